What follows belongs to an exercise in optimizing a design on an open flow for small area, a short achievable clock period and few clock cycles per item; a production flow would make more cautious choices.
Where RTL was checked, it was by simulation tests only, not by an equivalence proof against the original.
Runs are listed by start time; runs that overlapped did not see each other's results, and the first one shown may already differ from the original design.
Not every run is shown, and edits may drop behaviour that the tests do not exercise.
Only the layout flow was run in runs 2 to 5, 7, 9, 16 to 21, 23, 25, 28 to 34, 36, 37, 40, 41, 44, 45, 48 and 50; the RTL was not checked for function there.
Power figures rest on the tool's default switching activity, not on a simulated workload.

--- design/flow/config.mk ---
export PLATFORM = sky130hd
export DESIGN_NAME = divider
export DESIGN_NICKNAME = divider
export VERILOG_FILES = /design/flow/design.v
export SDC_FILE = /design/flow/constraint.sdc
export NUM_CORES = 4
export LEC_CHECK = 0
export CAP_MARGIN = 20
export CORE_MARGIN = 2
export CORE_UTILIZATION = 45
export PLACE_DENSITY = 0.6
export SLEW_MARGIN = 20
--- design/flow/constraint.sdc ---
create_clock -name core_clock -period 5.5 [get_ports {i_sclk}]
set_input_delay 1.1000 -clock core_clock [delete_from_list [all_inputs] [get_ports {i_sclk}]]
set_output_delay 1.1000 -clock core_clock [all_outputs]
set_load 0.01 [all_outputs]
--- design/flow/design.v ---
`timescale 10ns / 100ps
module divider #
(
    parameter   DIVIDEND_BITDEPTH   = (8'd16                                      )  ,        
    parameter   DIVISOR_BITDEPTH    = (8'd16                                      )   ,
    parameter   DIVIDER_DIV         = (8'd2)        ,        
    parameter   DIVIDER_COUNT       = ((8'd16                                      ) / (8'd2)  )      ,        
    parameter   DIVIDER_REMAIN      = ((8'd16                                      ) % (8'd2)  )              
)(
    input                           i_rstn          ,
    input                           i_sclk          ,
    input                           i_input_valid   ,
    input   [DIVIDEND_BITDEPTH-1:0] i_dividend      ,
    input   [ DIVISOR_BITDEPTH-1:0] i_divisor       ,
    output                          o_output_valid  ,
    output  [DIVIDEND_BITDEPTH-1:0] o_quotient      ,
    output  [DIVIDEND_BITDEPTH-1:0] o_remainder     
);
    reg     [DIVIDER_COUNT-1:0]     r_input_valid_d;
    wire    w_vld_upd   =   i_input_valid || (|r_input_valid_d);
    always @(posedge i_sclk or negedge i_rstn) 
         if (!i_rstn)   r_input_valid_d <= {DIVIDER_COUNT{1'd0}};
    else if (w_vld_upd) r_input_valid_d <= {r_input_valid_d[DIVIDER_COUNT-2:0], i_input_valid};
    wire    [DIVIDEND_BITDEPTH:0]       w_dividend[0:DIVIDEND_BITDEPTH-1]   ;    
    wire    [DIVISOR_BITDEPTH-1:0]      w_divisor[0:DIVIDEND_BITDEPTH-1]    ;    
    wire    [DIVIDEND_BITDEPTH-1:0]     w_quotient                          ;
    wire    [DIVIDEND_BITDEPTH:0]       w_remainder[0:DIVIDEND_BITDEPTH-1]  ;    
    reg     [DIVIDEND_BITDEPTH:0]       r_dividend[0:DIVIDER_COUNT-1]       ;
    reg     [DIVISOR_BITDEPTH-1:0]      r_divisor[0:DIVIDER_COUNT-1]        ;
    reg     [DIVIDEND_BITDEPTH-1:0]     r_quotient[0:DIVIDER_COUNT-1]       ;
    reg     [DIVIDEND_BITDEPTH:0]       r_remainder[0:DIVIDER_COUNT-1]      ;
    wire    [DIVIDER_COUNT-1:0]         w_div_upd   ;
        assign w_dividend[0]  =   {{(DIVIDEND_BITDEPTH){1'd0}} , i_dividend[DIVIDEND_BITDEPTH-1]}               ; 
        assign w_divisor[0]   =   {{(DIVIDEND_BITDEPTH-DIVISOR_BITDEPTH){1'd0}}, i_divisor}                     ;
        assign w_quotient[1]  =   w_dividend[0] < w_divisor[0] ? 1'd0 : 1'd1                                    ;
        assign w_remainder[0] =   w_quotient[1] ? w_dividend[0] - w_divisor[0] : w_dividend[0]                  ;
        assign w_dividend[1]  =  {w_remainder[0], i_dividend[DIVIDEND_BITDEPTH-2]}                              ;    
        assign w_divisor[1]   =   {{(DIVIDEND_BITDEPTH-DIVISOR_BITDEPTH){1'd0}}, i_divisor}                     ;
        assign w_quotient[0]  =   w_dividend[1] < w_divisor[1] ? 1'd0 : 1'd1                                    ;
        assign w_remainder[1] =   w_quotient[0] ? w_dividend[1] - w_divisor[1] : w_dividend[1]                  ;
    always  @(posedge i_sclk or negedge i_rstn)
        if (!i_rstn) begin
            r_dividend[0]   <=  {(DIVIDEND_BITDEPTH+1){1'd0}}     ;
            r_divisor[0]    <=  {(DIVISOR_BITDEPTH){1'd0}}      ;
            r_quotient[0]   <=  {(DIVIDEND_BITDEPTH){1'd0}}     ;
            r_remainder[0]  <=  {(DIVIDEND_BITDEPTH+1){1'd0}}     ;
        end
    else if(i_input_valid)   begin
            r_dividend[0]   <=  {1'd0, i_dividend[DIVIDEND_BITDEPTH-1-DIVIDER_DIV:0] , {DIVIDER_DIV{1'd0}}}  ;
            r_divisor[0]    <=  w_divisor[0]                                                                 ;
            r_quotient[0]   <=  {{(DIVIDEND_BITDEPTH-DIVIDER_DIV){1'd0}}, w_quotient[DIVIDER_DIV-1:0]}       ;
            r_remainder[0]  <=  w_remainder[DIVIDER_DIV-1]                                                   ;
        end
    genvar i;
    generate for ( i = 0 ; i < DIVIDER_COUNT - 1 ; i=i+1) begin : loop_for_divider
        assign  w_div_upd[i] = r_input_valid_d[i]      ;
        assign w_dividend[(i+1)*DIVIDER_DIV]    = {r_remainder[i], r_dividend[i][DIVIDEND_BITDEPTH-1]}                                                          ;    
        assign w_divisor[(i+1)*DIVIDER_DIV]     = {{(DIVIDEND_BITDEPTH-DIVISOR_BITDEPTH){1'd0}}, r_divisor[i]}                                                  ;
        assign w_quotient[(i+1)*DIVIDER_DIV+1]  = w_dividend[(i+1)*DIVIDER_DIV] < w_divisor[(i+1)*DIVIDER_DIV] ? 1'd0 : 1'd1                                    ;
        assign w_remainder[(i+1)*DIVIDER_DIV]   = w_quotient[(i+1)*DIVIDER_DIV+1] ? w_dividend[(i+1)*DIVIDER_DIV] - w_divisor[(i+1)*DIVIDER_DIV]: 
                                                                                    w_dividend[(i+1)*DIVIDER_DIV]                                               ;
        assign w_dividend[(i+1)*DIVIDER_DIV+1]  = {w_remainder[(i+1)*DIVIDER_DIV], r_dividend[i][DIVIDEND_BITDEPTH-2]}                   ;    
        assign w_divisor[(i+1)*DIVIDER_DIV+1]   = {{(DIVIDEND_BITDEPTH-DIVISOR_BITDEPTH){1'd0}}, r_divisor[i]}                                                  ;
        assign w_quotient[(i+1)*DIVIDER_DIV]    = w_dividend[(i+1)*DIVIDER_DIV+1] < w_divisor[(i+1)*DIVIDER_DIV+1] ? 1'd0 : 1'd1                                ;
        assign w_remainder[(i+1)*DIVIDER_DIV+1] = w_quotient[(i+1)*DIVIDER_DIV] ? w_dividend[(i+1)*DIVIDER_DIV+1] - w_divisor[(i+1)*DIVIDER_DIV+1]: 
                                                                                  w_dividend[(i+1)*DIVIDER_DIV+1]                                               ;
        always  @(posedge i_sclk or negedge i_rstn)
        if (!i_rstn) begin
            r_dividend[i+1]   <=  {(DIVIDEND_BITDEPTH){1'd0}}       ;
            r_divisor[i+1]    <=  {(DIVIDEND_BITDEPTH){1'd0}}       ;
            r_quotient[i+1]   <=  {(DIVIDEND_BITDEPTH){1'd0}}       ;
            r_remainder[i+1]  <=  {(DIVIDEND_BITDEPTH){1'd0}}       ;
        end
        else if(w_div_upd[i])   begin
            r_dividend[i+1]   <=  {r_dividend[i][DIVIDEND_BITDEPTH:0] , {DIVIDER_DIV{1'd0}} }                                                                                          ; 
            r_divisor[i+1]    <=  r_divisor[i]                                                                                                                                           ;
            r_quotient[i+1]   <=  {{(DIVIDEND_BITDEPTH-(i+2)*DIVIDER_DIV){1'd0}}, r_quotient[i][(i+1)*DIVIDER_DIV-1:0], w_quotient[(i+1)*DIVIDER_DIV+DIVIDER_DIV-1:(i+1)*DIVIDER_DIV]}   ;
            r_remainder[i+1]  <=  w_remainder[(i+1)*DIVIDER_DIV+(DIVIDER_DIV-1)]                                                                                                         ;
        end
    end
    endgenerate
    assign          o_output_valid  =   r_input_valid_d[DIVIDER_COUNT-1] ;
    assign          o_quotient      =   r_quotient[DIVIDER_COUNT-1]      ;
    assign          o_remainder     =   r_remainder[DIVIDER_COUNT-1]     ;
endmodule
--- design/flow/run.sh ---
#!/bin/bash
# synth_recipe.tcl (not shown) runs the flow's synth.tcl, then flattens the netlist and writes it again
# the make line also repeats each setting of config.mk as NAME=value (left out here)
make -C /OpenROAD-flow-scripts/flow DESIGN_CONFIG=/design/flow/config.mk WORK_HOME=/design/flow/orfs CLKGATE_MAP_FILE= SYNTH_SCRIPT=/design/flow/synth_recipe.tcl finish
==> out/metrics.cfg, run 1 <==
[synthesis]
yosysTopAreaCell=dfrtp_1
ys_types=86
ys_top_cells_by_area=dfrtp_1 35%, ha_1 11%, mux2_2 7.1%
yosysWarnings=5
syn_area_um2=26780
ys_ff_latch=376
synth_common_cells=376 x dfrtp_1, 269 x nand2_1, 257 x o21ai_0
async_flop_share_pct=100.0
synth.most_common_cell=dfrtp_1
synth_enable_flop_cells=0
ys_seq_area_share_pct=35.14
netlist_instances=2954
syn_avg_cell_area_um2=9.065
synth_ff_type=dfrtp_1
synth.top_cell.area_share_pct=35.14

[global_route]
use_met3_pct=2.563
grt_usage_pct=22.30
grt_pass1_vias=21560
grtUsageMet2_pct=39.21
grtUsageMet1_pct=29.05
grt.busiest_layer=met2
overflow=0
grt_pass1_wl_um=111600
antenna_found_initial=1
grt_max_degree=120

[route]
ant_nets=0
wl_um=67890
viasPerCell=5.662
first_pass_iters=6
wl_per_cell_um=17.74
drtIter0Drc=1213
drc=0
vias=21660

[placement]
gp_congestion=0.8862
hpwlAfterDp_um=51520
post_dp_cell_area_um2=28480
io_buffers=67

[timing]
slew_headroom_pct=41.09
fmax_ghz=0.1922
skew_ps=24.67
hold_violations=0
rsz0062_at_grt=false
finalSetupTns_ps=0
tightest_slew_ps=883.6
timing_max_transition_violations_final=0
fin_crit_ps=5203
period_share_pct=94.60
finalSetupViolCount=0

[floorplanning]
dieHeight_um=247.9
start_util_pct=45.46
core_area_um2=58910
io_pins=68
die-area_um2=61470
num_rows=89
die_w_um=247.9

[min_path]
worst_hold_path_type=primary input to asynchronous set/reset pin

[worst_setup_path]
worst_setup_path_start_kind=flop
worstPathRequired_ps=6020
r2r_cells=19
end_kind=flop
crit_fanout=16
critPathArrivalTime_ps=5720
path_class=flop to flop

[status]
status=finished clean

[cts]
cts_buffer_depth=3
clock-sinks=376
cts_buffers=44
htree_num_levels=2
postCtsHoldBufs=0
cts_tree=built
clock_latency_ps=600
clk_root_buffer_cell=clkbuf_16
clk_pin_slew_ps=60

[job]
maxCapViolCount=0

[finish]
drive_gt1_share_pct=11.63
area_delta_synth_final_pct=12.70
nets=3309
antennaDiodeCount=0
design_area_um2=30180

## registers in the layout, indices dropped and copies added (netlist names)
name             cells
r_dividend          56
r_divisor          112
r_input_valid_d      8
r_quotient          72
r_remainder        128
## placed cells by master, fill, tap and decap left out, drive strengths merged, types with 15 or more instances in the layout
cell type and instances:
mux2i 57, nand2b 33, a211oi 18, nor2b 51
inv 205, ha 242, a21oi 203, a31oi 56
and3 19, o211ai 23, o31ai 18, clkbuf 58
a21o 53, o21ai 263, xnor2 101, nand3 53
or3 21, nor3 46, a21boi 16, nor2 221
o21a 55, fa 15, dfrtp 376, mux2 176
xor2 56, buf 56, nand2 269, clkdlybuf4s50 65
## worst max-delay path, cell delays in order, from the launching register on
cell,delay (ps)
dfrtp_2,440
inv_1,120
ha_1,290
nor2b_1,140
o31a_1,320
o311ai_4,290
o211ai_1,200
a211oi_2,400
o21ai_4,190
mux2_2,340
ha_1,260
or3_1,390
o31ai_2,360
a31oi_2,180
o211ai_1,260
nand2b_1,90
a31o_1,230
buf_12,170
mux2_1,330
a21oi_1,140
## metrics by stage
step / hold slack, ps / util (%) / std cells / setup slack [ps]
4_1_cts: 477.6 / 51.09 / 3824 / 4.856
5_1_grt: 501.5 / 51.23 / 3826 / 9.480
3_3_place_gp: 461.2 / 48.35 / 3742 / 92.98
3_5_place_dp: 467.8 / 48.35 / 3742 / 28.61
6_report: 475.7 / 51.23 / 3826 / 297.2
2_1_floorplan: 446.5 / - / 2960 / 499.2
## area by class of cell
type | count | area [µm²]
Tap cell | 773 | 967.2
Sequential cell | 376 | 9419
Fill cell | 5426 | 28730
Inverter | 204 | 765.7
Timing Repair Buffer | 121 | 1176
Clock buffer | 58 | 1244
Clock inverter | 24 | 371.6
Multi-Input combinational cell | 2270 | 16230
## logic make-up after synthesis
| kind of cell | Yosys count | synth area share [%] |
|---|---|---|
| compound gates | 830 | 19.60 |
| xor+xnor | 157 | 5.135 |
| fa+ha+maj | 257 | 12.43 |
| buf+inv | 314 | 4.603 |
| flops | 376 | 35.14 |
| mux | 233 | 9.579 |
| other cells | 1 | 0.01400 |
| simple gates | 786 | 13.50 |
## timing repair
action / in CTS / in global routing
resized for setup: 0 / 16
buffers inserted: 0 / 2
endpoints found under the setup margin: 0 / 78
endpoints found under the hold margin: 0 / 0
## final timing paths
check                                               from                       endpoint  slack (ps)
min in group core_clock    r_dividend[5][12]$_DFFE_PN0P_  r_dividend[6][14]$_DFFE_PN0P_         480
max in group asynchronous                         i_rstn    r_divisor[1][1]$_DFFE_PN0P_        3730
hold / removal                                    i_rstn   r_divisor[4][15]$_DFFE_PN0P_         480
hold reg to reg            r_dividend[5][12]$_DFFE_PN0P_  r_dividend[6][14]$_DFFE_PN0P_         480
setup / recovery             r_divisor[1][1]$_DFFE_PN0P_  r_remainder[2][0]$_DFFE_PN0P_         300
setup reg to reg             r_divisor[1][1]$_DFFE_PN0P_  r_remainder[2][0]$_DFFE_PN0P_         300
## routing by layer
metal  vias up  part of all wire (%)
li1      10680                     -
met1     10560                    45
met2       315                    50
met3       101                   3.0
met4         4                   2.2
met5         -                 0.038
Testbench counts, summed over its fixed seeds: cycles 16,064, items 16,000.
Power of run 1 is not shown: default switching activity piles up to over one toggle a cycle in this logic, so the estimate is an artifact.
==> run 2: changes to the inputs <==
==> design/flow/design.v (replaced) <==
`timescale 10ns / 100ps
module divider #
(
    parameter   [16:0] REGMASK = (17'b1_1010_1010_1010_1000)
)(
    input           i_rstn          ,
    input           i_sclk          ,
    input           i_input_valid   ,
    input   [15:0]  i_dividend      ,
    input   [15:0]  i_divisor       ,
    output          o_output_valid  ,
    output  [15:0]  o_quotient      ,
    output  [15:0]  o_remainder
);
    wire    [15:0]  w_rem [0:16];
    wire    [15:0]  w_aq  [0:16];    
    wire    [15:0]  w_dvs [0:16];
    wire    [16:0]  w_vld;
    wire    [15:0]  s_rem [0:16];
    wire    [15:0]  s_aq  [0:16];
    wire    [15:0]  s_dvs [0:16];
    wire    [16:0]  s_vld;
    assign w_rem[0] = 16'd0;
    assign w_aq[0]  = i_dividend;
    assign w_dvs[0] = i_divisor;
    assign w_vld[0] = i_input_valid;
    genvar k;
    generate for (k = 0; k <= 16; k = k + 1) begin : stage
        if (k >= 1) begin : row
            wire    [k-1:0] x  = (k == 1) ? s_aq[k-1][15] : {s_rem[k-1][k-2 >= 0 ? k-2 : 0:0], s_aq[k-1][15]};
            wire    [k-1:0] bl = s_dvs[k-1][k-1:0];
            wire    [k:0]   d  = {1'b0, x} - {1'b0, bl};
            wire            hz = (k == 16) ? 1'b1 : ~|(s_dvs[k-1] >> k);
            wire            q  = hz & ~d[k];
            wire    [k-1:0] r  = q ? d[k-1:0] : x;
            assign w_rem[k] = {{(16-k){1'b0}}, r};
            assign w_aq[k]  = {s_aq[k-1][14:0], q};
            assign w_dvs[k] = s_dvs[k-1];
            assign w_vld[k] = s_vld[k-1];
        end
        if (REGMASK[k]) begin : pipe
            reg         r_vld;
            reg [15:0]  r_aq;
            always @(posedge i_sclk or negedge i_rstn)
                if (!i_rstn) r_vld <= 1'b0;
                else         r_vld <= w_vld[k];
            always @(posedge i_sclk)
                r_aq <= w_aq[k];
            assign s_vld[k] = r_vld;
            assign s_aq[k]  = r_aq;
            if (k >= 1) begin : rem
                reg [k-1:0] r_rem;
                always @(posedge i_sclk)
                    r_rem <= w_rem[k][k-1:0];
                assign s_rem[k] = {{(16-k){1'b0}}, r_rem};
            end else begin : norem
                assign s_rem[k] = 16'd0;
            end
            if (k < 16) begin : dvs
                reg [15:0] r_dvs;
                always @(posedge i_sclk)
                    r_dvs <= w_dvs[k];
                assign s_dvs[k] = r_dvs;
            end else begin : nodvs
                assign s_dvs[k] = 16'd0;
            end
        end else begin : thru
            assign s_vld[k] = w_vld[k];
            assign s_aq[k]  = w_aq[k];
            assign s_rem[k] = w_rem[k];
            assign s_dvs[k] = w_dvs[k];
        end
    end
    endgenerate
    assign o_output_valid = s_vld[16];
    assign o_quotient     = s_aq[16];
    assign o_remainder    = s_rem[16];
endmodule
==> run 2 against run 1 <==
  * Still clean on timing, DRC and antenna
  * Register-to-register slack gained 280 ps
  * Utilization grew 1.9 points
  * Final cell count shrank 51%
  * Clock skew shrank 2.8 ps
  * Sequential share of layout area grew 8.3 points
  * Fmax grew 5.7%
  * Synthesized cell count shrank 54%
  * Clock-buffer cell count shrank 18
  * Critical path depth shrank 1
  * First-iteration DRC count shrank 64%
  * Highest routed layer is now met4
==> out/metrics.cfg, run 2 <==
[route]
viasPerCell=5.096
first_pass_iters=7
wl_um=25930
drc=0
vias=9561
ant_nets=0
drtIter0Drc=431
wl_per_cell_um=13.82

[job]
maxCapViolCount=0

[floorplanning]
die_w_um=182.2
die-area_um2=33200
start_util_pct=45.52
core_area_um2=31390
io_pins=68
num_rows=65
dieHeight_um=182.2

[timing]
timing_max_transition_violations_final=0
fin_crit_ps=4921
layout_setup_ws_ps=579.4
hold_violations=0
tightest_slew_ps=995.5
whs_ps=321.7
fmax_ghz=0.2032
skew_ps=21.85
period_share_pct=89.47
slew_headroom_pct=33.25
finalSetupViolCount=0
finalSetupTns_ps=0
rsz0062_at_grt=false

[synthesis]
ys_ff_latch=327
synth_fa_ha_area_share_pct=13.92
yosys-mux-area-fraction_pct=9.097
synth_top_family_by_area=adder cells
synth.most_common_cell=dfxtp_1
ys_top_cells_by_area=dfxtp_1 45%, ha_1 12%, mux2_2 6.9%
synth_xor_area_share_pct=4.965
synthSimpleGateAreaFrac_pct=9.132
synth_compound_area_share_pct=12.49
yosysWarnings=1
ys_seq_area_share_pct=46.09
yosysTopAreaCell=dfxtp_1
netlist_instances=1348
ys_types=82
syn_avg_cell_area_um2=10.60
async_flop_share_pct=2.446
synth_common_cells=319 x dfxtp_1, 141 x inv_1, 135 x ha_1
synth_ff_type=dfxtp_1
syn_area_um2=14290
synth.top_cell.area_share_pct=44.69
synth_enable_flop_cells=0

[worst_setup_path]
worstPathRequired_ps=5890
path_cells=ha_1 -> inv_1 -> fa_1 -> a21o_1 -> a22o_1 -> o211ai_1 -> a21o_1 -> nor2_1 -> a21oi_1 -> inv_1 -> ha_1 -> nor2b_1 -> o31ai_2 -> a21oi_1 -> a31o_2 -> o211a_1 -> nor2_2 -> mux2_2
crit_fanout=12
critPathBufInv=2
end_kind=flop
critPathMaxStageDelay_ps=470
path_class=flop to flop
critPathArrivalTime_ps=5310
reg2reg_slack_ps=580
crit_family=compound AO/OA/AOI/OAI gates
crit_path_top_delay_cell=nor2_2
worst_setup_path_start_kind=flop

[cts]
clk_root_buffer_cell=clkbuf_16
clock-sinks=327
clock_latency_ps=520
cts_buffers=36
htree_num_levels=2
clk_pin_slew_ps=50
cts_resized=0
postCtsSetupBuffers=0
cts_buffer_depth=3
cts_tree=built
postCtsHoldBufs=0

[global_route]
grt_pass1_vias=9651
grt_pass1_wl_um=43850
grt_usage_pct=15.78
overflow=0
grt_max_degree=18
antenna_found_initial=0

[placement]
io_buffers=67
place_ws_ps=202.4
post_dp_cell_area_um2=15440
hpwlAfterDp_um=20030
dpl.cell_count=1812
gp_congestion=0.8757

[finish]
largest_reg_flops=128
regArea_um2=6586
drive_gt1_share_pct=13.03
fin_util_pct=53.10
multiInputGateArea_um2=7088
final_common_cell=dfxtp_1
top_regs=stage.pipe.r_aq: 128 flops, stage.pipe.dvs.r_dvs: 112 flops, stage.pipe.rem.r_rem: 79 flops
final_cells=1876
nets=1633
antennaDiodeCount=0
most-common-layout-cells=319 x dfxtp_1, 141 x inv_1, 135 x ha_1, 87 x mux2_2, 72 x nor2_1
design_area_um2=16670
regMostFlops=stage.pipe.r_aq
area_delta_synth_final_pct=16.65
nFillCells=2799

[min_path]
worst_hold_path_type=flop to flop

[power]
leakagePower_nw=7.463
power_density_nw_per_um2=389.0
vdd_drop_max_uv=275.4
finalPower_mw=6.485

[status]
status=finished clean

[run 2: cell count changes in the layout (fill, tap and decap cells not counted), sizes merged, moves of 50 or more]
| cell | before | now |
|---|---|---|
| inv | 205 | 146 |
| nand2 | 269 | 41 |
| dfxtp | 0 | 319 |
| mux2 | 176 | 95 |
| o21ai | 263 | 70 |
| xnor2 | 101 | 51 |
| a21oi | 203 | 60 |
| ha | 242 | 135 |
| dfrtp | 376 | 8 |
| nor2 | 221 | 73 |
[run 2: worst register-to-register path: stages (launching register included)]
cell,delay (ps)
dfxtp_1,350
ha_1,180
inv_1,60
fa_1,390
a21o_1,200
a22o_1,260
o211ai_1,310
a21o_1,380
nor2_1,70
a21oi_1,290
inv_1,90
ha_1,270
nor2b_1,140
o31ai_2,250
a21oi_1,140
a31o_2,290
o211a_1,240
nor2_2,470
mux2_2,410
[run 2: path summary, 6_finish.rpt]
kind,start,to,depth (start not counted)
worst max-delay path,stage[13].pipe.dvs.r_dvs[0]$_DFF_P_,stage[15].pipe.rem.r_rem[4]$_DFF_P_,18
worst min-delay path,stage[7].pipe.r_aq[7]$_DFF_P_,stage[9].pipe.r_aq[9]$_DFF_P_,0
worst max register to register,stage[13].pipe.dvs.r_dvs[0]$_DFF_P_,stage[15].pipe.rem.r_rem[4]$_DFF_P_,18
worst min register to register,stage[7].pipe.r_aq[7]$_DFF_P_,stage[9].pipe.r_aq[9]$_DFF_P_,0
max in group asynchronous,i_rstn,stage[9].pipe.r_vld$_DFF_PN0_,1
min in group asynchronous,i_rstn,stage[16].pipe.r_vld$_DFF_PN0_,1
[run 2: cell type report]
class                           instances  area share (%)
Clock buffer                           40           5.494
Clock inverter                         24           1.899
Inverter                              143           3.220
Multi-Input combinational cell        866           42.52
Sequential cell                       327           39.51
Tap cell                              402           3.017
Timing Repair Buffer                   74           4.338
[run 2: logic make-up (layout without fill, tap and decap cells)]
family,after synthesis,in the layout
flip-flops,327,327
AO/OA/AOI/OAI,267,267
XOR/XNOR,81,81
multiplexers,115,115
AND/OR/NAND/NOR,253,253
adder cells (fa/ha/maj),150,150
buffers and inverters,155,281
[run 2: report_power, final]
group / switching [mW] / total, mW / internal, mW
clock: 0.980 / 2.44 / 1.46
sequential: 0.0847 / 2.65 / 2.56
combinational: 0.689 / 1.39 / 0.704
[run 2: metal layers]
layer / GRT usage, % / wire length, µm
met4: 5.613 / 687
met1: 17.61 / 11060
met2: 30.09 / 13360
met5: 0 / 0
met3: 2.594 / 816
==> run 3: changes to the inputs <==
--- a/design/flow/config.mk
+++ b/design/flow/config.mk
@@ -5,8 +5,10 @@
 export SDC_FILE = /design/flow/constraint.sdc
 export NUM_CORES = 4
 export LEC_CHECK = 0
+export ABC_CLOCK_PERIOD_IN_PS = 2000
 export CAP_MARGIN = 20
 export CORE_MARGIN = 2
 export CORE_UTILIZATION = 45
 export PLACE_DENSITY = 0.6
+export SETUP_SLACK_MARGIN = 3.3
 export SLEW_MARGIN = 20
==> run 3 against run 2 <==
  * Critical path depth up 3
  * Power up 8.3%
  * Area after synthesis unchanged
  * Clock skew down 7.6 ps
  * Clock power up 5%
  * Register-to-register slack better by 750 ps
  * Setup slack better by 750 ps
  * Critical path type unchanged
==> out/metrics.cfg, run 3 <==
[timing]
tightest_slew_ps=487.7
finalSetupViolCount=0
layout_setup_ws_ps=1327
rsz0062_at_grt=true
fin_crit_ps=4173
fmax_ghz=0.2396
whs_ps=320.9
slew_headroom_pct=66.64
hold_violations=0
finalSetupTns_ps=0
skew_ps=14.20
timing_max_transition_violations_final=0
period_share_pct=75.87

[global_route]
antenna_found_initial=0
grt.busiest_layer=met2
grt_pass1_wl_um=47890
grt_max_degree=15
grtUsageMet1_pct=18.61
use_met3_pct=2.934
overflow=0
grt_pass1_vias=10400
grtUsageMet2_pct=34.31
grt_usage_pct=17.34

[synthesis]
synth_common_cells=319 x dfxtp_1, 141 x inv_1, 135 x ha_1
synth_enable_flop_cells=0
netlist_instances=1348
ys_top_cells_by_area=dfxtp_1 45%, ha_1 12%, mux2_2 6.9%
ys_types=82
syn_area_um2=14290
synth_ff_type=dfxtp_1
yosysWarnings=1
ys_seq_area_share_pct=46.09
yosysTopAreaCell=dfxtp_1
ys_ff_latch=327
async_flop_share_pct=2.446
synth.most_common_cell=dfxtp_1
synth.top_cell.area_share_pct=44.69
syn_avg_cell_area_um2=10.60

[cts]
cts_tree=built
clk_root_buffer_cell=clkbuf_16
cts_buffers=36
htree_num_levels=2
cts_buffer_depth=3
clk_pin_slew_ps=60
clock-sinks=327
clock_latency_ps=520

[power]
finalPower_mw=7.026
comb_power_share_pct=25.7
leakagePower_nw=8.570
pwr-share-seq_pct=37.8
intPower_mw=5.125
power_density_nw_per_um2=364.9
p_clk_share_pct=36.5
vdd_drop_max_uv=268.8
switching_share_pct=27.05
p_sw_mw=1.901

[finish]
fin_util_pct=61.34
nets=1769
antennaDiodeCount=0
drive_gt1_share_pct=32.90
area_delta_synth_final_pct=34.74
most-common-layout-cells=298 x dfxtp_1, 119 x inv_1, 102 x ha_1, 99 x buf_4, 64 x nor2_1
regMostFlops=stage.pipe.r_aq
final_common_cell=dfxtp_1
top_regs=stage.pipe.r_aq: 128 flops, stage.pipe.dvs.r_dvs: 112 flops, stage.pipe.rem.r_rem: 79 flops
multiInputGateArea_um2=8421
nFillCells=2538
largest_reg_flops=128
final_cells=2013
design_area_um2=19250
regArea_um2=6618

[route]
wl_met3_um=854
viasPerCell=5.020
highest_layer=met4
wl_um=29160
first_pass_iters=4
drc=0
m1WireLength_um=11890
drtIter0Drc=374
met2WireLength_um=15820
wl_per_cell_um=14.49
vias=10110
ant_nets=0

[worst_setup_path]
critPathArrivalTime_ps=4580
path_class=flop to flop
worstPathRequired_ps=5910
end_kind=flop
worst_setup_path_start_kind=flop
crit_fanout=6

[floorplanning]
num_rows=65
core_area_um2=31390
dieHeight_um=182.2
io_pins=68
die-area_um2=33200
die_w_um=182.2
start_util_pct=45.52

[placement]
gp_congestion=0.7944
io_buffers=67
post_dp_cell_area_um2=15940
dpl.cell_count=1811
place_ws_ps=517.7
hpwlAfterDp_um=20380

[status]
status=finished clean

[job]
maxCapViolCount=0

[min_path]
worst_hold_path_type=flop to flop

[run 3: cell families after synthesis]
group                      count (synthesis)  synth area share [%]
muxes                                    115                 9.097
buffers and inverters                    155                 4.308
AOI/OAI and AO/OA                        267                 12.49
adders and majority gates                150                 13.92
and+or+nand+nor                          253                 9.132
DFF                                      327                 46.09
xor gates and xnor gates                  81                 4.965
[run 3: power groups by stage]
stage	clock, mW	combinational, mW	sequential, mW
after floorplan	0	1.08	2.71
after global placement	0	1.44	2.71
after detailed placement	0	1.46	2.71
after CTS	2.63	1.69	2.66
after global routing	2.75	1.98	2.68
final	2.56	1.81	2.66
[run 3: timing repair]
item                       in CTS  in global routing
setup endpoints to repair     124                113
gates resized for setup       202                120
hold buffers                    0                  0
gates cloned                    4                  1
buffers inserted               93                 39
pin swaps                      73                 72
[run 3: worst paths after layout]
| path | slack (ps) | to | depth (start not counted) | startpoint |
|---|---|---|---|---|
| min reg2reg | 320 | stage[7].pipe.r_aq[14]$_DFF_P_ | 0 | stage[5].pipe.r_aq[12]$_DFF_P_ |
| min in group asynchronous | 850 | stage[3].pipe.r_vld$_DFF_PN0_ | 1 | i_rstn |
| max in group asynchronous | 4410 | stage[13].pipe.r_vld$_DFF_PN0_ | 1 | i_rstn |
| max reg2reg | 1330 | stage[15].pipe.rem.r_rem[14]$_DFF_P_ | 21 | stage[13].pipe.r_aq[15]$_DFF_P_ |
| max | 1330 | stage[15].pipe.rem.r_rem[14]$_DFF_P_ | 21 | stage[13].pipe.r_aq[15]$_DFF_P_ |
| min | 320 | stage[7].pipe.r_aq[14]$_DFF_P_ | 0 | stage[5].pipe.r_aq[12]$_DFF_P_ |
[run 3: critical path: stages, from the launching register on]
cell       delay, ps
dfxtp_2          320
inv_2             60
ha_4             130
inv_2             30
fa_2             330
a21o_1           180
a22o_1           250
o211ai_1         300
a21o_4           220
buf_6            110
nor2_4            30
a21oi_2          110
inv_1             60
ha_1             260
nor2b_4          140
o31ai_4          260
a21oi_2          120
a31o_4           280
o211a_4          250
nor2_4           160
clkbuf_16        190
mux2_4           290
[run 3: area by class of cell]
class,instances,area share [%]
timing repair buffer,207,9.676
multi-input combinational,868,43.73
sequential,327,34.37
clock buffer,46,5.082
inverter,143,2.866
clock inverter,19,1.625
tap,402,2.612
timing repair inverter,1,0.03899
==> run 4: changes to the inputs <==
--- a/design/flow/design.v
+++ b/design/flow/design.v
@@ -1,7 +1,7 @@
 `timescale 10ns / 100ps
 module divider #
 (
-    parameter   [16:0] REGMASK = (17'b1_1010_1010_1010_1000)
+    parameter   [16:0] REGMASK = (17'b1_1111_1111_1111_1000)
 )(
     input           i_rstn          ,
     input           i_sclk          ,
--- a/design/flow/config.mk
+++ b/design/flow/config.mk
@@ -5,7 +5,7 @@
 export SDC_FILE = /design/flow/constraint.sdc
 export NUM_CORES = 4
 export LEC_CHECK = 0
-export ABC_CLOCK_PERIOD_IN_PS = 2000
+export ABC_CLOCK_PERIOD_IN_PS = 2200
 export CAP_MARGIN = 20
 export CORE_MARGIN = 2
 export CORE_UTILIZATION = 45
==> run 4 against run 3 <==
  * Sequential power is 74% higher
  * Non-clock buffer count decreased by 33
  * Setup slack better by 890 ps
  * Highest routed layer unchanged
  * Fmax grew 27%
  * Still clean
  * Sequential share of layout area is 13 points higher
  * Utilization down 3.5 points
  * Final cell count rose by 26%
  * Synthesized cell count is 25% higher
  * First-iteration DRC count is 9.6% lower
  * Combinational power is 4% lower
  * Die area up 35%
  * Critical path type is now primary input to flop
  * Area after synthesis up 36%
==> out/metrics.cfg, run 4 <==
[cts]
clock_latency_ps=610
cts_tree=built
clock-sinks=579
clk_pin_slew_ps=60
cts_buffers=56
htree_num_levels=2
clk_root_buffer_cell=clkbuf_16
postCtsHoldBufs=0
cts_buffer_depth=3

[synthesis]
yosysTopAreaCell=dfxtp_1
ys_seq_area_share_pct=60.01
netlist_instances=1687
yosysWarnings=1
synth.top_cell.area_share_pct=58.20
ys_top_cells_by_area=dfxtp_1 58%, ha_1 8.7%, inv_1 3.6%
synth_enable_flop_cells=0
syn_avg_cell_area_um2=11.52
ys_ff_latch=579
synth.most_common_cell=dfxtp_1
synth_common_cells=565 x dfxtp_1, 185 x inv_1, 135 x ha_1
ys_types=72
synth_ff_type=dfxtp_1
async_flop_share_pct=2.418
syn_area_um2=19430

[floorplanning]
dieHeight_um=211.8
io_pins=68
core_area_um2=42890
die-area_um2=44860
die_w_um=211.8
start_util_pct=45.31
num_rows=76

[finish]
regMostFlops=stage.pipe.r_aq
fin_util_pct=57.87
most-common-layout-cells=538 x dfxtp_1, 173 x inv_1, 102 x ha_1, 73 x buf_4, 65 x nand2_1
antennaDiodeCount=0
drive_gt1_share_pct=26.41
final_cells=2539
final_common_cell=dfxtp_1
top_regs=stage.pipe.r_aq: 224 flops, stage.pipe.dvs.r_dvs: 208 flops, stage.pipe.rem.r_rem: 133 flops
area_delta_synth_final_pct=27.70
nets=2092
design_area_um2=24820
largest_reg_flops=224

[worst_setup_path]
critPathArrivalTime_ps=3810
crit_fanout=5
worst_setup_path_start_kind=primary input
critPathMaxStageDelay_ps=310
end_kind=flop
crit_top_cell=a21oi_1
crit_path_top_delay_cell=dlygate4sd2_1
path_cells=dlygate4sd2_1 -> or2_4 -> nor3_4 -> nand2_1 -> o21ai_2 -> fa_2 -> nor2_2 -> nor4b_2 -> a21oi_1 -> o22a_1 -> ha_4 -> o21ai_4 -> a21oi_4 -> nor2_1 -> a21oi_1
worstPathRequired_ps=6030
path_class=primary input to flop

[timing]
fmax_ghz=0.3049
finalSetupTns_ps=0
period_share_pct=59.64
timing_max_transition_violations_final=0
slew_headroom_pct=56.76
whs_ps=309.7
hold_violations=0
fin_crit_ps=3280
finalSetupViolCount=0
tightest_slew_ps=648.6
skew_ps=29.94
layout_setup_ws_ps=2220
rsz0062_at_grt=true

[power]
finalPower_mw=10.22
p_sw_mw=2.639
pwr-share-seq_pct=45.3
p_clk_share_pct=37.8
vdd_drop_max_uv=212.3
switching_share_pct=25.82
intPower_mw=7.580
leakagePower_nw=10.92
comb_power_share_pct=17.0
power_density_nw_per_um2=411.8

[global_route]
grt_pass1_wl_um=54900
grt_max_degree=17
antenna_found_initial=0
grtUsageMet1_pct=13.89
grtUsageMet2_pct=29.80
use_met3_pct=3.382
grt_pass1_vias=12340
grt_usage_pct=15.06
grt.busiest_layer=met2
overflow=0

[route]
wl_per_cell_um=13.36
wl_met3_um=1313
viasPerCell=4.801
met2WireLength_um=18640
m1WireLength_um=12320
wl_um=33930
first_pass_iters=4
drtIter0Drc=338
highest_layer=met4
drc=0
vias=12190
ant_nets=0

[job]
maxCapViolCount=0

[placement]
hpwlAfterDp_um=21920
place_ws_ps=843.8
dpl.cell_count=2329
post_dp_cell_area_um2=21010
gp_congestion=0.8108
io_buffers=67

[status]
status=finished clean

[min_path]
worst_hold_path_type=flop to flop

run 4: cell count changes after synthesis, moves of 9 or more:
cell,before,now
nor4_1,6,15
mux2_2,87,54
o21ai_0,66,106
nor3_1,34,15
nand2_1,41,81
dfxtp_1,319,565
nor2_1,72,60
inv_1,141,185
a21oi_1,58,75
run 4: critical path: cells and delay by family:
family | cells | cell delay, ps
AOI/OAI and AO/OA | 6 | 830
adders and majority gates | 2 | 580
buffers and inverters | 1 | 310
and+or+nand+nor | 6 | 990
run 4: layout make-up:
cell class                 instances  area, µm²
clock buffer                      71       1498
timing repair buffer             174       1518
multi-input combinational        911       8250
clock inverter                    34      421.7
inverter                         185      696.9
fill                            3470      18070
tap                              585      732.0
sequential                       579      11700
run 4: power groups by stage:
| stage | Sequential, mW | Clock, mW | Combinational (mW) |
|---|---|---|---|
| 4_1_cts | 4.62 | 3.98 | 1.55 |
| 2_1_floorplan | 4.70 | 0 | 0.970 |
| 3_3_place_gp | 4.70 | 0 | 1.31 |
| 3_5_place_dp | 4.70 | 0 | 1.36 |
| 6_report | 4.63 | 3.86 | 1.73 |
| 5_1_grt | 4.66 | 4.16 | 1.90 |
run 4: what timing repair did:
item | CTS | global route
cloned | 8 | 2
setup buffers | 64 | 31
endpoints found under the setup margin | 173 | 133
pin swaps | 65 | 87
gates resized for setup | 334 | 166
run 4: path summary, 6_finish.rpt:
check / start / end / slack [ps] / depth (start not counted)
min reg2reg: stage[5].pipe.r_aq[8]$_DFF_P_ / stage[6].pipe.r_aq[9]$_DFF_P_ / 310 / 0
min in group asynchronous: i_rstn / stage[5].pipe.r_vld$_DFF_PN0_ / 880 / 1
max reg2reg: stage[13].pipe.r_aq[15]$_DFF_P_ / stage[14].pipe.rem.r_rem[6]$_DFF_P_ / 2790 / 12
max: i_divisor[1] / stage[3].pipe.rem.r_rem[2]$_DFF_P_ / 2220 / 15
min: stage[5].pipe.r_aq[8]$_DFF_P_ / stage[6].pipe.r_aq[9]$_DFF_P_ / 310 / 0
max in group asynchronous: i_rstn / stage[16].pipe.r_vld$_DFF_PN0_ / 4240 / 1
run 4: kinds of logic (layout without fill, tap and decap cells):
group,Yosys count,count (layout),share of synthesized area [%]
flip-flops,579,579,60.01
AO/OA/AOI/OAI,309,313,9.909
AND/OR/NAND/NOR,284,284,7.430
buffers and inverters,201,464,3.960
adder cells (fa/ha/maj),150,150,10.24
multiplexers,84,84,4.854
XOR/XNOR,80,80,3.605
==> run 5: changes to the inputs <==
==> design/flow/config.mk (replaced) <==
export PLATFORM = sky130hd
export DESIGN_NAME = divider
export DESIGN_NICKNAME = divider
export VERILOG_FILES = /design/flow/design.v
export SDC_FILE = /design/flow/constraint.sdc
export NUM_CORES = 4
export LEC_CHECK = 0
export CAP_MARGIN = 20
export CORE_MARGIN = 2
export CORE_UTILIZATION = 45
export PLACE_DENSITY = 0.6
export SLEW_MARGIN = 20
==> run 5 against run 4 <==
  * Still clean
  * Sequential power hardly changed
  * Setup slack worse by 1100 ps
  * Via count is 6.2% lower
  * Highest routed layer unchanged
  * Register-to-register slack worse by 540 ps
  * Critical path type unchanged
  * Critical endpoint is now stage[3].pipe.rem.r_rem[0]$_DFF_P_
==> out/metrics.cfg, run 5 <==
[synthesis]
ys_top_cells_by_area=dfxtp_1 58%, ha_1 8.7%, inv_1 3.6%
yosysWarnings=1
synth.top_cell.area_share_pct=58.20
netlist_instances=1687
ys_types=72
syn_area_um2=19430
async_flop_share_pct=2.418
yosysTopAreaCell=dfxtp_1
ys_ff_latch=579
synth_common_cells=565 x dfxtp_1, 185 x inv_1, 135 x ha_1
synth_enable_flop_cells=0
syn_avg_cell_area_um2=11.52
ys_seq_area_share_pct=60.01
synth_ff_type=dfxtp_1
synth.most_common_cell=dfxtp_1

[placement]
io_buffers=67
hpwlAfterDp_um=21610
gp_congestion=0.7893

[global_route]
grtUsageMet2_pct=26.86
grtUsageMet1_pct=13.03
grt_pass1_wl_um=49780
grt_usage_pct=13.44
use_met3_pct=3.145
grt.busiest_layer=met2
antenna_found_initial=0
overflow=0
grt_pass1_vias=11390
grt_max_degree=31

[floorplanning]
core_area_um2=42890
start_util_pct=45.31
die_w_um=211.8
taps=585
die-area_um2=44860
dieHeight_um=211.8
io_pins=68
num_rows=76

[power]
p_sw_mw=2.372
pwr-share-seq_pct=45.4
power_density_nw_per_um2=441.9
leakagePower_nw=10.16
p_clk_share_pct=41.4
intPower_mw=7.767
vdd_drop_max_uv=267.5
comb_power_share_pct=13.2
switching_share_pct=23.40

[cts]
cts_resized=0
htree_num_levels=2
postCtsSetupBuffers=0
clk_root_buffer_cell=clkbuf_16
clk_pin_slew_ps=60
cts_buffer_depth=3
clock_latency_ps=620
cts_tree=built
postCtsHoldBufs=0
clock-sinks=579
cts_buffers=57

[worst_setup_path]
path_class=primary input to flop
crit_fanout=5
critPathArrivalTime_ps=4890
worstPathRequired_ps=6050
end_kind=flop
worst_setup_path_start_kind=primary input

[timing]
timing_max_transition_violations_final=0
fin_crit_ps=4343
fmax_ghz=0.2303
finalSetupTns_ps=0
tightest_slew_ps=905.5
period_share_pct=78.96
skew_ps=38.46
hold_violations=0
rsz0062_at_grt=false
finalSetupViolCount=0
slew_headroom_pct=39.63

[finish]
regArea_um2=11660
final_common_cell=dfxtp_1
largest_reg_flops=224
fin_util_pct=53.50
nonClkBufAreaFrac_pct=3.184
nFillCells=3677
signal_buffers=75
clock_area_share_pct=9.177
multiInputGateArea_um2=7022
multi_input_area_share_pct=30.60
nets=1990
multi_input_cells=907
area_delta_synth_final_pct=18.07
antennaDiodeCount=0
sequential_cell_total=579
clock_buffers=78
seq_share_pct=50.82
regMostFlops=stage.pipe.r_aq
inv_count=185
most-common-layout-cells=565 x dfxtp_1, 185 x inv_1, 135 x ha_1, 106 x o21ai_0, 81 x nand2_1
drive_gt1_share_pct=9.508
top_regs=stage.pipe.r_aq: 224 flops, stage.pipe.dvs.r_dvs: 208 flops, stage.pipe.rem.r_rem: 133 flops
dominant_cells=sequential cells

[route]
wl_um=29340
wl_per_cell_um=12.04
vias=11440
drc=0
ant_nets=0
drtIter0Drc=355
first_pass_iters=4
viasPerCell=4.695

[status]
status=finished clean

[min_path]
worst_hold_path_type=flop to flop

[job]
maxCapViolCount=0

run 5: cell counts after synthesis:
No cell type changed its count.
run 5: cells by family after synthesis:
logic type	Yosys count	share of synthesized area (%)
flip-flops	579	60.01
AO/OA/AOI/OAI	309	9.909
AND/OR/NAND/NOR	284	7.430
buffers and inverters	201	3.960
adder cells (fa/ha/maj)	150	10.24
multiplexers	84	4.854
XOR/XNOR	80	3.605
run 5: power groups by stage:
stage | Clock, mW | Combinational [mW] | Sequential [mW]
after floorplan | 0 | 0.940 | 4.70
after global placement | 0 | 1.29 | 4.70
after detailed placement | 0 | 1.33 | 4.70
after CTS | 4.33 | 1.34 | 4.61
after global routing | 4.51 | 1.50 | 4.63
final | 4.20 | 1.33 | 4.61
run 5: final timing paths:
kind	startpoint	endpoint	slack, ps	cells past startpoint
max	i_divisor[4]	stage[3].pipe.rem.r_rem[0]$_DFF_P_	1160	15
min	stage[4].pipe.r_aq[8]$_DFF_P_	stage[5].pipe.r_aq[9]$_DFF_P_	290	0
max reg2reg	stage[14].pipe.dvs.r_dvs[1]$_DFF_P_	stage[15].pipe.rem.r_rem[3]$_DFF_P_	2250	8
min reg2reg	stage[4].pipe.r_aq[8]$_DFF_P_	stage[5].pipe.r_aq[9]$_DFF_P_	290	0
max in group asynchronous	i_rstn	stage[14].pipe.r_vld$_DFF_PN0_	4250	1
min in group asynchronous	i_rstn	stage[12].pipe.r_vld$_DFF_PN0_	880	1
run 5: layer usage:
layer / share of wire (%) / wire length, µm
met1: 39 / 11450
met2: 55 / 16010
met3: 3.5 / 1039
met4: 2.8 / 832
met5: 0 / 0
run 5: critical path, cell delays in order:
cell	delay, ps
clkdlybuf4s50_1	420
nor4_1	350
nand4_1	290
nor3_1	370
o21ai_0	160
fa_1	460
nor3_1	280
nand2_1	80
o21ai_0	180
inv_1	90
ha_1	280
nor2b_1	110
o21ai_0	70
a21oi_1	420
mux2i_1	230
run 5: per-stage QoR:
stage               instances  total power, mW  area (µm²)  hold WS, ps  setup slack, ps
floorplan                1687            5.638       19430        309.6             1541
global placement         2331            5.985       20830        310.2            621.6
detailed placement       2331            6.033       20840        312.1            517.7
CTS                      2436            10.28       22950        292.4             1179
global route             2436            10.64       22950        293.9            845.0
finish                   2436            10.14       22950        294.8             1157
==> run 6: changes to the inputs <==
--- a/design/flow/design.v
+++ b/design/flow/design.v
@@ -1,7 +1,7 @@
 `timescale 10ns / 100ps
 module divider #
 (
-    parameter   [16:0] REGMASK = (17'b1_1111_1111_1111_1000)
+    parameter   [16:0] REGMASK = (17'b1_1111_1111_1111_1110)
 )(
     input           i_rstn          ,
     input           i_sclk          ,
--- a/design/flow/config.mk
+++ b/design/flow/config.mk
@@ -5,8 +5,10 @@
 export SDC_FILE = /design/flow/constraint.sdc
 export NUM_CORES = 4
 export LEC_CHECK = 0
+export ABC_CLOCK_PERIOD_IN_PS = 2600
 export CAP_MARGIN = 20
 export CORE_MARGIN = 2
 export CORE_UTILIZATION = 45
 export PLACE_DENSITY = 0.6
+export SETUP_SLACK_MARGIN = 2.9
 export SLEW_MARGIN = 20
==> run 6 against run 5 <==
  * Still clean
  * Power increased by 12%
  * Clock skew decreased by 21 ps
  * Clock power increased by 11%
  * Via count increased by 9.3%
  * Combinational power increased by 19%
  * Die area increased by 7.2%
  * Final cell count increased by 7.4%
  * Largest cell class unchanged
  * Largest power group unchanged
==> out/metrics.cfg, run 6 <==
[synthesis]
ys_types=69
yosysWarnings=1
yosys-mux-area-fraction_pct=2.962
synth_ff_type=dfxtp_1
async_flop_share_pct=2.469
yosysTopAreaCell=dfxtp_1
synth.most_common_cell=dfxtp_1
synth.top_cell.area_share_pct=60.63
syn_area_um2=20870
synth_xor_area_share_pct=3.106
ys_ff_latch=648
synth_enable_flop_cells=0
syn_avg_cell_area_um2=11.51
synth_top_family_by_area=compound AO/OA/AOI/OAI gates
synthSimpleGateAreaFrac_pct=7.716
netlist_instances=1813
synth_common_cells=632 x dfxtp_1, 189 x inv_1, 135 x ha_1
ys_top_cells_by_area=dfxtp_1 61%, ha_1 8.1%, inv_1 3.4%
ys_seq_area_share_pct=62.55
synth_fa_ha_area_share_pct=9.533
synth_compound_area_share_pct=10.18

[cts]
cts_buffers=66
clock_latency_ps=610
clk_pin_slew_ps=60
postCtsHoldBufs=0
clock-sinks=648
htree_num_levels=3
cts_buffer_depth=3
cts_tree=built
clk_root_buffer_cell=clkbuf_16

[placement]
hpwlAfterDp_um=24840
gp_congestion=0.8514
io_buffers=67
dpl.cell_count=2466

[worst_setup_path]
critPathArrivalTime_ps=3110
critPathBufInv=2
path_cells=inv_2 -> ha_4 -> fa_2 -> nor2b_4 -> o31a_1 -> o311ai_4 -> a31oi_2 -> a311o_2 -> buf_12 -> mux2_4
end_kind=flop
worst_setup_path_start_kind=flop
crit_path_top_delay_cell=a311o_2
critPathMaxStageDelay_ps=450
path_class=flop to flop
crit_fanout=8
crit_family=compound AO/OA/AOI/OAI gates
worstPathRequired_ps=5990

[route]
drc=0
vias=12490
first_pass_iters=5
viasPerCell=4.776
ant_nets=0
wl_per_cell_um=13.70
drtIter0Drc=399
wl_um=35830

[floorplanning]
num_rows=78
core_area_um2=45580
die-area_um2=48110
start_util_pct=45.79
io_pins=68
dieHeight_um=219.4
die_w_um=219.4

[timing]
fmax_ghz=0.3814
hold_violations=0
rsz0062_at_grt=true
tightest_slew_ps=660.3
finalSetupViolCount=0
timing_max_transition_violations_final=0
period_share_pct=47.68
fin_crit_ps=2622
slew_headroom_pct=55.84
skew_ps=17.86
finalSetupTns_ps=0

[power]
vdd_drop_max_uv=273.9
power_density_nw_per_um2=450.9
leakagePower_nw=11.29

[finish]
drive_gt1_share_pct=13.29
largest_reg_flops=256
regMostFlops=stage.pipe.r_aq
final_common_cell=dfxtp_1
nFillCells=3737
nets=2152
antennaDiodeCount=0
area_delta_synth_final_pct=21.15
most-common-layout-cells=627 x dfxtp_1, 187 x inv_1, 132 x ha_1, 109 x nand2_1, 95 x o21ai_0
fin_util_pct=55.47
final_cells=2616
top_regs=stage.pipe.r_aq: 256 flops, stage.pipe.dvs.r_dvs: 240 flops, stage.pipe.rem.r_rem: 136 flops

[global_route]
antenna_found_initial=0
grt_pass1_wl_um=58480
grtUsageMet1_pct=17.23
overflow=0
grtUsageMet2_pct=27.26
grt_usage_pct=15.26
use_met3_pct=3.493
grt_pass1_vias=12480
grt_max_degree=24
grt.busiest_layer=met2

[min_path]
worst_hold_path_type=flop to flop

[status]
status=finished clean

[job]
maxCapViolCount=0

## run 6: final timing paths
kind	from	to	slack, ps	depth (start not counted)
setup / recovery	stage[15].pipe.r_aq[15]$_DFF_P_	stage[16].pipe.rem.r_rem[4]$_DFF_P_	2880	10
hold / removal	stage[4].pipe.r_aq[14]$_DFF_P_	stage[5].pipe.r_aq[15]$_DFF_P_	310	0
setup reg to reg	stage[15].pipe.r_aq[15]$_DFF_P_	stage[16].pipe.rem.r_rem[4]$_DFF_P_	2880	10
hold reg to reg	stage[4].pipe.r_aq[14]$_DFF_P_	stage[5].pipe.r_aq[15]$_DFF_P_	310	0
max in group asynchronous	i_rstn	stage[7].pipe.r_vld$_DFF_PN0_	4170	1
min in group asynchronous	i_rstn	stage[15].pipe.r_vld$_DFF_PN0_	900	1
## run 6: routing by layer
layer,wire length [µm],vias to the layer above
met5,0,-
met4,1003,0
met3,1495,77
met2,18200,183
met1,15130,5795
li1,-,6439
## run 6: layout make-up
| class | count | area (µm²) | share of cell area (%) |
|---|---|---|---|
| Tap cell | 600 | 750.7 | 2.969 |
| Clock inverter | 26 | 411.6 | 1.628 |
| Sequential cell | 648 | 13060 | 51.65 |
| Multi-Input combinational cell | 958 | 7386 | 29.21 |
| Timing Repair Buffer | 103 | 1033 | 4.088 |
| Clock buffer | 91 | 1927 | 7.621 |
| Inverter | 190 | 715.7 | 2.831 |
## run 6: stage by stage
step | worst slack, ps | area (µm²) | power [mW] | hold WS (ps)
finish | 2878 | 25280 | 11.40 | 313.5
global route | 2798 | 25280 | 11.97 | 322.2
CTS | 2834 | 24910 | 11.47 | 317.3
detailed placement | 2415 | 22220 | 6.619 | 312.1
global placement | 2444 | 22220 | 6.594 | 309.9
floorplan | 3010 | 20870 | 6.227 | 309.6
## run 6: logic make-up (layout without fill, tap and decap cells)
kind of cell | count (synthesis) | count (layout)
muxes | 55 | 55
AOI/OAI and AO/OA | 336 | 338
xor gates and xnor gates | 74 | 74
and+or+nand+nor | 341 | 341
adders and majority gates | 150 | 150
buffers and inverters | 209 | 410
DFF | 648 | 648
## run 6: repair_timing
action / in CTS / in global routing
endpoints found under the setup margin: 84 / 84
buffers inserted: 14 / 12
gates cloned: 2 / 5
gates resized for setup: 55 / 65
pin swaps: 15 / 27
## run 6: power breakdown
group | switching (mW) | internal, mW | total (mW)
sequential | 0.156 | 5.01 | 5.17
clock | 1.83 | 2.82 | 4.66
combinational | 0.794 | 0.782 | 1.58
Testbench counts for the RTL of run 6, summed over its fixed seeds: cycles 16,128, items 16,000.
==> run 7: changes to the inputs <==
--- a/design/flow/design.v
+++ b/design/flow/design.v
@@ -1,7 +1,7 @@
 `timescale 10ns / 100ps
 module divider #
 (
-    parameter   [16:0] REGMASK = (17'b1_1111_1111_1111_1110)
+    parameter   [16:0] REGMASK = (17'b1_1111_1111_1010_1010)
 )(
     input           i_rstn          ,
     input           i_sclk          ,
==> run 7 against run 6 <==
  * Combinational power grew 6%
  * Still clean on timing, DRC and antenna
  * Clock-buffer cell count shrank 22
  * Design area is 7.7% lower
  * Synthesized cell count down 8.2%
==> out/metrics.cfg, run 7 <==
[synthesis]
ys_ff_latch=537
ys_types=70
synth.top_cell.area_share_pct=54.93
netlist_instances=1664
syn_area_um2=19100
yosysWarnings=1
yosysTopAreaCell=dfxtp_1
async_flop_share_pct=2.421
ys_top_cells_by_area=dfxtp_1 55%, ha_1 8.8%, mux2_2 5.4%
ys_seq_area_share_pct=56.63
synth_ff_type=dfxtp_1
synth_enable_flop_cells=0
synth_common_cells=524 x dfxtp_1, 174 x inv_1, 135 x ha_1
syn_avg_cell_area_um2=11.48
synth.most_common_cell=dfxtp_1

[timing]
whs_ps=319.2
finalSetupTns_ps=0
finalSetupViolCount=0
hold_violations=0
period_share_pct=63.96
skew_ps=11.41
timing_max_transition_violations_final=0
tightest_slew_ps=596.6
fin_crit_ps=3518
fmax_ghz=0.2843
rsz0062_at_grt=true
layout_setup_ws_ps=1982
slew_headroom_pct=59.79

[finish]
most-common-layout-cells=512 x dfxtp_1, 165 x inv_1, 128 x ha_1, 83 x nor2_1, 82 x mux2_2
final_common_cell=dfxtp_1
nets=2012
area_delta_synth_final_pct=22.24
regMostFlops=stage.pipe.r_aq
final_cells=2406
antennaDiodeCount=0
largest_reg_flops=208
drive_gt1_share_pct=18.53
nFillCells=3551
top_regs=stage.pipe.r_aq: 208 flops, stage.pipe.dvs.r_dvs: 192 flops, stage.pipe.rem.r_rem: 124 flops
design_area_um2=23340
fin_util_pct=55.65

[worst_setup_path]
crit_path_top_delay_cell=fa_2
r2r_start=stage[5].pipe.r_aq[15]$_DFF_P_
path_class=flop to flop
path_cells=inv_2 -> ha_4 -> inv_2 -> fa_2 -> a211oi_2 -> o21bai_1 -> a21oi_2 -> nor3_4 -> mux2i_2 -> ha_1 -> nor2b_1 -> o21a_1 -> o21a_1 -> o31a_1 -> o31a_4 -> mux2_4
critPathArrivalTime_ps=4000
worst_setup_path_start_kind=flop
worstPathRequired_ps=5980
end_kind=flop
critPathBufInv=2
critPathMaxStageDelay_ps=360
crit_family=compound AO/OA/AOI/OAI gates
crit_fanout=7
cp-startpoint=stage[5].pipe.r_aq[15]$_DFF_P_

[cts]
cts_buffers=55
clock_latency_ps=590
clock-sinks=537
htree_num_levels=2
postCtsHoldBufs=0
clk_root_buffer_cell=clkbuf_16
cts_tree=built
clk_pin_slew_ps=60
cts_buffer_depth=3

[global_route]
grt_usage_pct=15.76
overflow=0
antenna_found_initial=0
grt_pass1_vias=12110
grt_pass1_wl_um=56650
grt_max_degree=16

[min_path]
hp-start=stage[8].pipe.r_aq[11]$_DFF_P_
worst_hold_path_type=flop to flop

[placement]
hpwlAfterDp_um=24420
io_buffers=67
dpl.cell_count=2251
post_dp_cell_area_um2=20440
place_ws_ps=1795
gp_congestion=0.8376

[power]
pwr-share-seq_pct=43.0
finalPower_mw=9.988
comb_power_share_pct=16.8
intPower_mw=7.533
power_density_nw_per_um2=427.9
switching_share_pct=24.58
leakagePower_nw=10.39
vdd_drop_max_uv=222.1
p_clk_share_pct=40.2
p_sw_mw=2.455

[route]
viasPerCell=4.911
ant_nets=0
first_pass_iters=4
drc=0
wl_um=34450
wl_per_cell_um=14.32
vias=11820
drtIter0Drc=393

[floorplanning]
start_util_pct=45.53
dieHeight_um=210.0
die-area_um2=44100
io_pins=68
num_rows=75
die_w_um=210.0
core_area_um2=41950

[status]
status=finished clean

[job]
maxCapViolCount=0

run 7: cell count changes after synthesis, moves of 15 or more:
cell	before	now
mux2_2	37	91
dfxtp_1	632	524
nand2_1	113	44
o21ai_0	107	56
inv_1	189	174
mux2i_1	13	32
xor2_1	33	15
run 7: kinds of logic (layout without fill, tap and decap cells):
logic type               count (synthesis)  after routing  share of synthesized area, %
flip-flops                             537            537                         56.63
AND/OR/NAND/NOR                        269            269                         7.023
AO/OA/AOI/OAI                          314            314                         11.20
adder cells (fa/ha/maj)                150            150                         10.42
buffers and inverters                  196            399                         4.023
XOR/XNOR                                68             68                         3.118
multiplexers                           130            130                         7.593
run 7: cell type report:
cell class,instances,area [µm²],area share (%)
flip-flops and latches,537,10830,46.40
multi-input cells,931,7981,34.19
clock buffers,69,1551,6.646
repair buffers,125,1179,5.049
well taps,539,674.4,2.889
inverters,176,671.9,2.878
clock inverters,28,447.9,1.919
repair inverters,1,6.256,0.02680
run 7: worst paths after layout:
kind	to	slack (ps)	cells after the start
max	stage[7].pipe.rem.r_rem[2]$_DFF_P_	1980	16
max reg2reg	stage[7].pipe.rem.r_rem[2]$_DFF_P_	1980	16
min reg2reg	stage[9].pipe.r_aq[12]$_DFF_P_	320	0
min in group asynchronous	stage[3].pipe.r_vld$_DFF_PN0_	860	1
min	stage[9].pipe.r_aq[12]$_DFF_P_	320	0
max in group asynchronous	stage[14].pipe.r_vld$_DFF_PN0_	4290	1
run 7: power by group through the flow:
stage                     sequential, mW  clock, mW  combinational, mW
after global routing                4.32       4.31               1.86
after CTS                           4.29       4.15               1.64
after floorplan                     4.37          0               1.13
after global placement              4.38          0               1.53
after detailed placement            4.38          0               1.55
final                               4.29       4.01               1.68
run 7: timing repair:
| action | 4_1_cts | 5_1_grt |
|---|---|---|
| pin swaps | 23 | 33 |
| gates resized for setup | 57 | 63 |
| buffers inserted | 39 | 17 |
| setup endpoints to repair | 107 | 112 |
| gates cloned | 0 | 2 |
run 7: per-layer routing:
metal	track usage [%]	part of all wire, %	routed length, µm	vias to the layer above
li1	-	-	-	6064
met1	15.96	39	13290	5496
met2	30.46	54	18670	168
met3	3.337	3.4	1158	87
met4	7.753	3.8	1323	0
met5	0	0	0	-
==> run 8: changes to the inputs <==
--- a/design/flow/design.v
+++ b/design/flow/design.v
@@ -1,7 +1,7 @@
 `timescale 10ns / 100ps
 module divider #
 (
-    parameter   [16:0] REGMASK = (17'b1_1111_1111_1010_1010)
+    parameter   [16:0] REGMASK = (17'b1_1111_1111_1111_1110)
 )(
     input           i_rstn          ,
     input           i_sclk          ,
==> design/flow/config.mk (replaced) <==
export PLATFORM = sky130hd
export DESIGN_NAME = divider
export DESIGN_NICKNAME = divider
export VERILOG_FILES = /design/flow/design.v
export SDC_FILE = /design/flow/constraint.sdc
export NUM_CORES = 4
export LEC_CHECK = 0
export ABC_CLOCK_PERIOD_IN_PS = 1000
export CAP_MARGIN = 20
export CORE_MARGIN = 2
export CORE_UTILIZATION = 45
export PLACE_DENSITY = 0.6
export SETUP_SLACK_MARGIN = 3.0
export SLEW_MARGIN = 20
==> run 8 against run 7 <==
  * Highest routed layer unchanged
  * Sequential share of layout area is 4.8 points higher
  * Fmax is 36% higher
  * Routed wire length up 6.1%
  * Sequential power grew about 20%
  * Still clean
  * Utilization grew 0.39 points
  * Clock power increased by 16%
  * Critical path depth is 6 lower
  * Largest cell class unchanged
  * Clock-buffer cell count increased by 22
  * Critical endpoint is now stage[16].pipe.rem.r_rem[4]$_DFF_P_
  * Die area up 9.1%
==> out/metrics.cfg, run 8 <==
[worst_setup_path]
critPathBufInv=2
crit_family=compound AO/OA/AOI/OAI gates
worstPathRequired_ps=5990
critPathMaxStageDelay_ps=440
crit_fanout=8
path_cells=inv_2 -> ha_4 -> fa_2 -> nor2b_4 -> o31a_1 -> o311ai_4 -> a31oi_2 -> a311o_2 -> buf_12 -> mux2_4
path_class=flop to flop
crit_path_top_delay_cell=a311o_2
worst_setup_path_start_kind=flop
end_kind=flop
critPathArrivalTime_ps=3080

[cts]
cts_buffers=66
clock_latency_ps=610
clock-sinks=648
clk_pin_slew_ps=60
clk_root_buffer_cell=clkbuf_16
cts_tree=built
postCtsHoldBufs=0
htree_num_levels=3
cts_buffer_depth=3

[timing]
whs_ps=313.7
rsz0062_at_grt=true
slew_headroom_pct=53.30
timing_max_transition_violations_final=0
fin_crit_ps=2594
tightest_slew_ps=694.2
finalSetupViolCount=0
fmax_ghz=0.3855
layout_setup_ws_ps=2906
hold_violations=0
finalSetupTns_ps=0
period_share_pct=47.17
skew_ps=19.12

[synthesis]
syn_avg_cell_area_um2=11.51
async_flop_share_pct=2.469
yosysTopAreaCell=dfxtp_1
synth_common_cells=632 x dfxtp_1, 189 x inv_1, 135 x ha_1
syn_area_um2=20870
netlist_instances=1813
ys_types=69
ys_ff_latch=648
synth_ff_type=dfxtp_1
ys_seq_area_share_pct=62.55
synth.most_common_cell=dfxtp_1
ys_top_cells_by_area=dfxtp_1 61%, ha_1 8.1%, inv_1 3.4%
synth.top_cell.area_share_pct=60.63
yosysWarnings=1
synth_enable_flop_cells=0

[power]
power.group.top=sequential cells
switching_share_pct=24.47
power_density_nw_per_um2=445.6
vdd_drop_max_uv=249.0
leakagePower_nw=11.41
seq_power_mw=5.16
pwr-share-seq_pct=45.4
p_comb_mw=1.56
comb_power_share_pct=13.7
p_clk_mw=4.66
p_clk_share_pct=40.9
finalPower_mw=11.38
p_sw_mw=2.785
intPower_mw=8.597

[floorplanning]
die-area_um2=48110
dieHeight_um=219.4
num_rows=78
die_w_um=219.4
start_util_pct=45.79
core_area_um2=45580
io_pins=68

[finish]
drive_gt1_share_pct=15.37
most-common-layout-cells=621 x dfxtp_1, 183 x inv_1, 125 x ha_1, 109 x nand2_1, 89 x o21ai_0
fin_util_pct=56.05
antennaDiodeCount=0
nFillCells=3741
regMostFlops=stage.pipe.r_aq
design_area_um2=25540
final_common_cell=dfxtp_1
final_cells=2630
largest_reg_flops=256
nets=2166
top_regs=stage.pipe.r_aq: 256 flops, stage.pipe.dvs.r_dvs: 240 flops, stage.pipe.rem.r_rem: 136 flops
area_delta_synth_final_pct=22.40

[route]
first_pass_iters=5
vias=12630
drtIter0Drc=520
drc=0
wl_um=36560
viasPerCell=4.802
wl_per_cell_um=13.90
ant_nets=0

[global_route]
grtUsageMet1_pct=17.68
grt.busiest_layer=met2
antenna_found_initial=0
grtUsageMet2_pct=27.44
grt_pass1_vias=12540
grt_max_degree=23
overflow=0
grt_usage_pct=15.49
use_met3_pct=3.507
grt_pass1_wl_um=59330

[placement]
hpwlAfterDp_um=24840
post_dp_cell_area_um2=22220
place_ws_ps=2415
gp_congestion=0.8514
io_buffers=67
dpl.cell_count=2466

[job]
maxCapViolCount=0

[min_path]
worst_hold_path_type=flop to flop

[status]
status=finished clean

==> run 8: cell count changes in the layout (fill, tap and decap cells not counted), sizes merged, moves of 20 or more <==
| cell | previous run | this run |
|---|---|---|
| dfxtp | 524 | 632 |
| nand2 | 44 | 113 |
| o21ai | 58 | 109 |
| clkdlybuf4s50 | 54 | 34 |
| clkbuf | 69 | 93 |
| mux2 | 98 | 42 |
| inv | 176 | 196 |
| dlygate4sd2 | 6 | 33 |
==> run 8: what timing repair did <==
item	4_1_cts	5_1_grt
gates resized for setup	110	88
pin swaps	25	36
gates cloned	5	4
endpoints found under the setup margin	145	94
setup buffers	20	18
==> run 8: cell families (layout without fill, tap and decap cells) <==
family / count (synthesis) / after routing / share of synthesized area [%]
buf+inv: 209 / 424 / 3.957
xor+xnor: 74 / 74 / 3.106
flops: 648 / 648 / 62.55
compound gates: 336 / 338 / 10.18
fa+ha+maj: 150 / 150 / 9.533
simple gates: 341 / 341 / 7.716
mux: 55 / 55 / 2.962
==> run 8: path summary, 6_finish.rpt <==
path | startpoint | endpoint | slack (ps) | depth (start not counted)
worst min-delay path | stage[4].pipe.r_aq[14]$_DFF_P_ | stage[5].pipe.r_aq[15]$_DFF_P_ | 310 | 0
min in group asynchronous | i_rstn | stage[15].pipe.r_vld$_DFF_PN0_ | 900 | 1
max in group asynchronous | i_rstn | stage[7].pipe.r_vld$_DFF_PN0_ | 4170 | 1
worst max register to register | stage[15].pipe.r_aq[15]$_DFF_P_ | stage[16].pipe.rem.r_rem[4]$_DFF_P_ | 2910 | 10
worst max-delay path | stage[15].pipe.r_aq[15]$_DFF_P_ | stage[16].pipe.rem.r_rem[4]$_DFF_P_ | 2910 | 10
worst min register to register | stage[4].pipe.r_aq[14]$_DFF_P_ | stage[5].pipe.r_aq[15]$_DFF_P_ | 310 | 0
==> run 8: cell type report <==
class | count | area (µm²) | share of cell area [%]
Sequential cell | 648 | 13070 | 51.17
Multi-Input combinational cell | 958 | 7520 | 29.44
Clock buffer | 91 | 1927 | 7.543
Timing Repair Buffer | 117 | 1145 | 4.482
Tap cell | 600 | 750.7 | 2.939
Inverter | 190 | 718.2 | 2.812
Clock inverter | 26 | 411.6 | 1.612
==> run 8: metal layers <==
metal | wire length [µm] | up-vias
met2 | 18500 | 206
met4 | 1094 | 0
met3 | 1500 | 79
met5 | 0 | -
met1 | 15460 | 5880
li1 | - | 6464
Testbench counts for the RTL of run 8, summed over its fixed seeds: cycles 16,128, items 16,000.
==> run 9: changes to the inputs <==
--- a/design/flow/design.v
+++ b/design/flow/design.v
@@ -1,7 +1,7 @@
 `timescale 10ns / 100ps
 module divider #
 (
-    parameter   [16:0] REGMASK = (17'b1_1111_1111_1111_1110)
+    parameter   [16:0] REGMASK = (17'b1_1010_1010_1010_1010)
 )(
     input           i_rstn          ,
     input           i_sclk          ,
==> run 9 against run 8 <==
  * Clock skew is 2.5 ps higher
  * Synthesized cell count is 24% lower
  * Flip-flop and latch count is 287 lower
  * Utilization is 5.2 points higher
  * First-iteration DRC count is 55% lower
  * Routed wire length is 21% lower
  * Fmax is 36% lower
  * Setup slack worse by 1400 ps
==> out/metrics.cfg, run 9 <==
[finish]
nets=1778
final_common_cell=dfxtp_1
most-common-layout-cells=330 x dfxtp_1, 109 x inv_1, 94 x ha_1, 89 x nor2_1, 85 x buf_4
area_delta_synth_final_pct=34.31
top_regs=stage.pipe.r_aq: 144 flops, stage.pipe.dvs.r_dvs: 128 flops, stage.pipe.rem.r_rem: 80 flops
regMostFlops=stage.pipe.r_aq
final_cells=2065
drive_gt1_share_pct=28.96
antennaDiodeCount=0
largest_reg_flops=144

[status]
status=finished clean

[route]
drtIter0Drc=233
wl_per_cell_um=13.92
viasPerCell=4.870
first_pass_iters=4
vias=10060
drc=0
ant_nets=0
wl_um=28740

[synthesis]
yosysWarnings=1
ys_types=73
async_flop_share_pct=2.493
netlist_instances=1379
syn_avg_cell_area_um2=10.74
synth.top_cell.area_share_pct=47.59
syn_area_um2=14810
synth_ff_type=dfxtp_1
synth_common_cells=352 x dfxtp_1, 135 x ha_1, 133 x inv_1
synth_enable_flop_cells=0
synth.most_common_cell=dfxtp_1
ys_ff_latch=361
ys_seq_area_share_pct=49.11
yosysTopAreaCell=dfxtp_1
ys_top_cells_by_area=dfxtp_1 48%, ha_1 11%, mux2_2 5.6%

[floorplanning]
die-area_um2=34370
start_util_pct=45.63
io_pins=68
die_w_um=185.4
core_area_um2=32450
num_rows=66
dieHeight_um=185.4

[worst_setup_path]
critPathArrivalTime_ps=4440
cp-startpoint=stage[13].pipe.r_aq[15]$_DFF_P_
crit_path_top_delay_cell=fa_2
worst_setup_path_start_kind=flop
crit_fanout=8
crit_family=compound AO/OA/AOI/OAI gates
reg2reg_slack_ps=1470
path_cells=inv_2 -> ha_4 -> inv_2 -> fa_2 -> a211oi_2 -> o21ai_2 -> a31oi_4 -> a21oi_4 -> buf_12 -> mux2_4 -> ha_4 -> o21a_1 -> o31a_1 -> o21ai_4 -> a211oi_4 -> nor2_2 -> a311o_1 -> buf_6 -> buf_12 -> mux2_4
r2r_start=stage[13].pipe.r_aq[15]$_DFF_P_
path_class=flop to flop
worstPathRequired_ps=5910
rr_endpoint=stage[15].pipe.rem.r_rem[10]$_DFF_P_
critPathMaxStageDelay_ps=350
crit_cells=20
r2r_cells=20
crit_end=stage[15].pipe.rem.r_rem[10]$_DFF_P_
critPathBufInv=5
end_kind=flop

[timing]
skew_ps=21.62
rsz0062_at_grt=true
fmax_ghz=0.2482
slew_headroom_pct=66.86
period_share_pct=73.24
fin_crit_ps=4028
finalSetupTns_ps=0
timing_max_transition_violations_final=0
hold_violations=0
tightest_slew_ps=496.2
finalSetupViolCount=0

[cts]
cts_tree=built
clock_latency_ps=540
cts_buffer_depth=3
clock-sinks=361
htree_num_levels=2
clk_root_buffer_cell=clkbuf_16
cts_buffers=39
clk_pin_slew_ps=60
postCtsHoldBufs=0

[power]
finalPower_mw=7.460
pwr-share-seq_pct=39.1
p_sw_mw=1.974
p_clk_share_pct=37.7
intPower_mw=5.486
power_density_nw_per_um2=375.1
vdd_drop_max_uv=259.0
comb_power_share_pct=23.2
switching_share_pct=26.46
leakagePower_nw=8.957

[job]
maxCapViolCount=0

[placement]
dpl.cell_count=1883
gp_congestion=0.8456
io_buffers=67
hpwlAfterDp_um=19940

[global_route]
grt_pass1_wl_um=47600
grt_pass1_vias=10300
grt_max_degree=16
overflow=0
antenna_found_initial=0
grt_usage_pct=17.02

[min_path]
worst_hold_path_type=flop to flop
hp-start=stage[13].pipe.r_aq[1]$_DFF_P_

run 9: cell types whose count changed after synthesis, sizes merged, moves of 9 or more:
cell   before  now
nand3      21    6
o21ai     109   64
nor4       22   10
xnor2      41   55
nor2       87   97
mux2i      13   22
nand2     113   54
o31ai      19    5
dfxtp     632  352
inv       190  134
mux2       42   84
a21oi      84   71
run 9: stage by stage:
stage               util, %  area (µm²)  setup slack (ps)  hold WS, ps
floorplan                 -       15290              1411        309.5
global placement      50.73       16460              1060        309.9
detailed placement    50.73       16460             926.1        312.0
CTS                   59.35       19260              1535        323.8
global route          61.28       19890              1324        326.7
finish                61.28       19890              1472        321.5
run 9: kinds of logic after synthesis:
| group | share of synthesized area [%] |
|---|---|
| buf+inv | 3.802 |
| mux | 8.002 |
| xor+xnor | 4.968 |
| simple gates | 8.965 |
| flops | 49.11 |
| fa+ha+maj | 13.43 |
| compound gates | 11.72 |
run 9: power by group through the flow:
stage,sequential [mW],combinational (mW),clock (mW)
2_1_floorplan,2.98,1.02,0
3_3_place_gp,2.97,1.38,0
3_5_place_dp,2.97,1.40,0
4_1_cts,2.92,1.63,2.89
5_1_grt,2.94,1.91,3.00
6_report,2.92,1.73,2.81
run 9: worst min-delay path by stage:
stage	endpoint	slack, ps	depth (start not counted)
global route	stage[9].pipe.r_aq[15]$_DFF_P_	330	0
finish	stage[15].pipe.r_aq[3]$_DFF_P_	320	0
detailed placement	stage[9].pipe.r_aq[15]$_DFF_P_	310	0
floorplan	stage[11].pipe.r_aq[15]$_DFF_P_	310	0
global placement	stage[7].pipe.r_aq[15]$_DFF_P_	310	0
CTS	stage[15].pipe.r_aq[14]$_DFF_P_	320	0
run 9: what timing repair did:
item | CTS | global route
gates resized for setup | 154 | 85
cloned | 4 | 1
pin swaps | 60 | 32
buffers inserted | 80 | 26
endpoints found under the setup margin | 98 | 101
run 9: per-layer routing:
metal  wire length [µm]  global-route usage, %  vias to the layer above
met5                  0                      0                        -
met4                571                  4.698                        0
met3                875                  3.087                       45
met2              15130                  32.55                      128
met1              12160                  19.13                     4695
li1                   -                      -                     5189
run 9: final cells by class:
cell class / count / area, µm²
fill: 2641 / 12560
clock buffer: 48 / 1080
inverter: 134 / 503.0
timing repair buffer: 185 / 1780
sequential: 361 / 7305
tap: 442 / 553.0
multi-input combinational: 872 / 8314
clock inverter: 23 / 354.1
==> run 10: changes to the inputs <==
--- a/design/flow/design.v
+++ b/design/flow/design.v
@@ -1,7 +1,7 @@
 `timescale 10ns / 100ps
 module divider #
 (
-    parameter   [16:0] REGMASK = (17'b1_1010_1010_1010_1010)
+    parameter   [16:0] REGMASK = (17'b1_1111_1111_1111_1110)
 )(
     input           i_rstn          ,
     input           i_sclk          ,
==> design/flow/flow/run.sh (new file) <==
#!/bin/bash
# Standard synthesis, unchanged; then the standard layout with port buffers
# that the resizer may resize (no footprint matching).
set -e
bash standard.sh synth > synth.log 2>&1
bash standard.sh MATCH_CELL_FOOTPRINT=0 "BUFFER_PORTS_ARGS=-buffer_cell sky130_fd_sc_hd__buf_4" finish > layout.log 2>&1
==> design/flow/standard.sh (new file) <==
#!/bin/bash
# synth_recipe.tcl (not shown) runs the flow's synth.tcl, then flattens the netlist and writes it again
# the make line also repeats each setting of config.mk as NAME=value (left out here)
make -C /OpenROAD-flow-scripts/flow DESIGN_CONFIG=/design/flow/config.mk WORK_HOME=/design/flow/orfs CLKGATE_MAP_FILE= SYNTH_SCRIPT=/design/flow/synth_recipe.tcl "${@:-finish}"
removed: design/flow/run.sh
==> run 10 against run 9 <==
  * Still clean
  * Fmax up 55%
  * Area after synthesis increased by 41%
  * First-iteration DRC count rose to 2.6 times the previous value
  * Register-to-register slack improved by 1400 ps
  * Combinational power down 6%
  * Design area is 28% higher
  * Clock skew decreased by 4.2 ps
  * Clock-buffer cell count is 34 higher
  * Flip-flop and latch count is 287 higher
  * Largest power group unchanged
  * Highest routed layer unchanged
==> out/metrics.cfg, run 10 <==
[synthesis]
yosysTopAreaCell=dfxtp_1
synth_enable_flop_cells=0
synth.most_common_cell=dfxtp_1
ys_types=69
netlist_instances=1813
syn_avg_cell_area_um2=11.51
synth.top_cell.area_share_pct=60.63
synth_common_cells=632 x dfxtp_1, 189 x inv_1, 135 x ha_1
syn_area_um2=20870
ys_seq_area_share_pct=62.55
ys_top_cells_by_area=dfxtp_1 61%, ha_1 8.1%, inv_1 3.4%
async_flop_share_pct=2.469
yosysWarnings=1
ys_ff_latch=648
synth_ff_type=dfxtp_1

[route]
highest_layer=met4
wl_met3_um=1464
ant_nets=0
drc=0
first_pass_iters=5
viasPerCell=4.791
wl_um=36080
met2WireLength_um=18150
drtIter0Drc=611
wl_per_cell_um=13.69
m1WireLength_um=15400
vias=12630

[power]
finalPower_mw=11.59
intPower_mw=8.814
seq_power_mw=5.17
pwr-share-seq_pct=44.6
p_clk_mw=4.80
p_sw_mw=2.778
power.group.top=sequential cells
comb_power_share_pct=14.0
power_density_nw_per_um2=453.9
p_comb_mw=1.62
vdd_drop_max_uv=275.6
switching_share_pct=23.96
leakagePower_nw=11.47
p_clk_share_pct=41.4

[timing]
finalSetupTns_ps=0
finalSetupViolCount=0
period_share_pct=47.12
slew_headroom_pct=60.07
hold_violations=0
timing_max_transition_violations_final=0
fin_crit_ps=2592
skew_ps=17.42
tightest_slew_ps=599.0
fmax_ghz=0.3859
rsz0062_at_grt=true

[worst_setup_path]
worstPathRequired_ps=5980
critPathArrivalTime_ps=3070
r2r_start=stage[15].pipe.r_aq[15]$_DFF_P_
end_kind=flop
critPathBufInv=2
crit_path_top_delay_cell=a311o_2
crit_family=compound AO/OA/AOI/OAI gates
worst_setup_path_start_kind=flop
crit_fanout=6
r2r_cells=10
rr_endpoint=stage[16].pipe.rem.r_rem[4]$_DFF_P_
reg2reg_slack_ps=2910
critPathMaxStageDelay_ps=470
path_class=flop to flop
path_cells=inv_2 -> ha_4 -> fa_2 -> nor2b_4 -> o31a_1 -> o311ai_4 -> a31oi_2 -> a311o_2 -> buf_12 -> mux2_4

[global_route]
grt_pass1_wl_um=59200
grtUsageMet2_pct=27.55
antenna_found_initial=1
use_met3_pct=3.590
grt_usage_pct=15.38
grt.busiest_layer=met2
grt_max_degree=18
grt_pass1_vias=12680
grtUsageMet1_pct=17.62
overflow=0

[min_path]
holdPathStages=0
worst_hold_path_type=flop to flop
hp-start=stage[15].pipe.r_aq[14]$_DFF_P_
min_to=stage[16].pipe.r_aq[15]$_DFF_P_

[floorplanning]
dieHeight_um=219.4
die_w_um=219.4
num_rows=78
start_util_pct=45.79
io_pins=68
core_area_um2=45580
die-area_um2=48110

[cts]
clk_pin_slew_ps=60
cts_tree=built
clk_root_buffer_cell=clkbuf_16
postCtsHoldBufs=0
clock_latency_ps=590
postCtsSetupBuffers=33
cts_buffer_depth=3
cts_buffers=67
htree_num_levels=3
cts_resized=76
clock-sinks=648

[finish]
regMostFlops=stage.pipe.r_aq
area_delta_synth_final_pct=22.38
nets=2174
drive_gt1_share_pct=18.96
top_regs=stage.pipe.r_aq: 256 flops, stage.pipe.dvs.r_dvs: 240 flops, stage.pipe.rem.r_rem: 136 flops
antennaDiodeCount=0
fin_util_pct=56.04
most-common-layout-cells=624 x dfxtp_1, 187 x inv_1, 129 x ha_1, 106 x nand2_1, 103 x buf_4
largest_reg_flops=256
nFillCells=3808
final_common_cell=dfxtp_1

[job]
maxCapViolCount=0

[placement]
hpwlAfterDp_um=24980
io_buffers=67
gp_congestion=0.8304

[status]
status=finished clean

run 10: cell types whose count changed in the layout (fill, tap and decap cells not counted), sizes merged, moves of 33 or more:
| cell | delta |
|---|---|
| dfxtp | +280 |
| clkbuf | +33 |
| o21ai | +45 |
| nand2 | +59 |
| inv | +59 |
| mux2 | -42 |
| clkdlybuf4s50 | -38 |
run 10: layout make-up:
class / count / area [µm²] / area share [%]
clock buffers: 82 / 1874 / 7.339
clock inverters: 34 / 533.0 / 2.087
inverters: 190 / 715.7 / 2.802
multi-input cells: 958 / 7550 / 29.56
flip-flops and latches: 648 / 13070 / 51.16
well taps: 600 / 750.7 / 2.939
repair buffers: 124 / 1051 / 4.115
run 10: per-stage QoR:
| step | instance area (µm²) | setup WS [ps] | std cells | hold slack, ps |
|---|---|---|---|---|
| 4_1_cts | 25090 | 2896 | 2618 | 322.6 |
| 5_1_grt | 25540 | 2846 | 2636 | 323.8 |
| 2_1_floorplan | 20870 | 3010 | 1813 | 309.6 |
| 3_5_place_dp | 22040 | 2463 | 2465 | 312.1 |
| 3_3_place_gp | 22040 | 2352 | 2465 | 309.7 |
| 6_report | 25540 | 2908 | 2636 | 317.8 |
run 10: cells by family after synthesis:
| group | count (synthesis) | share of synthesized area [%] |
|---|---|---|
| muxes | 55 | 2.962 |
| AOI/OAI and AO/OA | 336 | 10.18 |
| adders and majority gates | 150 | 9.533 |
| and+or+nand+nor | 341 | 7.716 |
| DFF | 648 | 62.55 |
| xor gates and xnor gates | 74 | 3.106 |
| buffers and inverters | 209 | 3.957 |
run 10: worst max-delay path by stage:
stage / from / end / slack, ps / cells past startpoint
after floorplan: stage[13].pipe.r_aq[15]$_DFF_P_ / stage[14].pipe.rem.r_rem[6]$_DFF_P_ / 3010 / 10
after global placement: stage[10].pipe.dvs.r_dvs[2]$_DFF_P_ / stage[11].pipe.rem.r_rem[10]$_DFF_P_ / 2350 / 9
after detailed placement: stage[13].pipe.r_aq[15]$_DFF_P_ / stage[14].pipe.rem.r_rem[6]$_DFF_P_ / 2460 / 10
after CTS: stage[15].pipe.r_aq[15]$_DFF_P_ / stage[16].pipe.rem.r_rem[4]$_DFF_P_ / 2900 / 10
after global routing: stage[15].pipe.r_aq[15]$_DFF_P_ / stage[16].pipe.rem.r_rem[14]$_DFF_P_ / 2850 / 10
final: stage[15].pipe.r_aq[15]$_DFF_P_ / stage[16].pipe.rem.r_rem[4]$_DFF_P_ / 2910 / 10
Testbench counts for the RTL of run 10, summed over its fixed seeds: cycles 16,128, items 16,000.
==> run 11: changes to the inputs <==
==> design/flow/run.sh (new file) <==
#!/bin/bash
# synth_recipe.tcl (not shown) runs the flow's synth.tcl, then flattens the netlist and writes it again
# the make line also repeats each setting of config.mk as NAME=value (left out here)
make -C /OpenROAD-flow-scripts/flow DESIGN_CONFIG=/design/flow/config.mk WORK_HOME=/design/flow/orfs CLKGATE_MAP_FILE= SYNTH_SCRIPT=/design/flow/synth_recipe.tcl finish
--- a/design/flow/config.mk
+++ b/design/flow/config.mk
@@ -9,6 +9,7 @@
 export CAP_MARGIN = 20
 export CORE_MARGIN = 2
 export CORE_UTILIZATION = 45
+export CTS_BUF_LIST = sky130_fd_sc_hd__clkbuf_4 sky130_fd_sc_hd__clkbuf_8
 export PLACE_DENSITY = 0.6
 export SETUP_SLACK_MARGIN = 3.0
 export SLEW_MARGIN = 20
removed: design/flow/flow/run.sh
removed: design/flow/standard.sh
==> run 11 against run 10 <==
  * Clock-buffer cell count grew 62
  * Register-to-register slack about the same
  * Final cell count is 1.4% higher
  * Fmax fell by 0.34%
  * Setup slack worse by 8.7 ps
  * First-iteration DRC count shrank 29%
  * Largest cell class unchanged
  * Highest routed layer is now met5
==> out/metrics.cfg, run 11 <==
[power]
vdd_drop_max_uv=322.3
seq_power_mw=5.17
comb_power_share_pct=14.6
power.group.top=sequential cells
p_comb_mw=1.57
switching_share_pct=24.94
power_density_nw_per_um2=427.2
p_clk_mw=4.02
pwr-share-seq_pct=48.1
intPower_mw=8.070
p_sw_mw=2.682
leakagePower_nw=11.33
p_clk_share_pct=37.3

[floorplanning]
die-area_um2=48110
die_w_um=219.4
core_area_um2=45580
num_rows=78
start_util_pct=45.79
io_pins=68
dieHeight_um=219.4

[timing]
finalSetupTns_ps=0
hold_violations=0
tightest_slew_ps=654.4
skew_ps=26.08
period_share_pct=47.28
fmax_ghz=0.3846
rsz0062_at_grt=true
finalSetupViolCount=0
timing_max_transition_violations_final=0
slew_headroom_pct=56.23
fin_crit_ps=2600

[placement]
hpwlAfterDp_um=24840
io_buffers=67
gp_congestion=0.8514
post_dp_cell_area_um2=22220

[synthesis]
syn_avg_cell_area_um2=11.51
syn_area_um2=20870
netlist_instances=1813
synth_ff_type=dfxtp_1
yosysWarnings=1
ys_seq_area_share_pct=62.55
synth_common_cells=632 x dfxtp_1, 189 x inv_1, 135 x ha_1
synth.most_common_cell=dfxtp_1
ys_types=69
synth.top_cell.area_share_pct=60.63
yosysTopAreaCell=dfxtp_1
ys_top_cells_by_area=dfxtp_1 61%, ha_1 8.1%, inv_1 3.4%
ys_ff_latch=648
synth_enable_flop_cells=0
async_flop_share_pct=2.469

[job]
maxCapViolCount=0

[route]
drtIter0Drc=431
first_pass_iters=5
ant_nets=0
viasPerCell=4.757
wl_um=36430
vias=12720
wl_per_cell_um=13.62
drc=0

[finish]
regMostFlops=stage.pipe.r_aq
top_regs=stage.pipe.r_aq: 256 flops, stage.pipe.dvs.r_dvs: 240 flops, stage.pipe.rem.r_rem: 136 flops
largest_reg_flops=256
antennaDiodeCount=0
nets=2194
final_common_cell=dfxtp_1
area_delta_synth_final_pct=20.61
drive_gt1_share_pct=16.92
design_area_um2=25170
nFillCells=3803
most-common-layout-cells=624 x dfxtp_1, 185 x inv_1, 127 x ha_1, 116 x clkbuf_8, 111 x nand2_1

[global_route]
antenna_found_initial=1
grt_pass1_wl_um=59640
overflow=0
grt_max_degree=23
grt_usage_pct=15.55
grt_pass1_vias=12790

[cts]
cts_tree=built
clk_root_buffer_cell=clkbuf_8
htree_num_levels=3
cts_buffer_depth=3
clock-sinks=648
clk_pin_slew_ps=60
clock_latency_ps=680
cts_buffers=96

[status]
status=finished clean

[worst_setup_path]
critPathArrivalTime_ps=3170
crit_fanout=8
worst_setup_path_start_kind=flop
crit_path_top_delay_cell=a311o_2
crit_family=compound AO/OA/AOI/OAI gates
path_class=flop to flop
end_kind=flop
path_cells=inv_2 -> ha_4 -> fa_2 -> nor2b_4 -> o31a_1 -> o311ai_4 -> a31oi_2 -> a311o_2 -> buf_12 -> mux2_4
critPathMaxStageDelay_ps=420
worstPathRequired_ps=6070
critPathBufInv=2

[min_path]
worst_hold_path_type=flop to flop

==> run 11: cell counts after synthesis <==
Identical to the previous run, type by type.
==> run 11: logic make-up after synthesis <==
kind of cell | synth area share [%]
adders and majority gates | 9.533
muxes | 2.962
AOI/OAI and AO/OA | 10.18
DFF | 62.55
and+or+nand+nor | 7.716
xor gates and xnor gates | 3.106
buffers and inverters | 3.957
==> run 11: timing repair <==
| item | CTS | global route |
|---|---|---|
| hold buffers | 0 | 0 |
| resized for setup | 123 | 68 |
| gates cloned | 6 | 2 |
| pin swaps | 23 | 28 |
| setup buffers | 21 | 16 |
| endpoints found under the setup margin | 141 | 95 |
==> run 11: through the flow <==
stage | hold slack, ps | cells | setup WS, ps | total power, mW | utilization [%]
floorplan | 309.6 | 1813 | 3010 | 6.227 | -
global placement | 309.9 | 2466 | 2444 | 6.594 | 48.74
detailed placement | 312.1 | 2466 | 2415 | 6.619 | 48.74
CTS | 310.8 | 2656 | 2861 | 10.85 | 54.42
global route | 310.9 | 2674 | 2851 | 11.33 | 55.22
finish | 309.2 | 2674 | 2900 | 10.75 | 55.22
==> run 11: final timing paths <==
| kind | slack [ps] | endpoint | from | cells past startpoint |
|---|---|---|---|---|
| min reg2reg | 310 | stage[16].pipe.r_aq[9]$_DFF_P_ | stage[15].pipe.r_aq[8]$_DFF_P_ | 0 |
| min in group asynchronous | 840 | stage[6].pipe.r_vld$_DFF_PN0_ | i_rstn | 1 |
| max | 2900 | stage[16].pipe.rem.r_rem[4]$_DFF_P_ | stage[15].pipe.r_aq[15]$_DFF_P_ | 10 |
| max reg2reg | 2900 | stage[16].pipe.rem.r_rem[4]$_DFF_P_ | stage[15].pipe.r_aq[15]$_DFF_P_ | 10 |
| min | 310 | stage[16].pipe.r_aq[9]$_DFF_P_ | stage[15].pipe.r_aq[8]$_DFF_P_ | 0 |
| max in group asynchronous | 4240 | stage[10].pipe.r_vld$_DFF_PN0_ | i_rstn | 1 |
==> run 11: area by class of cell <==
type | count | area (µm²) | area share (%)
clock buffers | 144 | 1807 | 7.178
clock inverters | 19 | 236.5 | 0.9396
inverters | 190 | 715.7 | 2.844
multi-input cells | 958 | 7466 | 29.66
flip-flops and latches | 648 | 13070 | 51.93
well taps | 600 | 750.7 | 2.983
repair buffers | 115 | 1124 | 4.464
==> run 11: layer usage <==
layer	share of wire, %	GRT usage [%]
met1	42	17.68
met2	50	27.08
met3	4.4	3.784
met4	3.2	7.950
met5	0.036	0
==> run 12: changes to the inputs <==
==> design/flow/flow/run.sh (new file) <==
#!/bin/bash
# Standard synthesis, unchanged; then the standard layout with port buffers
# that the resizer may resize (no footprint matching).
set -e
bash standard.sh synth > synth.log 2>&1
bash standard.sh MATCH_CELL_FOOTPRINT=0 "BUFFER_PORTS_ARGS=-buffer_cell sky130_fd_sc_hd__buf_4" finish > layout.log 2>&1
==> design/flow/standard.sh (new file) <==
#!/bin/bash
# synth_recipe.tcl (not shown) runs the flow's synth.tcl, then flattens the netlist and writes it again
# the make line also repeats each setting of config.mk as NAME=value (left out here)
make -C /OpenROAD-flow-scripts/flow DESIGN_CONFIG=/design/flow/config.mk WORK_HOME=/design/flow/orfs CLKGATE_MAP_FILE= SYNTH_SCRIPT=/design/flow/synth_recipe.tcl "${@:-finish}"
--- a/design/flow/config.mk
+++ b/design/flow/config.mk
@@ -9,7 +9,6 @@
 export CAP_MARGIN = 20
 export CORE_MARGIN = 2
 export CORE_UTILIZATION = 45
-export CTS_BUF_LIST = sky130_fd_sc_hd__clkbuf_4 sky130_fd_sc_hd__clkbuf_8
 export PLACE_DENSITY = 0.6
-export SETUP_SLACK_MARGIN = 3.0
+export SETUP_SLACK_MARGIN = 3.4
 export SLEW_MARGIN = 20
removed: design/flow/run.sh
==> run 12 against run 11 <==
  * Still clean
  * Design area rose by 8.3%
  * Sequential share of layout area fell by 3.7 points
  * First-iteration DRC count rose by 15%
  * Combinational power rose by 16%
  * Setup slack got worse by 20 ps
  * Clock-buffer cell count fell by 57
  * Fmax fell by 0.78%
==> out/metrics.cfg, run 12 <==
[route]
ant_nets=0
viasPerCell=4.896
drc=0
vias=13240
drtIter0Drc=497
wl_per_cell_um=14.70
m1WireLength_um=16290
first_pass_iters=6
highest_layer=met5
met2WireLength_um=20710
wl_met3_um=1739
wl_um=39750

[finish]
area_delta_synth_final_pct=30.59
fin_util_pct=59.80
nFillCells=3643
regArea_um2=13150
nets=2242
most-common-layout-cells=568 x dfxtp_1, 166 x inv_1, 106 x buf_4, 99 x ha_1, 81 x nand2_1
top_regs=stage.pipe.r_aq: 256 flops, stage.pipe.dvs.r_dvs: 240 flops, stage.pipe.rem.r_rem: 136 flops
drive_gt1_share_pct=30.88
antennaDiodeCount=0
multiInputGateArea_um2=8646
final_common_cell=dfxtp_1
largest_reg_flops=256
regMostFlops=stage.pipe.r_aq

[floorplanning]
io_pins=68
dieHeight_um=219.4
start_util_pct=45.79
die-area_um2=48110
num_rows=78
core_area_um2=45580
die_w_um=219.4

[cts]
cts_buffer_depth=3
clk_pin_slew_ps=60
clock-sinks=648
clock_latency_ps=600
clk_root_buffer_cell=clkbuf_16
cts_tree=built
htree_num_levels=3
cts_buffers=66

[power]
p_sw_mw=2.879
pwr-share-seq_pct=45.4
intPower_mw=8.588
vdd_drop_max_uv=252.1
p_clk_share_pct=38.8
switching_share_pct=25.11
comb_power_share_pct=15.8
leakagePower_nw=11.96
power_density_nw_per_um2=420.8

[synthesis]
synthSimpleGateAreaFrac_pct=7.716
ys_ff_latch=648
synth.top_cell.area_share_pct=60.63
synth_fa_ha_area_share_pct=9.533
synth_ff_type=dfxtp_1
synth_xor_area_share_pct=3.106
synth.most_common_cell=dfxtp_1
yosysWarnings=1
yosysTopAreaCell=dfxtp_1
synth_compound_area_share_pct=10.18
async_flop_share_pct=2.469
synth_top_family_by_area=compound AO/OA/AOI/OAI gates
synth_enable_flop_cells=0
ys_types=69
ys_top_cells_by_area=dfxtp_1 61%, ha_1 8.1%, inv_1 3.4%
syn_area_um2=20870
netlist_instances=1813
syn_avg_cell_area_um2=11.51
ys_seq_area_share_pct=62.55
synth_common_cells=632 x dfxtp_1, 189 x inv_1, 135 x ha_1
yosys-mux-area-fraction_pct=2.962

[worst_setup_path]
worstPathRequired_ps=5980
path_class=flop to flop
worst_setup_path_start_kind=flop
end_kind=flop
critPathArrivalTime_ps=3100
crit_fanout=3

[global_route]
antenna_found_initial=3
grt.busiest_layer=met2
grtUsageMet2_pct=29.73
grt_pass1_wl_um=63170
grt_pass1_vias=13090
grtUsageMet1_pct=18.86
grt_max_degree=26
overflow=0
grt_usage_pct=16.50
use_met3_pct=3.534

[timing]
period_share_pct=47.65
rsz0062_at_grt=true
fmax_ghz=0.3816
layout_setup_ws_ps=2879
hold_violations=0
tightest_slew_ps=1048
slew_headroom_pct=29.54
finalSetupViolCount=0
timing_max_transition_violations_final=0
fin_crit_ps=2621
skew_ps=18.74
finalSetupTns_ps=0

[placement]
io_buffers=67
gp_congestion=0.8761
hpwlAfterDp_um=24680
place_ws_ps=2590

[status]
status=finished clean

[job]
maxCapViolCount=0

[min_path]
worst_hold_path_type=flop to flop

-- run 12: cell types whose count changed in the layout (fill, tap and decap cells not counted), moves of 39 or more --
cell / before / now
buf_4: 30 / 106
buf_6: 11 / 70
clkbuf_16: 0 / 68
clkbuf_8: 116 / 5
dfxtp_1: 624 / 568
dfxtp_2: 5 / 56
o21ai_0: 90 / 51
-- run 12: layout make-up --
cell class,count,share of cell area [%]
clock buffer,87,6.533
sequential,648,48.26
timing repair buffer,186,6.547
multi-input combinational,965,31.72
inverter,190,2.654
clock inverter,29,1.524
tap,600,2.755
-- run 12: final timing paths --
| check | start | to | slack, ps | cells past startpoint |
|---|---|---|---|---|
| min reg2reg | stage[2].pipe.r_aq[11]$_DFF_P_ | stage[3].pipe.r_aq[12]$_DFF_P_ | 320 | 0 |
| max reg2reg | stage[13].pipe.r_aq[15]$_DFF_P_ | stage[14].pipe.rem.r_rem[6]$_DFF_P_ | 2880 | 10 |
| max in group asynchronous | i_rstn | stage[12].pipe.r_vld$_DFF_PN0_ | 4970 | 1 |
| min | stage[2].pipe.r_aq[11]$_DFF_P_ | stage[3].pipe.r_aq[12]$_DFF_P_ | 320 | 0 |
| min in group asynchronous | i_rstn | stage[15].pipe.r_vld$_DFF_PN0_ | 350 | 1 |
| max | stage[13].pipe.r_aq[15]$_DFF_P_ | stage[14].pipe.rem.r_rem[6]$_DFF_P_ | 2880 | 10 |
-- run 12: power by group through the flow --
stage / sequential, mW / combinational [mW] / clock (mW)
after global routing: 5.23 / 2.00 / 4.79
after detailed placement: 5.27 / 1.37 / 0
after floorplan: 5.25 / 1.04 / 0
final: 5.21 / 1.82 / 4.44
after CTS: 5.19 / 1.67 / 4.59
after global placement: 5.27 / 1.33 / 0
-- run 12: stage by stage --
stage	cells	instance area (µm²)	power, mW	hold slack (ps)
final	2705	27250	11.47	316.0
after global routing	2705	27250	12.02	322.8
after CTS	2666	26310	11.45	314.2
after detailed placement	2464	22270	6.636	312.1
after global placement	2464	22270	6.596	309.5
after floorplan	1813	21130	6.282	309.5
-- run 12: what timing repair did --
action,4_1_cts,5_1_grt
setup endpoints to repair,169,162
buffers inserted,73,38
cloned,13,1
hold buffers,0,0
pin swaps,124,103
gates resized for setup,298,185
-- run 12: critical path, cell delays in order (launching register included) --
cell and delay (ps):
dfxtp_2 340, inv_2 40, ha_4 160, fa_2 410, nor2b_4 150, o31ai_4 80
a21oi_2 220, o22ai_2 110, a2111o_2 580, inv_4 110, mux2_4 290
==> run 13: changes to the inputs <==
==> design/flow/config.mk (replaced) <==
export PLATFORM = sky130hd
export DESIGN_NAME = divider
export DESIGN_NICKNAME = divider
export VERILOG_FILES = /design/flow/design.v
export SDC_FILE = /design/flow/constraint.sdc
export NUM_CORES = 4
export LEC_CHECK = 0
export ABC_AREA = 1
export CAP_MARGIN = 20
export CORE_MARGIN = 2
export CORE_UTILIZATION = 45
export PLACE_DENSITY = 0.6
export SETUP_SLACK_MARGIN = 3.0
export SLEW_MARGIN = 20
==> run 13 against run 12 <==
  * Still clean
  * Critical path depth shrank 9
  * Clock power increased by 1%
  * First-iteration DRC count rose by 68%
  * Design area shrank 4.8%
  * Register-to-register slack improved by 440 ps
  * Sequential share of layout area increased by 2.0 points
  * Via count increased by 13%
  * Die area increased by 7.7%
  * Routed wire length is 5.2% higher
  * Combinational power down 12%
  * Non-clock buffer count shrank 119
  * Fmax grew 19%
  * Critical endpoint is now o_output_valid
==> out/metrics.cfg, run 13 <==
[synthesis]
synth_xor_area_share_pct=2.530
ys_seq_area_share_pct=58.00
yosys-mux-area-fraction_pct=0
synth.top_cell.area_share_pct=56.22
synth_top_family_by_area=simple AND/OR/NAND/NOR gates
synthSimpleGateAreaFrac_pct=19.79
synth_common_cells=712 x nand2_1, 632 x dfxtp_1, 372 x inv_1
ys_ff_latch=648
syn_area_um2=22500
yosysWarnings=1
ys_top_cells_by_area=dfxtp_1 56%, nand2_1 12%, ha_1 7.5%
async_flop_share_pct=2.469
yosysTopAreaCell=dfxtp_1
netlist_instances=2475
synth_fa_ha_area_share_pct=8.840
ys_types=46
syn_avg_cell_area_um2=9.093
synth_enable_flop_cells=0
synth_ff_type=dfxtp_1
synth_compound_area_share_pct=3.931
synth.most_common_cell=nand2_1

[timing]
rsz0062_at_grt=false
period_share_pct=39.90
finalSetupViolCount=0
hold_violations=0
finalSetupTns_ps=0
layout_setup_ws_ps=3306
slew_headroom_pct=35.55
fmax_ghz=0.4557
timing_max_transition_violations_final=0
tightest_slew_ps=956.6
fin_crit_ps=2194
skew_ps=13.53

[route]
drc=0
first_pass_iters=5
viasPerCell=4.537
ant_nets=0
wl_per_cell_um=12.64
wl_um=41830
vias=15020
drtIter0Drc=834

[floorplanning]
die-area_um2=51810
die_w_um=227.6
num_rows=81
core_area_um2=49150
start_util_pct=45.78
io_pins=68
dieHeight_um=227.6

[finish]
nFillCells=4511
regArea_um2=13050
most-common-layout-cells=711 x nand2_1, 632 x dfxtp_1, 372 x inv_1, 135 x ha_1, 133 x nor2_1
final_cells=3310
multiInputGateArea_um2=7899
nets=2783
largest_reg_flops=256
fin_util_pct=52.80
regMostFlops=stage.pipe.r_aq
top_regs=stage.pipe.r_aq: 256 flops, stage.pipe.dvs.r_dvs: 240 flops, stage.pipe.rem.r_rem: 136 flops
drive_gt1_share_pct=8.806
antennaDiodeCount=0
final_common_cell=nand2_1
area_delta_synth_final_pct=15.33

[worst_setup_path]
critPathBufInv=1
reg2reg_slack_ps=3320
worst_setup_path_start_kind=flop
path_class=flop to output port
crit_family=flip-flops
critPathArrivalTime_ps=1090
r2r_start=stage[11].pipe.r_aq[15]$_DFF_P_
cp-startpoint=stage[16].pipe.r_vld$_DFF_PN0_
critPathMaxStageDelay_ps=370
crit_fanout=1
crit_path_top_delay_cell=dfrtp_1
path_cells=buf_4
end_kind=output port
worstPathRequired_ps=4400

[global_route]
grt_pass1_wl_um=69290
grt_pass1_vias=14560
grt_usage_pct=16.73
overflow=0
antenna_found_initial=1
grt_max_degree=26

[status]
status=finished clean

[placement]
io_buffers=67
place_ws_ps=3210
hpwlAfterDp_um=31710
dpl.cell_count=3193
gp_congestion=0.8264

[cts]
clk_root_buffer_cell=clkbuf_16
postCtsHoldBufs=0
cts_buffer_depth=3
cts_buffers=67
clock-sinks=648
cts_tree=built
clk_pin_slew_ps=60
htree_num_levels=3
clock_latency_ps=590
postCtsSetupBuffers=0

[power]
vdd_drop_max_uv=272.6
leakagePower_nw=13.18
power_density_nw_per_um2=434.4

[min_path]
hp-start=stage[1].pipe.r_aq[2]$_DFF_P_
worst_hold_path_type=flop to flop

[job]
maxCapViolCount=0

[run 13: cells by family (layout without fill, tap and decap cells)]
group,count (synthesis),count (layout)
DFF,648,648
buffers and inverters,391,562
AOI/OAI and AO/OA,154,154
xor gates and xnor gates,65,65
adders and majority gates,150,150
and+or+nand+nor,1067,1067
[run 13: path summary, 6_finish.rpt]
kind,cells past startpoint,endpoint
worst max-delay path,1,o_output_valid
worst min-delay path,0,stage[2].pipe.r_aq[3]$_DFF_P_
worst max register to register,12,stage[12].pipe.rem.r_rem[5]$_DFF_P_
worst min register to register,0,stage[2].pipe.r_aq[3]$_DFF_P_
max in group asynchronous,1,stage[10].pipe.r_vld$_DFF_PN0_
min in group asynchronous,1,stage[15].pipe.r_vld$_DFF_PN0_
[run 13: worst reg2reg max path, stage by stage (launching register included)]
cell and delay, ps:
dfxtp_1 330, inv_1 50, ha_1 220, fa_1 400, inv_1 130, nand3_1 90
nand3_2 110, nand3_1 80, nand3_1 100, nand2_2 200, inv_1 270, nand2_1 90
nand2_1 70
[run 13: report_power, final]
| part | total (mW) | internal, mW | switching (mW) |
|---|---|---|---|
| clock | 4.50 | 2.72 | 1.78 |
| combinational | 1.60 | 0.628 | 0.972 |
| sequential | 5.18 | 5.02 | 0.160 |
[run 13: layer usage]
metal / track usage, % / up-vias / wire [µm]
met5: 0 / - / 0
met4: 6.283 / 0 / 891
met3: 3.432 / 71 / 2217
met2: 28.01 / 284 / 19350
met1: 21.33 / 6734 / 19370
li1: - / 7929 / -
[run 13: repair_timing]
action,in CTS,in global routing
resized for setup,0,1
setup endpoints to repair,0,6
endpoints found under the hold margin,0,0
[run 13: layout make-up]
cell class / count / area share, %
flip-flops and latches: 648 / 50.29
multi-input cells: 1436 / 30.43
clock buffers: 85 / 7.265
inverters: 378 / 5.486
well taps: 664 / 3.201
repair buffers: 67 / 1.938
clock inverters: 32 / 1.384
[run 13: metrics by stage]
step           power (mW)  instance area [µm²]  hold WS (ps)
2_1_floorplan       6.443                22500         309.6
3_5_place_dp        6.872                23710         312.1
6_report            11.27                25950         320.4
3_3_place_gp        6.850                23710         309.6
4_1_cts             11.43                25950         322.6
5_1_grt             11.87                25950         325.2
==> run 14: changes to the inputs <==
--- a/design/flow/config.mk
+++ b/design/flow/config.mk
@@ -6,6 +6,7 @@
 export NUM_CORES = 4
 export LEC_CHECK = 0
 export ABC_AREA = 1
+export ABC_CLOCK_PERIOD_IN_PS = 2000
 export CAP_MARGIN = 20
 export CORE_MARGIN = 2
 export CORE_UTILIZATION = 45
==> run 14 against run 13 <==
  * Register-to-register slack about the same
  * Combinational power about the same
  * Sequential power about the same
  * Power did not move
  * Still clean on timing, DRC and antenna
  * Clock-buffer cell count unchanged
  * Utilization unchanged
  * Global-route usage is the same
  * Clock power hardly changed
  * Sequential share of layout area is the same
  * Highest routed layer unchanged
==> out/metrics.cfg, run 14 <==
[synthesis]
synth.most_common_cell=nand2_1
ys_top_cells_by_area=dfxtp_1 56%, nand2_1 12%, ha_1 7.5%
yosysTopAreaCell=dfxtp_1
synth.top_cell.area_share_pct=56.22
netlist_instances=2475
ys_types=46
syn_avg_cell_area_um2=9.093
synth_common_cells=712 x nand2_1, 632 x dfxtp_1, 372 x inv_1
yosysWarnings=1
async_flop_share_pct=2.469
syn_area_um2=22500
synth_enable_flop_cells=0
ys_ff_latch=648
ys_seq_area_share_pct=58.00
synth_ff_type=dfxtp_1

[cts]
htree_num_levels=3
cts_tree=built
cts_buffers=67
postCtsHoldBufs=0
clock-sinks=648
clk_pin_slew_ps=60
cts_buffer_depth=3
clock_latency_ps=590
cts_resized=0
postCtsSetupBuffers=0
clk_root_buffer_cell=clkbuf_16

[worst_setup_path]
worstPathRequired_ps=4400
reg2reg_slack_ps=3320
end_kind=output port
crit_fanout=1
path_cells=buf_4
worst_setup_path_start_kind=flop
critPathMaxStageDelay_ps=370
crit_path_top_delay_cell=dfrtp_1
critPathBufInv=1
path_class=flop to output port
critPathArrivalTime_ps=1090
crit_family=flip-flops

[floorplanning]
die-area_um2=51810
die_w_um=227.6
io_pins=68
start_util_pct=45.78
dieHeight_um=227.6
num_rows=81
core_area_um2=49150

[placement]
post_dp_cell_area_um2=23710
gp_congestion=0.8264
io_buffers=67
hpwlAfterDp_um=31710

[route]
first_pass_iters=5
viasPerCell=4.537
vias=15020
drc=0
drtIter0Drc=834
wl_um=41830
ant_nets=0
wl_per_cell_um=12.64

[timing]
slew_headroom_pct=35.55
period_share_pct=39.90
finalSetupTns_ps=0
hold_violations=0
fin_crit_ps=2194
timing_max_transition_violations_final=0
rsz0062_at_grt=false
skew_ps=13.53
fmax_ghz=0.4557
finalSetupViolCount=0
whs_ps=320.4
tightest_slew_ps=956.6

[global_route]
grt_pass1_vias=14560
grt_pass1_wl_um=69290
grt_max_degree=26
antenna_found_initial=1
grt_usage_pct=16.73
overflow=0

[finish]
nets=2783
largest_reg_flops=256
final_common_cell=nand2_1
design_area_um2=25950
most-common-layout-cells=711 x nand2_1, 632 x dfxtp_1, 372 x inv_1, 135 x ha_1, 133 x nor2_1
regMostFlops=stage.pipe.r_aq
top_regs=stage.pipe.r_aq: 256 flops, stage.pipe.dvs.r_dvs: 240 flops, stage.pipe.rem.r_rem: 136 flops
area_delta_synth_final_pct=15.33
antennaDiodeCount=0
drive_gt1_share_pct=8.806

[power]
vdd_drop_max_uv=272.6
power_density_nw_per_um2=434.4
leakagePower_nw=13.18

[status]
status=finished clean

[min_path]
worst_hold_path_type=flop to flop

[job]
maxCapViolCount=0

run 14: cell counts in the layout (fill, tap and decap cells not counted):
Identical to the previous run, type by type.
run 14: path summary, 6_finish.rpt:
path	start	end	cells past startpoint
hold reg to reg	stage[1].pipe.r_aq[2]$_DFF_P_	stage[2].pipe.r_aq[3]$_DFF_P_	0
hold / removal	stage[1].pipe.r_aq[2]$_DFF_P_	stage[2].pipe.r_aq[3]$_DFF_P_	0
setup / recovery	stage[16].pipe.r_vld$_DFF_PN0_	o_output_valid	1
setup reg to reg	stage[11].pipe.r_aq[15]$_DFF_P_	stage[12].pipe.rem.r_rem[5]$_DFF_P_	12
max in group asynchronous	i_rstn	stage[10].pipe.r_vld$_DFF_PN0_	1
min in group asynchronous	i_rstn	stage[15].pipe.r_vld$_DFF_PN0_	1
run 14: cell families (layout without fill, tap and decap cells):
family / after synthesis / count (layout) / share of synthesized area, %
flops: 648 / 648 / 58.00
compound gates: 154 / 154 / 3.931
fa+ha+maj: 150 / 150 / 8.840
simple gates: 1067 / 1067 / 19.79
xor+xnor: 65 / 65 / 2.530
buf+inv: 391 / 562 / 6.911
run 14: layout make-up:
class / instances / area, µm²
clock buffers: 85 / 1886
multi-input cells: 1436 / 7899
repair buffers: 67 / 503.0
well taps: 664 / 830.8
fillers: 4511 / 23200
flip-flops and latches: 648 / 13050
inverters: 378 / 1424
clock inverters: 32 / 359.1
run 14: report_power, final:
part | switching (mW) | internal, mW
sequential | 0.160 | 5.02
combinational | 0.972 | 0.628
clock | 1.78 | 2.72
run 14: through the flow:
stage	instances	total power, mW	worst slack, ps	util (%)
detailed placement	3193	6.872	3210	48.23
global placement	3193	6.850	3268	48.23
floorplan	2475	6.443	3484	-
CTS	3310	11.43	3202	52.80
global route	3310	11.87	3007	52.80
finish	3310	11.27	3306	52.80
run 14: per-layer routing:
layer	share of wire [%]	track usage, %
met5	0	0
met4	2.1	6.283
met3	5.3	3.432
met2	46	28.01
met1	46	21.33
==> run 15: changes to the inputs <==
--- a/design/flow/config.mk
+++ b/design/flow/config.mk
@@ -6,10 +6,11 @@
 export NUM_CORES = 4
 export LEC_CHECK = 0
 export ABC_AREA = 1
-export ABC_CLOCK_PERIOD_IN_PS = 2000
 export CAP_MARGIN = 20
 export CORE_MARGIN = 2
 export CORE_UTILIZATION = 45
+export CTS_CLUSTER_DIAMETER = 80
+export CTS_CLUSTER_SIZE = 30
 export PLACE_DENSITY = 0.6
 export SETUP_SLACK_MARGIN = 3.0
 export SLEW_MARGIN = 20
==> run 15 against run 14 <==
  * Still clean
  * Clock power down 36%
  * First-iteration DRC count down 0.84%
  * Clock-buffer cell count down 48
  * Clock skew up 6.9 ps
  * Routed wire length down 2.6%
  * Global-route usage down 0.47 points
  * Register-to-register slack worse by 20 ps
  * Utilization down 2.3 points
  * Power down 15%
==> out/metrics.cfg, run 15 <==
[worst_setup_path]
r2r_cells=12
rr_endpoint=stage[12].pipe.rem.r_rem[11]$_DFF_P_
path_class=flop to flop
reg2reg_slack_ps=3300
crit_fanout=19
end_kind=flop
worst_setup_path_start_kind=flop
critPathArrivalTime_ps=2710
worstPathRequired_ps=6000
r2r_start=stage[11].pipe.r_aq[15]$_DFF_P_
cp-startpoint=stage[11].pipe.r_aq[15]$_DFF_P_

[min_path]
holdPathStages=0
min_to=stage[16].pipe.r_aq[5]$_DFF_P_
hp-start=stage[15].pipe.r_aq[4]$_DFF_P_
worst_hold_path_type=flop to flop

[synthesis]
syn_area_um2=22500
netlist_instances=2475
yosysWarnings=1
async_flop_share_pct=2.469
synth_common_cells=712 x nand2_1, 632 x dfxtp_1, 372 x inv_1
ys_seq_area_share_pct=58.00
syn_avg_cell_area_um2=9.093
ys_top_cells_by_area=dfxtp_1 56%, nand2_1 12%, ha_1 7.5%
yosysTopAreaCell=dfxtp_1
synth_ff_type=dfxtp_1
synth.top_cell.area_share_pct=56.22
synth_enable_flop_cells=0
ys_ff_latch=648
synth.most_common_cell=nand2_1
ys_types=46

[floorplanning]
start_util_pct=45.78
die_w_um=227.6
core_area_um2=49150
num_rows=81
die-area_um2=51810
io_pins=68
dieHeight_um=227.6

[timing]
finalSetupViolCount=0
timing_max_transition_violations_final=0
rsz0062_at_grt=false
tightest_slew_ps=962.0
slew_headroom_pct=35.19
period_share_pct=40.07
whs_ps=320.9
skew_ps=20.47
finalSetupTns_ps=0
fin_crit_ps=2204
hold_violations=0
fmax_ghz=0.4537

[power]
pwr-share-seq_pct=53.7
p_clk_share_pct=29.8
power_density_nw_per_um2=387.7
finalPower_mw=9.628
intPower_mw=6.899
p_sw_mw=2.730
vdd_drop_max_uv=246.9
leakagePower_nw=12.61
switching_share_pct=28.35
comb_power_share_pct=16.6

[finish]
nFillCells=4624
antennaDiodeCount=0
regMostFlops=stage.pipe.r_aq
drive_gt1_share_pct=6.703
top_regs=stage.pipe.r_aq: 256 flops, stage.pipe.dvs.r_dvs: 240 flops, stage.pipe.rem.r_rem: 136 flops
area_delta_synth_final_pct=10.36
design_area_um2=24840
most-common-layout-cells=711 x nand2_1, 632 x dfxtp_1, 372 x inv_1, 135 x ha_1, 133 x nor2_1
nets=2750
fin_util_pct=50.53
largest_reg_flops=256
final_common_cell=nand2_1

[route]
wl_per_cell_um=12.56
drc=0
vias=14770
ant_nets=0
wl_um=40750
first_pass_iters=5
viasPerCell=4.552
drtIter0Drc=827

[placement]
hpwlAfterDp_um=31710
io_buffers=67
post_dp_cell_area_um2=23710
gp_congestion=0.8264

[cts]
cts_buffers=34
clk_pin_slew_ps=90
postCtsHoldBufs=0
clock-sinks=648
clock_latency_ps=570
postCtsSetupBuffers=0
cts_tree=built
cts_resized=0
clk_root_buffer_cell=clkbuf_16
htree_num_levels=2
cts_buffer_depth=3

[global_route]
grt_usage_pct=16.26
grt_max_degree=32
grt_pass1_vias=14110
antenna_found_initial=1
grt_pass1_wl_um=67700
overflow=0

[job]
maxCapViolCount=0

[status]
status=finished clean

[run 15: cell counts after synthesis]
No cell type changed its count.
[run 15: cell families (layout without fill, tap and decap cells)]
group,after synthesis,count (layout),share of synthesized area [%]
DFF,648,648,58.00
xor gates and xnor gates,65,65,2.530
AOI/OAI and AO/OA,154,154,3.931
buffers and inverters,391,497,6.911
and+or+nand+nor,1067,1067,19.79
adders and majority gates,150,150,8.840
[run 15: final cells by class]
type | instances | area (µm²) | share of cell area, %
repair buffers | 67 | 503.0 | 2.025
multi-input cells | 1436 | 7899 | 31.80
inverters | 378 | 1424 | 5.733
flip-flops and latches | 648 | 13050 | 52.55
clock buffers | 37 | 883.3 | 3.557
well taps | 664 | 830.8 | 3.345
clock inverters | 15 | 244.0 | 0.9824
[run 15: worst max path at each step]
stage                                           endpoint  slack [ps]  cells past startpoint
floorplan                stage[1].pipe.rem.r_rem$_DFF_P_        3480                      7
global placement         stage[1].pipe.rem.r_rem$_DFF_P_        3270                      8
detailed placement   stage[10].pipe.rem.r_rem[9]$_DFF_P_        3210                     14
CTS                  stage[10].pipe.rem.r_rem[9]$_DFF_P_        3200                     14
global route          stage[6].pipe.rem.r_rem[5]$_DFF_P_        3010                      8
finish              stage[12].pipe.rem.r_rem[11]$_DFF_P_        3300                     12
[run 15: layer usage]
metal / part of all wire, % / up-vias / global-route usage (%)
met1: 47 / 6642 / 21.38
met4: 2.1 / 0 / 4.449
met2: 46 / 245 / 27.67
met3: 4.7 / 53 / 2.751
met5: 0 / - / 0
li1: - / 7831 / -
[run 15: power groups by stage]
stage          logic [mW]  clock network (mW)  registers (mW)
3_3_place_gp         1.57                   0            5.28
2_1_floorplan        1.19                   0            5.25
6_report             1.60                2.86            5.17
4_1_cts              1.60                2.98            5.18
3_5_place_dp         1.59                   0            5.28
5_1_grt              1.83                3.14            5.21
[run 15: stage by stage]
step                worst slack, ps  std cells
floorplan                      3484       2475
global placement               3268       3193
detailed placement             3210       3193
CTS                            3197       3245
global route                   3013       3245
finish                         3296       3245
[run 15: critical path, stage by stage (launching register included)]
cell     delay [ps]
dfxtp_1         350
inv_1            50
ha_1            220
fa_1            410
inv_1           130
nand3_1          90
nand3_2         110
nand3_1          80
nand3_1         100
nand2_2         200
inv_1           270
nand2_1          90
nand2_1          60
==> run 16: changes to the inputs <==
--- a/design/flow/design.v
+++ b/design/flow/design.v
@@ -1,7 +1,7 @@
 `timescale 10ns / 100ps
 module divider #
 (
-    parameter   [16:0] REGMASK = (17'b1_1111_1111_1111_1110)
+    parameter   [16:0] REGMASK = (17'b1_1111_1111_1111_1100)
 )(
     input           i_rstn          ,
     input           i_sclk          ,
--- a/design/flow/config.mk
+++ b/design/flow/config.mk
@@ -9,8 +9,6 @@
 export CAP_MARGIN = 20
 export CORE_MARGIN = 2
 export CORE_UTILIZATION = 45
-export CTS_CLUSTER_DIAMETER = 80
-export CTS_CLUSTER_SIZE = 30
 export PLACE_DENSITY = 0.6
 export SETUP_SLACK_MARGIN = 3.0
 export SLEW_MARGIN = 20
==> run 16 against run 15 <==
  * Still clean
  * Power grew 10%
  * Setup slack worse by 52 ps
  * Area after synthesis is 3.1% lower
  * Critical endpoint is now stage[10].pipe.rem.r_rem[8]$_DFF_P_
==> out/metrics.cfg, run 16 <==
[synthesis]
synth_common_cells=711 x nand2_1, 599 x dfxtp_1, 378 x inv_1
async_flop_share_pct=2.443
synth.top_cell.area_share_pct=55.00
syn_avg_cell_area_um2=8.958
syn_area_um2=21800
synth_top_family_by_area=simple AND/OR/NAND/NOR gates
yosys-mux-area-fraction_pct=0
yosysWarnings=1
synth_fa_ha_area_share_pct=9.124
ys_ff_latch=614
synth.most_common_cell=nand2_1
synthSimpleGateAreaFrac_pct=20.27
yosysTopAreaCell=dfxtp_1
synth_enable_flop_cells=0
ys_top_cells_by_area=dfxtp_1 55%, nand2_1 12%, ha_1 7.7%
ys_seq_area_share_pct=56.72
synth_xor_area_share_pct=2.531
netlist_instances=2434
synth_ff_type=dfxtp_1
synth_compound_area_share_pct=4.229
ys_types=44

[worst_setup_path]
critPathMaxStageDelay_ps=410
cp-startpoint=stage[9].pipe.r_aq[15]$_DFF_P_
crit_top_cell=nand2_1
path_class=flop to flop
r2r_start=stage[9].pipe.r_aq[15]$_DFF_P_
crit_fanout=16
worstPathRequired_ps=6030
worst_setup_path_start_kind=flop
critPathArrivalTime_ps=2790
end_kind=flop
crit_path_top_delay_cell=fa_1
path_cells=inv_1 -> ha_1 -> fa_1 -> nand3b_1 -> nand2_1 -> nand2_1 -> nand2_1 -> nand2_1 -> nand2_1 -> nand2_2 -> inv_1 -> nand2_1 -> nand2_1

[floorplanning]
io_pins=68
die_w_um=224.1
dieHeight_um=224.1
core_area_um2=47750
start_util_pct=45.67
die-area_um2=50230
num_rows=80

[finish]
final_common_cell=nand2_1
area_delta_synth_final_pct=14.87
most-common-layout-cells=711 x nand2_1, 599 x dfxtp_1, 378 x inv_1, 135 x ha_1, 121 x nor2_1
regMostFlops=stage.pipe.r_aq
drive_gt1_share_pct=9.273
top_regs=stage.pipe.r_aq: 240 flops, stage.pipe.dvs.r_dvs: 224 flops, stage.pipe.rem.r_rem: 135 flops
nets=2735
antennaDiodeCount=0
largest_reg_flops=240

[cts]
clk_root_buffer_cell=clkbuf_16
clk_pin_slew_ps=60
cts_tree=built
postCtsHoldBufs=0
htree_num_levels=2
clock-sinks=614
cts_buffers=59
cts_buffer_depth=3
clock_latency_ps=640

[timing]
tightest_slew_ps=780.2
period_share_pct=41.01
timing_max_transition_violations_final=0
layout_setup_ws_ps=3244
hold_violations=0
rsz0062_at_grt=false
skew_ps=50.93
finalSetupViolCount=0
fin_crit_ps=2256
slew_headroom_pct=47.60
fmax_ghz=0.4433
finalSetupTns_ps=0

[job]
maxCapViolCount=0

[global_route]
grt_pass1_vias=14210
grt_max_degree=26
grt_pass1_wl_um=67670
overflow=0
antenna_found_initial=0
grt_usage_pct=16.57

[placement]
io_buffers=67
hpwlAfterDp_um=30790
place_ws_ps=2601
gp_congestion=0.8809

[route]
first_pass_iters=5
drc=0
wl_um=40600
viasPerCell=4.556
vias=14640
wl_per_cell_um=12.63
drtIter0Drc=876
ant_nets=0

[power]
finalPower_mw=10.61
leakagePower_nw=12.79
power_density_nw_per_um2=423.7
vdd_drop_max_uv=250.1

[status]
status=finished clean

[min_path]
worst_hold_path_type=primary input to asynchronous set/reset pin

[run 16: cell types whose count changed after synthesis, sizes merged, moves of 2 or more]
cell | before | now
dfxtp | 632 | 599
nand3 | 127 | 115
nor2 | 136 | 127
o21ai | 67 | 75
inv | 376 | 383
nand2 | 735 | 740
nand3b | 10 | 14
xor2 | 37 | 34
a21oi | 69 | 67
clkinv | 2 | 0
[run 16: layer usage]
metal	up-vias	routed length [µm]	track usage (%)	part of all wire, %
met2	280	17060	25.66	42
met5	-	0	0	0
li1	7770	-	-	-
met3	49	1889	3.397	4.7
met1	6544	21030	23.55	52
met4	0	624	4.409	1.5
[run 16: kinds of logic after synthesis]
logic type      after synthesis
xor+xnor                     63
fa+ha+maj                   150
flops                       614
compound gates              159
buf+inv                     395
simple gates               1053
[run 16: final timing paths]
check / to / slack, ps / cells past startpoint
max: stage[10].pipe.rem.r_rem[8]$_DFF_P_ / 3240 / 13
min: stage[2].pipe.r_vld$_DFF_PN0_ / 300 / 1
max reg2reg: stage[10].pipe.rem.r_rem[8]$_DFF_P_ / 3240 / 13
min reg2reg: stage[14].pipe.r_aq[15]$_DFF_P_ / 310 / 0
max in group asynchronous: stage[9].pipe.r_vld$_DFF_PN0_ / 5030 / 1
min in group core_clock: stage[14].pipe.r_aq[15]$_DFF_P_ / 310 / 0
[run 16: report_power, final]
group          total [mW]  switching (mW)  internal [mW]
sequential           4.92           0.167           4.75
combinational        1.59           0.958          0.632
clock                4.10            1.71           2.39
total                10.6            2.84           7.78
[run 16: cell type report]
type                    count  area [µm²]
inverters                 383        1443
fillers                  4299       22700
clock buffers              77        1655
clock inverters            33       402.9
multi-input cells        1425        7905
well taps                 615       769.5
flip-flops and latches    614       12370
repair buffers             67       503.0
[run 16: metrics by stage]
step	cells	area, µm²	utilization (%)	hold WS [ps]
2_1_floorplan	2434	21830	-	309.6
3_3_place_gp	3104	22990	48.14	309.7
3_5_place_dp	3104	22990	48.14	312.1
4_1_cts	3214	25050	52.46	264.7
5_1_grt	3214	25050	52.46	275.2
6_report	3214	25050	52.46	302.1
[run 16: critical path, delay by kind of cell (launching register included)]
| kind | cells | cell delay, ps |
|---|---|---|
| DFF | 1 | 340 |
| adders and majority gates | 2 | 640 |
| and+or+nand+nor | 9 | 940 |
| buffers and inverters | 2 | 280 |
[run 16: timing repair]
item	CTS	global route
gates resized for setup	0	1
endpoints found under the setup margin	0	2
buffers inserted	0	0
==> run 17: changes to the inputs <==
--- a/design/flow/design.v
+++ b/design/flow/design.v
@@ -1,7 +1,7 @@
 `timescale 10ns / 100ps
 module divider #
 (
-    parameter   [16:0] REGMASK = (17'b1_1111_1111_1111_1100)
+    parameter   [16:0] REGMASK = (17'b1_1111_1111_1111_1110)
 )(
     input           i_rstn          ,
     input           i_sclk          ,
@@ -29,10 +29,31 @@
         if (k >= 1) begin : row
             wire    [k-1:0] x  = (k == 1) ? s_aq[k-1][15] : {s_rem[k-1][k-2 >= 0 ? k-2 : 0:0], s_aq[k-1][15]};
             wire    [k-1:0] bl = s_dvs[k-1][k-1:0];
-            wire    [k:0]   d  = {1'b0, x} - {1'b0, bl};
+            localparam integer L = $clog2(k) + 1;
+            wire    [k-1:0] g0 = x & ~bl;
+            wire    [k-1:0] p0 = ~(x ^ bl);
+            wire    [k-1:0] gg [0:L];
+            wire    [k-1:0] pp [0:L];
+            assign gg[0] = {g0[k-1:1], g0[0] | p0[0]};
+            assign pp[0] = {p0[k-1:1], 1'b0};
+            genvar l, j;
+            for (l = 0; l < L; l = l + 1) begin : lvl
+                for (j = 0; j < k; j = j + 1) begin : bt
+                    if ((j >> l) & 1) begin : comb
+                        localparam integer m = ((j >> l) << l) - 1;
+                        assign gg[l+1][j] = gg[l][j] | (pp[l][j] & gg[l][m]);
+                        assign pp[l+1][j] = pp[l][j] & pp[l][m];
+                    end else begin : pass
+                        assign gg[l+1][j] = gg[l][j];
+                        assign pp[l+1][j] = pp[l][j];
+                    end
+                end
+            end
+            wire    [k:0]   c  = {gg[L], 1'b1};
+            wire    [k-1:0] d  = p0 ^ c[k-1:0];
             wire            hz = (k == 16) ? 1'b1 : ~|(s_dvs[k-1] >> k);
-            wire            q  = hz & ~d[k];
-            wire    [k-1:0] r  = q ? d[k-1:0] : x;
+            wire            q  = hz & c[k];
+            wire    [k-1:0] r  = q ? d : x;
             assign w_rem[k] = {{(16-k){1'b0}}, r};
             assign w_aq[k]  = {s_aq[k-1][14:0], q};
             assign w_dvs[k] = s_dvs[k-1];
--- a/design/flow/config.mk
+++ b/design/flow/config.mk
@@ -9,6 +9,8 @@
 export CAP_MARGIN = 20
 export CORE_MARGIN = 2
 export CORE_UTILIZATION = 45
+export CTS_CLUSTER_DIAMETER = 80
+export CTS_CLUSTER_SIZE = 30
 export PLACE_DENSITY = 0.6
 export SETUP_SLACK_MARGIN = 3.0
 export SLEW_MARGIN = 20
==> run 17 against run 16 <==
  * Die area shrank 4.6%
  * Combinational power shrank 25%
  * Fmax shrank 8.6%
  * Clock-buffer cell count shrank 44
  * Sequential power grew 4.7%
  * Register-to-register slack lost 210 ps
  * Largest power group unchanged
  * Setup slack lost 210 ps
==> out/metrics.cfg, run 17 <==
[status]
status=finished clean

[finish]
drive_gt1_share_pct=10.92
antennaDiodeCount=0
regMostFlops=stage.pipe.r_aq
largest_reg_flops=256
top_regs=stage.pipe.r_aq: 256 flops, stage.pipe.dvs.r_dvs: 240 flops, stage.pipe.rem.r_rem: 136 flops
regArea_um2=13050
final_common_cell=dfxtp_1
nets=2254
most-common-layout-cells=631 x dfxtp_1, 436 x nand2_1, 273 x inv_1, 117 x ha_1, 82 x nor2_1
area_delta_synth_final_pct=10.83
nFillCells=4099
fin_util_pct=50.64
multiInputGateArea_um2=6606

[timing]
period_share_pct=44.87
finalSetupTns_ps=0
finalSetupViolCount=0
tightest_slew_ps=520.7
hold_violations=0
fmax_ghz=0.4052
rsz0062_at_grt=true
fin_crit_ps=2468
skew_ps=24.75
timing_max_transition_violations_final=0
slew_headroom_pct=64.96

[power]
pwr-share-seq_pct=57.5
switching_share_pct=26.33
power_density_nw_per_um2=388.7
finalPower_mw=8.951
vdd_drop_max_uv=292.1
leakagePower_nw=11.31
intPower_mw=6.594
comb_power_share_pct=13.4
p_sw_mw=2.357
p_clk_share_pct=29.1

[global_route]
grt_pass1_vias=11650
grt_pass1_wl_um=50890
antenna_found_initial=0
overflow=0
grt_usage_pct=12.79
grt_max_degree=32

[route]
vias=11660
ant_nets=0
wl_per_cell_um=11.09
drtIter0Drc=414
drc=0
first_pass_iters=4
viasPerCell=4.370
wl_um=29610

[floorplanning]
die-area_um2=47910
io_pins=68
die_w_um=218.9
start_util_pct=45.69
num_rows=78
core_area_um2=45480
dieHeight_um=218.9

[cts]
htree_num_levels=1
clock-sinks=648
cts_tree=built
clk_pin_slew_ps=100
clock_latency_ps=610
clk_root_buffer_cell=clkbuf_16
cts_buffers=30
cts_buffer_depth=3

[worst_setup_path]
critPathMaxStageDelay_ps=360
reg2reg_slack_ps=3030
cp-startpoint=stage[8].pipe.r_aq[15]$_DFF_P_
crit_cells=16
critPathBufInv=4
r2r_cells=16
crit_path_top_delay_cell=dfxtp_2
end_kind=flop
crit_family=adder cells
worst_setup_path_start_kind=flop
critPathArrivalTime_ps=3030
path_class=flop to flop
path_cells=inv_2 -> ha_4 -> fa_2 -> inv_2 -> nand3_2 -> o211ai_1 -> nand3_1 -> nand2_2 -> a21oi_2 -> fa_2 -> nor2_2 -> nand4_1 -> buf_6 -> inv_4 -> nand3_2 -> nand2_1
worstPathRequired_ps=6060
r2r_start=stage[8].pipe.r_aq[15]$_DFF_P_
crit_fanout=8

[synthesis]
synth_fa_ha_area_share_pct=11.83
syn_area_um2=20780
ys_seq_area_share_pct=62.82
ys_top_cells_by_area=dfxtp_1 61%, nand2_1 8.1%, ha_1 7.1%
synth_ff_type=dfxtp_1
yosys-mux-area-fraction_pct=0
ys_ff_latch=648
synth_top_family_by_area=simple AND/OR/NAND/NOR gates
synth_xor_area_share_pct=1.897
synth.top_cell.area_share_pct=60.89
yosysTopAreaCell=dfxtp_1
synth_enable_flop_cells=0
synthSimpleGateAreaFrac_pct=13.04
async_flop_share_pct=2.469
synth_common_cells=632 x dfxtp_1, 447 x nand2_1, 277 x inv_1
syn_avg_cell_area_um2=10.58
synth_compound_area_share_pct=4.492
synth.most_common_cell=dfxtp_1
ys_types=38
yosysWarnings=3
netlist_instances=1964

[min_path]
holdPathStages=0
worst_hold_path_type=flop to flop
hp-start=stage[1].pipe.r_aq[11]$_DFF_P_

[placement]
io_buffers=67
gp_congestion=0.8193
hpwlAfterDp_um=22410

[job]
maxCapViolCount=0

-- run 17: cell types whose count changed in the layout (fill, tap and decap cells not counted), moves of 12 or more --
cell       change
nand3_1       -57
nor2_1        -39
dfxtp_1       +32
inv_1        -105
o21ai_1       -12
clkbuf_16     -30
ha_1          -18
nand4_1       -19
o21ai_2       +28
fa_1          +33
nand2_1      -275
-- run 17: path summary, 6_finish.rpt --
kind / end
hold / removal: stage[2].pipe.r_aq[12]$_DFF_P_
hold reg to reg: stage[2].pipe.r_aq[12]$_DFF_P_
max in group asynchronous: stage[5].pipe.r_vld$_DFF_PN0_
min in group asynchronous: stage[16].pipe.r_vld$_DFF_PN0_
setup / recovery: stage[9].pipe.rem.r_rem[7]$_DFF_P_
setup reg to reg: stage[9].pipe.rem.r_rem[7]$_DFF_P_
-- run 17: cell type report --
class	count	share of cell area [%]
sequential	648	56.69
inverter	282	4.646
timing repair buffer	75	2.478
clock buffer	33	3.309
tap	600	3.260
multi-input combinational	1015	28.69
clock inverter	16	0.9345
-- run 17: per-stage QoR --
| stage | instances | hold slack [ps] | setup WS, ps | cell area [µm²] |
|---|---|---|---|---|
| final | 2669 | 327.4 | 3032 | 23030 |
| after detailed placement | 2612 | 312.1 | 2382 | 21860 |
| after global routing | 2669 | 315.6 | 2841 | 23030 |
| after global placement | 2612 | 309.7 | 2482 | 21860 |
| after floorplan | 1964 | 309.6 | 3007 | 20780 |
| after CTS | 2667 | 308.5 | 2997 | 22910 |
-- run 17: repair_timing --
item,4_1_cts,5_1_grt
endpoints found under the setup margin,31,68
setup buffers,5,2
hold buffers,0,0
gates resized for setup,19,30
gates cloned,1,0
pin swaps,3,9
-- run 17: routing by layer --
metal	wire, µm	part of all wire, %	global-route usage (%)
met2	15550	53	25.14
met4	940	3.2	4.932
met3	1109	3.7	2.079
met1	12010	41	13.46
met5	0	0	0
-- run 17: logic make-up after synthesis --
kind of cell / Yosys count
buf+inv: 301
fa+ha+maj: 167
xor+xnor: 45
flops: 648
compound gates: 150
simple gates: 653
-- run 17: power groups by stage --
stage,Sequential (mW),Clock (mW),Combinational [mW]
3_5_place_dp,5.26,0,1.19
4_1_cts,5.15,2.72,1.20
5_1_grt,5.19,2.90,1.39
3_3_place_gp,5.26,0,1.14
6_report,5.15,2.60,1.20
2_1_floorplan,5.25,0,0.886
==> run 18: changes to the inputs <==
--- a/design/flow/design.v
+++ b/design/flow/design.v
@@ -1,7 +1,7 @@
 `timescale 10ns / 100ps
 module divider #
 (
-    parameter   [16:0] REGMASK = (17'b1_1111_1111_1111_1110)
+    parameter   [16:0] REGMASK = (17'b1_1111_1111_1111_1100)
 )(
     input           i_rstn          ,
     input           i_sclk          ,
@@ -29,31 +29,10 @@
         if (k >= 1) begin : row
             wire    [k-1:0] x  = (k == 1) ? s_aq[k-1][15] : {s_rem[k-1][k-2 >= 0 ? k-2 : 0:0], s_aq[k-1][15]};
             wire    [k-1:0] bl = s_dvs[k-1][k-1:0];
-            localparam integer L = $clog2(k) + 1;
-            wire    [k-1:0] g0 = x & ~bl;
-            wire    [k-1:0] p0 = ~(x ^ bl);
-            wire    [k-1:0] gg [0:L];
-            wire    [k-1:0] pp [0:L];
-            assign gg[0] = {g0[k-1:1], g0[0] | p0[0]};
-            assign pp[0] = {p0[k-1:1], 1'b0};
-            genvar l, j;
-            for (l = 0; l < L; l = l + 1) begin : lvl
-                for (j = 0; j < k; j = j + 1) begin : bt
-                    if ((j >> l) & 1) begin : comb
-                        localparam integer m = ((j >> l) << l) - 1;
-                        assign gg[l+1][j] = gg[l][j] | (pp[l][j] & gg[l][m]);
-                        assign pp[l+1][j] = pp[l][j] & pp[l][m];
-                    end else begin : pass
-                        assign gg[l+1][j] = gg[l][j];
-                        assign pp[l+1][j] = pp[l][j];
-                    end
-                end
-            end
-            wire    [k:0]   c  = {gg[L], 1'b1};
-            wire    [k-1:0] d  = p0 ^ c[k-1:0];
+            wire    [k:0]   d  = {1'b0, x} - {1'b0, bl};
             wire            hz = (k == 16) ? 1'b1 : ~|(s_dvs[k-1] >> k);
-            wire            q  = hz & c[k];
-            wire    [k-1:0] r  = q ? d : x;
+            wire            q  = hz & ~d[k];
+            wire    [k-1:0] r  = q ? d[k-1:0] : x;
             assign w_rem[k] = {{(16-k){1'b0}}, r};
             assign w_aq[k]  = {s_aq[k-1][14:0], q};
             assign w_dvs[k] = s_dvs[k-1];
==> run 18 against run 17 <==
  * Critical path type unchanged
  * Final cell count is 18% higher
  * Combinational power is 33% higher
  * Non-clock buffer count is 8 lower
  * Critical path depth is 3 lower
  * Sequential power is 4.5% lower
  * Global-route usage is 3.3 points higher
  * Largest power group unchanged
==> out/metrics.cfg, run 18 <==
[floorplanning]
die_w_um=224.1
start_util_pct=45.67
num_rows=80
io_pins=68
die-area_um2=50230
dieHeight_um=224.1
core_area_um2=47750

[synthesis]
yosys-mux-area-fraction_pct=0
async_flop_share_pct=2.443
netlist_instances=2434
synth_ff_type=dfxtp_1
ys_ff_latch=614
synth_compound_area_share_pct=4.229
synth_enable_flop_cells=0
synth_top_family_by_area=simple AND/OR/NAND/NOR gates
synth_common_cells=711 x nand2_1, 599 x dfxtp_1, 378 x inv_1
ys_seq_area_share_pct=56.72
synth.most_common_cell=nand2_1
yosysWarnings=1
synthSimpleGateAreaFrac_pct=20.27
syn_area_um2=21800
synth_xor_area_share_pct=2.531
synth.top_cell.area_share_pct=55.00
ys_top_cells_by_area=dfxtp_1 55%, nand2_1 12%, ha_1 7.7%
yosysTopAreaCell=dfxtp_1
ys_types=44
synth_fa_ha_area_share_pct=9.124
syn_avg_cell_area_um2=8.958

[timing]
fmax_ghz=0.4360
rsz0062_at_grt=false
period_share_pct=41.70
finalSetupTns_ps=0
layout_setup_ws_ps=3207
hold_violations=0
skew_ps=11.25
slew_headroom_pct=44.88
tightest_slew_ps=819.2
whs_ps=317.5
timing_max_transition_violations_final=0
finalSetupViolCount=0
fin_crit_ps=2294

[route]
wl_um=39900
ant_nets=0
drc=0
viasPerCell=4.553
wl_per_cell_um=12.66
vias=14350
drtIter0Drc=869
first_pass_iters=5

[finish]
largest_reg_flops=240
nets=2705
regMostFlops=stage.pipe.r_aq
drive_gt1_share_pct=7.292
area_delta_synth_final_pct=9.807
final_common_cell=nand2_1
top_regs=stage.pipe.r_aq: 240 flops, stage.pipe.dvs.r_dvs: 224 flops, stage.pipe.rem.r_rem: 135 flops
design_area_um2=23940
antennaDiodeCount=0
final_cells=3152
most-common-layout-cells=711 x nand2_1, 599 x dfxtp_1, 378 x inv_1, 135 x ha_1, 121 x nor2_1
fin_util_pct=50.14

[power]
vdd_drop_max_uv=221.8
leakagePower_nw=12.26
p_comb_mw=1.59
finalPower_mw=9.019
p_sw_mw=2.584
pwr-share-seq_pct=54.5
intPower_mw=6.435
seq_power_mw=4.92
power.group.top=sequential cells
comb_power_share_pct=17.6
p_clk_mw=2.52
power_density_nw_per_um2=376.7
p_clk_share_pct=27.9
switching_share_pct=28.65

[cts]
cts_tree=built
clock-sinks=614
postCtsSetupBuffers=0
cts_buffers=29
clk_root_buffer_cell=clkbuf_16
clk_pin_slew_ps=100
cts_resized=0
htree_num_levels=1
postCtsHoldBufs=0
cts_buffer_depth=3
clock_latency_ps=610

[placement]
hpwlAfterDp_um=30790
io_buffers=67
dpl.cell_count=3104
gp_congestion=0.8809
place_ws_ps=2601
post_dp_cell_area_um2=22990

[worst_setup_path]
path_class=flop to flop
worstPathRequired_ps=6050
end_kind=flop
critPathArrivalTime_ps=2840
crit_fanout=16
reg2reg_slack_ps=3210
worst_setup_path_start_kind=flop

[min_path]
worst_hold_path_type=primary input to asynchronous set/reset pin

[global_route]
grt_usage_pct=16.09
grt_pass1_vias=13850
antenna_found_initial=0
overflow=0
grt_max_degree=32
grt_pass1_wl_um=66300

[status]
status=finished clean

[job]
maxCapViolCount=0

run 18: changes by cell type in the layout (fill, tap and decap cells not counted), sizes merged, moves of 9 or more:
cell,previous run,this run
ha,118,135
inv,291,392
fa,49,15
nor2,84,127
nor3,4,15
nand3,57,115
xnor2,20,29
dfxtp,632,599
nand2,470,740
nand4,7,26
xor2,25,34
o21bai,0,10
run 18: worst max-delay path, cell delays in order (launching register included):
cell and delay, ps:
dfxtp_1 360, inv_1 50, ha_1 230, fa_1 410
nand3b_1 170, nand2_1 130, nand2_1 60, nand2_1 90
nand2_1 60, nand2_1 70, nand2_2 200, inv_1 240
nand2_1 80, nand2_1 70
run 18: final cells by class:
class | count | area, µm²
clock inverter | 16 | 207.7
multi-input combinational | 1425 | 7905
inverter | 383 | 1443
clock buffer | 32 | 747.0
timing repair buffer | 67 | 503.0
sequential | 614 | 12370
fill | 4417 | 23800
tap | 615 | 769.5
run 18: cells by family (layout without fill, tap and decap cells):
logic type / Yosys count / count (layout)
compound gates: 159 / 159
xor+xnor: 63 / 63
fa+ha+maj: 150 / 150
buf+inv: 395 / 498
flops: 614 / 614
simple gates: 1053 / 1053
run 18: final timing paths:
kind                                                start                             endpoint  depth (start not counted)
max in group asynchronous                          i_rstn       stage[13].pipe.r_vld$_DFF_PN0_                          1
min reg2reg                stage[12].pipe.r_aq[6]$_DFF_P_       stage[13].pipe.r_aq[7]$_DFF_P_                          0
max                        stage[9].pipe.r_aq[15]$_DFF_P_  stage[10].pipe.rem.r_rem[7]$_DFF_P_                         13
min in group core_clock    stage[12].pipe.r_aq[6]$_DFF_P_       stage[13].pipe.r_aq[7]$_DFF_P_                          0
max reg2reg                stage[9].pipe.r_aq[15]$_DFF_P_  stage[10].pipe.rem.r_rem[7]$_DFF_P_                         13
min                                                i_rstn        stage[2].pipe.r_vld$_DFF_PN0_                          1
run 18: per-layer routing:
layer | wire length [µm] | vias to the layer above | GRT usage [%]
met4 | 730 | 0 | 4.000
met2 | 16610 | 214 | 25.16
met5 | 0 | - | 0
met3 | 1446 | 41 | 1.967
li1 | - | 7674 | -
met1 | 21110 | 6423 | 23.60
==> run 19: changes to the inputs <==
--- a/design/flow/design.v
+++ b/design/flow/design.v
@@ -1,7 +1,7 @@
 `timescale 10ns / 100ps
 module divider #
 (
-    parameter   [16:0] REGMASK = (17'b1_1111_1111_1111_1100)
+    parameter   [16:0] REGMASK = (17'b1_1111_1111_1111_1110)
 )(
     input           i_rstn          ,
     input           i_sclk          ,
@@ -29,10 +29,31 @@
         if (k >= 1) begin : row
             wire    [k-1:0] x  = (k == 1) ? s_aq[k-1][15] : {s_rem[k-1][k-2 >= 0 ? k-2 : 0:0], s_aq[k-1][15]};
             wire    [k-1:0] bl = s_dvs[k-1][k-1:0];
-            wire    [k:0]   d  = {1'b0, x} - {1'b0, bl};
+            localparam integer L = $clog2(k) + 1;
+            wire    [k-1:0] gi = x & ~bl;            
+            wire    [k-1:0] ti = x | ~bl;            
+            wire    [k-1:0] gg [0:L];
+            wire    [k-1:0] pp [0:L];
+            assign gg[0] = {gi[k-1:1], 1'b1};
+            assign pp[0] = {ti[(k > 1 ? k-2 : 0):0], 1'b0};
+            genvar l, j;
+            for (l = 0; l < L; l = l + 1) begin : lvl
+                for (j = 0; j < k; j = j + 1) begin : bt
+                    if ((j >> l) & 1) begin : comb
+                        localparam integer m = ((j >> l) << l) - 1;
+                        assign gg[l+1][j] = gg[l][j] | (pp[l][j] & gg[l][m]);
+                        assign pp[l+1][j] = pp[l][j] & pp[l][m];
+                    end else begin : pass
+                        assign gg[l+1][j] = gg[l][j];
+                        assign pp[l+1][j] = pp[l][j];
+                    end
+                end
+            end
+            wire    [k:0]   c  = {ti & gg[L], 1'b1};
+            wire    [k-1:0] d  = ~(x ^ bl) ^ c[k-1:0];
             wire            hz = (k == 16) ? 1'b1 : ~|(s_dvs[k-1] >> k);
-            wire            q  = hz & ~d[k];
-            wire    [k-1:0] r  = q ? d[k-1:0] : x;
+            wire            q  = hz & c[k];
+            wire    [k-1:0] r  = q ? d : x;
             assign w_rem[k] = {{(16-k){1'b0}}, r};
             assign w_aq[k]  = {s_aq[k-1][14:0], q};
             assign w_dvs[k] = s_dvs[k-1];
==> run 19 against run 18 <==
  * Flip-flop and latch count grew 34
  * Critical endpoint is now stage[9].pipe.rem.r_rem[3]$_DFF_P_
  * Combinational power down 24%
  * Clock-buffer cell count rose by 3
  * Area after synthesis rose by 5.1%
  * Register-to-register slack hardly changed
  * Worst hold slack improved by 11 ps
==> out/metrics.cfg, run 19 <==
[status]
status=finished clean

[timing]
finalSetupTns_ps=0
whs_ps=328.6
timing_max_transition_violations_final=0
rsz0062_at_grt=true
period_share_pct=41.67
fin_crit_ps=2292
tightest_slew_ps=612.0
skew_ps=16.11
hold_violations=0
finalSetupViolCount=0
fmax_ghz=0.4363
slew_headroom_pct=59.10

[placement]
post_dp_cell_area_um2=24140
io_buffers=67
gp_congestion=0.7795
dpl.cell_count=2936
hpwlAfterDp_um=24490

[route]
first_pass_iters=4
ant_nets=0
viasPerCell=4.354
wl_per_cell_um=10.60
wl_um=31680
vias=13020
drtIter0Drc=338
drc=0

[floorplanning]
die_w_um=229.7
die-area_um2=52750
num_rows=82
core_area_um2=50170
io_pins=68
dieHeight_um=229.7
start_util_pct=45.68

[cts]
clock-sinks=648
clk_pin_slew_ps=100
clk_root_buffer_cell=clkbuf_16
htree_num_levels=1
cts_buffers=31
cts_buffer_depth=3
clock_latency_ps=600
cts_tree=built
postCtsHoldBufs=0

[synthesis]
ys_ff_latch=648
syn_avg_cell_area_um2=10.35
ys_types=47
synth_enable_flop_cells=0
synth_ff_type=dfxtp_1
synth.top_cell.area_share_pct=55.21
syn_area_um2=22920
ys_seq_area_share_pct=56.96
yosysTopAreaCell=dfxtp_1
synth_common_cells=632 x dfxtp_1, 402 x nand2_1, 385 x inv_1
async_flop_share_pct=2.469
yosysWarnings=2
ys_top_cells_by_area=dfxtp_1 55%, ha_1 14%, nand2_1 6.6%
netlist_instances=2214
synth.most_common_cell=dfxtp_1

[min_path]
worst_hold_path_type=primary input to asynchronous set/reset pin

[worst_setup_path]
worst_setup_path_start_kind=flop
rr_endpoint=stage[9].pipe.rem.r_rem[3]$_DFF_P_
r2r_start=stage[8].pipe.rem.r_rem[1]$_DFF_P_
crit_fanout=14
critPathArrivalTime_ps=2800
cp-startpoint=stage[8].pipe.rem.r_rem[1]$_DFF_P_
worstPathRequired_ps=6010
crit_end=stage[9].pipe.rem.r_rem[3]$_DFF_P_
reg2reg_slack_ps=3210
r2r_cells=14
end_kind=flop
path_class=flop to flop

[finish]
regMostFlops=stage.pipe.r_aq
top_regs=stage.pipe.r_aq: 256 flops, stage.pipe.dvs.r_dvs: 240 flops, stage.pipe.rem.r_rem: 136 flops
final_cells=2989
nets=2646
area_delta_synth_final_pct=10.09
final_common_cell=dfxtp_1
design_area_um2=25230
most-common-layout-cells=632 x dfxtp_1, 400 x nand2_1, 385 x inv_1, 264 x ha_1, 109 x nor2_1
antennaDiodeCount=0
drive_gt1_share_pct=7.337
fin_util_pct=50.29
largest_reg_flops=256

[power]
intPower_mw=6.722
leakagePower_nw=12.76
vdd_drop_max_uv=294.4
p_sw_mw=2.414
p_clk_share_pct=30.0
comb_power_share_pct=13.3
switching_share_pct=26.42
power_density_nw_per_um2=362.1
pwr-share-seq_pct=56.8

[global_route]
grt_pass1_vias=13450
antenna_found_initial=0
overflow=0
grt_pass1_wl_um=55590
grt_usage_pct=12.38
grt_max_degree=32

[job]
maxCapViolCount=0

[run 19: worst max-delay path: stages, from the launching register on]
cell and delay, ps:
dfxtp_1 360, inv_1 80, ha_1 200, nor2_1 90
o21ai_0 100, nand2_1 120, nand2_1 60, nand2_1 100
nand3_1 100, a21oi_2 150, fa_1 170, nor4b_2 210
nand2_2 120, buf_12 170, o21ai_0 170
[run 19: kinds of logic (layout without fill, tap and decap cells)]
logic type / after synthesis / after routing / synth area share [%]
simple gates: 649 / 649 / 12.01
fa+ha+maj: 313 / 313 / 18.69
xor+xnor: 38 / 38 / 1.452
flops: 648 / 648 / 56.96
buf+inv: 408 / 511 / 6.945
compound gates: 158 / 158 / 3.942
[run 19: stage by stage]
stage	total power, mW	setup WS [ps]
floorplan	6.170	3372
global placement	6.466	2999
detailed placement	6.527	2906
CTS	9.285	3056
global route	9.672	2920
finish	9.136	3208
[run 19: routing by layer]
layer | track usage [%] | vias up | wire, µm
li1 | - | 6840 | -
met3 | 1.662 | 58 | 884
met4 | 4.545 | 0 | 856
met5 | 0 | - | 0
met2 | 26.60 | 119 | 18030
met1 | 11.41 | 5998 | 11900
[run 19: area by class of cell]
type	instances	area (µm²)
multi-input cells	1158	8288
inverters	391	1470
clock buffers	35	810.8
clock inverters	17	244.0
fillers	4523	24940
repair buffers	68	523.0
well taps	672	840.8
flip-flops and latches	648	13050
[run 19: worst min-delay path by stage]
stage,start,endpoint,slack [ps]
6_report,i_rstn,stage[3].pipe.r_vld$_DFF_PN0_,330
5_1_grt,i_rstn,stage[4].pipe.r_vld$_DFF_PN0_,300
4_1_cts,i_rstn,stage[3].pipe.r_vld$_DFF_PN0_,290
3_5_place_dp,stage[9].pipe.r_aq[11]$_DFF_P_,stage[10].pipe.r_aq[12]$_DFF_P_,310
3_3_place_gp,stage[2].pipe.r_aq[14]$_DFF_P_,stage[3].pipe.r_aq[15]$_DFF_P_,310
2_1_floorplan,stage[9].pipe.r_aq[9]$_DFF_P_,stage[10].pipe.r_aq[10]$_DFF_P_,310
[run 19: what timing repair did]
action                                  4_1_cts  5_1_grt
resized for setup                             1        3
setup buffers                                 1        0
endpoints found under the setup margin        5       17
hold endpoints to repair                      0        0
[run 19: power groups by stage]
stage / Combinational, mW / Sequential (mW) / Clock (mW)
global route: 1.42 / 5.23 / 3.02
global placement: 1.17 / 5.29 / 0
CTS: 1.23 / 5.19 / 2.86
detailed placement: 1.22 / 5.30 / 0
finish: 1.21 / 5.19 / 2.74
floorplan: 0.885 / 5.29 / 0
==> run 20: changes to the inputs <==
--- a/design/flow/design.v
+++ b/design/flow/design.v
@@ -50,10 +50,9 @@
                 end
             end
             wire    [k:0]   c  = {ti & gg[L], 1'b1};
-            wire    [k-1:0] d  = ~(x ^ bl) ^ c[k-1:0];
             wire            hz = (k == 16) ? 1'b1 : ~|(s_dvs[k-1] >> k);
             wire            q  = hz & c[k];
-            wire    [k-1:0] r  = q ? d : x;
+            wire    [k-1:0] r  = x ^ ({k{q}} & ~(bl ^ c[k-1:0]));
             assign w_rem[k] = {{(16-k){1'b0}}, r};
             assign w_aq[k]  = {s_aq[k-1][14:0], q};
             assign w_dvs[k] = s_dvs[k-1];
--- a/design/flow/config.mk
+++ b/design/flow/config.mk
@@ -12,5 +12,5 @@
 export CTS_CLUSTER_DIAMETER = 80
 export CTS_CLUSTER_SIZE = 30
 export PLACE_DENSITY = 0.6
-export SETUP_SLACK_MARGIN = 3.0
+export SETUP_SLACK_MARGIN = 3.3
 export SLEW_MARGIN = 20
==> run 20 against run 19 <==
  * Still clean
  * Non-clock buffer count fell by 1
  * Routed wire length fell by 2.4%
  * Sequential share of layout area rose by 5.7 points
  * Fmax rose by 4.7%
  * Via count rose by 3.2%
  * Register-to-register slack improved by 310 ps
  * Setup slack improved by 100 ps
  * Critical path type is now flop to output port
==> out/metrics.cfg, run 20 <==
[status]
status=finished clean

[synthesis]
async_flop_share_pct=2.469
synth_common_cells=632 x dfxtp_1, 628 x nand2_1, 308 x inv_1
yosysWarnings=2
synth_top_family_by_area=simple AND/OR/NAND/NOR gates
ys_seq_area_share_pct=63.53
netlist_instances=2252
synth_ff_type=dfxtp_1
yosys-mux-area-fraction_pct=0
yosysTopAreaCell=dfxtp_1
ys_types=43
synth.top_cell.area_share_pct=61.58
synth_xor_area_share_pct=3.490
syn_avg_cell_area_um2=9.123
ys_top_cells_by_area=dfxtp_1 62%, nand2_1 11%, inv_1 5.6%
synthSimpleGateAreaFrac_pct=21.08
synth.most_common_cell=dfxtp_1
synth_enable_flop_cells=0
synth_compound_area_share_pct=5.572
syn_area_um2=20540
ys_ff_latch=648
synth_fa_ha_area_share_pct=0

[floorplanning]
start_util_pct=45.47
dieHeight_um=217.7
io_pins=68
die_w_um=217.7
core_area_um2=45190
die-area_um2=47380
num_rows=78

[worst_setup_path]
worstPathRequired_ps=4400
worst_setup_path_start_kind=flop
path_cells=buf_6
critPathBufInv=1
crit_family=flip-flops
crit_cells=1
crit_path_top_delay_cell=dfrtp_1
end_kind=output port
crit_fanout=1
critPathMaxStageDelay_ps=380
r2r_cells=10
rr_endpoint=stage[16].pipe.rem.r_rem[10]$_DFF_P_
critPathArrivalTime_ps=1090
path_class=flop to output port
reg2reg_slack_ps=3520
r2r_start=stage[15].pipe.rem.r_rem[3]$_DFF_P_

[job]
maxCapViolCount=0

[cts]
cts_tree=built
postCtsHoldBufs=0
clk_root_buffer_cell=clkbuf_16
cts_buffers=30
clock-sinks=648
cts_buffer_depth=3
htree_num_levels=1
clk_pin_slew_ps=100
clock_latency_ps=600

[min_path]
worst_hold_path_type=flop to flop
holdPathStages=0
min_to=stage[7].pipe.r_aq[10]$_DFF_P_
hp-start=stage[6].pipe.r_aq[9]$_DFF_P_

[finish]
final_common_cell=nand2_1
regMostFlops=stage.pipe.r_aq
drive_gt1_share_pct=8.736
largest_reg_flops=256
design_area_um2=22760
antennaDiodeCount=0
most-common-layout-cells=628 x nand2_1, 621 x dfxtp_1, 308 x inv_1, 110 x nand3_1
nets=2377
area_delta_synth_final_pct=10.78
final_cells=2958
top_regs=stage.pipe.r_aq: 256 flops, stage.pipe.dvs.r_dvs: 240 flops, stage.pipe.rem.r_rem: 136 flops
fin_util_pct=50.37

[timing]
fin_crit_ps=2189
whs_ps=326.5
skew_ps=19.30
finalSetupViolCount=0
rsz0062_at_grt=true
finalSetupTns_ps=0
tightest_slew_ps=715.6
fmax_ghz=0.4568
slew_headroom_pct=52.29
period_share_pct=39.80
timing_max_transition_violations_final=0
hold_violations=0
layout_setup_ws_ps=3311

[power]
finalPower_mw=8.667
power_density_nw_per_um2=380.8
vdd_drop_max_uv=297.5
leakagePower_nw=11.03

[route]
drc=0
drtIter0Drc=668
wl_um=30920
viasPerCell=4.541
wl_per_cell_um=10.45
first_pass_iters=8
ant_nets=0
vias=13430

[placement]
gp_congestion=0.8091
io_buffers=67
dpl.cell_count=2909
place_ws_ps=3363
hpwlAfterDp_um=22830
post_dp_cell_area_um2=21690

[global_route]
grt_max_degree=31
grt_usage_pct=12.81
antenna_found_initial=0
overflow=0
grt_pass1_vias=12520
grt_pass1_wl_um=51760

-- run 20: power breakdown --
part           total (mW)  internal (mW)  switching, mW
clock network        2.58           1.09           1.49
logic               0.958          0.367          0.591
registers            5.13           4.98          0.147
total                8.67           6.44           2.23
-- run 20: repair_timing --
item                                    CTS  global route
setup buffers                             0             0
endpoints found under the setup margin    5            25
pin swaps                                 0             1
resized for setup                         8            17
cloned                                    0             1
-- run 20: cells by family after synthesis --
logic type	after synthesis
XOR/XNOR	81
buffers and inverters	328
flip-flops	648
AO/OA/AOI/OAI	202
AND/OR/NAND/NOR	993
-- run 20: layer usage --
metal	GRT usage (%)	share of wire (%)	vias up
li1	-	-	7190
met1	12.91	40	5970
met2	26.05	54	201
met3	1.785	3.2	72
met4	4.909	2.9	0
met5	0	0	-
-- run 20: final cells by class --
type | instances | area, µm²
multi-input combinational | 1277 | 6210
clock buffer | 33 | 783.3
tap | 600 | 750.7
sequential | 648 | 13070
clock inverter | 15 | 203.9
timing repair buffer | 67 | 551.8
inverter | 318 | 1194
fill | 4110 | 22430
-- run 20: worst reg2reg max path: stages, from the launching register on --
cell,delay [ps]
dfxtp_1,340
inv_1,70
nand2_1,60
o21ai_0,140
nor2_1,150
nand2_2,80
nand2_4,120
nand2_4,100
a21oi_2,570
nand4_1,190
nand2_1,100
-- run 20: worst max-delay path by stage --
stage                                             start                             endpoint
global route             stage[16].pipe.r_vld$_DFF_PN0_                       o_output_valid
finish                   stage[16].pipe.r_vld$_DFF_PN0_                       o_output_valid
CTS                      stage[16].pipe.r_vld$_DFF_PN0_                       o_output_valid
global placement                          i_divisor[10]      stage[1].pipe.rem.r_rem$_DFF_P_
detailed placement  stage[12].pipe.rem.r_rem[0]$_DFF_P_  stage[13].pipe.rem.r_rem[2]$_DFF_P_
floorplan                                 i_divisor[10]      stage[1].pipe.rem.r_rem$_DFF_P_
==> run 21: changes to the inputs <==
--- a/design/flow/config.mk
+++ b/design/flow/config.mk
@@ -12,5 +12,5 @@
 export CTS_CLUSTER_DIAMETER = 80
 export CTS_CLUSTER_SIZE = 30
 export PLACE_DENSITY = 0.6
-export SETUP_SLACK_MARGIN = 3.3
+export SETUP_SLACK_MARGIN = 3.0
 export SLEW_MARGIN = 20
==> run 21 against run 20 <==
  * Die area stayed put
  * Combinational power fell by 2%
  * First-iteration DRC count is 8.4% lower
  * Register-to-register slack worse by 150 ps
  * Flip-flop and latch count is the same
  * Final cell count about the same
  * Worst hold slack about the same
  * Global-route usage hardly changed
  * Synthesized cell count stayed put
  * Clock-buffer cell count unchanged
  * Sequential power barely moved
==> out/metrics.cfg, run 21 <==
[synthesis]
synth_enable_flop_cells=0
ys_ff_latch=648
synth.top_cell.area_share_pct=61.58
synth_common_cells=632 x dfxtp_1, 628 x nand2_1, 308 x inv_1
syn_area_um2=20540
yosysTopAreaCell=dfxtp_1
synth_ff_type=dfxtp_1
syn_avg_cell_area_um2=9.123
ys_types=43
synth.most_common_cell=dfxtp_1
yosysWarnings=2
netlist_instances=2252
async_flop_share_pct=2.469
ys_seq_area_share_pct=63.53
ys_top_cells_by_area=dfxtp_1 62%, nand2_1 11%, inv_1 5.6%

[global_route]
grt_pass1_wl_um=51750
grt_usage_pct=12.80
grt_max_degree=31
overflow=0
grt_pass1_vias=12520
antenna_found_initial=0

[route]
ant_nets=0
wl_um=30650
viasPerCell=4.531
first_pass_iters=6
vias=13400
wl_per_cell_um=10.37
drc=0
drtIter0Drc=612

[cts]
clock-sinks=648
cts_tree=built
htree_num_levels=1
clk_root_buffer_cell=clkbuf_16
clock_latency_ps=600
cts_resized=0
postCtsHoldBufs=0
cts_buffers=30
clk_pin_slew_ps=100
cts_buffer_depth=3
postCtsSetupBuffers=0

[placement]
post_dp_cell_area_um2=21690
hpwlAfterDp_um=22830
io_buffers=67
dpl.cell_count=2909
place_ws_ps=3363
gp_congestion=0.8091

[power]
intPower_mw=6.427
leakagePower_nw=11.01
pwr-share-seq_pct=59.3
switching_share_pct=25.59
power_density_nw_per_um2=380.8
p_clk_share_pct=29.8
comb_power_share_pct=10.9
p_sw_mw=2.210
vdd_drop_max_uv=297.6
finalPower_mw=8.637

[finish]
regMostFlops=stage.pipe.r_aq
nets=2376
final_cells=2957
largest_reg_flops=256
top_regs=stage.pipe.r_aq: 256 flops, stage.pipe.dvs.r_dvs: 240 flops, stage.pipe.rem.r_rem: 136 flops
design_area_um2=22680
drive_gt1_share_pct=8.231
antennaDiodeCount=0
nFillCells=4119
area_delta_synth_final_pct=10.40
fin_util_pct=50.19
most-common-layout-cells=632 x dfxtp_1, 628 x nand2_1, 308 x inv_1, 110 x nand3_1
final_common_cell=dfxtp_1

[job]
maxCapViolCount=0

[worst_setup_path]
crit_family=flip-flops
critPathMaxStageDelay_ps=370
critPathArrivalTime_ps=1090
path_cells=buf_4
critPathBufInv=1
worstPathRequired_ps=4400
worst_setup_path_start_kind=flop
crit_fanout=1
r2r_start=stage[12].pipe.rem.r_rem[0]$_DFF_P_
crit_path_top_delay_cell=dfrtp_1
end_kind=output port
r2r_cells=12
reg2reg_slack_ps=3370
rr_endpoint=stage[13].pipe.rem.r_rem[2]$_DFF_P_
path_class=flop to output port

[min_path]
holdPathStages=0
min_to=stage[7].pipe.r_aq[10]$_DFF_P_
worst_hold_path_type=flop to flop
hp-start=stage[6].pipe.r_aq[9]$_DFF_P_

[timing]
hold_violations=0
timing_max_transition_violations_final=0
layout_setup_ws_ps=3306
slew_headroom_pct=43.48
skew_ps=18.83
tightest_slew_ps=847.9
finalSetupViolCount=0
fin_crit_ps=2194
fmax_ghz=0.4557
period_share_pct=39.90
rsz0062_at_grt=false
finalSetupTns_ps=0
whs_ps=326.5

[floorplanning]
die_w_um=217.7
die-area_um2=47380
dieHeight_um=217.7
start_util_pct=45.47
core_area_um2=45190
io_pins=68
num_rows=78

[status]
status=finished clean

## run 21: layout make-up
| class | count | area, µm² | share of cell area [%] |
|---|---|---|---|
| sequential | 648 | 13050 | 57.55 |
| multi-input combinational | 1276 | 6193 | 27.31 |
| inverter | 318 | 1194 | 5.263 |
| clock buffer | 33 | 783.3 | 3.453 |
| tap | 600 | 750.7 | 3.310 |
| timing repair buffer | 67 | 503.0 | 2.218 |
| clock inverter | 15 | 203.9 | 0.8992 |
## run 21: worst register-to-register path, cell delays in order (launching register included)
cell and delay (ps):
dfxtp_1 340, inv_1 60, nand2_1 70, nand2_1 50, inv_1 40, nand2_1 70, nand2_2 100, nand2_1 70
nand2_2 90, nand2_1 100, a21oi_2 700, nand2_1 170, xor2_1 180
## run 21: power groups by stage
stage	Combinational (mW)	Sequential (mW)	Clock [mW]
floorplan	0.691	5.22	0
global placement	0.897	5.23	0
detailed placement	0.937	5.23	0
CTS	0.940	5.12	2.71
global route	1.07	5.16	2.87
finish	0.940	5.12	2.58
## run 21: worst max-delay path by stage
| stage | cells past startpoint | endpoint | startpoint |
|---|---|---|---|
| finish | 1 | o_output_valid | stage[16].pipe.r_vld$_DFF_PN0_ |
| global route | 12 | stage[13].pipe.rem.r_rem[4]$_DFF_P_ | stage[12].pipe.rem.r_rem[0]$_DFF_P_ |
| CTS | 1 | o_output_valid | stage[16].pipe.r_vld$_DFF_PN0_ |
| detailed placement | 12 | stage[13].pipe.rem.r_rem[2]$_DFF_P_ | stage[12].pipe.rem.r_rem[0]$_DFF_P_ |
| global placement | 5 | stage[1].pipe.rem.r_rem$_DFF_P_ | i_divisor[10] |
| floorplan | 4 | stage[1].pipe.rem.r_rem$_DFF_P_ | i_divisor[10] |
## run 21: per-layer routing
| layer | GRT usage [%] | vias to the layer above | share of wire [%] |
|---|---|---|---|
| li1 | - | 7183 | - |
| met2 | 26.04 | 193 | 54 |
| met5 | 0 | - | 0 |
| met3 | 1.785 | 62 | 3.2 |
| met1 | 12.91 | 5960 | 40 |
| met4 | 4.909 | 0 | 2.6 |
## run 21: kinds of logic (layout without fill, tap and decap cells)
| family | after synthesis | count (layout) | synth area share, % |
|---|---|---|---|
| xor+xnor | 81 | 81 | 3.490 |
| buf+inv | 328 | 433 | 6.322 |
| flops | 648 | 648 | 63.53 |
| simple gates | 993 | 993 | 21.08 |
| compound gates | 202 | 202 | 5.572 |
==> run 22: changes to the inputs <==
--- a/design/flow/design.v
+++ b/design/flow/design.v
@@ -29,7 +29,7 @@
         if (k >= 1) begin : row
             wire    [k-1:0] x  = (k == 1) ? s_aq[k-1][15] : {s_rem[k-1][k-2 >= 0 ? k-2 : 0:0], s_aq[k-1][15]};
             wire    [k-1:0] bl = s_dvs[k-1][k-1:0];
-            localparam integer L = $clog2(k) + 1;
+            localparam integer L = 5;                  
             wire    [k-1:0] gi = x & ~bl;            
             wire    [k-1:0] ti = x | ~bl;            
             wire    [k-1:0] gg [0:L];
==> run 22 against run 21 <==
  * Area after synthesis stayed put
  * Setup slack unchanged
  * Routed wire length is the same
  * Utilization unchanged
  * Power is the same
  * Clock power about the same
  * Sequential power is essentially flat
  * Register-to-register slack is essentially flat
  * Via count unchanged
  * Combinational power hardly changed
  * Critical path type unchanged
==> out/metrics.cfg, run 22 <==
[floorplanning]
dieHeight_um=217.7
die-area_um2=47380
start_util_pct=45.47
die_w_um=217.7
num_rows=78
io_pins=68
core_area_um2=45190

[power]
comb_power_share_pct=10.9
leakagePower_nw=11.01
switching_share_pct=25.59
intPower_mw=6.427
p_sw_mw=2.210
pwr-share-seq_pct=59.3
vdd_drop_max_uv=297.6
power_density_nw_per_um2=380.8
p_clk_share_pct=29.8

[route]
ant_nets=0
wl_um=30650
viasPerCell=4.531
wl_met3_um=979
first_pass_iters=6
drtIter0Drc=612
m1WireLength_um=12360
highest_layer=met4
wl_per_cell_um=10.37
drc=0
met2WireLength_um=16530
vias=13400

[cts]
clk_root_buffer_cell=clkbuf_16
cts_tree=built
postCtsHoldBufs=0
clock_latency_ps=600
postCtsSetupBuffers=0
cts_resized=0
cts_buffers=30
cts_buffer_depth=3
clk_pin_slew_ps=100
clock-sinks=648
htree_num_levels=1

[timing]
skew_ps=18.83
slew_headroom_pct=43.48
fmax_ghz=0.4557
finalSetupViolCount=0
period_share_pct=39.90
fin_crit_ps=2194
hold_violations=0
finalSetupTns_ps=0
rsz0062_at_grt=false
tightest_slew_ps=847.9
timing_max_transition_violations_final=0

[placement]
io_buffers=67
post_dp_cell_area_um2=21690
gp_congestion=0.8091
hpwlAfterDp_um=22830
dpl.cell_count=2909

[synthesis]
netlist_instances=2252
yosysTopAreaCell=dfxtp_1
yosysWarnings=2
ys_types=43
synth_common_cells=632 x dfxtp_1, 628 x nand2_1, 308 x inv_1
ys_top_cells_by_area=dfxtp_1 62%, nand2_1 11%, inv_1 5.6%
yosys-mux-area-fraction_pct=0
ys_ff_latch=648
synth.most_common_cell=dfxtp_1
synth_xor_area_share_pct=3.490
async_flop_share_pct=2.469
syn_avg_cell_area_um2=9.123
synth_ff_type=dfxtp_1
synth_top_family_by_area=simple AND/OR/NAND/NOR gates
synth.top_cell.area_share_pct=61.58
synth_compound_area_share_pct=5.572
synth_fa_ha_area_share_pct=0
ys_seq_area_share_pct=63.53
synthSimpleGateAreaFrac_pct=21.08
syn_area_um2=20540
synth_enable_flop_cells=0

[worst_setup_path]
crit_fanout=1
end_kind=output port
crit_family=flip-flops
crit_path_top_delay_cell=dfrtp_1
path_cells=buf_4
critPathBufInv=1
critPathMaxStageDelay_ps=370
worst_setup_path_start_kind=flop
path_class=flop to output port
worstPathRequired_ps=4400
critPathArrivalTime_ps=1090

[finish]
design_area_um2=22680
largest_reg_flops=256
drive_gt1_share_pct=8.231
top_regs=stage.pipe.r_aq: 256 flops, stage.pipe.dvs.r_dvs: 240 flops, stage.pipe.rem.r_rem: 136 flops
area_delta_synth_final_pct=10.40
final_cells=2957
antennaDiodeCount=0
regMostFlops=stage.pipe.r_aq
most-common-layout-cells=632 x dfxtp_1, 628 x nand2_1, 308 x inv_1, 110 x nand3_1
final_common_cell=dfxtp_1
nets=2376

[global_route]
grt_max_degree=31
overflow=0
antenna_found_initial=0
grt_pass1_vias=12520
grt_pass1_wl_um=51750
grt_usage_pct=12.80

[job]
maxCapViolCount=0

[min_path]
worst_hold_path_type=flop to flop

[status]
status=finished clean

## run 22: routing by layer
metal	vias to the layer above	track usage, %
li1	7183	-
met1	5960	12.91
met2	193	26.04
met3	62	1.785
met4	0	4.909
met5	-	0
## run 22: per-stage QoR
step	total power [mW]	utilization, %	worst slack [ps]	hold slack, ps
6_report	8.637	50.19	3306	326.5
5_1_grt	9.098	50.19	3041	308.2
2_1_floorplan	5.908	-	3635	309.6
4_1_cts	8.769	50.19	3246	291.7
3_3_place_gp	6.125	48.01	3367	309.6
3_5_place_dp	6.168	48.01	3363	312.1
## run 22: path summary, 6_finish.rpt
check / depth (start not counted) / from / end / slack, ps
worst max register to register: 12 / stage[12].pipe.rem.r_rem[0]$_DFF_P_ / stage[13].pipe.rem.r_rem[2]$_DFF_P_ / 3370
max in group asynchronous: 1 / i_rstn / stage[12].pipe.r_vld$_DFF_PN0_ / 4990
worst min register to register: 0 / stage[6].pipe.r_aq[9]$_DFF_P_ / stage[7].pipe.r_aq[10]$_DFF_P_ / 330
min in group asynchronous: 1 / i_rstn / stage[16].pipe.r_vld$_DFF_PN0_ / 340
worst min-delay path: 0 / stage[6].pipe.r_aq[9]$_DFF_P_ / stage[7].pipe.r_aq[10]$_DFF_P_ / 330
worst max-delay path: 1 / stage[16].pipe.r_vld$_DFF_PN0_ / o_output_valid / 3310
## run 22: layout make-up
| cell class | instances | area [µm²] |
|---|---|---|
| Inverter | 318 | 1194 |
| Sequential cell | 648 | 13050 |
| Multi-Input combinational cell | 1276 | 6193 |
| Clock buffer | 33 | 783.3 |
| Tap cell | 600 | 750.7 |
| Timing Repair Buffer | 67 | 503.0 |
| Clock inverter | 15 | 203.9 |
| Fill cell | 4119 | 22510 |
## run 22: kinds of logic after synthesis
kind of cell           after synthesis
buffers and inverters              328
AO/OA/AOI/OAI                      202
flip-flops                         648
XOR/XNOR                            81
AND/OR/NAND/NOR                    993
## run 22: power by group through the flow
stage | Sequential (mW) | Combinational [mW] | Clock [mW]
2_1_floorplan | 5.22 | 0.691 | 0
3_3_place_gp | 5.23 | 0.897 | 0
3_5_place_dp | 5.23 | 0.937 | 0
4_1_cts | 5.12 | 0.940 | 2.71
5_1_grt | 5.16 | 1.07 | 2.87
6_report | 5.12 | 0.940 | 2.58
Testbench counts for the RTL of run 22, summed over its fixed seeds: cycles 16,128, items 16,000.
==> run 23: changes to the inputs <==
--- a/design/flow/design.v
+++ b/design/flow/design.v
@@ -29,7 +29,7 @@
         if (k >= 1) begin : row
             wire    [k-1:0] x  = (k == 1) ? s_aq[k-1][15] : {s_rem[k-1][k-2 >= 0 ? k-2 : 0:0], s_aq[k-1][15]};
             wire    [k-1:0] bl = s_dvs[k-1][k-1:0];
-            localparam integer L = 5;                  
+            localparam integer L = 7;                  
             wire    [k-1:0] gi = x & ~bl;            
             wire    [k-1:0] ti = x | ~bl;            
             wire    [k-1:0] gg [0:L];
@@ -39,8 +39,11 @@
             genvar l, j;
             for (l = 0; l < L; l = l + 1) begin : lvl
                 for (j = 0; j < k; j = j + 1) begin : bt
-                    if ((j >> l) & 1) begin : comb
-                        localparam integer m = ((j >> l) << l) - 1;
+                    localparam integer s  = (l < 4) ? l : 6 - l;
+                    localparam integer ok = (l < 4) ? ((j + 1) % (2 << s) == 0)
+                                                    : ((j + 1) % (2 << s) == (1 << s) && j >= (2 << s));
+                    if (ok) begin : comb
+                        localparam integer m = j - (1 << s);
                         assign gg[l+1][j] = gg[l][j] | (pp[l][j] & gg[l][m]);
                         assign pp[l+1][j] = pp[l][j] & pp[l][m];
                     end else begin : pass
--- a/design/flow/config.mk
+++ b/design/flow/config.mk
@@ -12,5 +12,5 @@
 export CTS_CLUSTER_DIAMETER = 80
 export CTS_CLUSTER_SIZE = 30
 export PLACE_DENSITY = 0.6
-export SETUP_SLACK_MARGIN = 3.0
+export SETUP_SLACK_MARGIN = 3.3
 export SLEW_MARGIN = 20
==> run 23 against run 22 <==
  * Still clean on timing, DRC and antenna
  * Clock skew grew 7.6 ps
  * Via count shrank 7.2%
  * Clock-buffer cell count grew 6
  * First-iteration DRC count shrank 17%
  * Power grew 1.6%
  * Register-to-register slack gained 160 ps
  * Routed wire length shrank 7.7%
  * Final cell count shrank 5.6%
  * Combinational power shrank 13%
  * Critical path depth is the same
==> out/metrics.cfg, run 23 <==
[finish]
most-common-layout-cells=632 x dfxtp_1, 520 x nand2_1, 291 x inv_1, 115 x nand3_1, 108 x o21ai_0
antennaDiodeCount=0
area_delta_synth_final_pct=11.61
drive_gt1_share_pct=8.595
regMostFlops=stage.pipe.r_aq
largest_reg_flops=256
nets=2213
final_common_cell=dfxtp_1
fin_util_pct=50.67
top_regs=stage.pipe.r_aq: 256 flops, stage.pipe.dvs.r_dvs: 240 flops, stage.pipe.rem.r_rem: 136 flops

[floorplanning]
dieHeight_um=214.8
start_util_pct=45.40
die-area_um2=46120
num_rows=77
io_pins=68
core_area_um2=44030
die_w_um=214.8

[cts]
clk_root_buffer_cell=clkbuf_16
cts_tree=built
clock_latency_ps=570
htree_num_levels=2
clock-sinks=648
clk_pin_slew_ps=100
cts_buffer_depth=3
cts_buffers=34
postCtsHoldBufs=0

[route]
ant_nets=0
drtIter0Drc=509
drc=0
wl_um=28290
wl_per_cell_um=10.14
viasPerCell=4.457
first_pass_iters=8
vias=12440

[worst_setup_path]
crit_fanout=1
critPathArrivalTime_ps=1060
worstPathRequired_ps=4400
path_class=flop to output port
end_kind=output port
worst_setup_path_start_kind=flop
path_cells=buf_6
crit_path_top_delay_cell=dfrtp_1
critPathBufInv=1
crit_family=flip-flops
critPathMaxStageDelay_ps=380

[power]
finalPower_mw=8.774
vdd_drop_max_uv=263.0
leakagePower_nw=10.55
power_density_nw_per_um2=393.3

[synthesis]
synth.top_cell.area_share_pct=63.30
ys_seq_area_share_pct=65.30
synth.most_common_cell=dfxtp_1
ys_ff_latch=648
syn_avg_cell_area_um2=9.559
ys_top_cells_by_area=dfxtp_1 63%, nand2_1 9.8%, inv_1 5.5%
synth_ff_type=dfxtp_1
synth_common_cells=632 x dfxtp_1, 521 x nand2_1, 291 x inv_1
ys_types=46
synth_enable_flop_cells=0
yosysWarnings=2
syn_area_um2=19990
yosysTopAreaCell=dfxtp_1
netlist_instances=2091
async_flop_share_pct=2.469

[placement]
hpwlAfterDp_um=20760
gp_congestion=0.7923
io_buffers=67

[global_route]
grt.busiest_layer=met2
grt_pass1_wl_um=48800
grt_usage_pct=12.49
antenna_found_initial=0
grtUsageMet1_pct=12.94
grt_pass1_vias=11680
overflow=0
grtUsageMet2_pct=24.30
grt_max_degree=32
use_met3_pct=2.180

[timing]
period_share_pct=39.23
finalSetupTns_ps=0
slew_headroom_pct=54.69
tightest_slew_ps=678.1
finalSetupViolCount=0
whs_ps=320.3
skew_ps=26.47
rsz0062_at_grt=true
hold_violations=0
fin_crit_ps=2158
timing_max_transition_violations_final=0
fmax_ghz=0.4635

[job]
maxCapViolCount=0

[status]
status=finished clean

[min_path]
worst_hold_path_type=flop to flop

[run 23: repair_timing]
item / CTS / global route
endpoints found under the setup margin: 1 / 50
resized for setup: 1 / 11
pin swaps: 0 / 1
setup buffers: 0 / 0
hold endpoints to repair: 0 / 0
[run 23: area by class of cell]
type,count,area [µm²]
fillers,3987,21720
flip-flops and latches,648,13050
multi-input cells,1130,5749
inverters,296,1116
clock buffers,39,910.9
well taps,592,740.7
repair buffers,68,514.2
clock inverters,18,225.2
[run 23: metal layers]
layer  part of all wire, %  wire length (µm)
met3                   3.0               853
met1                    41             11710
met4                   3.0               859
met5                     0                 0
met2                    53             14860
[run 23: logic make-up after synthesis]
family | after synthesis | share of synthesized area [%]
buffers and inverters | 313 | 6.197
and+or+nand+nor | 828 | 18.02
xor gates and xnor gates | 108 | 4.883
DFF | 648 | 65.30
AOI/OAI and AO/OA | 194 | 5.602
[run 23: worst paths after layout]
| kind | slack (ps) | cells after the start | endpoint | start |
|---|---|---|---|---|
| max | 3340 | 1 | o_output_valid | stage[16].pipe.r_vld$_DFF_PN0_ |
| min | 320 | 0 | stage[3].pipe.r_aq[12]$_DFF_P_ | stage[2].pipe.r_aq[11]$_DFF_P_ |
| max reg2reg | 3530 | 10 | stage[16].pipe.rem.r_rem[13]$_DFF_P_ | stage[15].pipe.rem.r_rem[0]$_DFF_P_ |
| min reg2reg | 320 | 0 | stage[3].pipe.r_aq[12]$_DFF_P_ | stage[2].pipe.r_aq[11]$_DFF_P_ |
| max in group asynchronous | 4960 | 1 | stage[6].pipe.r_vld$_DFF_PN0_ | i_rstn |
| min in group asynchronous | 370 | 1 | stage[2].pipe.r_vld$_DFF_PN0_ | i_rstn |
[run 23: power breakdown]
group          switching, mW  total (mW)  internal, mW
combinational          0.485       0.819         0.334
clock                   1.56        2.83          1.28
sequential             0.146        5.12          4.97
[run 23: through the flow]
stage / setup WS [ps] / instance area [µm²] / cells
floorplan: 3592 / 19990 / 2091
global placement: 3444 / 21120 / 2734
detailed placement: 3360 / 21120 / 2734
CTS: 3304 / 22260 / 2791
global route: 3293 / 22310 / 2791
finish: 3342 / 22310 / 2791
==> run 24: changes to the inputs <==
--- a/design/flow/design.v
+++ b/design/flow/design.v
@@ -29,7 +29,7 @@
         if (k >= 1) begin : row
             wire    [k-1:0] x  = (k == 1) ? s_aq[k-1][15] : {s_rem[k-1][k-2 >= 0 ? k-2 : 0:0], s_aq[k-1][15]};
             wire    [k-1:0] bl = s_dvs[k-1][k-1:0];
-            localparam integer L = 7;                  
+            localparam integer L = 5;                  
             wire    [k-1:0] gi = x & ~bl;            
             wire    [k-1:0] ti = x | ~bl;            
             wire    [k-1:0] gg [0:L];
@@ -39,11 +39,8 @@
             genvar l, j;
             for (l = 0; l < L; l = l + 1) begin : lvl
                 for (j = 0; j < k; j = j + 1) begin : bt
-                    localparam integer s  = (l < 4) ? l : 6 - l;
-                    localparam integer ok = (l < 4) ? ((j + 1) % (2 << s) == 0)
-                                                    : ((j + 1) % (2 << s) == (1 << s) && j >= (2 << s));
-                    if (ok) begin : comb
-                        localparam integer m = j - (1 << s);
+                    if ((j >> l) & 1) begin : comb
+                        localparam integer m = ((j >> l) << l) - 1;
                         assign gg[l+1][j] = gg[l][j] | (pp[l][j] & gg[l][m]);
                         assign pp[l+1][j] = pp[l][j] & pp[l][m];
                     end else begin : pass
--- a/design/flow/config.mk
+++ b/design/flow/config.mk
@@ -8,9 +8,9 @@
 export ABC_AREA = 1
 export CAP_MARGIN = 20
 export CORE_MARGIN = 2
-export CORE_UTILIZATION = 45
+export CORE_UTILIZATION = 65
 export CTS_CLUSTER_DIAMETER = 80
 export CTS_CLUSTER_SIZE = 30
-export PLACE_DENSITY = 0.6
+export PLACE_DENSITY = 0.75
 export SETUP_SLACK_MARGIN = 3.3
 export SLEW_MARGIN = 20
==> run 24 against run 23 <==
  * Still clean on timing, DRC and antenna
  * Fmax decreased by 0.89%
  * Combinational power is 16% higher
  * Worst hold slack better by 4.1 ps
  * Largest cell class unchanged
==> out/metrics.cfg, run 24 <==
[status]
status=finished clean

[worst_setup_path]
worst_setup_path_start_kind=flop
critPathArrivalTime_ps=1080
path_class=flop to output port
critPathMaxStageDelay_ps=390
worstPathRequired_ps=4400
crit_family=flip-flops
critPathBufInv=1
crit_fanout=1
end_kind=output port
path_cells=buf_6
crit_path_top_delay_cell=dfrtp_1

[global_route]
grt_pass1_vias=12680
antenna_found_initial=1
grt_max_degree=32
grt_usage_pct=18.49
overflow=0
grt_pass1_wl_um=51700

[placement]
place_ws_ps=3373
hpwlAfterDp_um=22930
io_buffers=67
gp_congestion=0.8179
post_dp_cell_area_um2=21450

[route]
drc=0
wl_um=30940
drtIter0Drc=513
ant_nets=0
viasPerCell=4.921
first_pass_iters=7
wl_per_cell_um=11.25
vias=13540

[cts]
htree_num_levels=1
postCtsSetupBuffers=0
clk_pin_slew_ps=100
cts_tree=built
clk_root_buffer_cell=clkbuf_16
cts_buffer_depth=3
cts_buffers=27
clock_latency_ps=580
clock-sinks=648

[floorplanning]
die_w_um=181.8
num_rows=65
dieHeight_um=181.8
io_pins=68
start_util_pct=65.61
core_area_um2=31310
die-area_um2=33050

[timing]
finalSetupTns_ps=0
layout_setup_ws_ps=3323
rsz0062_at_grt=true
slew_headroom_pct=52.66
fin_crit_ps=2177
period_share_pct=39.58
timing_max_transition_violations_final=0
hold_violations=0
tightest_slew_ps=707.5
finalSetupViolCount=0
fmax_ghz=0.4594
skew_ps=21.46

[power]
p_comb_mw=0.954
intPower_mw=6.355
p_clk_share_pct=28.1
switching_share_pct=24.82
p_sw_mw=2.098
power.group.top=sequential cells
comb_power_share_pct=11.3
p_clk_mw=2.38
seq_power_mw=5.12
vdd_drop_max_uv=301.6
leakagePower_nw=10.95
pwr-share-seq_pct=60.6
power_density_nw_per_um2=379.2

[synthesis]
ys_ff_latch=648
synth_enable_flop_cells=0
synth_ff_type=dfxtp_1
syn_area_um2=20540
syn_avg_cell_area_um2=9.123
synth.top_cell.area_share_pct=61.58
synth.most_common_cell=dfxtp_1
yosysTopAreaCell=dfxtp_1
ys_types=43
async_flop_share_pct=2.469
synthSimpleGateAreaFrac_pct=21.08
synth_fa_ha_area_share_pct=0
ys_top_cells_by_area=dfxtp_1 62%, nand2_1 11%, inv_1 5.6%
synth_top_family_by_area=simple AND/OR/NAND/NOR gates
synth_common_cells=632 x dfxtp_1, 628 x nand2_1, 308 x inv_1
ys_seq_area_share_pct=63.53
yosys-mux-area-fraction_pct=0
synth_compound_area_share_pct=5.572
netlist_instances=2252
synth_xor_area_share_pct=3.490
yosysWarnings=2

[finish]
final_common_cell=dfxtp_1
most-common-layout-cells=632 x dfxtp_1, 628 x nand2_1, 308 x inv_1, 110 x nand3_1
drive_gt1_share_pct=7.918
design_area_um2=22290
fin_util_pct=71.19
antennaDiodeCount=0
top_regs=stage.pipe.r_aq: 256 flops, stage.pipe.dvs.r_dvs: 240 flops, stage.pipe.rem.r_rem: 136 flops
nets=2374
largest_reg_flops=256
area_delta_synth_final_pct=8.496
regMostFlops=stage.pipe.r_aq

[job]
maxCapViolCount=0

[min_path]
worst_hold_path_type=flop to flop

run 24: cell types whose count changed in the layout (fill, tap and decap cells not counted), moves of 11 or more:
cell | previous run | this run
inv_1 | 291 | 308
nand2_1 | 520 | 628
nand2_2 | 20 | 35
nor2_1 | 67 | 97
o21ai_0 | 108 | 97
o21ai_1 | 8 | 34
o22ai_1 | 17 | 3
xnor2_1 | 25 | 5
run 24: final timing paths:
path,end,depth (start not counted),slack (ps),startpoint
worst max-delay path,o_output_valid,1,3320,stage[16].pipe.r_vld$_DFF_PN0_
worst min-delay path,stage[3].pipe.r_aq[12]$_DFF_P_,0,320,stage[2].pipe.r_aq[11]$_DFF_P_
worst max register to register,stage[16].pipe.rem.r_rem[4]$_DFF_P_,10,3500,stage[15].pipe.rem.r_rem[2]$_DFF_P_
worst min register to register,stage[3].pipe.r_aq[12]$_DFF_P_,0,320,stage[2].pipe.r_aq[11]$_DFF_P_
max in group asynchronous,stage[5].pipe.r_vld$_DFF_PN0_,1,4970,i_rstn
min in group asynchronous,stage[16].pipe.r_vld$_DFF_PN0_,1,360,i_rstn
run 24: cell type report:
type                       instances  area (µm²)
tap                              402       503.0
multi-input combinational       1277        6210
fill                            2281        9021
clock inverter                    10       141.4
clock buffer                      29       683.2
inverter                         318        1194
sequential                       648       13050
timing repair buffer              67       506.7
run 24: kinds of logic (layout without fill, tap and decap cells):
logic type                after synthesis  in the layout
xor gates and xnor gates               81             81
and+or+nand+nor                       993            993
buffers and inverters                 328            424
DFF                                   648            648
AOI/OAI and AO/OA                     202            203
run 24: worst register-to-register path, cell delays in order, from the launching register on:
cell and delay, ps:
dfxtp_1 360, inv_1 70, o21ai_0 190, inv_1 90, nand2_2 120, nand2_2 70, nand2_4 120, nand2_4 90
a21oi_2 550, nand2_4 80, xor2_2 160
run 24: what timing repair did:
item | CTS | global route
cloned | 0 | 1
resized for setup | 1 | 1
hold buffers | 0 | 0
endpoints found under the setup margin | 1 | 17
pin swaps | 0 | 1
run 24: per-layer routing:
metal  vias up  track usage (%)  routed length, µm
met1      6127            18.61              12430
met4         2            5.854                758
met3        57            2.306                868
li1       7166                -                  -
met2       185            38.57              16870
met5         -                0                 16
run 24: per-stage QoR:
step | power, mW | hold slack [ps] | instances
final | 8.453 | 324.4 | 2751
after detailed placement | 6.167 | 312.1 | 2711
after floorplan | 5.908 | 309.6 | 2252
after global placement | 6.111 | 309.5 | 2711
after CTS | 8.506 | 327.5 | 2750
after global routing | 8.847 | 328.7 | 2751
Testbench counts for the RTL of run 24, summed over its fixed seeds: cycles 16,128, items 16,000.
==> run 25: changes to the inputs <==
--- a/design/flow/design.v
+++ b/design/flow/design.v
@@ -29,7 +29,7 @@
         if (k >= 1) begin : row
             wire    [k-1:0] x  = (k == 1) ? s_aq[k-1][15] : {s_rem[k-1][k-2 >= 0 ? k-2 : 0:0], s_aq[k-1][15]};
             wire    [k-1:0] bl = s_dvs[k-1][k-1:0];
-            localparam integer L = 5;                  
+            localparam integer L = 7;                  
             wire    [k-1:0] gi = x & ~bl;            
             wire    [k-1:0] ti = x | ~bl;            
             wire    [k-1:0] gg [0:L];
@@ -39,8 +39,11 @@
             genvar l, j;
             for (l = 0; l < L; l = l + 1) begin : lvl
                 for (j = 0; j < k; j = j + 1) begin : bt
-                    if ((j >> l) & 1) begin : comb
-                        localparam integer m = ((j >> l) << l) - 1;
+                    localparam integer s  = (l < 4) ? l : 6 - l;
+                    localparam integer ok = (l < 4) ? ((j + 1) % (2 << s) == 0)
+                                                    : ((j + 1) % (2 << s) == (1 << s) && j >= (2 << s));
+                    if (ok) begin : comb
+                        localparam integer m = j - (1 << s);
                         assign gg[l+1][j] = gg[l][j] | (pp[l][j] & gg[l][m]);
                         assign pp[l+1][j] = pp[l][j] & pp[l][m];
                     end else begin : pass
--- a/design/flow/config.mk
+++ b/design/flow/config.mk
@@ -12,5 +12,5 @@
 export CTS_CLUSTER_DIAMETER = 80
 export CTS_CLUSTER_SIZE = 30
 export PLACE_DENSITY = 0.75
-export SETUP_SLACK_MARGIN = 3.3
+export SETUP_SLACK_MARGIN = 3.5
 export SLEW_MARGIN = 20
==> run 25 against run 24 <==
  * Still clean
  * Global-route usage decreased by 0.19 points
  * Sequential power about the same
  * Power decreased by 2.3%
  * Area after synthesis decreased by 2.7%
  * Final cell count decreased by 6.1%
  * Flip-flop and latch count unchanged
  * Synthesized cell count decreased by 7.1%
  * Clock skew increased by 1.3 ps
  * Setup slack got worse by 14 ps
  * Die area decreased by 2.7%
  * Routed wire length decreased by 3.1%
  * Highest routed layer is now met4
==> out/metrics.cfg, run 25 <==
[cts]
clock-sinks=648
postCtsHoldBufs=0
cts_buffer_depth=3
clock_latency_ps=580
clk_pin_slew_ps=100
cts_tree=built
htree_num_levels=1
cts_resized=52
cts_buffers=26
postCtsSetupBuffers=0
clk_root_buffer_cell=clkbuf_16

[finish]
nFillCells=2180
antennaDiodeCount=0
most-common-layout-cells=599 x dfxtp_1, 513 x nand2_1, 288 x inv_1, 112 x nand3_1, 101 x o21ai_0
regMostFlops=stage.pipe.r_aq
nets=2216
largest_reg_flops=256
drive_gt1_share_pct=10.47
area_delta_synth_final_pct=10.51
final_cells=2583
top_regs=stage.pipe.r_aq: 256 flops, stage.pipe.dvs.r_dvs: 240 flops, stage.pipe.rem.r_rem: 136 flops
final_common_cell=dfxtp_1

[floorplanning]
num_rows=64
start_util_pct=65.69
die-area_um2=32170
dieHeight_um=179.4
core_area_um2=30430
die_w_um=179.4
io_pins=68

[route]
first_pass_iters=5
drc=0
ant_nets=0
wl_per_cell_um=11.61
drtIter0Drc=585
viasPerCell=4.933
wl_um=29990
vias=12740

[timing]
skew_ps=22.73
finalSetupViolCount=0
fin_crit_ps=2191
tightest_slew_ps=803.0
rsz0062_at_grt=true
slew_headroom_pct=46.36
fmax_ghz=0.4563
hold_violations=0
finalSetupTns_ps=0
period_share_pct=39.84
timing_max_transition_violations_final=0

[worst_setup_path]
crit_family=flip-flops
worstPathRequired_ps=4400
crit_path_top_delay_cell=dfrtp_1
end_kind=output port
path_cells=buf_6
worst_setup_path_start_kind=flop
critPathArrivalTime_ps=1090
crit_cells=1
critPathMaxStageDelay_ps=390
crit_fanout=1
critPathBufInv=1
path_class=flop to output port
r2r_cells=13

[synthesis]
ys_types=46
ys_top_cells_by_area=dfxtp_1 63%, nand2_1 9.8%, inv_1 5.5%
ys_ff_latch=648
synth_common_cells=632 x dfxtp_1, 521 x nand2_1, 291 x inv_1
netlist_instances=2091
syn_area_um2=19990
syn_avg_cell_area_um2=9.559
async_flop_share_pct=2.469
yosysTopAreaCell=dfxtp_1
synth.most_common_cell=dfxtp_1
synth.top_cell.area_share_pct=63.30
yosysWarnings=2
ys_seq_area_share_pct=65.30
synth_ff_type=dfxtp_1
synth_enable_flop_cells=0

[placement]
hpwlAfterDp_um=20980
io_buffers=67
dpl.cell_count=2538
gp_congestion=0.8106

[global_route]
grt_usage_pct=18.30
grt_pass1_vias=11980
overflow=0
grtUsageMet1_pct=19.55
antenna_found_initial=0
grt_max_degree=32
grtUsageMet2_pct=36.54
grt_pass1_wl_um=49320
use_met3_pct=2.173
grt.busiest_layer=met2

[min_path]
worst_hold_path_type=flop to flop
holdPathStages=0

[job]
maxCapViolCount=0

[power]
vdd_drop_max_uv=274.5
leakagePower_nw=10.46
finalPower_mw=8.263
power_density_nw_per_um2=374.1

[status]
status=finished clean

-- run 25: path summary, 6_finish.rpt --
kind / start / endpoint / slack [ps]
setup / recovery: stage[16].pipe.r_vld$_DFF_PN0_ / o_output_valid / 3310
hold / removal: stage[8].pipe.r_aq[3]$_DFF_P_ / stage[9].pipe.r_aq[4]$_DFF_P_ / 330
setup reg to reg: stage[6].pipe.dvs.r_dvs[0]$_DFF_P_ / stage[7].pipe.rem.r_rem[4]$_DFF_P_ / 3610
hold reg to reg: stage[8].pipe.r_aq[3]$_DFF_P_ / stage[9].pipe.r_aq[4]$_DFF_P_ / 330
max in group asynchronous: i_rstn / stage[2].pipe.r_vld$_DFF_PN0_ / 4970
min in group asynchronous: i_rstn / stage[12].pipe.r_vld$_DFF_PN0_ / 350
-- run 25: cell families (layout without fill, tap and decap cells) --
logic type,Yosys count,in the layout,synth area share (%)
buf+inv,313,406,6.197
xor+xnor,108,108,4.883
flops,648,648,65.30
simple gates,828,831,18.02
compound gates,194,194,5.602
-- run 25: per-stage QoR --
step	utilization [%]	cell area, µm²	worst slack (ps)	hold slack, ps
detailed placement	68.61	20880	3371	312.1
CTS	71.58	21780	3266	324.8
finish	72.59	22090	3309	328.8
global route	72.59	22090	3245	334.1
floorplan	-	19990	3592	309.6
global placement	68.61	20880	3450	309.5
-- run 25: routing by layer --
layer,routed length [µm],vias up,part of all wire (%)
li1,-,6713,-
met1,11890,5749,40
met2,16280,209,54
met3,906,70,3.0
met4,911,0,3.0
met5,0,-,0
-- run 25: report_power, final --
group          switching, mW  internal [mW]  total (mW)
logic                  0.518          0.386       0.904
clock network           1.32          0.887        2.21
registers              0.163           4.99        5.15
-- run 25: worst reg2reg max path, cell delays in order, from the launching register on --
cell and delay (ps):
dfxtp_2 390, nand3_1 120, nand2_1 80, nand2_1 90, o21ai_2 100, o211ai_1 140, nand3_1 140, nand2_1 80
nand2_2 100, nand2_4 80, nand2_4 100, clkinvlp_4 190, nand3b_1 130, nand2_1 50
-- run 25: area by class of cell --
type / instances / area, µm² / area share (%)
Clock buffer: 29 / 661.9 / 2.996
Clock inverter: 5 / 71.32 / 0.3229
Inverter: 296 / 1134 / 5.132
Multi-Input combinational cell: 1133 / 5902 / 26.72
Sequential cell: 648 / 13090 / 59.28
Tap cell: 396 / 495.5 / 2.243
Timing Repair Buffer: 75 / 724.4 / 3.280
Timing Repair inverter: 1 / 6.256 / 0.02832
==> run 26: changes to the inputs <==
--- a/design/flow/design.v
+++ b/design/flow/design.v
@@ -1,7 +1,7 @@
 `timescale 10ns / 100ps
 module divider #
 (
-    parameter   [16:0] REGMASK = (17'b1_1111_1111_1111_1110)
+    parameter   [16:0] REGMASK = (17'b1_1111_1111_1111_1100)
 )(
     input           i_rstn          ,
     input           i_sclk          ,
--- a/design/flow/config.mk
+++ b/design/flow/config.mk
@@ -8,9 +8,9 @@
 export ABC_AREA = 1
 export CAP_MARGIN = 20
 export CORE_MARGIN = 2
-export CORE_UTILIZATION = 65
+export CORE_UTILIZATION = 45
 export CTS_CLUSTER_DIAMETER = 80
 export CTS_CLUSTER_SIZE = 30
-export PLACE_DENSITY = 0.75
-export SETUP_SLACK_MARGIN = 3.5
+export PLACE_DENSITY = 0.6
+export SETUP_SLACK_MARGIN = 3.3
 export SLEW_MARGIN = 20
==> run 26 against run 25 <==
  * Register-to-register slack worse by 80 ps
  * Global-route usage is 6.1 points lower
  * First-iteration DRC count down 18%
  * Fmax increased by 0.15%
  * Clock-buffer cell count up 1
  * Highest routed layer unchanged
  * Power decreased by 3.2%
  * Die area rose by 38%
  * Non-clock buffer count is 6 lower
  * Clock power up 5%
  * Synthesized cell count shrank 1.6%
  * Largest cell class unchanged
==> out/metrics.cfg, run 26 <==
[cts]
clock_latency_ps=600
cts_buffers=27
cts_buffer_depth=3
cts_tree=built
clock-sinks=614
clk_pin_slew_ps=100
postCtsSetupBuffers=0
postCtsHoldBufs=0
clk_root_buffer_cell=clkbuf_16
htree_num_levels=1
cts_resized=3

[power]
vdd_drop_max_uv=321.7
seq_power_mw=4.86
p_clk_mw=2.31
p_sw_mw=1.992
intPower_mw=6.008
p_comb_mw=0.826
comb_power_share_pct=10.3
power_density_nw_per_um2=375.9
switching_share_pct=24.90
p_clk_share_pct=28.9
pwr-share-seq_pct=60.7
leakagePower_nw=10.16
power.group.top=sequential cells

[synthesis]
netlist_instances=2057
yosysWarnings=2
ys_top_cells_by_area=dfxtp_1 62%, nand2_1 10%, inv_1 5.7%
synth.most_common_cell=dfxtp_1
ys_ff_latch=614
async_flop_share_pct=2.443
synth.top_cell.area_share_pct=62.14
ys_seq_area_share_pct=64.09
ys_types=45
synth_common_cells=599 x dfxtp_1, 518 x nand2_1, 295 x inv_1
syn_area_um2=19300
syn_avg_cell_area_um2=9.381
yosysTopAreaCell=dfxtp_1
synth_ff_type=dfxtp_1
synth_enable_flop_cells=0

[worst_setup_path]
crit_family=flip-flops
critPathMaxStageDelay_ps=380
worst_setup_path_start_kind=flop
crit_path_top_delay_cell=dfrtp_1
reg2reg_slack_ps=3530
critPathArrivalTime_ps=1090
crit_fanout=1
worstPathRequired_ps=4400
critPathBufInv=1
path_cells=buf_6
end_kind=output port
path_class=flop to output port

[route]
vias=12070
wl_um=27250
drtIter0Drc=477
ant_nets=0
wl_per_cell_um=10.13
drc=0
viasPerCell=4.487
first_pass_iters=5

[floorplanning]
dieHeight_um=211.1
num_rows=75
die-area_um2=44550
io_pins=68
die_w_um=211.1
start_util_pct=45.80
core_area_um2=42130

[finish]
most-common-layout-cells=595 x dfxtp_1, 518 x nand2_1, 295 x inv_1, 111 x nand3_1, 107 x o21ai_0
top_regs=stage.pipe.r_aq: 240 flops, stage.pipe.dvs.r_dvs: 224 flops, stage.pipe.rem.r_rem: 135 flops
antennaDiodeCount=0
design_area_um2=21280
largest_reg_flops=240
nets=2174
area_delta_synth_final_pct=10.29
drive_gt1_share_pct=8.364
final_common_cell=dfxtp_1
regMostFlops=stage.pipe.r_aq

[global_route]
grt_max_degree=32
overflow=0
grt_usage_pct=12.25
grt_pass1_vias=11270
antenna_found_initial=0
grt_pass1_wl_um=46600

[timing]
fmax_ghz=0.4570
tightest_slew_ps=747.8
finalSetupTns_ps=0
hold_violations=0
timing_max_transition_violations_final=0
finalSetupViolCount=0
slew_headroom_pct=48.86
skew_ps=18.98
rsz0062_at_grt=true
period_share_pct=39.79
fin_crit_ps=2188

[placement]
hpwlAfterDp_um=20270
post_dp_cell_area_um2=20370
io_buffers=67
gp_congestion=0.8119

[status]
status=finished clean

[min_path]
worst_hold_path_type=flop to flop

[job]
maxCapViolCount=0

-- run 26: cell types whose count changed in the layout (fill, tap and decap cells not counted), moves of 6 or more --
cell / delta
buf_4: +26
dfxtp_2: -29
inv_1: +7
nor2_1: +8
buf_6: -29
o21ai_0: +6
-- run 26: metrics by stage --
stage	util [%]	hold slack [ps]	std cells	total power, mW	setup slack (ps)
final	50.51	328.4	2691	7.999	3312
after detailed placement	48.34	312.1	2647	5.785	3005
after CTS	50.34	308.2	2689	8.116	3269
after global placement	48.34	309.5	2647	5.750	3017
after global routing	50.51	314.7	2691	8.440	3257
after floorplan	-	309.6	2057	5.560	3426
-- run 26: cell families (layout without fill, tap and decap cells) --
| kind of cell | Yosys count | count (layout) | synth area share (%) |
|---|---|---|---|
| and+or+nand+nor | 822 | 823 | 18.48 |
| DFF | 614 | 614 | 64.09 |
| buffers and inverters | 316 | 410 | 6.471 |
| AOI/OAI and AO/OA | 197 | 197 | 5.907 |
| xor gates and xnor gates | 108 | 108 | 5.057 |
-- run 26: worst paths after layout --
check                                                     from                              endpoint  depth (start not counted)
setup / recovery                stage[16].pipe.r_vld$_DFF_PN0_                        o_output_valid                          1
hold / removal                   stage[7].pipe.r_aq[3]$_DFF_P_         stage[8].pipe.r_aq[4]$_DFF_P_                          0
setup reg to reg           stage[13].pipe.dvs.r_dvs[0]$_DFF_P_  stage[14].pipe.rem.r_rem[11]$_DFF_P_                         15
hold reg to reg                  stage[7].pipe.r_aq[3]$_DFF_P_         stage[8].pipe.r_aq[4]$_DFF_P_                          0
max in group asynchronous                               i_rstn         stage[8].pipe.r_vld$_DFF_PN0_                          1
min in group asynchronous                               i_rstn         stage[3].pipe.r_vld$_DFF_PN0_                          1
-- run 26: cell type report --
cell class / count / area (µm²)
clock buffers: 30 / 686.9
fillers: 3823 / 20850
inverters: 299 / 1130
clock inverters: 12 / 150.1
repair buffers: 69 / 533.0
flip-flops and latches: 614 / 12370
well taps: 539 / 674.4
multi-input cells: 1128 / 5737
-- run 26: routing by layer --
| metal | routed length (µm) | vias to the layer above | track usage [%] |
|---|---|---|---|
| li1 | - | 6568 | - |
| met1 | 11710 | 5378 | 13.19 |
| met2 | 14310 | 94 | 24.35 |
| met3 | 767 | 34 | 1.858 |
| met4 | 462 | 0 | 3.594 |
| met5 | 0 | - | 0 |
Testbench counts for the RTL of run 26, summed over its fixed seeds: cycles 16,120, items 16,000.
==> run 27: changes to the inputs <==
--- a/design/flow/config.mk
+++ b/design/flow/config.mk
@@ -12,5 +12,5 @@
 export CTS_CLUSTER_DIAMETER = 80
 export CTS_CLUSTER_SIZE = 30
 export PLACE_DENSITY = 0.6
-export SETUP_SLACK_MARGIN = 3.3
+export SETUP_SLACK_MARGIN = 3.45
 export SLEW_MARGIN = 20
==> run 27 against run 26 <==
  * Power is 3.3% higher
  * Setup slack better by 1.9 ps
  * Clock power is 8% higher
  * Sequential share of layout area is 1.0 points lower
  * Critical path depth stayed put
  * Global-route usage hardly changed
  * Final cell count is 0.45% higher
  * Area after synthesis stayed put
  * Worst hold slack worse by 5.7 ps
  * Routed wire length is 1.5% higher
  * Non-clock buffer count is 7 higher
  * Largest cell class unchanged
  * Largest power group unchanged
==> out/metrics.cfg, run 27 <==
[status]
status=finished clean

[cts]
clk_root_buffer_cell=clkbuf_16
clock-sinks=614
htree_num_levels=1
clk_pin_slew_ps=100
cts_buffer_depth=3
cts_tree=built
clock_latency_ps=580
cts_buffers=28
postCtsHoldBufs=0

[placement]
gp_congestion=0.8111
hpwlAfterDp_um=20240
io_buffers=67

[synthesis]
syn_avg_cell_area_um2=9.381
synthSimpleGateAreaFrac_pct=18.48
yosysTopAreaCell=dfxtp_1
ys_types=45
synth.top_cell.area_share_pct=62.14
synth_common_cells=599 x dfxtp_1, 518 x nand2_1, 295 x inv_1
synth_enable_flop_cells=0
ys_top_cells_by_area=dfxtp_1 62%, nand2_1 10%, inv_1 5.7%
syn_area_um2=19300
synth_ff_type=dfxtp_1
ys_ff_latch=614
yosys-mux-area-fraction_pct=0
synth_fa_ha_area_share_pct=0
synth.most_common_cell=dfxtp_1
async_flop_share_pct=2.443
yosysWarnings=2
synth_compound_area_share_pct=5.907
synth_top_family_by_area=simple AND/OR/NAND/NOR gates
synth_xor_area_share_pct=5.057
ys_seq_area_share_pct=64.09
netlist_instances=2057

[worst_setup_path]
reg2reg_slack_ps=3610
r2r_cells=15
path_class=flop to output port
cp-startpoint=stage[16].pipe.r_vld$_DFF_PN0_
critPathMaxStageDelay_ps=390
crit_end=o_output_valid
worst_setup_path_start_kind=flop
worstPathRequired_ps=4400
crit_fanout=1
r2r_start=stage[12].pipe.dvs.r_dvs[0]$_DFF_P_
critPathBufInv=1
rr_endpoint=stage[13].pipe.rem.r_rem[4]$_DFF_P_
crit_cells=1
crit_path_top_delay_cell=dfrtp_1
path_cells=buf_6
end_kind=output port
crit_family=flip-flops
critPathArrivalTime_ps=1090

[global_route]
overflow=0
antenna_found_initial=0
grt_pass1_vias=11300
grt_max_degree=32
grt_pass1_wl_um=46600
grt_usage_pct=12.25

[finish]
antennaDiodeCount=0
fin_util_pct=51.55
area_delta_synth_final_pct=12.56
largest_reg_flops=240
most-common-layout-cells=566 x dfxtp_1, 515 x nand2_1, 293 x inv_1, 111 x nand3_1, 104 x o21ai_0
nets=2183
drive_gt1_share_pct=10.63
final_common_cell=dfxtp_1
nFillCells=3750
regMostFlops=stage.pipe.r_aq
top_regs=stage.pipe.r_aq: 240 flops, stage.pipe.dvs.r_dvs: 224 flops, stage.pipe.rem.r_rem: 135 flops

[route]
drtIter0Drc=506
viasPerCell=4.507
drc=0
wl_per_cell_um=10.24
ant_nets=0
vias=12180
wl_um=27670
first_pass_iters=6

[power]
finalPower_mw=8.260
vdd_drop_max_uv=252.4
power_density_nw_per_um2=380.3
leakagePower_nw=10.30

[timing]
tightest_slew_ps=756.4
fmax_ghz=0.4574
whs_ps=322.7
rsz0062_at_grt=true
timing_max_transition_violations_final=0
hold_violations=0
fin_crit_ps=2186
finalSetupTns_ps=0
finalSetupViolCount=0
period_share_pct=39.75
skew_ps=19.85
slew_headroom_pct=48.27

[floorplanning]
start_util_pct=45.80
io_pins=68
dieHeight_um=211.1
die_w_um=211.1
num_rows=75
die-area_um2=44550
core_area_um2=42130

[min_path]
worst_hold_path_type=flop to flop

[job]
maxCapViolCount=0

-- run 27: cell counts after synthesis --
Identical to the previous run, type by type.
-- run 27: area by class of cell --
cell class / count / area, µm² / share of cell area, %
clock buffers: 32 / 737.0 / 3.393
clock inverters: 14 / 211.5 / 0.9735
inverters: 299 / 1144 / 5.265
multi-input cells: 1129 / 5814 / 26.77
flip-flops and latches: 614 / 12410 / 57.13
well taps: 539 / 674.4 / 3.105
repair buffers: 76 / 732.0 / 3.370
-- run 27: repair_timing --
action                     4_1_cts  5_1_grt
pin swaps                        0        6
resized for setup               52       50
cloned                           0        2
setup endpoints to repair       60      121
setup buffers                    0        8
-- run 27: worst min-delay path by stage --
stage / endpoint / start / cells past startpoint
2_1_floorplan: stage[10].pipe.r_aq[10]$_DFF_P_ / stage[9].pipe.r_aq[9]$_DFF_P_ / 0
3_3_place_gp: stage[9].pipe.r_aq[7]$_DFF_P_ / stage[8].pipe.r_aq[6]$_DFF_P_ / 0
3_5_place_dp: stage[10].pipe.r_aq[15]$_DFF_P_ / stage[9].pipe.r_aq[14]$_DFF_P_ / 0
4_1_cts: stage[15].pipe.r_vld$_DFF_PN0_ / i_rstn / 1
5_1_grt: stage[16].pipe.r_vld$_DFF_PN0_ / i_rstn / 1
6_report: stage[7].pipe.r_aq[10]$_DFF_P_ / stage[6].pipe.r_aq[9]$_DFF_P_ / 0
-- run 27: cells by family (layout without fill, tap and decap cells) --
family	count (synthesis)	count (layout)
AO/OA/AOI/OAI	197	197
flip-flops	614	614
XOR/XNOR	108	108
AND/OR/NAND/NOR	822	824
buffers and inverters	316	421
-- run 27: where the power goes --
part           total [mW]  internal [mW]  switching, mW
clock                2.50           1.11           1.39
sequential           4.88           4.73          0.152
combinational       0.880          0.379          0.501
total                8.26           6.22           2.04
-- run 27: stage by stage --
stage / instances / worst slack [ps] / instance area, µm²
floorplan: 2057 / 3477 / 19300
global placement: 2647 / 3138 / 20370
detailed placement: 2647 / 3094 / 20370
CTS: 2693 / 3275 / 21480
global route: 2703 / 3246 / 21720
finish: 2703 / 3314 / 21720
-- run 27: per-layer routing --
metal | GRT usage [%] | up-vias | part of all wire, %
li1 | - | 6595 | -
met1 | 13.27 | 5431 | 42
met2 | 23.88 | 105 | 52
met3 | 1.740 | 51 | 2.8
met4 | 4.565 | 0 | 2.6
met5 | 0 | - | 0
-- run 27: worst register-to-register path, delay by kind of cell, from the launching register on --
kind,cells,cell delay (ps)
simple gates,12,1160
flops,1,370
buf+inv,2,200
compound gates,1,70
==> run 28: changes to the inputs <==
--- a/design/flow/design.v
+++ b/design/flow/design.v
@@ -1,7 +1,7 @@
 `timescale 10ns / 100ps
 module divider #
 (
-    parameter   [16:0] REGMASK = (17'b1_1111_1111_1111_1100)
+    parameter   [16:0] REGMASK = (17'b1_1111_1111_1111_0100)
 )(
     input           i_rstn          ,
     input           i_sclk          ,
--- a/design/flow/config.mk
+++ b/design/flow/config.mk
@@ -12,5 +12,5 @@
 export CTS_CLUSTER_DIAMETER = 80
 export CTS_CLUSTER_SIZE = 30
 export PLACE_DENSITY = 0.6
-export SETUP_SLACK_MARGIN = 3.45
+export SETUP_SLACK_MARGIN = 3.3
 export SLEW_MARGIN = 20
==> run 28 against run 27 <==
  * Sequential share of layout area is 1.4 points lower
  * Worst hold slack better by 6.6 ps
  * First-iteration DRC count is 1.2% lower
  * Clock power is 2% higher
  * Global-route usage is 0.40 points higher
  * Flip-flop and latch count is 36 lower
  * Final cell count is 0.70% lower
  * Fmax is 0.11% lower
  * Synthesized cell count is 0.15% lower
  * Via count is 0.63% lower
  * Sequential power is 6.1% lower
  * Setup slack worse by 2.3 ps
  * Critical path type unchanged
  * Largest cell class unchanged
  * Largest power group unchanged
  * Highest routed layer unchanged
==> out/metrics.cfg, run 28 <==
[worst_setup_path]
critPathBufInv=1
crit_path_top_delay_cell=dfrtp_1
worst_setup_path_start_kind=flop
r2r_start=stage[13].pipe.rem.r_rem[0]$_DFF_P_
crit_family=flip-flops
worstPathRequired_ps=4400
rr_endpoint=stage[14].pipe.rem.r_rem[11]$_DFF_P_
path_cells=buf_6
critPathArrivalTime_ps=1090
end_kind=output port
critPathMaxStageDelay_ps=390
reg2reg_slack_ps=3520
r2r_cells=15
path_class=flop to output port
crit_fanout=1

[cts]
clock_latency_ps=590
cts_resized=1
clk_pin_slew_ps=100
htree_num_levels=1
clock-sinks=578
postCtsSetupBuffers=0
cts_buffer_depth=3
cts_tree=built
cts_buffers=28
clk_root_buffer_cell=clkbuf_16
postCtsHoldBufs=0

[synthesis]
yosysWarnings=2
synth_enable_flop_cells=0
synth.top_cell.area_share_pct=59.99
synth_common_cells=564 x dfxtp_1, 538 x nand2_1, 294 x inv_1
synth.most_common_cell=dfxtp_1
ys_top_cells_by_area=dfxtp_1 60%, nand2_1 11%, inv_1 5.9%
netlist_instances=2054
syn_avg_cell_area_um2=9.163
yosysTopAreaCell=dfxtp_1
ys_types=48
syn_area_um2=18820
ys_ff_latch=578
ys_seq_area_share_pct=61.85
synth_ff_type=dfxtp_1
async_flop_share_pct=2.422

[global_route]
grt_pass1_wl_um=47530
grt_max_degree=31
grt_usage_pct=12.65
overflow=0
antenna_found_initial=0
grt_pass1_vias=11390

[finish]
nets=2169
regMostFlops=stage.pipe.r_aq
nFillCells=3666
area_delta_synth_final_pct=10.99
antennaDiodeCount=0
largest_reg_flops=224
final_common_cell=dfxtp_1
top_regs=stage.pipe.r_aq: 224 flops, stage.pipe.dvs.r_dvs: 208 flops, stage.pipe.rem.r_rem: 132 flops
most-common-layout-cells=563 x dfxtp_1, 538 x nand2_1, 294 x inv_1, 113 x nand3_1, 99 x o21ai_0
drive_gt1_share_pct=9.433

[route]
wl_per_cell_um=10.20
vias=12110
m1WireLength_um=11760
drtIter0Drc=500
viasPerCell=4.510
met2WireLength_um=14160
wl_met3_um=888
first_pass_iters=5
highest_layer=met4
wl_um=27380
drc=0
ant_nets=0

[timing]
fin_crit_ps=2189
whs_ps=329.3
hold_violations=0
skew_ps=20.40
finalSetupTns_ps=0
period_share_pct=39.79
fmax_ghz=0.4569
rsz0062_at_grt=true
tightest_slew_ps=764.8
finalSetupViolCount=0
slew_headroom_pct=47.70
timing_max_transition_violations_final=0

[min_path]
holdPathStages=0
hp-start=stage[2].pipe.r_aq[10]$_DFF_P_
worst_hold_path_type=flop to flop
min_to=stage[4].pipe.r_aq[12]$_DFF_P_

[power]
finalPower_mw=7.990
switching_share_pct=25.22
vdd_drop_max_uv=188.5
power_density_nw_per_um2=382.5
leakagePower_nw=10.13
pwr-share-seq_pct=57.3
intPower_mw=5.975
comb_power_share_pct=10.6
p_clk_share_pct=32.1
p_sw_mw=2.015

[floorplanning]
die_w_um=208.5
dieHeight_um=208.5
num_rows=74
start_util_pct=45.89
io_pins=68
die-area_um2=43480
core_area_um2=41020

[status]
status=finished clean

[placement]
hpwlAfterDp_um=20200
gp_congestion=0.8216
io_buffers=67

[job]
maxCapViolCount=0

run 28: metal layers:
metal,vias up,global-route usage [%]
li1,6543,-
met1,5387,13.59
met2,132,24.88
met3,43,1.977
met4,0,4.292
met5,-,0
run 28: kinds of logic after synthesis:
group                  synth area share (%)
AO/OA/AOI/OAI                         6.029
flip-flops                            61.85
XOR/XNOR                              5.099
buffers and inverters                 6.967
AND/OR/NAND/NOR                       20.06
run 28: metrics by stage:
stage          worst slack, ps  instance area [µm²]  utilization [%]  std cells
4_1_cts                   3270                20880            50.92       2684
2_1_floorplan             3426                18820                -       2054
6_report                  3311                20890            50.93       2684
5_1_grt                   3250                20890            50.93       2684
3_5_place_dp              2880                19850            48.40       2636
3_3_place_gp              2888                19850            48.38       2636
run 28: worst max path at each step:
stage	from	endpoint	cells after the start
finish	stage[16].pipe.r_vld$_DFF_PN0_	o_output_valid	1
global route	stage[16].pipe.r_vld$_DFF_PN0_	o_output_valid	1
CTS	stage[16].pipe.r_vld$_DFF_PN0_	o_output_valid	1
detailed placement	i_divisor[15]	stage[2].pipe.rem.r_rem[1]$_DFF_P_	6
global placement	i_divisor[15]	stage[2].pipe.rem.r_rem[0]$_DFF_P_	7
floorplan	i_divisor[5]	stage[2].pipe.rem.r_rem[1]$_DFF_P_	5
run 28: power groups by stage:
stage          clock network [mW]  logic [mW]  registers, mW
3_5_place_dp                    0       0.845           4.68
3_3_place_gp                    0       0.812           4.68
5_1_grt                      2.83       0.969           4.62
4_1_cts                      2.68       0.848           4.58
6_report                     2.56       0.844           4.58
2_1_floorplan                   0       0.637           4.67
run 28: layout make-up:
type / instances / area (µm²) / share of cell area, %
clock buffer: 32 / 747.0 / 3.576
multi-input combinational: 1152 / 5892 / 28.20
clock inverter: 16 / 280.3 / 1.342
sequential: 578 / 11640 / 55.73
inverter: 306 / 1149 / 5.498
tap: 532 / 665.6 / 3.186
timing repair buffer: 68 / 514.2 / 2.462
==> run 29: changes to the inputs <==
--- a/design/flow/design.v
+++ b/design/flow/design.v
@@ -1,7 +1,7 @@
 `timescale 10ns / 100ps
 module divider #
 (
-    parameter   [16:0] REGMASK = (17'b1_1111_1111_1111_0100)
+    parameter   [16:0] REGMASK = (17'b1_1111_1111_1101_0100)
 )(
     input           i_rstn          ,
     input           i_sclk          ,
==> run 29 against run 28 <==
  * Still clean
  * Final cell count down 4.6%
  * Critical path depth up 12
  * Design area shrank 4.2%
  * Area after synthesis down 7.3%
  * Via count decreased by 5.2%
  * Register-to-register slack got worse by 190 ps
  * Sequential power shrank 6.3%
  * Clock skew decreased by 0.64 ps
  * Critical path type is now flop to flop
  * Critical endpoint is now stage[6].pipe.rem.r_rem[2]$_DFF_P_
  * Highest routed layer unchanged
==> out/metrics.cfg, run 29 <==
[timing]
rsz0062_at_grt=true
slew_headroom_pct=24.73
fin_crit_ps=2173
timing_max_transition_violations_final=0
hold_violations=0
skew_ps=19.76
finalSetupTns_ps=0
whs_ps=328.0
period_share_pct=39.51
fmax_ghz=0.4601
tightest_slew_ps=1129
finalSetupViolCount=0

[route]
wl_um=26730
drtIter0Drc=347
highest_layer=met4
vias=11480
m1WireLength_um=10530
wl_met3_um=861
met2WireLength_um=14460
viasPerCell=4.481
first_pass_iters=5
wl_per_cell_um=10.44
ant_nets=0
drc=0

[synthesis]
synth.most_common_cell=dfxtp_1
ys_ff_latch=540
ys_types=46
netlist_instances=1911
async_flop_share_pct=2.407
synth.top_cell.area_share_pct=60.48
synth_enable_flop_cells=0
yosysWarnings=2
syn_area_um2=17440
syn_avg_cell_area_um2=9.128
ys_top_cells_by_area=dfxtp_1 60%, nand2_1 11%, inv_1 5.7%
ys_seq_area_share_pct=62.35
yosysTopAreaCell=dfxtp_1
synth_ff_type=dfxtp_1
synth_common_cells=527 x dfxtp_1, 489 x nand2_1, 265 x inv_1

[worst_setup_path]
critPathBufInv=0
worst_setup_path_start_kind=flop
critPathMaxStageDelay_ps=330
path_class=flop to flop
reg2reg_slack_ps=3330
worstPathRequired_ps=5960
end_kind=flop
critPathArrivalTime_ps=2630
crit_fanout=8
cp-startpoint=stage[4].pipe.dvs.r_dvs[11]$_DFF_P_
r2r_start=stage[4].pipe.dvs.r_dvs[11]$_DFF_P_
crit_path_top_delay_cell=dfxtp_2
crit_family=simple AND/OR/NAND/NOR gates
path_cells=or2_4 -> nor2_4 -> nand2_2 -> nor2_8 -> nand4_1 -> nand3_2 -> nand2_2 -> o21ai_4 -> nand2_4 -> a21oi_4 -> nand2_1 -> nand2_1 -> nand2_2
crit_top_cell=nand2_2

[finish]
antennaDiodeCount=0
nets=2067
most-common-layout-cells=507 x dfxtp_1, 457 x nand2_1, 259 x inv_1, 107 x xor2_1, 105 x o21ai_0
design_area_um2=20020
regMostFlops=stage.pipe.r_aq
drive_gt1_share_pct=14.54
multiInputGateArea_um2=5891
regArea_um2=10910
largest_reg_flops=208
final_common_cell=dfxtp_1
area_delta_synth_final_pct=14.76
top_regs=stage.pipe.r_aq: 208 flops, stage.pipe.dvs.r_dvs: 192 flops, stage.pipe.rem.r_rem: 127 flops
fin_util_pct=52.04
nFillCells=3453

[cts]
cts_tree=built
clock_latency_ps=570
clk_pin_slew_ps=100
cts_buffer_depth=3
clock-sinks=540
clk_root_buffer_cell=clkbuf_16
htree_num_levels=1
cts_buffers=24

[global_route]
antenna_found_initial=0
overflow=0
grt_usage_pct=12.38
grt_max_degree=31
grt_pass1_vias=10320
grt_pass1_wl_um=43130

[power]
pwr-share-seq_pct=59.4
leakagePower_nw=9.526
comb_power_share_pct=12.2
intPower_mw=5.405
switching_share_pct=25.18
vdd_drop_max_uv=237.6
p_clk_share_pct=28.4
p_sw_mw=1.819
power_density_nw_per_um2=360.9

[status]
status=finished clean

[floorplanning]
die_w_um=200.9
dieHeight_um=200.9
core_area_um2=38470
die-area_um2=40350
start_util_pct=45.35
num_rows=72
io_pins=68

[placement]
post_dp_cell_area_um2=18540
hpwlAfterDp_um=18770
gp_congestion=0.8338
io_buffers=67

[min_path]
worst_hold_path_type=flop to flop
hp-start=stage[7].pipe.r_aq[8]$_DFF_P_

[job]
maxCapViolCount=0

run 29: changes by cell type in the layout (fill, tap and decap cells not counted), moves of 23 or more:
cell,delta
inv_1,-35
buf_4,+24
xor2_1,+23
nand4_1,-24
dfxtp_1,-56
nand2_1,-81
run 29: cells by family after synthesis:
group	after synthesis	share of synthesized area, %
buf+inv	284	6.291
flops	540	62.35
compound gates	201	6.427
simple gates	766	18.91
xor+xnor	120	6.025
run 29: final timing paths:
kind | cells past startpoint | to
worst max-delay path | 13 | stage[6].pipe.rem.r_rem[2]$_DFF_P_
worst min-delay path | 0 | stage[8].pipe.r_aq[9]$_DFF_P_
worst max register to register | 13 | stage[6].pipe.rem.r_rem[2]$_DFF_P_
worst min register to register | 0 | stage[8].pipe.r_aq[9]$_DFF_P_
max in group asynchronous | 1 | stage[10].pipe.r_vld$_DFF_PN0_
min in group asynchronous | 1 | stage[9].pipe.r_vld$_DFF_PN0_
run 29: power groups by stage:
stage	Clock, mW	Sequential (mW)	Combinational [mW]
3_5_place_dp	0	4.38	0.775
4_1_cts	2.15	4.29	0.797
6_report	2.05	4.29	0.878
2_1_floorplan	0	4.38	0.554
3_3_place_gp	0	4.38	0.748
5_1_grt	2.30	4.32	0.997
run 29: area by class of cell:
class                           count  area share, %
Timing Repair inverter              5         0.1563
Clock buffer                       28          3.232
Sequential cell                   540          54.52
Multi-Input combinational cell   1093          29.43
Inverter                          275          5.344
Tap cell                          518          3.238
Timing Repair Buffer               93          3.569
Clock inverter                      9         0.5126
run 29: through the flow:
step / total power [mW] / setup slack [ps] / instances
global placement: 5.128 / 2930 / 2487
detailed placement: 5.158 / 2871 / 2487
finish: 7.225 / 3327 / 2561
CTS: 7.242 / 3305 / 2528
floorplan: 4.931 / 3306 / 1911
global route: 7.621 / 3173 / 2561
run 29: repair_timing:
action                                  4_1_cts  5_1_grt
pin swaps                                     8       48
endpoints found under the setup margin       76      102
setup buffers                                 4       22
hold buffers                                  0        0
cloned                                        0       11
gates resized for setup                      29      127
run 29: routing by layer:
layer,vias up,global-route usage (%)
met3,47,2.078
met1,5108,13.19
met5,-,0
li1,6194,-
met4,0,4.259
met2,127,24.33
==> run 30: changes to the inputs <==
--- a/design/flow/design.v
+++ b/design/flow/design.v
@@ -1,7 +1,7 @@
 `timescale 10ns / 100ps
 module divider #
 (
-    parameter   [16:0] REGMASK = (17'b1_1111_1111_1101_0100)
+    parameter   [16:0] REGMASK = (17'b1_1111_1111_0101_0100)
 )(
     input           i_rstn          ,
     input           i_sclk          ,
==> run 30 against run 29 <==
  * Synthesized cell count fell by 0.21%
  * Area after synthesis fell by 3.8%
  * Final cell count rose by 1.9%
  * Setup slack got worse by 170 ps
  * Clock skew increased by 1.3 ps
  * Clock power shrank 5%
  * Non-clock buffer count grew 104
  * Register-to-register slack got worse by 170 ps
  * Sequential share of layout area decreased by 6.6 points
  * Utilization increased by 5.5 points
  * Via count is 6.5% higher
==> out/metrics.cfg, run 30 <==
[status]
status=finished clean

[worst_setup_path]
rr_endpoint=stage[6].pipe.rem.r_rem[4]$_DFF_P_
crit_top_cell=nand2_1
path_class=flop to flop
worst_setup_path_start_kind=flop
critPathMaxStageDelay_ps=330
crit_path_top_delay_cell=dfxtp_2
crit_fanout=7
r2r_cells=14
reg2reg_slack_ps=3160
path_cells=nor2_2 -> nor3b_2 -> nand4_1 -> nor2_1 -> and2_4 -> nand4_1 -> nand3_2 -> nand2_2 -> o21ai_4 -> nand2_4 -> a21oi_4 -> nand2_1 -> nand2_1 -> nand2_1
end_kind=flop
crit_family=simple AND/OR/NAND/NOR gates
r2r_start=stage[4].pipe.dvs.r_dvs[14]$_DFF_P_
critPathArrivalTime_ps=2790
critPathBufInv=0
worstPathRequired_ps=5950

[timing]
tightest_slew_ps=891.9
fmax_ghz=0.4273
period_share_pct=42.55
rsz0062_at_grt=true
hold_violations=0
slew_headroom_pct=40.08
fin_crit_ps=2340
timing_max_transition_violations_final=0
skew_ps=21.08
finalSetupViolCount=0
finalSetupTns_ps=0

[synthesis]
synth_ff_type=dfxtp_1
ys_top_cells_by_area=dfxtp_1 58%, nand2_1 11%, inv_1 6.2%
synth_enable_flop_cells=0
ys_seq_area_share_pct=59.98
synth.top_cell.area_share_pct=58.19
synth_top_family_by_area=simple AND/OR/NAND/NOR gates
yosys-mux-area-fraction_pct=0
syn_avg_cell_area_um2=8.804
async_flop_share_pct=2.400
ys_types=49
synthSimpleGateAreaFrac_pct=20.36
synth_common_cells=492 x nand2_1, 488 x dfxtp_1, 278 x inv_1
synth_fa_ha_area_share_pct=0.05962
yosysWarnings=2
synth_compound_area_share_pct=7.207
synth.most_common_cell=nand2_1
ys_ff_latch=500
syn_area_um2=16790
synth_xor_area_share_pct=5.522
netlist_instances=1907
yosysTopAreaCell=dfxtp_1

[floorplanning]
die_w_um=197.2
core_area_um2=36700
io_pins=68
num_rows=70
dieHeight_um=197.2
start_util_pct=45.75
die-area_um2=38870

[job]
maxCapViolCount=0

[placement]
io_buffers=67
gp_congestion=0.8480
hpwlAfterDp_um=19390

[min_path]
holdPathStages=0
hp-start=stage[6].pipe.r_aq[12]$_DFF_P_
worst_hold_path_type=flop to flop
min_to=stage[8].pipe.r_aq[14]$_DFF_P_

[finish]
nets=2166
most-common-layout-cells=449 x dfxtp_1, 401 x nand2_1, 249 x inv_1, 171 x buf_4, 86 x xor2_1
area_delta_synth_final_pct=25.87
nFillCells=3148
regArea_um2=10140
top_regs=stage.pipe.r_aq: 192 flops, stage.pipe.dvs.r_dvs: 176 flops, stage.pipe.rem.r_rem: 120 flops
final_common_cell=dfxtp_1
antennaDiodeCount=0
multiInputGateArea_um2=6960
regMostFlops=stage.pipe.r_aq
drive_gt1_share_pct=28.87
largest_reg_flops=192

[cts]
cts_buffer_depth=3
clock-sinks=500
cts_buffers=23
clk_root_buffer_cell=clkbuf_16
clk_pin_slew_ps=100
postCtsHoldBufs=0
clock_latency_ps=550
htree_num_levels=1
cts_tree=built

[global_route]
overflow=0
grt_pass1_vias=11260
grt_max_degree=32
grt_usage_pct=14.73
antenna_found_initial=0
grt_pass1_wl_um=48060

[route]
wl_um=30960
ant_nets=0
drc=0
drtIter0Drc=407
first_pass_iters=5
viasPerCell=4.685
vias=12220
wl_per_cell_um=11.87

[power]
vdd_drop_max_uv=196.8
power_density_nw_per_um2=334.2
finalPower_mw=7.062
leakagePower_nw=9.949

-- run 30: cell count changes in the layout (fill, tap and decap cells not counted), moves of 27 or more --
cell     before  now
buf_4        91  171
dfxtp_1     507  449
nand2_1     457  401
nand2_2      40   79
nand3_2      11   50
nand3_1      91   53
o21ai_0     105   76
o21ai_2      12   39
-- run 30: metal layers --
layer	wire length (µm)	part of all wire, %	GRT usage [%]	vias to the layer above
met5	0	0	0	-
met3	759	2.5	1.827	73
met1	11640	38	14.62	5605
li1	-	-	-	6412
met2	17360	56	30.18	134
met4	1198	3.9	6.405	0
-- run 30: cell type report --
cell class | instances | share of cell area, %
Clock buffer | 25 | 2.759
Multi-Input combinational cell | 1121 | 32.94
Sequential cell | 500 | 47.97
Timing Repair inverter | 2 | 0.07105
Timing Repair Buffer | 197 | 7.674
Inverter | 286 | 5.258
Clock inverter | 10 | 0.5625
Tap cell | 468 | 2.771
-- run 30: per-stage QoR --
step	hold slack (ps)	std cells	instance area, µm²	util, %	setup slack (ps)
global route	330.1	2609	21130	57.58	2964
floorplan	309.6	1907	16790	-	3306
global placement	309.7	2431	17800	48.51	2591
finish	327.7	2609	21130	57.58	3160
CTS	329.2	2561	19760	53.85	3174
detailed placement	312.1	2431	17800	48.51	2502
-- run 30: repair_timing --
action	in CTS	in global routing
setup endpoints to repair	119	127
pin swaps	73	150
setup buffers	85	43
gates resized for setup	167	320
gates cloned	10	5
-- run 30: how the worst max path moves through the flow --
stage,slack [ps],endpoint,startpoint,cells past startpoint
global placement,2590,stage[15].pipe.rem.r_rem[12]$_DFF_P_,stage[14].pipe.dvs.r_dvs[0]$_DFF_P_,19
CTS,3170,stage[13].pipe.rem.r_rem[2]$_DFF_P_,stage[12].pipe.dvs.r_dvs[0]$_DFF_P_,21
detailed placement,2500,stage[15].pipe.rem.r_rem[0]$_DFF_P_,stage[14].pipe.dvs.r_dvs[0]$_DFF_P_,19
finish,3160,stage[6].pipe.rem.r_rem[4]$_DFF_P_,stage[4].pipe.dvs.r_dvs[14]$_DFF_P_,14
floorplan,3310,stage[2].pipe.rem.r_rem[0]$_DFF_P_,i_divisor[5],7
global route,2960,stage[6].pipe.rem.r_rem[3]$_DFF_P_,stage[4].pipe.dvs.r_dvs[14]$_DFF_P_,14
-- run 30: report_power, final --
group / switching [mW] / leakage [nW] / internal (mW)
logic: 0.635 / 5.40 / 0.490
registers: 0.144 / 4.22 / 3.85
clock network: 1.13 / 0.338 / 0.810
==> run 31: changes to the inputs <==
--- a/design/flow/design.v
+++ b/design/flow/design.v
@@ -1,7 +1,7 @@
 `timescale 10ns / 100ps
 module divider #
 (
-    parameter   [16:0] REGMASK = (17'b1_1111_1111_0101_0100)
+    parameter   [16:0] REGMASK = (17'b1_1111_1101_0101_0100)
 )(
     input           i_rstn          ,
     input           i_sclk          ,
==> run 31 against run 30 <==
  * Via count is 3.6% lower
  * Register-to-register slack got worse by 180 ps
  * Final cell count is 2.4% lower
  * Die area is 6.0% lower
  * Routed wire length fell by 1.6%
  * Utilization increased by 1.1 points
  * Fmax shrank 7.3%
  * Largest cell class unchanged
  * Highest routed layer unchanged
==> out/metrics.cfg, run 31 <==
[timing]
rsz0062_at_grt=true
fin_crit_ps=2524
tightest_slew_ps=984.2
finalSetupViolCount=0
timing_max_transition_violations_final=0
period_share_pct=45.89
hold_violations=0
skew_ps=19.72
fmax_ghz=0.3962
finalSetupTns_ps=0
slew_headroom_pct=33.88

[finish]
regMostFlops=stage.pipe.r_aq
most-common-layout-cells=411 x nand2_1, 407 x dfxtp_1, 230 x inv_1, 172 x buf_4, 92 x nand2_2
final_common_cell=nand2_1
drive_gt1_share_pct=29.94
nets=2115
top_regs=stage.pipe.r_aq: 176 flops, stage.pipe.dvs.r_dvs: 160 flops, stage.pipe.rem.r_rem: 111 flops
largest_reg_flops=176
area_delta_synth_final_pct=28.65
antennaDiodeCount=0
final_cells=2546
nFillCells=2977

[worst_setup_path]
critPathMaxStageDelay_ps=340
critPathArrivalTime_ps=2960
rr_endpoint=stage[6].pipe.rem.r_rem[1]$_DFF_P_
cp-startpoint=stage[4].pipe.dvs.r_dvs[8]$_DFF_P_
crit_top_cell=nand2_2
r2r_start=stage[4].pipe.dvs.r_dvs[8]$_DFF_P_
crit_fanout=7
crit_path_top_delay_cell=dfxtp_1
path_class=flop to flop
reg2reg_slack_ps=2980
end_kind=flop
worstPathRequired_ps=5930
critPathBufInv=2
path_cells=nor4_1 -> nand3_1 -> nor2_2 -> inv_1 -> a21oi_4 -> nand2_2 -> nor2_4 -> xor2_2 -> nand2_1 -> o21ai_1 -> inv_2 -> nand2_4 -> nand2_8 -> o21ai_2 -> nand2_2
crit_family=simple AND/OR/NAND/NOR gates
r2r_cells=15
worst_setup_path_start_kind=flop

[power]
leakagePower_nw=9.610
vdd_drop_max_uv=263.9
power_density_nw_per_um2=329.2

[global_route]
overflow=0
grt_pass1_wl_um=47880
grt.busiest_layer=met2
grt_pass1_vias=10820
use_met3_pct=2.111
grt_max_degree=32
antenna_found_initial=0
grtUsageMet1_pct=16.89
grtUsageMet2_pct=31.15
grt_usage_pct=15.82

[synthesis]
ys_top_cells_by_area=dfxtp_1 57%, nand2_1 12%, inv_1 6.2%
syn_area_um2=15760
synth.most_common_cell=nand2_1
ys_types=45
ys_seq_area_share_pct=58.55
async_flop_share_pct=2.402
synth_ff_type=dfxtp_1
netlist_instances=1848
yosysTopAreaCell=dfxtp_1
yosysWarnings=2
synth_enable_flop_cells=0
syn_avg_cell_area_um2=8.525
synth.top_cell.area_share_pct=56.80
synth_common_cells=512 x nand2_1, 447 x dfxtp_1, 259 x inv_1
ys_ff_latch=458

[status]
status=finished clean

[cts]
clock_latency_ps=560
clk_root_buffer_cell=clkbuf_16
cts_tree=built
clk_pin_slew_ps=110
clock-sinks=458
cts_buffers=22
cts_buffer_depth=3
htree_num_levels=1

[route]
wl_met3_um=824
wl_per_cell_um=11.96
met2WireLength_um=16570
wl_um=30460
drtIter0Drc=410
drc=0
m1WireLength_um=12180
first_pass_iters=5
viasPerCell=4.630
ant_nets=0
highest_layer=met4
vias=11790

[floorplanning]
core_area_um2=34540
num_rows=68
die-area_um2=36520
io_pins=68
die_w_um=191.1
start_util_pct=45.61
dieHeight_um=191.1

[min_path]
min_to=stage[13].pipe.r_aq[3]$_DFF_P_
worst_hold_path_type=flop to flop
hp-start=stage[12].pipe.r_aq[2]$_DFF_P_
holdPathStages=0

[placement]
io_buffers=67
hpwlAfterDp_um=19680
dpl.cell_count=2362
gp_congestion=0.8441

[job]
maxCapViolCount=0

run 31: through the flow:
stage               cell area [µm²]  hold slack, ps  setup slack (ps)  util, %  total power, mW
global placement              16820           309.5              2539    48.70            4.489
global route                  20270           327.0              2829    58.68            7.029
finish                        20270           330.4              2976    58.68            6.673
floorplan                     15800           309.6              3275        -            4.267
CTS                           19090           323.1              2967    55.28            6.573
detailed placement            16820           312.1              2447    48.70            4.509
run 31: final cells by class:
| cell class | count | area (µm²) | share of cell area, % |
|---|---|---|---|
| Multi-Input combinational cell | 1116 | 6812 | 33.60 |
| Tap cell | 455 | 569.3 | 2.809 |
| Sequential cell | 458 | 9291 | 45.84 |
| Timing Repair Buffer | 211 | 1804 | 8.901 |
| Inverter | 271 | 1069 | 5.272 |
| Clock inverter | 11 | 156.4 | 0.7716 |
| Clock buffer | 24 | 568.0 | 2.802 |
run 31: report_power, final:
group | leakage (nW) | internal, mW | switching, mW | total [mW]
Sequential | 3.86 | 3.54 | 0.142 | 3.68
Combinational | 5.40 | 0.479 | 0.615 | 1.09
Clock | 0.351 | 0.803 | 1.10 | 1.90
run 31: cells by family (layout without fill, tap and decap cells):
family / count (synthesis) / count (layout) / share of synthesized area, %
AND/OR/NAND/NOR: 798 / 804 / 21.46
XOR/XNOR: 108 / 108 / 6.004
buffers and inverters: 280 / 517 / 6.846
flip-flops: 458 / 458 / 58.55
AO/OA/AOI/OAI: 204 / 204 / 7.148
run 31: what timing repair did:
| action | 4_1_cts | 5_1_grt |
|---|---|---|
| hold endpoints to repair | 0 | 0 |
| endpoints found under the setup margin | 117 | 120 |
| buffers inserted | 95 | 44 |
| gates cloned | 8 | 2 |
| pin swaps | 106 | 138 |
| hold buffers | 0 | 0 |
| resized for setup | 239 | 264 |
run 31: worst max-delay path by stage:
stage / cells past startpoint / slack [ps] / end
2_1_floorplan: 23 / 3270 / stage[10].pipe.rem.r_rem[1]$_DFF_P_
3_3_place_gp: 21 / 2540 / stage[15].pipe.rem.r_rem[12]$_DFF_P_
3_5_place_dp: 21 / 2450 / stage[15].pipe.rem.r_rem[11]$_DFF_P_
4_1_cts: 17 / 2970 / stage[6].pipe.rem.r_rem[2]$_DFF_P_
5_1_grt: 15 / 2830 / stage[6].pipe.rem.r_rem[1]$_DFF_P_
6_report: 15 / 2980 / stage[6].pipe.rem.r_rem[1]$_DFF_P_
run 31: worst reg2reg max path, delay by kind of cell (launching register included):
kind	cells	cell delay, ps
flops	1	340
simple gates	9	1250
buf+inv	2	160
xor+xnor	1	200
compound gates	3	450
==> run 32: changes to the inputs <==
--- a/design/flow/design.v
+++ b/design/flow/design.v
@@ -1,7 +1,7 @@
 `timescale 10ns / 100ps
 module divider #
 (
-    parameter   [16:0] REGMASK = (17'b1_1111_1101_0101_0100)
+    parameter   [16:0] REGMASK = (17'b1_1111_1111_1110_0100)
 )(
     input           i_rstn          ,
     input           i_sclk          ,
==> run 32 against run 31 <==
  * Still clean on timing, DRC and antenna
  * Power grew 14%
  * Routed wire length rose by 1.6%
  * Clock skew decreased by 5.3 ps
  * Synthesized cell count decreased by 3.5%
  * Sequential power increased by 18%
  * Flip-flop and latch count increased by 83
  * Global-route usage fell by 0.72 points
  * First-iteration DRC count fell by 7.6%
  * Critical path type unchanged
==> out/metrics.cfg, run 32 <==
[synthesis]
synth_top_family_by_area=simple AND/OR/NAND/NOR gates
ys_top_cells_by_area=dfxtp_1 61%, nand2_1 7.9%, inv_1 5.1%
synth_enable_flop_cells=0
synth.most_common_cell=dfxtp_1
netlist_instances=1784
yosysWarnings=2
synth_compound_area_share_pct=6.925
ys_ff_latch=541
async_flop_share_pct=2.403
synth_common_cells=528 x dfxtp_1, 361 x nand2_1, 235 x inv_1
synthSimpleGateAreaFrac_pct=17.53
synth_xor_area_share_pct=6.314
yosys-mux-area-fraction_pct=0
ys_seq_area_share_pct=63.34
synth_fa_ha_area_share_pct=0.1164
synth_ff_type=dfxtp_1
synth.top_cell.area_share_pct=61.45
ys_types=52
syn_avg_cell_area_um2=9.641
yosysTopAreaCell=dfxtp_1
syn_area_um2=17200

[placement]
io_buffers=67
dpl.cell_count=2355
hpwlAfterDp_um=19890
post_dp_cell_area_um2=18290
gp_congestion=0.8681

[cts]
cts_tree=built
postCtsHoldBufs=0
clock_latency_ps=570
clk_root_buffer_cell=clkbuf_16
cts_buffer_depth=3
clk_pin_slew_ps=100
htree_num_levels=1
clock-sinks=541
cts_buffers=25

[finish]
regArea_um2=10960
fin_util_pct=57.64
area_delta_synth_final_pct=26.23
nets=2047
largest_reg_flops=208
final_common_cell=dfxtp_1
final_cells=2535
multiInputGateArea_um2=6643
regMostFlops=stage.pipe.r_aq
most-common-layout-cells=487 x dfxtp_1, 300 x nand2_1, 211 x inv_1, 170 x buf_4, 95 x xor2_1
drive_gt1_share_pct=30.58
antennaDiodeCount=0
top_regs=stage.pipe.r_aq: 208 flops, stage.pipe.dvs.r_dvs: 192 flops, stage.pipe.rem.r_rem: 128 flops
design_area_um2=21710
nFillCells=3228

[timing]
skew_ps=14.47
slew_headroom_pct=43.07
fin_crit_ps=2467
rsz0062_at_grt=true
timing_max_transition_violations_final=0
finalSetupViolCount=0
period_share_pct=44.85
tightest_slew_ps=850.9
hold_violations=0
finalSetupTns_ps=0
fmax_ghz=0.4054

[global_route]
grt_max_degree=32
grt_usage_pct=15.10
grt_pass1_vias=11000
overflow=0
grt_pass1_wl_um=48940
antenna_found_initial=0

[route]
wl_per_cell_um=12.21
vias=11740
wl_um=30960
viasPerCell=4.630
drc=0
first_pass_iters=4
ant_nets=0
drtIter0Drc=379

[worst_setup_path]
cp-startpoint=stage[2].pipe.dvs.r_dvs[11]$_DFF_P_
critPathArrivalTime_ps=2930
r2r_start=stage[2].pipe.dvs.r_dvs[11]$_DFF_P_
path_class=flop to flop
worstPathRequired_ps=5960
worst_setup_path_start_kind=flop
crit_fanout=7
end_kind=flop

[floorplanning]
dieHeight_um=199.5
die_w_um=199.5
num_rows=71
start_util_pct=45.67
die-area_um2=39800
core_area_um2=37670
io_pins=68

[power]
vdd_drop_max_uv=278.5
leakagePower_nw=9.769
power_density_nw_per_um2=351.5
finalPower_mw=7.631

[status]
status=finished clean

[min_path]
hp-start=stage[2].pipe.r_aq[0]$_DFF_P_
worst_hold_path_type=flop to flop

[job]
maxCapViolCount=0

==> run 32: cell count changes after synthesis, moves of 14 or more <==
cell	previous run	this run
dfxtp_1	447	528
inv_1	259	235
nand2_1	512	361
nor2_1	92	78
o21ai_0	122	87
or2_2	9	24
==> run 32: cell families after synthesis <==
kind of cell / Yosys count
adder cells (fa/ha/maj): 2
flip-flops: 541
AND/OR/NAND/NOR: 662
XOR/XNOR: 124
AO/OA/AOI/OAI: 201
buffers and inverters: 254
==> run 32: worst paths after layout <==
kind                                                       to  slack [ps]  depth (start not counted)
hold reg to reg                 stage[5].pipe.r_aq[3]$_DFF_P_         330                          0
setup reg to reg           stage[5].pipe.rem.r_rem[3]$_DFF_P_        3030                         17
max in group asynchronous      stage[10].pipe.r_vld$_DFF_PN0_        4990                          1
hold / removal                  stage[5].pipe.r_aq[3]$_DFF_P_         330                          0
min in group asynchronous      stage[16].pipe.r_vld$_DFF_PN0_         350                          1
setup / recovery           stage[5].pipe.rem.r_rem[3]$_DFF_P_        3030                         17
==> run 32: per-layer routing <==
layer	global-route usage (%)	vias to the layer above	routed length, µm
li1	-	6086	-
met1	15.54	5446	11830
met2	30.59	147	17360
met3	2.093	58	906
met4	5.295	0	860
met5	0	-	0
==> run 32: stage by stage <==
step / hold WS [ps] / setup WS, ps
after floorplan: 309.6 / 3306
after global placement: 310.0 / 2728
after detailed placement: 312.1 / 2660
after CTS: 312.8 / 3068
after global routing: 318.4 / 2826
final: 327.0 / 3033
==> run 32: what timing repair did <==
item / CTS / global route
gates resized for setup: 223 / 223
endpoints found under the setup margin: 123 / 131
gates cloned: 7 / 1
setup buffers: 93 / 40
pin swaps: 97 / 147
==> run 32: worst max-delay path, cell delays in order (launching register included) <==
cell     delay [ps]
dfxtp_2         340
nor2_2          100
nand3_2         130
or2_4           260
nor4_4          210
nand2_2         120
a21oi_4         230
nand4_1         200
nand3_2         130
nand2_1          50
inv_1            60
nand2_2          80
nand2_4          80
nand2_4          70
nand2_4         110
nand3_1          80
nand2_1          60
nand2_1          50
==> run 32: layout make-up <==
cell class	instances	area share [%]
clock buffer	29	2.997
clock inverter	10	0.6454
inverter	246	4.368
multi-input combinational	993	30.59
sequential	541	50.48
tap	511	2.945
timing repair buffer	204	7.924
timing repair inverter	1	0.05186
==> run 32: report_power, final <==
group / internal, mW / leakage, nW / switching, mW
Sequential: 4.17 / 4.56 / 0.157
Combinational: 0.539 / 4.82 / 0.621
Clock: 0.904 / 0.384 / 1.24
==> run 33: changes to the inputs <==
--- a/design/flow/design.v
+++ b/design/flow/design.v
@@ -1,7 +1,7 @@
 `timescale 10ns / 100ps
 module divider #
 (
-    parameter   [16:0] REGMASK = (17'b1_1111_1111_1110_0100)
+    parameter   [16:0] REGMASK = (17'b1_1111_1111_1010_1000)
 )(
     input           i_rstn          ,
     input           i_sclk          ,
==> run 33 against run 32 <==
  * Non-clock buffer count shrank 80
  * Setup slack better by 210 ps
  * Clock skew up 2.6 ps
  * Utilization decreased by 3.5 points
  * Fmax grew 9.2%
  * Sequential power fell by 7.2%
  * Critical path type unchanged
  * Largest power group unchanged
  * Highest routed layer unchanged
==> out/metrics.cfg, run 33 <==
[status]
status=finished clean

[timing]
timing_max_transition_violations_final=0
fin_crit_ps=2260
skew_ps=17.09
finalSetupTns_ps=0
period_share_pct=41.08
layout_setup_ws_ps=3240
slew_headroom_pct=12.97
hold_violations=0
rsz0062_at_grt=true
fmax_ghz=0.4426
tightest_slew_ps=1305
finalSetupViolCount=0
whs_ps=318.9

[floorplanning]
dieHeight_um=196.4
die_w_um=196.4
die-area_um2=38570
start_util_pct=45.61
core_area_um2=36520
num_rows=70
io_pins=68

[finish]
largest_reg_flops=192
final_cells=2438
fin_util_pct=54.17
nets=1992
area_delta_synth_final_pct=18.76
design_area_um2=19780
final_common_cell=dfxtp_1
regMostFlops=stage.pipe.r_aq
most-common-layout-cells=470 x dfxtp_1, 351 x nand2_1, 260 x inv_1, 114 x xor2_1, 112 x buf_4
top_regs=stage.pipe.r_aq: 192 flops, stage.pipe.dvs.r_dvs: 176 flops, stage.pipe.rem.r_rem: 123 flops
nFillCells=3259
antennaDiodeCount=0
drive_gt1_share_pct=19.80

[power]
power.group.top=sequential cells
intPower_mw=5.203
seq_power_mw=4.02
p_clk_mw=2.08
vdd_drop_max_uv=224.1
p_comb_mw=0.976
leakagePower_nw=9.273
p_clk_share_pct=29.4
p_sw_mw=1.877
comb_power_share_pct=13.8
finalPower_mw=7.080
pwr-share-seq_pct=56.8
switching_share_pct=26.51
power_density_nw_per_um2=357.9

[synthesis]
ys_ff_latch=503
syn_avg_cell_area_um2=9.198
synth_enable_flop_cells=0
ys_seq_area_share_pct=60.81
synth_compound_area_share_pct=7.279
synth_ff_type=dfxtp_1
synthSimpleGateAreaFrac_pct=17.62
yosysTopAreaCell=dfxtp_1
ys_types=51
async_flop_share_pct=2.386
yosys-mux-area-fraction_pct=0
yosysWarnings=2
ys_top_cells_by_area=dfxtp_1 59%, nand2_1 9.0%, inv_1 6.2%
synth_common_cells=491 x dfxtp_1, 398 x nand2_1, 274 x inv_1
synth.top_cell.area_share_pct=59.01
synth_fa_ha_area_share_pct=0
synth_xor_area_share_pct=7.519
synth_top_family_by_area=simple AND/OR/NAND/NOR gates
synth.most_common_cell=dfxtp_1
netlist_instances=1811
syn_area_um2=16660

[worst_setup_path]
worst_setup_path_start_kind=flop
critPathArrivalTime_ps=2710
worstPathRequired_ps=5950
path_cells=inv_2 -> nor2_4 -> o21ai_1 -> o21ai_1 -> o21ai_1 -> nand2_1 -> o21ai_2 -> nand3_1 -> nand2_2 -> nand3_2 -> nand2_2 -> nand2_2 -> nand2_2 -> o21ai_4 -> nand2_4 -> buf_12 -> nand2_8 -> o21ai_2 -> nand2_1
crit_top_cell=nand2_2
crit_path_top_delay_cell=dfxtp_2
path_class=flop to flop
critPathMaxStageDelay_ps=340
end_kind=flop
crit_fanout=10

[global_route]
grt_pass1_wl_um=43950
grt_max_degree=31
overflow=0
grt_usage_pct=13.48
antenna_found_initial=0
grt_pass1_vias=10320

[route]
drtIter0Drc=363
wl_um=27360
vias=11260
ant_nets=0
wl_per_cell_um=11.22
viasPerCell=4.618
first_pass_iters=4
drc=0

[placement]
post_dp_cell_area_um2=17720
io_buffers=67
dpl.cell_count=2339
gp_congestion=0.8381
place_ws_ps=2415
hpwlAfterDp_um=19070

[cts]
clock_latency_ps=550
clk_root_buffer_cell=clkbuf_16
htree_num_levels=1
cts_buffers=24
clk_pin_slew_ps=100
cts_buffer_depth=3
cts_tree=built
clock-sinks=503

[min_path]
worst_hold_path_type=flop to flop

[job]
maxCapViolCount=0

## run 33: cell count changes after synthesis, sizes merged, moves of 4 or more
cell / before / now
xor2: 100 / 116
nand2: 383 / 414
a21o: 5 / 1
o22ai: 17 / 26
a21boi: 4 / 0
o21ai: 130 / 140
inv: 246 / 282
nor2: 86 / 81
or2: 26 / 7
nand3b: 18 / 7
nor3: 6 / 11
dfxtp: 528 / 491
nor4: 8 / 3
nand3: 102 / 108
## run 33: kinds of logic after synthesis
kind of cell | count (synthesis)
AND/OR/NAND/NOR | 662
XOR/XNOR | 143
AO/OA/AOI/OAI | 212
buffers and inverters | 291
flip-flops | 503
## run 33: repair_timing
action / 4_1_cts / 5_1_grt
gates cloned: 3 / 2
endpoints found under the setup margin: 102 / 129
hold buffers: 0 / 0
pin swaps: 26 / 81
gates resized for setup: 62 / 177
setup buffers: 27 / 28
## run 33: cell type report
cell class / count / area, µm² / share of cell area, %
repair buffers: 124 / 1016 / 5.136
clock buffers: 26 / 639.4 / 3.232
inverters: 283 / 1079 / 5.452
flip-flops and latches: 503 / 10170 / 51.40
multi-input cells: 1021 / 6137 / 31.02
clock inverters: 13 / 157.7 / 0.7969
well taps: 468 / 585.6 / 2.960
## run 33: worst max-delay path, delay by kind of cell, from the launching register on
kind | cells | cell delay (ps)
AO/OA/AOI/OAI | 6 | 610
flip-flops | 1 | 340
AND/OR/NAND/NOR | 11 | 980
buffers and inverters | 2 | 210
## run 33: per-layer routing
| layer | vias up | GRT usage (%) | routed length (µm) |
|---|---|---|---|
| li1 | 5966 | - | - |
| met1 | 5120 | 13.54 | 10670 |
| met2 | 122 | 27.90 | 15130 |
| met3 | 50 | 2.070 | 853 |
| met4 | 0 | 4.237 | 714 |
| met5 | - | 0 | 0 |
## run 33: worst paths after layout
kind,slack [ps],cells past startpoint,end,startpoint
worst max-delay path,3240,19,stage[15].pipe.rem.r_rem[11]$_DFF_P_,stage[14].pipe.dvs.r_dvs[0]$_DFF_P_
min in group asynchronous,360,1,stage[16].pipe.r_vld$_DFF_PN0_,i_rstn
worst max register to register,3240,19,stage[15].pipe.rem.r_rem[11]$_DFF_P_,stage[14].pipe.dvs.r_dvs[0]$_DFF_P_
worst min-delay path,320,0,stage[8].pipe.r_aq[11]$_DFF_P_,stage[7].pipe.r_aq[10]$_DFF_P_
worst min register to register,320,0,stage[8].pipe.r_aq[11]$_DFF_P_,stage[7].pipe.r_aq[10]$_DFF_P_
max in group asynchronous,4980,1,stage[5].pipe.r_vld$_DFF_PN0_,i_rstn
==> run 34: changes to the inputs <==
--- a/design/flow/design.v
+++ b/design/flow/design.v
@@ -1,7 +1,7 @@
 `timescale 10ns / 100ps
 module divider #
 (
-    parameter   [16:0] REGMASK = (17'b1_1111_1111_1010_1000)
+    parameter   [16:0] REGMASK = (17'b1_1111_1111_1101_0000)
 )(
     input           i_rstn          ,
     input           i_sclk          ,
==> run 34 against run 33 <==
  * Still clean on timing, DRC and antenna
  * Sequential power is essentially flat
  * Power grew 3.8%
  * Critical endpoint is now stage[6].pipe.rem.r_rem[3]$_DFF_P_
  * Critical path type unchanged
  * Clock-buffer cell count unchanged
  * Routed wire length increased by 10%
  * Combinational power increased by 16%
==> out/metrics.cfg, run 34 <==
[cts]
clock_latency_ps=560
cts_resized=210
clk_root_buffer_cell=clkbuf_16
cts_tree=built
cts_buffers=24
htree_num_levels=1
clk_pin_slew_ps=110
postCtsHoldBufs=0
postCtsSetupBuffers=63
clock-sinks=505
cts_buffer_depth=3

[floorplanning]
num_rows=70
die-area_um2=38250
die_w_um=195.6
io_pins=68
start_util_pct=45.44
dieHeight_um=195.6
core_area_um2=36350

[finish]
area_delta_synth_final_pct=26.40
most-common-layout-cells=451 x dfxtp_1, 315 x nand2_1, 217 x inv_1, 153 x buf_4, 101 x xor2_1
nFillCells=3081
final_common_cell=dfxtp_1
largest_reg_flops=192
nets=2028
top_regs=stage.pipe.r_aq: 192 flops, stage.pipe.dvs.r_dvs: 176 flops, stage.pipe.rem.r_rem: 125 flops
regMostFlops=stage.pipe.r_aq
drive_gt1_share_pct=29.09
antennaDiodeCount=0
final_cells=2472

[power]
vdd_drop_max_uv=234.5
finalPower_mw=7.348
leakagePower_nw=9.553
power_density_nw_per_um2=351.9

[timing]
layout_setup_ws_ps=3061
fmax_ghz=0.4100
period_share_pct=44.35
timing_max_transition_violations_final=0
skew_ps=25.54
slew_headroom_pct=35.25
hold_violations=0
whs_ps=324.7
finalSetupViolCount=0
finalSetupTns_ps=0
rsz0062_at_grt=true
fin_crit_ps=2439
tightest_slew_ps=963.8

[placement]
hpwlAfterDp_um=19730
place_ws_ps=2280
dpl.cell_count=2317
io_buffers=67
gp_congestion=0.8522

[min_path]
worst_hold_path_type=flop to flop
min_to=stage[13].pipe.r_aq[15]$_DFF_P_
hp-start=stage[12].pipe.r_aq[14]$_DFF_P_
holdPathStages=0

[synthesis]
synth.most_common_cell=dfxtp_1
ys_ff_latch=505
syn_avg_cell_area_um2=9.248
syn_area_um2=16520
ys_seq_area_share_pct=61.57
synth_common_cells=493 x dfxtp_1, 379 x nand2_1, 251 x inv_1
async_flop_share_pct=2.376
netlist_instances=1786
synth_enable_flop_cells=0
ys_types=44
yosysWarnings=2
synth.top_cell.area_share_pct=59.75
synth_ff_type=dfxtp_1
yosysTopAreaCell=dfxtp_1
ys_top_cells_by_area=dfxtp_1 60%, nand2_1 8.6%, inv_1 5.7%

[worst_setup_path]
crit_fanout=7
rr_endpoint=stage[6].pipe.rem.r_rem[3]$_DFF_P_
crit_family=simple AND/OR/NAND/NOR gates
reg2reg_slack_ps=3060
worstPathRequired_ps=5970
r2r_start=stage[4].pipe.dvs.r_dvs[14]$_DFF_P_
crit_path_top_delay_cell=dfxtp_2
critPathMaxStageDelay_ps=330
end_kind=flop
critPathBufInv=2
worst_setup_path_start_kind=flop
r2r_cells=17
critPathArrivalTime_ps=2910
crit_top_cell=nand2_2
path_cells=or2_4 -> nor3_2 -> nor3b_4 -> a21boi_4 -> nand2_2 -> nor2_1 -> nand2_1 -> nand2_2 -> inv_2 -> nand2_2 -> nand2_2 -> inv_2 -> nand2_2 -> nand2_4 -> nand3_4 -> o21bai_1 -> nand2_1
path_class=flop to flop

[route]
drc=0
m1WireLength_um=11990
drtIter0Drc=364
ant_nets=0
viasPerCell=4.682
wl_per_cell_um=12.22
wl_um=30220
highest_layer=met4
first_pass_iters=5
met2WireLength_um=16710
vias=11580
wl_met3_um=855

[global_route]
grt_usage_pct=15.40
overflow=0
grt_max_degree=32
antenna_found_initial=0
grt_pass1_wl_um=49230
grt_pass1_vias=11150

[status]
status=finished clean

[job]
maxCapViolCount=0

## run 34: cell type report
| cell class | count | area, µm² | area share [%] |
|---|---|---|---|
| inverter | 260 | 1075 | 5.148 |
| sequential | 505 | 10230 | 48.99 |
| timing repair buffer | 181 | 1501 | 7.192 |
| clock inverter | 11 | 193.9 | 0.9289 |
| clock buffer | 26 | 629.4 | 3.015 |
| tap | 468 | 585.6 | 2.805 |
| multi-input combinational | 1021 | 6665 | 31.92 |
## run 34: how the worst max path moves through the flow
| stage | startpoint | end | slack, ps | cells past startpoint |
|---|---|---|---|---|
| 2_1_floorplan | i_divisor[11] | stage[4].pipe.rem.r_rem[0]$_DFF_P_ | 2830 | 15 |
| 3_3_place_gp | i_divisor[7] | stage[4].pipe.rem.r_rem[0]$_DFF_P_ | 2320 | 18 |
| 3_5_place_dp | i_divisor[7] | stage[4].pipe.rem.r_rem[0]$_DFF_P_ | 2280 | 18 |
| 4_1_cts | stage[4].pipe.dvs.r_dvs[14]$_DFF_P_ | stage[6].pipe.rem.r_rem[2]$_DFF_P_ | 3060 | 15 |
| 5_1_grt | stage[4].pipe.dvs.r_dvs[14]$_DFF_P_ | stage[6].pipe.rem.r_rem[2]$_DFF_P_ | 2840 | 17 |
| 6_report | stage[4].pipe.dvs.r_dvs[14]$_DFF_P_ | stage[6].pipe.rem.r_rem[3]$_DFF_P_ | 3060 | 17 |
## run 34: worst reg2reg max path, cell delays in order, from the launching register on
cell,delay [ps]
dfxtp_2,330
or2_4,250
nor3_2,110
nor3b_4,230
a21boi_4,320
nand2_2,100
nor2_1,100
nand2_1,60
nand2_2,100
inv_2,50
nand2_2,80
nand2_2,60
inv_2,50
nand2_2,50
nand2_4,90
nand3_4,120
o21bai_1,190
nand2_1,60
## run 34: routing by layer
layer	vias up	global-route usage (%)
li1	6064	-
met1	5340	16.19
met2	118	31.30
met3	53	2.090
met4	0	4.580
met5	-	0
## run 34: cells by family after synthesis
kind of cell | synth area share [%]
flops | 61.57
buf+inv | 6.090
xor+xnor | 7.212
simple gates | 17.79
fa+ha+maj | 0.1894
compound gates | 7.143
## run 34: stage by stage
step | area [µm²] | utilization (%)
after floorplan | 16620 | -
after global placement | 17700 | 48.69
after detailed placement | 17700 | 48.69
after CTS | 19760 | 54.37
after global routing | 20880 | 57.44
final | 20880 | 57.44
## run 34: where the power goes
group          switching (mW)  total (mW)  internal, mW
logic                   0.613        1.13         0.521
clock network            1.18        2.16         0.977
registers               0.152        4.05          3.90
total                    1.95        7.35          5.40
==> run 35: changes to the inputs <==
--- a/design/flow/design.v
+++ b/design/flow/design.v
@@ -1,7 +1,7 @@
 `timescale 10ns / 100ps
 module divider #
 (
-    parameter   [16:0] REGMASK = (17'b1_1111_1111_1101_0000)
+    parameter   [16:0] REGMASK = (17'b1_1111_1111_1110_1000)
 )(
     input           i_rstn          ,
     input           i_sclk          ,
==> run 35 against run 34 <==
  * Design area decreased by 4.1%
  * Die area increased by 6.9%
  * Critical endpoint is now o_output_valid
  * Synthesized cell count is 7.3% higher
  * Sequential power rose by 6.7%
  * Worst hold slack improved by 2.0 ps
  * Clock-buffer cell count rose by 1
  * Setup slack gained 260 ps
  * First-iteration DRC count increased by 24%
  * Largest cell class unchanged
  * Global-route usage decreased by 2.1 points
  * Power increased by 2.0%
==> out/metrics.cfg, run 35 <==
[route]
drtIter0Drc=450
wl_per_cell_um=10.89
first_pass_iters=5
wl_um=27880
viasPerCell=4.503
ant_nets=0
vias=11530
drc=0

[worst_setup_path]
reg2reg_slack_ps=3420
crit_fanout=1
path_class=flop to output port
crit_family=flip-flops
critPathBufInv=1
worst_setup_path_start_kind=flop
critPathArrivalTime_ps=1080
crit_path_top_delay_cell=dfrtp_1
crit_end=o_output_valid
cp-startpoint=stage[16].pipe.r_vld$_DFF_PN0_
crit_cells=1
r2r_start=stage[10].pipe.dvs.r_dvs[14]$_DFF_P_
path_cells=buf_6
worstPathRequired_ps=4400
critPathMaxStageDelay_ps=380
r2r_cells=5
end_kind=output port
rr_endpoint=stage[11].pipe.rem.r_rem[7]$_DFF_P_

[finish]
area_delta_synth_final_pct=13.27
multiInputGateArea_um2=5807
nFillCells=3541
regMostFlops=stage.pipe.r_aq
top_regs=stage.pipe.r_aq: 208 flops, stage.pipe.dvs.r_dvs: 192 flops, stage.pipe.rem.r_rem: 129 flops
most-common-layout-cells=519 x dfxtp_1, 457 x nand2_1, 262 x inv_1, 105 x xor2_1, 93 x o21ai_0
largest_reg_flops=208
final_common_cell=dfxtp_1
regArea_um2=10930
drive_gt1_share_pct=11.51
nets=2062
antennaDiodeCount=0
fin_util_pct=51.68
final_cells=2560

[cts]
cts_tree=built
clk_pin_slew_ps=100
htree_num_levels=1
cts_buffers=26
cts_buffer_depth=3
clk_root_buffer_cell=clkbuf_16
clock-sinks=542
clock_latency_ps=580

[placement]
dpl.cell_count=2494
place_ws_ps=2866
gp_congestion=0.8053
hpwlAfterDp_um=20830
io_buffers=67

[job]
maxCapViolCount=0

[timing]
rsz0062_at_grt=true
tightest_slew_ps=983.6
timing_max_transition_violations_final=0
fin_crit_ps=2175
layout_setup_ws_ps=3325
finalSetupTns_ps=0
finalSetupViolCount=0
period_share_pct=39.55
fmax_ghz=0.4598
skew_ps=24.65
hold_violations=0
slew_headroom_pct=34.29

[synthesis]
ys_types=50
yosysWarnings=2
syn_avg_cell_area_um2=9.219
ys_top_cells_by_area=dfxtp_1 60%, nand2_1 9.8%, inv_1 5.6%
synth_ff_type=dfxtp_1
yosysTopAreaCell=dfxtp_1
synth_common_cells=529 x dfxtp_1, 462 x nand2_1, 263 x inv_1
syn_area_um2=17670
synth.most_common_cell=dfxtp_1
netlist_instances=1917
async_flop_share_pct=2.399
synth.top_cell.area_share_pct=59.92
synth_enable_flop_cells=0
ys_ff_latch=542
ys_seq_area_share_pct=61.76

[global_route]
grt_usage_pct=13.29
grt_max_degree=32
grt_pass1_wl_um=45880
grt_pass1_vias=10440
antenna_found_initial=1
overflow=0

[floorplanning]
start_util_pct=45.62
io_pins=68
die_w_um=202.2
num_rows=72
core_area_um2=38740
die-area_um2=40870
dieHeight_um=202.2

[power]
switching_share_pct=25.63
power_density_nw_per_um2=374.6
pwr-share-seq_pct=57.6
power.group.top=sequential cells
p_clk_share_pct=30.7
comb_power_share_pct=11.6
p_sw_mw=1.922
finalPower_mw=7.498
p_clk_mw=2.30
intPower_mw=5.576
leakagePower_nw=9.484
seq_power_mw=4.32
vdd_drop_max_uv=207.2
p_comb_mw=0.873

[status]
status=finished clean

[min_path]
worst_hold_path_type=primary input to asynchronous set/reset pin

-- run 35: cell types whose count changed after synthesis, moves of 7 or more --
| cell | change |
|---|---|
| xnor2_1 | -8 |
| dfxtp_1 | +36 |
| inv_1 | +12 |
| nand2_1 | +83 |
| or2_2 | -17 |
| nor2_4 | +10 |
| o21ai_1 | +14 |
| nor2_1 | -12 |
| nand4_1 | -8 |
| a21oi_1 | -7 |
-- run 35: how the worst min path moves through the flow --
| stage | startpoint | endpoint | slack (ps) | cells past startpoint |
|---|---|---|---|---|
| after floorplan | stage[9].pipe.r_aq[9]$_DFF_P_ | stage[10].pipe.r_aq[10]$_DFF_P_ | 310 | 0 |
| after global placement | stage[10].pipe.r_aq[10]$_DFF_P_ | stage[11].pipe.r_aq[11]$_DFF_P_ | 310 | 0 |
| after detailed placement | stage[9].pipe.r_aq[10]$_DFF_P_ | stage[10].pipe.r_aq[11]$_DFF_P_ | 310 | 0 |
| after CTS | i_rstn | stage[5].pipe.r_vld$_DFF_PN0_ | 300 | 1 |
| after global routing | i_rstn | stage[5].pipe.r_vld$_DFF_PN0_ | 310 | 1 |
| final | i_rstn | stage[3].pipe.r_vld$_DFF_PN0_ | 330 | 1 |
-- run 35: cell families (layout without fill, tap and decap cells) --
| family | Yosys count | count (layout) | synth area share [%] |
|---|---|---|---|
| compound gates | 210 | 210 | 6.705 |
| xor+xnor | 130 | 130 | 6.442 |
| buf+inv | 287 | 409 | 6.265 |
| flops | 542 | 542 | 61.76 |
| simple gates | 748 | 751 | 18.82 |
-- run 35: routing by layer --
layer  global-route usage [%]  part of all wire, %  vias up
li1                         -                    -     6220
met1                    15.69                   45     5084
met2                    24.17                   48      166
met3                    1.903                  3.5       58
met4                    5.474                  3.3        0
met5                        0                    0        -
-- run 35: what timing repair did --
| item | 4_1_cts | 5_1_grt |
|---|---|---|
| buffers inserted | 2 | 18 |
| gates cloned | 0 | 3 |
| pin swaps | 1 | 7 |
| setup endpoints to repair | 27 | 75 |
| resized for setup | 7 | 32 |
| hold buffers | 0 | 0 |
-- run 35: layout make-up --
type / instances / area share, %
Timing Repair Buffer: 88 / 3.381
Multi-Input combinational cell: 1091 / 29.01
Tap cell: 518 / 3.238
Sequential cell: 542 / 54.59
Clock inverter: 16 / 1.250
Clock buffer: 27 / 3.269
Inverter: 278 / 5.263
-- run 35: stage by stage --
stage               instance area [µm²]  hold WS [ps]
floorplan                         17700         309.6
global placement                  18790         309.6
detailed placement                18790         312.1
CTS                               19750         303.7
global route                      20020         308.4
finish                            20020         326.8
Testbench counts for the RTL of run 35, summed over its fixed seeds: cycles 16,104, items 16,000.
==> run 36: changes to the inputs <==
--- a/design/flow/design.v
+++ b/design/flow/design.v
@@ -1,7 +1,8 @@
 `timescale 10ns / 100ps
 module divider #
 (
-    parameter   [16:0] REGMASK = (17'b1_1111_1111_1110_1000)
+    parameter   [16:0] REGMASK = (17'b1_1111_1111_1010_1000),
+    parameter   [16:0] FASTMASK = (17'b0_0000_0000_1111_0000)
 )(
     input           i_rstn          ,
     input           i_sclk          ,
@@ -40,10 +41,11 @@
             for (l = 0; l < L; l = l + 1) begin : lvl
                 for (j = 0; j < k; j = j + 1) begin : bt
                     localparam integer s  = (l < 4) ? l : 6 - l;
-                    localparam integer ok = (l < 4) ? ((j + 1) % (2 << s) == 0)
-                                                    : ((j + 1) % (2 << s) == (1 << s) && j >= (2 << s));
+                    localparam integer ok = FASTMASK[k] ? (l < 4 && ((j >> l) & 1))
+                                          : (l < 4) ? ((j + 1) % (2 << s) == 0)
+                                          : ((j + 1) % (2 << s) == (1 << s) && j >= (2 << s));
                     if (ok) begin : comb
-                        localparam integer m = j - (1 << s);
+                        localparam integer m = FASTMASK[k] ? ((j >> l) << l) - 1 : j - (1 << s);
                         assign gg[l+1][j] = gg[l][j] | (pp[l][j] & gg[l][m]);
                         assign pp[l+1][j] = pp[l][j] & pp[l][m];
                     end else begin : pass
==> run 36 against run 35 <==
  * Final cell count decreased by 2.5%
  * Global-route usage increased by 0.71 points
  * Combinational power increased by 4.1%
  * Setup slack got worse by 29 ps
  * Still clean
  * Register-to-register slack got worse by 120 ps
  * First-iteration DRC count decreased by 14%
  * Critical path depth increased by 12
  * Utilization increased by 2.1 points
  * Flip-flop and latch count decreased by 39
  * Critical endpoint is now stage[7].pipe.rem.r_rem[5]$_DFF_P_
==> out/metrics.cfg, run 36 <==
[timing]
finalSetupViolCount=0
period_share_pct=40.07
slew_headroom_pct=24.17
rsz0062_at_grt=true
hold_violations=0
skew_ps=15.73
timing_max_transition_violations_final=0
fin_crit_ps=2204
tightest_slew_ps=1129
finalSetupTns_ps=0
fmax_ghz=0.4538
whs_ps=320.9

[worst_setup_path]
crit_path_top_delay_cell=dfxtp_2
rr_endpoint=stage[7].pipe.rem.r_rem[5]$_DFF_P_
worstPathRequired_ps=5950
reg2reg_slack_ps=3300
crit_top_cell=nand3_2
path_class=flop to flop
end_kind=flop
critPathMaxStageDelay_ps=340
critPathArrivalTime_ps=2650
crit_fanout=7
r2r_start=stage[5].pipe.dvs.r_dvs[9]$_DFF_P_
worst_setup_path_start_kind=flop
r2r_cells=13
path_cells=nor2_2 -> nand3_2 -> nor3_4 -> buf_6 -> nand4_1 -> nand3_2 -> nand2_2 -> o21ai_4 -> nand2_2 -> a21oi_4 -> nand3_2 -> nand2_1 -> nand2_1

[floorplanning]
die-area_um2=38570
num_rows=70
core_area_um2=36520
io_pins=68
die_w_um=196.4
start_util_pct=45.60
dieHeight_um=196.4

[global_route]
grt_pass1_wl_um=45580
grt_usage_pct=14.00
overflow=0
grt_pass1_vias=10590
antenna_found_initial=0
grt_max_degree=32

[min_path]
hp-start=stage[7].pipe.r_aq[9]$_DFF_P_
min_to=stage[8].pipe.r_aq[10]$_DFF_P_
holdPathStages=0
worst_hold_path_type=flop to flop

[finish]
largest_reg_flops=192
design_area_um2=19630
antennaDiodeCount=0
nets=2051
most-common-layout-cells=468 x dfxtp_1, 459 x nand2_1, 242 x inv_1, 101 x buf_4
final_common_cell=dfxtp_1
drive_gt1_share_pct=17.32
regMostFlops=stage.pipe.r_aq
area_delta_synth_final_pct=17.87
top_regs=stage.pipe.r_aq: 192 flops, stage.pipe.dvs.r_dvs: 176 flops, stage.pipe.rem.r_rem: 123 flops

[job]
maxCapViolCount=0

[route]
vias=11560
viasPerCell=4.631
drtIter0Drc=387
first_pass_iters=5
wl_per_cell_um=11.22
ant_nets=0
drc=0
wl_um=28000

[power]
power_density_nw_per_um2=350.6
finalPower_mw=6.883
vdd_drop_max_uv=284.9
leakagePower_nw=9.319

[synthesis]
synth_common_cells=502 x nand2_1, 491 x dfxtp_1, 255 x inv_1
ys_top_cells_by_area=dfxtp_1 59%, nand2_1 11%, inv_1 5.7%
synth.top_cell.area_share_pct=59.01
ys_seq_area_share_pct=60.82
ys_ff_latch=503
synth_enable_flop_cells=0
async_flop_share_pct=2.386
synth.most_common_cell=nand2_1
syn_avg_cell_area_um2=8.869
ys_types=49
yosysTopAreaCell=dfxtp_1
syn_area_um2=16660
netlist_instances=1878
synth_ff_type=dfxtp_1
yosysWarnings=2

[placement]
hpwlAfterDp_um=19130
post_dp_cell_area_um2=17720
gp_congestion=0.8196
io_buffers=67

[status]
status=finished clean

[cts]
cts_tree=built
clock-sinks=503
clock_latency_ps=540
htree_num_levels=1
cts_buffer_depth=3
clk_pin_slew_ps=110
cts_buffers=23
clk_root_buffer_cell=clkbuf_16
postCtsHoldBufs=0

## run 36: timing repair
action                                 4_1_cts  5_1_grt
setup endpoints to repair                  121      125
setup buffers                               15       27
endpoints found under the hold margin        0        0
gates resized for setup                     88      162
pin swaps                                   17       71
gates cloned                                 9        3
## run 36: worst max path at each step
stage / from / endpoint / depth (start not counted)
4_1_cts: stage[11].pipe.dvs.r_dvs[0]$_DFF_P_ / stage[12].pipe.rem.r_rem[7]$_DFF_P_ / 16
6_report: stage[5].pipe.dvs.r_dvs[9]$_DFF_P_ / stage[7].pipe.rem.r_rem[5]$_DFF_P_ / 13
2_1_floorplan: i_divisor[13] / stage[3].pipe.rem.r_rem[1]$_DFF_P_ / 13
3_3_place_gp: i_divisor[13] / stage[3].pipe.rem.r_rem[1]$_DFF_P_ / 14
3_5_place_dp: i_divisor[13] / stage[3].pipe.rem.r_rem[1]$_DFF_P_ / 14
5_1_grt: stage[5].pipe.dvs.r_dvs[11]$_DFF_P_ / stage[7].pipe.rem.r_rem[5]$_DFF_P_ / 13
## run 36: logic make-up (layout without fill, tap and decap cells)
logic type                count (synthesis)  count (layout)  share of synthesized area, %
xor gates and xnor gates                113             113                         5.942
AOI/OAI and AO/OA                       225             225                         7.610
and+or+nand+nor                         767             777                         19.46
buffers and inverters                   270             409                         6.175
DFF                                     503             503                         60.82
## run 36: critical path: cells and delay by family (launching register included)
kind            cells  cell delay (ps)
simple gates       10             1150
buf+inv             1              150
flops               1              340
compound gates      2              460
## run 36: cell type report
class                   instances  area (µm²)
well taps                     468       585.6
multi-input cells            1115        6245
repair inverters                2       12.51
repair buffers                110       885.9
flip-flops and latches        503       10170
inverters                     261        1005
clock buffers                  27       620.6
clock inverters                 9       107.6
fillers                      3301       16890
## run 36: routing by layer
metal | track usage, % | up-vias | routed length (µm)
met5 | 0 | - | 0
met4 | 4.433 | 0 | 872
met3 | 1.831 | 57 | 779
met2 | 28.66 | 125 | 15390
met1 | 14.51 | 5206 | 10960
li1 | - | 6167 | -
## run 36: power by group
group / total, mW / switching [mW] / internal [mW]
logic: 0.909 / 0.531 / 0.378
registers: 4.01 / 0.132 / 3.87
clock network: 1.97 / 1.12 / 0.851
## run 36: stage by stage
step	worst slack [ps]	std cells	util (%)
2_1_floorplan	3144	1878	-
5_1_grt	3105	2495	53.75
4_1_cts	3262	2465	51.78
6_report	3296	2495	53.75
3_5_place_dp	2655	2405	48.52
3_3_place_gp	2753	2405	48.51
==> run 37: changes to the inputs <==
--- a/design/flow/design.v
+++ b/design/flow/design.v
@@ -1,8 +1,8 @@
 `timescale 10ns / 100ps
 module divider #
 (
-    parameter   [16:0] REGMASK = (17'b1_1111_1111_1010_1000),
-    parameter   [16:0] FASTMASK = (17'b0_0000_0000_1111_0000)
+    parameter   [16:0] REGMASK = (17'b1_1111_1111_1110_1000),
+    parameter   [16:0] FASTMASK = (17'b0_0000_0000_0011_0000)
 )(
     input           i_rstn          ,
     input           i_sclk          ,
==> run 37 against run 36 <==
  * Final cell count grew 2.6%
  * Global-route usage shrank 0.71 points
  * Largest cell class unchanged
  * Setup slack gained 29 ps
  * Non-clock buffer count shrank 22
  * Via count shrank 0.23%
  * Largest power group unchanged
  * Still clean
  * Critical path type is now flop to output port
  * Critical path depth shrank 12
==> out/metrics.cfg, run 37 <==
[status]
status=finished clean

[cts]
cts_buffers=26
clk_root_buffer_cell=clkbuf_16
htree_num_levels=1
cts_tree=built
clock_latency_ps=580
clock-sinks=542
cts_buffer_depth=3
clk_pin_slew_ps=100

[route]
drc=0
first_pass_iters=5
drtIter0Drc=450
vias=11530
wl_per_cell_um=10.89
viasPerCell=4.503
ant_nets=0
wl_um=27880

[finish]
most-common-layout-cells=519 x dfxtp_1, 457 x nand2_1, 262 x inv_1, 105 x xor2_1, 93 x o21ai_0
top_regs=stage.pipe.r_aq: 208 flops, stage.pipe.dvs.r_dvs: 192 flops, stage.pipe.rem.r_rem: 129 flops
regMostFlops=stage.pipe.r_aq
area_delta_synth_final_pct=13.27
largest_reg_flops=208
nets=2062
antennaDiodeCount=0
drive_gt1_share_pct=11.51
multiInputGateArea_um2=5807
final_common_cell=dfxtp_1
regArea_um2=10930
nFillCells=3541

[worst_setup_path]
crit_family=flip-flops
crit_path_top_delay_cell=dfrtp_1
reg2reg_slack_ps=3420
crit_fanout=1
rr_endpoint=stage[11].pipe.rem.r_rem[7]$_DFF_P_
worstPathRequired_ps=4400
r2r_start=stage[10].pipe.dvs.r_dvs[14]$_DFF_P_
worst_setup_path_start_kind=flop
critPathMaxStageDelay_ps=380
path_cells=buf_6
critPathArrivalTime_ps=1080
crit_cells=1
end_kind=output port
path_class=flop to output port
cp-startpoint=stage[16].pipe.r_vld$_DFF_PN0_
critPathBufInv=1
crit_end=o_output_valid
r2r_cells=5

[synthesis]
ys_seq_area_share_pct=61.76
ys_types=50
yosysTopAreaCell=dfxtp_1
ys_ff_latch=542
synth.most_common_cell=dfxtp_1
synth_enable_flop_cells=0
yosysWarnings=2
synth.top_cell.area_share_pct=59.92
netlist_instances=1917
async_flop_share_pct=2.399
syn_avg_cell_area_um2=9.219
synth_common_cells=529 x dfxtp_1, 462 x nand2_1, 263 x inv_1
synth_ff_type=dfxtp_1
ys_top_cells_by_area=dfxtp_1 60%, nand2_1 9.8%, inv_1 5.6%
syn_area_um2=17670

[timing]
whs_ps=326.8
tightest_slew_ps=983.6
period_share_pct=39.55
skew_ps=24.65
fin_crit_ps=2175
fmax_ghz=0.4598
hold_violations=0
rsz0062_at_grt=true
finalSetupViolCount=0
finalSetupTns_ps=0
timing_max_transition_violations_final=0
slew_headroom_pct=34.29

[floorplanning]
num_rows=72
dieHeight_um=202.2
start_util_pct=45.62
core_area_um2=38740
die-area_um2=40870
die_w_um=202.2
io_pins=68

[global_route]
grt_usage_pct=13.29
antenna_found_initial=1
grt_max_degree=32
overflow=0
grt_pass1_vias=10440
grt_pass1_wl_um=45880

[job]
maxCapViolCount=0

[power]
finalPower_mw=7.498
vdd_drop_max_uv=207.2
power_density_nw_per_um2=374.6
leakagePower_nw=9.484

[placement]
io_buffers=67
hpwlAfterDp_um=20830
gp_congestion=0.8053

[min_path]
worst_hold_path_type=primary input to asynchronous set/reset pin

==> run 37: cell count changes in the layout (fill, tap and decap cells not counted), sizes merged, moves of 12 or more <==
| cell | previous run | this run |
|---|---|---|
| buf | 110 | 88 |
| dfxtp | 491 | 529 |
| nand3 | 110 | 98 |
| nand2 | 518 | 479 |
| inv | 268 | 285 |
| o21ai | 155 | 139 |
==> run 37: through the flow <==
| stage | area [µm²] | worst slack, ps | instances | utilization (%) |
|---|---|---|---|---|
| 2_1_floorplan | 17700 | 3223 | 1917 | - |
| 3_3_place_gp | 18790 | 2923 | 2494 | 48.51 |
| 3_5_place_dp | 18790 | 2866 | 2494 | 48.51 |
| 4_1_cts | 19750 | 3287 | 2539 | 50.98 |
| 5_1_grt | 20020 | 3270 | 2560 | 51.68 |
| 6_report | 20020 | 3325 | 2560 | 51.68 |
==> run 37: area by class of cell <==
type / count / share of cell area [%]
Clock buffer: 27 / 3.269
Clock inverter: 16 / 1.250
Inverter: 278 / 5.263
Multi-Input combinational cell: 1091 / 29.01
Sequential cell: 542 / 54.59
Tap cell: 518 / 3.238
Timing Repair Buffer: 88 / 3.381
==> run 37: kinds of logic after synthesis <==
group           after synthesis  synth area share [%]
compound gates              210                 6.705
xor+xnor                    130                 6.442
buf+inv                     287                 6.265
flops                       542                 61.76
simple gates                748                 18.82
==> run 37: power breakdown <==
group          switching (mW)  leakage (nW)  internal, mW
logic                   0.503          4.48         0.370
clock network            1.27         0.440          1.03
registers               0.144          4.57          4.18
total                    1.92          9.48          5.58
==> run 37: what timing repair did <==
action / CTS / global route
hold buffers: 0 / 0
resized for setup: 7 / 32
cloned: 0 / 3
endpoints found under the setup margin: 27 / 75
setup buffers: 2 / 18
pin swaps: 1 / 7
==> run 37: metal layers <==
layer,vias up,wire (µm),GRT usage [%]
met5,-,0,0
met4,0,924,5.474
met1,5084,12490,15.69
met3,58,974,1.903
met2,166,13490,24.17
li1,6220,-,-
==> run 38: changes to the inputs <==
--- a/design/flow/design.v
+++ b/design/flow/design.v
@@ -1,8 +1,7 @@
 `timescale 10ns / 100ps
 module divider #
 (
-    parameter   [16:0] REGMASK = (17'b1_1111_1111_1110_1000),
-    parameter   [16:0] FASTMASK = (17'b0_0000_0000_0011_0000)
+    parameter   [16:0] REGMASK = (17'b1_1111_1111_1110_1000)
 )(
     input           i_rstn          ,
     input           i_sclk          ,
@@ -41,11 +40,10 @@
             for (l = 0; l < L; l = l + 1) begin : lvl
                 for (j = 0; j < k; j = j + 1) begin : bt
                     localparam integer s  = (l < 4) ? l : 6 - l;
-                    localparam integer ok = FASTMASK[k] ? (l < 4 && ((j >> l) & 1))
-                                          : (l < 4) ? ((j + 1) % (2 << s) == 0)
-                                          : ((j + 1) % (2 << s) == (1 << s) && j >= (2 << s));
+                    localparam integer ok = (l < 4) ? ((j + 1) % (2 << s) == 0)
+                                                    : ((j + 1) % (2 << s) == (1 << s) && j >= (2 << s));
                     if (ok) begin : comb
-                        localparam integer m = FASTMASK[k] ? ((j >> l) << l) - 1 : j - (1 << s);
+                        localparam integer m = j - (1 << s);
                         assign gg[l+1][j] = gg[l][j] | (pp[l][j] & gg[l][m]);
                         assign pp[l+1][j] = pp[l][j] & pp[l][m];
                     end else begin : pass
--- a/design/flow/config.mk
+++ b/design/flow/config.mk
@@ -8,9 +8,9 @@
 export ABC_AREA = 1
 export CAP_MARGIN = 20
 export CORE_MARGIN = 2
-export CORE_UTILIZATION = 45
+export CORE_UTILIZATION = 55
 export CTS_CLUSTER_DIAMETER = 80
 export CTS_CLUSTER_SIZE = 30
-export PLACE_DENSITY = 0.6
+export PLACE_DENSITY = 0.7
 export SETUP_SLACK_MARGIN = 3.3
 export SLEW_MARGIN = 20
==> run 38 against run 37 <==
  * Combinational power grew 0.8%
  * Still clean
  * Sequential share of layout area is 0.75 points higher
  * Clock-buffer cell count is the same
  * Register-to-register slack improved by 20 ps
  * Non-clock buffer count up 4
  * Clock power decreased by 14%
  * Die area is 18% lower
  * Setup slack better by 5.4 ps
  * Design area decreased by 1.4%
  * Global-route usage up 2.7 points
==> out/metrics.cfg, run 38 <==
[status]
status=finished clean

[finish]
antennaDiodeCount=0
nets=2062
largest_reg_flops=208
fin_util_pct=62.39
most-common-layout-cells=523 x dfxtp_1, 453 x nand2_1, 261 x inv_1, 105 x xor2_1, 93 x o21ai_0
regMostFlops=stage.pipe.r_aq
area_delta_synth_final_pct=11.68
drive_gt1_share_pct=11.39
final_cells=2439
top_regs=stage.pipe.r_aq: 208 flops, stage.pipe.dvs.r_dvs: 192 flops, stage.pipe.rem.r_rem: 129 flops
design_area_um2=19740
final_common_cell=dfxtp_1

[synthesis]
syn_avg_cell_area_um2=9.219
synth_xor_area_share_pct=6.442
synth.top_cell.area_share_pct=59.92
async_flop_share_pct=2.399
synth_fa_ha_area_share_pct=0
synth_enable_flop_cells=0
synthSimpleGateAreaFrac_pct=18.82
netlist_instances=1917
yosysTopAreaCell=dfxtp_1
ys_top_cells_by_area=dfxtp_1 60%, nand2_1 9.8%, inv_1 5.6%
synth.most_common_cell=dfxtp_1
syn_area_um2=17670
ys_ff_latch=542
ys_types=50
synth_compound_area_share_pct=6.704
synth_common_cells=529 x dfxtp_1, 462 x nand2_1, 263 x inv_1
synth_ff_type=dfxtp_1
ys_seq_area_share_pct=61.76
yosysWarnings=2
yosys-mux-area-fraction_pct=0
synth_top_family_by_area=simple AND/OR/NAND/NOR gates

[timing]
layout_setup_ws_ps=3330
slew_headroom_pct=36.17
tightest_slew_ps=955.3
hold_violations=0
rsz0062_at_grt=true
timing_max_transition_violations_final=0
fin_crit_ps=2170
fmax_ghz=0.4609
period_share_pct=39.45
finalSetupTns_ps=0
finalSetupViolCount=0
whs_ps=325.9
skew_ps=23.73

[power]
power_density_nw_per_um2=363.1
finalPower_mw=7.167
vdd_drop_max_uv=294.8
leakagePower_nw=9.415

[floorplanning]
core_area_um2=31640
start_util_pct=55.86
die_w_um=183.3
die-area_um2=33580
num_rows=65
dieHeight_um=183.3
io_pins=68

[job]
maxCapViolCount=0

[worst_setup_path]
crit_fanout=1
worstPathRequired_ps=4400
worst_setup_path_start_kind=flop
critPathMaxStageDelay_ps=390
path_cells=buf_6
crit_family=flip-flops
path_class=flop to output port
critPathArrivalTime_ps=1070
end_kind=output port
critPathBufInv=1
crit_path_top_delay_cell=dfrtp_1

[global_route]
overflow=0
grt_pass1_vias=10460
grt_max_degree=32
antenna_found_initial=0
grt_pass1_wl_um=45240
grt_usage_pct=16.04

[cts]
cts_buffers=23
cts_buffer_depth=3
clk_pin_slew_ps=100
clock_latency_ps=570
clock-sinks=542
clk_root_buffer_cell=clkbuf_16
cts_tree=built
postCtsHoldBufs=0
htree_num_levels=1

[placement]
post_dp_cell_area_um2=18650
hpwlAfterDp_um=20280
gp_congestion=0.8624
place_ws_ps=2844
dpl.cell_count=2378
io_buffers=67

[route]
drtIter0Drc=533
viasPerCell=4.748
first_pass_iters=5
drc=0
vias=11580
ant_nets=0
wl_um=27210
wl_per_cell_um=11.16

[min_path]
worst_hold_path_type=flop to flop

-- run 38: cell count changes in the layout (fill, tap and decap cells not counted), moves of 3 or more --
cell / before / now
nor2_4: 12 / 16
dfxtp_2: 10 / 6
clkbuf_16: 26 / 23
inv_12: 3 / 0
dfxtp_1: 519 / 523
nand2_1: 457 / 453
nand2_2: 16 / 19
buf_6: 1 / 6
clkinv_8: 4 / 0
nor2_2: 11 / 8
-- run 38: worst paths after layout --
kind,startpoint,endpoint,slack [ps],depth (start not counted)
max,stage[16].pipe.r_vld$_DFF_PN0_,o_output_valid,3330,1
min,stage[13].pipe.r_aq[12]$_DFF_P_,stage[14].pipe.r_aq[13]$_DFF_P_,330,0
max reg2reg,stage[9].pipe.dvs.r_dvs[13]$_DFF_P_,stage[10].pipe.rem.r_rem[0]$_DFF_P_,3440,7
min reg2reg,stage[13].pipe.r_aq[12]$_DFF_P_,stage[14].pipe.r_aq[13]$_DFF_P_,330,0
max in group asynchronous,i_rstn,stage[6].pipe.r_vld$_DFF_PN0_,4980,1
min in group asynchronous,i_rstn,stage[7].pipe.r_vld$_DFF_PN0_,350,1
-- run 38: layout make-up --
cell class                 count  area, µm²
timing repair buffer          92      738.2
clock buffer                  27      600.6
tap                          402      503.0
fill                        2597      11900
inverter                     278       1054
clock inverter                 8      92.59
multi-input combinational   1090       5827
sequential                   542      10920
-- run 38: cells by family (layout without fill, tap and decap cells) --
| kind of cell | Yosys count | after routing |
|---|---|---|
| xor gates and xnor gates | 130 | 130 |
| AOI/OAI and AO/OA | 210 | 210 |
| DFF | 542 | 542 |
| and+or+nand+nor | 748 | 750 |
| buffers and inverters | 287 | 405 |
-- run 38: repair_timing --
action,CTS,global route
gates cloned,0,2
endpoints found under the hold margin,0,0
setup buffers,3,21
resized for setup,3,47
pin swaps,1,18
endpoints found under the setup margin,12,70
-- run 38: power by group --
part           total (mW)  internal, mW  switching (mW)
registers            4.32          4.18           0.143
logic               0.880         0.375           0.505
clock network        1.97         0.817            1.15
-- run 38: routing by layer --
| metal | part of all wire (%) | up-vias | global-route usage (%) |
|---|---|---|---|
| li1 | - | 6192 | - |
| met1 | 44 | 5166 | 19.14 |
| met2 | 50 | 175 | 29.85 |
| met3 | 3.1 | 48 | 2.025 |
| met4 | 2.5 | 0 | 5.216 |
| met5 | 0 | - | 0 |
Testbench counts for the RTL of run 38, summed over its fixed seeds: cycles 16,104, items 16,000.
==> run 39: changes to the inputs <==
--- a/design/flow/config.mk
+++ b/design/flow/config.mk
@@ -8,9 +8,9 @@
 export ABC_AREA = 1
 export CAP_MARGIN = 20
 export CORE_MARGIN = 2
-export CORE_UTILIZATION = 55
+export CORE_UTILIZATION = 40
 export CTS_CLUSTER_DIAMETER = 80
 export CTS_CLUSTER_SIZE = 30
-export PLACE_DENSITY = 0.7
+export PLACE_DENSITY = 0.5
 export SETUP_SLACK_MARGIN = 3.3
 export SLEW_MARGIN = 20
==> run 39 against run 38 <==
  * Die area increased by 37%
  * Clock power increased by 27%
  * Register-to-register slack improved by 50 ps
  * Final cell count increased by 8.5%
  * Design area increased by 3.2%
  * Combinational power increased by 2%
  * First-iteration DRC count decreased by 17%
  * Via count decreased by 0.81%
  * Largest cell class unchanged
==> out/metrics.cfg, run 39 <==
[cts]
clock-sinks=542
htree_num_levels=1
cts_tree=built
cts_buffers=29
clk_pin_slew_ps=100
cts_buffer_depth=3
clock_latency_ps=600
postCtsHoldBufs=0
clk_root_buffer_cell=clkbuf_16

[timing]
period_share_pct=39.99
finalSetupViolCount=0
hold_violations=0
fmax_ghz=0.4547
timing_max_transition_violations_final=0
rsz0062_at_grt=true
slew_headroom_pct=34.10
finalSetupTns_ps=0
fin_crit_ps=2199
skew_ps=19.36
whs_ps=325.1
tightest_slew_ps=981.0
layout_setup_ws_ps=3301

[placement]
place_ws_ps=2799
gp_congestion=0.8109
hpwlAfterDp_um=21900
dpl.cell_count=2568
io_buffers=67
post_dp_cell_area_um2=18890

[global_route]
grt.busiest_layer=met2
grt_max_degree=32
use_met3_pct=1.716
grtUsageMet2_pct=22.16
grt_usage_pct=12.51
overflow=0
grt_pass1_wl_um=48550
antenna_found_initial=0
grtUsageMet1_pct=15.45
grt_pass1_vias=10560

[synthesis]
yosysWarnings=2
ys_ff_latch=542
netlist_instances=1917
ys_types=50
yosysTopAreaCell=dfxtp_1
syn_area_um2=17670
synth_common_cells=529 x dfxtp_1, 462 x nand2_1, 263 x inv_1
ys_top_cells_by_area=dfxtp_1 60%, nand2_1 9.8%, inv_1 5.6%
synth.top_cell.area_share_pct=59.92
async_flop_share_pct=2.399
synth_ff_type=dfxtp_1
synth.most_common_cell=dfxtp_1
synth_enable_flop_cells=0
syn_avg_cell_area_um2=9.219
ys_seq_area_share_pct=61.76

[route]
wl_per_cell_um=11.27
drc=0
ant_nets=0
vias=11490
first_pass_iters=4
wl_um=29840
viasPerCell=4.340
drtIter0Drc=443

[power]
vdd_drop_max_uv=237.6
leakagePower_nw=9.590
power_density_nw_per_um2=378.6
finalPower_mw=7.714

[worst_setup_path]
crit_family=flip-flops
path_cells=buf_6
end_kind=output port
crit_fanout=1
critPathMaxStageDelay_ps=390
critPathArrivalTime_ps=1100
critPathBufInv=1
crit_path_top_delay_cell=dfrtp_1
worstPathRequired_ps=4400
path_class=flop to output port
worst_setup_path_start_kind=flop

[finish]
nets=2070
largest_reg_flops=208
final_cells=2647
nFillCells=4250
drive_gt1_share_pct=12.46
top_regs=stage.pipe.r_aq: 208 flops, stage.pipe.dvs.r_dvs: 192 flops, stage.pipe.rem.r_rem: 129 flops
area_delta_synth_final_pct=15.30
final_common_cell=dfxtp_1
fin_util_pct=46.38
design_area_um2=20380
regMostFlops=stage.pipe.r_aq
antennaDiodeCount=0
most-common-layout-cells=518 x dfxtp_1, 454 x nand2_1, 263 x inv_1, 105 x xor2_1, 92 x o21ai_0

[floorplanning]
die-area_um2=45880
io_pins=68
core_area_um2=43930
start_util_pct=40.23
die_w_um=214.2
dieHeight_um=214.2
num_rows=77

[job]
maxCapViolCount=0

[status]
status=finished clean

[min_path]
worst_hold_path_type=primary input to asynchronous set/reset pin

run 39: cell type report:
type                       count  area (µm²)  share of cell area, %
inverter                     278        1064                  5.219
clock buffer                  32       747.0                  3.666
tap                          592       740.7                  3.635
multi-input combinational   1092        5899                  28.95
clock inverter                19       266.5                  1.308
sequential                   542       10930                  53.63
timing repair buffer          92       730.7                  3.586
run 39: timing repair:
item / 4_1_cts / 5_1_grt
setup buffers: 0 / 24
endpoints found under the setup margin: 28 / 88
pin swaps: 0 / 13
cloned: 0 / 4
resized for setup: 10 / 52
run 39: report_power, final:
| part | internal, mW | switching, mW | total (mW) |
|---|---|---|---|
| clock | 1.09 | 1.41 | 2.50 |
| combinational | 0.375 | 0.520 | 0.895 |
| sequential | 4.18 | 0.145 | 4.32 |
| total | 5.64 | 2.07 | 7.71 |
run 39: cell families (layout without fill, tap and decap cells):
| group | count (synthesis) | count (layout) | synth area share (%) |
|---|---|---|---|
| buffers and inverters | 287 | 421 | 6.265 |
| xor gates and xnor gates | 130 | 130 | 6.442 |
| and+or+nand+nor | 748 | 752 | 18.82 |
| AOI/OAI and AO/OA | 210 | 210 | 6.705 |
| DFF | 542 | 542 | 61.76 |
run 39: per-layer routing:
layer / vias to the layer above / part of all wire (%)
li1: 6229 / -
met1: 5089 / 46
met2: 118 / 49
met3: 51 / 3.0
met4: 0 / 2.6
met5: - / 0
run 39: worst paths after layout:
check	start	slack [ps]	cells after the start	to
min in group core_clock	stage[11].pipe.r_aq[11]$_DFF_P_	330	0	stage[12].pipe.r_aq[12]$_DFF_P_
hold / removal	i_rstn	330	1	stage[16].pipe.r_vld$_DFF_PN0_
setup / recovery	stage[16].pipe.r_vld$_DFF_PN0_	3300	1	o_output_valid
setup reg to reg	stage[13].pipe.rem.r_rem[0]$_DFF_P_	3490	16	stage[14].pipe.rem.r_rem[7]$_DFF_P_
hold reg to reg	stage[11].pipe.r_aq[11]$_DFF_P_	330	0	stage[12].pipe.r_aq[12]$_DFF_P_
max in group asynchronous	i_rstn	5000	1	stage[15].pipe.r_vld$_DFF_PN0_
run 39: worst reg2reg max path: cells and delay by family, from the launching register on:
kind                   cells  cell delay [ps]
XOR/XNOR                   1              150
flip-flops                 1              350
AO/OA/AOI/OAI              2              250
AND/OR/NAND/NOR           11              910
buffers and inverters      2              280
==> run 40: changes to the inputs <==
--- a/design/flow/design.v
+++ b/design/flow/design.v
@@ -1,7 +1,9 @@
 `timescale 10ns / 100ps
 module divider #
 (
-    parameter   [16:0] REGMASK = (17'b1_1111_1111_1110_1000)
+    parameter   [16:0] REGMASK = (17'b1_1111_1111_1010_1000),
+    parameter   [16:0] FASTMASK = (17'b0_0000_0000_1111_0000),
+    parameter   [16:0] HZMASK = (17'b0_0000_0000_1111_0000)
 )(
     input           i_rstn          ,
     input           i_sclk          ,
@@ -20,6 +22,7 @@
     wire    [15:0]  s_aq  [0:16];
     wire    [15:0]  s_dvs [0:16];
     wire    [16:0]  s_vld;
+    wire    [16:0]  hzf;             
     assign w_rem[0] = 16'd0;
     assign w_aq[0]  = i_dividend;
     assign w_dvs[0] = i_divisor;
@@ -40,10 +43,11 @@
             for (l = 0; l < L; l = l + 1) begin : lvl
                 for (j = 0; j < k; j = j + 1) begin : bt
                     localparam integer s  = (l < 4) ? l : 6 - l;
-                    localparam integer ok = (l < 4) ? ((j + 1) % (2 << s) == 0)
-                                                    : ((j + 1) % (2 << s) == (1 << s) && j >= (2 << s));
+                    localparam integer ok = FASTMASK[k] ? (l < 4 && ((j >> l) & 1))
+                                          : (l < 4) ? ((j + 1) % (2 << s) == 0)
+                                          : ((j + 1) % (2 << s) == (1 << s) && j >= (2 << s));
                     if (ok) begin : comb
-                        localparam integer m = j - (1 << s);
+                        localparam integer m = FASTMASK[k] ? ((j >> l) << l) - 1 : j - (1 << s);
                         assign gg[l+1][j] = gg[l][j] | (pp[l][j] & gg[l][m]);
                         assign pp[l+1][j] = pp[l][j] & pp[l][m];
                     end else begin : pass
@@ -53,7 +57,7 @@
                 end
             end
             wire    [k:0]   c  = {ti & gg[L], 1'b1};
-            wire            hz = (k == 16) ? 1'b1 : ~|(s_dvs[k-1] >> k);
+            wire            hz = (k == 16) ? 1'b1 : HZMASK[k] ? hzf[k] : ~|(s_dvs[k-1] >> k);
             wire            q  = hz & c[k];
             wire    [k-1:0] r  = x ^ ({k{q}} & ~(bl ^ c[k-1:0]));
             assign w_rem[k] = {{(16-k){1'b0}}, r};
@@ -79,6 +83,15 @@
             end else begin : norem
                 assign s_rem[k] = 16'd0;
             end
+            genvar h;
+            for (h = k + 1; h < 16; h = h + 1) begin : hzreg
+                if (HZMASK[h] && ((REGMASK >> (k + 1)) & ((17'd1 << (h - k - 1)) - 17'd1)) == 17'd0) begin : r
+                    reg r_hz;
+                    always @(posedge i_sclk)
+                        r_hz <= ~|(w_dvs[k] >> h);
+                    assign hzf[h] = r_hz;
+                end
+            end
             if (k < 16) begin : dvs
                 reg [15:0] r_dvs;
                 always @(posedge i_sclk)
--- a/design/flow/config.mk
+++ b/design/flow/config.mk
@@ -8,9 +8,9 @@
 export ABC_AREA = 1
 export CAP_MARGIN = 20
 export CORE_MARGIN = 2
-export CORE_UTILIZATION = 40
+export CORE_UTILIZATION = 45
 export CTS_CLUSTER_DIAMETER = 80
 export CTS_CLUSTER_SIZE = 30
-export PLACE_DENSITY = 0.5
+export PLACE_DENSITY = 0.6
 export SETUP_SLACK_MARGIN = 3.3
 export SLEW_MARGIN = 20
==> run 40 against run 39 <==
  * Non-clock buffer count is 27 higher
  * Global-route usage is 2.0 points higher
  * Clock power is 16% lower
  * Still clean on timing, DRC and antenna
  * Sequential power is 6.5% lower
  * Die area is 15% lower
  * Final cell count is 5.7% lower
  * Highest routed layer unchanged
==> out/metrics.cfg, run 40 <==
[min_path]
holdPathStages=0
worst_hold_path_type=flop to flop
min_to=stage[14].pipe.r_aq[14]$_DFF_P_
hp-start=stage[13].pipe.r_aq[13]$_DFF_P_

[synthesis]
yosysTopAreaCell=dfxtp_1
ys_top_cells_by_area=dfxtp_1 59%, nand2_1 11%, inv_1 5.4%
netlist_instances=1868
synth_ff_type=dfxtp_1
synth.most_common_cell=dfxtp_1
synth_common_cells=495 x dfxtp_1, 492 x nand2_1, 241 x inv_1
async_flop_share_pct=2.367
ys_types=52
synth.top_cell.area_share_pct=59.14
yosysWarnings=2
syn_avg_cell_area_um2=8.969
synth_enable_flop_cells=0
ys_seq_area_share_pct=60.94
syn_area_um2=16750
ys_ff_latch=507

[timing]
finalSetupTns_ps=0
timing_max_transition_violations_final=0
finalSetupViolCount=0
period_share_pct=40.09
hold_violations=0
fin_crit_ps=2205
skew_ps=19.64
slew_headroom_pct=21.70
rsz0062_at_grt=true
tightest_slew_ps=1174
fmax_ghz=0.4535

[worst_setup_path]
r2r_cells=18
cp-startpoint=stage[5].pipe.dvs.r_dvs[1]$_DFF_P_
rr_endpoint=stage[7].pipe.rem.r_rem[5]$_DFF_P_
end_kind=flop
crit_fanout=7
path_class=flop to flop
reg2reg_slack_ps=3300
critPathArrivalTime_ps=2660
worstPathRequired_ps=5950
worst_setup_path_start_kind=flop
r2r_start=stage[5].pipe.dvs.r_dvs[1]$_DFF_P_

[finish]
regMostFlops=stage.pipe.r_aq
multi_input_cells=1103
dominant_cells=sequential cells
area_delta_synth_final_pct=18.73
seq_share_pct=51.54
nonClkBufAreaFrac_pct=4.812
most-common-layout-cells=472 x dfxtp_1, 447 x nand2_1, 228 x inv_1, 109 x buf_4, 95 x xor2_1
clock_buffers=29
clock_area_share_pct=4.044
sequential_cell_total=507
multiInputGateArea_um2=6274
largest_reg_flops=192
inv_count=259
top_regs=stage.pipe.r_aq: 192 flops, stage.pipe.dvs.r_dvs: 176 flops, stage.pipe.rem.r_rem: 123 flops
drive_gt1_share_pct=18.89
fin_util_pct=54.34
nets=2049
regArea_um2=10250
nFillCells=3259
antennaDiodeCount=1
multi_input_area_share_pct=31.54
signal_buffers=119
final_common_cell=dfxtp_1

[global_route]
grt_pass1_vias=10630
antenna_found_initial=0
grt_usage_pct=14.53
grt_max_degree=32
grt_pass1_wl_um=46940
overflow=0

[floorplanning]
dieHeight_um=197.0
num_rows=70
taps=468
core_area_um2=36610
start_util_pct=45.77
die_w_um=197.0
die-area_um2=38790
io_pins=68

[power]
power_density_nw_per_um2=355.2
leakagePower_nw=9.393
vdd_drop_max_uv=252.0

[route]
drtIter0Drc=490
viasPerCell=4.671
first_pass_iters=5
vias=11660
wl_per_cell_um=11.94
drc=0
wl_um=29810
ant_nets=0

[cts]
clk_root_buffer_cell=clkbuf_16
cts_buffers=24
clock-sinks=507
htree_num_levels=1
cts_tree=built
clock_latency_ps=560
clk_pin_slew_ps=100
cts_buffer_depth=3

[placement]
gp_congestion=0.8662
hpwlAfterDp_um=20040
io_buffers=67

[status]
status=finished clean

[job]
maxCapViolCount=0

[run 40: cell count changes after synthesis, sizes merged, moves of 5 or more]
cell and delta:
nand4 -8, dfxtp -34, inv -22, xnor2 -8, nand2 +32, o21ai +19, nor2 -5, nand3b -6
a21boi +5, xor2 -10
[run 40: metal layers]
metal | wire (µm) | vias up | global-route usage (%) | share of wire (%)
li1 | - | 6158 | - | -
met1 | 12320 | 5316 | 16.14 | 41
met2 | 15830 | 127 | 28.02 | 53
met3 | 895 | 57 | 2.122 | 3.0
met4 | 765 | 0 | 5.096 | 2.6
met5 | 0 | - | 0 | 0
[run 40: report_power, final]
part / switching [mW] / internal, mW
Sequential: 0.138 / 3.90
Clock: 1.18 / 0.913
Combinational: 0.546 / 0.392
Total: 1.86 / 5.21
[run 40: kinds of logic after synthesis]
kind of cell | after synthesis | share of synthesized area (%)
simple gates | 753 | 19.19
flops | 507 | 60.94
buf+inv | 266 | 6.109
compound gates | 230 | 7.908
xor+xnor | 112 | 5.855
[run 40: how the worst max path moves through the flow]
stage / endpoint / slack (ps) / depth (start not counted)
after global routing: stage[7].pipe.rem.r_rem[5]$_DFF_P_ / 3180 / 20
after global placement: stage[3].pipe.r_aq[0]$_DFF_P_ / 2600 / 11
after floorplan: stage[3].pipe.r_aq[0]$_DFF_P_ / 3150 / 12
after CTS: stage[12].pipe.rem.r_rem[7]$_DFF_P_ / 3280 / 16
final: stage[7].pipe.rem.r_rem[5]$_DFF_P_ / 3300 / 18
after detailed placement: stage[3].pipe.r_aq[0]$_DFF_P_ / 2530 / 13
[run 40: critical path, stage by stage (launching register included)]
cell,delay (ps)
dfxtp_4,380
inv_4,60
nand2_1,60
nand2_2,110
nand2_4,70
nand2_4,100
nand2_8,70
a21boi_4,170
nand2_2,90
nand2_2,80
nand2_2,70
nand2_4,100
inv_6,40
nor2_4,110
nand2_4,70
a21oi_4,250
nand3_2,100
nand2_1,110
nand2_1,70
[run 40: metrics by stage]
stage	cell area [µm²]	cells	setup WS, ps	hold WS [ps]	power, mW
2_1_floorplan	16790	1868	3152	309.6	4.655
3_3_place_gp	17820	2394	2597	309.6	4.864
3_5_place_dp	17820	2394	2534	312.1	4.887
4_1_cts	19140	2466	3280	323.3	7.050
5_1_grt	19890	2495	3176	327.1	7.440
6_report	19890	2496	3295	327.1	7.066
[run 40: what timing repair did]
action                                 CTS  global route
cloned                                   6             4
endpoints found under the hold margin    0             0
setup endpoints to repair               97           129
gates resized for setup                 71           172
buffers inserted                        27            25
hold buffers                             0             0
pin swaps                               27            73
==> run 41: changes to the inputs <==
--- a/design/flow/design.v
+++ b/design/flow/design.v
@@ -1,9 +1,9 @@
 `timescale 10ns / 100ps
 module divider #
 (
-    parameter   [16:0] REGMASK = (17'b1_1111_1111_1010_1000),
-    parameter   [16:0] FASTMASK = (17'b0_0000_0000_1111_0000),
-    parameter   [16:0] HZMASK = (17'b0_0000_0000_1111_0000)
+    parameter   [16:0] REGMASK = (17'b1_1111_1110_1010_1000),
+    parameter   [16:0] FASTMASK = (17'b0_0000_0011_1111_0000),
+    parameter   [16:0] HZMASK = (17'b0_0000_0011_1111_0000)
 )(
     input           i_rstn          ,
     input           i_sclk          ,
==> run 41 against run 40 <==
  * Critical path depth decreased by 3
  * Final cell count increased by 1.7%
  * Combinational power increased by 23%
  * Largest power group unchanged
  * Design area increased by 2.2%
  * Critical path type is now primary input to flop
  * Still clean on timing, DRC and antenna
  * Utilization increased by 3.1 points
==> out/metrics.cfg, run 41 <==
[min_path]
worst_hold_path_type=flop to flop
hp-start=stage[7].pipe.dvs.r_dvs[10]$_DFF_P_

[global_route]
overflow=0
grt_pass1_vias=11060
grt_pass1_wl_um=48530
grt_usage_pct=15.76
grt_max_degree=32
antenna_found_initial=0

[route]
viasPerCell=4.752
ant_nets=0
first_pass_iters=5
vias=12060
wl_um=31000
drtIter0Drc=464
wl_per_cell_um=12.22
drc=0

[floorplanning]
die_w_um=193.1
num_rows=69
start_util_pct=45.47
core_area_um2=35400
io_pins=68
die-area_um2=37290
dieHeight_um=193.1

[finish]
antennaDiodeCount=0
regMostFlops=stage.pipe.r_aq
nFillCells=3030
area_delta_synth_final_pct=26.36
drive_gt1_share_pct=29.03
top_regs=stage.pipe.r_aq: 176 flops, stage.pipe.dvs.r_dvs: 160 flops, stage.pipe.rem.r_rem: 115 flops
largest_reg_flops=176
nets=2101
most-common-layout-cells=414 x dfxtp_1, 372 x nand2_1, 241 x inv_1, 170 x buf_4, 97 x xor2_1
final_common_cell=dfxtp_1

[timing]
finalSetupTns_ps=0
period_share_pct=44.24
fmax_ghz=0.4109
timing_max_transition_violations_final=0
hold_violations=0
skew_ps=44.49
finalSetupViolCount=0
tightest_slew_ps=786.3
rsz0062_at_grt=true
slew_headroom_pct=47.39
whs_ps=325.1
fin_crit_ps=2433

[worst_setup_path]
end_kind=flop
crit_family=simple AND/OR/NAND/NOR gates
r2r_start=stage[7].pipe.rem.r_rem[0]$_DFF_P_
path_class=primary input to flop
path_cells=buf_8 -> nor3_4 -> inv_2 -> nor4_4 -> nand2_2 -> nor2_4 -> o2111ai_2 -> nand2_1 -> nand2_1 -> nand2_2 -> o21ai_2 -> nand3_2 -> nor2_1 -> nand2_1 -> nand2_1
critPathMaxStageDelay_ps=380
critPathBufInv=2
critPathArrivalTime_ps=2860
worstPathRequired_ps=5930
crit_fanout=5
worst_setup_path_start_kind=primary input
cp-startpoint=i_divisor[15]
crit_top_cell=nand2_1
crit_path_top_delay_cell=nor4_4
reg2reg_slack_ps=3150

[power]
finalPower_mw=6.831
vdd_drop_max_uv=250.3
power_density_nw_per_um2=335.9
leakagePower_nw=9.626

[placement]
hpwlAfterDp_um=20540
gp_congestion=0.8479
io_buffers=67

[synthesis]
synth.top_cell.area_share_pct=56.85
ys_seq_area_share_pct=58.56
ys_top_cells_by_area=dfxtp_1 57%, nand2_1 11%, inv_1 6.2%
syn_avg_cell_area_um2=8.695
yosysTopAreaCell=dfxtp_1
async_flop_share_pct=2.350
ys_ff_latch=468
yosysWarnings=2
synth_ff_type=dfxtp_1
synth_common_cells=479 x nand2_1, 457 x dfxtp_1, 266 x inv_1
synth.most_common_cell=nand2_1
synth_enable_flop_cells=0
ys_types=46
netlist_instances=1851
syn_area_um2=16090

[job]
maxCapViolCount=0

[cts]
clock_latency_ps=550
clk_root_buffer_cell=clkbuf_16
clk_pin_slew_ps=100
cts_buffer_depth=3
cts_tree=built
cts_buffers=22
htree_num_levels=1
clock-sinks=468

[status]
status=finished clean

run 41: final timing paths:
kind                            cells after the start                                  end
worst max register to register                     20   stage[9].pipe.rem.r_rem[4]$_DFF_P_
worst min-delay path                                0  stage[9].pipe.dvs.r_dvs[10]$_DFF_P_
worst min register to register                      0  stage[9].pipe.dvs.r_dvs[10]$_DFF_P_
worst max-delay path                               15   stage[3].pipe.rem.r_rem[1]$_DFF_P_
min in group asynchronous                           1        stage[3].pipe.r_vld$_DFF_PN0_
max in group asynchronous                           1       stage[13].pipe.r_vld$_DFF_PN0_
run 41: stage by stage:
stage	worst slack, ps	cell area, µm²	util (%)	instances
final	3067	20340	57.45	2538
after global routing	2947	20340	57.45	2538
after CTS	3144	19050	53.83	2485
after detailed placement	2250	17170	48.51	2375
after global placement	2381	17160	48.49	2374
after floorplan	2969	16110	-	1851
run 41: where the power goes:
group	internal [mW]	switching, mW	total [mW]
Combinational	0.497	0.651	1.15
Clock	0.864	1.07	1.93
Sequential	3.61	0.138	3.75
run 41: cells by family after synthesis:
| logic type | after synthesis | share of synthesized area (%) |
|---|---|---|
| AO/OA/AOI/OAI | 188 | 6.927 |
| XOR/XNOR | 121 | 6.585 |
| buffers and inverters | 290 | 6.826 |
| flip-flops | 468 | 58.56 |
| AND/OR/NAND/NOR | 784 | 21.11 |
run 41: cell type report:
cell class / instances / area [µm²] / area share, %
tap: 461 / 576.8 / 2.836
timing repair buffer: 191 / 1534 / 7.543
clock inverter: 10 / 147.6 / 0.7260
timing repair inverter: 1 / 6.256 / 0.03076
sequential: 468 / 9503 / 46.73
multi-input combinational: 1098 / 6872 / 33.79
clock buffer: 25 / 593.1 / 2.916
inverter: 284 / 1105 / 5.433
run 41: layer usage:
metal  routed length (µm)  global-route usage [%]
met5                    0                       0
met4                 1428                   7.605
met3                 1016                   1.991
met2                16270                   30.65
met1                12290                   16.62
run 41: timing repair:
action	4_1_cts	5_1_grt
endpoints found under the hold margin	0	0
hold buffers	0	0
setup buffers	69	52
gates resized for setup	195	265
setup endpoints to repair	108	125
pin swaps	87	145
cloned	6	1
==> run 42: changes to the inputs <==
==> design/flow/design.v: back to that of run 35 <==
==> design/flow/flow/run.sh (replaced) <==
#!/bin/bash
# Standard synthesis, unchanged; then the standard layout with port buffers
# that the resizer may resize (no footprint matching): buf_4 on outputs,
# buf_2 on inputs. Each step's output goes to its own log here.
set -e
bash standard.sh synth > synth.log 2>&1
bash standard.sh MATCH_CELL_FOOTPRINT=0 "PRE_GLOBAL_PLACE_TCL=$PWD/flow/pre_gpl.tcl" finish > layout.log 2>&1
==> design/flow/flow/pre_gpl.tcl (new file) <==
# Output ports get a buf_4 each; the input ports then get a buf_2 each
# (global_place.tcl runs buffer_ports with BUFFER_PORTS_ARGS after this hook).
buffer_ports -outputs -buffer_cell sky130_fd_sc_hd__buf_4
set ::env(BUFFER_PORTS_ARGS) "-inputs -buffer_cell sky130_fd_sc_hd__buf_2"
==> run 42 against run 41 <==
  * Flip-flop and latch count grew 74
  * Clock skew shrank 24 ps
  * Via count shrank 5.2%
  * Worst hold slack lost 2.1 ps
==> out/metrics.cfg, run 42 <==
[timing]
fin_crit_ps=2212
skew_ps=20.98
finalSetupTns_ps=0
fmax_ghz=0.4521
slew_headroom_pct=33.99
rsz0062_at_grt=true
timing_max_transition_violations_final=0
hold_violations=0
period_share_pct=40.22
finalSetupViolCount=0
tightest_slew_ps=988.0

[cts]
htree_num_levels=1
clk_root_buffer_cell=clkbuf_16
clk_pin_slew_ps=100
cts_resized=5
clock_latency_ps=570
postCtsHoldBufs=0
cts_buffers=25
clock-sinks=542
cts_buffer_depth=3
cts_tree=built
postCtsSetupBuffers=2

[worst_setup_path]
path_class=primary input to flop
worstPathRequired_ps=5960
r2r_cells=5
end_kind=flop
critPathArrivalTime_ps=2680
r2r_start=stage[10].pipe.dvs.r_dvs[14]$_DFF_P_
crit_fanout=4
rr_endpoint=stage[11].pipe.rem.r_rem[4]$_DFF_P_
reg2reg_slack_ps=3430
worst_setup_path_start_kind=primary input

[synthesis]
ys_ff_latch=542
synth.top_cell.area_share_pct=59.92
yosysWarnings=2
ys_top_cells_by_area=dfxtp_1 60%, nand2_1 9.8%, inv_1 5.6%
synth_common_cells=529 x dfxtp_1, 462 x nand2_1, 263 x inv_1
async_flop_share_pct=2.399
synth_enable_flop_cells=0
syn_avg_cell_area_um2=9.219
ys_types=50
synth_ff_type=dfxtp_1
syn_area_um2=17670
netlist_instances=1917
ys_seq_area_share_pct=61.76
synth.most_common_cell=dfxtp_1
yosysTopAreaCell=dfxtp_1

[global_route]
grt_usage_pct=13.71
grtUsageMet2_pct=25.42
antenna_found_initial=1
grt_pass1_wl_um=47320
grt_max_degree=32
grtUsageMet1_pct=16.25
use_met3_pct=1.725
overflow=0
grt_pass1_vias=10700
grt.busiest_layer=met2

[power]
power_density_nw_per_um2=371.0
vdd_drop_max_uv=224.8
leakagePower_nw=9.269

[min_path]
worst_hold_path_type=flop to flop
min_to=stage[7].pipe.r_aq[15]$_DFF_P_
holdPathStages=0
hp-start=stage[6].pipe.r_aq[14]$_DFF_P_

[placement]
hpwlAfterDp_um=20770
io_buffers=67
gp_congestion=0.7963
post_dp_cell_area_um2=18460

[floorplanning]
core_area_um2=38740
die_w_um=202.2
die-area_um2=40870
io_pins=68
num_rows=72
start_util_pct=45.62
dieHeight_um=202.2

[route]
m1WireLength_um=12550
wl_um=28540
met2WireLength_um=14520
viasPerCell=4.524
wl_per_cell_um=11.29
wl_met3_um=761
drtIter0Drc=416
vias=11440
highest_layer=met4
drc=0
first_pass_iters=4
ant_nets=0

[finish]
final_common_cell=dfxtp_1
most-common-layout-cells=525 x dfxtp_1, 455 x nand2_1, 262 x inv_1, 105 x xor2_1, 92 x o21ai_0
antennaDiodeCount=0
design_area_um2=19700
nFillCells=3522
largest_reg_flops=208
drive_gt1_share_pct=10.15
nets=2030
regMostFlops=stage.pipe.r_aq
area_delta_synth_final_pct=11.46
top_regs=stage.pipe.r_aq: 208 flops, stage.pipe.dvs.r_dvs: 192 flops, stage.pipe.rem.r_rem: 129 flops

[status]
status=finished clean

[job]
maxCapViolCount=0

run 42: changes by cell type in the layout (fill, tap and decap cells not counted), sizes merged, moves of 9 or more:
cell	delta
buf	-135
dfxtp	+72
nand3	-50
nor2	+28
o21ai	+26
nand2	-21
nand4	-9
run 42: area by class of cell:
type | count | area [µm²] | area share, %
clock buffer | 30 | 654.4 | 3.322
clock inverter | 12 | 167.7 | 0.8511
inverter | 278 | 1061 | 5.386
multi-input combinational | 1092 | 5871 | 29.80
sequential | 542 | 10920 | 55.44
tap | 518 | 648.1 | 3.290
timing repair buffer | 56 | 376.6 | 1.912
run 42: how the worst max path moves through the flow:
| stage | startpoint | endpoint | depth (start not counted) |
|---|---|---|---|
| 6_report | i_divisor[9] | stage[3].pipe.rem.r_rem[0]$_DFF_P_ | 12 |
| 3_5_place_dp | i_divisor[3] | stage[3].pipe.rem.r_rem[0]$_DFF_P_ | 12 |
| 2_1_floorplan | i_divisor[9] | stage[3].pipe.rem.r_rem[0]$_DFF_P_ | 11 |
| 4_1_cts | stage[9].pipe.r_aq[15]$_DFF_P_ | stage[10].pipe.rem.r_rem[0]$_DFF_P_ | 17 |
| 3_3_place_gp | i_divisor[7] | stage[3].pipe.rem.r_rem[0]$_DFF_P_ | 12 |
| 5_1_grt | i_divisor[9] | stage[3].pipe.rem.r_rem[0]$_DFF_P_ | 12 |
run 42: worst max-delay path, cell delays in order:
cell and delay, ps:
buf_2 110, nor2_2 110, nand4_1 170, nor3_2 320, o2111ai_2 190, nand2_1 140
nand2_1 80, nand3b_1 140, nand2_2 90, and2_4 140, nand2_2 40, nand2_1 40
run 42: where the power goes:
part,internal [mW],total [mW],leakage [nW],switching (mW)
logic,0.302,0.769,4.31,0.468
clock network,0.950,2.19,0.391,1.24
registers,4.18,4.35,4.57,0.174
run 42: per-stage QoR:
stage	util [%]	setup WS, ps	power [mW]	hold WS, ps	cells
3_5_place_dp	47.65	2823	5.166	312.1	2461
3_3_place_gp	47.65	2941	5.136	309.6	2461
4_1_cts	49.90	3313	7.358	328.8	2505
5_1_grt	50.85	3209	7.712	323.2	2528
6_report	50.85	3288	7.309	323.0	2528
2_1_floorplan	-	3223	5.003	309.6	1917
run 42: cell families after synthesis:
family,count (synthesis),synth area share (%)
xor gates and xnor gates,130,6.442
and+or+nand+nor,748,18.82
AOI/OAI and AO/OA,210,6.705
buffers and inverters,287,6.265
DFF,542,61.76
Testbench counts for the RTL of run 42, summed over its fixed seeds: cycles 16,104, items 16,000.
==> run 43: changes to the inputs <==
==> design/flow/flow/run.sh (replaced) <==
#!/bin/bash
# Standard synthesis, unchanged; then the standard layout with port buffers
# that the resizer may resize (no footprint matching).
set -e
bash standard.sh synth > synth.log 2>&1
bash standard.sh MATCH_CELL_FOOTPRINT=0 "BUFFER_PORTS_ARGS=-buffer_cell sky130_fd_sc_hd__buf_4" finish > layout.log 2>&1
--- a/design/flow/config.mk
+++ b/design/flow/config.mk
@@ -12,5 +12,5 @@
 export CTS_CLUSTER_DIAMETER = 80
 export CTS_CLUSTER_SIZE = 30
 export PLACE_DENSITY = 0.6
-export SETUP_SLACK_MARGIN = 3.3
+export SETUP_SLACK_MARGIN = 3.36
 export SLEW_MARGIN = 20
removed: design/flow/flow/pre_gpl.tcl
==> run 43 against run 42 <==
  * Still clean
  * Utilization is 1.6 points higher
  * Synthesized cell count stayed put
  * Via count is 0.80% higher
  * Routed wire length is 0.75% lower
  * Combinational power is about 20% higher
  * Setup slack better by 35 ps
  * Die area stayed put
  * Final cell count is 1.4% higher
  * Area after synthesis stayed put
  * Largest cell class unchanged
==> out/metrics.cfg, run 43 <==
[global_route]
grt_usage_pct=13.71
antenna_found_initial=0
grt_pass1_wl_um=47340
grt_max_degree=32
overflow=0
grt_pass1_vias=10760

[worst_setup_path]
path_class=flop to output port
crit_end=o_output_valid
worst_setup_path_start_kind=flop
r2r_start=stage[3].pipe.dvs.r_dvs[4]$_DFF_P_
crit_path_top_delay_cell=dfrtp_1
path_cells=buf_6
crit_fanout=1
crit_cells=1
r2r_cells=16
cp-startpoint=stage[16].pipe.r_vld$_DFF_PN0_
rr_endpoint=stage[5].pipe.rem.r_rem[3]$_DFF_P_
critPathMaxStageDelay_ps=390
reg2reg_slack_ps=3470
end_kind=output port
critPathBufInv=1
crit_family=flip-flops
worstPathRequired_ps=4400
critPathArrivalTime_ps=1080

[cts]
clk_pin_slew_ps=100
cts_tree=built
clock_latency_ps=580
cts_buffers=25
htree_num_levels=1
cts_buffer_depth=3
clk_root_buffer_cell=clkbuf_16
clock-sinks=542

[power]
vdd_drop_max_uv=272.1
leakagePower_nw=9.555
power_density_nw_per_um2=368.6

[min_path]
worst_hold_path_type=flop to flop
hp-start=stage[7].pipe.r_aq[7]$_DFF_P_

[floorplanning]
core_area_um2=38740
die-area_um2=40870
num_rows=72
dieHeight_um=202.2
io_pins=68
die_w_um=202.2
start_util_pct=45.62

[synthesis]
ys_seq_area_share_pct=61.76
yosysWarnings=2
yosysTopAreaCell=dfxtp_1
async_flop_share_pct=2.399
ys_top_cells_by_area=dfxtp_1 60%, nand2_1 9.8%, inv_1 5.6%
syn_area_um2=17670
synth.most_common_cell=dfxtp_1
synth.top_cell.area_share_pct=59.92
ys_ff_latch=542
synth_common_cells=529 x dfxtp_1, 462 x nand2_1, 263 x inv_1
syn_avg_cell_area_um2=9.219
netlist_instances=1917
synth_ff_type=dfxtp_1
synth_enable_flop_cells=0
ys_types=50

[timing]
skew_ps=25.40
tightest_slew_ps=886.9
fin_crit_ps=2177
slew_headroom_pct=40.42
period_share_pct=39.59
hold_violations=0
finalSetupTns_ps=0
rsz0062_at_grt=true
finalSetupViolCount=0
timing_max_transition_violations_final=0
fmax_ghz=0.4593

[route]
ant_nets=0
first_pass_iters=5
wl_per_cell_um=11.05
viasPerCell=4.496
drtIter0Drc=427
drc=0
vias=11530
wl_um=28330

[finish]
area_delta_synth_final_pct=14.94
top_regs=stage.pipe.r_aq: 208 flops, stage.pipe.dvs.r_dvs: 192 flops, stage.pipe.rem.r_rem: 129 flops
drive_gt1_share_pct=13.44
final_common_cell=dfxtp_1
most-common-layout-cells=493 x dfxtp_1, 452 x nand2_1, 262 x inv_1, 105 x xor2_1, 93 x o21ai_0
regMostFlops=stage.pipe.r_aq
antennaDiodeCount=0
design_area_um2=20310
final_cells=2564
largest_reg_flops=208
nets=2067

[placement]
hpwlAfterDp_um=21170
dpl.cell_count=2494
io_buffers=67
gp_congestion=0.8178
post_dp_cell_area_um2=18820

[job]
maxCapViolCount=0

[status]
status=finished clean

run 43: cell counts after synthesis:
Identical to the previous run, type by type.
run 43: final cells by class:
cell class | count | area, µm²
clock buffers | 30 | 674.4
clock inverters | 11 | 161.4
well taps | 518 | 648.1
fillers | 3474 | 18420
multi-input cells | 1091 | 5908
flip-flops and latches | 542 | 10960
repair buffers | 94 | 899.6
inverters | 278 | 1061
run 43: worst min path at each step:
| stage | endpoint | slack, ps | cells past startpoint |
|---|---|---|---|
| finish | stage[8].pipe.r_aq[8]$_DFF_P_ | 330 | 0 |
| global route | stage[5].pipe.r_vld$_DFF_PN0_ | 320 | 1 |
| CTS | stage[5].pipe.r_vld$_DFF_PN0_ | 310 | 1 |
| detailed placement | stage[10].pipe.r_aq[14]$_DFF_P_ | 310 | 0 |
| global placement | stage[5].pipe.r_aq[5]$_DFF_P_ | 310 | 0 |
| floorplan | stage[10].pipe.r_aq[10]$_DFF_P_ | 310 | 0 |
run 43: what timing repair did:
item,in CTS,in global routing
resized for setup,45,84
setup buffers,2,24
endpoints found under the setup margin,56,127
pin swaps,1,24
hold buffers,0,0
gates cloned,0,3
run 43: power by group:
part / internal, mW / leakage (nW) / total, mW / switching [mW]
combinational: 0.411 / 4.57 / 0.924 / 0.513
clock: 0.980 / 0.411 / 2.22 / 1.24
sequential: 4.19 / 4.58 / 4.34 / 0.153
total: 5.58 / 9.56 / 7.49 / 1.91
run 43: through the flow:
step                power, mW  setup slack [ps]  hold slack, ps  util [%]
global route            7.894              3228           317.8     52.44
CTS                     7.507              3288           309.3     51.15
detailed placement      5.252              2798           312.1     48.57
floorplan               5.004              3233           309.6         -
global placement        5.221              2948           309.5     48.57
finish                  7.487              3323           329.8     52.44
run 43: per-layer routing:
layer / vias to the layer above / share of wire [%] / track usage [%]
met3: 44 / 3.5 / 1.967
met1: 5112 / 44 / 16.10
met5: - / 0 / 0
li1: 6225 / - / -
met4: 0 / 2.1 / 5.318
met2: 147 / 51 / 25.16
run 43: logic make-up (layout without fill, tap and decap cells):
group                     count (synthesis)  count (layout)  share of synthesized area [%]
xor gates and xnor gates                130             130                          6.442
DFF                                     542             542                          61.76
AOI/OAI and AO/OA                       210             210                          6.705
and+or+nand+nor                         748             751                          18.82
buffers and inverters                   287             413                          6.265
==> run 44: changes to the inputs <==
==> design/flow/design.v (replaced) <==
`timescale 10ns / 100ps
module divider_row #
(
    parameter   integer K = 1
)(
    input   [K-1:0] x,
    input   [K-1:0] bl,
    input           hz,
    output          q,
    output  [K-1:0] d,
    output  [K-1:0] r
);
    localparam integer L = 7;                    
    wire    [K-1:0] gi = x & ~bl;                
    wire    [K-1:0] ti = x | ~bl;                
    wire    [K-1:0] gg [0:L];
    wire    [K-1:0] pp [0:L];
    assign gg[0] = {gi[K-1:1], 1'b1};
    assign pp[0] = {ti[(K > 1 ? K-2 : 0):0], 1'b0};
    genvar l, j;
    generate for (l = 0; l < L; l = l + 1) begin : lvl
        for (j = 0; j < K; j = j + 1) begin : bt
            localparam integer s  = (l < 4) ? l : 6 - l;
            localparam integer ok = (l < 4) ? ((j + 1) % (2 << s) == 0)
                                            : ((j + 1) % (2 << s) == (1 << s) && j >= (2 << s));
            if (ok) begin : comb
                localparam integer m = j - (1 << s);
                assign gg[l+1][j] = gg[l][j] | (pp[l][j] & gg[l][m]);
                assign pp[l+1][j] = pp[l][j] & pp[l][m];
            end else begin : pass
                assign gg[l+1][j] = gg[l][j];
                assign pp[l+1][j] = pp[l][j];
            end
        end
    end
    endgenerate
    wire    [K:0]   c  = {ti & gg[L], 1'b1};
    wire    [K-1:0] u  = ~(bl ^ c[K-1:0]);
    assign q = hz & c[K];
    assign d = x ^ u;
    assign r = x ^ ({K{q}} & u);
endmodule
module divider #
(
    parameter   [16:0] REGMASK  = (17'b1_1111_1110_1010_1000),
    parameter   [16:0] SPECMASK = (17'b0_0000_0010_1010_0000)
)(
    input           i_rstn          ,
    input           i_sclk          ,
    input           i_input_valid   ,
    input   [15:0]  i_dividend      ,
    input   [15:0]  i_divisor       ,
    output          o_output_valid  ,
    output  [15:0]  o_quotient      ,
    output  [15:0]  o_remainder
);
    wire    [15:0]  w_rem [0:16];
    wire    [15:0]  w_aq  [0:16];    
    wire    [15:0]  w_dvs [0:16];
    wire    [16:0]  w_vld;
    wire    [15:0]  s_rem [0:16];
    wire    [15:0]  s_aq  [0:16];
    wire    [15:0]  s_dvs [0:16];
    wire    [16:0]  s_vld;
    wire    [15:0]  w_x   [0:16];    
    wire    [15:0]  w_d   [0:16];    
    assign w_rem[0] = 16'd0;
    assign w_aq[0]  = i_dividend;
    assign w_dvs[0] = i_divisor;
    assign w_vld[0] = i_input_valid;
    assign w_x[0]   = 16'd0;
    assign w_d[0]   = 16'd0;
    genvar k;
    generate for (k = 0; k <= 16; k = k + 1) begin : stage
        if (k >= 1) begin : row
            wire            a  = s_aq[k-1][15];
            wire    [k-1:0] x  = (k == 1) ? a : {s_rem[k-1][k-2 >= 0 ? k-2 : 0:0], a};
            wire    [k-1:0] bl = s_dvs[k-1][k-1:0];
            wire            hz = (k == 16) ? 1'b1 : ~|(s_dvs[k-1] >> k);
            wire            q;
            wire    [k-1:0] d;
            wire    [k-1:0] r;
            if (SPECMASK[k] && k >= 2) begin : spec
                wire            qp = s_aq[k-1][0];
                wire    [k-2:0] xp = w_x[k-1][k-2:0];
                wire    [k-2:0] dp = w_d[k-1][k-2:0];
                wire            q0, q1;
                wire    [k-1:0] d0, d1, r0, r1;
                divider_row #(.K(k)) u0 (.x({xp, a}), .bl(bl), .hz(hz), .q(q0), .d(d0), .r(r0));
                divider_row #(.K(k)) u1 (.x({dp, a}), .bl(bl), .hz(hz), .q(q1), .d(d1), .r(r1));
                assign q = qp ? q1 : q0;
                assign d = qp ? d1 : d0;
                assign r = qp ? r1 : r0;
            end else begin : plain
                divider_row #(.K(k)) u (.x(x), .bl(bl), .hz(hz), .q(q), .d(d), .r(r));
            end
            assign w_x[k]   = {{(16-k){1'b0}}, x};
            assign w_d[k]   = {{(16-k){1'b0}}, d};
            assign w_rem[k] = {{(16-k){1'b0}}, r};
            assign w_aq[k]  = {s_aq[k-1][14:0], q};
            assign w_dvs[k] = s_dvs[k-1];
            assign w_vld[k] = s_vld[k-1];
        end
        if (REGMASK[k]) begin : pipe
            reg         r_vld;
            reg [15:0]  r_aq;
            always @(posedge i_sclk or negedge i_rstn)
                if (!i_rstn) r_vld <= 1'b0;
                else         r_vld <= w_vld[k];
            always @(posedge i_sclk)
                r_aq <= w_aq[k];
            assign s_vld[k] = r_vld;
            assign s_aq[k]  = r_aq;
            if (k >= 1) begin : rem
                reg [k-1:0] r_rem;
                always @(posedge i_sclk)
                    r_rem <= w_rem[k][k-1:0];
                assign s_rem[k] = {{(16-k){1'b0}}, r_rem};
            end else begin : norem
                assign s_rem[k] = 16'd0;
            end
            if (k < 16) begin : dvs
                reg [15:0] r_dvs;
                always @(posedge i_sclk)
                    r_dvs <= w_dvs[k];
                assign s_dvs[k] = r_dvs;
            end else begin : nodvs
                assign s_dvs[k] = 16'd0;
            end
        end else begin : thru
            assign s_vld[k] = w_vld[k];
            assign s_aq[k]  = w_aq[k];
            assign s_rem[k] = w_rem[k];
            assign s_dvs[k] = w_dvs[k];
        end
    end
    endgenerate
    assign o_output_valid = s_vld[16];
    assign o_quotient     = s_aq[16];
    assign o_remainder    = s_rem[16];
endmodule
--- a/design/flow/config.mk
+++ b/design/flow/config.mk
@@ -12,5 +12,5 @@
 export CTS_CLUSTER_DIAMETER = 80
 export CTS_CLUSTER_SIZE = 30
 export PLACE_DENSITY = 0.6
-export SETUP_SLACK_MARGIN = 3.36
+export SETUP_SLACK_MARGIN = 3.3
 export SLEW_MARGIN = 20
==> run 44 against run 43 <==
  * Global-route usage rose by 2.2 points
  * Flip-flop and latch count fell by 80
  * Sequential share of layout area fell by 6.8 points
  * Clock-buffer cell count fell by 2
  * Via count rose by 6.1%
  * Fmax fell by 18%
  * Routed wire length rose by 12%
  * Die area fell by 3.0%
  * Critical path type is now flop to flop
==> out/metrics.cfg, run 44 <==
[min_path]
min_to=stage[13].pipe.r_aq[4]$_DFF_P_
hp-start=stage[12].pipe.r_aq[3]$_DFF_P_
worst_hold_path_type=flop to flop
holdPathStages=0

[floorplanning]
core_area_um2=37580
start_util_pct=45.61
die_w_um=199.2
num_rows=71
die-area_um2=39670
dieHeight_um=199.2
io_pins=68

[global_route]
grt_pass1_vias=11170
grtUsageMet1_pct=20.69
grt.busiest_layer=met2
grtUsageMet2_pct=27.68
grt_pass1_wl_um=51500
overflow=0
use_met3_pct=1.873
grt_max_degree=32
grt_usage_pct=15.86
antenna_found_initial=1

[synthesis]
syn_area_um2=17140
yosysWarnings=18
yosysTopAreaCell=dfxtp_1
ys_top_cells_by_area=dfxtp_1 53%, nand2_1 12%, inv_1 6.5%
synth.top_cell.area_share_pct=52.68
syn_avg_cell_area_um2=8.489
async_flop_share_pct=2.381
netlist_instances=2019
synth_enable_flop_cells=0
synth_ff_type=dfxtp_1
ys_seq_area_share_pct=54.28
synth_common_cells=532 x nand2_1, 451 x dfxtp_1, 296 x inv_1
ys_types=52
ys_ff_latch=462
synth.most_common_cell=nand2_1

[placement]
io_buffers=67
hpwlAfterDp_um=23740
place_ws_ps=2632
gp_congestion=0.8342

[finish]
drive_gt1_share_pct=15.83
final_common_cell=nand2_1
nets=2185
area_delta_synth_final_pct=15.43
nFillCells=3460
antennaDiodeCount=0
largest_reg_flops=176
top_regs=stage.pipe.r_aq: 176 flops, stage.pipe.dvs.r_dvs: 160 flops, stage.pipe.rem.r_rem: 115 flops
most-common-layout-cells=515 x nand2_1, 431 x dfxtp_1, 280 x inv_1, 111 x nand3_1, 106 x o21ai_0
regMostFlops=stage.pipe.r_aq

[timing]
skew_ps=31.14
layout_setup_ws_ps=2829
period_share_pct=48.56
fmax_ghz=0.3744
rsz0062_at_grt=true
tightest_slew_ps=883.5
hold_violations=0
finalSetupViolCount=0
fin_crit_ps=2671
finalSetupTns_ps=0
slew_headroom_pct=40.97
timing_max_transition_violations_final=0

[worst_setup_path]
path_class=flop to flop
worstPathRequired_ps=5970
rr_endpoint=stage[9].pipe.rem.r_rem[2]$_DFF_P_
reg2reg_slack_ps=2830
r2r_start=stage[7].pipe.r_aq[15]$_DFF_P_
end_kind=flop
r2r_cells=17
worst_setup_path_start_kind=flop
critPathArrivalTime_ps=3140
crit_fanout=8

[power]
intPower_mw=4.955
power.group.top=sequential cells
p_comb_mw=1.09
pwr-share-seq_pct=53.7
p_clk_share_pct=30.6
p_sw_mw=1.959
power_density_nw_per_um2=349.4
switching_share_pct=28.33
vdd_drop_max_uv=283.1
leakagePower_nw=9.469
seq_power_mw=3.71
p_clk_mw=2.12
finalPower_mw=6.913
comb_power_share_pct=15.7

[cts]
clk_root_buffer_cell=clkbuf_16
cts_buffer_depth=3
cts_buffers=25
clock-sinks=462
clk_pin_slew_ps=100
cts_tree=built
clock_latency_ps=560
htree_num_levels=1

[route]
wl_um=31660
wl_met3_um=1178
wl_per_cell_um=11.88
ant_nets=0
drtIter0Drc=622
first_pass_iters=5
vias=12230
drc=0
met2WireLength_um=14730
viasPerCell=4.589
m1WireLength_um=15020
highest_layer=met5

[status]
status=finished clean

[job]
maxCapViolCount=0

-- run 44: cell families (layout without fill, tap and decap cells) --
logic type      Yosys count  after routing  share of synthesized area, %
compound gates          223            223                         7.658
xor+xnor                116            116                         5.971
fa+ha+maj                12             12                         1.270
buf+inv                 323            455                         7.541
flops                   462            462                         54.28
simple gates            883            886                         23.28
-- run 44: per-stage QoR --
step	instance area [µm²]	hold WS (ps)	utilization [%]	std cells
4_1_cts	19390	315.6	51.60	2644
3_3_place_gp	18240	309.6	48.54	2584
6_report	19790	320.0	52.65	2665
2_1_floorplan	17220	309.6	-	2019
5_1_grt	19790	320.0	52.65	2665
3_5_place_dp	18240	312.1	48.54	2584
-- run 44: worst max-delay path: stages (launching register included) --
cell      delay [ps]
dfxtp_2          340
inv_2             50
ha_4             150
inv_4             60
a21oi_4           40
o221ai_4         180
nand2_2          100
a21oi_2          130
o21ai_2           80
fa_1             530
o21ai_1          140
inv_1             80
nand2_4           80
nand2_4           80
a21oi_4          270
nand4_1          130
nand3_1           90
nand2_1           60
-- run 44: worst max-delay path by stage --
stage | depth (start not counted) | start | to
final | 17 | stage[7].pipe.r_aq[15]$_DFF_P_ | stage[9].pipe.rem.r_rem[2]$_DFF_P_
after global routing | 20 | stage[7].pipe.r_aq[15]$_DFF_P_ | stage[9].pipe.rem.r_rem[2]$_DFF_P_
after CTS | 20 | stage[7].pipe.r_aq[15]$_DFF_P_ | stage[9].pipe.rem.r_rem[2]$_DFF_P_
after detailed placement | 15 | stage[7].pipe.dvs.r_dvs[2]$_DFF_P_ | stage[9].pipe.rem.r_rem[2]$_DFF_P_
after global placement | 15 | stage[7].pipe.dvs.r_dvs[2]$_DFF_P_ | stage[9].pipe.rem.r_rem[7]$_DFF_P_
after floorplan | 18 | stage[7].pipe.r_aq[15]$_DFF_P_ | stage[9].pipe.rem.r_rem[7]$_DFF_P_
-- run 44: what timing repair did --
| action | in CTS | in global routing |
|---|---|---|
| cloned | 2 | 3 |
| resized for setup | 46 | 52 |
| setup buffers | 15 | 18 |
| hold buffers | 0 | 0 |
| pin swaps | 38 | 46 |
| setup endpoints to repair | 32 | 83 |
-- run 44: cell type report --
cell class	count	area [µm²]	area share, %
Timing Repair inverter	2	15.01	0.07589
Timing Repair Buffer	101	815.8	4.123
Sequential cell	462	9339	47.20
Clock inverter	15	239.0	1.208
Tap cell	511	639.4	3.232
Inverter	309	1185	5.989
Multi-Input combinational cell	1237	6905	34.90
Clock buffer	28	646.9	3.269
==> run 45: changes to the inputs <==
--- a/design/flow/design.v
+++ b/design/flow/design.v
@@ -42,8 +42,8 @@
 endmodule
 module divider #
 (
-    parameter   [16:0] REGMASK  = (17'b1_1111_1110_1010_1000),
-    parameter   [16:0] SPECMASK = (17'b0_0000_0010_1010_0000)
+    parameter   [16:0] REGMASK  = (17'b1_1111_1111_1010_1000),
+    parameter   [16:0] SPECMASK = (17'b0_0000_0000_1010_0000)
 )(
     input           i_rstn          ,
     input           i_sclk          ,
==> run 45 against run 44 <==
  * Setup slack improved by 110 ps
  * Flip-flop and latch count rose by 41
  * Non-clock buffer count decreased by 5
  * Sequential share of layout area is 3.5 points higher
  * Global-route usage decreased by 1.3 points
  * First-iteration DRC count down 6.9%
  * Design area rose by 1.2%
  * Critical path type unchanged
==> out/metrics.cfg, run 45 <==
[status]
status=finished clean

[timing]
tightest_slew_ps=706.4
finalSetupTns_ps=0
timing_max_transition_violations_final=0
whs_ps=324.9
layout_setup_ws_ps=2935
rsz0062_at_grt=true
fin_crit_ps=2565
hold_violations=0
slew_headroom_pct=52.70
skew_ps=19.28
finalSetupViolCount=0
period_share_pct=46.64
fmax_ghz=0.3899

[global_route]
grt_pass1_wl_um=50360
grt_pass1_vias=11240
overflow=0
grt_usage_pct=14.55
antenna_found_initial=1
grt_max_degree=32

[min_path]
holdPathStages=0
hp-start=stage[3].pipe.r_aq[4]$_DFF_P_
worst_hold_path_type=flop to flop
min_to=stage[5].pipe.r_aq[6]$_DFF_P_

[worst_setup_path]
path_class=flop to flop
r2r_start=stage[5].pipe.r_aq[15]$_DFF_P_
r2r_cells=18
worst_setup_path_start_kind=flop
rr_endpoint=stage[7].pipe.rem.r_rem[2]$_DFF_P_
cp-startpoint=stage[5].pipe.r_aq[15]$_DFF_P_
end_kind=flop
worstPathRequired_ps=5970
crit_end=stage[7].pipe.rem.r_rem[2]$_DFF_P_
critPathArrivalTime_ps=3030
reg2reg_slack_ps=2930
crit_fanout=6

[floorplanning]
dieHeight_um=202.1
die_w_um=202.1
die-area_um2=40850
num_rows=72
core_area_um2=38740
start_util_pct=45.60
io_pins=68

[route]
first_pass_iters=5
vias=12230
drc=0
drtIter0Drc=579
ant_nets=0
wl_per_cell_um=10.99
viasPerCell=4.508
wl_um=29810

[cts]
clk_root_buffer_cell=clkbuf_16
postCtsHoldBufs=0
cts_buffer_depth=3
clock-sinks=503
clk_pin_slew_ps=100
cts_buffers=25
clock_latency_ps=570
cts_tree=built
htree_num_levels=1

[power]
vdd_drop_max_uv=208.4
pwr-share-seq_pct=56.6
switching_share_pct=26.81
intPower_mw=5.183
p_clk_share_pct=30.1
leakagePower_nw=9.715
finalPower_mw=7.082
power_density_nw_per_um2=353.8
p_sw_mw=1.899
comb_power_share_pct=13.3

[synthesis]
syn_area_um2=17660
ys_types=54
syn_avg_cell_area_um2=8.538
ys_seq_area_share_pct=57.35
synth_ff_type=dfxtp_1
ys_ff_latch=503
yosysTopAreaCell=dfxtp_1
synth.top_cell.area_share_pct=55.65
async_flop_share_pct=2.386
yosysWarnings=18
synth.most_common_cell=nand2_1
netlist_instances=2069
synth_common_cells=583 x nand2_1, 491 x dfxtp_1, 296 x inv_1
synth_enable_flop_cells=0
ys_top_cells_by_area=dfxtp_1 56%, nand2_1 12%, inv_1 6.3%

[placement]
hpwlAfterDp_um=22570
dpl.cell_count=2644
io_buffers=67
place_ws_ps=2785
gp_congestion=0.8310

[finish]
nFillCells=3647
final_cells=2713
nets=2223
top_regs=stage.pipe.r_aq: 192 flops, stage.pipe.dvs.r_dvs: 176 flops, stage.pipe.rem.r_rem: 123 flops
most-common-layout-cells=571 x nand2_1, 485 x dfxtp_1, 290 x inv_1, 124 x nand3_1, 116 x o21ai_0
area_delta_synth_final_pct=13.32
drive_gt1_share_pct=12.53
regMostFlops=stage.pipe.r_aq
largest_reg_flops=192
antennaDiodeCount=0
final_common_cell=nand2_1

[job]
maxCapViolCount=0

-- run 45: cell types whose count changed after synthesis, sizes merged, moves of 3 or more --
cell	delta
xnor2	-3
dfxtp	+40
nand3	+13
fa	-4
xor2	-14
nand2	+35
o21ai	+11
o22ai	-6
nor2	+5
a21oi	-9
nand4	-19
nand3b	+6
-- run 45: power by group through the flow --
stage	combinational, mW	clock, mW	sequential (mW)
after detailed placement	0.888	0	4.09
final	0.941	2.13	4.01
after global routing	1.08	2.37	4.04
after global placement	0.865	0	4.09
after CTS	0.914	2.24	4.01
after floorplan	0.653	0	4.08
-- run 45: layout make-up --
| type | count | area [µm²] | area share [%] |
|---|---|---|---|
| clock buffer | 28 | 656.9 | 3.282 |
| clock inverter | 13 | 190.2 | 0.9501 |
| inverter | 310 | 1175 | 5.869 |
| multi-input combinational | 1245 | 6480 | 32.37 |
| sequential | 503 | 10140 | 50.67 |
| tap | 518 | 648.1 | 3.238 |
| timing repair buffer | 96 | 724.4 | 3.619 |
-- run 45: per-layer routing --
layer / share of wire, % / vias up / global-route usage (%) / wire length [µm]
li1: - / 6660 / - / -
met1: 46 / 5394 / 18.21 / 13800
met2: 48 / 146 / 26.07 / 14400
met3: 3.8 / 30 / 2.322 / 1139
met4: 1.6 / 0 / 3.780 / 466
met5: 0 / - / 0 / 0
-- run 45: worst max-delay path: stages (launching register included) --
cell and delay, ps:
dfxtp_2 330, inv_2 70, ha_4 120, inv_2 40
fa_2 340, fa_2 560, inv_2 50, o21ai_2 100
inv_1 60, nand2_2 80, nand3_2 80, nand2_2 70
nand2_2 70, nand2_4 90, nand3_4 110, nor2_1 140
nand2_1 50, nand3_1 70, nand2_1 50
-- run 45: through the flow --
step | instance area, µm² | utilization (%)
after detailed placement | 18780 | 48.47
after floorplan | 17710 | -
final | 20020 | 51.67
after global placement | 18780 | 48.47
after CTS | 19770 | 51.03
after global routing | 20020 | 51.67
-- run 45: cell families (layout without fill, tap and decap cells) --
family                   after synthesis  in the layout  share of synthesized area [%]
adder cells (fa/ha/maj)                8              8                         0.7721
buffers and inverters                322            447                          7.225
AND/OR/NAND/NOR                      925            926                          22.98
AO/OA/AOI/OAI                        212            212                          6.772
XOR/XNOR                              99             99                          4.909
flip-flops                           503            503                          57.35
-- run 45: timing repair --
| item | 4_1_cts | 5_1_grt |
|---|---|---|
| cloned | 1 | 0 |
| resized for setup | 20 | 28 |
| setup endpoints to repair | 25 | 48 |
| buffers inserted | 8 | 19 |
| pin swaps | 16 | 18 |
==> run 46: changes to the inputs <==
==> design/flow/design.v: back to that of run 35 <==
--- a/design/flow/config.mk
+++ b/design/flow/config.mk
@@ -6,11 +6,11 @@
 export NUM_CORES = 4
 export LEC_CHECK = 0
 export ABC_AREA = 1
-export CAP_MARGIN = 20
+export CAP_MARGIN = 5
 export CORE_MARGIN = 2
 export CORE_UTILIZATION = 45
 export CTS_CLUSTER_DIAMETER = 80
 export CTS_CLUSTER_SIZE = 30
 export PLACE_DENSITY = 0.6
 export SETUP_SLACK_MARGIN = 3.3
-export SLEW_MARGIN = 20
+export SLEW_MARGIN = 5
==> run 46 against run 45 <==
  * Sequential power rose by 7.7%
  * Flip-flop and latch count rose by 39
  * Design area barely moved
  * Area after synthesis barely moved
  * Clock-buffer cell count fell by 1
  * Via count fell by 5.7%
  * Clock skew rose by 5.4 ps
  * Sequential share of layout area rose by 3.9 points
  * Synthesized cell count fell by 7.3%
  * Critical path type is now flop to output port
  * Largest cell class unchanged
  * Highest routed layer unchanged
==> out/metrics.cfg, run 46 <==
[timing]
layout_setup_ws_ps=3325
slew_headroom_pct=34.29
skew_ps=24.65
tightest_slew_ps=983.6
fmax_ghz=0.4598
whs_ps=326.8
finalSetupViolCount=0
finalSetupTns_ps=0
hold_violations=0
fin_crit_ps=2175
timing_max_transition_violations_final=0
period_share_pct=39.55
rsz0062_at_grt=true

[synthesis]
synth.top_cell.area_share_pct=59.92
synth_ff_type=dfxtp_1
yosysWarnings=2
synth_enable_flop_cells=0
ys_seq_area_share_pct=61.76
yosysTopAreaCell=dfxtp_1
ys_types=50
async_flop_share_pct=2.399
synth.most_common_cell=dfxtp_1
synth_common_cells=529 x dfxtp_1, 462 x nand2_1, 263 x inv_1
ys_top_cells_by_area=dfxtp_1 60%, nand2_1 9.8%, inv_1 5.6%
ys_ff_latch=542
netlist_instances=1917
syn_area_um2=17670
syn_avg_cell_area_um2=9.219

[min_path]
worst_hold_path_type=primary input to asynchronous set/reset pin

[global_route]
grt_max_degree=32
grt_usage_pct=13.29
grt_pass1_wl_um=45880
grt_pass1_vias=10440
overflow=0
antenna_found_initial=1

[worst_setup_path]
critPathMaxStageDelay_ps=380
crit_family=flip-flops
path_class=flop to output port
worstPathRequired_ps=4400
worst_setup_path_start_kind=flop
crit_fanout=1
reg2reg_slack_ps=3420
critPathArrivalTime_ps=1080
end_kind=output port
crit_path_top_delay_cell=dfrtp_1
critPathBufInv=1
path_cells=buf_6

[finish]
final_cells=2560
regArea_um2=10930
drive_gt1_share_pct=11.51
antennaDiodeCount=0
most-common-layout-cells=519 x dfxtp_1, 457 x nand2_1, 262 x inv_1, 105 x xor2_1, 93 x o21ai_0
final_common_cell=dfxtp_1
regMostFlops=stage.pipe.r_aq
largest_reg_flops=208
multiInputGateArea_um2=5807
area_delta_synth_final_pct=13.27
top_regs=stage.pipe.r_aq: 208 flops, stage.pipe.dvs.r_dvs: 192 flops, stage.pipe.rem.r_rem: 129 flops
nFillCells=3541
nets=2062

[route]
ant_nets=0
drc=0
drtIter0Drc=450
vias=11530
viasPerCell=4.503
first_pass_iters=5
wl_per_cell_um=10.89
wl_um=27880

[cts]
clk_root_buffer_cell=clkbuf_16
clk_pin_slew_ps=100
htree_num_levels=1
cts_buffers=26
cts_tree=built
clock-sinks=542
cts_buffer_depth=3
postCtsHoldBufs=0
clock_latency_ps=580

[floorplanning]
num_rows=72
core_area_um2=38740
start_util_pct=45.62
io_pins=68
die_w_um=202.2
dieHeight_um=202.2
die-area_um2=40870

[power]
leakagePower_nw=9.484
power_density_nw_per_um2=374.6
vdd_drop_max_uv=207.2
finalPower_mw=7.498

[placement]
io_buffers=67
hpwlAfterDp_um=20830
place_ws_ps=2866
gp_congestion=0.8053
dpl.cell_count=2494

[status]
status=finished clean

[job]
maxCapViolCount=0

==> run 46: kinds of logic after synthesis <==
kind of cell | after synthesis | synth area share (%)
buffers and inverters | 287 | 6.265
XOR/XNOR | 130 | 6.442
AO/OA/AOI/OAI | 210 | 6.705
AND/OR/NAND/NOR | 748 | 18.82
flip-flops | 542 | 61.76
==> run 46: per-layer routing <==
metal  GRT usage (%)  vias to the layer above  part of all wire (%)
met4           5.474                        0                   3.3
li1                -                     6220                     -
met5               0                        -                     0
met3           1.903                       58                   3.5
met2           24.17                      166                    48
met1           15.69                     5084                    45
==> run 46: cell type report <==
| class | count | area share (%) |
|---|---|---|
| clock inverter | 16 | 1.250 |
| multi-input combinational | 1091 | 29.01 |
| sequential | 542 | 54.59 |
| timing repair buffer | 88 | 3.381 |
| clock buffer | 27 | 3.269 |
| tap | 518 | 3.238 |
| inverter | 278 | 5.263 |
==> run 46: metrics by stage <==
step	util [%]	instance area, µm²
floorplan	-	17700
global placement	48.51	18790
detailed placement	48.51	18790
CTS	50.98	19750
global route	51.68	20020
finish	51.68	20020
==> run 46: what timing repair did <==
| item | in CTS | in global routing |
|---|---|---|
| cloned | 0 | 3 |
| endpoints found under the hold margin | 0 | 0 |
| pin swaps | 1 | 7 |
| gates resized for setup | 7 | 32 |
| buffers inserted | 2 | 18 |
| setup endpoints to repair | 27 | 75 |
==> run 46: worst paths after layout <==
| path | cells after the start | start | to |
|---|---|---|---|
| min | 1 | i_rstn | stage[3].pipe.r_vld$_DFF_PN0_ |
| max | 1 | stage[16].pipe.r_vld$_DFF_PN0_ | o_output_valid |
| min in group core_clock | 0 | stage[14].pipe.r_aq[4]$_DFF_P_ | stage[15].pipe.r_aq[5]$_DFF_P_ |
| max in group asynchronous | 1 | i_rstn | stage[6].pipe.r_vld$_DFF_PN0_ |
| min reg2reg | 0 | stage[14].pipe.r_aq[4]$_DFF_P_ | stage[15].pipe.r_aq[5]$_DFF_P_ |
| max reg2reg | 5 | stage[10].pipe.dvs.r_dvs[14]$_DFF_P_ | stage[11].pipe.rem.r_rem[7]$_DFF_P_ |
==> run 46: where the power goes <==
part | internal [mW] | switching [mW]
registers | 4.18 | 0.144
logic | 0.370 | 0.503
clock network | 1.03 | 1.27
total | 5.58 | 1.92
Testbench counts for the RTL of run 46, summed over its fixed seeds: cycles 16,104, items 16,000.
==> run 47: changes to the inputs <==
--- a/design/flow/config.mk
+++ b/design/flow/config.mk
@@ -6,11 +6,13 @@
 export NUM_CORES = 4
 export LEC_CHECK = 0
 export ABC_AREA = 1
-export CAP_MARGIN = 5
+export CAP_MARGIN = 20
 export CORE_MARGIN = 2
 export CORE_UTILIZATION = 45
 export CTS_CLUSTER_DIAMETER = 80
 export CTS_CLUSTER_SIZE = 30
+export GPL_ROUTABILITY_DRIVEN = 0
+export GPL_TIMING_DRIVEN = 0
 export PLACE_DENSITY = 0.6
 export SETUP_SLACK_MARGIN = 3.3
-export SLEW_MARGIN = 5
+export SLEW_MARGIN = 20
==> run 47 against run 46 <==
  * Still clean
  * Non-clock buffer count down 1
  * Via count down 0.49%
  * Synthesized cell count unchanged
  * Design area fell by 0.57%
  * Setup slack hardly changed
  * Clock-buffer cell count unchanged
==> out/metrics.cfg, run 47 <==
[status]
status=finished clean

[floorplanning]
start_util_pct=45.62
io_pins=68
die_w_um=202.2
core_area_um2=38740
num_rows=72
die-area_um2=40870
dieHeight_um=202.2

[global_route]
overflow=0
grtUsageMet1_pct=15.77
grt_pass1_vias=10500
grt_usage_pct=13.46
use_met3_pct=1.903
grt.busiest_layer=met2
grt_max_degree=32
grtUsageMet2_pct=24.80
grt_pass1_wl_um=46270
antenna_found_initial=0

[cts]
clock-sinks=542
postCtsHoldBufs=0
clock_latency_ps=570
cts_buffers=24
htree_num_levels=1
cts_tree=built
cts_buffer_depth=3
clk_pin_slew_ps=100
clk_root_buffer_cell=clkbuf_16

[timing]
hold_violations=0
fin_crit_ps=2176
fmax_ghz=0.4597
slew_headroom_pct=46.02
period_share_pct=39.55
whs_ps=326.4
skew_ps=25.43
rsz0062_at_grt=true
finalSetupTns_ps=0
tightest_slew_ps=803.5
finalSetupViolCount=0
timing_max_transition_violations_final=0

[synthesis]
ys_seq_area_share_pct=61.76
synth.top_cell.area_share_pct=59.92
yosysTopAreaCell=dfxtp_1
yosysWarnings=2
syn_avg_cell_area_um2=9.219
ys_top_cells_by_area=dfxtp_1 60%, nand2_1 9.8%, inv_1 5.6%
ys_types=50
async_flop_share_pct=2.399
synth_enable_flop_cells=0
synth_ff_type=dfxtp_1
syn_area_um2=17670
synth_common_cells=529 x dfxtp_1, 462 x nand2_1, 263 x inv_1
synth.most_common_cell=dfxtp_1
netlist_instances=1917
ys_ff_latch=542

[worst_setup_path]
critPathArrivalTime_ps=1080
rr_endpoint=stage[15].pipe.rem.r_rem[2]$_DFF_P_
path_cells=buf_6
crit_fanout=1
path_class=flop to output port
crit_path_top_delay_cell=dfrtp_1
r2r_cells=17
critPathMaxStageDelay_ps=390
worst_setup_path_start_kind=flop
crit_family=flip-flops
r2r_start=stage[14].pipe.dvs.r_dvs[0]$_DFF_P_
end_kind=output port
crit_cells=1
reg2reg_slack_ps=3460
worstPathRequired_ps=4400
critPathBufInv=1

[finish]
fin_util_pct=51.38
regMostFlops=stage.pipe.r_aq
largest_reg_flops=208
nets=2059
nFillCells=3535
most-common-layout-cells=526 x dfxtp_1, 456 x nand2_1, 261 x inv_1, 105 x xor2_1, 92 x o21ai_0
drive_gt1_share_pct=11.05
top_regs=stage.pipe.r_aq: 208 flops, stage.pipe.dvs.r_dvs: 192 flops, stage.pipe.rem.r_rem: 129 flops
final_common_cell=dfxtp_1
antennaDiodeCount=0
final_cells=2555
area_delta_synth_final_pct=12.62

[route]
first_pass_iters=7
vias=11470
viasPerCell=4.490
drc=0
wl_um=28210
ant_nets=0
wl_per_cell_um=11.04
drtIter0Drc=499

[placement]
hpwlAfterDp_um=20880
io_buffers=67
dpl.cell_count=2502

[power]
power_density_nw_per_um2=368.7
finalPower_mw=7.338
leakagePower_nw=9.423
vdd_drop_max_uv=206.4

[min_path]
holdPathStages=0
hp-start=stage[3].pipe.r_aq[4]$_DFF_P_
min_to=stage[5].pipe.r_aq[6]$_DFF_P_
worst_hold_path_type=flop to flop

[job]
maxCapViolCount=0

run 47: cell counts after synthesis:
Identical to the previous run, type by type.
run 47: logic make-up after synthesis:
family	share of synthesized area [%]
buffers and inverters	6.265
XOR/XNOR	6.442
AO/OA/AOI/OAI	6.705
AND/OR/NAND/NOR	18.82
flip-flops	61.76
run 47: area by class of cell:
class                           instances  area [µm²]  area share [%]
Clock buffer                           27       611.8           3.074
Tap cell                              518       648.1           3.256
Inverter                              278        1049           5.268
Multi-Input combinational cell       1091        5811           29.19
Buffer                                  9       86.33          0.4337
Sequential cell                       542       10920           54.86
Timing Repair Buffer                   78       605.6           3.042
Clock inverter                         12       173.9          0.8738
run 47: metal layers:
layer / share of wire, % / vias to the layer above
met1: 44 / 5084
met3: 3.2 / 48
li1: - / 6191
met2: 50 / 149
met4: 3.0 / 0
met5: 0 / -
run 47: power breakdown:
group	internal, mW	leakage (nW)	switching (mW)
sequential	4.18	4.57	0.141
combinational	0.370	4.47	0.516
clock	0.937	0.382	1.20
total	5.48	9.42	1.85
run 47: worst max-delay path by stage:
| stage | endpoint | slack (ps) | from |
|---|---|---|---|
| after detailed placement | stage[3].pipe.rem.r_rem[0]$_DFF_P_ | 2770 | i_divisor[7] |
| after global placement | stage[3].pipe.rem.r_rem[0]$_DFF_P_ | 2800 | i_divisor[7] |
| after global routing | stage[10].pipe.rem.r_rem[1]$_DFF_P_ | 3260 | stage[9].pipe.r_aq[15]$_DFF_P_ |
| after floorplan | stage[3].pipe.rem.r_rem[0]$_DFF_P_ | 3220 | i_divisor[9] |
| after CTS | o_output_valid | 3280 | stage[16].pipe.r_vld$_DFF_PN0_ |
| final | o_output_valid | 3320 | stage[16].pipe.r_vld$_DFF_PN0_ |
run 47: worst reg2reg max path, cell delays in order, from the launching register on:
cell and delay [ps]:
dfxtp_1 330, inv_1 100, nor2_4 50, o21ai_2 60, nand3_1 100, nand3_1 130, nand3_1 80, nand2_1 120
nand2_1 70, nand2_1 80, nand2_1 90, nand2_1 90, nand2_1 80, nand2_2 90, clkbuf_4 210, nand3_1 100
nand2_1 90, nand2_1 60
run 47: what timing repair did:
action	4_1_cts	5_1_grt
pin swaps	0	20
setup buffers	0	9
gates resized for setup	2	50
setup endpoints to repair	7	60
gates cloned	0	5
run 47: per-stage QoR:
| step | instance area, µm² | setup WS [ps] |
|---|---|---|
| floorplan | 17700 | 3223 |
| global placement | 18850 | 2802 |
| detailed placement | 18850 | 2767 |
| CTS | 19650 | 3285 |
| global route | 19900 | 3262 |
| finish | 19900 | 3324 |
==> run 48: changes to the inputs <==
--- a/design/flow/design.v
+++ b/design/flow/design.v
@@ -1,7 +1,8 @@
 `timescale 10ns / 100ps
 module divider #
 (
-    parameter   [16:0] REGMASK = (17'b1_1111_1111_1110_1000)
+    parameter   [16:0] REGMASK = (17'b1_1111_1111_1110_1000),
+    parameter   [16:0] FASTMASK = (17'b1_1111_0000_0000_0000)
 )(
     input           i_rstn          ,
     input           i_sclk          ,
@@ -40,10 +41,11 @@
             for (l = 0; l < L; l = l + 1) begin : lvl
                 for (j = 0; j < k; j = j + 1) begin : bt
                     localparam integer s  = (l < 4) ? l : 6 - l;
-                    localparam integer ok = (l < 4) ? ((j + 1) % (2 << s) == 0)
-                                                    : ((j + 1) % (2 << s) == (1 << s) && j >= (2 << s));
+                    localparam integer ok = FASTMASK[k] ? (l < 4 && ((j >> l) & 1))
+                                          : (l < 4) ? ((j + 1) % (2 << s) == 0)
+                                          : ((j + 1) % (2 << s) == (1 << s) && j >= (2 << s));
                     if (ok) begin : comb
-                        localparam integer m = j - (1 << s);
+                        localparam integer m = FASTMASK[k] ? ((j >> l) << l) - 1 : j - (1 << s);
                         assign gg[l+1][j] = gg[l][j] | (pp[l][j] & gg[l][m]);
                         assign pp[l+1][j] = pp[l][j] & pp[l][m];
                     end else begin : pass
--- a/design/flow/config.mk
+++ b/design/flow/config.mk
@@ -11,7 +11,6 @@
 export CORE_UTILIZATION = 45
 export CTS_CLUSTER_DIAMETER = 80
 export CTS_CLUSTER_SIZE = 30
-export GPL_ROUTABILITY_DRIVEN = 0
 export GPL_TIMING_DRIVEN = 0
 export PLACE_DENSITY = 0.6
 export SETUP_SLACK_MARGIN = 3.3
==> run 48 against run 47 <==
  * Still clean
  * Worst hold slack lost 8.2 ps
  * Clock skew is 8.9 ps lower
  * Area after synthesis is 1.2% higher
  * Highest routed layer unchanged
  * Clock-buffer cell count fell by 1
  * Sequential power barely moved
  * Combinational power is 6.8% higher
  * Critical path type is now primary input to flop
  * Largest power group unchanged
==> out/metrics.cfg, run 48 <==
[route]
wl_um=27750
viasPerCell=4.552
ant_nets=0
drtIter0Drc=439
first_pass_iters=5
wl_per_cell_um=10.75
drc=0
vias=11750

[cts]
clock_latency_ps=570
cts_buffers=24
cts_buffer_depth=3
htree_num_levels=1
cts_tree=built
clk_root_buffer_cell=clkbuf_16
clock-sinks=542
clk_pin_slew_ps=100
postCtsHoldBufs=0

[placement]
hpwlAfterDp_um=20930
io_buffers=67
post_dp_cell_area_um2=19090
gp_congestion=0.8737

[global_route]
grt_pass1_vias=10870
grt_pass1_wl_um=46610
overflow=0
grt_max_degree=32
grt_usage_pct=13.32
antenna_found_initial=0

[floorplanning]
dieHeight_um=203.3
die-area_um2=41350
die_w_um=203.3
num_rows=73
start_util_pct=45.32
io_pins=68
core_area_um2=39460

[finish]
drive_gt1_share_pct=10.89
area_delta_synth_final_pct=11.71
antennaDiodeCount=0
nFillCells=3651
regArea_um2=10920
top_regs=stage.pipe.r_aq: 208 flops, stage.pipe.dvs.r_dvs: 192 flops, stage.pipe.rem.r_rem: 129 flops
nets=2082
design_area_um2=19970
fin_util_pct=50.62
largest_reg_flops=208
multiInputGateArea_um2=5951
most-common-layout-cells=528 x dfxtp_1, 465 x nand2_1, 262 x inv_1, 104 x nand3_1, 101 x xor2_1
final_common_cell=dfxtp_1
regMostFlops=stage.pipe.r_aq

[worst_setup_path]
path_class=primary input to flop
worst_setup_path_start_kind=primary input
critPathArrivalTime_ps=2680
reg2reg_slack_ps=3490
rr_endpoint=stage[15].pipe.rem.r_rem[7]$_DFF_P_
r2r_cells=11
cp-startpoint=i_divisor[7]
worstPathRequired_ps=6010
crit_end=stage[3].pipe.rem.r_rem[0]$_DFF_P_
r2r_start=stage[14].pipe.dvs.r_dvs[4]$_DFF_P_
end_kind=flop
crit_fanout=3

[synthesis]
synth_common_cells=529 x dfxtp_1, 469 x nand2_1, 263 x inv_1
yosysTopAreaCell=dfxtp_1
ys_types=54
ys_ff_latch=542
yosysWarnings=2
netlist_instances=1949
synth_enable_flop_cells=0
async_flop_share_pct=2.399
syn_avg_cell_area_um2=9.174
synth_ff_type=dfxtp_1
synth.top_cell.area_share_pct=59.23
synth.most_common_cell=dfxtp_1
ys_seq_area_share_pct=61.05
ys_top_cells_by_area=dfxtp_1 59%, nand2_1 9.8%, inv_1 5.5%
syn_area_um2=17880

[power]
power_density_nw_per_um2=371.3
p_clk_share_pct=29.1
finalPower_mw=7.415
comb_power_share_pct=12.8
switching_share_pct=25.58
p_sw_mw=1.897
vdd_drop_max_uv=234.1
leakagePower_nw=9.459
pwr-share-seq_pct=58.2
intPower_mw=5.519

[timing]
whs_ps=318.3
finalSetupViolCount=0
fmax_ghz=0.4608
hold_violations=0
skew_ps=16.55
finalSetupTns_ps=0
slew_headroom_pct=41.25
timing_max_transition_violations_final=0
period_share_pct=39.46
fin_crit_ps=2170
rsz0062_at_grt=true
tightest_slew_ps=879.4

[job]
maxCapViolCount=0

[min_path]
worst_hold_path_type=flop to flop
holdPathStages=0
min_to=stage[14].pipe.r_aq[15]$_DFF_P_
hp-start=stage[13].pipe.r_aq[14]$_DFF_P_

[status]
status=finished clean

run 48: cell types whose count changed in the layout (fill, tap and decap cells not counted), moves of 8 or more:
cell / change
o21ai_1: -23
nand3_1: +15
nand2_1: +9
nor2_4: -8
nor2_1: +28
o21ai_2: +10
run 48: power by group through the flow:
| stage | clock, mW | sequential (mW) | combinational (mW) |
|---|---|---|---|
| finish | 2.15 | 4.31 | 0.946 |
| global route | 2.40 | 4.35 | 1.08 |
| CTS | 2.26 | 4.32 | 0.928 |
| detailed placement | 0 | 4.41 | 0.926 |
| global placement | 0 | 4.40 | 0.891 |
| floorplan | 0 | 4.40 | 0.656 |
run 48: repair_timing:
action / in CTS / in global routing
endpoints found under the setup margin: 1 / 31
gates cloned: 0 / 1
pin swaps: 0 / 9
setup buffers: 0 / 4
gates resized for setup: 1 / 21
run 48: critical path, stage by stage:
cell and delay (ps):
buf_4 120, nor2_4 90, nand4_1 210, nor3_2 290, o2111ai_1 140, nand2_1 120
nand2_1 90, nand2_2 100, nand2_1 70, nand2_2 80, inv_2 50, nand3_1 70
nand2_1 80, nand2_1 70
run 48: per-layer routing:
| layer | track usage, % | up-vias | part of all wire (%) |
|---|---|---|---|
| li1 | - | 6315 | - |
| met1 | 13.64 | 5215 | 40 |
| met2 | 26.01 | 156 | 52 |
| met3 | 1.918 | 68 | 3.2 |
| met4 | 6.908 | 0 | 4.5 |
| met5 | 0 | - | 0 |
run 48: logic make-up (layout without fill, tap and decap cells):
| kind of cell | Yosys count | in the layout | synth area share (%) |
|---|---|---|---|
| compound gates | 206 | 206 | 7.165 |
| xor+xnor | 122 | 122 | 5.976 |
| buf+inv | 284 | 392 | 6.193 |
| flops | 542 | 542 | 61.05 |
| simple gates | 795 | 795 | 19.62 |
run 48: area by class of cell:
class	instances	area share [%]
Buffer	6	0.2694
Sequential cell	542	54.65
Inverter	278	5.324
Clock inverter	10	0.8081
Timing Repair Buffer	72	2.712
Clock buffer	26	3.151
Multi-Input combinational cell	1123	29.79
Tap cell	525	3.289
run 48: metrics by stage:
stage          setup slack (ps)  instances
4_1_cts                    3291       2577
2_1_floorplan              3296       1949
5_1_grt                    3233       2582
6_report                   3330       2582
3_3_place_gp               2869       2541
3_5_place_dp               2828       2541
==> run 49: changes to the inputs <==
--- a/design/flow/design.v
+++ b/design/flow/design.v
@@ -1,8 +1,7 @@
 `timescale 10ns / 100ps
 module divider #
 (
-    parameter   [16:0] REGMASK = (17'b1_1111_1111_1110_1000),
-    parameter   [16:0] FASTMASK = (17'b1_1111_0000_0000_0000)
+    parameter   [16:0] REGMASK = (17'b1_1111_1111_1110_1000)
 )(
     input           i_rstn          ,
     input           i_sclk          ,
@@ -41,11 +40,10 @@
             for (l = 0; l < L; l = l + 1) begin : lvl
                 for (j = 0; j < k; j = j + 1) begin : bt
                     localparam integer s  = (l < 4) ? l : 6 - l;
-                    localparam integer ok = FASTMASK[k] ? (l < 4 && ((j >> l) & 1))
-                                          : (l < 4) ? ((j + 1) % (2 << s) == 0)
-                                          : ((j + 1) % (2 << s) == (1 << s) && j >= (2 << s));
+                    localparam integer ok = (l < 4) ? ((j + 1) % (2 << s) == 0)
+                                                    : ((j + 1) % (2 << s) == (1 << s) && j >= (2 << s));
                     if (ok) begin : comb
-                        localparam integer m = FASTMASK[k] ? ((j >> l) << l) - 1 : j - (1 << s);
+                        localparam integer m = j - (1 << s);
                         assign gg[l+1][j] = gg[l][j] | (pp[l][j] & gg[l][m]);
                         assign pp[l+1][j] = pp[l][j] & pp[l][m];
                     end else begin : pass
==> run 49 against run 48 <==
  * Via count down 2.4%
  * Synthesized cell count down 1.6%
  * Area after synthesis down 1.2%
  * Combinational power down 6.3%
  * Clock-buffer cell count up 1
  * Die area down 1.1%
  * Clock skew up 8.9 ps
  * Critical path type is now flop to output port
==> out/metrics.cfg, run 49 <==
[floorplanning]
die_w_um=202.2
core_area_um2=38740
io_pins=68
start_util_pct=45.62
num_rows=72
die-area_um2=40870
dieHeight_um=202.2

[cts]
cts_buffer_depth=3
cts_tree=built
clock-sinks=542
htree_num_levels=1
clock_latency_ps=570
cts_buffers=24
clk_root_buffer_cell=clkbuf_16
postCtsSetupBuffers=0
cts_resized=2
clk_pin_slew_ps=100
postCtsHoldBufs=0

[timing]
hold_violations=0
timing_max_transition_violations_final=0
fmax_ghz=0.4597
whs_ps=326.4
tightest_slew_ps=803.5
rsz0062_at_grt=true
finalSetupViolCount=0
fin_crit_ps=2176
period_share_pct=39.55
slew_headroom_pct=46.02
finalSetupTns_ps=0
skew_ps=25.43

[finish]
area_delta_synth_final_pct=12.62
top_regs=stage.pipe.r_aq: 208 flops, stage.pipe.dvs.r_dvs: 192 flops, stage.pipe.rem.r_rem: 129 flops
regArea_um2=10920
nFillCells=3535
multiInputGateArea_um2=5811
final_common_cell=dfxtp_1
drive_gt1_share_pct=11.05
most-common-layout-cells=526 x dfxtp_1, 456 x nand2_1, 261 x inv_1, 105 x xor2_1, 92 x o21ai_0
regMostFlops=stage.pipe.r_aq
largest_reg_flops=208
antennaDiodeCount=0
nets=2059
fin_util_pct=51.38

[route]
drtIter0Drc=499
ant_nets=0
first_pass_iters=7
vias=11470
m1WireLength_um=12410
wl_per_cell_um=11.04
drc=0
viasPerCell=4.490
met2WireLength_um=14050
highest_layer=met4
wl_met3_um=907
wl_um=28210

[synthesis]
synth_common_cells=529 x dfxtp_1, 462 x nand2_1, 263 x inv_1
synth.most_common_cell=dfxtp_1
async_flop_share_pct=2.399
syn_avg_cell_area_um2=9.219
yosysTopAreaCell=dfxtp_1
ys_top_cells_by_area=dfxtp_1 60%, nand2_1 9.8%, inv_1 5.6%
synth_enable_flop_cells=0
synth.top_cell.area_share_pct=59.92
yosysWarnings=2
ys_types=50
netlist_instances=1917
ys_ff_latch=542
ys_seq_area_share_pct=61.76
syn_area_um2=17670
synth_ff_type=dfxtp_1

[worst_setup_path]
worst_setup_path_start_kind=flop
path_class=flop to output port
crit_family=flip-flops
critPathArrivalTime_ps=1080
end_kind=output port
critPathBufInv=1
critPathMaxStageDelay_ps=390
crit_fanout=1
path_cells=buf_6
worstPathRequired_ps=4400
crit_path_top_delay_cell=dfrtp_1

[power]
p_sw_mw=1.855
finalPower_mw=7.338
switching_share_pct=25.28
vdd_drop_max_uv=206.4
leakagePower_nw=9.423
power_density_nw_per_um2=368.7
intPower_mw=5.483
pwr-share-seq_pct=58.8
comb_power_share_pct=12.1
p_clk_share_pct=29.1

[global_route]
grtUsageMet1_pct=15.77
grtUsageMet2_pct=24.80
use_met3_pct=1.903
grt.busiest_layer=met2
grt_pass1_vias=10500
grt_max_degree=32
grt_pass1_wl_um=46270
overflow=0
grt_usage_pct=13.46
antenna_found_initial=0

[min_path]
worst_hold_path_type=flop to flop

[placement]
hpwlAfterDp_um=20880
gp_congestion=0.8302
io_buffers=67

[status]
status=finished clean

[job]
maxCapViolCount=0

==> run 49: cell types whose count changed after synthesis, moves of 6 or more <==
| cell | before | now |
|---|---|---|
| o21ai_1 | 16 | 44 |
| o21ai_2 | 12 | 2 |
| nand3_1 | 105 | 91 |
| nor2_1 | 104 | 79 |
| nand3b_1 | 6 | 13 |
| nand4_1 | 34 | 27 |
| nand2_2 | 20 | 14 |
| nor2_4 | 2 | 10 |
| nand2_1 | 469 | 462 |
==> run 49: area by class of cell <==
type	count	share of cell area, %
Sequential cell	542	54.86
Multi-Input combinational cell	1091	29.19
Buffer	9	0.4337
Timing Repair Buffer	78	3.042
Tap cell	518	3.256
Inverter	278	5.268
Clock buffer	27	3.074
Clock inverter	12	0.8738
==> run 49: cells by family (layout without fill, tap and decap cells) <==
family	Yosys count	in the layout	synth area share [%]
XOR/XNOR	130	130	6.442
AND/OR/NAND/NOR	748	750	18.82
AO/OA/AOI/OAI	210	211	6.705
buffers and inverters	287	404	6.265
flip-flops	542	542	61.76
==> run 49: worst paths after layout <==
check | start | endpoint | slack, ps | cells after the start
worst max-delay path | stage[16].pipe.r_vld$_DFF_PN0_ | o_output_valid | 3320 | 1
worst min-delay path | stage[3].pipe.r_aq[4]$_DFF_P_ | stage[5].pipe.r_aq[6]$_DFF_P_ | 330 | 0
worst max register to register | stage[14].pipe.dvs.r_dvs[0]$_DFF_P_ | stage[15].pipe.rem.r_rem[2]$_DFF_P_ | 3460 | 17
worst min register to register | stage[3].pipe.r_aq[4]$_DFF_P_ | stage[5].pipe.r_aq[6]$_DFF_P_ | 330 | 0
max in group asynchronous | i_rstn | stage[6].pipe.r_vld$_DFF_PN0_ | 4990 | 1
min in group asynchronous | i_rstn | stage[16].pipe.r_vld$_DFF_PN0_ | 350 | 1
==> run 49: metrics by stage <==
stage          setup slack [ps]  area (µm²)  cells
2_1_floorplan              3223       17700   1917
3_3_place_gp               2802       18850   2502
3_5_place_dp               2767       18850   2502
4_1_cts                    3285       19650   2541
5_1_grt                    3262       19900   2555
6_report                   3324       19900   2555
==> run 49: power by group through the flow <==
| stage | Combinational [mW] | Sequential [mW] | Clock (mW) |
|---|---|---|---|
| floorplan | 0.606 | 4.40 | 0 |
| global placement | 0.824 | 4.40 | 0 |
| detailed placement | 0.851 | 4.41 | 0 |
| CTS | 0.853 | 4.32 | 2.23 |
| global route | 1.01 | 4.35 | 2.39 |
| finish | 0.886 | 4.32 | 2.14 |
Testbench counts for the RTL of run 49, summed over its fixed seeds: cycles 16,104, items 16,000.
==> run 50: changes to the inputs <==
==> design/flow/design.v (replaced) <==
`timescale 10ns / 100ps
module divider_row #
(
    parameter   integer K = 1
)(
    input   [K-1:0] x,
    input   [K-1:0] bl,
    input           hz,
    output          q,
    output  [K-1:0] u,
    output  [K-1:0] r
);
    localparam integer L = 7;                    
    wire    [K-1:0] gi = x & ~bl;                
    wire    [K-1:0] ti = x | ~bl;                
    wire    [K-1:0] gg [0:L];
    wire    [K-1:0] pp [0:L];
    assign gg[0] = {gi[K-1:1], 1'b1};
    assign pp[0] = {ti[(K > 1 ? K-2 : 0):0], 1'b0};
    genvar l, j;
    generate for (l = 0; l < L; l = l + 1) begin : lvl
        for (j = 0; j < K; j = j + 1) begin : bt
            localparam integer s  = (l < 4) ? l : 6 - l;
            localparam integer ok = (l < 4) ? ((j + 1) % (2 << s) == 0)
                                            : ((j + 1) % (2 << s) == (1 << s) && j >= (2 << s));
            if (ok) begin : comb
                localparam integer m = j - (1 << s);
                assign gg[l+1][j] = gg[l][j] | (pp[l][j] & gg[l][m]);
                assign pp[l+1][j] = pp[l][j] & pp[l][m];
            end else begin : pass
                assign gg[l+1][j] = gg[l][j];
                assign pp[l+1][j] = pp[l][j];
            end
        end
    end
    endgenerate
    wire    [K:0]   c  = {ti & gg[L], 1'b1};
    assign u = ~(bl ^ c[K-1:0]);                 
    assign q = hz & c[K];
    assign r = x ^ ({K{q}} & u);
endmodule
module divider #
(
    parameter   [16:0] REGMASK  = (17'b1_1111_1111_1010_1000),
    parameter   [16:0] SPECMASK = (17'b0_0000_0000_1000_0000)
)(
    input           i_rstn          ,
    input           i_sclk          ,
    input           i_input_valid   ,
    input   [15:0]  i_dividend      ,
    input   [15:0]  i_divisor       ,
    output          o_output_valid  ,
    output  [15:0]  o_quotient      ,
    output  [15:0]  o_remainder
);
    wire    [15:0]  w_rem [0:16];
    wire    [15:0]  w_aq  [0:16];    
    wire    [15:0]  w_dvs [0:16];
    wire    [16:0]  w_vld;
    wire    [15:0]  s_rem [0:16];
    wire    [15:0]  s_aq  [0:16];
    wire    [15:0]  s_dvs [0:16];
    wire    [16:0]  s_vld;
    wire    [15:0]  w_x   [0:16];    
    wire    [15:0]  w_u   [0:16];    
    assign w_rem[0] = 16'd0;
    assign w_aq[0]  = i_dividend;
    assign w_dvs[0] = i_divisor;
    assign w_vld[0] = i_input_valid;
    assign w_x[0]   = 16'd0;
    assign w_u[0]   = 16'd0;
    genvar k;
    generate for (k = 0; k <= 16; k = k + 1) begin : stage
        if (k >= 1) begin : row
            wire            a  = s_aq[k-1][15];
            wire    [k-1:0] x  = (k == 1) ? a : {s_rem[k-1][k-2 >= 0 ? k-2 : 0:0], a};
            wire    [k-1:0] bl = s_dvs[k-1][k-1:0];
            wire            hz = (k == 16) ? 1'b1 : ~|(s_dvs[k-1] >> k);
            wire            q;
            wire    [k-1:0] u;
            wire    [k-1:0] r;
            if (SPECMASK[k] && k >= 2) begin : spec
                wire            qp = s_aq[k-1][0];
                wire    [k-2:0] xp = w_x[k-1][k-2:0];
                wire    [k-2:0] up = w_u[k-1][k-2:0];
                wire            q0, q1;
                wire    [k-1:0] u0, u1, r0, r1;
                divider_row #(.K(k)) row0 (.x({xp, a}), .bl(bl), .hz(hz), .q(q0), .u(u0), .r(r0));
                divider_row #(.K(k)) row1 (.x({xp ^ up, a}), .bl(bl), .hz(hz), .q(q1), .u(u1), .r(r1));
                assign q = qp ? q1 : q0;
                assign u = qp ? u1 : u0;
                assign r = x ^ ({k{q}} & u);
            end else begin : plain
                divider_row #(.K(k)) row (.x(x), .bl(bl), .hz(hz), .q(q), .u(u), .r(r));
            end
            assign w_x[k]   = {{(16-k){1'b0}}, x};
            assign w_u[k]   = {{(16-k){1'b0}}, u};
            assign w_rem[k] = {{(16-k){1'b0}}, r};
            assign w_aq[k]  = {s_aq[k-1][14:0], q};
            assign w_dvs[k] = s_dvs[k-1];
            assign w_vld[k] = s_vld[k-1];
        end
        if (REGMASK[k]) begin : pipe
            reg         r_vld;
            reg [15:0]  r_aq;
            always @(posedge i_sclk or negedge i_rstn)
                if (!i_rstn) r_vld <= 1'b0;
                else         r_vld <= w_vld[k];
            always @(posedge i_sclk)
                r_aq <= w_aq[k];
            assign s_vld[k] = r_vld;
            assign s_aq[k]  = r_aq;
            if (k >= 1) begin : rem
                reg [k-1:0] r_rem;
                always @(posedge i_sclk)
                    r_rem <= w_rem[k][k-1:0];
                assign s_rem[k] = {{(16-k){1'b0}}, r_rem};
            end else begin : norem
                assign s_rem[k] = 16'd0;
            end
            if (k < 16) begin : dvs
                reg [15:0] r_dvs;
                always @(posedge i_sclk)
                    r_dvs <= w_dvs[k];
                assign s_dvs[k] = r_dvs;
            end else begin : nodvs
                assign s_dvs[k] = 16'd0;
            end
        end else begin : thru
            assign s_vld[k] = w_vld[k];
            assign s_aq[k]  = w_aq[k];
            assign s_rem[k] = w_rem[k];
            assign s_dvs[k] = w_dvs[k];
        end
    end
    endgenerate
    assign o_output_valid = s_vld[16];
    assign o_quotient     = s_aq[16];
    assign o_remainder    = s_rem[16];
endmodule
==> run 50 against run 49 <==
  * Largest cell class unchanged
  * Sequential power shrank 6.9%
  * Flip-flop and latch count shrank 39
  * Combinational power rose by 7.7%
  * Fmax fell by 21%
  * Clock power increased by 3%
  * First-iteration DRC count rose by 2.6%
  * Synthesized cell count rose by 1.8%
  * Critical endpoint is now stage[7].pipe.r_aq[0]$_DFF_P_
  * Sequential share of layout area is 3.5 points lower
==> out/metrics.cfg, run 50 <==
[route]
drtIter0Drc=512
wl_per_cell_um=11.46
first_pass_iters=6
vias=11870
drc=0
viasPerCell=4.573
wl_um=29740
ant_nets=0

[finish]
fin_util_pct=52.30
top_regs=stage.pipe.r_aq: 192 flops, stage.pipe.dvs.r_dvs: 176 flops, stage.pipe.rem.r_rem: 123 flops
nets=2107
most-common-layout-cells=480 x nand2_1, 480 x dfxtp_1, 266 x inv_1, 107 x xor2_1, 99 x nand3_1
regMostFlops=stage.pipe.r_aq
final_cells=2595
area_delta_synth_final_pct=14.09
drive_gt1_share_pct=13.05
antennaDiodeCount=0
design_area_um2=19750
largest_reg_flops=192

[status]
status=finished clean

[worst_setup_path]
path_class=flop to flop
worst_setup_path_start_kind=flop
critPathArrivalTime_ps=3180
worstPathRequired_ps=5950
crit_fanout=5
crit_family=adder cells
path_cells=inv_2 -> ha_4 -> inv_2 -> fa_2 -> fa_2 -> xnor2_2 -> buf_4 -> xor2_2 -> nand2_1 -> nand3_2 -> nand2_2 -> o21ai_1 -> nand2_1 -> o21ai_2 -> nand2_4 -> buf_6 -> and2_1
critPathMaxStageDelay_ps=370
critPathBufInv=4
end_kind=flop
crit_path_top_delay_cell=fa_2
reg2reg_slack_ps=2760

[timing]
hold_violations=0
period_share_pct=49.76
finalSetupViolCount=0
whs_ps=327.9
timing_max_transition_violations_final=0
skew_ps=17.35
rsz0062_at_grt=true
layout_setup_ws_ps=2763
finalSetupTns_ps=0
tightest_slew_ps=1039
fmax_ghz=0.3654
fin_crit_ps=2737
slew_headroom_pct=30.57

[cts]
cts_buffers=24
clock_latency_ps=560
cts_buffer_depth=3
postCtsHoldBufs=0
clk_root_buffer_cell=clkbuf_16
clk_pin_slew_ps=100
htree_num_levels=1
clock-sinks=503
cts_tree=built

[global_route]
overflow=0
grt_max_degree=32
antenna_found_initial=0
grt_pass1_vias=11050
grt_pass1_wl_um=49110
grt_usage_pct=14.46

[synthesis]
yosys-mux-area-fraction_pct=0
syn_area_um2=17310
synth_xor_area_share_pct=6.622
ys_top_cells_by_area=dfxtp_1 57%, nand2_1 11%, inv_1 5.8%
synth_ff_type=dfxtp_1
synth_compound_area_share_pct=7.077
syn_avg_cell_area_um2=8.871
synthSimpleGateAreaFrac_pct=20.46
ys_seq_area_share_pct=58.53
synth_common_cells=491 x dfxtp_1, 485 x nand2_1, 269 x inv_1
yosysTopAreaCell=dfxtp_1
synth.most_common_cell=dfxtp_1
synth.top_cell.area_share_pct=56.79
synth_fa_ha_area_share_pct=0.4193
netlist_instances=1951
async_flop_share_pct=2.386
synth_enable_flop_cells=0
ys_ff_latch=503
synth_top_family_by_area=simple AND/OR/NAND/NOR gates
ys_types=55
yosysWarnings=18

[power]
power_density_nw_per_um2=363.0
p_clk_share_pct=30.6
finalPower_mw=7.168
vdd_drop_max_uv=263.2
leakagePower_nw=9.429
comb_power_share_pct=13.3
intPower_mw=5.308
p_sw_mw=1.861
pwr-share-seq_pct=56.0
switching_share_pct=25.96

[floorplanning]
io_pins=68
die_w_um=200.1
start_util_pct=45.84
die-area_um2=40050
num_rows=71
core_area_um2=37760
dieHeight_um=200.1

[min_path]
worst_hold_path_type=flop to flop

[job]
maxCapViolCount=0

[placement]
hpwlAfterDp_um=22300
io_buffers=67
place_ws_ps=2691
post_dp_cell_area_um2=18530
dpl.cell_count=2529
gp_congestion=0.8730

run 50: cell types whose count changed in the layout (fill, tap and decap cells not counted), sizes merged, moves of 2 or more:
cell    previous run  this run
buf               85       100
nor4               6         2
clkbuf            29        33
dfxtp            529       491
inv              282       292
nand4             27        34
nor3              11        13
nand2            479       505
xnor2             25        22
fa                 0         3
xor2             105       108
a21oi             26        29
nand3             97       112
run 50: power by group through the flow:
| stage | logic (mW) | registers (mW) | clock network, mW |
|---|---|---|---|
| after floorplan | 0.646 | 4.09 | 0 |
| after detailed placement | 0.906 | 4.10 | 0 |
| after global placement | 0.879 | 4.10 | 0 |
| after global routing | 1.08 | 4.05 | 2.43 |
| final | 0.954 | 4.02 | 2.20 |
| after CTS | 0.913 | 4.02 | 2.29 |
run 50: path summary, 6_finish.rpt:
check                                          startpoint                             end  cells after the start
max reg2reg                stage[5].pipe.r_aq[15]$_DFF_P_   stage[7].pipe.r_aq[0]$_DFF_P_                     17
max                        stage[5].pipe.r_aq[15]$_DFF_P_   stage[7].pipe.r_aq[0]$_DFF_P_                     17
max in group asynchronous                          i_rstn   stage[8].pipe.r_vld$_DFF_PN0_                      1
min in group asynchronous                          i_rstn   stage[3].pipe.r_vld$_DFF_PN0_                      1
min reg2reg                stage[12].pipe.r_aq[4]$_DFF_P_  stage[13].pipe.r_aq[5]$_DFF_P_                      0
min                        stage[12].pipe.r_aq[4]$_DFF_P_  stage[13].pipe.r_aq[5]$_DFF_P_                      0
run 50: final cells by class:
type	count	area (µm²)
Clock buffer	29	640.6
Fill cell	3477	18010
Clock inverter	13	235.2
Multi-Input combinational cell	1146	6171
Sequential cell	503	10150
Timing Repair Buffer	89	690.7
Buffer	15	133.9
Inverter	289	1087
Tap cell	511	639.4
run 50: repair_timing:
item / CTS / global route
setup buffers: 5 / 13
resized for setup: 4 / 40
setup endpoints to repair: 13 / 56
gates cloned: 1 / 5
pin swaps: 6 / 8
run 50: logic make-up (layout without fill, tap and decap cells):
family / Yosys count / in the layout
adder cells (fa/ha/maj): 4 / 4
buffers and inverters: 304 / 435
XOR/XNOR: 130 / 130
AND/OR/NAND/NOR: 795 / 796
flip-flops: 503 / 503
AO/OA/AOI/OAI: 215 / 216
run 50: layer usage:
layer,wire length [µm],GRT usage [%],part of all wire (%),up-vias
met5,0,0,0,-
li1,-,-,-,6335
met3,994,2.018,3.3,68
met2,15000,27.03,50,156
met4,1098,6.183,3.7,0
met1,12650,16.36,43,5309
==> run 51: changes to the inputs <==
==> design/flow/design.v: back to that of run 35 <==
--- a/design/flow/config.mk
+++ b/design/flow/config.mk
@@ -9,8 +9,8 @@
 export CAP_MARGIN = 20
 export CORE_MARGIN = 2
 export CORE_UTILIZATION = 45
-export CTS_CLUSTER_DIAMETER = 80
-export CTS_CLUSTER_SIZE = 30
+export CTS_CLUSTER_DIAMETER = 70
+export CTS_CLUSTER_SIZE = 24
 export GPL_TIMING_DRIVEN = 0
 export PLACE_DENSITY = 0.6
 export SETUP_SLACK_MARGIN = 3.3
==> run 51 against run 50 <==
  * Non-clock buffer count down 19
  * Clock-buffer cell count up 4
  * Clock power up 12%
  * Die area up 2.1%
  * Setup slack better by 560 ps
  * Register-to-register slack better by 700 ps
  * Clock skew down 1.7 ps
  * Sequential share of layout area up 2.9 points
  * Critical path depth down 16
  * Critical path type is now flop to output port
  * Largest cell class unchanged
  * Largest power group unchanged
==> out/metrics.cfg, run 51 <==
[finish]
nFillCells=3516
nets=2064
top_regs=stage.pipe.r_aq: 208 flops, stage.pipe.dvs.r_dvs: 192 flops, stage.pipe.rem.r_rem: 129 flops
drive_gt1_share_pct=11.45
antennaDiodeCount=0
final_common_cell=dfxtp_1
multiInputGateArea_um2=5806
regArea_um2=10920
regMostFlops=stage.pipe.r_aq
most-common-layout-cells=525 x dfxtp_1, 456 x nand2_1, 261 x inv_1, 105 x xor2_1, 93 x o21ai_0
final_cells=2562
area_delta_synth_final_pct=13.71
largest_reg_flops=208

[job]
maxCapViolCount=0

[timing]
skew_ps=15.63
finalSetupTns_ps=0
slew_headroom_pct=44.39
finalSetupViolCount=0
tightest_slew_ps=827.8
rsz0062_at_grt=true
hold_violations=0
period_share_pct=39.64
fmax_ghz=0.4587
fin_crit_ps=2180
timing_max_transition_violations_final=0

[synthesis]
ys_types=50
synth_common_cells=529 x dfxtp_1, 462 x nand2_1, 263 x inv_1
syn_area_um2=17670
ys_top_cells_by_area=dfxtp_1 60%, nand2_1 9.8%, inv_1 5.6%
syn_avg_cell_area_um2=9.219
yosysTopAreaCell=dfxtp_1
synth.top_cell.area_share_pct=59.92
yosysWarnings=2
async_flop_share_pct=2.399
ys_ff_latch=542
netlist_instances=1917
ys_seq_area_share_pct=61.76
synth.most_common_cell=dfxtp_1
synth_ff_type=dfxtp_1
synth_enable_flop_cells=0

[worst_setup_path]
r2r_cells=18
r2r_start=stage[14].pipe.dvs.r_dvs[0]$_DFF_P_
end_kind=output port
path_cells=buf_6
crit_path_top_delay_cell=dfrtp_1
critPathBufInv=1
critPathMaxStageDelay_ps=380
crit_fanout=1
reg2reg_slack_ps=3460
path_class=flop to output port
crit_family=flip-flops
worstPathRequired_ps=4400
rr_endpoint=stage[15].pipe.rem.r_rem[1]$_DFF_P_
worst_setup_path_start_kind=flop
critPathArrivalTime_ps=1080

[cts]
htree_num_levels=1
clk_root_buffer_cell=clkbuf_16
cts_buffers=31
cts_tree=built
postCtsHoldBufs=0
clock_latency_ps=590
clk_pin_slew_ps=90
cts_buffer_depth=3
clock-sinks=542

[global_route]
antenna_found_initial=0
grt_max_degree=26
grt_usage_pct=13.65
grt_pass1_wl_um=46930
overflow=0
grt_pass1_vias=10600

[power]
leakagePower_nw=9.525
vdd_drop_max_uv=280.0
power_density_nw_per_um2=381.6

[placement]
dpl.cell_count=2502
hpwlAfterDp_um=20880
io_buffers=67
gp_congestion=0.8302

[min_path]
worst_hold_path_type=primary input to asynchronous set/reset pin

[floorplanning]
die-area_um2=40870
core_area_um2=38740
start_util_pct=45.62
io_pins=68
die_w_um=202.2
num_rows=72
dieHeight_um=202.2

[status]
status=finished clean

[route]
drc=0
wl_um=28330
vias=11520
ant_nets=0
first_pass_iters=5
viasPerCell=4.496
wl_per_cell_um=11.06
drtIter0Drc=560

run 51: how the worst max path moves through the flow:
stage                                     endpoint  depth (start not counted)                            start
6_report                            o_output_valid                          1   stage[16].pipe.r_vld$_DFF_PN0_
5_1_grt        stage[11].pipe.rem.r_rem[4]$_DFF_P_                         15  stage[10].pipe.r_aq[15]$_DFF_P_
4_1_cts                             o_output_valid                          1   stage[16].pipe.r_vld$_DFF_PN0_
3_5_place_dp    stage[3].pipe.rem.r_rem[0]$_DFF_P_                         12                     i_divisor[7]
3_3_place_gp    stage[3].pipe.rem.r_rem[0]$_DFF_P_                         12                     i_divisor[7]
2_1_floorplan   stage[3].pipe.rem.r_rem[0]$_DFF_P_                         11                     i_divisor[9]
run 51: final cells by class:
type                            instances  share of cell area, %
Inverter                              278                  5.205
Sequential cell                       542                  54.34
Timing Repair Buffer                   76                  2.864
Buffer                                  9                 0.4296
Clock buffer                           33                  3.897
Clock inverter                         15                  1.152
Tap cell                              518                  3.225
Multi-Input combinational cell       1091                  28.89
run 51: cell families (layout without fill, tap and decap cells):
family / Yosys count / count (layout) / share of synthesized area [%]
flops: 542 / 542 / 61.76
buf+inv: 287 / 411 / 6.265
simple gates: 748 / 750 / 18.82
compound gates: 210 / 211 / 6.705
xor+xnor: 130 / 130 / 6.442
run 51: repair_timing:
| action | CTS | global route |
|---|---|---|
| resized for setup | 2 | 43 |
| endpoints found under the setup margin | 7 | 55 |
| pin swaps | 0 | 14 |
| gates cloned | 0 | 4 |
| setup buffers | 0 | 8 |
run 51: stage by stage:
step | utilization [%] | setup WS, ps | instance area (µm²) | power, mW | hold WS [ps]
after floorplan | - | 3223 | 17700 | 5.003 | 309.6
after global placement | 48.66 | 2802 | 18850 | 5.228 | 309.5
after detailed placement | 48.66 | 2767 | 18850 | 5.259 | 312.1
after CTS | 51.31 | 3281 | 19880 | 7.739 | 301.8
after global routing | 51.88 | 3228 | 20100 | 8.086 | 304.1
final | 51.88 | 3320 | 20100 | 7.670 | 325.9
run 51: power by group:
part	internal (mW)	switching [mW]
registers	4.17	0.141
clock network	1.17	1.30
logic	0.367	0.515
run 51: per-layer routing:
metal  global-route usage, %  wire length [µm]  vias up
met5                       0                 0        -
met4                   6.152              1050        0
met3                   1.935               896       66
met2                   24.85             13990      160
met1                   15.88             12390     5076
li1                        -                 -     6217
Testbench counts for the RTL of run 51, summed over its fixed seeds: cycles 16,104, items 16,000.
==> run 52: changes to the inputs <==
--- a/design/flow/config.mk
+++ b/design/flow/config.mk
@@ -8,10 +8,10 @@
 export ABC_AREA = 1
 export CAP_MARGIN = 20
 export CORE_MARGIN = 2
-export CORE_UTILIZATION = 45
-export CTS_CLUSTER_DIAMETER = 70
-export CTS_CLUSTER_SIZE = 24
+export CORE_UTILIZATION = 50
+export CTS_CLUSTER_DIAMETER = 80
+export CTS_CLUSTER_SIZE = 30
 export GPL_TIMING_DRIVEN = 0
-export PLACE_DENSITY = 0.6
+export PLACE_DENSITY = 0.65
 export SETUP_SLACK_MARGIN = 3.3
 export SLEW_MARGIN = 20
==> run 52 against run 51 <==
  * Flip-flop and latch count did not move
  * Largest power group unchanged
  * Global-route usage rose by 1.3 points
  * Critical endpoint is now stage[3].pipe.rem.r_rem[0]$_DFF_P_
  * Routed wire length fell by 0.91%
  * Fmax barely moved
==> out/metrics.cfg, run 52 <==
[worst_setup_path]
crit_family=simple AND/OR/NAND/NOR gates
critPathMaxStageDelay_ps=310
end_kind=flop
crit_top_cell=nand2_1
crit_fanout=4
path_class=primary input to flop
worstPathRequired_ps=5970
critPathArrivalTime_ps=2650
crit_path_top_delay_cell=nor3_4
r2r_start=stage[10].pipe.dvs.r_dvs[14]$_DFF_P_
rr_endpoint=stage[11].pipe.rem.r_rem[5]$_DFF_P_
path_cells=buf_4 -> nor2_1 -> nand4_1 -> nor3_4 -> inv_2 -> nor3_4 -> nand2_1 -> nand3_1 -> nand2_2 -> and2_1 -> nand2_1 -> nand2_1
r2r_cells=5
reg2reg_slack_ps=3490
critPathBufInv=2
worst_setup_path_start_kind=primary input

[cts]
cts_buffer_depth=3
clock_latency_ps=570
clk_pin_slew_ps=100
clk_root_buffer_cell=clkbuf_16
clock-sinks=542
htree_num_levels=1
cts_buffers=24
cts_tree=built

[power]
vdd_drop_max_uv=335.2
leakagePower_nw=9.414
power_density_nw_per_um2=371.5
finalPower_mw=7.349

[route]
vias=11430
first_pass_iters=4
drtIter0Drc=474
viasPerCell=4.592
wl_um=28070
ant_nets=0
wl_per_cell_um=11.28
drc=0

[timing]
skew_ps=29.97
finalSetupViolCount=0
rsz0062_at_grt=true
tightest_slew_ps=897.5
hold_violations=0
whs_ps=329.2
fin_crit_ps=2182
timing_max_transition_violations_final=0
slew_headroom_pct=40.04
period_share_pct=39.67
finalSetupTns_ps=0
fmax_ghz=0.4583

[global_route]
grt_usage_pct=14.98
grt_pass1_vias=10480
grt_max_degree=32
grt_pass1_wl_um=45730
antenna_found_initial=0
overflow=0

[floorplanning]
io_pins=68
num_rows=68
die_w_um=192.0
dieHeight_um=192.0
die-area_um2=36870
start_util_pct=50.91
core_area_um2=34710

[synthesis]
synth_top_family_by_area=simple AND/OR/NAND/NOR gates
synthSimpleGateAreaFrac_pct=18.82
synth_compound_area_share_pct=6.704
synth_ff_type=dfxtp_1
ys_top_cells_by_area=dfxtp_1 60%, nand2_1 9.8%, inv_1 5.6%
synth.most_common_cell=dfxtp_1
ys_ff_latch=542
synth_fa_ha_area_share_pct=0
synth_xor_area_share_pct=6.442
syn_area_um2=17670
synth_enable_flop_cells=0
synth.top_cell.area_share_pct=59.92
ys_seq_area_share_pct=61.76
synth_common_cells=529 x dfxtp_1, 462 x nand2_1, 263 x inv_1
yosysTopAreaCell=dfxtp_1
async_flop_share_pct=2.399
yosys-mux-area-fraction_pct=0
ys_types=50
yosysWarnings=2
syn_avg_cell_area_um2=9.219
netlist_instances=1917

[finish]
final_common_cell=dfxtp_1
nets=2056
drive_gt1_share_pct=10.67
largest_reg_flops=208
regMostFlops=stage.pipe.r_aq
nFillCells=3025
antennaDiodeCount=0
most-common-layout-cells=527 x dfxtp_1, 456 x nand2_1, 261 x inv_1, 105 x xor2_1, 92 x o21ai_0
top_regs=stage.pipe.r_aq: 208 flops, stage.pipe.dvs.r_dvs: 192 flops, stage.pipe.rem.r_rem: 129 flops
fin_util_pct=56.99
area_delta_synth_final_pct=11.94

[status]
status=finished clean

[min_path]
hp-start=stage[14].pipe.r_aq[4]$_DFF_P_
min_to=stage[15].pipe.r_aq[5]$_DFF_P_
worst_hold_path_type=flop to flop
holdPathStages=0

[placement]
io_buffers=67
gp_congestion=0.8674
hpwlAfterDp_um=21050

[job]
maxCapViolCount=0

==> run 52: cell count changes in the layout (fill, tap and decap cells not counted), moves of 2 or more <==
cell       before  now
nor2_2         12    9
dfxtp_1       525  527
nor2_1         72   76
nand3_1        88   86
inv_6           4    1
nand3_2         7    9
clkbuf_16      31   24
dfxtp_2         4    2
clkinv_8        6    4
==> run 52: per-layer routing <==
metal	up-vias	wire, µm	track usage, %	part of all wire, %
met1	5041	12460	17.41	44
met3	48	829	2.119	3.0
met5	-	0	0	0
li1	6199	-	-	-
met4	0	833	5.079	3.0
met2	141	13950	28.08	50
==> run 52: worst register-to-register path, cell delays in order, from the launching register on <==
cell and delay [ps]:
dfxtp_1 320, nor3_1 170, nor3b_1 750, nand3_2 350, nor2_2 190, xor2_1 140
==> run 52: power breakdown <==
part / leakage, nW / switching [mW] / internal, mW
Sequential: 4.57 / 0.139 / 4.18
Combinational: 4.46 / 0.519 / 0.371
Clock: 0.387 / 1.19 / 0.951
Total: 9.41 / 1.85 / 5.50
==> run 52: final cells by class <==
type	instances	area (µm²)	area share [%]
clock buffers	28	625.6	3.162
inverters	278	1049	5.300
repair buffers	75	564.3	2.852
well taps	455	569.3	2.878
clock inverters	11	177.7	0.8981
plain buffers	9	86.33	0.4364
flip-flops and latches	542	10920	55.19
multi-input cells	1091	5793	29.28
==> run 52: worst max-delay path by stage <==
stage | from | endpoint | slack (ps) | cells past startpoint
after detailed placement | i_divisor[7] | stage[3].pipe.rem.r_rem[0]$_DFF_P_ | 2730 | 12
after global routing | i_divisor[7] | stage[3].pipe.rem.r_rem[0]$_DFF_P_ | 3190 | 12
after CTS | stage[16].pipe.r_vld$_DFF_PN0_ | o_output_valid | 3300 | 1
after global placement | i_divisor[7] | stage[3].pipe.rem.r_rem[0]$_DFF_P_ | 2810 | 12
after floorplan | i_divisor[9] | stage[3].pipe.rem.r_rem[0]$_DFF_P_ | 3220 | 11
final | i_divisor[7] | stage[3].pipe.rem.r_rem[0]$_DFF_P_ | 3320 | 12
==> run 52: metrics by stage <==
step / cell area [µm²] / worst slack (ps) / cells
after detailed placement: 18770 / 2730 / 2439
after global routing: 19780 / 3189 / 2489
after global placement: 18770 / 2809 / 2439
after CTS: 19590 / 3298 / 2478
after floorplan: 17700 / 3223 / 1917
final: 19780 / 3318 / 2489
==> run 52: timing repair <==
action,CTS,global route
pin swaps,0,7
endpoints found under the setup margin,7,59
setup buffers,0,7
gates cloned,0,4
resized for setup,3,35
hold buffers,0,0

-- port drivers added, routing unchanged --
The flow's constraints put no driver on any port. The routed layouts listed below were extracted and timed again, unchanged, in two steps.
Step 1 sets driving cells, clkbuf_16 on the clock port and buf_2 on the other inputs (assumed; they add their load-dependent delay and slew).
Step 2 also shifts input and output timing later by t, the mid clock arrival at the registers, as if the neighbouring blocks saw the same clock.
Slacks: ideal ports / drivers / drivers and shift; pairs: ideal ports / drivers.
| run | shift t [ns] | slack for setup (ns) | latest minus earliest clock arrival (ns) | worst data-port slew with drivers (ns) | pins driven straight from the clock port |
|---|---|---|---|---|---|
| run 1 | 0.645 | 0.297 / 0.297 / 0.167 | 0.028 / 0.029 | 0.05 | 1 |
| run 2 | 0.566 | 0.579 / 0.579 / 0.264 | 0.028 / 0.028 | 0.03 | 1 |
| run 3 | 0.567 | 1.327 / 1.327 / 1.057 | 0.016 / 0.016 | 0.04 | 1 |
| run 4 | 0.652 | 2.220 / 2.247 / 1.595 | 0.034 / 0.034 | 0.06 | 1 |
| run 5 | 0.652 | 1.157 / 1.190 / 0.538 | 0.038 / 0.038 | 0.04 | 1 |
| run 6 | 0.653 | 2.878 / 2.878 / 2.878 | 0.021 / 0.021 | 0.04 | 1 |
| run 7 | 0.641 | 1.982 / 1.982 / 1.982 | 0.015 / 0.015 | 0.04 | 1 |
| run 8 | 0.651 | 2.906 / 2.906 / 2.906 | 0.020 / 0.021 | 0.04 | 1 |
| run 9 | 0.579 | 1.472 / 1.472 / 1.472 | 0.024 / 0.023 | 0.04 | 1 |
| run 10 | 0.633 | 2.908 / 2.908 / 2.908 | 0.022 / 0.022 | 0.05 | 1 |
| run 11 | 0.716 | 2.900 / 2.900 / 2.900 | 0.031 / 0.031 | 0.04 | 1 |
| run 12 | 0.644 | 2.879 / 2.879 / 2.879 | 0.019 / 0.018 | 0.04 | 1 |
| run 13 | 0.639 | 3.306 / 3.249 / 3.295 | 0.014 / 0.014 | 0.05 | 1 |
| run 14 | 0.639 | 3.306 / 3.249 / 3.295 | 0.014 / 0.014 | 0.05 | 1 |
| run 15 | 0.621 | 3.296 / 3.267 / 3.296 | 0.024 / 0.025 | 0.05 | 1 |
| run 16 | 0.670 | 3.244 / 3.209 / 2.640 | 0.052 / 0.052 | 0.03 | 1 |
| run 17 | 0.657 | 3.032 / 3.032 / 3.032 | 0.030 / 0.029 | 0.03 | 1 |
| run 18 | 0.655 | 3.206 / 3.206 / 2.633 | 0.015 / 0.015 | 0.03 | 1 |
| run 19 | 0.653 | 3.208 / 3.208 / 3.208 | 0.017 / 0.017 | 0.04 | 1 |
| run 20 | 0.645 | 3.311 / 3.260 / 3.380 | 0.023 / 0.023 | 0.04 | 1 |
| run 21 | 0.645 | 3.306 / 3.255 / 3.366 | 0.023 / 0.023 | 0.04 | 1 |
| run 22 | 0.645 | 3.306 / 3.255 / 3.366 | 0.023 / 0.023 | 0.04 | 1 |
| run 23 | 0.615 | 3.342 / 3.289 / 3.419 | 0.033 / 0.033 | 0.04 | 1 |
| run 24 | 0.620 | 3.323 / 3.272 / 3.337 | 0.024 / 0.024 | 0.04 | 1 |
| run 25 | 0.615 | 3.309 / 3.262 / 3.387 | 0.026 / 0.027 | 0.04 | 1 |
| run 26 | 0.637 | 3.312 / 3.260 / 2.994 | 0.022 / 0.023 | 0.04 | 1 |
| run 27 | 0.625 | 3.314 / 3.263 / 3.128 | 0.021 / 0.021 | 0.04 | 1 |
| run 28 | 0.627 | 3.311 / 3.261 / 2.821 | 0.021 / 0.021 | 0.03 | 1 |
| run 29 | 0.606 | 3.327 / 3.297 / 2.948 | 0.020 / 0.020 | 0.03 | 1 |
| run 30 | 0.593 | 3.160 / 3.160 / 2.832 | 0.024 / 0.023 | 0.03 | 1 |
| run 31 | 0.602 | 2.976 / 2.976 / 2.956 | 0.020 / 0.020 | 0.04 | 1 |
| run 32 | 0.621 | 3.033 / 3.033 / 2.937 | 0.016 / 0.016 | 0.03 | 1 |
| run 33 | 0.597 | 3.240 / 3.240 / 2.669 | 0.020 / 0.020 | 0.04 | 1 |
| run 34 | 0.603 | 3.061 / 3.061 / 2.548 | 0.027 / 0.027 | 0.05 | 1 |
| run 35 | 0.623 | 3.325 / 3.275 / 2.873 | 0.025 / 0.025 | 0.05 | 1 |
| run 36 | 0.585 | 3.296 / 3.296 / 2.777 | 0.018 / 0.017 | 0.05 | 1 |
| run 37 | 0.623 | 3.325 / 3.275 / 2.873 | 0.025 / 0.025 | 0.05 | 1 |
| run 38 | 0.604 | 3.330 / 3.280 / 2.769 | 0.024 / 0.024 | 0.04 | 1 |
| run 39 | 0.639 | 3.301 / 3.247 / 2.774 | 0.025 / 0.026 | 0.03 | 1 |
| run 40 | 0.603 | 3.295 / 3.286 / 2.752 | 0.020 / 0.021 | 0.03 | 1 |
| run 41 | 0.581 | 3.067 / 3.078 / 2.497 | 0.044 / 0.044 | 0.05 | 1 |
| run 42 | 0.615 | 3.288 / 3.322 / 2.708 | 0.026 / 0.025 | 0.04 | 1 |
| run 43 | 0.615 | 3.323 / 3.272 / 2.762 | 0.027 / 0.027 | 0.05 | 1 |
| run 44 | 0.607 | 2.829 / 2.829 / 2.829 | 0.031 / 0.031 | 0.04 | 1 |
| run 45 | 0.607 | 2.935 / 2.935 / 2.935 | 0.019 / 0.019 | 0.04 | 1 |
| run 46 | 0.623 | 3.325 / 3.275 / 2.873 | 0.025 / 0.025 | 0.05 | 1 |
| run 47 | 0.608 | 3.324 / 3.275 / 2.789 | 0.031 / 0.030 | 0.05 | 1 |
| run 48 | 0.615 | 3.330 / 3.280 / 2.745 | 0.019 / 0.019 | 0.03 | 1 |
| run 49 | 0.608 | 3.324 / 3.275 / 2.789 | 0.031 / 0.030 | 0.05 | 1 |
| run 50 | 0.604 | 2.763 / 2.763 / 2.763 | 0.020 / 0.020 | 0.04 | 1 |
| run 51 | 0.638 | 3.320 / 3.270 / 2.751 | 0.018 / 0.018 | 0.05 | 1 |
| run 52 | 0.602 | 3.318 / 3.283 / 2.742 | 0.033 / 0.032 | 0.03 | 1 |
After both steps every run listed still meets setup and hold. For run 4, which loses most, drivers alone change the setup slack by +0.027 ns; drivers and shift together by -0.625 ns.
